Source: an optimization exercise on an open RTL-to-GDS flow (aim: small area). Production flows keep margins and buffers that such runs may drop. Where RTL was checked, it was by simulation tests only, not by an equivalence proof against the original. The runs stand in the order in which they began. Some may have run side by side, so a run need not build on the results above it, and the first need not be the original design. Not every run is shown, and edits may drop behaviour that the tests do not exercise. The RTL of runs 4, 12 and 20 to 22 was laid out without a check of its function. The clock port is modelled as an ideal driver; clocking choices that lean on that would not hold on a real chip. Power figures rest on the tool's default switching activity, not on a simulated workload.

`design/flow/run.sh`:
```
#!/bin/bash
# synth_recipe.tcl (not shown) runs the flow's synth.tcl, then flattens the netlist and writes it again
# the make line also repeats each setting of config.mk as NAME=value (left out here)
make -C /OpenROAD-flow-scripts/flow DESIGN_CONFIG=/design/flow/config.mk WORK_HOME=/design/flow/orfs CLKGATE_MAP_FILE= SYNTH_SCRIPT=/design/flow/synth_recipe.tcl finish
```
`design/flow/config.mk`:
```
export PLATFORM = sky130hd
export DESIGN_NAME = top_mac_st
export DESIGN_NICKNAME = top_mac_st
export VERILOG_FILES = /design/flow/design.v
export SDC_FILE = /design/flow/constraint.sdc
export NUM_CORES = 4
export LEC_CHECK = 0
export CAP_MARGIN = 20
export CORE_MARGIN = 2
export CORE_UTILIZATION = 40
export SLEW_MARGIN = 20
```
`design/flow/constraint.sdc`:
```
create_clock -name core_clock -period 10.0 [get_ports {clk}]
set_input_delay 2.0000 -clock core_clock [delete_from_list [all_inputs] [get_ports {clk}]]
set_output_delay 2.0000 -clock core_clock [all_outputs]
set_load 0.01 [all_outputs]
```
`design/flow/design.v`:
```
module mac_st (clk, rst, accu_rst, a, w, config_aw, z);
	parameter HEADROOM = 4;
	input 		  clk, rst, accu_rst;
	input         [7:0] a ;            
	input         [7:0] w ;            
	input         [1:0] config_aw;
	output   reg  [15+HEADROOM:0] z;
	logic         [15+HEADROOM:0] z_tmp;
	logic         mode_8b, mode_4b, mode_2b;
	reg			  [15:0] mult;
	logic         [15:0] mult_tmp, p_88;
	logic         en8, en84;
    M88_top M88 (
    .a(a),
    .w(w),
    .mode_8b(mode_8b),.mode_4b(mode_4b), .mode_2b(mode_2b),
    .p(p_88)
    );
	always_comb begin
		case (config_aw)
			default: {mode_8b,mode_4b,mode_2b} = {1'b1, 1'b0, 1'b0};
			2'b01: {mode_8b,mode_4b,mode_2b} = {1'b0, 1'b1, 1'b0};
			2'b11: {mode_8b,mode_4b,mode_2b} = {1'b0, 1'b0, 1'b1};
		endcase
	end
	always_comb begin
		case (1'b1)
			default: mult_tmp = p_88;
			mode_4b: mult_tmp = {'0,p_88[12:4]};
			mode_2b: mult_tmp = {'0,p_88[11:6]};
		endcase
	end
	always_comb begin
		case (1'b1)
			default: z_tmp    = (accu_rst) ? '0 : $signed(z) + $signed({{HEADROOM{mult[15]}},mult});
			mode_4b: z_tmp    = (accu_rst) ? '0 : $signed(z[8+HEADROOM:0]) + $signed({{HEADROOM{mult[8]}},mult[8:0]});
			mode_2b: z_tmp    = (accu_rst) ? '0 : $signed(z[5+HEADROOM:0]) + $signed({{HEADROOM{mult[5]}},mult[5:0]});
		endcase
	end
	always_comb begin
		en8   = mode_8b;
		en84  = mode_8b|mode_4b;
	end
	always_ff @(posedge clk) begin
		if (rst) begin
			z    [5+HEADROOM:0]  <= 0;
			mult [5         :0]  <= 0;
		end
		else begin
			z    [5+HEADROOM:0]  <= z_tmp    [5+HEADROOM:0];
			mult [5         :0]  <= mult_tmp [5         :0];
		end
	end
	always_ff @(posedge clk) begin
		if (en8) begin
			if (rst) begin
				z    [15+HEADROOM: 9+HEADROOM]  <= 0;
				mult [15         : 9         ]  <= 0;
			end
			else begin
				z    [15+HEADROOM: 9+HEADROOM]  <= z_tmp    [15+HEADROOM: 9+HEADROOM];
				mult [15         : 9         ]  <= mult_tmp [15         : 9         ];
			end
		end
	end
	always_ff @(posedge clk) begin
		if (en84) begin
			if (rst) begin
				z    [8+HEADROOM:6+HEADROOM]  <= 0;
				mult [8         :6         ]  <= 0;
			end
			else begin
				z    [8+HEADROOM:6+HEADROOM]  <= z_tmp    [8+HEADROOM:6+HEADROOM];
				mult [8         :6         ]  <= mult_tmp [8         :6         ];
			end
		end
	end
endmodule  
module M_22_0 (xr1, xr2, yc1, yc2, sin11, sin12, sin21, cin11, cin12, sout21, sout22, sout12, cout21, cout22);
	input          xr1, xr2;                
	input          yc1, yc2;                
	input          sin11, sin12, sin21;     
	input          cin11, cin12;            
	output         sout21, sout22, sout12;  
	output         cout21, cout22;          
	logic          c11_21;                  
	logic          c12_22;                  
	logic          s11_22;                  
	M_adderUnit	M11 (
		.a         (xr1),
		.b         (yc1),
		.sin       (sin11),
		.cin       (cin11),
		.enable    (1'b1),
		.not_sel   (1'b1),
		.sout      (s11_22),
		.cout      (c11_21)
	);
	M_adderUnit	M12 (
		.a         (xr1),
		.b         (yc2),
		.sin       (sin12),
		.cin       (cin12),
		.enable    (1'b1),
		.not_sel   (1'b0),
		.sout      (sout12),
		.cout      (c12_22)
	);
	M_adderUnit	M21 (
		.a         (xr2),
		.b         (yc1),
		.sin       (sin21),
		.cin       (c11_21),
		.enable    (1'b1),
		.not_sel   (1'b1),
		.sout      (sout21),
		.cout      (cout21)
	);
	M_adderUnit	M22 (
		.a         (xr2),
		.b         (yc2),
		.sin       (s11_22),
		.cin       (c12_22),
		.enable    (1'b1),
		.not_sel   (1'b0),
		.sout      (sout22),
		.cout      (cout22)
	);
endmodule  
module M_22_16 (xr1, xr2, yc1, yc2, sin11, sin12, sin21, cin11, cin12, sout21, sout22, sout12, cout21, cout22, mode_2b);
	input          xr1, xr2;                
	input          yc1, yc2;                
	input          sin11, sin12, sin21;     
	input          cin11, cin12;            
	input          mode_2b;
	output         sout21, sout22, sout12;  
	output         cout21, cout22;          
	logic          c11_21;                  
	logic          c12_22;                  
	logic          s11_22;                  
	M_adderUnit	M11 (
		.a         (xr1),
		.b         (yc1),
		.sin       (sin11),
		.cin       (cin11),
		.enable    (~mode_2b),
		.not_sel   (1'b0),
		.sout      (s11_22),
		.cout      (c11_21)
	);
	M_adderUnit	M12 (
		.a         (xr1),
		.b         (yc2),
		.sin       (sin12),
		.cin       (cin12),
		.enable    (~mode_2b),
		.not_sel   (1'b0),
		.sout      (sout12),
		.cout      (c12_22)
	);
	M_adderUnit	M21 (
		.a         (xr2),
		.b         (yc1),
		.sin       (sin21),
		.cin       (c11_21),
		.enable    (~mode_2b),
		.not_sel   (1'b0),
		.sout      (sout21),
		.cout      (cout21)
	);
	M_adderUnit	M22 (
		.a         (xr2),
		.b         (yc2),
		.sin       (s11_22),
		.cin       (c12_22),
		.enable    (~mode_2b),
		.not_sel   (1'b0),
		.sout      (sout22),
		.cout      (cout22)
	);
endmodule  
module M_22_18 (xr1, xr2, yc1, yc2, sin11, sin12, sin21, cin11, cin12, sout21, sout22, sout12, cout21, cout22, mode_2b);
	input          xr1, xr2;                
	input          yc1, yc2;                
	input          sin11, sin12, sin21;     
	input          cin11, cin12;            
	input          mode_2b;
	output         sout21, sout22, sout12;  
	output         cout21, cout22;          
	logic          c11_21;                  
	logic          c12_22;                  
	logic          s11_22;                  
	M_adderUnit	M11 (
		.a         (xr1),
		.b         (yc1),
		.sin       (sin11),
		.cin       (cin11),
		.enable    (1'b1),
		.not_sel   (mode_2b),
		.sout      (s11_22),
		.cout      (c11_21)
	);
	M_adderUnit	M12 (
		.a         (xr1),
		.b         (yc2),
		.sin       (sin12),
		.cin       (cin12),
		.enable    (1'b1),
		.not_sel   (1'b0),
		.sout      (sout12),
		.cout      (c12_22)
	);
	M_adderUnit	M21 (
		.a         (xr2),
		.b         (yc1),
		.sin       (sin21),
		.cin       (c11_21),
		.enable    (1'b1),
		.not_sel   (mode_2b),
		.sout      (sout21),
		.cout      (cout21)
	);
	M_adderUnit	M22 (
		.a         (xr2),
		.b         (yc2),
		.sin       (s11_22),
		.cin       (c12_22),
		.enable    (1'b1),
		.not_sel   (1'b0),
		.sout      (sout22),
		.cout      (cout22)
	);
endmodule  
module M_22_2 (xr1, xr2, yc1, yc2, sin11, sin12, sin21, cin11, cin12, sout21, sout22, sout12, cout21, cout22, mode_2b);
	input          xr1, xr2;                
	input          yc1, yc2;                
	input          sin11, sin12, sin21;     
	input          cin11, cin12;            
	input          mode_2b;
	output         sout21, sout22, sout12;  
	output         cout21, cout22;          
	logic          c11_21;                  
	logic          c12_22;                  
	logic          s11_22;                  
	M_adderUnit	M11 (
		.a         (xr1),
		.b         (yc1),
		.sin       (sin11),
		.cin       (cin11),
		.enable    (~mode_2b),
		.not_sel   (1'b1),
		.sout      (s11_22),
		.cout      (c11_21)
	);
	M_adderUnit	M12 (
		.a         (xr1),
		.b         (yc2),
		.sin       (sin12),
		.cin       (cin12),
		.enable    (~mode_2b),
		.not_sel   (1'b0),
		.sout      (sout12),
		.cout      (c12_22)
	);
	M_adderUnit	M21 (
		.a         (xr2),
		.b         (yc1),
		.sin       (sin21),
		.cin       (c11_21),
		.enable    (~mode_2b),
		.not_sel   (1'b1),
		.sout      (sout21),
		.cout      (cout21)
	);
	M_adderUnit	M22 (
		.a         (xr2),
		.b         (yc2),
		.sin       (s11_22),
		.cin       (c12_22),
		.enable    (~mode_2b),
		.not_sel   (1'b0),
		.sout      (sout22),
		.cout      (cout22)
	);
endmodule  
module M_22_32 (xr1, xr2, yc1, yc2, sin11, sin12, sin21, cin11, cin12, sout21, sout22, sout12, cout21, cout22, mode_8b);
	input          xr1, xr2;                
	input          yc1, yc2;                
	input          sin11, sin12, sin21;     
	input          cin11, cin12;            
	input          mode_8b;
	output         sout21, sout22, sout12;  
	output         cout21, cout22;          
	logic          c11_21;                  
	logic          c12_22;                  
	logic          s11_22;                  
	M_adderUnit	M11 (
		.a         (xr1),
		.b         (yc1),
		.sin       (sin11),
		.cin       (cin11),
		.enable    (mode_8b),
		.not_sel   (1'b0),
		.sout      (s11_22),
		.cout      (c11_21)
	);
	M_adderUnit	M12 (
		.a         (xr1),
		.b         (yc2),
		.sin       (sin12),
		.cin       (cin12),
		.enable    (mode_8b),
		.not_sel   (1'b0),
		.sout      (sout12),
		.cout      (c12_22)
	);
	M_adderUnit	M21 (
		.a         (xr2),
		.b         (yc1),
		.sin       (sin21),
		.cin       (c11_21),
		.enable    (mode_8b),
		.not_sel   (1'b0),
		.sout      (sout21),
		.cout      (cout21)
	);
	M_adderUnit	M22 (
		.a         (xr2),
		.b         (yc2),
		.sin       (s11_22),
		.cin       (c12_22),
		.enable    (mode_8b),
		.not_sel   (1'b0),
		.sout      (sout22),
		.cout      (cout22)
	);
endmodule  
module M_22_36 (xr1, xr2, yc1, yc2, sin11, sin12, sin21, cin11, cin12, sout21, sout22, sout12, cout21, cout22, mode_8b);
	input          xr1, xr2;                
	input          yc1, yc2;                
	input          sin11, sin12, sin21;     
	input          cin11, cin12;            
	input          mode_8b;
	output         sout21, sout22, sout12;  
	output         cout21, cout22;          
	logic          c11_21;                  
	logic          c12_22;                  
	logic          s11_22;                  
	M_adderUnit	M11 (
		.a         (xr1),
		.b         (yc1),
		.sin       (sin11),
		.cin       (cin11),
		.enable    (1'b1),
		.not_sel   (~mode_8b),
		.sout      (s11_22),
		.cout      (c11_21)
	);
	M_adderUnit	M12 (
		.a         (xr1),
		.b         (yc2),
		.sin       (sin12),
		.cin       (cin12),
		.enable    (1'b1),
		.not_sel   (1'b0),
		.sout      (sout12),
		.cout      (c12_22)
	);
	M_adderUnit	M21 (
		.a         (xr2),
		.b         (yc1),
		.sin       (sin21),
		.cin       (c11_21),
		.enable    (1'b1),
		.not_sel   (~mode_8b),
		.sout      (sout21),
		.cout      (cout21)
	);
	M_adderUnit	M22 (
		.a         (xr2),
		.b         (yc2),
		.sin       (s11_22),
		.cin       (c12_22),
		.enable    (1'b1),
		.not_sel   (1'b0),
		.sout      (sout22),
		.cout      (cout22)
	);
endmodule  
module M_22_38 (xr1, xr2, yc1, yc2, sin11, sin12, sin21, cin11, cin12, sout21, sout22, sout12, cout21, cout22, mode_2b, mode_4b);
	input          xr1, xr2;                
	input          yc1, yc2;                
	input          sin11, sin12, sin21;     
	input          cin11, cin12;            
	input          mode_2b;
	input          mode_4b;
	output         sout21, sout22, sout12;  
	output         cout21, cout22;          
	logic          c11_21;                  
	logic          c12_22;                  
	logic          s11_22;                  
	M_adderUnit	M11 (
		.a         (xr1),
		.b         (yc1),
		.sin       (sin11),
		.cin       (cin11),
		.enable    (~mode_2b),
		.not_sel   (mode_4b),
		.sout      (s11_22),
		.cout      (c11_21)
	);
	M_adderUnit	M12 (
		.a         (xr1),
		.b         (yc2),
		.sin       (sin12),
		.cin       (cin12),
		.enable    (~mode_2b),
		.not_sel   (1'b0),
		.sout      (sout12),
		.cout      (c12_22)
	);
	M_adderUnit	M21 (
		.a         (xr2),
		.b         (yc1),
		.sin       (sin21),
		.cin       (c11_21),
		.enable    (~mode_2b),
		.not_sel   (mode_4b),
		.sout      (sout21),
		.cout      (cout21)
	);
	M_adderUnit	M22 (
		.a         (xr2),
		.b         (yc2),
		.sin       (s11_22),
		.cin       (c12_22),
		.enable    (~mode_2b),
		.not_sel   (1'b0),
		.sout      (sout22),
		.cout      (cout22)
	);
endmodule  
module M_22_4 (xr1, xr2, yc1, yc2, sin11, sin12, sin21, cin11, cin12, sout21, sout22, sout12, cout21, cout22, mode_8b);
	input          xr1, xr2;                
	input          yc1, yc2;                
	input          sin11, sin12, sin21;     
	input          cin11, cin12;            
	input          mode_8b;
	output         sout21, sout22, sout12;  
	output         cout21, cout22;          
	logic          c11_21;                  
	logic          c12_22;                  
	logic          s11_22;                  
	M_adderUnit	M11 (
		.a         (xr1),
		.b         (yc1),
		.sin       (sin11),
		.cin       (cin11),
		.enable    (mode_8b),
		.not_sel   (1'b1),
		.sout      (s11_22),
		.cout      (c11_21)
	);
	M_adderUnit	M12 (
		.a         (xr1),
		.b         (yc2),
		.sin       (sin12),
		.cin       (cin12),
		.enable    (mode_8b),
		.not_sel   (1'b0),
		.sout      (sout12),
		.cout      (c12_22)
	);
	M_adderUnit	M21 (
		.a         (xr2),
		.b         (yc1),
		.sin       (sin21),
		.cin       (c11_21),
		.enable    (mode_8b),
		.not_sel   (1'b1),
		.sout      (sout21),
		.cout      (cout21)
	);
	M_adderUnit	M22 (
		.a         (xr2),
		.b         (yc2),
		.sin       (s11_22),
		.cin       (c12_22),
		.enable    (mode_8b),
		.not_sel   (1'b0),
		.sout      (sout22),
		.cout      (cout22)
	);
endmodule  
module M_44_0 (xr1, xr2, xr3, xr4, 
               yc1, yc2, yc3, yc4,
               sin11, sin12, sin13, sin14, 
               sin21, sin31, sin41,
               cin11, cin12, cin13, cin14, 
               sout14, sout24, sout34, sout44,
               sout41, sout42, sout43, 
               cout41, cout42, cout43, cout44, 
               mode_2b);
	input          xr1, xr2, xr3, xr4;                
	input          yc1, yc2, yc3, yc4;                
	input          sin11, sin12, sin13, sin14;        
	input          sin21, sin31, sin41;               
	input          cin11, cin12, cin13, cin14;        
	input          mode_2b;
	output         sout14, sout24, sout34, sout44;    
	output         sout41, sout42, sout43;            
	output         cout41, cout42, cout43, cout44;    
	logic          c21_31, c22_32, c23_33, c24_34;            
	logic          s21_32, s22_33, s23_34, s12_23, s32_43;    
	M_22_0	M_22_0 (
		.xr1 (xr1),.xr2 (xr2),.yc1 (yc1),.yc2 (yc2),
		.sin11 (sin11),.sin12 (sin12),.sin21 (sin21),
		.cin11 (cin11),.cin12 (cin12),
		.sout21 (s21_32),.sout22 (s22_33),.sout12 (s12_23),
		.cout21 (c21_31),.cout22 (c22_32)
	);
	M_22_2	M_22_2 (
		.xr1 (xr3),.xr2 (xr4),.yc1 (yc1),.yc2 (yc2),
		.sin11 (sin31),.sin12 (s21_32),.sin21 (sin41),
		.cin11 (c21_31),.cin12 (c22_32),
		.mode_2b (mode_2b),
		.sout21 (sout41),.sout22 (sout42),.sout12 (s32_43),
		.cout21 (cout41),.cout22 (cout42)
	);
	M_22_16	M_22_16 (
		.xr1 (xr1),.xr2 (xr2),.yc1 (yc3),.yc2 (yc4),
		.sin11 (sin13),.sin12 (sin14),.sin21 (s12_23),
		.cin11 (cin13),.cin12 (cin14),
		.mode_2b (mode_2b),
		.sout21 (s23_34),.sout22 (sout24),.sout12 (sout14),
		.cout21 (c23_33),.cout22 (c24_34)
	);
	M_22_18	M_22_18 (
		.xr1 (xr3),.xr2 (xr4),.yc1 (yc3),.yc2 (yc4),
		.sin11 (s22_33),.sin12 (s23_34),.sin21 (s32_43),
		.cin11 (c23_33),.cin12 (c24_34),
		.mode_2b (mode_2b),
		.sout21 (sout43),.sout22 (sout44),.sout12 (sout34),
		.cout21 (cout43),.cout22 (cout44)
	);
endmodule  
module M_44_32 (xr1, xr2, xr3, xr4, 
                yc1, yc2, yc3, yc4,
                sin11, sin12, sin13, sin14, 
                sin21, sin31, sin41,
                cin11, cin12, cin13, cin14, 
                sout14, sout24, sout34, sout44,
                sout41, sout42, sout43, 
                cout41, cout42, cout43, cout44, 
                mode_8b);
	input          xr1, xr2, xr3, xr4;                
	input          yc1, yc2, yc3, yc4;                
	input          sin11, sin12, sin13, sin14;        
	input          sin21, sin31, sin41;               
	input          cin11, cin12, cin13, cin14;        
	input          mode_8b;
	output         sout14, sout24, sout34, sout44;    
	output         sout41, sout42, sout43;            
	output         cout41, cout42, cout43, cout44;    
	logic          c21_31, c22_32, c23_33, c24_34;            
	logic          s21_32, s22_33, s23_34, s12_23, s32_43;    
	M_22_32	M_22_32 (
		.xr1 (xr1),.xr2 (xr2),.yc1 (yc1),.yc2 (yc2),
		.sin11 (sin11),.sin12 (sin12),.sin21 (sin21),
		.cin11 (cin11),.cin12 (cin12),
		.mode_8b (mode_8b),
		.sout21 (s21_32),.sout22 (s22_33),.sout12 (s12_23),
		.cout21 (c21_31),.cout22 (c22_32)
	);
	M_22_32	M_22_34 (
		.xr1 (xr3),.xr2 (xr4),.yc1 (yc1),.yc2 (yc2),
		.sin11 (sin31),.sin12 (s21_32),.sin21 (sin41),
		.cin11 (c21_31),.cin12 (c22_32),
		.mode_8b (mode_8b),
		.sout21 (sout41),.sout22 (sout42),.sout12 (s32_43),
		.cout21 (cout41),.cout22 (cout42)
	);
	M_22_32	M_22_48 (
		.xr1 (xr1),.xr2 (xr2),.yc1 (yc3),.yc2 (yc4),
		.sin11 (sin13),.sin12 (sin14),.sin21 (s12_23),
		.cin11 (cin13),.cin12 (cin14),
		.mode_8b (mode_8b),
		.sout21 (s23_34),.sout22 (sout24),.sout12 (sout14),
		.cout21 (c23_33),.cout22 (c24_34)
	);
	M_22_32	M_22_50 (
		.xr1 (xr3),.xr2 (xr4),.yc1 (yc3),.yc2 (yc4),
		.sin11 (s22_33),.sin12 (s23_34),.sin21 (s32_43),
		.cin11 (c23_33),.cin12 (c24_34),
		.mode_8b (mode_8b),
		.sout21 (sout43),.sout22 (sout44),.sout12 (sout34),
		.cout21 (cout43),.cout22 (cout44)
	);
endmodule  
module M_44_36 (xr1, xr2, xr3, xr4, 
               yc1, yc2, yc3, yc4,
               sin11, sin12, sin13, sin14, 
               sin21, sin31, sin41,
               cin11, cin12, cin13, cin14, 
               sout14, sout24, sout34, sout44,
               sout41, sout42, sout43, 
               cout41, cout42, cout43, cout44, 
               mode_2b, mode_4b, mode_8b);
	input          xr1, xr2, xr3, xr4;                
	input          yc1, yc2, yc3, yc4;                
	input          sin11, sin12, sin13, sin14;        
	input          sin21, sin31, sin41;               
	input          cin11, cin12, cin13, cin14;        
	input          mode_2b;
	input          mode_4b;
	input          mode_8b;
	output         sout14, sout24, sout34, sout44;    
	output         sout41, sout42, sout43;            
	output         cout41, cout42, cout43, cout44;    
	logic          c21_31, c22_32, c23_33, c24_34;            
	logic          s21_32, s22_33, s23_34, s12_23, s32_43;    
	M_22_36	M_22_36 (
		.xr1 (xr1),.xr2 (xr2),.yc1 (yc1),.yc2 (yc2),
		.sin11 (sin11),.sin12 (sin12),.sin21 (sin21),
		.cin11 (cin11),.cin12 (cin12),
		.mode_8b(mode_8b),
		.sout21 (s21_32),.sout22 (s22_33),.sout12 (s12_23),
		.cout21 (c21_31),.cout22 (c22_32)
	);
	M_22_38	M_22_38 (
		.xr1 (xr3),.xr2 (xr4),.yc1 (yc1),.yc2 (yc2),
		.sin11 (sin31),.sin12 (s21_32),.sin21 (sin41),
		.cin11 (c21_31),.cin12 (c22_32),
		.mode_2b (mode_2b),
		.mode_4b (mode_4b),
		.sout21 (sout41),.sout22 (sout42),.sout12 (s32_43),
		.cout21 (cout41),.cout22 (cout42)
	);
	M_22_16	M_22_52 (
		.xr1 (xr1),.xr2 (xr2),.yc1 (yc3),.yc2 (yc4),
		.sin11 (sin13),.sin12 (sin14),.sin21 (s12_23),
		.cin11 (cin13),.cin12 (cin14),
		.mode_2b (mode_2b),
		.sout21 (s23_34),.sout22 (sout24),.sout12 (sout14),
		.cout21 (c23_33),.cout22 (c24_34)
	);
	M_22_18	M_22_54 (
		.xr1 (xr3),.xr2 (xr4),.yc1 (yc3),.yc2 (yc4),
		.sin11 (s22_33),.sin12 (s23_34),.sin21 (s32_43),
		.cin11 (c23_33),.cin12 (c24_34),
		.mode_2b (mode_2b),
		.sout21 (sout43),.sout22 (sout44),.sout12 (sout34),
		.cout21 (cout43),.cout22 (cout44)
	);
endmodule  
module M_44_4 (xr1, xr2, xr3, xr4, 
               yc1, yc2, yc3, yc4,
               sin11, sin12, sin13, sin14, 
               sin21, sin31, sin41,
               cin11, cin12, cin13, cin14, 
               sout14, sout24, sout34, sout44,
               sout41, sout42, sout43, 
               cout41, cout42, cout43, cout44, 
               mode_8b);
	input          xr1, xr2, xr3, xr4;                
	input          yc1, yc2, yc3, yc4;                
	input          sin11, sin12, sin13, sin14;        
	input          sin21, sin31, sin41;               
	input          cin11, cin12, cin13, cin14;        
	input          mode_8b;
	output         sout14, sout24, sout34, sout44;    
	output         sout41, sout42, sout43;            
	output         cout41, cout42, cout43, cout44;    
	logic          c21_31, c22_32, c23_33, c24_34;            
	logic          s21_32, s22_33, s23_34, s12_23, s32_43;    
	M_22_4	M_22_4 (
		.xr1 (xr1),.xr2 (xr2),.yc1 (yc1),.yc2 (yc2),
		.sin11 (sin11),.sin12 (sin12),.sin21 (sin21),
		.cin11 (cin11),.cin12 (cin12),
		.mode_8b (mode_8b),
		.sout21 (s21_32),.sout22 (s22_33),.sout12 (s12_23),
		.cout21 (c21_31),.cout22 (c22_32)
	);
	M_22_4	M_22_6 (
		.xr1 (xr3),.xr2 (xr4),.yc1 (yc1),.yc2 (yc2),
		.sin11 (sin31),.sin12 (s21_32),.sin21 (sin41),
		.cin11 (c21_31),.cin12 (c22_32),
		.mode_8b (mode_8b),
		.sout21 (sout41),.sout22 (sout42),.sout12 (s32_43),
		.cout21 (cout41),.cout22 (cout42)
	);
	M_22_32	M_22_20 (
		.xr1 (xr1),.xr2 (xr2),.yc1 (yc3),.yc2 (yc4),
		.sin11 (sin13),.sin12 (sin14),.sin21 (s12_23),
		.cin11 (cin13),.cin12 (cin14),
		.mode_8b (mode_8b),
		.sout21 (s23_34),.sout22 (sout24),.sout12 (sout14),
		.cout21 (c23_33),.cout22 (c24_34)
	);
	M_22_32	M_22_22 (
		.xr1 (xr3),.xr2 (xr4),.yc1 (yc3),.yc2 (yc4),
		.sin11 (s22_33),.sin12 (s23_34),.sin21 (s32_43),
		.cin11 (c23_33),.cin12 (c24_34),
		.mode_8b (mode_8b),
		.sout21 (sout43),.sout22 (sout44),.sout12 (sout34),
		.cout21 (cout43),.cout22 (cout44)
	);
endmodule  
module M_88_0 (xr1, xr2, xr3, xr4, xr5, xr6, xr7, xr8, 
               yc1, yc2, yc3, yc4, yc5, yc6, yc7, yc8,
               sin11, sin12, sin13, sin14, sin15, sin16, sin17, sin18, 
               sin21, sin31, sin41, sin51, sin61, sin71, sin81,
               cin11, cin12, cin13, cin14, cin15, cin16, cin17, cin18, 
               sout18, sout28, sout38, sout48, sout58, sout68, sout78, sout88,
               sout81, sout82, sout83, sout84, sout85, sout86, sout87, 
               cout81, cout82, cout83, cout84, cout85, cout86, cout87, cout88, 
               mode_2b, mode_4b, mode_8b);
	input          xr1, xr2, xr3, xr4, xr5, xr6, xr7, xr8;                        
	input          yc1, yc2, yc3, yc4, yc5, yc6, yc7, yc8;                        
	input          sin11, sin12, sin13, sin14, sin15, sin16, sin17, sin18;        
	input          sin21, sin31, sin41, sin51, sin61, sin71, sin81;               
	input          cin11, cin12, cin13, cin14, cin15, cin16, cin17, cin18;        
	input          mode_2b, mode_4b, mode_8b;
	output         sout18, sout28, sout38, sout48, sout58, sout68, sout78, sout88;    
	output         sout81, sout82, sout83, sout84, sout85, sout86, sout87;            
	output         cout81, cout82, cout83, cout84, cout85, cout86, cout87, cout88;    
	logic          c41_51, c42_52, c43_53, c44_54, c45_55, c46_56, c47_57, c48_58;                                          
	logic          s41_52, s42_53, s43_54, s44_55, s45_56, s46_57,s47_58, s14_25, s24_35,s34_45, s54_65, s64_75, s74_85;    
	M_44_0	M_44_0 (
		.xr1(xr1),.xr2(xr2), .xr3(xr3), .xr4(xr4),
		.yc1(yc1),.yc2(yc2), .yc3(yc3),.yc4(yc4),
		.sin11(sin11), .sin12(sin12), .sin13(sin13), .sin14(sin14),
		.sin21(sin21), .sin31(sin31), .sin41(sin41),
		.cin11(cin11), .cin12(cin12), .cin13(cin13), .cin14(cin14),
		.mode_2b(mode_2b),
		.sout14(s14_25), .sout24(s24_35), .sout34(s34_45), .sout44(s44_55),
		.sout41(s41_52), .sout42(s42_53), .sout43(s43_54),
		.cout41(c41_51), .cout42(c42_52), .cout43(c43_53), .cout44(c44_54)
	);
	M_44_4	M_44_4 (
		.xr1(xr5),.xr2(xr6), .xr3(xr7), .xr4(xr8),
		.yc1(yc1),.yc2(yc2), .yc3(yc3),.yc4(yc4),
		.sin11(sin51), .sin12(s41_52), .sin13(s42_53), .sin14(s43_54),
		.sin21(sin61), .sin31(sin71), .sin41(sin81),
		.cin11(c41_51), .cin12(c42_52), .cin13(c43_53), .cin14(c44_54),
		.mode_8b(mode_8b),
		.sout14(s54_65), .sout24(s64_75), .sout34(s74_85), .sout44(sout84),
		.sout41(sout81), .sout42(sout82), .sout43(sout83),
		.cout41(cout81), .cout42(cout82), .cout43(cout83), .cout44(cout84)
	);
	M_44_32	M_44_32 (
		.xr1(xr1),.xr2(xr2), .xr3(xr3), .xr4(xr4),
		.yc1(yc5),.yc2(yc6), .yc3(yc7),.yc4(yc8),
		.sin11(sin15), .sin12(sin16), .sin13(sin17), .sin14(sin18),
		.sin21(s14_25), .sin31(s24_35), .sin41(s34_45),
		.cin11(cin15), .cin12(cin16), .cin13(cin17), .cin14(cin18),
		.mode_8b(mode_8b),
		.sout14(sout18), .sout24(sout28), .sout34(sout38), .sout44(sout48),
		.sout41(s45_56), .sout42(s46_57), .sout43(s47_58),
		.cout41(c45_55), .cout42(c46_56), .cout43(c47_57), .cout44(c48_58)
	);
	M_44_36	M_44_36 (
		.xr1(xr5),.xr2(xr6), .xr3(xr7), .xr4(xr8),
		.yc1(yc5),.yc2(yc6), .yc3(yc7),.yc4(yc8),
		.sin11(s44_55), .sin12(s45_56), .sin13(s46_57), .sin14(s47_58),
		.sin21(s54_65), .sin31(s64_75), .sin41(s74_85),
		.cin11(c45_55), .cin12(c46_56), .cin13(c47_57), .cin14(c48_58),
		.mode_2b(mode_2b), .mode_4b(mode_4b), .mode_8b(mode_8b),
		.sout14(sout58), .sout24(sout68), .sout34(sout78), .sout44(sout88),
		.sout41(sout85), .sout42(sout86), .sout43(sout87),
		.cout41(cout85), .cout42(cout86), .cout43(cout87), .cout44(cout88)
	);
endmodule  
module M88_downAdder (s,c,mode_8b,p_high);
	input    [6:0] s;
	input    [7:0] c;
	input          mode_8b;
	output   [7:0] p_high;
	assign p_high = (mode_8b) ? {1'b1,s}+c : {1'b0,s}+c;
endmodule  
module M88_top (a, w, p, mode_8b, mode_4b, mode_2b);
	input    [7:0] a;       
	input    [7:0] w;       
	input          mode_8b;
	input          mode_4b;
	input          mode_2b;
	output  [15:0] p;      
	logic          sout81, sout82, sout83, sout84, sout85, sout86, sout87;            
	logic          cout81, cout82, cout83, cout84, cout85, cout86, cout87, cout88;    
	logic          sin11, sin21, sin31, sin51, sin61;                                 
	always_comb begin
		sin11 = mode_8b;
		sin21 = mode_4b;
		sin31 = mode_2b;
		sin51 = mode_2b;
		sin61 = mode_4b;
	end	
	M_88_0	M_88_0 (
		.xr1(a[0]), .xr2(a[1]), .xr3(a[2]), .xr4(a[3]), .xr5(a[4]), .xr6(a[5]), .xr7(a[6]), .xr8(a[7]), 
		.yc1(w[7]), .yc2(w[6]), .yc3(w[5]), .yc4(w[4]), .yc5(w[3]), .yc6(w[2]), .yc7(w[1]), .yc8(w[0]),
		.sin11(sin11), .sin12(1'b0), .sin13(1'b0), .sin14(1'b0), .sin15(1'b0), .sin16(1'b0), .sin17(1'b0), .sin18(1'b0),
		.sin21(sin21), .sin31(sin31), .sin41(1'b0), .sin51(sin51), .sin61(sin61), .sin71(1'b0), .sin81(1'b0),
        .cin11(1'b0), .cin12(1'b0), .cin13(1'b0), .cin14(1'b0), .cin15(1'b0), .cin16(1'b0), .cin17(1'b0), .cin18(1'b0),
		.mode_2b(mode_2b), .mode_4b(mode_4b), .mode_8b(mode_8b),
		.sout18(p[0]), .sout28(p[1]), .sout38(p[2]), .sout48(p[3]), .sout58(p[4]), .sout68(p[5]), .sout78(p[6]), .sout88(p[7]),
		.sout81(sout81), .sout82(sout82), .sout83(sout83), .sout84(sout84), .sout85(sout85), .sout86(sout86), .sout87(sout87), 
		.cout81(cout81), .cout82(cout82), .cout83(cout83), .cout84(cout84), .cout85(cout85), .cout86(cout86), .cout87(cout87), .cout88(cout88)
	);
	M88_downAdder	M88_downAdder (
		.s({sout81,sout82,sout83,sout84,sout85,sout86,sout87}),
		.c({cout81,cout82,cout83,cout84,cout85,cout86,cout87,cout88}),
		.mode_8b(mode_8b),
		.p_high(p[15:8])
	);
endmodule  
module M_adderUnit (a, b, sin, cin, enable, not_sel, sout, cout);
	input          a;
	input          b;
	input          sin;
	input          cin;
	input          enable;
	input          not_sel;
	output         sout;
	output         cout;
	logic ab;
	always_comb begin
		if (enable)
			ab = (not_sel) ? ~(a&b) : (a&b);
		else
			ab = 1'b0;
	end	
	assign {cout,sout} = sin + cin + ab;
endmodule  
module top_mac_st (clk, rst, accu_rst, a, w, config_aw, z);
	parameter HEADROOM = 4;
	input 		             clk;
	input 		             rst;
	input 		             accu_rst;
	input    [7:0]           a ;            
	input    [7:0]           w ;            
	input    [1:0]           config_aw;
	output   [15+HEADROOM:0] z;
	reg		 [7:0]           a_reg;
	reg		 [7:0]           w_reg;
	reg                      rst_reg;
	reg                      accu_rst_reg;
	mac_st #(
		.HEADROOM   (HEADROOM)
	)
	mac (
		.clk        (clk),
		.rst        (rst_reg),
		.accu_rst   (accu_rst_reg),
		.a          (a_reg),
		.w          (w_reg),
		.config_aw  (config_aw),
		.z          (z)
	);
	always_ff @(posedge clk) begin
		rst_reg       <= rst;
		accu_rst_reg  <= accu_rst;
	end
	always_ff @(posedge clk) begin
		if (rst == 1) begin
			w_reg <= 0;
			a_reg <= 0;
		end
		else begin
			w_reg <= w;
			a_reg <= a;
		end
	end
endmodule  
```
==> report_table.html, run 1 <==
<table>
<tr><th>Metric</th><th>Value</th></tr>
<tr><th colspan="2">Status</th></tr>
<tr><td>Outcome</td><td>finished clean</td></tr>
<tr><th colspan="2">Clocking</th></tr>
<tr><td>TritonCTS sink count</td><td>54</td></tr>
<tr><td>Htree depth</td><td>2</td></tr>
<tr><td>Buffer depth of the longest clock path</td><td>2</td></tr>
<tr><td>Clock insertion delay at the later pin of the skew report</td><td>300 ps</td></tr>
<tr><td>Cts bufs inserted</td><td>5</td></tr>
<tr><td>TritonCTS clock tree</td><td>built</td></tr>
<tr><td>Hold buffers post-CTS</td><td>0</td></tr>
<tr><td>Clock tree root buffer cell</td><td>sky130_fd_sc_hd__clkbuf_16</td></tr>
<tr><td>Clk pin slew, worst setup/hold paths</td><td>60 ps</td></tr>
<tr><td>Post-CTS Setup Inserts</td><td>0</td></tr>
<tr><td>Post-cts sizing count</td><td>0</td></tr>
<tr><th colspan="2">Logic synthesis</th></tr>
<tr><td>#FFs+latches synth</td><td>54</td></tr>
<tr><td>Synthesized cell area</td><td>0.00505 mm2</td></tr>
<tr><td>Average footprint of a synthesized cell</td><td>9.35 um2</td></tr>
<tr><td>Portion of the post-synthesis area used by sequential elements</td><td>25.4%</td></tr>
<tr><td>Cell variety after synth</td><td>50</td></tr>
<tr><td>Synth Warn #</td><td>4</td></tr>
<tr><td>Leading register cell type out of synthesis</td><td>sky130_fd_sc_hd__dfxtp_1</td></tr>
<tr><td>Cells after synthesis</td><td>540</td></tr>
<tr><td>Number of enable-type register cells in the synthesized netlist</td><td>20</td></tr>
<tr><td>Share of synthesized flip-flops with an asynchronous set or reset</td><td>0%</td></tr>
<tr><th colspan="2">Critical path</th></tr>
<tr><td>CP endpoint kind</td><td>flop</td></tr>
<tr><td>Startpoint Class</td><td>input port</td></tr>
<tr><td>Data arrival time of the critical path</td><td>8590 ps</td></tr>
<tr><td>Critical Path Fanout Max</td><td>14</td></tr>
<tr><td>Crit path kind</td><td>input port to flop</td></tr>
<tr><td>Required time of the critical path</td><td>10,050 ps</td></tr>
<tr><th colspan="2">Place</th></tr>
<tr><td>Final HPWL DP</td><td>8390 um</td></tr>
<tr><td>Count of buffers inserted at the top-level ports</td><td>40</td></tr>
<tr><td>Placed Instance Area</td><td>0.00561 mm2</td></tr>
<tr><td>Final weighted congestion in routability-driven placement</td><td>0.822</td></tr>
<tr><th colspan="2">GRT</th></tr>
<tr><td>Global-route wire length before repair</td><td>17,500 um</td></tr>
<tr><td>Number of global-route vias before repair</td><td>3,795</td></tr>
<tr><td>Total global routing overflow</td><td>0</td></tr>
<tr><td>Total track usage</td><td>16.4%</td></tr>
<tr><td>Number of antenna violations at the first check in global routing</td><td>0</td></tr>
<tr><td>Pin count of the biggest net entering global routing</td><td>22</td></tr>
<tr><th colspan="2">Route</th></tr>
<tr><td>Total length of routed wires</td><td>10,200 um</td></tr>
<tr><td>Number of DRC violations after detailed-routing iteration 0</td><td>203</td></tr>
<tr><td>Total vias in the final route</td><td>3,694</td></tr>
<tr><td>Post-detailed-route count of antenna-violating nets</td><td>0</td></tr>
<tr><td>DRC Markers</td><td>0</td></tr>
<tr><td>Top layer reached by signal wires</td><td>met4</td></tr>
<tr><td>Number of vias per cell after detailed routing</td><td>4.97</td></tr>
<tr><td>Detail Route met3 WL</td><td>276 um</td></tr>
<tr><td>Total iterations of the first detailed-routing run</td><td>4</td></tr>
<tr><td>Total met2 wirelength after detailed routing</td><td>5060 um</td></tr>
<tr><td>Post-Route M1 WL</td><td>4590 um</td></tr>
<tr><td>Wirelength per Cell</td><td>13.6 um</td></tr>
<tr><th colspan="2">Finish</th></tr>
<tr><td>Register with the most flip-flops</td><td>mac.z</td></tr>
<tr><td>Max FFs per register</td><td>20</td></tr>
<tr><td>Area overhead of the layout relative to synthesis</td><td>14.3%</td></tr>
<tr><td>Final instance area</td><td>0.00577 mm2</td></tr>
<tr><td>Final-stage net count</td><td>684</td></tr>
<tr><td>Fraction of final layout cells sized beyond drive strength 1</td><td>3.85%</td></tr>
<tr><td>Largest registers</td><td>mac.z: 20 flops, mac.mult: 16 flops</td></tr>
<tr><td>Diode insertion count for antenna repair</td><td>0</td></tr>
<tr><th colspan="2">Power</th></tr>
<tr><td>Maximum VDD drop</td><td>0.0605 mV</td></tr>
<tr><td>Power per cell area</td><td>146 mW/mm2</td></tr>
<tr><td>Leakage power</td><td>2.64 nW</td></tr>
<tr><th colspan="2">Timing</th></tr>
<tr><td>Transition time at the pin with the least slew margin</td><td>797 ps</td></tr>
<tr><td>Number of hold-slack violations in the final timing report</td><td>0</td></tr>
<tr><td>Maximum achievable frequency</td><td>117 MHz</td></tr>
<tr><td>Count of endpoints failing setup in the final report</td><td>0</td></tr>
<tr><td>Remaining max-slew budget at the tightest pin</td><td>46.5%</td></tr>
<tr><td>Post-route fraction of the period consumed by the critical path</td><td>85.4%</td></tr>
<tr><td>Max-slew violation count</td><td>0</td></tr>
<tr><td>Final worst path period need</td><td>8540 ps</td></tr>
<tr><td>Unrepaired setup endpoints after global routing</td><td>no</td></tr>
<tr><td>Final sum of negative setup slack</td><td>0 ps</td></tr>
<tr><td>Skew final</td><td>9.09 ps</td></tr>
<tr><th colspan="2">Die</th></tr>
<tr><td>Core area</td><td>0.0125 mm2</td></tr>
<tr><td>Die area</td><td>0.0135 mm2</td></tr>
<tr><td>Row cnt</td><td>41</td></tr>
<tr><td>Effective utilization at floorplan</td><td>40.5%</td></tr>
<tr><td>Height of the chip</td><td>116 um</td></tr>
<tr><td>Width of the die</td><td>116 um</td></tr>
<tr><td>Count of pins on the block boundary</td><td>41</td></tr>
<tr><th colspan="2">Run</th></tr>
<tr><td>Number of max-capacitance violations reported</td><td>0</td></tr>
<tr><th colspan="2">Hold path</th></tr>
<tr><td>Hold Path Class</td><td>flop to flop</td></tr>
</table>
path summary, 6_finish.rpt:
| kind | from | to | slack [ps] | cells past startpoint |
|---|---|---|---|---|
| worst min register to register | mac.mult[0] | mac.z[0] | 550 | 2 |
| worst min-delay path | mac.mult[0] | mac.z[0] | 550 | 2 |
| worst max-delay path | config_aw[0] | mac.mult[15] | 1460 | 22 |
| worst max register to register | w_reg[7] | mac.mult[15] | 3900 | 20 |
critical path, stage by stage:
cell and delay (ps):
sky130_fd_sc_hd__clkdlybuf4s50_1 790, sky130_fd_sc_hd__nand2b_1 260, sky130_fd_sc_hd__inv_1 270, sky130_fd_sc_hd__fa_1 470, sky130_fd_sc_hd__fa_1 530, sky130_fd_sc_hd__fa_1 550
sky130_fd_sc_hd__inv_1 60, sky130_fd_sc_hd__fa_1 530, sky130_fd_sc_hd__inv_1 60, sky130_fd_sc_hd__fa_1 520, sky130_fd_sc_hd__inv_1 50, sky130_fd_sc_hd__fa_1 440
sky130_fd_sc_hd__fa_1 540, sky130_fd_sc_hd__inv_1 50, sky130_fd_sc_hd__ha_1 270, sky130_fd_sc_hd__a21o_1 180, sky130_fd_sc_hd__a21oi_1 230, sky130_fd_sc_hd__nor2b_1 80
sky130_fd_sc_hd__o21a_1 180, sky130_fd_sc_hd__o41a_1 320, sky130_fd_sc_hd__xor2_1 140, sky130_fd_sc_hd__nor2_1 60
synth_stat cells (6+ instances only):
cell | n | area (um2)
sky130_fd_sc_hd__nand3_1 | 8 | 40.0
sky130_fd_sc_hd__xnor2_1 | 25 | 219
sky130_fd_sc_hd__a21o_1 | 17 | 128
sky130_fd_sc_hd__and3_1 | 12 | 75.1
sky130_fd_sc_hd__dfxtp_1 | 34 | 681
sky130_fd_sc_hd__clkbuf_1 | 12 | 45.0
sky130_fd_sc_hd__a211oi_1 | 6 | 45.0
sky130_fd_sc_hd__o21ai_0 | 11 | 55.1
sky130_fd_sc_hd__a21oi_1 | 31 | 155
sky130_fd_sc_hd__mux2i_1 | 7 | 70.1
sky130_fd_sc_hd__inv_1 | 60 | 225
sky130_fd_sc_hd__and2_1 | 25 | 156
sky130_fd_sc_hd__fa_1 | 45 | 901
sky130_fd_sc_hd__ha_1 | 47 | 588
sky130_fd_sc_hd__edfxtp_1 | 20 | 601
sky130_fd_sc_hd__nor2_1 | 41 | 154
sky130_fd_sc_hd__nand2_1 | 30 | 113
sky130_fd_sc_hd__nor2b_1 | 32 | 200
sky130_fd_sc_hd__xor2_1 | 11 | 96.3
cell usage in the layout (no fill, tap or decap), types with 2 or more instances in the layout:
| cell | n |
|---|---|
| sky130_fd_sc_hd__nor2_1 | 41 |
| sky130_fd_sc_hd__a22oi_1 | 2 |
| sky130_fd_sc_hd__o31ai_1 | 3 |
| sky130_fd_sc_hd__nand3_1 | 8 |
| sky130_fd_sc_hd__ha_1 | 47 |
| sky130_fd_sc_hd__a21o_1 | 17 |
| sky130_fd_sc_hd__dfxtp_1 | 34 |
| sky130_fd_sc_hd__buf_4 | 3 |
| sky130_fd_sc_hd__or3_1 | 2 |
| sky130_fd_sc_hd__nor2b_1 | 32 |
| sky130_fd_sc_hd__nand2b_1 | 2 |
| sky130_fd_sc_hd__and2_1 | 25 |
| sky130_fd_sc_hd__fa_1 | 45 |
| sky130_fd_sc_hd__o21bai_1 | 5 |
| sky130_fd_sc_hd__nor3_1 | 5 |
| sky130_fd_sc_hd__o22ai_1 | 5 |
| sky130_fd_sc_hd__a21oi_1 | 31 |
| sky130_fd_sc_hd__and3_1 | 12 |
| sky130_fd_sc_hd__inv_1 | 60 |
| sky130_fd_sc_hd__mux2i_1 | 7 |
| sky130_fd_sc_hd__o21ai_0 | 11 |
| sky130_fd_sc_hd__nand4_1 | 2 |
| sky130_fd_sc_hd__edfxtp_1 | 20 |
| sky130_fd_sc_hd__nand2_1 | 30 |
| sky130_fd_sc_hd__clkdlybuf4s50_1 | 40 |
| sky130_fd_sc_hd__xnor2_1 | 25 |
| sky130_fd_sc_hd__xor2_1 | 11 |
| sky130_fd_sc_hd__o21a_1 | 5 |
| sky130_fd_sc_hd__clkbuf_16 | 6 |
| sky130_fd_sc_hd__a41oi_1 | 2 |
| sky130_fd_sc_hd__a31oi_1 | 4 |
| sky130_fd_sc_hd__a211oi_1 | 6 |
| sky130_fd_sc_hd__or2_2 | 5 |
layout make-up:
type	count	area, um2
timing repair buffer	43	423
sequential	54	1280
inverter	61	229
tap	172	215
clock buffer	7	154
multi-input combinational	406	3460
fill	1233	6700
clock inverter	1	6.26
stage by stage:
| stage | hold slack (ps) | total power (W) | cells | util [%] | setup WS, ps |
|---|---|---|---|---|---|
| finish | 551 | 0.000840 | 744 | 46.3 | 1460 |
| floorplan | 516 | 0.000565 | 540 | - | 1820 |
| global route | 578 | 0.000917 | 744 | 46.3 | 1180 |
| global placement | 528 | 0.000653 | 736 | 45.0 | 1350 |
| detailed placement | 543 | 0.000662 | 736 | 45.0 | 1130 |
| CTS | 565 | 0.000853 | 744 | 46.3 | 1440 |
routing by layer:
layer / up-vias / global-route usage, %
li1: 1870 / -
met3: 14 / 3.22
met4: 0 / 5.56
met5: - / 0
met2: 54 / 29.4
met1: 1756 / 19.8
logic make-up (layout without fill, tap and decap cells):
| group | count (synthesis) | count (layout) | share of synthesized area, % |
|---|---|---|---|
| simple gates | 168 | 168 | 17.3 |
| compound gates | 103 | 103 | 14.2 |
| fa+ha+maj | 92 | 92 | 29.5 |
| buf+inv | 80 | 112 | 6.02 |
| flops | 54 | 54 | 25.4 |
| xor+xnor | 36 | 36 | 6.25 |
| mux | 7 | 7 | 1.39 |
power breakdown:
part           leakage (nW)  switching, W  internal, W
clock                0.0796     0.0000787     0.000108
combinational          2.07      0.000206     0.000173
sequential            0.493     0.0000209     0.000253
==> run 2: changes to the inputs <==
==> design/flow/design.v (replaced) <==
module mac_st (a, w, c0, c1, acc, sum);
  input  [7:0]  a;
  input  [7:0]  w;
  input         c0, c1;     
  input  [19:0] acc;
  output [19:0] sum;
  wire m2 = c0 & c1;       
  wire m8 = ~c0;           
  wire m4 = c0 & ~c1;      
  wire nm2 = ~m2;
  wire [7:0] anm2 = a & {8{nm2}};   
  wire [7:0] am8  = a & {8{m8}};    
  wire pp_0_0;
  wire pp_0_1;
  wire pp_0_2;
  wire pp_0_3;
  wire pp_0_4;
  wire pp_0_5;
  wire pp_0_6;
  wire pp_0_7;
  wire pp_1_0;
  wire pp_1_1;
  wire pp_1_2;
  wire pp_1_3;
  wire pp_1_4;
  wire pp_1_5;
  wire pp_1_6;
  wire pp_1_7;
  wire pp_2_0;
  wire pp_2_1;
  wire pp_2_2;
  wire pp_2_3;
  wire pp_2_4;
  wire pp_2_5;
  wire pp_2_6;
  wire pp_2_7;
  wire pp_3_0;
  wire pp_3_1;
  wire pp_3_2;
  wire pp_3_3;
  wire pp_3_4;
  wire pp_3_5;
  wire pp_3_6;
  wire pp_3_7;
  wire pp_4_0;
  wire pp_4_1;
  wire pp_4_2;
  wire pp_4_3;
  wire pp_4_4;
  wire pp_4_5;
  wire pp_4_6;
  wire pp_4_7;
  wire pp_5_0;
  wire pp_5_1;
  wire pp_5_2;
  wire pp_5_3;
  wire pp_5_4;
  wire pp_5_5;
  wire pp_5_6;
  wire pp_5_7;
  wire pp_6_0;
  wire pp_6_1;
  wire pp_6_2;
  wire pp_6_3;
  wire pp_6_4;
  wire pp_6_5;
  wire pp_6_6;
  wire pp_6_7;
  wire pp_7_0;
  wire pp_7_1;
  wire pp_7_2;
  wire pp_7_3;
  wire pp_7_4;
  wire pp_7_5;
  wire pp_7_6;
  wire pp_7_7;
  wire t_s1;
  wire t_c1;
  wire t_s2;
  wire t_c2;
  wire t_s3;
  wire t_c3;
  wire t_s4;
  wire t_c4;
  wire t_s5;
  wire t_c5;
  wire t_s6;
  wire t_c6;
  wire t_s7;
  wire t_c7;
  wire t_s8;
  wire t_c8;
  wire t_s9;
  wire t_c9;
  wire t_s10;
  wire t_c10;
  wire t_s11;
  wire t_c11;
  wire t_s12;
  wire t_c12;
  wire t_s13;
  wire t_c13;
  wire t_s14;
  wire t_c14;
  wire t_s15;
  wire t_c15;
  wire t_s16;
  wire t_c16;
  wire t_s17;
  wire t_c17;
  wire t_s18;
  wire t_c18;
  wire t_s19;
  wire t_c19;
  wire t_s20;
  wire t_c20;
  wire t_s21;
  wire t_c21;
  wire t_s22;
  wire t_c22;
  wire t_s23;
  wire t_c23;
  wire t_s24;
  wire t_c24;
  wire t_s25;
  wire t_c25;
  wire t_s26;
  wire t_c26;
  wire t_s27;
  wire t_c27;
  wire t_s28;
  wire t_c28;
  wire t_s29;
  wire t_c29;
  wire t_s30;
  wire t_c30;
  wire t_s31;
  wire t_c31;
  wire t_s32;
  wire t_c32;
  wire t_s33;
  wire t_c33;
  wire t_s34;
  wire t_c34;
  wire t_s35;
  wire t_c35;
  wire t_s36;
  wire t_c36;
  wire t_s37;
  wire t_c37;
  wire t_s38;
  wire t_c38;
  wire t_s39;
  wire t_c39;
  wire t_s40;
  wire t_c40;
  wire t_s41;
  wire t_c41;
  wire t_s42;
  wire t_c42;
  wire t_s43;
  wire t_c43;
  wire t_s44;
  wire t_c44;
  wire t_s45;
  wire t_c45;
  wire t_s46;
  wire t_c46;
  wire t_s47;
  wire t_c47;
  wire t_s48;
  wire t_c48;
  wire t_s49;
  wire t_c49;
  wire t_s50;
  wire t_c50;
  wire t_s51;
  wire t_c51;
  wire t_s52;
  wire t_c52;
  wire t_s53;
  wire t_c53;
  wire t_s54;
  wire t_c54;
  wire t_s55;
  wire t_c55;
  wire t_s56;
  wire t_c56;
  wire t_s57;
  wire t_c57;
  wire t_s58;
  wire t_c58;
  wire t_s59;
  wire t_c59;
  wire t_s60;
  wire t_c60;
  wire t_s61;
  wire t_c61;
  wire t_s62;
  wire t_c62;
  wire t_s63;
  wire t_c63;
  wire t_s64;
  wire t_c64;
  wire t_s65;
  wire t_c65;
  wire t_s66;
  wire t_c66;
  wire t_s67;
  wire t_c67;
  wire t_s68;
  wire t_c68;
  wire t_s69;
  wire t_c69;
  wire t_s70;
  wire t_c70;
  wire t_s71;
  wire t_c71;
  wire t_s72;
  wire t_c72;
  wire t_s73;
  wire t_c73;
  wire t_s74;
  wire t_c74;
  wire t_s75;
  wire t_c75;
  wire t_s76;
  wire t_c76;
  wire t_s77;
  wire t_c77;
  wire t_s78;
  wire t_c78;
  wire t_s79;
  wire t_c79;
  wire t_s80;
  wire t_c80;
  wire t_s81;
  wire t_c81;
  wire t_s82;
  wire t_c82;
  wire t_s83;
  wire t_c83;
  wire t_s84;
  wire t_c84;
  wire t_s85;
  wire t_c85;
  wire t_s86;
  wire t_c86;
  wire t_s87;
  wire t_c87;
  wire t_s88;
  wire t_c88;
  wire t_s89;
  wire t_c89;
  assign pp_0_0 = am8[0] & w[0];
  assign pp_0_1 = am8[0] & w[1];
  assign pp_0_2 = am8[0] & w[2];
  assign pp_0_3 = am8[0] & w[3];
  assign pp_0_4 = anm2[0] & w[4];
  assign pp_0_5 = anm2[0] & w[5];
  assign pp_0_6 = a[0] & w[6];
  assign pp_0_7 = ~(a[0] & w[7]);
  assign pp_1_0 = am8[1] & w[0];
  assign pp_1_1 = am8[1] & w[1];
  assign pp_1_2 = am8[1] & w[2];
  assign pp_1_3 = am8[1] & w[3];
  assign pp_1_4 = anm2[1] & w[4];
  assign pp_1_5 = anm2[1] & w[5];
  assign pp_1_6 = a[1] & w[6];
  assign pp_1_7 = ~(a[1] & w[7]);
  assign pp_2_0 = am8[2] & w[0];
  assign pp_2_1 = am8[2] & w[1];
  assign pp_2_2 = am8[2] & w[2];
  assign pp_2_3 = am8[2] & w[3];
  assign pp_2_4 = a[2] & w[4];
  assign pp_2_5 = (a[2] & w[5]) ^ m2;
  assign pp_2_6 = anm2[2] & w[6];
  assign pp_2_7 = ~(anm2[2] & w[7]);
  assign pp_3_0 = am8[3] & w[0];
  assign pp_3_1 = am8[3] & w[1];
  assign pp_3_2 = am8[3] & w[2];
  assign pp_3_3 = am8[3] & w[3];
  assign pp_3_4 = a[3] & w[4];
  assign pp_3_5 = (a[3] & w[5]) ^ m2;
  assign pp_3_6 = anm2[3] & w[6];
  assign pp_3_7 = ~(anm2[3] & w[7]);
  assign pp_4_0 = anm2[4] & w[0];
  assign pp_4_1 = anm2[4] & w[1];
  assign pp_4_2 = a[4] & w[2];
  assign pp_4_3 = (a[4] & w[3]) ^ c0;
  assign pp_4_4 = am8[4] & w[4];
  assign pp_4_5 = am8[4] & w[5];
  assign pp_4_6 = am8[4] & w[6];
  assign pp_4_7 = ~(am8[4] & w[7]);
  assign pp_5_0 = anm2[5] & w[0];
  assign pp_5_1 = anm2[5] & w[1];
  assign pp_5_2 = a[5] & w[2];
  assign pp_5_3 = (a[5] & w[3]) ^ c0;
  assign pp_5_4 = am8[5] & w[4];
  assign pp_5_5 = am8[5] & w[5];
  assign pp_5_6 = am8[5] & w[6];
  assign pp_5_7 = ~(am8[5] & w[7]);
  assign pp_6_0 = a[6] & w[0];
  assign pp_6_1 = (a[6] & w[1]) ^ m2;
  assign pp_6_2 = anm2[6] & w[2];
  assign pp_6_3 = (anm2[6] & w[3]) ^ c0;
  assign pp_6_4 = am8[6] & w[4];
  assign pp_6_5 = am8[6] & w[5];
  assign pp_6_6 = am8[6] & w[6];
  assign pp_6_7 = ~(am8[6] & w[7]);
  assign pp_7_0 = a[7] & w[0];
  assign pp_7_1 = (a[7] & w[1]) ^ m2;
  assign pp_7_2 = anm2[7] & w[2];
  assign pp_7_3 = (anm2[7] & w[3]) ^ c0;
  assign pp_7_4 = am8[7] & w[4];
  assign pp_7_5 = am8[7] & w[5];
  assign pp_7_6 = am8[7] & w[6];
  assign pp_7_7 = ~(am8[7] & w[7]);
  assign t_s1 = pp_0_7 ^ pp_1_6;
  assign t_c1 = pp_0_7 & pp_1_6;
  assign t_s2 = pp_1_7 ^ pp_2_6;
  assign t_c2 = pp_1_7 & pp_2_6;
  assign t_s3 = pp_0_5 ^ pp_1_4;
  assign t_c3 = pp_0_5 & pp_1_4;
  assign t_s4 = pp_0_6 ^ pp_1_5 ^ pp_2_4;
  assign t_c4 = (pp_0_6 & pp_1_5) | (pp_0_6 & pp_2_4) | (pp_1_5 & pp_2_4);
  assign t_s5 = pp_3_3 ^ pp_4_2;
  assign t_c5 = pp_3_3 & pp_4_2;
  assign t_s6 = t_s1 ^ pp_2_5 ^ pp_3_4;
  assign t_c6 = (t_s1 & pp_2_5) | (t_s1 & pp_3_4) | (pp_2_5 & pp_3_4);
  assign t_s7 = pp_4_3 ^ pp_5_2 ^ pp_6_1;
  assign t_c7 = (pp_4_3 & pp_5_2) | (pp_4_3 & pp_6_1) | (pp_5_2 & pp_6_1);
  assign t_s8 = pp_7_0 ^ acc[7];
  assign t_c8 = pp_7_0 & acc[7];
  assign t_s9 = t_c1 ^ t_s2 ^ pp_3_5;
  assign t_c9 = (t_c1 & t_s2) | (t_c1 & pp_3_5) | (t_s2 & pp_3_5);
  assign t_s10 = pp_4_4 ^ pp_5_3 ^ pp_6_2;
  assign t_c10 = (pp_4_4 & pp_5_3) | (pp_4_4 & pp_6_2) | (pp_5_3 & pp_6_2);
  assign t_s11 = pp_7_1 ^ acc[8] ^ m4;
  assign t_c11 = (pp_7_1 & acc[8]) | (pp_7_1 & m4) | (acc[8] & m4);
  assign t_s12 = t_c2 ^ pp_2_7 ^ pp_3_6;
  assign t_c12 = (t_c2 & pp_2_7) | (t_c2 & pp_3_6) | (pp_2_7 & pp_3_6);
  assign t_s13 = pp_4_5 ^ pp_5_4 ^ pp_6_3;
  assign t_c13 = (pp_4_5 & pp_5_4) | (pp_4_5 & pp_6_3) | (pp_5_4 & pp_6_3);
  assign t_s14 = pp_7_2 ^ acc[9] ^ m2;
  assign t_c14 = (pp_7_2 & acc[9]) | (pp_7_2 & m2) | (acc[9] & m2);
  assign t_s15 = pp_3_7 ^ pp_4_6 ^ pp_5_5;
  assign t_c15 = (pp_3_7 & pp_4_6) | (pp_3_7 & pp_5_5) | (pp_4_6 & pp_5_5);
  assign t_s16 = pp_6_4 ^ pp_7_3 ^ acc[10];
  assign t_c16 = (pp_6_4 & pp_7_3) | (pp_6_4 & acc[10]) | (pp_7_3 & acc[10]);
  assign t_s17 = pp_4_7 ^ pp_5_6 ^ pp_6_5;
  assign t_c17 = (pp_4_7 & pp_5_6) | (pp_4_7 & pp_6_5) | (pp_5_6 & pp_6_5);
  assign t_s18 = pp_0_3 ^ pp_1_2;
  assign t_c18 = pp_0_3 & pp_1_2;
  assign t_s19 = pp_0_4 ^ pp_1_3 ^ pp_2_2;
  assign t_c19 = (pp_0_4 & pp_1_3) | (pp_0_4 & pp_2_2) | (pp_1_3 & pp_2_2);
  assign t_s20 = pp_3_1 ^ pp_4_0;
  assign t_c20 = pp_3_1 & pp_4_0;
  assign t_s21 = t_s3 ^ pp_2_3 ^ pp_3_2;
  assign t_c21 = (t_s3 & pp_2_3) | (t_s3 & pp_3_2) | (pp_2_3 & pp_3_2);
  assign t_s22 = pp_4_1 ^ pp_5_0 ^ acc[5];
  assign t_c22 = (pp_4_1 & pp_5_0) | (pp_4_1 & acc[5]) | (pp_5_0 & acc[5]);
  assign t_s23 = t_c3 ^ t_s4 ^ t_s5;
  assign t_c23 = (t_c3 & t_s4) | (t_c3 & t_s5) | (t_s4 & t_s5);
  assign t_s24 = pp_5_1 ^ pp_6_0 ^ acc[6];
  assign t_c24 = (pp_5_1 & pp_6_0) | (pp_5_1 & acc[6]) | (pp_6_0 & acc[6]);
  assign t_s25 = t_c4 ^ t_c5 ^ t_s6;
  assign t_c25 = (t_c4 & t_c5) | (t_c4 & t_s6) | (t_c5 & t_s6);
  assign t_s26 = t_s7 ^ t_s8 ^ m8;
  assign t_c26 = (t_s7 & t_s8) | (t_s7 & m8) | (t_s8 & m8);
  assign t_s27 = t_c6 ^ t_c7 ^ t_c8;
  assign t_c27 = (t_c6 & t_c7) | (t_c6 & t_c8) | (t_c7 & t_c8);
  assign t_s28 = t_s9 ^ t_s10 ^ t_s11;
  assign t_c28 = (t_s9 & t_s10) | (t_s9 & t_s11) | (t_s10 & t_s11);
  assign t_s29 = t_c9 ^ t_c10 ^ t_c11;
  assign t_c29 = (t_c9 & t_c10) | (t_c9 & t_c11) | (t_c10 & t_c11);
  assign t_s30 = t_s12 ^ t_s13 ^ t_s14;
  assign t_c30 = (t_s12 & t_s13) | (t_s12 & t_s14) | (t_s13 & t_s14);
  assign t_s31 = t_c12 ^ t_c13 ^ t_c14;
  assign t_c31 = (t_c12 & t_c13) | (t_c12 & t_c14) | (t_c13 & t_c14);
  assign t_s32 = t_s15 ^ t_s16 ^ m2;
  assign t_c32 = (t_s15 & t_s16) | (t_s15 & m2) | (t_s16 & m2);
  assign t_s33 = t_c15 ^ t_c16 ^ t_s17;
  assign t_c33 = (t_c15 & t_c16) | (t_c15 & t_s17) | (t_c16 & t_s17);
  assign t_s34 = pp_7_4 ^ acc[11] ^ m4;
  assign t_c34 = (pp_7_4 & acc[11]) | (pp_7_4 & m4) | (acc[11] & m4);
  assign t_s35 = t_c17 ^ pp_5_7 ^ pp_6_6;
  assign t_c35 = (t_c17 & pp_5_7) | (t_c17 & pp_6_6) | (pp_5_7 & pp_6_6);
  assign t_s36 = pp_7_5 ^ acc[12] ^ c0;
  assign t_c36 = (pp_7_5 & acc[12]) | (pp_7_5 & c0) | (acc[12] & c0);
  assign t_s37 = pp_6_7 ^ pp_7_6 ^ acc[13];
  assign t_c37 = (pp_6_7 & pp_7_6) | (pp_6_7 & acc[13]) | (pp_7_6 & acc[13]);
  assign t_s38 = pp_0_2 ^ pp_1_1;
  assign t_c38 = pp_0_2 & pp_1_1;
  assign t_s39 = t_s18 ^ pp_2_1 ^ pp_3_0;
  assign t_c39 = (t_s18 & pp_2_1) | (t_s18 & pp_3_0) | (pp_2_1 & pp_3_0);
  assign t_s40 = t_c18 ^ t_s19 ^ t_s20;
  assign t_c40 = (t_c18 & t_s19) | (t_c18 & t_s20) | (t_s19 & t_s20);
  assign t_s41 = t_c19 ^ t_c20 ^ t_s21;
  assign t_c41 = (t_c19 & t_c20) | (t_c19 & t_s21) | (t_c20 & t_s21);
  assign t_s42 = t_c21 ^ t_c22 ^ t_s23;
  assign t_c42 = (t_c21 & t_c22) | (t_c21 & t_s23) | (t_c22 & t_s23);
  assign t_s43 = t_c23 ^ t_c24 ^ t_s25;
  assign t_c43 = (t_c23 & t_c24) | (t_c23 & t_s25) | (t_c24 & t_s25);
  assign t_s44 = t_c25 ^ t_c26 ^ t_s27;
  assign t_c44 = (t_c25 & t_c26) | (t_c25 & t_s27) | (t_c26 & t_s27);
  assign t_s45 = t_c27 ^ t_c28 ^ t_s29;
  assign t_c45 = (t_c27 & t_c28) | (t_c27 & t_s29) | (t_c28 & t_s29);
  assign t_s46 = t_c29 ^ t_c30 ^ t_s31;
  assign t_c46 = (t_c29 & t_c30) | (t_c29 & t_s31) | (t_c30 & t_s31);
  assign t_s47 = t_c31 ^ t_c32 ^ t_s33;
  assign t_c47 = (t_c31 & t_c32) | (t_c31 & t_s33) | (t_c32 & t_s33);
  assign t_s48 = t_c33 ^ t_c34 ^ t_s35;
  assign t_c48 = (t_c33 & t_c34) | (t_c33 & t_s35) | (t_c34 & t_s35);
  assign t_s49 = t_c35 ^ t_c36 ^ t_s37;
  assign t_c49 = (t_c35 & t_c36) | (t_c35 & t_s37) | (t_c36 & t_s37);
  assign t_s50 = t_c37 ^ pp_7_7 ^ acc[14];
  assign t_c50 = (t_c37 & pp_7_7) | (t_c37 & acc[14]) | (pp_7_7 & acc[14]);
  assign t_s51 = pp_0_1 ^ pp_1_0;
  assign t_c51 = pp_0_1 & pp_1_0;
  assign t_s52 = t_s38 ^ pp_2_0 ^ acc[2];
  assign t_c52 = (t_s38 & pp_2_0) | (t_s38 & acc[2]) | (pp_2_0 & acc[2]);
  assign t_s53 = t_c38 ^ t_s39 ^ acc[3];
  assign t_c53 = (t_c38 & t_s39) | (t_c38 & acc[3]) | (t_s39 & acc[3]);
  assign t_s54 = t_c39 ^ t_s40 ^ acc[4];
  assign t_c54 = (t_c39 & t_s40) | (t_c39 & acc[4]) | (t_s40 & acc[4]);
  assign t_s55 = t_c40 ^ t_s41 ^ t_s22;
  assign t_c55 = (t_c40 & t_s41) | (t_c40 & t_s22) | (t_s41 & t_s22);
  assign t_s56 = t_c41 ^ t_s42 ^ t_s24;
  assign t_c56 = (t_c41 & t_s42) | (t_c41 & t_s24) | (t_s42 & t_s24);
  assign t_s57 = t_c42 ^ t_s43 ^ t_s26;
  assign t_c57 = (t_c42 & t_s43) | (t_c42 & t_s26) | (t_s43 & t_s26);
  assign t_s58 = t_c43 ^ t_s44 ^ t_s28;
  assign t_c58 = (t_c43 & t_s44) | (t_c43 & t_s28) | (t_s44 & t_s28);
  assign t_s59 = t_c44 ^ t_s45 ^ t_s30;
  assign t_c59 = (t_c44 & t_s45) | (t_c44 & t_s30) | (t_s45 & t_s30);
  assign t_s60 = t_c45 ^ t_s46 ^ t_s32;
  assign t_c60 = (t_c45 & t_s46) | (t_c45 & t_s32) | (t_s46 & t_s32);
  assign t_s61 = t_c46 ^ t_s47 ^ t_s34;
  assign t_c61 = (t_c46 & t_s47) | (t_c46 & t_s34) | (t_s47 & t_s34);
  assign t_s62 = t_c47 ^ t_s48 ^ t_s36;
  assign t_c62 = (t_c47 & t_s48) | (t_c47 & t_s36) | (t_s48 & t_s36);
  assign t_s63 = t_c48 ^ t_s49 ^ c0;
  assign t_c63 = (t_c48 & t_s49) | (t_c48 & c0) | (t_s49 & c0);
  assign t_s64 = t_c49 ^ t_s50 ^ c0;
  assign t_c64 = (t_c49 & t_s50) | (t_c49 & c0) | (t_s50 & c0);
  assign t_s65 = t_c50 ^ acc[15] ^ m8;
  assign t_c65 = (t_c50 & acc[15]) | (t_c50 & m8) | (acc[15] & m8);
  assign t_s66 = acc[16] ^ 1'b1;
  assign t_c66 = acc[16] & 1'b1;
  assign t_s67 = acc[17] ^ 1'b1;
  assign t_c67 = acc[17] & 1'b1;
  assign t_s68 = acc[18] ^ 1'b1;
  assign t_c68 = acc[18] & 1'b1;
  assign t_s69 = acc[19] ^ 1'b1;
  assign t_c69 = acc[19] & 1'b1;
  assign t_s70 = pp_0_0 ^ acc[0];
  assign t_c70 = pp_0_0 & acc[0];
  assign t_s71 = t_s51 ^ acc[1] ^ t_c70;
  assign t_c71 = (t_s51 & acc[1]) | (t_s51 & t_c70) | (acc[1] & t_c70);
  assign t_s72 = t_c51 ^ t_s52 ^ t_c71;
  assign t_c72 = (t_c51 & t_s52) | (t_c51 & t_c71) | (t_s52 & t_c71);
  assign t_s73 = t_c52 ^ t_s53 ^ t_c72;
  assign t_c73 = (t_c52 & t_s53) | (t_c52 & t_c72) | (t_s53 & t_c72);
  assign t_s74 = t_c53 ^ t_s54 ^ t_c73;
  assign t_c74 = (t_c53 & t_s54) | (t_c53 & t_c73) | (t_s54 & t_c73);
  assign t_s75 = t_c54 ^ t_s55 ^ t_c74;
  assign t_c75 = (t_c54 & t_s55) | (t_c54 & t_c74) | (t_s55 & t_c74);
  assign t_s76 = t_c55 ^ t_s56 ^ t_c75;
  assign t_c76 = (t_c55 & t_s56) | (t_c55 & t_c75) | (t_s56 & t_c75);
  assign t_s77 = t_c56 ^ t_s57 ^ t_c76;
  assign t_c77 = (t_c56 & t_s57) | (t_c56 & t_c76) | (t_s57 & t_c76);
  assign t_s78 = t_c57 ^ t_s58 ^ t_c77;
  assign t_c78 = (t_c57 & t_s58) | (t_c57 & t_c77) | (t_s58 & t_c77);
  assign t_s79 = t_c58 ^ t_s59 ^ t_c78;
  assign t_c79 = (t_c58 & t_s59) | (t_c58 & t_c78) | (t_s59 & t_c78);
  assign t_s80 = t_c59 ^ t_s60 ^ t_c79;
  assign t_c80 = (t_c59 & t_s60) | (t_c59 & t_c79) | (t_s60 & t_c79);
  assign t_s81 = t_c60 ^ t_s61 ^ t_c80;
  assign t_c81 = (t_c60 & t_s61) | (t_c60 & t_c80) | (t_s61 & t_c80);
  assign t_s82 = t_c61 ^ t_s62 ^ t_c81;
  assign t_c82 = (t_c61 & t_s62) | (t_c61 & t_c81) | (t_s62 & t_c81);
  assign t_s83 = t_c62 ^ t_s63 ^ t_c82;
  assign t_c83 = (t_c62 & t_s63) | (t_c62 & t_c82) | (t_s63 & t_c82);
  assign t_s84 = t_c63 ^ t_s64 ^ t_c83;
  assign t_c84 = (t_c63 & t_s64) | (t_c63 & t_c83) | (t_s64 & t_c83);
  assign t_s85 = t_c64 ^ t_s65 ^ t_c84;
  assign t_c85 = (t_c64 & t_s65) | (t_c64 & t_c84) | (t_s65 & t_c84);
  assign t_s86 = t_c65 ^ t_s66 ^ t_c85;
  assign t_c86 = (t_c65 & t_s66) | (t_c65 & t_c85) | (t_s66 & t_c85);
  assign t_s87 = t_c66 ^ t_s67 ^ t_c86;
  assign t_c87 = (t_c66 & t_s67) | (t_c66 & t_c86) | (t_s67 & t_c86);
  assign t_s88 = t_c67 ^ t_s68 ^ t_c87;
  assign t_c88 = (t_c67 & t_s68) | (t_c67 & t_c87) | (t_s68 & t_c87);
  assign t_s89 = t_c68 ^ t_s69 ^ t_c88;
  assign t_c89 = (t_c68 & t_s69) | (t_c68 & t_c88) | (t_s69 & t_c88);
  assign sum = {t_s89, t_s88, t_s87, t_s86, t_s85, t_s84, t_s83, t_s82, t_s81, t_s80, t_s79, t_s78, t_s77, t_s76, t_s75, t_s74, t_s73, t_s72, t_s71, t_s70};
endmodule
module top_mac_st (clk, rst, accu_rst, a, w, config_aw, z);
	parameter HEADROOM = 4;
	input                    clk;
	input                    rst;
	input                    accu_rst;
	input    [7:0]           a;         
	input    [7:0]           w;         
	input    [1:0]           config_aw;
	output   [15+HEADROOM:0] z;
	reg      [7:0]           a1, w1, a2, w2;
	reg                      clr1;
	reg      [15+HEADROOM:0] acc;
	wire     [15+HEADROOM:0] sum;
	mac_st mac (
		.a   (a2),
		.w   (w2),
		.c0  (config_aw[0]),
		.c1  (config_aw[1]),
		.acc (acc),
		.sum (sum)
	);
	always_ff @(posedge clk) begin
		a1   <= rst ? 8'd0 : a;       
		w1   <= w;
		clr1 <= rst | accu_rst;
		a2   <= a1;
		w2   <= w1;
		acc  <= clr1 ? '0 : sum;
	end
	genvar k;
	generate
		for (k = 0; k < 20; k = k + 1) begin : g_z
			if (k < 10)
				assign z[k] = config_aw[0] ? (config_aw[1] ? acc[k+6] : acc[k+4]) : acc[k];
			else if (k < 13)
				assign z[k] = config_aw[0] ? acc[k+4] : acc[k];
			else
				assign z[k] = acc[k];
		end
	endgenerate
endmodule  
==> report_table.html, run 2 <==
<table>
<tr><th>Metric</th><th>Value</th></tr>
<tr><th colspan="2">Status</th></tr>
<tr><td>Outcome</td><td>finished clean</td></tr>
<tr><th colspan="2">Clocking</th></tr>
<tr><td>TritonCTS sink count</td><td>53 (-1.9%)</td></tr>
<tr><td>Clk pin slew, worst setup/hold paths</td><td>110 ps (+50 ps)</td></tr>
<tr><td>Htree depth</td><td>2 (unchanged)</td></tr>
<tr><td>Clock tree root buffer cell</td><td>sky130_fd_sc_hd__clkbuf_8</td></tr>
<tr><td>Post-CTS Setup Inserts</td><td>0 (unchanged)</td></tr>
<tr><td>TritonCTS clock tree</td><td>built</td></tr>
<tr><td>Cts bufs inserted</td><td>5 (unchanged)</td></tr>
<tr><td>Clock insertion delay at the later pin of the skew report</td><td>320 ps (+20 ps)</td></tr>
<tr><td>Buffer depth of the longest clock path</td><td>2 (unchanged)</td></tr>
<tr><th colspan="2">Power</th></tr>
<tr><td>Total Power Consumption</td><td>0.000833 W (-0.93%)</td></tr>
<tr><td>Leakage power</td><td>2.07 nW (-22%)</td></tr>
<tr><td>Power per cell area</td><td>182 mW/mm2 (+25%)</td></tr>
<tr><td>Maximum VDD drop</td><td>0.0924 mV (+53%)</td></tr>
<tr><th colspan="2">Route</th></tr>
<tr><td>Post-detailed-route count of antenna-violating nets</td><td>0 (unchanged)</td></tr>
<tr><td>Total iterations of the first detailed-routing run</td><td>4 (unchanged)</td></tr>
<tr><td>Total vias in the final route</td><td>2,407 (-35%)</td></tr>
<tr><td>Wirelength per Cell</td><td>13.4 um (-1.8%)</td></tr>
<tr><td>DRC Markers</td><td>0 (unchanged)</td></tr>
<tr><td>Total length of routed wires</td><td>7310 um (-28%)</td></tr>
<tr><td>Number of DRC violations after detailed-routing iteration 0</td><td>56 (-72%)</td></tr>
<tr><td>Number of vias per cell after detailed routing</td><td>4.41 (-11%)</td></tr>
<tr><th colspan="2">Timing</th></tr>
<tr><td>Number of hold-slack violations in the final timing report</td><td>0 (unchanged)</td></tr>
<tr><td>Post-route fraction of the period consumed by the critical path</td><td>97.0% (+12 points)</td></tr>
<tr><td>Maximum achievable frequency</td><td>103 MHz (-12%)</td></tr>
<tr><td>Final sum of negative setup slack</td><td>0 ps (unchanged)</td></tr>
<tr><td>Remaining max-slew budget at the tightest pin</td><td>48.3% (+1.8 points)</td></tr>
<tr><td>Minimum setup slack in the final design</td><td>302 ps (-1160 ps)</td></tr>
<tr><td>Count of endpoints failing setup in the final report</td><td>0 (unchanged)</td></tr>
<tr><td>Unrepaired setup endpoints after global routing</td><td>no</td></tr>
<tr><td>Max-slew violation count</td><td>0 (unchanged)</td></tr>
<tr><td>Skew final</td><td>15.0 ps (+5.87 ps)</td></tr>
<tr><td>Final worst path period need</td><td>9700 ps (+1160 ps)</td></tr>
<tr><td>Transition time at the pin with the least slew margin</td><td>774 ps (-22.7 ps)</td></tr>
<tr><th colspan="2">Run</th></tr>
<tr><td>Number of max-capacitance violations reported</td><td>0 (unchanged)</td></tr>
<tr><th colspan="2">Critical path</th></tr>
<tr><td>Startpoint Class</td><td>input port</td></tr>
<tr><td>Worst r2r dst</td><td>acc[18]</td></tr>
<tr><td>Critical R2R Launch</td><td>w2[3]</td></tr>
<tr><td>Required time of the critical path</td><td>10,260 ps (+210 ps)</td></tr>
<tr><td>Cells on worst reg2reg path</td><td>25 (+25%)</td></tr>
<tr><td>Slack of the worst reg-to-reg path</td><td>2060 ps (-1840 ps)</td></tr>
<tr><td>CP endpoint kind</td><td>flop</td></tr>
<tr><td>Critical Path Fanout Max</td><td>5 (-9)</td></tr>
<tr><td>Data arrival time of the critical path</td><td>9960 ps (+1370 ps)</td></tr>
<tr><td>Crit path kind</td><td>input port to flop</td></tr>
<tr><td>Start point of the critical path</td><td>config_aw[1]</td></tr>
<tr><th colspan="2">Finish</th></tr>
<tr><td>Final instance area</td><td>0.00457 mm2 (-21%)</td></tr>
<tr><td>Area overhead of the layout relative to synthesis</td><td>16.1%</td></tr>
<tr><td>Fraction of final layout cells sized beyond drive strength 1</td><td>6.30% (+2.4 points)</td></tr>
<tr><td>Number of standard cells in the layout, taps in and fillers out</td><td>546 (-27%)</td></tr>
<tr><td>Diode insertion count for antenna repair</td><td>0 (unchanged)</td></tr>
<tr><td>Max FFs per register</td><td>20 (unchanged)</td></tr>
<tr><td>Register with the most flip-flops</td><td>acc</td></tr>
<tr><td>Final-stage net count</td><td>517 (-24%)</td></tr>
<tr><td>Commonest non-fill, non-tap cell in the layout</td><td>sky130_fd_sc_hd__inv_1</td></tr>
<tr><td>Most used cells in the layout excluding fill and tap cells</td><td>sky130_fd_sc_hd__inv_1, sky130_fd_sc_hd__fa_1, sky130_fd_sc_hd__dfxtp_1, sky130_fd_sc_hd__clkdlybuf4s50_1, sky130_fd_sc_hd__nor2b_1</td></tr>
<tr><th colspan="2">Hold path</th></tr>
<tr><td>End of the worst hold path</td><td>w2[4]</td></tr>
<tr><td>Cell depth of the worst min-delay path</td><td>0 (-2)</td></tr>
<tr><td>Source of the worst hold timing path</td><td>w1[4]</td></tr>
<tr><td>Hold Path Class</td><td>flop to flop</td></tr>
<tr><th colspan="2">Place</th></tr>
<tr><td>Final HPWL DP</td><td>6070 um (-28%)</td></tr>
<tr><td>Placed Cells incl. Taps</td><td>538 (-27%)</td></tr>
<tr><td>Pre-CTS setup slack</td><td>-382 ps (-1520 ps)</td></tr>
<tr><td>Final weighted congestion in routability-driven placement</td><td>0.839 (+2.1%)</td></tr>
<tr><td>Count of buffers inserted at the top-level ports</td><td>40 (unchanged)</td></tr>
<tr><td>Placed Instance Area</td><td>0.00444 mm2 (-21%)</td></tr>
<tr><th colspan="2">Logic synthesis</th></tr>
<tr><td>Share of Yosys cell area claimed by the top area cell type</td><td>37.7% (+20 points)</td></tr>
<tr><td>Cell variety after synth</td><td>24 (-52%)</td></tr>
<tr><td>Top cells by instance count after synthesis</td><td>sky130_fd_sc_hd__inv_1, sky130_fd_sc_hd__fa_1, sky130_fd_sc_hd__dfxtp_1</td></tr>
<tr><td>#FFs+latches synth</td><td>53 (-1.9%)</td></tr>
<tr><td>Library cell with the highest instance count after synthesis</td><td>sky130_fd_sc_hd__inv_1</td></tr>
<tr><td>Number of enable-type register cells in the synthesized netlist</td><td>0 (-100%)</td></tr>
<tr><td>Most area-hungry cell type in the Yosys netlist</td><td>sky130_fd_sc_hd__fa_1</td></tr>
<tr><td>Ranking of synthesized cells by area</td><td>sky130_fd_sc_hd__fa_1, sky130_fd_sc_hd__dfxtp_1, sky130_fd_sc_hd__inv_1</td></tr>
<tr><td>Average footprint of a synthesized cell</td><td>10.5 um2 (+12%)</td></tr>
<tr><td>Synth Warn #</td><td>1 (-3)</td></tr>
<tr><td>Leading register cell type out of synthesis</td><td>sky130_fd_sc_hd__dfxtp_1</td></tr>
<tr><td>Cells after synthesis</td><td>374 (-31%)</td></tr>
<tr><td>Portion of the post-synthesis area used by sequential elements</td><td>27.0% (+1.6 points)</td></tr>
<tr><td>Share of synthesized flip-flops with an asynchronous set or reset</td><td>0% (unchanged)</td></tr>
<tr><td>Synthesized cell area</td><td>0.00393 mm2 (-22%)</td></tr>
<tr><th colspan="2">GRT</th></tr>
<tr><td>Number of global-route vias before repair</td><td>2,689 (-29%)</td></tr>
<tr><td>Number of antenna violations at the first check in global routing</td><td>0 (unchanged)</td></tr>
<tr><td>Total track usage</td><td>16.2% (-0.20 points)</td></tr>
<tr><td>Total global routing overflow</td><td>0 (unchanged)</td></tr>
<tr><td>Pin count of the biggest net entering global routing</td><td>26 (+18%)</td></tr>
<tr><td>Global-route wire length before repair</td><td>13,000 um (-25%)</td></tr>
<tr><th colspan="2">Die</th></tr>
<tr><td>Row cnt</td><td>36 (-12%)</td></tr>
<tr><td>Effective utilization at floorplan</td><td>40.8% (+0.31 points)</td></tr>
<tr><td>Die area</td><td>0.0106 mm2 (-21%)</td></tr>
<tr><td>Width of the die</td><td>103 um (-11%)</td></tr>
<tr><td>Height of the chip</td><td>103 um (-11%)</td></tr>
<tr><td>Core area</td><td>0.00964 mm2 (-23%)</td></tr>
<tr><td>Count of pins on the block boundary</td><td>41 (unchanged)</td></tr>
</table>
## run 2: how the worst max path moves through the flow
stage               to  slack, ps
4_1_cts        acc[18]         40
6_report       acc[18]        300
3_3_place_gp   acc[18]       -320
5_1_grt        acc[18]         40
3_5_place_dp   acc[18]       -380
2_1_floorplan  acc[18]        430
## run 2: logic make-up (layout without fill, tap and decap cells)
group	Yosys count	count (layout)	share of synthesized area, %
flops	53	53	27.0
simple gates	114	114	15.3
mux	14	14	3.63
xor+xnor	7	7	1.91
buf+inv	91	130	9.89
compound gates	11	11	1.40
fa+ha+maj	84	84	40.9
## run 2: per-layer routing
metal	vias up	global-route usage, %	part of all wire (%)
li1	1160	-	-
met1	1194	22.3	48
met2	43	26.0	47
met3	10	3.25	3.2
met4	0	5.26	1.7
met5	-	0	0
## run 2: layout make-up
type                       instances  area [um2]
fill                             924        5070
timing repair buffer              46         452
tap                              133         166
sequential                        53        1060
inverter                          76         285
clock buffer                       5        68.8
multi-input combinational        230        2500
clock inverter                     3        28.8
## run 2: power by group
| part | internal, W | total (W) | switching, W | leakage, nW |
|---|---|---|---|---|
| clock | 0.0000525 | 0.000130 | 0.0000779 | 0.0506 |
| sequential | 0.000237 | 0.000267 | 0.0000303 | 0.441 |
| combinational | 0.000233 | 0.000435 | 0.000202 | 1.58 |
## run 2: repair_timing
item | CTS | global route
resized for setup | 4 | 7
hold buffers | 0 | 0
setup endpoints to repair | 2 | 3
pin swaps | 0 | 1
## run 2: worst max-delay path: stages
cell and delay, ps:
sky130_fd_sc_hd__clkdlybuf4s50_1 500, sky130_fd_sc_hd__nand2_2 100, sky130_fd_sc_hd__and3_1 210, sky130_fd_sc_hd__ha_1 310, sky130_fd_sc_hd__fa_1 550, sky130_fd_sc_hd__fa_1 420
sky130_fd_sc_hd__fa_1 470, sky130_fd_sc_hd__fa_2 370, sky130_fd_sc_hd__fa_1 390, sky130_fd_sc_hd__fa_1 390, sky130_fd_sc_hd__fa_2 350, sky130_fd_sc_hd__fa_2 340
sky130_fd_sc_hd__fa_2 350, sky130_fd_sc_hd__fa_1 440, sky130_fd_sc_hd__fa_1 390, sky130_fd_sc_hd__fa_1 390, sky130_fd_sc_hd__fa_1 400, sky130_fd_sc_hd__fa_2 380
sky130_fd_sc_hd__fa_1 400, sky130_fd_sc_hd__inv_1 90, sky130_fd_sc_hd__fa_2 220, sky130_fd_sc_hd__fa_1 390, sky130_fd_sc_hd__nor2_1 100
## run 2: through the flow
stage          utilization (%)  hold WS (ps)
2_1_floorplan                -           310
6_report                  47.4           321
3_5_place_dp              46.1           312
5_1_grt                   47.4           332
4_1_cts                   47.2           327
3_3_place_gp              46.1           310
==> run 3: changes to the inputs <==
==> design/flow/design.v (replaced) <==
module mac_fa (x, y, z, s, c);
	input  x, y, z;
	output s, c;
	assign s = x ^ y ^ z;
	assign c = (x & y) | (x & z) | (y & z);
endmodule
module mac_ha (x, y, s, c);
	input  x, y;
	output s, c;
	assign s = x ^ y;
	assign c = x & y;
endmodule
module top_mac_st (clk, rst, accu_rst, a, w, config_aw, z);
	parameter HEADROOM = 4;
	input                    clk;
	input                    rst;
	input                    accu_rst;
	input    [7:0]           a;         
	input    [7:0]           w;         
	input    [1:0]           config_aw;
	output   [15+HEADROOM:0] z;
	reg      [7:0]           a1, w1, a2, w2;
	reg                      clr1;
	reg      [19:0]          acc;
	wire     [19:0]          sum;
	wire c0 = config_aw[0];
	wire c1 = config_aw[1];
	wire m2 = c0 & c1;          
	wire m8 = ~c0;              
	wire nm2 = ~m2;
	wire [7:0] anm2 = a2 & {8{nm2}};    
	wire [7:0] am8  = a2 & {8{m8}};     
	wire pp_0_0_1;
	wire pp_0_1_2;
	wire pp_0_2_3;
	wire pp_0_3_4;
	wire pp_0_4_5;
	wire pp_0_5_6;
	wire pp_0_6_7;
	wire pp_0_7_8;
	wire pp_1_0_9;
	wire pp_1_1_10;
	wire pp_1_2_11;
	wire pp_1_3_12;
	wire pp_1_4_13;
	wire pp_1_5_14;
	wire pp_1_6_15;
	wire pp_1_7_16;
	wire pp_2_0_17;
	wire pp_2_1_18;
	wire pp_2_2_19;
	wire pp_2_3_20;
	wire pp_2_4_21;
	wire pp_2_5_22;
	wire pp_2_6_23;
	wire pp_2_7_24;
	wire pp_3_0_25;
	wire pp_3_1_26;
	wire pp_3_2_27;
	wire pp_3_3_28;
	wire pp_3_4_29;
	wire pp_3_5_30;
	wire pp_3_6_31;
	wire pp_3_7_32;
	wire pp_4_0_33;
	wire pp_4_1_34;
	wire pp_4_2_35;
	wire pp_4_3_36;
	wire pp_4_4_37;
	wire pp_4_5_38;
	wire pp_4_6_39;
	wire pp_4_7_40;
	wire pp_5_0_41;
	wire pp_5_1_42;
	wire pp_5_2_43;
	wire pp_5_3_44;
	wire pp_5_4_45;
	wire pp_5_5_46;
	wire pp_5_6_47;
	wire pp_5_7_48;
	wire pp_6_0_49;
	wire pp_6_1_50;
	wire pp_6_2_51;
	wire pp_6_3_52;
	wire pp_6_4_53;
	wire pp_6_5_54;
	wire pp_6_6_55;
	wire pp_6_7_56;
	wire pp_7_0_57;
	wire pp_7_1_58;
	wire pp_7_2_59;
	wire pp_7_3_60;
	wire pp_7_4_61;
	wire pp_7_5_62;
	wire pp_7_6_63;
	wire pp_7_7_64;
	wire hs65;
	wire hc66;
	wire fs67;
	wire fc68;
	wire hs69;
	wire hc70;
	wire fs71;
	wire fc72;
	wire fs73;
	wire fc74;
	wire hs75;
	wire hc76;
	wire fs77;
	wire fc78;
	wire fs79;
	wire fc80;
	wire fs81;
	wire fc82;
	wire hs83;
	wire hc84;
	wire fs85;
	wire fc86;
	wire fs87;
	wire fc88;
	wire fs89;
	wire fc90;
	wire fs91;
	wire fc92;
	wire hs93;
	wire hc94;
	wire fs95;
	wire fc96;
	wire fs97;
	wire fc98;
	wire fs99;
	wire fc100;
	wire fs101;
	wire fc102;
	wire fs103;
	wire fc104;
	wire hs105;
	wire hc106;
	wire fs107;
	wire fc108;
	wire fs109;
	wire fc110;
	wire fs111;
	wire fc112;
	wire fs113;
	wire fc114;
	wire fs115;
	wire fc116;
	wire fs117;
	wire fc118;
	wire hs119;
	wire hc120;
	wire fs121;
	wire fc122;
	wire fs123;
	wire fc124;
	wire fs125;
	wire fc126;
	wire fs127;
	wire fc128;
	wire fs129;
	wire fc130;
	wire fs131;
	wire fc132;
	wire fs133;
	wire fc134;
	wire fs135;
	wire fc136;
	wire fs137;
	wire fc138;
	wire fs139;
	wire fc140;
	wire fs141;
	wire fc142;
	wire fs143;
	wire fc144;
	wire fs145;
	wire fc146;
	wire fs147;
	wire fc148;
	wire fs149;
	wire fc150;
	wire hs151;
	wire hc152;
	wire fs153;
	wire fc154;
	wire fs155;
	wire fc156;
	wire fs157;
	wire fc158;
	wire fs159;
	wire fc160;
	wire fs161;
	wire fc162;
	wire fs163;
	wire fc164;
	wire fs165;
	wire fc166;
	wire fs167;
	wire fc168;
	wire fs169;
	wire fc170;
	wire fs171;
	wire fc172;
	wire fs173;
	wire fc174;
	wire fs175;
	wire fc176;
	wire fs177;
	wire fc178;
	wire fs179;
	wire fc180;
	wire fs181;
	wire fc182;
	wire fs183;
	wire fc184;
	wire fs185;
	wire fc186;
	wire fs187;
	wire fc188;
	wire fs189;
	wire fc190;
	wire fs191;
	wire fc192;
	wire fs193;
	wire fc194;
	wire fs195;
	wire fc196;
	wire fs197;
	wire fc198;
	wire fs199;
	wire fc200;
	wire fs201;
	wire fc202;
	wire fs203;
	wire fc204;
	wire fs205;
	wire fc206;
	wire fs207;
	wire fc208;
	wire is209;
	wire fs210;
	wire fc211;
	wire is212;
	wire fs213;
	wire fc214;
	wire is215;
	wire fs216;
	wire fc217;
	wire is218;
	wire xs219;
	assign pp_0_0_1 = (am8[0] & w2[0]);
	assign pp_0_1_2 = (am8[0] & w2[1]);
	assign pp_0_2_3 = (am8[0] & w2[2]);
	assign pp_0_3_4 = (am8[0] & w2[3]);
	assign pp_0_4_5 = (anm2[0] & w2[4]);
	assign pp_0_5_6 = (anm2[0] & w2[5]);
	assign pp_0_6_7 = (a2[0] & w2[6]);
	assign pp_0_7_8 = ~(a2[0] & w2[7]);
	assign pp_1_0_9 = (am8[1] & w2[0]);
	assign pp_1_1_10 = (am8[1] & w2[1]);
	assign pp_1_2_11 = (am8[1] & w2[2]);
	assign pp_1_3_12 = (am8[1] & w2[3]);
	assign pp_1_4_13 = (anm2[1] & w2[4]);
	assign pp_1_5_14 = (anm2[1] & w2[5]);
	assign pp_1_6_15 = (a2[1] & w2[6]);
	assign pp_1_7_16 = ~(a2[1] & w2[7]);
	assign pp_2_0_17 = (am8[2] & w2[0]);
	assign pp_2_1_18 = (am8[2] & w2[1]);
	assign pp_2_2_19 = (am8[2] & w2[2]);
	assign pp_2_3_20 = (am8[2] & w2[3]);
	assign pp_2_4_21 = (a2[2] & w2[4]);
	assign pp_2_5_22 = ((a2[2] & w2[5]) ^ m2);
	assign pp_2_6_23 = ((anm2[2] & w2[6]) | m2);
	assign pp_2_7_24 = ~(anm2[2] & w2[7]);
	assign pp_3_0_25 = (am8[3] & w2[0]);
	assign pp_3_1_26 = (am8[3] & w2[1]);
	assign pp_3_2_27 = (am8[3] & w2[2]);
	assign pp_3_3_28 = (am8[3] & w2[3]);
	assign pp_3_4_29 = (a2[3] & w2[4]);
	assign pp_3_5_30 = ((a2[3] & w2[5]) ^ m2);
	assign pp_3_6_31 = (anm2[3] & w2[6]);
	assign pp_3_7_32 = ~(anm2[3] & w2[7]);
	assign pp_4_0_33 = (anm2[4] & w2[0]);
	assign pp_4_1_34 = (anm2[4] & w2[1]);
	assign pp_4_2_35 = (a2[4] & w2[2]);
	assign pp_4_3_36 = ((a2[4] & w2[3]) ^ c0);
	assign pp_4_4_37 = ((am8[4] & w2[4]) | c0);
	assign pp_4_5_38 = (am8[4] & w2[5]);
	assign pp_4_6_39 = ((am8[4] & w2[6]) | m2);
	assign pp_4_7_40 = ~((am8[4] & w2[7]) | c0);
	assign pp_5_0_41 = (anm2[5] & w2[0]);
	assign pp_5_1_42 = (anm2[5] & w2[1]);
	assign pp_5_2_43 = (a2[5] & w2[2]);
	assign pp_5_3_44 = ((a2[5] & w2[3]) ^ c0);
	assign pp_5_4_45 = (am8[5] & w2[4]);
	assign pp_5_5_46 = (am8[5] & w2[5]);
	assign pp_5_6_47 = (am8[5] & w2[6]);
	assign pp_5_7_48 = ~((am8[5] & w2[7]) | m2);
	assign pp_6_0_49 = (a2[6] & w2[0]);
	assign pp_6_1_50 = ((a2[6] & w2[1]) ^ m2);
	assign pp_6_2_51 = (anm2[6] & w2[2]);
	assign pp_6_3_52 = ((anm2[6] & w2[3]) ^ c0);
	assign pp_6_4_53 = (am8[6] & w2[4]);
	assign pp_6_5_54 = (am8[6] & w2[5]);
	assign pp_6_6_55 = (am8[6] & w2[6]);
	assign pp_6_7_56 = ~(am8[6] & w2[7]);
	assign pp_7_0_57 = (a2[7] & w2[0]);
	assign pp_7_1_58 = ((a2[7] & w2[1]) ^ m2);
	assign pp_7_2_59 = (anm2[7] & w2[2]);
	assign pp_7_3_60 = ((anm2[7] & w2[3]) ^ c0);
	assign pp_7_4_61 = ((am8[7] & w2[4]) | m2);
	assign pp_7_5_62 = (am8[7] & w2[5]);
	assign pp_7_6_63 = (am8[7] & w2[6]);
	assign pp_7_7_64 = ~(am8[7] & w2[7]);
	mac_ha u_hs65 (.x(acc[0]), .y(pp_0_0_1), .s(hs65), .c(hc66));
	mac_fa u_fs67 (.x(acc[1]), .y(pp_0_1_2), .z(pp_1_0_9), .s(fs67), .c(fc68));
	mac_ha u_hs69 (.x(hc66), .y(fs67), .s(hs69), .c(hc70));
	mac_fa u_fs71 (.x(acc[2]), .y(pp_0_2_3), .z(pp_1_1_10), .s(fs71), .c(fc72));
	mac_fa u_fs73 (.x(pp_2_0_17), .y(fc68), .z(fs71), .s(fs73), .c(fc74));
	mac_ha u_hs75 (.x(hc70), .y(fs73), .s(hs75), .c(hc76));
	mac_fa u_fs77 (.x(acc[3]), .y(pp_0_3_4), .z(pp_1_2_11), .s(fs77), .c(fc78));
	mac_fa u_fs79 (.x(pp_2_1_18), .y(pp_3_0_25), .z(fc72), .s(fs79), .c(fc80));
	mac_fa u_fs81 (.x(fs77), .y(fc74), .z(fs79), .s(fs81), .c(fc82));
	mac_ha u_hs83 (.x(hc76), .y(fs81), .s(hs83), .c(hc84));
	mac_fa u_fs85 (.x(acc[4]), .y(pp_0_4_5), .z(pp_1_3_12), .s(fs85), .c(fc86));
	mac_fa u_fs87 (.x(pp_2_2_19), .y(pp_3_1_26), .z(pp_4_0_33), .s(fs87), .c(fc88));
	mac_fa u_fs89 (.x(fc78), .y(fs85), .z(fs87), .s(fs89), .c(fc90));
	mac_fa u_fs91 (.x(fc80), .y(fs89), .z(fc82), .s(fs91), .c(fc92));
	mac_ha u_hs93 (.x(hc84), .y(fs91), .s(hs93), .c(hc94));
	mac_fa u_fs95 (.x(acc[5]), .y(pp_0_5_6), .z(pp_1_4_13), .s(fs95), .c(fc96));
	mac_fa u_fs97 (.x(pp_2_3_20), .y(pp_3_2_27), .z(pp_4_1_34), .s(fs97), .c(fc98));
	mac_fa u_fs99 (.x(pp_5_0_41), .y(fc86), .z(fc88), .s(fs99), .c(fc100));
	mac_fa u_fs101 (.x(fs95), .y(fs97), .z(fc90), .s(fs101), .c(fc102));
	mac_fa u_fs103 (.x(fs99), .y(fs101), .z(fc92), .s(fs103), .c(fc104));
	mac_ha u_hs105 (.x(hc94), .y(fs103), .s(hs105), .c(hc106));
	mac_fa u_fs107 (.x(acc[6]), .y(pp_0_6_7), .z(pp_1_5_14), .s(fs107), .c(fc108));
	mac_fa u_fs109 (.x(pp_2_4_21), .y(pp_3_3_28), .z(pp_4_2_35), .s(fs109), .c(fc110));
	mac_fa u_fs111 (.x(pp_5_1_42), .y(pp_6_0_49), .z(fc96), .s(fs111), .c(fc112));
	mac_fa u_fs113 (.x(fc98), .y(fs107), .z(fs109), .s(fs113), .c(fc114));
	mac_fa u_fs115 (.x(fc100), .y(fs111), .z(fs113), .s(fs115), .c(fc116));
	mac_fa u_fs117 (.x(fc102), .y(fs115), .z(fc104), .s(fs117), .c(fc118));
	mac_ha u_hs119 (.x(hc106), .y(fs117), .s(hs119), .c(hc120));
	mac_fa u_fs121 (.x(m8), .y(acc[7]), .z(pp_0_7_8), .s(fs121), .c(fc122));
	mac_fa u_fs123 (.x(pp_1_6_15), .y(pp_2_5_22), .z(pp_3_4_29), .s(fs123), .c(fc124));
	mac_fa u_fs125 (.x(pp_4_3_36), .y(pp_5_2_43), .z(pp_6_1_50), .s(fs125), .c(fc126));
	mac_fa u_fs127 (.x(pp_7_0_57), .y(fc108), .z(fc110), .s(fs127), .c(fc128));
	mac_fa u_fs129 (.x(fs121), .y(fs123), .z(fs125), .s(fs129), .c(fc130));
	mac_fa u_fs131 (.x(fc112), .y(fc114), .z(fs127), .s(fs131), .c(fc132));
	mac_fa u_fs133 (.x(fs129), .y(fc116), .z(fs131), .s(fs133), .c(fc134));
	mac_fa u_fs135 (.x(fs133), .y(fc118), .z(hc120), .s(fs135), .c(fc136));
	mac_fa u_fs137 (.x(acc[8]), .y(pp_1_7_16), .z(pp_2_6_23), .s(fs137), .c(fc138));
	mac_fa u_fs139 (.x(pp_3_5_30), .y(pp_4_4_37), .z(pp_5_3_44), .s(fs139), .c(fc140));
	mac_fa u_fs141 (.x(pp_6_2_51), .y(pp_7_1_58), .z(fc122), .s(fs141), .c(fc142));
	mac_fa u_fs143 (.x(fc124), .y(fc126), .z(fs137), .s(fs143), .c(fc144));
	mac_fa u_fs145 (.x(fs139), .y(fc128), .z(fc130), .s(fs145), .c(fc146));
	mac_fa u_fs147 (.x(fs141), .y(fs143), .z(fc132), .s(fs147), .c(fc148));
	mac_fa u_fs149 (.x(fs145), .y(fc134), .z(fs147), .s(fs149), .c(fc150));
	mac_ha u_hs151 (.x(fs149), .y(fc136), .s(hs151), .c(hc152));
	mac_fa u_fs153 (.x(acc[9]), .y(pp_2_7_24), .z(pp_3_6_31), .s(fs153), .c(fc154));
	mac_fa u_fs155 (.x(pp_4_5_38), .y(pp_5_4_45), .z(pp_6_3_52), .s(fs155), .c(fc156));
	mac_fa u_fs157 (.x(pp_7_2_59), .y(fc138), .z(fc140), .s(fs157), .c(fc158));
	mac_fa u_fs159 (.x(fs153), .y(fs155), .z(fc142), .s(fs159), .c(fc160));
	mac_fa u_fs161 (.x(fc144), .y(fs157), .z(fc146), .s(fs161), .c(fc162));
	mac_fa u_fs163 (.x(fs159), .y(fc148), .z(fs161), .s(fs163), .c(fc164));
	mac_fa u_fs165 (.x(fc150), .y(fs163), .z(hc152), .s(fs165), .c(fc166));
	mac_fa u_fs167 (.x(acc[10]), .y(pp_3_7_32), .z(pp_4_6_39), .s(fs167), .c(fc168));
	mac_fa u_fs169 (.x(pp_5_5_46), .y(pp_6_4_53), .z(pp_7_3_60), .s(fs169), .c(fc170));
	mac_fa u_fs171 (.x(fc154), .y(fc156), .z(fs167), .s(fs171), .c(fc172));
	mac_fa u_fs173 (.x(fs169), .y(fc158), .z(fs171), .s(fs173), .c(fc174));
	mac_fa u_fs175 (.x(fc160), .y(fs173), .z(fc162), .s(fs175), .c(fc176));
	mac_fa u_fs177 (.x(fc164), .y(fs175), .z(fc166), .s(fs177), .c(fc178));
	mac_fa u_fs179 (.x(acc[11]), .y(pp_4_7_40), .z(pp_5_6_47), .s(fs179), .c(fc180));
	mac_fa u_fs181 (.x(pp_6_5_54), .y(pp_7_4_61), .z(fc168), .s(fs181), .c(fc182));
	mac_fa u_fs183 (.x(fc170), .y(fs179), .z(fc172), .s(fs183), .c(fc184));
	mac_fa u_fs185 (.x(fs181), .y(fc174), .z(fs183), .s(fs185), .c(fc186));
	mac_fa u_fs187 (.x(fs185), .y(fc176), .z(fc178), .s(fs187), .c(fc188));
	mac_fa u_fs189 (.x(acc[12]), .y(pp_5_7_48), .z(pp_6_6_55), .s(fs189), .c(fc190));
	mac_fa u_fs191 (.x(pp_7_5_62), .y(fc180), .z(fs189), .s(fs191), .c(fc192));
	mac_fa u_fs193 (.x(fc182), .y(fs191), .z(fc184), .s(fs193), .c(fc194));
	mac_fa u_fs195 (.x(fc186), .y(fs193), .z(fc188), .s(fs195), .c(fc196));
	mac_fa u_fs197 (.x(acc[13]), .y(pp_6_7_56), .z(pp_7_6_63), .s(fs197), .c(fc198));
	mac_fa u_fs199 (.x(fc190), .y(fs197), .z(fc192), .s(fs199), .c(fc200));
	mac_fa u_fs201 (.x(fs199), .y(fc194), .z(fc196), .s(fs201), .c(fc202));
	mac_fa u_fs203 (.x(acc[14]), .y(pp_7_7_64), .z(fc198), .s(fs203), .c(fc204));
	mac_fa u_fs205 (.x(fs203), .y(fc200), .z(fc202), .s(fs205), .c(fc206));
	mac_fa u_fs207 (.x(acc[15]), .y(fc204), .z(fc206), .s(fs207), .c(fc208));
	assign is209 = ~fs207;
	mac_fa u_fs210 (.x(acc[16]), .y(fc208), .z(fs207), .s(fs210), .c(fc211));
	assign is212 = ~fs210;
	mac_fa u_fs213 (.x(acc[17]), .y(fc211), .z(fs210), .s(fs213), .c(fc214));
	assign is215 = ~fs213;
	mac_fa u_fs216 (.x(acc[18]), .y(fc214), .z(fs213), .s(fs216), .c(fc217));
	assign is218 = ~fs216;
	assign xs219 = ~(acc[19] ^ fc217 ^ fs216);
	assign sum = {xs219, is218, is215, is212, is209, fs205, fs201, fs195, fs187, fs177, fs165, hs151, fs135, hs119, hs105, hs93, hs83, hs75, hs69, hs65};
	always_ff @(posedge clk) begin
		a1   <= rst ? 8'd0 : a;       
		w1   <= w;
		clr1 <= rst | accu_rst;
		a2   <= a1;
		w2   <= w1;
		acc  <= clr1 ? '0 : sum;
	end
	genvar k;
	generate
		for (k = 0; k < 20; k = k + 1) begin : g_z
			if (k < 10)
				assign z[k] = (c0 ? (c1 ? acc[k+6] : acc[k+4]) : acc[k]);
			else if (k < 13)
				assign z[k] = (c0 ? acc[k+4] : acc[k]);
			else
				assign z[k] = acc[k];
		end
	endgenerate
endmodule  
--- a/design/flow/config.mk
+++ b/design/flow/config.mk
@@ -10,2 +10,3 @@
 export CORE_UTILIZATION = 40
 export SLEW_MARGIN = 20
+export SYNTH_HIERARCHICAL = 1
==> report_table.html, run 3 <==
<table>
<tr><th>Metric</th><th>Value</th></tr>
<tr><th colspan="2">Clocking</th></tr>
<tr><td>Buffer depth of the longest clock path</td><td>2 (unchanged)</td></tr>
<tr><td>Htree depth</td><td>2 (unchanged)</td></tr>
<tr><td>TritonCTS sink count</td><td>53 (unchanged)</td></tr>
<tr><td>Clk pin slew, worst setup/hold paths</td><td>100 ps (about the same)</td></tr>
<tr><td>Cts bufs inserted</td><td>5 (unchanged)</td></tr>
<tr><td>Clock insertion delay at the later pin of the skew report</td><td>310 ps (about the same)</td></tr>
<tr><td>TritonCTS clock tree</td><td>built</td></tr>
<tr><td>Clock tree root buffer cell</td><td>sky130_fd_sc_hd__clkbuf_8</td></tr>
<tr><th colspan="2">Power</th></tr>
<tr><td>Maximum VDD drop</td><td>0.242 mV (+160%)</td></tr>
<tr><td>Power per cell area</td><td>216 mW/mm2 (+18%)</td></tr>
<tr><td>Leakage power</td><td>1.85 nW (-11%)</td></tr>
<tr><th colspan="2">Timing</th></tr>
<tr><td>Maximum achievable frequency</td><td>102 MHz (-1.4%)</td></tr>
<tr><td>Max-slew violation count</td><td>0 (unchanged)</td></tr>
<tr><td>Remaining max-slew budget at the tightest pin</td><td>55.0% (+6.7 points)</td></tr>
<tr><td>Worst hold slack</td><td>336 ps (+15.0 ps)</td></tr>
<tr><td>Post-route fraction of the period consumed by the critical path</td><td>98.4% (+1.4 points)</td></tr>
<tr><td>Number of hold-slack violations in the final timing report</td><td>0 (unchanged)</td></tr>
<tr><td>Final worst path period need</td><td>9840 ps (+139 ps)</td></tr>
<tr><td>Skew final</td><td>2.22 ps (-12.7 ps)</td></tr>
<tr><td>Unrepaired setup endpoints after global routing</td><td>yes</td></tr>
<tr><td>Count of endpoints failing setup in the final report</td><td>0 (unchanged)</td></tr>
<tr><td>Transition time at the pin with the least slew margin</td><td>673 ps (-101 ps)</td></tr>
<tr><th colspan="2">Logic synthesis</th></tr>
<tr><td>Average footprint of a synthesized cell</td><td>12.1 um2 (+15%)</td></tr>
<tr><td>Cell variety after synth</td><td>25 (+4.2%)</td></tr>
<tr><td>Most area-hungry cell type in the Yosys netlist</td><td>sky130_fd_sc_hd__fa_1</td></tr>
<tr><td>#FFs+latches synth</td><td>53 (unchanged)</td></tr>
<tr><td>Cells after synthesis</td><td>293 (-22%)</td></tr>
<tr><td>Library cell with the highest instance count after synthesis</td><td>sky130_fd_sc_hd__fa_1</td></tr>
<tr><td>Portion of the post-synthesis area used by sequential elements</td><td>29.9% (+2.9 points)</td></tr>
<tr><td>Top cells by instance count after synthesis</td><td>sky130_fd_sc_hd__fa_1, sky130_fd_sc_hd__dfxtp_1, sky130_fd_sc_hd__and2_1</td></tr>
<tr><td>Synthesized cell area</td><td>0.00355 mm2 (-9.6%)</td></tr>
<tr><td>Number of enable-type register cells in the synthesized netlist</td><td>0 (unchanged)</td></tr>
<tr><td>Ranking of synthesized cells by area</td><td>sky130_fd_sc_hd__fa_1, sky130_fd_sc_hd__dfxtp_1, sky130_fd_sc_hd__and2_1</td></tr>
<tr><td>Share of synthesized flip-flops with an asynchronous set or reset</td><td>0% (unchanged)</td></tr>
<tr><td>Synth Warn #</td><td>7 (+6)</td></tr>
<tr><td>Leading register cell type out of synthesis</td><td>sky130_fd_sc_hd__dfxtp_1</td></tr>
<tr><td>Share of Yosys cell area claimed by the top area cell type</td><td>37.7% (+0.075 points)</td></tr>
<tr><th colspan="2">Route</th></tr>
<tr><td>Total length of routed wires</td><td>6840 um (-6.4%)</td></tr>
<tr><td>Total iterations of the first detailed-routing run</td><td>4 (unchanged)</td></tr>
<tr><td>DRC Markers</td><td>0 (unchanged)</td></tr>
<tr><td>Number of vias per cell after detailed routing</td><td>4.87 (+10%)</td></tr>
<tr><td>Number of DRC violations after detailed-routing iteration 0</td><td>90 (+61%)</td></tr>
<tr><td>Total vias in the final route</td><td>2,148 (-11%)</td></tr>
<tr><td>Wirelength per Cell</td><td>15.5 um (+16%)</td></tr>
<tr><td>Post-detailed-route count of antenna-violating nets</td><td>0 (unchanged)</td></tr>
<tr><th colspan="2">Place</th></tr>
<tr><td>Placed Instance Area</td><td>0.00408 mm2 (-8.0%)</td></tr>
<tr><td>Final weighted congestion in routability-driven placement</td><td>0.840 (about the same)</td></tr>
<tr><td>Placed Cells incl. Taps</td><td>432 (-20%)</td></tr>
<tr><td>Count of buffers inserted at the top-level ports</td><td>40 (unchanged)</td></tr>
<tr><td>Final HPWL DP</td><td>5540 um (-8.8%)</td></tr>
<tr><th colspan="2">Die</th></tr>
<tr><td>Die area</td><td>0.00965 mm2 (-9.3%)</td></tr>
<tr><td>Effective utilization at floorplan</td><td>40.9% (+0.15 points)</td></tr>
<tr><td>Height of the chip</td><td>98.3 um (-4.8%)</td></tr>
<tr><td>Count of pins on the block boundary</td><td>41 (unchanged)</td></tr>
<tr><td>Width of the die</td><td>98.3 um (-4.8%)</td></tr>
<tr><td>Row cnt</td><td>34 (-5.6%)</td></tr>
<tr><td>Core area</td><td>0.00868 mm2 (-10%)</td></tr>
<tr><th colspan="2">Finish</th></tr>
<tr><td>Commonest non-fill, non-tap cell in the layout</td><td>sky130_fd_sc_hd__dfxtp_1</td></tr>
<tr><td>Register with the most flip-flops</td><td>acc</td></tr>
<tr><td>Most used cells in the layout excluding fill and tap cells</td><td>sky130_fd_sc_hd__dfxtp_1, sky130_fd_sc_hd__fa_1, sky130_fd_sc_hd__clkdlybuf4s50_1, sky130_fd_sc_hd__and2_1, sky130_fd_sc_hd__nor2b_1</td></tr>
<tr><td>Fraction of final layout cells sized beyond drive strength 1</td><td>13.5% (+7.2 points)</td></tr>
<tr><td>Diode insertion count for antenna repair</td><td>0 (unchanged)</td></tr>
<tr><td>Area overhead of the layout relative to synthesis</td><td>18.6%</td></tr>
<tr><td>Final-stage net count</td><td>428 (-17%)</td></tr>
<tr><td>Filler Cell Count</td><td>809 (-12%)</td></tr>
<tr><td>Max FFs per register</td><td>20 (unchanged)</td></tr>
<tr><td>Number of standard cells in the layout, taps in and fillers out</td><td>441 (-19%)</td></tr>
<tr><td>Final instance area</td><td>0.00421 mm2 (-7.7%)</td></tr>
<tr><th colspan="2">GRT</th></tr>
<tr><td>Total track usage</td><td>15.5% (-0.72 points)</td></tr>
<tr><td>Number of antenna violations at the first check in global routing</td><td>0 (unchanged)</td></tr>
<tr><td>Total global routing overflow</td><td>0 (unchanged)</td></tr>
<tr><td>Pin count of the biggest net entering global routing</td><td>24 (-7.7%)</td></tr>
<tr><td>Global-route wire length before repair</td><td>11,800 um (-9.5%)</td></tr>
<tr><td>Number of global-route vias before repair</td><td>2,404 (-11%)</td></tr>
<tr><th colspan="2">Critical path</th></tr>
<tr><td>Worst path slowest cell</td><td>sky130_fd_sc_hd__fa_2</td></tr>
<tr><td>Cell mode on critical path</td><td>sky130_fd_sc_hd__fa_2</td></tr>
<tr><td>Startpoint Class</td><td>input port</td></tr>
<tr><td>Critical Path Fanout Max</td><td>5 (unchanged)</td></tr>
<tr><td>Crit path kind</td><td>input port to flop</td></tr>
<tr><td>Cell-by-cell trace of the critical path</td><td>buf_4 -&gt; nor2b_4 -&gt; and2_4 -&gt; fa_1 -&gt; fa_2 -&gt; fa_2 -&gt; fa_2 -&gt; fa_2 -&gt; fa_1 -&gt; ha_2 -&gt; fa_2 -&gt; ha_2 -&gt; fa_2 -&gt; fa_2 -&gt; fa_2 -&gt; fa_2 -&gt; fa_2 -&gt; fa_2 -&gt; fa_2 -&gt; fa_1 -&gt; fa_1 -&gt; fa_2 -&gt; nor2b_1 -&gt; mux2_4</td></tr>
<tr><td>Required time of the critical path</td><td>10,210 ps (-50 ps)</td></tr>
<tr><td>CP endpoint kind</td><td>flop</td></tr>
<tr><td>Data arrival time of the critical path</td><td>10,050 ps (+90 ps)</td></tr>
<tr><td>Peak per-stage delay on the critical path</td><td>560 ps (about the same)</td></tr>
<tr><th colspan="2">Hold path</th></tr>
<tr><td>Hold Path Class</td><td>flop to flop</td></tr>
<tr><th colspan="2">Run</th></tr>
<tr><td>Number of max-capacitance violations reported</td><td>0 (unchanged)</td></tr>
<tr><th colspan="2">Status</th></tr>
<tr><td>Outcome</td><td>finished clean</td></tr>
</table>
==> run 3: cell count changes after synthesis, moves of 3 or more <==
cell / previous run / this run
sky130_fd_sc_hd__nand2_1: 26 / 14
sky130_fd_sc_hd__nor2b_1: 30 / 22
sky130_fd_sc_hd__and2_1: 26 / 33
sky130_fd_sc_hd__inv_1: 76 / 1
sky130_fd_sc_hd__buf_4: 9 / 12
sky130_fd_sc_hd__fa_1: 74 / 67
sky130_fd_sc_hd__a22o_1: 0 / 4
sky130_fd_sc_hd__and2b_1: 0 / 10
==> run 3: path summary, 6_finish.rpt <==
path | startpoint | end | slack, ps | depth (start not counted)
max | config_aw[0] | acc[19] | 160 | 24
min | a1[4] | a2[4] | 340 | 0
max reg2reg | w2[1] | acc[19] | 1490 | 23
min reg2reg | a1[4] | a2[4] | 340 | 0
==> run 3: area by class of cell <==
type / count / area, um2 / area share (%)
multi-input combinational: 222 / 2450 / 58.1
sequential: 53 / 1060 / 25.2
timing repair buffer: 49 / 464 / 11.0
tap: 108 / 135 / 3.21
clock buffer: 5 / 68.8 / 1.63
clock inverter: 3 / 33.8 / 0.802
inverter: 1 / 3.75 / 0.0891
==> run 3: logic make-up (layout without fill, tap and decap cells) <==
family / after synthesis / in the layout / share of synthesized area (%)
xor+xnor: 7 / 7 / 1.73
fa+ha+maj: 75 / 75 / 40.6
buf+inv: 18 / 58 / 3.27
simple gates: 110 / 110 / 17.7
flops: 53 / 53 / 29.9
compound gates: 16 / 16 / 2.75
mux: 14 / 14 / 4.08
==> run 3: metal layers <==
layer / share of wire [%] / track usage (%) / vias to the layer above
met1: 46 / 20.3 / 1102
met3: 3.3 / 2.72 / 8
met4: 1.3 / 4.32 / 0
met5: 0 / 0 / -
met2: 50 / 26.8 / 37
li1: - / - / 1001
==> run 3: stage by stage <==
stage | util [%] | total power, W | worst slack, ps | TNS [ps]
2_1_floorplan | - | 0.000651 | 0.163 | 0
3_3_place_gp | 47.1 | 0.000755 | -724 | -1160
3_5_place_dp | 47.1 | 0.000764 | -806 | -1370
4_1_cts | 48.4 | 0.000901 | 6.82 | 0
5_1_grt | 48.6 | 0.00102 | -57.5 | -57.5
6_report | 48.6 | 0.000910 | 163 | 0
==> run 3: critical path: cells and delay by family <==
family | cells | cell delay, ps
simple gates | 3 | 420
fa+ha+maj | 19 | 7180
buf+inv | 1 | 150
mux | 1 | 280
==> run 3: where the power goes <==
group	leakage, nW	switching [W]	internal, W	total, W
combinational	1.36	0.000221	0.000289	0.000510
clock	0.0511	0.0000776	0.0000523	0.000130
sequential	0.441	0.0000311	0.000238	0.000270
==> run 3: repair_timing <==
action | 4_1_cts | 5_1_grt
pin swaps | 3 | 2
hold buffers | 0 | 0
hold endpoints to repair | 0 | 0
setup buffers | 0 | 1
setup endpoints to repair | 2 | 1
resized for setup | 11 | 3
==> run 3: per-module statistics from Yosys, one instance, submodules excluded <==
module	flops+latches	cell area, um2	cells inside
mac_fa	0	20.0	1
mac_ha	0	12.5	1
top_mac_st	53	2110	218
==> run 4: changes to the inputs <==
--- a/design/flow/design.v
+++ b/design/flow/design.v
@@ -22,8 +22,9 @@
 	reg      [7:0]           a1, w1, a2, w2;
 	reg                      clr1;
+	reg      [1:0]           cfg;       
 	reg      [19:0]          acc;
 	wire     [19:0]          sum;
-	wire c0 = config_aw[0];
-	wire c1 = config_aw[1];
+	wire c0 = cfg[0];
+	wire c1 = cfg[1];
 	wire m2 = c0 & c1;          
 	wire m8 = ~c0;              
@@ -399,4 +400,5 @@
 		w1   <= w;
 		clr1 <= rst | accu_rst;
+		cfg  <= config_aw;
 		a2   <= a1;
 		w2   <= w1;
==> design/flow/flow/run.sh (new file) <==
#!/bin/bash
# Own layout flow: the standard ORFS flow (standard.sh, unchanged synthesis) with
# layout-only changes:
#  - buffers that synthesis inserted are removed at floorplan (REMOVE_ABC_BUFFERS);
#  - port buffers are the smallest buffer (buf_1) instead of clkdlybuf4s50_1;
#  - the clock tree uses clkbuf_8 and no dummy loads.
set -euo pipefail
export REMOVE_ABC_BUFFERS=1
export BUFFER_PORTS_ARGS="-buffer_cell sky130_fd_sc_hd__buf_1"
export CTS_ARGS="-sink_clustering_enable -repair_clock_nets -buf_list sky130_fd_sc_hd__clkbuf_8 -root_buf sky130_fd_sc_hd__clkbuf_8 -dont_use_dummy_load"
bash standard.sh > standard.log 2>&1
==> design/flow/standard.sh (new file) <==
#!/bin/bash
# synth_recipe.tcl (not shown) runs the flow's synth.tcl, then flattens the netlist and writes it again
# the make line also repeats each setting of config.mk as NAME=value (left out here)
make -C /OpenROAD-flow-scripts/flow DESIGN_CONFIG=/design/flow/config.mk WORK_HOME=/design/flow/orfs CLKGATE_MAP_FILE= SYNTH_SCRIPT=/design/flow/synth_recipe.tcl "${@:-finish}"
removed: design/flow/run.sh
==> report_table.html, run 4 <==
<table>
<tr><th>Metric</th><th>Value</th></tr>
<tr><th colspan="2">Finish</th></tr>
<tr><td>Number of standard cells in the layout, taps in and fillers out</td><td>435 (-1.4%)</td></tr>
<tr><td>Fraction of final layout cells sized beyond drive strength 1</td><td>4.59% (-8.9 points)</td></tr>
<tr><td>Area overhead of the layout relative to synthesis</td><td>7.56%</td></tr>
<tr><td>Filler Cell Count</td><td>846 (+4.6%)</td></tr>
<tr><td>Diode insertion count for antenna repair</td><td>0 (unchanged)</td></tr>
<tr><td>Final-stage net count</td><td>425 (-0.70%)</td></tr>
<tr><td>Most used cells in the layout excluding fill and tap cells</td><td>sky130_fd_sc_hd__fa_1, sky130_fd_sc_hd__dfxtp_1, sky130_fd_sc_hd__buf_1, sky130_fd_sc_hd__and2_1, sky130_fd_sc_hd__nor2b_1</td></tr>
<tr><td>Max FFs per register</td><td>20 (unchanged)</td></tr>
<tr><td>Core utilization of the finished layout</td><td>44.3% (-4.2 points)</td></tr>
<tr><td>Register with the most flip-flops</td><td>acc</td></tr>
<tr><td>Commonest non-fill, non-tap cell in the layout</td><td>sky130_fd_sc_hd__fa_1</td></tr>
<tr><th colspan="2">GRT</th></tr>
<tr><td>Most used routing layer</td><td>met2</td></tr>
<tr><td>Total track usage</td><td>16.0% (+0.45 points)</td></tr>
<tr><td>Global-route wire length before repair</td><td>11,800 um (+0.24%)</td></tr>
<tr><td>Global Route met1 Usage</td><td>19.6% (-0.70 points)</td></tr>
<tr><td>Number of global-route vias before repair</td><td>2,432 (+1.2%)</td></tr>
<tr><td>Global-route met2 utilization</td><td>28.7% (+1.9 points)</td></tr>
<tr><td>Met3 Usage GRT</td><td>3.48% (+0.76 points)</td></tr>
<tr><td>Total global routing overflow</td><td>0 (unchanged)</td></tr>
<tr><td>Number of antenna violations at the first check in global routing</td><td>0 (unchanged)</td></tr>
<tr><td>Pin count of the biggest net entering global routing</td><td>24 (unchanged)</td></tr>
<tr><th colspan="2">Die</th></tr>
<tr><td>Height of the chip</td><td>98.8 um (+0.54%)</td></tr>
<tr><td>Width of the die</td><td>98.8 um (+0.54%)</td></tr>
<tr><td>Die area</td><td>0.00976 mm2 (+1.1%)</td></tr>
<tr><td>Count of pins on the block boundary</td><td>41 (unchanged)</td></tr>
<tr><td>Row cnt</td><td>34 (unchanged)</td></tr>
<tr><td>Core area</td><td>0.00872 mm2 (+0.49%)</td></tr>
<tr><td>Effective utilization at floorplan</td><td>41.2% (+0.26 points)</td></tr>
<tr><th colspan="2">Route</th></tr>
<tr><td>DRC Markers</td><td>0 (unchanged)</td></tr>
<tr><td>Wirelength per Cell</td><td>15.4 um (-0.59%)</td></tr>
<tr><td>Total iterations of the first detailed-routing run</td><td>6 (+2)</td></tr>
<tr><td>Number of DRC violations after detailed-routing iteration 0</td><td>50 (-44%)</td></tr>
<tr><td>Number of vias per cell after detailed routing</td><td>4.88 (+0.20%)</td></tr>
<tr><td>Total vias in the final route</td><td>2,123 (-1.2%)</td></tr>
<tr><td>Post-detailed-route count of antenna-violating nets</td><td>0 (unchanged)</td></tr>
<tr><td>Total length of routed wires</td><td>6710 um (-1.9%)</td></tr>
<tr><th colspan="2">Timing</th></tr>
<tr><td>Maximum achievable frequency</td><td>106 MHz (+4.3%)</td></tr>
<tr><td>Skew final</td><td>34.1 ps (+31.9 ps)</td></tr>
<tr><td>Count of endpoints failing setup in the final report</td><td>0 (unchanged)</td></tr>
<tr><td>Final sum of negative setup slack</td><td>0 ps (unchanged)</td></tr>
<tr><td>Number of hold-slack violations in the final timing report</td><td>0 (unchanged)</td></tr>
<tr><td>Remaining max-slew budget at the tightest pin</td><td>54.8% (-0.27 points)</td></tr>
<tr><td>Unrepaired setup endpoints after global routing</td><td>no</td></tr>
<tr><td>Transition time at the pin with the least slew margin</td><td>677 ps (+4.08 ps)</td></tr>
<tr><td>Final worst path period need</td><td>9430 ps (-403 ps)</td></tr>
<tr><td>Post-route fraction of the period consumed by the critical path</td><td>94.3% (-4.0 points)</td></tr>
<tr><td>Max-slew violation count</td><td>0 (unchanged)</td></tr>
<tr><th colspan="2">Critical path</th></tr>
<tr><td>CP endpoint kind</td><td>flop</td></tr>
<tr><td>Data arrival time of the critical path</td><td>9640 ps (-410 ps)</td></tr>
<tr><td>Cells on worst reg2reg path</td><td>23 (unchanged)</td></tr>
<tr><td>Startpoint Class</td><td>flop</td></tr>
<tr><td>Slack of the worst reg-to-reg path</td><td>570 ps (-920 ps)</td></tr>
<tr><td>Worst r2r dst</td><td>acc[19]</td></tr>
<tr><td>Crit path kind</td><td>flop to flop</td></tr>
<tr><td>Required time of the critical path</td><td>10,210 ps (about the same)</td></tr>
<tr><td>Critical Path Fanout Max</td><td>5 (unchanged)</td></tr>
<tr><td>Critical R2R Launch</td><td>w2[2]</td></tr>
<tr><th colspan="2">Power</th></tr>
<tr><td>Maximum VDD drop</td><td>0.179 mV (-26%)</td></tr>
<tr><td>Leakage power</td><td>1.73 nW (-6.4%)</td></tr>
<tr><td>Power per cell area</td><td>209 mW/mm2 (-3.1%)</td></tr>
<tr><th colspan="2">Clocking</th></tr>
<tr><td>Cts bufs inserted</td><td>5 (unchanged)</td></tr>
<tr><td>Hold buffers post-CTS</td><td>0 (unchanged)</td></tr>
<tr><td>Clock tree root buffer cell</td><td>sky130_fd_sc_hd__clkbuf_8</td></tr>
<tr><td>Buffer depth of the longest clock path</td><td>2 (unchanged)</td></tr>
<tr><td>TritonCTS clock tree</td><td>built</td></tr>
<tr><td>Post-cts sizing count</td><td>0 (-11)</td></tr>
<tr><td>Htree depth</td><td>2 (unchanged)</td></tr>
<tr><td>TritonCTS sink count</td><td>55 (+3.8%)</td></tr>
<tr><td>Clk pin slew, worst setup/hold paths</td><td>90 ps (about the same)</td></tr>
<tr><td>Post-CTS Setup Inserts</td><td>0 (unchanged)</td></tr>
<tr><td>Clock insertion delay at the later pin of the skew report</td><td>320 ps (about the same)</td></tr>
<tr><th colspan="2">Place</th></tr>
<tr><td>Placed Cells incl. Taps</td><td>430 (-0.46%)</td></tr>
<tr><td>Final HPWL DP</td><td>5440 um (-1.8%)</td></tr>
<tr><td>Count of buffers inserted at the top-level ports</td><td>40 (unchanged)</td></tr>
<tr><td>Final weighted congestion in routability-driven placement</td><td>0.823 (-2.1%)</td></tr>
<tr><th colspan="2">Logic synthesis</th></tr>
<tr><td>Library cell with the highest instance count after synthesis</td><td>sky130_fd_sc_hd__fa_1</td></tr>
<tr><td>Synthesized cell area</td><td>0.00359 mm2 (+1.1%)</td></tr>
<tr><td>Share of synthesized flip-flops with an asynchronous set or reset</td><td>0% (unchanged)</td></tr>
<tr><td>Leading register cell type out of synthesis</td><td>sky130_fd_sc_hd__dfxtp_1</td></tr>
<tr><td>Portion of the post-synthesis area used by sequential elements</td><td>30.6% (+0.78 points)</td></tr>
<tr><td>#FFs+latches synth</td><td>55 (+3.8%)</td></tr>
<tr><td>Synth Warn #</td><td>7 (unchanged)</td></tr>
<tr><td>Share of Yosys cell area claimed by the top area cell type</td><td>37.3% (-0.42 points)</td></tr>
<tr><td>Average footprint of a synthesized cell</td><td>12.2 um2 (+0.44%)</td></tr>
<tr><td>Cell variety after synth</td><td>25 (unchanged)</td></tr>
<tr><td>Top cells by instance count after synthesis</td><td>sky130_fd_sc_hd__fa_1, sky130_fd_sc_hd__dfxtp_1, sky130_fd_sc_hd__and2_1</td></tr>
<tr><td>Number of enable-type register cells in the synthesized netlist</td><td>0 (unchanged)</td></tr>
<tr><td>Most area-hungry cell type in the Yosys netlist</td><td>sky130_fd_sc_hd__fa_1</td></tr>
<tr><td>Cells after synthesis</td><td>295 (+0.68%)</td></tr>
<tr><td>Ranking of synthesized cells by area</td><td>sky130_fd_sc_hd__fa_1, sky130_fd_sc_hd__dfxtp_1, sky130_fd_sc_hd__and2_1</td></tr>
<tr><th colspan="2">Hold path</th></tr>
<tr><td>Source of the worst hold timing path</td><td>w1[2]</td></tr>
<tr><td>End of the worst hold path</td><td>w2[2]</td></tr>
<tr><td>Hold Path Class</td><td>flop to flop</td></tr>
<tr><td>Cell depth of the worst min-delay path</td><td>0 (unchanged)</td></tr>
<tr><th colspan="2">Run</th></tr>
<tr><td>Number of max-capacitance violations reported</td><td>0 (unchanged)</td></tr>
<tr><th colspan="2">Status</th></tr>
<tr><td>Outcome</td><td>finished clean</td></tr>
</table>
run 4: cell types whose count changed in the layout (fill, tap and decap cells not counted), moves of 2 or more:
cell,previous run,this run
sky130_fd_sc_hd__and2_1,31,33
sky130_fd_sc_hd__buf_4,10,4
sky130_fd_sc_hd__nor2b_4,2,0
sky130_fd_sc_hd__nor2b_1,20,22
sky130_fd_sc_hd__and2_4,2,0
sky130_fd_sc_hd__fa_2,15,0
sky130_fd_sc_hd__ha_2,2,0
sky130_fd_sc_hd__clkinv_4,2,0
sky130_fd_sc_hd__clkdlybuf4s50_1,38,0
sky130_fd_sc_hd__buf_1,0,40
sky130_fd_sc_hd__dfxtp_1,53,55
sky130_fd_sc_hd__ha_1,6,8
sky130_fd_sc_hd__fa_1,52,67
run 4: per-stage QoR:
stage / area (um2) / worst slack (ps) / power (W) / hold WS (ps)
6_report: 3860 / 566 / 0.000808 / 332
5_1_grt: 3860 / 47.8 / 0.000916 / 342
4_1_cts: 3860 / 478 / 0.000829 / 333
3_5_place_dp: 3800 / 481 / 0.000716 / 312
3_3_place_gp: 3800 / 578 / 0.000705 / 310
2_1_floorplan: 3480 / 129 / 0.000621 / 310
run 4: worst max-delay path by stage:
stage / from / endpoint / slack, ps
final: w2[2] / acc[19] / 570
after global routing: cfg[0] / acc[19] / 50
after CTS: w2[1] / acc[19] / 480
after detailed placement: w2[1] / acc[19] / 480
after global placement: w2[1] / acc[19] / 580
after floorplan: cfg[0] / acc[19] / 130
run 4: critical path, stage by stage (launching register included):
cell                      delay, ps
sky130_fd_sc_hd__dfxtp_1        380
sky130_fd_sc_hd__nor2b_1        250
sky130_fd_sc_hd__and2_1         190
sky130_fd_sc_hd__fa_1           410
sky130_fd_sc_hd__fa_1           430
sky130_fd_sc_hd__fa_1           450
sky130_fd_sc_hd__fa_1           440
sky130_fd_sc_hd__fa_1           420
sky130_fd_sc_hd__fa_1           460
sky130_fd_sc_hd__ha_1           220
sky130_fd_sc_hd__fa_1           400
sky130_fd_sc_hd__ha_1           230
sky130_fd_sc_hd__fa_1           420
sky130_fd_sc_hd__fa_1           420
sky130_fd_sc_hd__fa_1           430
sky130_fd_sc_hd__fa_1           430
sky130_fd_sc_hd__fa_1           420
sky130_fd_sc_hd__fa_1           420
sky130_fd_sc_hd__fa_1           510
sky130_fd_sc_hd__fa_1           580
sky130_fd_sc_hd__fa_1           470
sky130_fd_sc_hd__fa_1           420
sky130_fd_sc_hd__xor2_1         170
sky130_fd_sc_hd__mux2_2         340
run 4: area by class of cell:
type	count	area, um2	share of cell area, %
multi-input combinational	222	2380	61.5
timing repair buffer	44	180	4.66
inverter	1	3.75	0.0971
sequential	55	1100	28.5
tap	108	135	3.50
clock buffer	5	68.8	1.78
run 4: power breakdown:
group	internal, W	switching, W
registers	0.000246	0.0000304
logic	0.000216	0.000205
clock network	0.0000454	0.0000658
total	0.000507	0.000301
run 4: routing by layer:
| metal | share of wire (%) | up-vias | routed length [um] |
|---|---|---|---|
| li1 | - | 999 | - |
| met1 | 43 | 1074 | 2890 |
| met2 | 53 | 43 | 3530 |
| met3 | 3.2 | 7 | 216 |
| met4 | 1.2 | 0 | 78 |
| met5 | 0 | - | 0 |
run 4: Yosys stat by module, one instance, submodules excluded:
| module | cell area [um2] | copies in the design | cells | flops+latches |
|---|---|---|---|---|
| mac_fa | 20.0 | 67 | 1 | 0 |
| mac_ha | 12.5 | 8 | 1 | 0 |
| top_mac_st | 2150 | 1 | 220 | 55 |
run 4: cell families after synthesis:
| logic type | after synthesis | synth area share [%] |
|---|---|---|
| AO/OA/AOI/OAI | 16 | 2.72 |
| XOR/XNOR | 7 | 1.71 |
| adder cells (fa/ha/maj) | 75 | 40.1 |
| buffers and inverters | 18 | 3.24 |
| flip-flops | 55 | 30.6 |
| multiplexers | 14 | 4.04 |
| AND/OR/NAND/NOR | 110 | 17.5 |
==> run 5: changes to the inputs <==
--- a/design/flow/design.v
+++ b/design/flow/design.v
@@ -21,5 +21,6 @@
 	output   [15+HEADROOM:0] z;
 	reg      [7:0]           a1, w1, a2, w2;
-	reg                      clr1;
+	reg                      clr1;      
+	reg                      rst1;      
 	reg      [1:0]           cfg;       
 	reg      [19:0]          acc;
@@ -397,7 +398,8 @@
 	assign sum = {xs219, is218, is215, is212, is209, fs205, fs201, fs195, fs187, fs177, fs165, hs151, fs135, hs119, hs105, hs93, hs83, hs75, hs69, hs65};
 	always_ff @(posedge clk) begin
-		a1   <= rst ? 8'd0 : a;       
+		a1   <= a;
 		w1   <= w;
-		clr1 <= rst | accu_rst;
+		rst1 <= rst;
+		clr1 <= rst | accu_rst | rst1;
 		cfg  <= config_aw;
 		a2   <= a1;
==> design/flow/flow/run.sh (replaced) <==
#!/bin/bash
# Own layout flow: the standard ORFS flow (standard.sh, unchanged synthesis) with
# layout-only changes:
#  - buffers that synthesis inserted are removed at floorplan (REMOVE_ABC_BUFFERS);
#  - port buffers are the smallest buffer (buf_1) instead of clkdlybuf4s50_1;
#  - the clock tree uses clkbuf_8, clusters of up to 30 sinks and no dummy loads.
set -euo pipefail
export REMOVE_ABC_BUFFERS=1
export BUFFER_PORTS_ARGS="-buffer_cell sky130_fd_sc_hd__buf_1"
export CTS_ARGS="-sink_clustering_enable -repair_clock_nets -buf_list sky130_fd_sc_hd__clkbuf_8 -root_buf sky130_fd_sc_hd__clkbuf_8 -dont_use_dummy_load -sink_clustering_size 30"
bash standard.sh > standard.log 2>&1
==> report_table.html, run 5 <==
<table>
<tr><th>Metric</th><th>Value</th></tr>
<tr><th colspan="2">GRT</th></tr>
<tr><td>Total track usage</td><td>16.3% (+0.29 points)</td></tr>
<tr><td>Pin count of the biggest net entering global routing</td><td>21 (-13%)</td></tr>
<tr><td>Met3 Usage GRT</td><td>3.22% (-0.25 points)</td></tr>
<tr><td>Number of global-route vias before repair</td><td>2,465 (+1.4%)</td></tr>
<tr><td>Global-route met2 utilization</td><td>28.5% (-0.28 points)</td></tr>
<tr><td>Number of antenna violations at the first check in global routing</td><td>0 (unchanged)</td></tr>
<tr><td>Global-route wire length before repair</td><td>12,200 um (+3.1%)</td></tr>
<tr><td>Total global routing overflow</td><td>0 (unchanged)</td></tr>
<tr><td>Most used routing layer</td><td>met2</td></tr>
<tr><td>Global Route met1 Usage</td><td>20.9% (+1.3 points)</td></tr>
<tr><th colspan="2">Timing</th></tr>
<tr><td>Final sum of negative setup slack</td><td>0 ps (unchanged)</td></tr>
<tr><td>Unrepaired setup endpoints after global routing</td><td>no</td></tr>
<tr><td>Final worst path period need</td><td>9420 ps (-12.8 ps)</td></tr>
<tr><td>Post-route fraction of the period consumed by the critical path</td><td>94.2% (-0.13 points)</td></tr>
<tr><td>Number of hold-slack violations in the final timing report</td><td>0 (unchanged)</td></tr>
<tr><td>Count of endpoints failing setup in the final report</td><td>0 (unchanged)</td></tr>
<tr><td>Max-slew violation count</td><td>0 (unchanged)</td></tr>
<tr><td>Transition time at the pin with the least slew margin</td><td>577 ps (-100 ps)</td></tr>
<tr><td>Maximum achievable frequency</td><td>106 MHz (+0.14%)</td></tr>
<tr><td>Skew final</td><td>25.6 ps (-8.47 ps)</td></tr>
<tr><td>Remaining max-slew budget at the tightest pin</td><td>61.5% (+6.7 points)</td></tr>
<tr><th colspan="2">Route</th></tr>
<tr><td>DRC Markers</td><td>0 (unchanged)</td></tr>
<tr><td>Number of vias per cell after detailed routing</td><td>4.94 (+1.2%)</td></tr>
<tr><td>Post-detailed-route count of antenna-violating nets</td><td>0 (unchanged)</td></tr>
<tr><td>Number of DRC violations after detailed-routing iteration 0</td><td>78 (+56%)</td></tr>
<tr><td>Wirelength per Cell</td><td>16.0 um (+3.5%)</td></tr>
<tr><td>Total iterations of the first detailed-routing run</td><td>5 (-1)</td></tr>
<tr><td>Total length of routed wires</td><td>6870 um (+2.3%)</td></tr>
<tr><td>Total vias in the final route</td><td>2,123 (unchanged)</td></tr>
<tr><th colspan="2">Logic synthesis</th></tr>
<tr><td>Synthesized cell area</td><td>0.00356 mm2 (-0.84%)</td></tr>
<tr><td>Cells after synthesis</td><td>289 (-2.0%)</td></tr>
<tr><td>Share of synthesized flip-flops with an asynchronous set or reset</td><td>0% (unchanged)</td></tr>
<tr><td>Portion of the post-synthesis area used by sequential elements</td><td>31.5% (+0.82 points)</td></tr>
<tr><td>Ranking of synthesized cells by area</td><td>sky130_fd_sc_hd__fa_1, sky130_fd_sc_hd__dfxtp_1, sky130_fd_sc_hd__and2_1</td></tr>
<tr><td>XOR/XNOR Fraction of Synth Area</td><td>1.72% (+0.014 points)</td></tr>
<tr><td>Top cells by instance count after synthesis</td><td>sky130_fd_sc_hd__fa_1, sky130_fd_sc_hd__dfxtp_1, sky130_fd_sc_hd__and2_1</td></tr>
<tr><td>Most area-hungry cell type in the Yosys netlist</td><td>sky130_fd_sc_hd__fa_1</td></tr>
<tr><td>#FFs+latches synth</td><td>56 (+1.8%)</td></tr>
<tr><td>Simple-Gate Fraction of Synth Area</td><td>16.1% (-1.4 points)</td></tr>
<tr><td>Average footprint of a synthesized cell</td><td>12.3 um2 (+1.2%)</td></tr>
<tr><td>Largest family of logic cells by synthesized area</td><td>adder cells</td></tr>
<tr><td>Post-synthesis mux area share</td><td>4.07% (+0.034 points)</td></tr>
<tr><td>Complex-gate fraction of the synthesized area</td><td>2.88% (+0.16 points)</td></tr>
<tr><td>Cell variety after synth</td><td>26 (+4.0%)</td></tr>
<tr><td>Library cell with the highest instance count after synthesis</td><td>sky130_fd_sc_hd__fa_1</td></tr>
<tr><td>Share of Yosys cell area claimed by the top area cell type</td><td>37.6% (+0.31 points)</td></tr>
<tr><td>Number of enable-type register cells in the synthesized netlist</td><td>0 (unchanged)</td></tr>
<tr><td>Leading register cell type out of synthesis</td><td>sky130_fd_sc_hd__dfxtp_1</td></tr>
<tr><td>Synth Warn #</td><td>7 (unchanged)</td></tr>
<tr><td>Post-synthesis share of cell area spent on full adders, half adders and majority gates</td><td>40.4% (+0.34 points)</td></tr>
<tr><th colspan="2">Finish</th></tr>
<tr><td>Most used cells in the layout excluding fill and tap cells</td><td>sky130_fd_sc_hd__fa_1, sky130_fd_sc_hd__dfxtp_1, sky130_fd_sc_hd__buf_1, sky130_fd_sc_hd__and2_1</td></tr>
<tr><td>Register with the most flip-flops</td><td>acc</td></tr>
<tr><td>Area overhead of the layout relative to synthesis</td><td>7.87%</td></tr>
<tr><td>Diode insertion count for antenna repair</td><td>0 (unchanged)</td></tr>
<tr><td>Final-stage net count</td><td>420 (-1.2%)</td></tr>
<tr><td>Final instance area</td><td>0.00384 mm2 (-0.55%)</td></tr>
<tr><td>Filler Cell Count</td><td>851 (+0.59%)</td></tr>
<tr><td>Fraction of final layout cells sized beyond drive strength 1</td><td>4.97% (+0.38 points)</td></tr>
<tr><td>Max FFs per register</td><td>20 (unchanged)</td></tr>
<tr><td>Commonest non-fill, non-tap cell in the layout</td><td>sky130_fd_sc_hd__fa_1</td></tr>
<tr><th colspan="2">Place</th></tr>
<tr><td>Final weighted congestion in routability-driven placement</td><td>0.865 (+5.2%)</td></tr>
<tr><td>Placed Instance Area</td><td>0.00377 mm2 (-0.63%)</td></tr>
<tr><td>Final HPWL DP</td><td>5560 um (+2.2%)</td></tr>
<tr><td>Count of buffers inserted at the top-level ports</td><td>40 (unchanged)</td></tr>
<tr><th colspan="2">Power</th></tr>
<tr><td>Power per cell area</td><td>235 mW/mm2 (+13%)</td></tr>
<tr><td>Sequential Power Share</td><td>31.1% (-3.1 points)</td></tr>
<tr><td>Switching share of power</td><td>39.3% (+2.1 points)</td></tr>
<tr><td>Switching power total</td><td>0.000356 W (+18%)</td></tr>
<tr><td>Maximum VDD drop</td><td>0.190 mV (+6.0%)</td></tr>
<tr><td>Clock network fraction of design power</td><td>12.4% (-1.3 points)</td></tr>
<tr><td>Cell-internal power</td><td>0.000549 W (+8.2%)</td></tr>
<tr><td>Leakage power</td><td>1.71 nW (-0.97%)</td></tr>
<tr><td>Relative contribution of combinational cells to total power</td><td>56.5% (+4.4 points)</td></tr>
<tr><th colspan="2">Critical path</th></tr>
<tr><td>Startpoint Class</td><td>flop</td></tr>
<tr><td>Crit path kind</td><td>flop to flop</td></tr>
<tr><td>Critical R2R Launch</td><td>cfg[0]</td></tr>
<tr><td>Data arrival time of the critical path</td><td>9620 ps (-20 ps)</td></tr>
<tr><td>Critical Path Fanout Max</td><td>16 (+11)</td></tr>
<tr><td>Cells on worst reg2reg path</td><td>23 (unchanged)</td></tr>
<tr><td>Start point of the critical path</td><td>cfg[0]</td></tr>
<tr><td>CP endpoint kind</td><td>flop</td></tr>
<tr><td>Required time of the critical path</td><td>10,190 ps (-20 ps)</td></tr>
<tr><th colspan="2">Hold path</th></tr>
<tr><td>Hold Path Class</td><td>flop to flop</td></tr>
<tr><td>Cell depth of the worst min-delay path</td><td>0 (unchanged)</td></tr>
<tr><td>Source of the worst hold timing path</td><td>w1[7]</td></tr>
<tr><th colspan="2">Clocking</th></tr>
<tr><td>Clock insertion delay at the later pin of the skew report</td><td>320 ps (about the same)</td></tr>
<tr><td>TritonCTS sink count</td><td>56 (+1.8%)</td></tr>
<tr><td>Post-cts sizing count</td><td>0 (unchanged)</td></tr>
<tr><td>Post-CTS Setup Inserts</td><td>0 (unchanged)</td></tr>
<tr><td>Clk pin slew, worst setup/hold paths</td><td>110 ps (+20 ps)</td></tr>
<tr><td>Clock tree root buffer cell</td><td>sky130_fd_sc_hd__clkbuf_8</td></tr>
<tr><td>Hold buffers post-CTS</td><td>0 (unchanged)</td></tr>
<tr><td>Cts bufs inserted</td><td>5 (unchanged)</td></tr>
<tr><td>Buffer depth of the longest clock path</td><td>2 (unchanged)</td></tr>
<tr><td>Htree depth</td><td>2 (unchanged)</td></tr>
<tr><td>TritonCTS clock tree</td><td>built</td></tr>
<tr><th colspan="2">Run</th></tr>
<tr><td>Number of max-capacitance violations reported</td><td>0 (unchanged)</td></tr>
<tr><th colspan="2">Die</th></tr>
<tr><td>Row cnt</td><td>34 (unchanged)</td></tr>
<tr><td>Width of the die</td><td>98.4 um (-0.40%)</td></tr>
<tr><td>Effective utilization at floorplan</td><td>41.1% (-0.14 points)</td></tr>
<tr><td>Core area</td><td>0.00868 mm2 (-0.49%)</td></tr>
<tr><td>Height of the chip</td><td>98.4 um (-0.40%)</td></tr>
<tr><td>Die area</td><td>0.00968 mm2 (-0.80%)</td></tr>
<tr><td>Count of pins on the block boundary</td><td>41 (unchanged)</td></tr>
<tr><th colspan="2">Status</th></tr>
<tr><td>Outcome</td><td>finished clean</td></tr>
</table>
[run 5: cell types whose count changed after synthesis, sizes merged]
cell and delta:
nor2b -9, dfxtp +1, a22o -2, or3 +1, a21oi +2, a31oi +2, nand3b -2, and2b +2
or2 -1
[run 5: area by class of cell]
type | count | area, um2 | area share [%]
Clock buffer | 5 | 68.8 | 1.79
Inverter | 1 | 3.75 | 0.0977
Multi-Input combinational cell | 215 | 2330 | 60.5
Sequential cell | 56 | 1120 | 29.2
Tap cell | 108 | 135 | 3.52
Timing Repair Buffer | 45 | 188 | 4.88
[run 5: final timing paths]
kind,endpoint,slack [ps]
max reg2reg,acc[19],580
min reg2reg,w2[7],310
max,acc[19],580
min,w2[7],310
[run 5: kinds of logic (layout without fill, tap and decap cells)]
| family | count (synthesis) | after routing |
|---|---|---|
| buffers and inverters | 18 | 51 |
| adder cells (fa/ha/maj) | 75 | 75 |
| AO/OA/AOI/OAI | 18 | 18 |
| AND/OR/NAND/NOR | 101 | 101 |
| multiplexers | 14 | 14 |
| XOR/XNOR | 7 | 7 |
| flip-flops | 56 | 56 |
[run 5: modules after synthesis, one instance, submodules excluded]
module | cells inside | times used | cell area [um2] | flip-flops and latches
mac_ha | 1 | 8 | 12.5 | 0
mac_fa | 1 | 67 | 20.0 | 0
top_mac_st | 214 | 1 | 2120 | 56
[run 5: metal layers]
layer	vias up	wire, um
li1	983	-
met1	1081	2910
met2	51	3590
met3	8	280
met4	0	86
met5	-	0
[run 5: per-stage QoR]
step                      setup WS [ps]  hold slack (ps)  cells  utilization, %  power (W)
after CTS                           480              312    430            44.3   0.000933
after floorplan                     116              310    272               -   0.000687
after detailed placement            469              314    425            43.5   0.000820
final                               579              314    430            44.3   0.000905
after global routing               49.4              309    430            44.3    0.00105
after global placement              626              310    425            43.5   0.000792
[run 5: worst max-delay path, cell delays in order, from the launching register on]
cell,delay [ps]
sky130_fd_sc_hd__dfxtp_1,450
sky130_fd_sc_hd__buf_4,260
sky130_fd_sc_hd__nand2_2,110
sky130_fd_sc_hd__and3_1,210
sky130_fd_sc_hd__fa_1,520
sky130_fd_sc_hd__fa_1,470
sky130_fd_sc_hd__fa_1,500
sky130_fd_sc_hd__fa_1,460
sky130_fd_sc_hd__fa_1,470
sky130_fd_sc_hd__ha_1,230
sky130_fd_sc_hd__fa_1,390
sky130_fd_sc_hd__ha_1,220
sky130_fd_sc_hd__fa_1,410
sky130_fd_sc_hd__fa_1,420
sky130_fd_sc_hd__fa_1,420
sky130_fd_sc_hd__fa_1,420
sky130_fd_sc_hd__fa_1,430
sky130_fd_sc_hd__fa_1,430
sky130_fd_sc_hd__fa_1,510
sky130_fd_sc_hd__fa_1,580
sky130_fd_sc_hd__fa_1,480
sky130_fd_sc_hd__fa_1,420
sky130_fd_sc_hd__xor2_1,170
sky130_fd_sc_hd__mux2_2,340
[run 5: power groups by stage]
stage	registers, W	clock network [W]	logic, W
3_5_place_dp	0.000288	0	0.000532
2_1_floorplan	0.000279	0	0.000408
5_1_grt	0.000287	0.000126	0.000633
3_3_place_gp	0.000287	0	0.000505
6_report	0.000282	0.000112	0.000512
4_1_cts	0.000283	0.000119	0.000532
==> run 6: changes to the inputs <==
==> design/flow/flow/run.sh (replaced) <==
#!/bin/bash
# Own layout flow: the standard ORFS flow (standard.sh, unchanged synthesis) with
# layout-only changes:
#  - buffers that synthesis inserted are removed at floorplan (REMOVE_ABC_BUFFERS);
#  - port buffers are the smallest buffer (buf_1) instead of clkdlybuf4s50_1;
#  - the clock tree uses clkbuf_4 leaves, a clkbuf_8 root and no dummy loads.
set -euo pipefail
export REMOVE_ABC_BUFFERS=1
export BUFFER_PORTS_ARGS="-buffer_cell sky130_fd_sc_hd__buf_1"
export CTS_ARGS="-sink_clustering_enable -repair_clock_nets -buf_list sky130_fd_sc_hd__clkbuf_4 -root_buf sky130_fd_sc_hd__clkbuf_8 -dont_use_dummy_load"
bash standard.sh > standard.log 2>&1
==> report_table.html, run 6 <==
<table>
<tr><th>Metric</th><th>Value</th></tr>
<tr><th colspan="2">Die</th></tr>
<tr><td>Height of the chip</td><td>98.4 um (unchanged)</td></tr>
<tr><td>Width of the die</td><td>98.4 um (unchanged)</td></tr>
<tr><td>Die area</td><td>0.00968 mm2 (unchanged)</td></tr>
<tr><td>Count of pins on the block boundary</td><td>41 (unchanged)</td></tr>
<tr><td>Row cnt</td><td>34 (unchanged)</td></tr>
<tr><td>Effective utilization at floorplan</td><td>41.1% (unchanged)</td></tr>
<tr><td>Core area</td><td>0.00868 mm2 (unchanged)</td></tr>
<tr><th colspan="2">Route</th></tr>
<tr><td>Wirelength per Cell</td><td>16.0 um (unchanged)</td></tr>
<tr><td>Total length of routed wires</td><td>6870 um (unchanged)</td></tr>
<tr><td>DRC Markers</td><td>0 (unchanged)</td></tr>
<tr><td>Number of DRC violations after detailed-routing iteration 0</td><td>78 (unchanged)</td></tr>
<tr><td>Total vias in the final route</td><td>2,123 (unchanged)</td></tr>
<tr><td>Number of vias per cell after detailed routing</td><td>4.94 (unchanged)</td></tr>
<tr><td>Post-detailed-route count of antenna-violating nets</td><td>0 (unchanged)</td></tr>
<tr><td>Total iterations of the first detailed-routing run</td><td>5 (unchanged)</td></tr>
<tr><th colspan="2">Timing</th></tr>
<tr><td>Transition time at the pin with the least slew margin</td><td>577 ps (unchanged)</td></tr>
<tr><td>Number of hold-slack violations in the final timing report</td><td>0 (unchanged)</td></tr>
<tr><td>Final sum of negative setup slack</td><td>0 ps (unchanged)</td></tr>
<tr><td>Max-slew violation count</td><td>0 (unchanged)</td></tr>
<tr><td>Skew final</td><td>25.6 ps (unchanged)</td></tr>
<tr><td>Worst hold slack</td><td>314 ps (unchanged)</td></tr>
<tr><td>Final worst path period need</td><td>9420 ps (unchanged)</td></tr>
<tr><td>Maximum achievable frequency</td><td>106 MHz (unchanged)</td></tr>
<tr><td>Unrepaired setup endpoints after global routing</td><td>no</td></tr>
<tr><td>Remaining max-slew budget at the tightest pin</td><td>61.5% (unchanged)</td></tr>
<tr><td>Post-route fraction of the period consumed by the critical path</td><td>94.2% (unchanged)</td></tr>
<tr><td>Count of endpoints failing setup in the final report</td><td>0 (unchanged)</td></tr>
<tr><th colspan="2">Critical path</th></tr>
<tr><td>Critical Path Fanout Max</td><td>16 (unchanged)</td></tr>
<tr><td>Worst path slowest cell</td><td>sky130_fd_sc_hd__fa_1</td></tr>
<tr><td>Cell-by-cell trace of the critical path</td><td>buf_4 -&gt; nand2_2 -&gt; and3_1 -&gt; fa_1 -&gt; fa_1 -&gt; fa_1 -&gt; fa_1 -&gt; fa_1 -&gt; ha_1 -&gt; fa_1 -&gt; ha_1 -&gt; fa_1 -&gt; fa_1 -&gt; fa_1 -&gt; fa_1 -&gt; fa_1 -&gt; fa_1 -&gt; fa_1 -&gt; fa_1 -&gt; fa_1 -&gt; fa_1 -&gt; xor2_1 -&gt; mux2_2</td></tr>
<tr><td>Cell mode on critical path</td><td>sky130_fd_sc_hd__fa_1</td></tr>
<tr><td>Crit path kind</td><td>flop to flop</td></tr>
<tr><td>Required time of the critical path</td><td>10,190 ps (about the same)</td></tr>
<tr><td>CP endpoint kind</td><td>flop</td></tr>
<tr><td>Peak per-stage delay on the critical path</td><td>580 ps (about the same)</td></tr>
<tr><td>Data arrival time of the critical path</td><td>9620 ps (about the same)</td></tr>
<tr><td>Startpoint Class</td><td>flop</td></tr>
<tr><th colspan="2">Logic synthesis</th></tr>
<tr><td>Average footprint of a synthesized cell</td><td>12.3 um2 (unchanged)</td></tr>
<tr><td>Cells after synthesis</td><td>289 (unchanged)</td></tr>
<tr><td>Leading register cell type out of synthesis</td><td>sky130_fd_sc_hd__dfxtp_1</td></tr>
<tr><td>Ranking of synthesized cells by area</td><td>sky130_fd_sc_hd__fa_1, sky130_fd_sc_hd__dfxtp_1, sky130_fd_sc_hd__and2_1</td></tr>
<tr><td>Synth Warn #</td><td>7 (unchanged)</td></tr>
<tr><td>Library cell with the highest instance count after synthesis</td><td>sky130_fd_sc_hd__fa_1</td></tr>
<tr><td>Share of synthesized flip-flops with an asynchronous set or reset</td><td>0% (unchanged)</td></tr>
<tr><td>#FFs+latches synth</td><td>56 (unchanged)</td></tr>
<tr><td>Most area-hungry cell type in the Yosys netlist</td><td>sky130_fd_sc_hd__fa_1</td></tr>
<tr><td>Cell variety after synth</td><td>26 (unchanged)</td></tr>
<tr><td>Top cells by instance count after synthesis</td><td>sky130_fd_sc_hd__fa_1, sky130_fd_sc_hd__dfxtp_1, sky130_fd_sc_hd__and2_1</td></tr>
<tr><td>Portion of the post-synthesis area used by sequential elements</td><td>31.5% (unchanged)</td></tr>
<tr><td>Number of enable-type register cells in the synthesized netlist</td><td>0 (unchanged)</td></tr>
<tr><td>Share of Yosys cell area claimed by the top area cell type</td><td>37.6% (unchanged)</td></tr>
<tr><td>Synthesized cell area</td><td>0.00356 mm2 (unchanged)</td></tr>
<tr><th colspan="2">Power</th></tr>
<tr><td>Switching share of power</td><td>39.3% (unchanged)</td></tr>
<tr><td>Relative contribution of combinational cells to total power</td><td>56.5% (about the same)</td></tr>
<tr><td>Cell-internal power</td><td>0.000549 W (unchanged)</td></tr>
<tr><td>Maximum VDD drop</td><td>0.190 mV (unchanged)</td></tr>
<tr><td>Switching power total</td><td>0.000356 W (unchanged)</td></tr>
<tr><td>Total Power Consumption</td><td>0.000905 W (unchanged)</td></tr>
<tr><td>Leakage power</td><td>1.71 nW (unchanged)</td></tr>
<tr><td>Clock network fraction of design power</td><td>12.4% (about the same)</td></tr>
<tr><td>Sequential Power Share</td><td>31.1% (about the same)</td></tr>
<tr><td>Power per cell area</td><td>235 mW/mm2 (unchanged)</td></tr>
<tr><th colspan="2">Clocking</th></tr>
<tr><td>Clock tree root buffer cell</td><td>sky130_fd_sc_hd__clkbuf_8</td></tr>
<tr><td>Cts bufs inserted</td><td>5 (unchanged)</td></tr>
<tr><td>Hold buffers post-CTS</td><td>0 (unchanged)</td></tr>
<tr><td>Htree depth</td><td>2 (unchanged)</td></tr>
<tr><td>Buffer depth of the longest clock path</td><td>2 (unchanged)</td></tr>
<tr><td>TritonCTS sink count</td><td>56 (unchanged)</td></tr>
<tr><td>Clock insertion delay at the later pin of the skew report</td><td>320 ps (about the same)</td></tr>
<tr><td>Post-CTS Setup Inserts</td><td>0 (unchanged)</td></tr>
<tr><td>TritonCTS clock tree</td><td>built</td></tr>
<tr><td>Post-cts sizing count</td><td>0 (unchanged)</td></tr>
<tr><td>Clk pin slew, worst setup/hold paths</td><td>110 ps (about the same)</td></tr>
<tr><th colspan="2">GRT</th></tr>
<tr><td>Number of global-route vias before repair</td><td>2,465 (unchanged)</td></tr>
<tr><td>Total track usage</td><td>16.3% (unchanged)</td></tr>
<tr><td>Number of antenna violations at the first check in global routing</td><td>0 (unchanged)</td></tr>
<tr><td>Global-route wire length before repair</td><td>12,200 um (unchanged)</td></tr>
<tr><td>Total global routing overflow</td><td>0 (unchanged)</td></tr>
<tr><td>Pin count of the biggest net entering global routing</td><td>21 (unchanged)</td></tr>
<tr><th colspan="2">Finish</th></tr>
<tr><td>Area overhead of the layout relative to synthesis</td><td>7.87% (unchanged)</td></tr>
<tr><td>Most used cells in the layout excluding fill and tap cells</td><td>sky130_fd_sc_hd__fa_1, sky130_fd_sc_hd__dfxtp_1, sky130_fd_sc_hd__buf_1, sky130_fd_sc_hd__and2_1</td></tr>
<tr><td>Register with the most flip-flops</td><td>acc</td></tr>
<tr><td>Core utilization of the finished layout</td><td>44.3% (unchanged)</td></tr>
<tr><td>Final-stage net count</td><td>420 (unchanged)</td></tr>
<tr><td>Commonest non-fill, non-tap cell in the layout</td><td>sky130_fd_sc_hd__fa_1</td></tr>
<tr><td>Diode insertion count for antenna repair</td><td>0 (unchanged)</td></tr>
<tr><td>Fraction of final layout cells sized beyond drive strength 1</td><td>4.97% (unchanged)</td></tr>
<tr><td>Max FFs per register</td><td>20 (unchanged)</td></tr>
<tr><th colspan="2">Hold path</th></tr>
<tr><td>Hold Path Class</td><td>flop to flop</td></tr>
<tr><th colspan="2">Place</th></tr>
<tr><td>Final weighted congestion in routability-driven placement</td><td>0.865 (unchanged)</td></tr>
<tr><td>Count of buffers inserted at the top-level ports</td><td>40 (unchanged)</td></tr>
<tr><td>Final HPWL DP</td><td>5560 um (unchanged)</td></tr>
<tr><th colspan="2">Status</th></tr>
<tr><td>Outcome</td><td>finished clean</td></tr>
<tr><th colspan="2">Run</th></tr>
<tr><td>Number of max-capacitance violations reported</td><td>0 (unchanged)</td></tr>
</table>
==> run 6: logic make-up (layout without fill, tap and decap cells) <==
logic type / Yosys count / in the layout / share of synthesized area, %
simple gates: 101 / 101 / 16.1
fa+ha+maj: 75 / 75 / 40.4
flops: 56 / 56 / 31.5
compound gates: 18 / 18 / 2.88
buf+inv: 18 / 51 / 3.30
mux: 14 / 14 / 4.07
xor+xnor: 7 / 7 / 1.72
==> run 6: final timing paths <==
kind	slack, ps	start	cells after the start	endpoint
min	310	w1[7]	0	w2[7]
max reg2reg	580	cfg[0]	23	acc[19]
min reg2reg	310	w1[7]	0	w2[7]
max	580	cfg[0]	23	acc[19]
==> run 6: modules after synthesis (local to each module, per instance) <==
module,area [um2],flip-flops and latches,cells,copies in the design
mac_ha,12.5,0,1,8
top_mac_st,2120,56,214,1
mac_fa,20.0,0,1,67
==> run 6: power groups by stage <==
stage | sequential [W] | clock, W | combinational [W]
after floorplan | 0.000279 | 0 | 0.000408
after global placement | 0.000287 | 0 | 0.000505
after detailed placement | 0.000288 | 0 | 0.000532
after CTS | 0.000283 | 0.000119 | 0.000532
after global routing | 0.000287 | 0.000126 | 0.000633
final | 0.000282 | 0.000112 | 0.000512
==> run 6: layer usage <==
layer,track usage (%),share of wire (%),vias up
li1,-,-,983
met3,3.22,4.1,8
met2,28.5,52,51
met1,20.9,42,1081
met5,0,0,-
met4,3.79,1.3,0
==> run 6: per-stage QoR <==
stage               worst slack (ps)  std cells  area (um2)
floorplan                        116        272        3450
finish                           579        430        3840
global route                    49.4        430        3840
global placement                 626        425        3770
CTS                              480        430        3840
detailed placement               469        425        3770
==> run 6: area by class of cell <==
class                   instances  area, um2
clock buffers                   5       68.8
multi-input cells             215       2330
fillers                       851       4830
well taps                     108        135
repair buffers                 45        188
flip-flops and latches         56       1120
inverters                       1       3.75
==> run 6: critical path: cells and delay by family (launching register included) <==
kind,cells,cell delay (ps)
xor gates and xnor gates,1,170
DFF,1,450
and+or+nand+nor,2,320
buffers and inverters,1,260
muxes,1,340
adders and majority gates,18,7780
==> run 7: changes to the inputs <==
==> design/flow/design.v (replaced) <==
module mac_fa (x, y, z, s, c);
	input  x, y, z;
	output s, c;
	assign s = x ^ y ^ z;
	assign c = (x & y) | (x & z) | (y & z);
endmodule
module mac_ha (x, y, s, c);
	input  x, y;
	output s, c;
	assign s = x ^ y;
	assign c = x & y;
endmodule
module mac_and2b (a, b, y);
	input  a, b;
	output y;
	assign y = a & ~b;
endmodule
module mac_a21o (a, b, c, y);
	input  a, b, c;
	output y;
	assign y = (a & b) | c;
endmodule
module mac_a21oi (a, b, c, y);
	input  a, b, c;
	output y;
	assign y = ~((a & b) | c);
endmodule
module mac_a222oi (a, b, c, d, e, f, y);
	input  a, b, c, d, e, f;
	output y;
	assign y = ~((a & b) | (c & d) | (e & f));
endmodule
module mac_a22oi (a, b, c, d, y);
	input  a, b, c, d;
	output y;
	assign y = ~((a & b) | (c & d));
endmodule
module mac_a31o (a, b, c, d, y);
	input  a, b, c, d;
	output y;
	assign y = (a & b & c) | d;
endmodule
module mac_a31oi (a, b, c, d, y);
	input  a, b, c, d;
	output y;
	assign y = ~((a & b & c) | d);
endmodule
module mac_and2 (a, b, y);
	input  a, b;
	output y;
	assign y = a & b;
endmodule
module mac_and3 (a, b, c, y);
	input  a, b, c;
	output y;
	assign y = a & b & c;
endmodule
module mac_inv (a, y);
	input  a;
	output y;
	assign y = ~a;
endmodule
module mac_nand2 (a, b, y);
	input  a, b;
	output y;
	assign y = ~(a & b);
endmodule
module mac_nand3 (a, b, c, y);
	input  a, b, c;
	output y;
	assign y = ~(a & b & c);
endmodule
module mac_or2 (a, b, y);
	input  a, b;
	output y;
	assign y = a | b;
endmodule
module mac_xor2 (a, b, y);
	input  a, b;
	output y;
	assign y = a ^ b;
endmodule
module top_mac_st (clk, rst, accu_rst, a, w, config_aw, z);
	parameter HEADROOM = 4;
	input                    clk;
	input                    rst;
	input                    accu_rst;
	input    [7:0]           a;         
	input    [7:0]           w;         
	input    [1:0]           config_aw;
	output   [15+HEADROOM:0] z;
	reg      [7:0]           a1, w1, a2, w2;
	reg                      rst1;      
	reg                      clr1;      
	reg      [1:0]           cfg;       
	reg      [19:0]          accn;      
	wire     [19:0]          accd;      
	wire c0 = cfg[0];
	wire c1 = cfg[1];
	wire m8, s8, s4, m2, nm2, clr1n;
	mac_inv  u_m8 (.a(c0), .y(m8));                
	assign s8 = m8;
	mac_and2b u_s4 (.a(c0), .b(c1), .y(s4));        
	mac_and2 u_m2 (.a(c0), .b(c1), .y(m2));        
	assign s2 = m2;
	mac_inv  u_nm2 (.a(m2), .y(nm2));
	mac_inv  u_clr1n (.a(clr1), .y(clr1n));
	wire s2;
	wire pp_0_0_1;
	wire pp_0_1_2;
	wire pp_0_2_3;
	wire pp_0_3_4;
	wire pp_0_4_5;
	wire pp_0_5_6;
	wire pp_0_6_7;
	wire pp_0_7_8;
	wire pp_1_0_9;
	wire pp_1_1_10;
	wire pp_1_2_11;
	wire pp_1_3_12;
	wire pp_1_4_13;
	wire pp_1_5_14;
	wire pp_1_6_15;
	wire pp_1_7_16;
	wire pp_2_0_17;
	wire pp_2_1_18;
	wire pp_2_2_19;
	wire pp_2_3_20;
	wire pp_2_4_21;
	wire pp_2_5_22;
	wire px23;
	wire pp_2_6_24;
	wire pp_2_7_25;
	wire pp_3_0_26;
	wire pp_3_1_27;
	wire pp_3_2_28;
	wire pp_3_3_29;
	wire pp_3_4_30;
	wire pp_3_5_31;
	wire px32;
	wire pp_3_6_33;
	wire pp_3_7_34;
	wire pp_4_0_35;
	wire pp_4_1_36;
	wire pp_4_2_37;
	wire pp_4_3_38;
	wire px39;
	wire pp_4_4_40;
	wire pp_4_5_41;
	wire pp_4_6_42;
	wire pp_4_7_43;
	wire pp_5_0_44;
	wire pp_5_1_45;
	wire pp_5_2_46;
	wire pp_5_3_47;
	wire px48;
	wire pp_5_4_49;
	wire pp_5_5_50;
	wire pp_5_6_51;
	wire pp_5_7_52;
	wire pp_6_0_53;
	wire pp_6_1_54;
	wire px55;
	wire pp_6_2_56;
	wire pp_6_3_57;
	wire px58;
	wire pp_6_4_59;
	wire pp_6_5_60;
	wire pp_6_6_61;
	wire pp_6_7_62;
	wire pp_7_0_63;
	wire pp_7_1_64;
	wire px65;
	wire pp_7_2_66;
	wire pp_7_3_67;
	wire px68;
	wire pp_7_4_69;
	wire pp_7_5_70;
	wire pp_7_6_71;
	wire pp_7_7_72;
	wire hc73;
	wire hs74;
	wire fs75;
	wire fc76;
	wire hc77;
	wire hs78;
	wire fs79;
	wire fc80;
	wire fs81;
	wire fc82;
	wire hc83;
	wire hs84;
	wire fs85;
	wire fc86;
	wire fs87;
	wire fc88;
	wire fs89;
	wire fc90;
	wire hc91;
	wire hs92;
	wire fs93;
	wire fc94;
	wire fs95;
	wire fc96;
	wire fs97;
	wire fc98;
	wire fs99;
	wire fc100;
	wire hc101;
	wire hs102;
	wire fs103;
	wire fc104;
	wire fs105;
	wire fc106;
	wire fs107;
	wire fc108;
	wire fs109;
	wire fc110;
	wire fs111;
	wire fc112;
	wire hc113;
	wire hs114;
	wire fs115;
	wire fc116;
	wire fs117;
	wire fc118;
	wire fs119;
	wire fc120;
	wire fs121;
	wire fc122;
	wire fs123;
	wire fc124;
	wire fs125;
	wire fc126;
	wire hc127;
	wire hs128;
	wire fs129;
	wire fc130;
	wire fs131;
	wire fc132;
	wire fs133;
	wire fc134;
	wire fs135;
	wire fc136;
	wire fs137;
	wire fc138;
	wire fs139;
	wire fc140;
	wire fs141;
	wire fc142;
	wire fs143;
	wire fc144;
	wire fs145;
	wire fc146;
	wire fs147;
	wire fc148;
	wire fs149;
	wire fc150;
	wire fs151;
	wire fc152;
	wire fs153;
	wire fc154;
	wire fs155;
	wire fc156;
	wire fs157;
	wire fc158;
	wire hc159;
	wire hs160;
	wire fs161;
	wire fc162;
	wire fs163;
	wire fc164;
	wire fs165;
	wire fc166;
	wire fs167;
	wire fc168;
	wire fs169;
	wire fc170;
	wire fs171;
	wire fc172;
	wire fs173;
	wire fc174;
	wire fs175;
	wire fc176;
	wire fs177;
	wire fc178;
	wire fs179;
	wire fc180;
	wire fs181;
	wire fc182;
	wire fs183;
	wire fc184;
	wire fs185;
	wire fc186;
	wire fs187;
	wire fc188;
	wire fs189;
	wire fc190;
	wire fs191;
	wire fc192;
	wire fs193;
	wire fc194;
	wire fs195;
	wire fc196;
	wire fs197;
	wire fc198;
	wire fs199;
	wire fc200;
	wire fs201;
	wire fc202;
	wire fs203;
	wire fc204;
	wire fs205;
	wire fc206;
	wire fs207;
	wire fc208;
	wire fs209;
	wire fc210;
	wire fs211;
	wire fc212;
	wire fs213;
	wire fc214;
	wire fs215;
	wire fc216;
	wire fs217;
	wire fc218;
	wire fs219;
	wire fc220;
	wire fs221;
	wire fc222;
	wire xs223;
	wire xs224;
	mac_nand3 u_pp_0_0_1 (.a(a2[0]), .b(w2[0]), .c(m8), .y(pp_0_0_1));
	mac_nand3 u_pp_0_1_2 (.a(a2[0]), .b(w2[1]), .c(m8), .y(pp_0_1_2));
	mac_nand3 u_pp_0_2_3 (.a(a2[0]), .b(w2[2]), .c(m8), .y(pp_0_2_3));
	mac_nand3 u_pp_0_3_4 (.a(a2[0]), .b(w2[3]), .c(m8), .y(pp_0_3_4));
	mac_nand3 u_pp_0_4_5 (.a(a2[0]), .b(w2[4]), .c(nm2), .y(pp_0_4_5));
	mac_nand3 u_pp_0_5_6 (.a(a2[0]), .b(w2[5]), .c(nm2), .y(pp_0_5_6));
	mac_nand2 u_pp_0_6_7 (.a(a2[0]), .b(w2[6]), .y(pp_0_6_7));
	mac_and2 u_pp_0_7_8 (.a(a2[0]), .b(w2[7]), .y(pp_0_7_8));
	mac_nand3 u_pp_1_0_9 (.a(a2[1]), .b(w2[0]), .c(m8), .y(pp_1_0_9));
	mac_nand3 u_pp_1_1_10 (.a(a2[1]), .b(w2[1]), .c(m8), .y(pp_1_1_10));
	mac_nand3 u_pp_1_2_11 (.a(a2[1]), .b(w2[2]), .c(m8), .y(pp_1_2_11));
	mac_nand3 u_pp_1_3_12 (.a(a2[1]), .b(w2[3]), .c(m8), .y(pp_1_3_12));
	mac_nand3 u_pp_1_4_13 (.a(a2[1]), .b(w2[4]), .c(nm2), .y(pp_1_4_13));
	mac_nand3 u_pp_1_5_14 (.a(a2[1]), .b(w2[5]), .c(nm2), .y(pp_1_5_14));
	mac_nand2 u_pp_1_6_15 (.a(a2[1]), .b(w2[6]), .y(pp_1_6_15));
	mac_and2 u_pp_1_7_16 (.a(a2[1]), .b(w2[7]), .y(pp_1_7_16));
	mac_nand3 u_pp_2_0_17 (.a(a2[2]), .b(w2[0]), .c(m8), .y(pp_2_0_17));
	mac_nand3 u_pp_2_1_18 (.a(a2[2]), .b(w2[1]), .c(m8), .y(pp_2_1_18));
	mac_nand3 u_pp_2_2_19 (.a(a2[2]), .b(w2[2]), .c(m8), .y(pp_2_2_19));
	mac_nand3 u_pp_2_3_20 (.a(a2[2]), .b(w2[3]), .c(m8), .y(pp_2_3_20));
	mac_nand2 u_pp_2_4_21 (.a(a2[2]), .b(w2[4]), .y(pp_2_4_21));
	mac_nand2 u_px23 (.a(a2[2]), .b(w2[5]), .y(px23));
	mac_xor2 u_pp_2_5_22 (.a(px23), .b(m2), .y(pp_2_5_22));
	mac_a21oi u_pp_2_6_24 (.a(a2[2]), .b(w2[6]), .c(m2), .y(pp_2_6_24));
	mac_and3 u_pp_2_7_25 (.a(a2[2]), .b(w2[7]), .c(nm2), .y(pp_2_7_25));
	mac_nand3 u_pp_3_0_26 (.a(a2[3]), .b(w2[0]), .c(m8), .y(pp_3_0_26));
	mac_nand3 u_pp_3_1_27 (.a(a2[3]), .b(w2[1]), .c(m8), .y(pp_3_1_27));
	mac_nand3 u_pp_3_2_28 (.a(a2[3]), .b(w2[2]), .c(m8), .y(pp_3_2_28));
	mac_nand3 u_pp_3_3_29 (.a(a2[3]), .b(w2[3]), .c(m8), .y(pp_3_3_29));
	mac_nand2 u_pp_3_4_30 (.a(a2[3]), .b(w2[4]), .y(pp_3_4_30));
	mac_nand2 u_px32 (.a(a2[3]), .b(w2[5]), .y(px32));
	mac_xor2 u_pp_3_5_31 (.a(px32), .b(m2), .y(pp_3_5_31));
	mac_nand3 u_pp_3_6_33 (.a(a2[3]), .b(w2[6]), .c(nm2), .y(pp_3_6_33));
	mac_and3 u_pp_3_7_34 (.a(a2[3]), .b(w2[7]), .c(nm2), .y(pp_3_7_34));
	mac_nand3 u_pp_4_0_35 (.a(a2[4]), .b(w2[0]), .c(nm2), .y(pp_4_0_35));
	mac_nand3 u_pp_4_1_36 (.a(a2[4]), .b(w2[1]), .c(nm2), .y(pp_4_1_36));
	mac_nand2 u_pp_4_2_37 (.a(a2[4]), .b(w2[2]), .y(pp_4_2_37));
	mac_nand2 u_px39 (.a(a2[4]), .b(w2[3]), .y(px39));
	mac_xor2 u_pp_4_3_38 (.a(px39), .b(c0), .y(pp_4_3_38));
	mac_a21oi u_pp_4_4_40 (.a(a2[4]), .b(w2[4]), .c(c0), .y(pp_4_4_40));
	mac_nand3 u_pp_4_5_41 (.a(a2[4]), .b(w2[5]), .c(m8), .y(pp_4_5_41));
	mac_a31oi u_pp_4_6_42 (.a(a2[4]), .b(w2[6]), .c(m8), .d(m2), .y(pp_4_6_42));
	mac_a21o u_pp_4_7_43 (.a(a2[4]), .b(w2[7]), .c(c0), .y(pp_4_7_43));
	mac_nand3 u_pp_5_0_44 (.a(a2[5]), .b(w2[0]), .c(nm2), .y(pp_5_0_44));
	mac_nand3 u_pp_5_1_45 (.a(a2[5]), .b(w2[1]), .c(nm2), .y(pp_5_1_45));
	mac_nand2 u_pp_5_2_46 (.a(a2[5]), .b(w2[2]), .y(pp_5_2_46));
	mac_nand2 u_px48 (.a(a2[5]), .b(w2[3]), .y(px48));
	mac_xor2 u_pp_5_3_47 (.a(px48), .b(c0), .y(pp_5_3_47));
	mac_nand3 u_pp_5_4_49 (.a(a2[5]), .b(w2[4]), .c(m8), .y(pp_5_4_49));
	mac_nand3 u_pp_5_5_50 (.a(a2[5]), .b(w2[5]), .c(m8), .y(pp_5_5_50));
	mac_nand3 u_pp_5_6_51 (.a(a2[5]), .b(w2[6]), .c(m8), .y(pp_5_6_51));
	mac_a31o u_pp_5_7_52 (.a(a2[5]), .b(w2[7]), .c(m8), .d(m2), .y(pp_5_7_52));
	mac_nand2 u_pp_6_0_53 (.a(a2[6]), .b(w2[0]), .y(pp_6_0_53));
	mac_nand2 u_px55 (.a(a2[6]), .b(w2[1]), .y(px55));
	mac_xor2 u_pp_6_1_54 (.a(px55), .b(m2), .y(pp_6_1_54));
	mac_nand3 u_pp_6_2_56 (.a(a2[6]), .b(w2[2]), .c(nm2), .y(pp_6_2_56));
	mac_nand3 u_px58 (.a(a2[6]), .b(w2[3]), .c(nm2), .y(px58));
	mac_xor2 u_pp_6_3_57 (.a(px58), .b(c0), .y(pp_6_3_57));
	mac_nand3 u_pp_6_4_59 (.a(a2[6]), .b(w2[4]), .c(m8), .y(pp_6_4_59));
	mac_nand3 u_pp_6_5_60 (.a(a2[6]), .b(w2[5]), .c(m8), .y(pp_6_5_60));
	mac_nand3 u_pp_6_6_61 (.a(a2[6]), .b(w2[6]), .c(m8), .y(pp_6_6_61));
	mac_and3 u_pp_6_7_62 (.a(a2[6]), .b(w2[7]), .c(m8), .y(pp_6_7_62));
	mac_nand2 u_pp_7_0_63 (.a(a2[7]), .b(w2[0]), .y(pp_7_0_63));
	mac_nand2 u_px65 (.a(a2[7]), .b(w2[1]), .y(px65));
	mac_xor2 u_pp_7_1_64 (.a(px65), .b(m2), .y(pp_7_1_64));
	mac_nand3 u_pp_7_2_66 (.a(a2[7]), .b(w2[2]), .c(nm2), .y(pp_7_2_66));
	mac_nand3 u_px68 (.a(a2[7]), .b(w2[3]), .c(nm2), .y(px68));
	mac_xor2 u_pp_7_3_67 (.a(px68), .b(c0), .y(pp_7_3_67));
	mac_a31oi u_pp_7_4_69 (.a(a2[7]), .b(w2[4]), .c(m8), .d(m2), .y(pp_7_4_69));
	mac_nand3 u_pp_7_5_70 (.a(a2[7]), .b(w2[5]), .c(m8), .y(pp_7_5_70));
	mac_nand3 u_pp_7_6_71 (.a(a2[7]), .b(w2[6]), .c(m8), .y(pp_7_6_71));
	mac_and3 u_pp_7_7_72 (.a(a2[7]), .b(w2[7]), .c(m8), .y(pp_7_7_72));
	mac_or2 u_hc73 (.a(accn[0]), .b(pp_0_0_1), .y(hc73));
	mac_xor2 u_hs74 (.a(accn[0]), .b(pp_0_0_1), .y(hs74));
	mac_fa u_fs75 (.x(accn[1]), .y(pp_0_1_2), .z(pp_1_0_9), .s(fs75), .c(fc76));
	mac_or2 u_hc77 (.a(hc73), .b(fs75), .y(hc77));
	mac_xor2 u_hs78 (.a(hc73), .b(fs75), .y(hs78));
	mac_fa u_fs79 (.x(accn[2]), .y(pp_0_2_3), .z(pp_1_1_10), .s(fs79), .c(fc80));
	mac_fa u_fs81 (.x(pp_2_0_17), .y(fc76), .z(fs79), .s(fs81), .c(fc82));
	mac_or2 u_hc83 (.a(hc77), .b(fs81), .y(hc83));
	mac_xor2 u_hs84 (.a(hc77), .b(fs81), .y(hs84));
	mac_fa u_fs85 (.x(accn[3]), .y(pp_0_3_4), .z(pp_1_2_11), .s(fs85), .c(fc86));
	mac_fa u_fs87 (.x(pp_2_1_18), .y(pp_3_0_26), .z(fc80), .s(fs87), .c(fc88));
	mac_fa u_fs89 (.x(fs85), .y(fc82), .z(fs87), .s(fs89), .c(fc90));
	mac_or2 u_hc91 (.a(hc83), .b(fs89), .y(hc91));
	mac_xor2 u_hs92 (.a(hc83), .b(fs89), .y(hs92));
	mac_fa u_fs93 (.x(accn[4]), .y(pp_0_4_5), .z(pp_1_3_12), .s(fs93), .c(fc94));
	mac_fa u_fs95 (.x(pp_2_2_19), .y(pp_3_1_27), .z(pp_4_0_35), .s(fs95), .c(fc96));
	mac_fa u_fs97 (.x(fc86), .y(fs93), .z(fs95), .s(fs97), .c(fc98));
	mac_fa u_fs99 (.x(fc88), .y(fs97), .z(fc90), .s(fs99), .c(fc100));
	mac_or2 u_hc101 (.a(hc91), .b(fs99), .y(hc101));
	mac_xor2 u_hs102 (.a(hc91), .b(fs99), .y(hs102));
	mac_fa u_fs103 (.x(accn[5]), .y(pp_0_5_6), .z(pp_1_4_13), .s(fs103), .c(fc104));
	mac_fa u_fs105 (.x(pp_2_3_20), .y(pp_3_2_28), .z(pp_4_1_36), .s(fs105), .c(fc106));
	mac_fa u_fs107 (.x(pp_5_0_44), .y(fc94), .z(fc96), .s(fs107), .c(fc108));
	mac_fa u_fs109 (.x(fs103), .y(fs105), .z(fc98), .s(fs109), .c(fc110));
	mac_fa u_fs111 (.x(fs107), .y(fs109), .z(fc100), .s(fs111), .c(fc112));
	mac_or2 u_hc113 (.a(hc101), .b(fs111), .y(hc113));
	mac_xor2 u_hs114 (.a(hc101), .b(fs111), .y(hs114));
	mac_fa u_fs115 (.x(accn[6]), .y(pp_0_6_7), .z(pp_1_5_14), .s(fs115), .c(fc116));
	mac_fa u_fs117 (.x(pp_2_4_21), .y(pp_3_3_29), .z(pp_4_2_37), .s(fs117), .c(fc118));
	mac_fa u_fs119 (.x(pp_5_1_45), .y(pp_6_0_53), .z(fc104), .s(fs119), .c(fc120));
	mac_fa u_fs121 (.x(fc106), .y(fs115), .z(fs117), .s(fs121), .c(fc122));
	mac_fa u_fs123 (.x(fc108), .y(fs119), .z(fs121), .s(fs123), .c(fc124));
	mac_fa u_fs125 (.x(fc110), .y(fs123), .z(fc112), .s(fs125), .c(fc126));
	mac_or2 u_hc127 (.a(hc113), .b(fs125), .y(hc127));
	mac_xor2 u_hs128 (.a(hc113), .b(fs125), .y(hs128));
	mac_fa u_fs129 (.x(c0), .y(accn[7]), .z(pp_0_7_8), .s(fs129), .c(fc130));
	mac_fa u_fs131 (.x(pp_1_6_15), .y(pp_2_5_22), .z(pp_3_4_30), .s(fs131), .c(fc132));
	mac_fa u_fs133 (.x(pp_4_3_38), .y(pp_5_2_46), .z(pp_6_1_54), .s(fs133), .c(fc134));
	mac_fa u_fs135 (.x(pp_7_0_63), .y(fc116), .z(fc118), .s(fs135), .c(fc136));
	mac_fa u_fs137 (.x(fs129), .y(fs131), .z(fs133), .s(fs137), .c(fc138));
	mac_fa u_fs139 (.x(fc120), .y(fc122), .z(fs135), .s(fs139), .c(fc140));
	mac_fa u_fs141 (.x(fs137), .y(fc124), .z(fs139), .s(fs141), .c(fc142));
	mac_fa u_fs143 (.x(fs141), .y(fc126), .z(hc127), .s(fs143), .c(fc144));
	mac_fa u_fs145 (.x(accn[8]), .y(pp_1_7_16), .z(pp_2_6_24), .s(fs145), .c(fc146));
	mac_fa u_fs147 (.x(pp_3_5_31), .y(pp_4_4_40), .z(pp_5_3_47), .s(fs147), .c(fc148));
	mac_fa u_fs149 (.x(pp_6_2_56), .y(pp_7_1_64), .z(fc130), .s(fs149), .c(fc150));
	mac_fa u_fs151 (.x(fc132), .y(fc134), .z(fs145), .s(fs151), .c(fc152));
	mac_fa u_fs153 (.x(fs147), .y(fc136), .z(fc138), .s(fs153), .c(fc154));
	mac_fa u_fs155 (.x(fs149), .y(fs151), .z(fc140), .s(fs155), .c(fc156));
	mac_fa u_fs157 (.x(fs153), .y(fc142), .z(fs155), .s(fs157), .c(fc158));
	mac_or2 u_hc159 (.a(fs157), .b(fc144), .y(hc159));
	mac_xor2 u_hs160 (.a(fs157), .b(fc144), .y(hs160));
	mac_fa u_fs161 (.x(accn[9]), .y(pp_2_7_25), .z(pp_3_6_33), .s(fs161), .c(fc162));
	mac_fa u_fs163 (.x(pp_4_5_41), .y(pp_5_4_49), .z(pp_6_3_57), .s(fs163), .c(fc164));
	mac_fa u_fs165 (.x(pp_7_2_66), .y(fc146), .z(fc148), .s(fs165), .c(fc166));
	mac_fa u_fs167 (.x(fs161), .y(fs163), .z(fc150), .s(fs167), .c(fc168));
	mac_fa u_fs169 (.x(fc152), .y(fs165), .z(fc154), .s(fs169), .c(fc170));
	mac_fa u_fs171 (.x(fs167), .y(fc156), .z(fs169), .s(fs171), .c(fc172));
	mac_fa u_fs173 (.x(fc158), .y(fs171), .z(hc159), .s(fs173), .c(fc174));
	mac_fa u_fs175 (.x(accn[10]), .y(pp_3_7_34), .z(pp_4_6_42), .s(fs175), .c(fc176));
	mac_fa u_fs177 (.x(pp_5_5_50), .y(pp_6_4_59), .z(pp_7_3_67), .s(fs177), .c(fc178));
	mac_fa u_fs179 (.x(fc162), .y(fc164), .z(fs175), .s(fs179), .c(fc180));
	mac_fa u_fs181 (.x(fs177), .y(fc166), .z(fs179), .s(fs181), .c(fc182));
	mac_fa u_fs183 (.x(fc168), .y(fs181), .z(fc170), .s(fs183), .c(fc184));
	mac_fa u_fs185 (.x(fc172), .y(fs183), .z(fc174), .s(fs185), .c(fc186));
	mac_fa u_fs187 (.x(accn[11]), .y(pp_4_7_43), .z(pp_5_6_51), .s(fs187), .c(fc188));
	mac_fa u_fs189 (.x(pp_6_5_60), .y(pp_7_4_69), .z(fc176), .s(fs189), .c(fc190));
	mac_fa u_fs191 (.x(fc178), .y(fs187), .z(fc180), .s(fs191), .c(fc192));
	mac_fa u_fs193 (.x(fs189), .y(fc182), .z(fs191), .s(fs193), .c(fc194));
	mac_fa u_fs195 (.x(fs193), .y(fc184), .z(fc186), .s(fs195), .c(fc196));
	mac_fa u_fs197 (.x(accn[12]), .y(pp_5_7_52), .z(pp_6_6_61), .s(fs197), .c(fc198));
	mac_fa u_fs199 (.x(pp_7_5_70), .y(fc188), .z(fs197), .s(fs199), .c(fc200));
	mac_fa u_fs201 (.x(fc190), .y(fs199), .z(fc192), .s(fs201), .c(fc202));
	mac_fa u_fs203 (.x(fc194), .y(fs201), .z(fc196), .s(fs203), .c(fc204));
	mac_fa u_fs205 (.x(accn[13]), .y(pp_6_7_62), .z(pp_7_6_71), .s(fs205), .c(fc206));
	mac_fa u_fs207 (.x(fc198), .y(fs205), .z(fc200), .s(fs207), .c(fc208));
	mac_fa u_fs209 (.x(fs207), .y(fc202), .z(fc204), .s(fs209), .c(fc210));
	mac_fa u_fs211 (.x(accn[14]), .y(pp_7_7_72), .z(fc206), .s(fs211), .c(fc212));
	mac_fa u_fs213 (.x(fs211), .y(fc208), .z(fc210), .s(fs213), .c(fc214));
	mac_fa u_fs215 (.x(accn[15]), .y(fc212), .z(fc214), .s(fs215), .c(fc216));
	mac_fa u_fs217 (.x(accn[16]), .y(fc216), .z(fs215), .s(fs217), .c(fc218));
	mac_fa u_fs219 (.x(accn[17]), .y(fc218), .z(fs217), .s(fs219), .c(fc220));
	mac_fa u_fs221 (.x(accn[18]), .y(fc220), .z(fs219), .s(fs221), .c(fc222));
	mac_xor2 u_xs223 (.a(accn[19]), .b(fc222), .y(xs223));
	mac_xor2 u_xs224 (.a(xs223), .b(fs221), .y(xs224));
	mac_nand2 u_accd_0 (.a(hs74), .b(clr1n), .y(accd[0]));
	mac_nand2 u_accd_1 (.a(hs78), .b(clr1n), .y(accd[1]));
	mac_nand2 u_accd_2 (.a(hs84), .b(clr1n), .y(accd[2]));
	mac_nand2 u_accd_3 (.a(hs92), .b(clr1n), .y(accd[3]));
	mac_nand2 u_accd_4 (.a(hs102), .b(clr1n), .y(accd[4]));
	mac_nand2 u_accd_5 (.a(hs114), .b(clr1n), .y(accd[5]));
	mac_nand2 u_accd_6 (.a(hs128), .b(clr1n), .y(accd[6]));
	mac_or2 u_accd_7 (.a(fs143), .b(clr1), .y(accd[7]));
	mac_nand2 u_accd_8 (.a(hs160), .b(clr1n), .y(accd[8]));
	mac_or2 u_accd_9 (.a(fs173), .b(clr1), .y(accd[9]));
	mac_or2 u_accd_10 (.a(fs185), .b(clr1), .y(accd[10]));
	mac_or2 u_accd_11 (.a(fs195), .b(clr1), .y(accd[11]));
	mac_or2 u_accd_12 (.a(fs203), .b(clr1), .y(accd[12]));
	mac_or2 u_accd_13 (.a(fs209), .b(clr1), .y(accd[13]));
	mac_or2 u_accd_14 (.a(fs213), .b(clr1), .y(accd[14]));
	mac_nand2 u_accd_15 (.a(fs215), .b(clr1n), .y(accd[15]));
	mac_nand2 u_accd_16 (.a(fs217), .b(clr1n), .y(accd[16]));
	mac_nand2 u_accd_17 (.a(fs219), .b(clr1n), .y(accd[17]));
	mac_nand2 u_accd_18 (.a(fs221), .b(clr1n), .y(accd[18]));
	mac_nand2 u_accd_19 (.a(xs224), .b(clr1n), .y(accd[19]));
	mac_a222oi u_z_0 (.a(accn[0]), .b(s8), .c(accn[4]), .d(s4), .e(accn[6]), .f(s2), .y(z[0]));
	mac_a222oi u_z_1 (.a(accn[1]), .b(s8), .c(accn[5]), .d(s4), .e(accn[7]), .f(s2), .y(z[1]));
	mac_a222oi u_z_2 (.a(accn[2]), .b(s8), .c(accn[6]), .d(s4), .e(accn[8]), .f(s2), .y(z[2]));
	mac_a222oi u_z_3 (.a(accn[3]), .b(s8), .c(accn[7]), .d(s4), .e(accn[9]), .f(s2), .y(z[3]));
	mac_a222oi u_z_4 (.a(accn[4]), .b(s8), .c(accn[8]), .d(s4), .e(accn[10]), .f(s2), .y(z[4]));
	mac_a222oi u_z_5 (.a(accn[5]), .b(s8), .c(accn[9]), .d(s4), .e(accn[11]), .f(s2), .y(z[5]));
	mac_a222oi u_z_6 (.a(accn[6]), .b(s8), .c(accn[10]), .d(s4), .e(accn[12]), .f(s2), .y(z[6]));
	mac_a222oi u_z_7 (.a(accn[7]), .b(s8), .c(accn[11]), .d(s4), .e(accn[13]), .f(s2), .y(z[7]));
	mac_a222oi u_z_8 (.a(accn[8]), .b(s8), .c(accn[12]), .d(s4), .e(accn[14]), .f(s2), .y(z[8]));
	mac_a222oi u_z_9 (.a(accn[9]), .b(s8), .c(accn[13]), .d(s4), .e(accn[15]), .f(s2), .y(z[9]));
	mac_a22oi u_z_10 (.a(accn[10]), .b(s8), .c(accn[14]), .d(c0), .y(z[10]));
	mac_a22oi u_z_11 (.a(accn[11]), .b(s8), .c(accn[15]), .d(c0), .y(z[11]));
	mac_a22oi u_z_12 (.a(accn[12]), .b(s8), .c(accn[16]), .d(c0), .y(z[12]));
	mac_inv u_z_13 (.a(accn[13]), .y(z[13]));
	mac_inv u_z_14 (.a(accn[14]), .y(z[14]));
	mac_inv u_z_15 (.a(accn[15]), .y(z[15]));
	mac_inv u_z_16 (.a(accn[16]), .y(z[16]));
	mac_inv u_z_17 (.a(accn[17]), .y(z[17]));
	mac_inv u_z_18 (.a(accn[18]), .y(z[18]));
	mac_inv u_z_19 (.a(accn[19]), .y(z[19]));
	always_ff @(posedge clk) begin
		a1   <= a;
		w1   <= w;
		rst1 <= rst;
		clr1 <= rst | accu_rst | rst1;
		cfg  <= config_aw;
		a2   <= a1;
		w2   <= w1;
		accn <= accd;
	end
endmodule  
==> design/flow/flow/run.sh (replaced) <==
#!/bin/bash
# Own layout flow: the standard ORFS flow (standard.sh, unchanged synthesis) with
# layout-only changes:
#  - buffers that synthesis inserted are removed at floorplan (REMOVE_ABC_BUFFERS);
#  - port buffers are the smallest buffer (buf_1) instead of clkdlybuf4s50_1;
#  - the clock tree uses clkbuf_8 and no dummy loads;
set -euo pipefail
export REMOVE_ABC_BUFFERS=1
export BUFFER_PORTS_ARGS="-buffer_cell sky130_fd_sc_hd__buf_1"
export CTS_ARGS="-sink_clustering_enable -repair_clock_nets -buf_list sky130_fd_sc_hd__clkbuf_8 -root_buf sky130_fd_sc_hd__clkbuf_8 -dont_use_dummy_load"
bash standard.sh > standard.log 2>&1
==> report_table.html, run 7 <==
<table>
<tr><th>Metric</th><th>Value</th></tr>
<tr><th colspan="2">Route</th></tr>
<tr><td>DRC Markers</td><td>0 (unchanged)</td></tr>
<tr><td>Total iterations of the first detailed-routing run</td><td>7 (+2)</td></tr>
<tr><td>Wirelength per Cell</td><td>17.1 um (+6.9%)</td></tr>
<tr><td>Total vias in the final route</td><td>2,153 (+1.4%)</td></tr>
<tr><td>Number of vias per cell after detailed routing</td><td>5.19 (+5.1%)</td></tr>
<tr><td>Number of DRC violations after detailed-routing iteration 0</td><td>126 (+62%)</td></tr>
<tr><td>Post-detailed-route count of antenna-violating nets</td><td>0 (unchanged)</td></tr>
<tr><td>Total length of routed wires</td><td>7080 um (+3.2%)</td></tr>
<tr><th colspan="2">Critical path</th></tr>
<tr><td>Cells on worst reg2reg path</td><td>25 (+8.7%)</td></tr>
<tr><td>Data arrival time of the critical path</td><td>9650 ps (+30 ps)</td></tr>
<tr><td>Crit path kind</td><td>flop to flop</td></tr>
<tr><td>Critical Path Fanout Max</td><td>12 (-4)</td></tr>
<tr><td>Startpoint Class</td><td>flop</td></tr>
<tr><td>Required time of the critical path</td><td>10,190 ps (about the same)</td></tr>
<tr><td>CP endpoint kind</td><td>flop</td></tr>
<tr><th colspan="2">Timing</th></tr>
<tr><td>Number of hold-slack violations in the final timing report</td><td>0 (unchanged)</td></tr>
<tr><td>Remaining max-slew budget at the tightest pin</td><td>72.0% (+11 points)</td></tr>
<tr><td>Unrepaired setup endpoints after global routing</td><td>no</td></tr>
<tr><td>Final worst path period need</td><td>9470 ps (+44.7 ps)</td></tr>
<tr><td>Final sum of negative setup slack</td><td>0 ps (unchanged)</td></tr>
<tr><td>Transition time at the pin with the least slew margin</td><td>420 ps (-157 ps)</td></tr>
<tr><td>Max-slew violation count</td><td>0 (unchanged)</td></tr>
<tr><td>Count of endpoints failing setup in the final report</td><td>0 (unchanged)</td></tr>
<tr><td>Maximum achievable frequency</td><td>106 MHz (-0.47%)</td></tr>
<tr><td>Post-route fraction of the period consumed by the critical path</td><td>94.7% (+0.45 points)</td></tr>
<tr><td>Skew final</td><td>20.3 ps (-5.30 ps)</td></tr>
<tr><th colspan="2">Finish</th></tr>
<tr><td>Max FFs per register</td><td>20 (unchanged)</td></tr>
<tr><td>Diode insertion count for antenna repair</td><td>0 (unchanged)</td></tr>
<tr><td>Final-stage net count</td><td>400 (-4.8%)</td></tr>
<tr><td>Commonest non-fill, non-tap cell in the layout</td><td>sky130_fd_sc_hd__fa_1</td></tr>
<tr><td>Core utilization of the finished layout</td><td>45.6% (+1.3 points)</td></tr>
<tr><td>Most used cells in the layout excluding fill and tap cells</td><td>sky130_fd_sc_hd__fa_1, sky130_fd_sc_hd__dfxtp_1, sky130_fd_sc_hd__buf_1, sky130_fd_sc_hd__nand3_1, sky130_fd_sc_hd__nand2_1</td></tr>
<tr><td>Register with the most flip-flops</td><td>accn</td></tr>
<tr><td>Area overhead of the layout relative to synthesis</td><td>12.1%</td></tr>
<tr><td>Fraction of final layout cells sized beyond drive strength 1</td><td>5.48% (+0.51 points)</td></tr>
<tr><th colspan="2">Status</th></tr>
<tr><td>Outcome</td><td>finished clean</td></tr>
<tr><th colspan="2">Hold path</th></tr>
<tr><td>Cell depth of the worst min-delay path</td><td>0 (unchanged)</td></tr>
<tr><td>Hold Path Class</td><td>flop to flop</td></tr>
<tr><th colspan="2">Logic synthesis</th></tr>
<tr><td>Library cell with the highest instance count after synthesis</td><td>sky130_fd_sc_hd__fa_1</td></tr>
<tr><td>Synthesized cell area</td><td>0.00329 mm2 (-7.7%)</td></tr>
<tr><td>Share of Yosys cell area claimed by the top area cell type</td><td>40.8% (+3.1 points)</td></tr>
<tr><td>Cells after synthesis</td><td>259 (-10%)</td></tr>
<tr><td>Synth Warn #</td><td>7 (unchanged)</td></tr>
<tr><td>Leading register cell type out of synthesis</td><td>sky130_fd_sc_hd__dfxtp_1</td></tr>
<tr><td>Cell variety after synth</td><td>17 (-35%)</td></tr>
<tr><td>#FFs+latches synth</td><td>56 (unchanged)</td></tr>
<tr><td>Share of synthesized flip-flops with an asynchronous set or reset</td><td>0% (unchanged)</td></tr>
<tr><td>Portion of the post-synthesis area used by sequential elements</td><td>34.1% (+2.6 points)</td></tr>
<tr><td>Top cells by instance count after synthesis</td><td>sky130_fd_sc_hd__fa_1, sky130_fd_sc_hd__dfxtp_1, sky130_fd_sc_hd__nand3_1</td></tr>
<tr><td>Number of enable-type register cells in the synthesized netlist</td><td>0 (unchanged)</td></tr>
<tr><td>Most area-hungry cell type in the Yosys netlist</td><td>sky130_fd_sc_hd__fa_1</td></tr>
<tr><td>Average footprint of a synthesized cell</td><td>12.7 um2 (+3.0%)</td></tr>
<tr><td>Ranking of synthesized cells by area</td><td>sky130_fd_sc_hd__fa_1, sky130_fd_sc_hd__dfxtp_1, sky130_fd_sc_hd__nand3_1</td></tr>
<tr><th colspan="2">GRT</th></tr>
<tr><td>Total global routing overflow</td><td>0 (unchanged)</td></tr>
<tr><td>Number of antenna violations at the first check in global routing</td><td>0 (unchanged)</td></tr>
<tr><td>Total track usage</td><td>17.9% (+1.6 points)</td></tr>
<tr><td>Global-route wire length before repair</td><td>12,100 um (-0.74%)</td></tr>
<tr><td>Number of global-route vias before repair</td><td>2,459 (-0.24%)</td></tr>
<tr><td>Pin count of the biggest net entering global routing</td><td>39 (+86%)</td></tr>
<tr><th colspan="2">Clocking</th></tr>
<tr><td>Clock insertion delay at the later pin of the skew report</td><td>310 ps (about the same)</td></tr>
<tr><td>Clk pin slew, worst setup/hold paths</td><td>90 ps (-20 ps)</td></tr>
<tr><td>TritonCTS clock tree</td><td>built</td></tr>
<tr><td>Cts bufs inserted</td><td>5 (unchanged)</td></tr>
<tr><td>Buffer depth of the longest clock path</td><td>2 (unchanged)</td></tr>
<tr><td>Hold buffers post-CTS</td><td>0 (unchanged)</td></tr>
<tr><td>Htree depth</td><td>2 (unchanged)</td></tr>
<tr><td>Clock tree root buffer cell</td><td>sky130_fd_sc_hd__clkbuf_8</td></tr>
<tr><td>TritonCTS sink count</td><td>56 (unchanged)</td></tr>
<tr><th colspan="2">Power</th></tr>
<tr><td>Leakage power</td><td>1.27 nW (-26%)</td></tr>
<tr><td>Power per cell area</td><td>239 mW/mm2 (+1.6%)</td></tr>
<tr><td>Maximum VDD drop</td><td>0.153 mV (-19%)</td></tr>
<tr><th colspan="2">Place</th></tr>
<tr><td>Count of buffers inserted at the top-level ports</td><td>40 (unchanged)</td></tr>
<tr><td>Final HPWL DP</td><td>5490 um (-1.3%)</td></tr>
<tr><td>Final weighted congestion in routability-driven placement</td><td>0.830 (-4.1%)</td></tr>
<tr><th colspan="2">Die</th></tr>
<tr><td>Row cnt</td><td>33 (-2.9%)</td></tr>
<tr><td>Width of the die</td><td>94.7 um (-3.7%)</td></tr>
<tr><td>Effective utilization at floorplan</td><td>40.7% (-0.40 points)</td></tr>
<tr><td>Core area</td><td>0.00809 mm2 (-6.7%)</td></tr>
<tr><td>Count of pins on the block boundary</td><td>41 (unchanged)</td></tr>
<tr><td>Height of the chip</td><td>94.7 um (-3.7%)</td></tr>
<tr><td>Die area</td><td>0.00897 mm2 (-7.4%)</td></tr>
<tr><th colspan="2">Run</th></tr>
<tr><td>Number of max-capacitance violations reported</td><td>0 (unchanged)</td></tr>
</table>
run 7: cell types whose count changed after synthesis, moves of 12 or more:
cell                      before  now
sky130_fd_sc_hd__nand3_1       2   38
sky130_fd_sc_hd__a21oi_1      13    0
sky130_fd_sc_hd__and2b_1      12    0
sky130_fd_sc_hd__nor2_1       14    0
sky130_fd_sc_hd__nor2b_1      13    0
sky130_fd_sc_hd__nand2_1      14   27
sky130_fd_sc_hd__and2_1       33    3
sky130_fd_sc_hd__or2_1         0   15
sky130_fd_sc_hd__xor2_1        5   18
run 7: kinds of logic (layout without fill, tap and decap cells):
| logic type | count (synthesis) | after routing | synth area share, % |
|---|---|---|---|
| buffers and inverters | 10 | 61 | 1.14 |
| and+or+nand+nor | 89 | 89 | 13.7 |
| xor gates and xnor gates | 18 | 18 | 4.79 |
| DFF | 56 | 56 | 34.1 |
| adders and majority gates | 67 | 67 | 40.8 |
| AOI/OAI and AO/OA | 19 | 19 | 5.59 |
run 7: worst max-delay path, cell delays in order, from the launching register on:
cell	delay, ps
sky130_fd_sc_hd__dfxtp_1	320
sky130_fd_sc_hd__buf_4	200
sky130_fd_sc_hd__and2_1	200
sky130_fd_sc_hd__inv_1	140
sky130_fd_sc_hd__nand3_1	140
sky130_fd_sc_hd__fa_1	530
sky130_fd_sc_hd__fa_1	450
sky130_fd_sc_hd__fa_1	500
sky130_fd_sc_hd__fa_1	460
sky130_fd_sc_hd__fa_1	500
sky130_fd_sc_hd__or2_1	260
sky130_fd_sc_hd__fa_1	420
sky130_fd_sc_hd__or2_1	260
sky130_fd_sc_hd__fa_1	420
sky130_fd_sc_hd__fa_1	420
sky130_fd_sc_hd__fa_1	430
sky130_fd_sc_hd__fa_1	420
sky130_fd_sc_hd__fa_1	430
sky130_fd_sc_hd__fa_1	430
sky130_fd_sc_hd__fa_1	510
sky130_fd_sc_hd__fa_1	570
sky130_fd_sc_hd__fa_1	470
sky130_fd_sc_hd__fa_1	420
sky130_fd_sc_hd__xor2_1	200
sky130_fd_sc_hd__xor2_1	170
sky130_fd_sc_hd__nand2_1	60
run 7: power by group:
part	internal [W]	leakage (nW)	switching [W]
logic	0.000235	0.766	0.000258
registers	0.000247	0.467	0.0000314
clock network	0.0000454	0.0359	0.0000658
total	0.000528	1.27	0.000355
run 7: per-layer routing:
| metal | up-vias | global-route usage, % | wire length [um] |
|---|---|---|---|
| met3 | 10 | 3.19 | 272 |
| met4 | 0 | 5.19 | 128 |
| met2 | 62 | 30.4 | 3660 |
| li1 | 971 | - | - |
| met5 | - | 0 | 0 |
| met1 | 1110 | 23.6 | 3020 |
run 7: worst paths after layout:
check	start	endpoint	slack [ps]
max	cfg[0]	accn[19]	530
min	w1[2]	w2[2]	330
max reg2reg	cfg[0]	accn[19]	530
min reg2reg	w1[2]	w2[2]	330
run 7: final cells by class:
cell class                      count  area [um2]
Inverter                           10        37.5
Tap cell                          105         131
Timing Repair Buffer               46         199
Fill cell                         774        4400
Clock buffer                        5        68.8
Multi-Input combinational cell    193        2130
Sequential cell                    56        1120
run 7: per-stage QoR:
step / hold slack [ps] / total power, W / cells / setup WS (ps) / cell area [um2]
2_1_floorplan: 310 / 0.000664 / 259 / 54.6 / 3290
3_3_place_gp: 310 / 0.000769 / 410 / 566 / 3620
3_5_place_dp: 312 / 0.000784 / 410 / 410 / 3620
4_1_cts: 331 / 0.000895 / 415 / 417 / 3690
5_1_grt: 337 / 0.000982 / 415 / 37.7 / 3690
6_report: 330 / 0.000883 / 415 / 534 / 3690
run 7: repair_timing:
item,in CTS,in global routing
endpoints found under the setup margin,0,1
hold endpoints to repair,0,0
setup buffers,0,0
gates resized for setup,0,1
run 7: per-module statistics from Yosys (local to each module, per instance), excerpt:
module / cells / flops+latches / cell area (um2)
mac_a21o: 1 / 0 / 7.51
mac_a222oi: 1 / 0 / 10.0
mac_a22oi: 1 / 0 / 12.5
mac_a31oi: 1 / 0 / 6.26
mac_and2: 1 / 0 / 6.26
mac_and2b: 1 / 0 / 13.8
mac_and3: 1 / 0 / 6.26
mac_fa: 1 / 0 / 20.0
mac_inv: 1 / 0 / 3.75
mac_nand2: 1 / 0 / 3.75
mac_nand3: 1 / 0 / 5.00
mac_or2: 1 / 0 / 6.26
mac_xor2: 1 / 0 / 8.76
top_mac_st: 57 / 56 / 1130
==> run 8: changes to the inputs <==
--- a/design/flow/flow/run.sh
+++ b/design/flow/flow/run.sh
@@ -5,7 +5,9 @@
 #  - port buffers are the smallest buffer (buf_1) instead of clkdlybuf4s50_1;
 #  - the clock tree uses clkbuf_8 and no dummy loads;
+#  - after global routing, cells off the critical paths are downsized (RECOVER_POWER).
 set -euo pipefail
 export REMOVE_ABC_BUFFERS=1
 export BUFFER_PORTS_ARGS="-buffer_cell sky130_fd_sc_hd__buf_1"
 export CTS_ARGS="-sink_clustering_enable -repair_clock_nets -buf_list sky130_fd_sc_hd__clkbuf_8 -root_buf sky130_fd_sc_hd__clkbuf_8 -dont_use_dummy_load"
+export RECOVER_POWER=100
 bash standard.sh > standard.log 2>&1
==> report_table.html, run 8 <==
<table>
<tr><th>Metric</th><th>Value</th></tr>
<tr><th colspan="2">Clocking</th></tr>
<tr><td>Buffer depth of the longest clock path</td><td>2 (unchanged)</td></tr>
<tr><td>Clock insertion delay at the later pin of the skew report</td><td>310 ps (about the same)</td></tr>
<tr><td>Cts bufs inserted</td><td>5 (unchanged)</td></tr>
<tr><td>Hold buffers post-CTS</td><td>0 (unchanged)</td></tr>
<tr><td>TritonCTS sink count</td><td>56 (unchanged)</td></tr>
<tr><td>Clock tree root buffer cell</td><td>sky130_fd_sc_hd__clkbuf_8</td></tr>
<tr><td>Htree depth</td><td>2 (unchanged)</td></tr>
<tr><td>TritonCTS clock tree</td><td>built</td></tr>
<tr><td>Clk pin slew, worst setup/hold paths</td><td>90 ps (about the same)</td></tr>
<tr><th colspan="2">Critical path</th></tr>
<tr><td>Data arrival time of the critical path</td><td>9670 ps (+20 ps)</td></tr>
<tr><td>Worst path slowest cell</td><td>sky130_fd_sc_hd__fa_1</td></tr>
<tr><td>Peak per-stage delay on the critical path</td><td>560 ps (about the same)</td></tr>
<tr><td>Startpoint Class</td><td>flop</td></tr>
<tr><td>CP endpoint kind</td><td>flop</td></tr>
<tr><td>Cell mode on critical path</td><td>sky130_fd_sc_hd__fa_1</td></tr>
<tr><td>Critical Path Fanout Max</td><td>12 (unchanged)</td></tr>
<tr><td>Required time of the critical path</td><td>10,190 ps (about the same)</td></tr>
<tr><td>Crit path kind</td><td>flop to flop</td></tr>
<tr><th colspan="2">Logic synthesis</th></tr>
<tr><td>Post-synthesis mux area share</td><td>0% (unchanged)</td></tr>
<tr><td>Cells after synthesis</td><td>259 (unchanged)</td></tr>
<tr><td>Leading register cell type out of synthesis</td><td>sky130_fd_sc_hd__dfxtp_1</td></tr>
<tr><td>XOR/XNOR Fraction of Synth Area</td><td>4.79% (unchanged)</td></tr>
<tr><td>Library cell with the highest instance count after synthesis</td><td>sky130_fd_sc_hd__fa_1</td></tr>
<tr><td>Synthesized cell area</td><td>0.00329 mm2 (unchanged)</td></tr>
<tr><td>Synth Warn #</td><td>7 (unchanged)</td></tr>
<tr><td>Largest family of logic cells by synthesized area</td><td>adder cells</td></tr>
<tr><td>Cell variety after synth</td><td>17 (unchanged)</td></tr>
<tr><td>Share of Yosys cell area claimed by the top area cell type</td><td>40.8% (unchanged)</td></tr>
<tr><td>Top cells by instance count after synthesis</td><td>sky130_fd_sc_hd__fa_1, sky130_fd_sc_hd__dfxtp_1, sky130_fd_sc_hd__nand3_1</td></tr>
<tr><td>Portion of the post-synthesis area used by sequential elements</td><td>34.1% (unchanged)</td></tr>
<tr><td>#FFs+latches synth</td><td>56 (unchanged)</td></tr>
<tr><td>Average footprint of a synthesized cell</td><td>12.7 um2 (unchanged)</td></tr>
<tr><td>Complex-gate fraction of the synthesized area</td><td>5.59% (unchanged)</td></tr>
<tr><td>Number of enable-type register cells in the synthesized netlist</td><td>0 (unchanged)</td></tr>
<tr><td>Simple-Gate Fraction of Synth Area</td><td>13.7% (unchanged)</td></tr>
<tr><td>Ranking of synthesized cells by area</td><td>sky130_fd_sc_hd__fa_1, sky130_fd_sc_hd__dfxtp_1, sky130_fd_sc_hd__nand3_1</td></tr>
<tr><td>Share of synthesized flip-flops with an asynchronous set or reset</td><td>0% (unchanged)</td></tr>
<tr><td>Post-synthesis share of cell area spent on full adders, half adders and majority gates</td><td>40.8% (unchanged)</td></tr>
<tr><td>Most area-hungry cell type in the Yosys netlist</td><td>sky130_fd_sc_hd__fa_1</td></tr>
<tr><th colspan="2">Die</th></tr>
<tr><td>Count of pins on the block boundary</td><td>41 (unchanged)</td></tr>
<tr><td>Width of the die</td><td>94.7 um (unchanged)</td></tr>
<tr><td>Height of the chip</td><td>94.7 um (unchanged)</td></tr>
<tr><td>Die area</td><td>0.00897 mm2 (unchanged)</td></tr>
<tr><td>Row cnt</td><td>33 (unchanged)</td></tr>
<tr><td>Core area</td><td>0.00809 mm2 (unchanged)</td></tr>
<tr><td>Effective utilization at floorplan</td><td>40.7% (unchanged)</td></tr>
<tr><th colspan="2">Timing</th></tr>
<tr><td>Transition time at the pin with the least slew margin</td><td>1030 ps (+609 ps)</td></tr>
<tr><td>Number of hold-slack violations in the final timing report</td><td>0 (unchanged)</td></tr>
<tr><td>Count of endpoints failing setup in the final report</td><td>0 (unchanged)</td></tr>
<tr><td>Final sum of negative setup slack</td><td>0 ps (unchanged)</td></tr>
<tr><td>Max-slew violation count</td><td>0 (unchanged)</td></tr>
<tr><td>Remaining max-slew budget at the tightest pin</td><td>31.4% (-41 points)</td></tr>
<tr><td>Maximum achievable frequency</td><td>105 MHz (-0.14%)</td></tr>
<tr><td>Final worst path period need</td><td>9480 ps (+13.5 ps)</td></tr>
<tr><td>Post-route fraction of the period consumed by the critical path</td><td>94.8% (+0.13 points)</td></tr>
<tr><td>Skew final</td><td>20.6 ps (+0.294 ps)</td></tr>
<tr><td>Unrepaired setup endpoints after global routing</td><td>no</td></tr>
<tr><td>Minimum setup slack in the final design</td><td>520 ps (-13.5 ps)</td></tr>
<tr><th colspan="2">Status</th></tr>
<tr><td>Outcome</td><td>finished clean</td></tr>
<tr><th colspan="2">Route</th></tr>
<tr><td>Total length of routed wires</td><td>7070 um (-0.21%)</td></tr>
<tr><td>Total iterations of the first detailed-routing run</td><td>7 (unchanged)</td></tr>
<tr><td>Total vias in the final route</td><td>2,138 (-0.70%)</td></tr>
<tr><td>Number of vias per cell after detailed routing</td><td>5.15 (-0.70%)</td></tr>
<tr><td>DRC Markers</td><td>0 (unchanged)</td></tr>
<tr><td>Post-Route M1 WL</td><td>2950 um (-2.2%)</td></tr>
<tr><td>Number of DRC violations after detailed-routing iteration 0</td><td>130 (+3.2%)</td></tr>
<tr><td>Wirelength per Cell</td><td>17.0 um (-0.21%)</td></tr>
<tr><td>Total met2 wirelength after detailed routing</td><td>3640 um (-0.49%)</td></tr>
<tr><td>Detail Route met3 WL</td><td>368 um (+35%)</td></tr>
<tr><td>Top layer reached by signal wires</td><td>met4</td></tr>
<tr><td>Post-detailed-route count of antenna-violating nets</td><td>0 (unchanged)</td></tr>
<tr><th colspan="2">Place</th></tr>
<tr><td>Pre-CTS setup slack</td><td>410 ps (unchanged)</td></tr>
<tr><td>Count of buffers inserted at the top-level ports</td><td>40 (unchanged)</td></tr>
<tr><td>Final HPWL DP</td><td>5490 um (unchanged)</td></tr>
<tr><td>Final weighted congestion in routability-driven placement</td><td>0.830 (unchanged)</td></tr>
<tr><th colspan="2">Finish</th></tr>
<tr><td>Filler Cell Count</td><td>778 (+0.52%)</td></tr>
<tr><td>Final-stage net count</td><td>400 (unchanged)</td></tr>
<tr><td>Diode insertion count for antenna repair</td><td>0 (unchanged)</td></tr>
<tr><td>Area overhead of the layout relative to synthesis</td><td>11.6%</td></tr>
<tr><td>Fraction of final layout cells sized beyond drive strength 1</td><td>4.19% (-1.3 points)</td></tr>
<tr><td>Most used cells in the layout excluding fill and tap cells</td><td>sky130_fd_sc_hd__fa_1, sky130_fd_sc_hd__dfxtp_1, sky130_fd_sc_hd__buf_1, sky130_fd_sc_hd__nand3_1, sky130_fd_sc_hd__nand2_1</td></tr>
<tr><td>Register with the most flip-flops</td><td>accn</td></tr>
<tr><td>Commonest non-fill, non-tap cell in the layout</td><td>sky130_fd_sc_hd__fa_1</td></tr>
<tr><td>Max FFs per register</td><td>20 (unchanged)</td></tr>
<tr><th colspan="2">GRT</th></tr>
<tr><td>Total global routing overflow</td><td>0 (unchanged)</td></tr>
<tr><td>Pin count of the biggest net entering global routing</td><td>39 (unchanged)</td></tr>
<tr><td>Number of antenna violations at the first check in global routing</td><td>0 (unchanged)</td></tr>
<tr><td>Number of global-route vias before repair</td><td>2,459 (unchanged)</td></tr>
<tr><td>Global-route wire length before repair</td><td>12,100 um (unchanged)</td></tr>
<tr><td>Total track usage</td><td>17.9% (unchanged)</td></tr>
<tr><th colspan="2">Power</th></tr>
<tr><td>Total Power Consumption</td><td>0.000882 W (-0.15%)</td></tr>
<tr><td>Maximum VDD drop</td><td>0.155 mV (+1.0%)</td></tr>
<tr><td>Leakage power</td><td>1.26 nW (-0.41%)</td></tr>
<tr><td>Power per cell area</td><td>240 mW/mm2 (+0.36%)</td></tr>
<tr><th colspan="2">Run</th></tr>
<tr><td>Number of max-capacitance violations reported</td><td>0 (unchanged)</td></tr>
<tr><th colspan="2">Hold path</th></tr>
<tr><td>Hold Path Class</td><td>flop to flop</td></tr>
</table>
[run 8: per-stage QoR]
step	utilization [%]	instance area (um2)	cells	hold WS, ps
3_3_place_gp	44.7	3620	410	310
5_1_grt	45.4	3670	415	337
3_5_place_dp	44.7	3620	410	312
2_1_floorplan	-	3290	259	310
6_report	45.4	3670	415	330
4_1_cts	45.5	3690	415	331
[run 8: path summary, 6_finish.rpt]
| path | startpoint | cells past startpoint | slack [ps] | end |
|---|---|---|---|---|
| setup reg to reg | cfg[0] | 25 | 520 | accn[19] |
| setup / recovery | cfg[0] | 25 | 520 | accn[19] |
| hold / removal | w1[2] | 0 | 330 | w2[2] |
| hold reg to reg | w1[2] | 0 | 330 | w2[2] |
[run 8: modules after synthesis (local to each module, per instance), a selection]
module	times used	flip-flops and latches	area (um2)
top_mac_st	1	56	1130
mac_a22oi	3	0	12.5
mac_a222oi	10	0	10.0
mac_xor2	18	0	8.76
mac_a21oi	2	0	8.76
mac_a31o	1	0	8.76
mac_and2	3	0	6.26
mac_nand3	38	0	5.00
mac_inv	10	0	3.75
[run 8: layout make-up]
class	count	area [um2]	area share, %
Multi-Input combinational cell	193	2120	57.7
Sequential cell	56	1120	30.5
Timing Repair Buffer	46	195	5.32
Tap cell	105	131	3.58
Clock buffer	5	68.8	1.87
Inverter	10	37.5	1.02
[run 8: logic make-up after synthesis]
logic type                 count (synthesis)
and+or+nand+nor                           89
adders and majority gates                 67
DFF                                       56
AOI/OAI and AO/OA                         19
xor gates and xnor gates                  18
buffers and inverters                     10
[run 8: worst max-delay path: cells and delay by family (launching register included)]
family | cells | cell delay, ps
adder cells (fa/ha/maj) | 16 | 7380
buffers and inverters | 2 | 340
XOR/XNOR | 2 | 370
flip-flops | 1 | 320
AND/OR/NAND/NOR | 5 | 910
[run 8: routing by layer]
layer	global-route usage, %	up-vias
met4	5.19	0
met5	0	-
met1	23.6	1094
met3	3.19	8
met2	30.4	65
li1	-	971
[run 8: repair_timing]
item                       4_1_cts  5_1_grt
setup buffers                    0        0
setup endpoints to repair        0        1
gates resized for setup          0        1
[run 8: power by group]
group	switching (W)	internal (W)
Clock	0.0000657	0.0000454
Sequential	0.0000298	0.000247
Combinational	0.000259	0.000235
Total	0.000355	0.000527
==> run 9: changes to the inputs <==
--- a/design/flow/design.v
+++ b/design/flow/design.v
@@ -11,8 +11,8 @@
 	assign c = x & y;
 endmodule
-module mac_and2b (a, b, y);
+module mac_nor2 (a, b, y);
 	input  a, b;
 	output y;
-	assign y = a & ~b;
+	assign y = ~(a | b);
 endmodule
 module mac_a21o (a, b, c, y);
@@ -31,9 +31,4 @@
 	assign y = ~((a & b) | (c & d) | (e & f));
 endmodule
-module mac_a22oi (a, b, c, d, y);
-	input  a, b, c, d;
-	output y;
-	assign y = ~((a & b) | (c & d));
-endmodule
 module mac_a31o (a, b, c, d, y);
 	input  a, b, c, d;
@@ -101,5 +96,5 @@
 	mac_inv  u_m8 (.a(c0), .y(m8));                
 	assign s8 = m8;
-	mac_and2b u_s4 (.a(c0), .b(c1), .y(s4));        
+	mac_nor2 u_s4 (.a(m8), .b(c1), .y(s4));        
 	mac_and2 u_m2 (.a(c0), .b(c1), .y(m2));        
 	assign s2 = m2;
@@ -518,7 +513,7 @@
 	mac_a222oi u_z_8 (.a(accn[8]), .b(s8), .c(accn[12]), .d(s4), .e(accn[14]), .f(s2), .y(z[8]));
 	mac_a222oi u_z_9 (.a(accn[9]), .b(s8), .c(accn[13]), .d(s4), .e(accn[15]), .f(s2), .y(z[9]));
-	mac_a22oi u_z_10 (.a(accn[10]), .b(s8), .c(accn[14]), .d(c0), .y(z[10]));
-	mac_a22oi u_z_11 (.a(accn[11]), .b(s8), .c(accn[15]), .d(c0), .y(z[11]));
-	mac_a22oi u_z_12 (.a(accn[12]), .b(s8), .c(accn[16]), .d(c0), .y(z[12]));
+	mac_a222oi u_z_10 (.a(accn[10]), .b(s8), .c(accn[14]), .d(s4), .e(accn[16]), .f(s2), .y(z[10]));
+	mac_a222oi u_z_11 (.a(accn[11]), .b(s8), .c(accn[15]), .d(s4), .e(accn[17]), .f(s2), .y(z[11]));
+	mac_a222oi u_z_12 (.a(accn[12]), .b(s8), .c(accn[16]), .d(s4), .e(accn[18]), .f(s2), .y(z[12]));
 	mac_inv u_z_13 (.a(accn[13]), .y(z[13]));
 	mac_inv u_z_14 (.a(accn[14]), .y(z[14]));
==> report_table.html, run 9 <==
<table>
<tr><th>Metric</th><th>Value</th></tr>
<tr><th colspan="2">Power</th></tr>
<tr><td>Maximum VDD drop</td><td>0.187 mV (+21%)</td></tr>
<tr><td>Leakage power</td><td>1.25 nW (-0.77%)</td></tr>
<tr><td>Power per cell area</td><td>240 mW/mm2 (about the same)</td></tr>
<tr><td>Total Power Consumption</td><td>0.000878 W (-0.37%)</td></tr>
<tr><th colspan="2">Route</th></tr>
<tr><td>Number of vias per cell after detailed routing</td><td>5.29 (+2.7%)</td></tr>
<tr><td>DRC Markers</td><td>0 (unchanged)</td></tr>
<tr><td>Number of DRC violations after detailed-routing iteration 0</td><td>232 (+78%)</td></tr>
<tr><td>Post-detailed-route count of antenna-violating nets</td><td>0 (unchanged)</td></tr>
<tr><td>Total vias in the final route</td><td>2,174 (+1.7%)</td></tr>
<tr><td>Wirelength per Cell</td><td>17.1 um (+0.64%)</td></tr>
<tr><td>Total iterations of the first detailed-routing run</td><td>7 (unchanged)</td></tr>
<tr><td>Total length of routed wires</td><td>7050 um (-0.33%)</td></tr>
<tr><th colspan="2">Clocking</th></tr>
<tr><td>Hold buffers post-CTS</td><td>0 (unchanged)</td></tr>
<tr><td>Post-CTS Setup Inserts</td><td>0 (unchanged)</td></tr>
<tr><td>Clock insertion delay at the later pin of the skew report</td><td>310 ps (about the same)</td></tr>
<tr><td>TritonCTS sink count</td><td>56 (unchanged)</td></tr>
<tr><td>Post-cts sizing count</td><td>0 (unchanged)</td></tr>
<tr><td>Htree depth</td><td>2 (unchanged)</td></tr>
<tr><td>Clock tree root buffer cell</td><td>sky130_fd_sc_hd__clkbuf_8</td></tr>
<tr><td>Cts bufs inserted</td><td>5 (unchanged)</td></tr>
<tr><td>Clk pin slew, worst setup/hold paths</td><td>90 ps (about the same)</td></tr>
<tr><td>TritonCTS clock tree</td><td>built</td></tr>
<tr><td>Buffer depth of the longest clock path</td><td>2 (unchanged)</td></tr>
<tr><th colspan="2">Place</th></tr>
<tr><td>Count of buffers inserted at the top-level ports</td><td>40 (unchanged)</td></tr>
<tr><td>Placed Cells incl. Taps</td><td>406 (-0.98%)</td></tr>
<tr><td>Final HPWL DP</td><td>5420 um (-1.3%)</td></tr>
<tr><td>Final weighted congestion in routability-driven placement</td><td>0.851 (+2.5%)</td></tr>
<tr><th colspan="2">Finish</th></tr>
<tr><td>Final-stage net count</td><td>399 (-0.25%)</td></tr>
<tr><td>Number of standard cells in the layout, taps in and fillers out</td><td>411 (-0.96%)</td></tr>
<tr><td>Diode insertion count for antenna repair</td><td>0 (unchanged)</td></tr>
<tr><td>Filler Cell Count</td><td>774 (-0.51%)</td></tr>
<tr><td>Register with the most flip-flops</td><td>accn</td></tr>
<tr><td>Area overhead of the layout relative to synthesis</td><td>11.7%</td></tr>
<tr><td>Commonest non-fill, non-tap cell in the layout</td><td>sky130_fd_sc_hd__fa_1</td></tr>
<tr><td>Most used cells in the layout excluding fill and tap cells</td><td>sky130_fd_sc_hd__fa_1, sky130_fd_sc_hd__dfxtp_1, sky130_fd_sc_hd__buf_1, sky130_fd_sc_hd__nand3_1, sky130_fd_sc_hd__nand2_1</td></tr>
<tr><td>Max FFs per register</td><td>20 (unchanged)</td></tr>
<tr><td>Fraction of final layout cells sized beyond drive strength 1</td><td>3.88% (-0.31 points)</td></tr>
<tr><th colspan="2">Critical path</th></tr>
<tr><td>CP delay by family, top</td><td>adder cells</td></tr>
<tr><td>Cell mode on critical path</td><td>sky130_fd_sc_hd__fa_1</td></tr>
<tr><td>Cells on worst reg2reg path</td><td>24 (-4.0%)</td></tr>
<tr><td>Crit path kind</td><td>flop to flop</td></tr>
<tr><td>Worst r2r dst</td><td>accn[19]</td></tr>
<tr><td>Cell-by-cell trace of the critical path</td><td>inv_1 -&gt; buf_4 -&gt; nand3_1 -&gt; fa_1 -&gt; fa_1 -&gt; fa_1 -&gt; fa_1 -&gt; fa_1 -&gt; or2_0 -&gt; fa_1 -&gt; or2_1 -&gt; fa_1 -&gt; fa_1 -&gt; fa_1 -&gt; fa_1 -&gt; fa_1 -&gt; fa_1 -&gt; fa_1 -&gt; fa_1 -&gt; fa_1 -&gt; fa_1 -&gt; xor2_1 -&gt; xor2_1 -&gt; nand2_1</td></tr>
<tr><td>Critical R2R Launch</td><td>cfg[0]</td></tr>
<tr><td>Buf/Inv on CP</td><td>2 (unchanged)</td></tr>
<tr><td>Peak per-stage delay on the critical path</td><td>560 ps (about the same)</td></tr>
<tr><td>Slack of the worst reg-to-reg path</td><td>520 ps (about the same)</td></tr>
<tr><td>Data arrival time of the critical path</td><td>9660 ps (about the same)</td></tr>
<tr><td>Startpoint Class</td><td>flop</td></tr>
<tr><td>Required time of the critical path</td><td>10,180 ps (about the same)</td></tr>
<tr><td>CP endpoint kind</td><td>flop</td></tr>
<tr><td>Critical Path Fanout Max</td><td>37 (+25)</td></tr>
<tr><td>Worst path slowest cell</td><td>sky130_fd_sc_hd__fa_1</td></tr>
<tr><th colspan="2">Timing</th></tr>
<tr><td>Count of endpoints failing setup in the final report</td><td>0 (unchanged)</td></tr>
<tr><td>Max-slew violation count</td><td>0 (unchanged)</td></tr>
<tr><td>Number of hold-slack violations in the final timing report</td><td>0 (unchanged)</td></tr>
<tr><td>Transition time at the pin with the least slew margin</td><td>822 ps (-207 ps)</td></tr>
<tr><td>Worst hold slack</td><td>332 ps (+1.78 ps)</td></tr>
<tr><td>Skew final</td><td>30.4 ps (+9.77 ps)</td></tr>
<tr><td>Post-route fraction of the period consumed by the critical path</td><td>94.8% (about the same)</td></tr>
<tr><td>Remaining max-slew budget at the tightest pin</td><td>45.0% (+14 points)</td></tr>
<tr><td>Maximum achievable frequency</td><td>105 MHz (about the same)</td></tr>
<tr><td>Final worst path period need</td><td>9480 ps (-0.0190 ps)</td></tr>
<tr><td>Final sum of negative setup slack</td><td>0 ps (unchanged)</td></tr>
<tr><td>Unrepaired setup endpoints after global routing</td><td>no</td></tr>
<tr><th colspan="2">Logic synthesis</th></tr>
<tr><td>Top cells by instance count after synthesis</td><td>sky130_fd_sc_hd__fa_1, sky130_fd_sc_hd__dfxtp_1, sky130_fd_sc_hd__nand3_1</td></tr>
<tr><td>Leading register cell type out of synthesis</td><td>sky130_fd_sc_hd__dfxtp_1</td></tr>
<tr><td>Synth Warn #</td><td>7 (unchanged)</td></tr>
<tr><td>Number of enable-type register cells in the synthesized netlist</td><td>0 (unchanged)</td></tr>
<tr><td>Most area-hungry cell type in the Yosys netlist</td><td>sky130_fd_sc_hd__fa_1</td></tr>
<tr><td>Average footprint of a synthesized cell</td><td>12.6 um2 (-0.53%)</td></tr>
<tr><td>Share of synthesized flip-flops with an asynchronous set or reset</td><td>0% (unchanged)</td></tr>
<tr><td>Ranking of synthesized cells by area</td><td>sky130_fd_sc_hd__fa_1, sky130_fd_sc_hd__dfxtp_1, sky130_fd_sc_hd__nand3_1</td></tr>
<tr><td>Cell variety after synth</td><td>16 (-1)</td></tr>
<tr><td>#FFs+latches synth</td><td>56 (unchanged)</td></tr>
<tr><td>Cells after synthesis</td><td>259 (unchanged)</td></tr>
<tr><td>Share of Yosys cell area claimed by the top area cell type</td><td>41.0% (+0.22 points)</td></tr>
<tr><td>Synthesized cell area</td><td>0.00327 mm2 (-0.53%)</td></tr>
<tr><td>Library cell with the highest instance count after synthesis</td><td>sky130_fd_sc_hd__fa_1</td></tr>
<tr><td>Portion of the post-synthesis area used by sequential elements</td><td>34.3% (+0.18 points)</td></tr>
<tr><th colspan="2">Die</th></tr>
<tr><td>Count of pins on the block boundary</td><td>41 (unchanged)</td></tr>
<tr><td>Row cnt</td><td>32 (-3.0%)</td></tr>
<tr><td>Width of the die</td><td>94.5 um (-0.25%)</td></tr>
<tr><td>Effective utilization at floorplan</td><td>41.7% (+1.0 points)</td></tr>
<tr><td>Height of the chip</td><td>94.5 um (-0.25%)</td></tr>
<tr><td>Die area</td><td>0.00892 mm2 (-0.51%)</td></tr>
<tr><td>Core area</td><td>0.00785 mm2 (-3.0%)</td></tr>
<tr><th colspan="2">GRT</th></tr>
<tr><td>Total track usage</td><td>17.8% (-0.15 points)</td></tr>
<tr><td>Global-route wire length before repair</td><td>11,900 um (-1.8%)</td></tr>
<tr><td>Pin count of the biggest net entering global routing</td><td>38 (-2.6%)</td></tr>
<tr><td>Number of antenna violations at the first check in global routing</td><td>0 (unchanged)</td></tr>
<tr><td>Number of global-route vias before repair</td><td>2,355 (-4.2%)</td></tr>
<tr><td>Total global routing overflow</td><td>0 (unchanged)</td></tr>
<tr><th colspan="2">Hold path</th></tr>
<tr><td>End of the worst hold path</td><td>a2[2]</td></tr>
<tr><td>Source of the worst hold timing path</td><td>a1[2]</td></tr>
<tr><td>Hold Path Class</td><td>flop to flop</td></tr>
<tr><td>Cell depth of the worst min-delay path</td><td>0 (unchanged)</td></tr>
<tr><th colspan="2">Status</th></tr>
<tr><td>Outcome</td><td>finished clean</td></tr>
<tr><th colspan="2">Run</th></tr>
<tr><td>Number of max-capacitance violations reported</td><td>0 (unchanged)</td></tr>
</table>
run 9: cell types whose count changed after synthesis:
cell	change
sky130_fd_sc_hd__a22oi_2	-3
sky130_fd_sc_hd__nor2_1	+1
sky130_fd_sc_hd__a222oi_1	+3
sky130_fd_sc_hd__nor2b_4	-1
run 9: through the flow:
stage          setup WS, ps  utilization, %  cell area [um2]
2_1_floorplan           154               -             3270
3_3_place_gp            600            45.7             3590
3_5_place_dp            473            45.7             3590
4_1_cts                 492            46.6             3660
5_1_grt                14.5            46.6             3660
6_report                520            46.6             3660
run 9: cell type report:
| cell class | instances | area (um2) | share of cell area [%] |
|---|---|---|---|
| multi-input cells | 193 | 2110 | 57.8 |
| clock buffers | 5 | 68.8 | 1.88 |
| flip-flops and latches | 56 | 1120 | 30.7 |
| inverters | 10 | 37.5 | 1.03 |
| well taps | 102 | 128 | 3.49 |
| repair buffers | 45 | 188 | 5.13 |
run 9: how the worst max path moves through the flow:
| stage | start | to | slack [ps] | cells after the start |
|---|---|---|---|---|
| after floorplan | cfg[0] | accn[19] | 150 | 24 |
| after global placement | a2[1] | accn[19] | 600 | 23 |
| after detailed placement | cfg[0] | accn[19] | 470 | 24 |
| after CTS | cfg[0] | accn[19] | 490 | 24 |
| after global routing | cfg[0] | accn[19] | 10 | 24 |
| final | cfg[0] | accn[19] | 520 | 24 |
run 9: modules after synthesis (local to each module, per instance), a selection:
module	flops+latches	area (um2)
mac_xor2	0	8.76
mac_a21oi	0	8.76
mac_a31oi	0	6.26
mac_a31o	0	8.76
mac_and3	0	6.26
mac_inv	0	3.75
mac_fa	0	20.0
mac_and2	0	6.26
mac_or2	0	6.26
run 9: power breakdown:
| part | leakage [nW] | switching (W) | total [W] | internal [W] |
|---|---|---|---|---|
| Combinational | 0.751 | 0.000255 | 0.000489 | 0.000234 |
| Sequential | 0.467 | 0.0000317 | 0.000279 | 0.000247 |
| Clock | 0.0359 | 0.0000656 | 0.000111 | 0.0000454 |
run 9: routing by layer:
layer / GRT usage, % / share of wire, % / vias to the layer above
li1: - / - / 976
met1: 24.2 / 42 / 1111
met2: 29.9 / 50 / 77
met3: 3.75 / 6.1 / 10
met4: 3.14 / 1.0 / 0
met5: 0 / 0 / -
run 9: logic make-up after synthesis:
kind of cell	after synthesis	synth area share, %
simple gates	89	13.4
buf+inv	10	1.15
compound gates	19	5.39
fa+ha+maj	67	41.0
flops	56	34.3
xor+xnor	18	4.82
run 9: worst register-to-register path, delay by kind of cell, from the launching register on:
family | cells | cell delay (ps)
AND/OR/NAND/NOR | 4 | 750
flip-flops | 1 | 320
buffers and inverters | 2 | 550
adder cells (fa/ha/maj) | 16 | 7360
XOR/XNOR | 2 | 340
==> run 10: changes to the inputs <==
--- a/design/flow/flow/run.sh
+++ b/design/flow/flow/run.sh
@@ -4,9 +4,10 @@
 #  - buffers that synthesis inserted are removed at floorplan (REMOVE_ABC_BUFFERS);
 #  - port buffers are the smallest buffer (buf_1) instead of clkdlybuf4s50_1;
-#  - the clock tree uses clkbuf_8 and no dummy loads;
+#  - the clock tree is one clkbuf_16 at the centre of the flip-flops (flow/pre_cts.tcl);
 #  - after global routing, cells off the critical paths are downsized (RECOVER_POWER).
 set -euo pipefail
 export REMOVE_ABC_BUFFERS=1
 export BUFFER_PORTS_ARGS="-buffer_cell sky130_fd_sc_hd__buf_1"
+export PRE_CTS_TCL="$PWD/flow/pre_cts.tcl"
 export CTS_ARGS="-sink_clustering_enable -repair_clock_nets -buf_list sky130_fd_sc_hd__clkbuf_8 -root_buf sky130_fd_sc_hd__clkbuf_8 -dont_use_dummy_load"
 export RECOVER_POWER=100
==> design/flow/flow/pre_cts.tcl (new file) <==
# Clock tree of one buffer: the clock port drives one clkbuf_16 placed at the centre of the
# flip-flops, and that buffer drives every flip-flop (all registers see the same clock path).
set block [ord::get_db_block]
set sx 0
set sy 0
set n 0
foreach inst [$block getInsts] {
  if { [string match "sky130_fd_sc_hd__df*" [[$inst getMaster] getName]] } {
    set box [$inst getBBox]
    set sx [expr { $sx + ([$box xMin] + [$box xMax]) / 2.0 }]
    set sy [expr { $sy + ([$box yMin] + [$box yMax]) / 2.0 }]
    incr n
  }
}
set dbu [$block getDefUnits]
set x [expr { $sx / $n / $dbu }]
set y [expr { $sy / $n / $dbu }]
puts "clock buffer at $x $y for $n flip-flops"
insert_buffer -buffer_cell sky130_fd_sc_hd__clkbuf_16 -net clk -buffer_name clkbuf_root -net_name clknet_root -location [list $x $y]
==> report_table.html, run 10 <==
<table>
<tr><th>Metric</th><th>Value</th></tr>
<tr><th colspan="2">Clocking</th></tr>
<tr><td>TritonCTS clock tree</td><td>built</td></tr>
<tr><td>Hold buffers post-CTS</td><td>0 (unchanged)</td></tr>
<tr><td>TritonCTS sink count</td><td>56 (unchanged)</td></tr>
<tr><td>Cts bufs inserted</td><td>5 (unchanged)</td></tr>
<tr><td>Clock insertion delay at the later pin of the skew report</td><td>420 ps (+110 ps)</td></tr>
<tr><td>Post-cts sizing count</td><td>0 (unchanged)</td></tr>
<tr><td>Clk pin slew, worst setup/hold paths</td><td>90 ps (about the same)</td></tr>
<tr><td>Post-CTS Setup Inserts</td><td>0 (unchanged)</td></tr>
<tr><th colspan="2">Critical path</th></tr>
<tr><td>Start point of the critical path</td><td>cfg[0]</td></tr>
<tr><td>Crit path kind</td><td>flop to flop</td></tr>
<tr><td>Critical Path Fanout Max</td><td>37 (unchanged)</td></tr>
<tr><td>Data arrival time of the critical path</td><td>9750 ps (+90 ps)</td></tr>
<tr><td>Cell-by-cell trace of the critical path</td><td>inv_1 -&gt; buf_4 -&gt; nand3_1 -&gt; fa_1 -&gt; fa_1 -&gt; fa_1 -&gt; fa_1 -&gt; fa_1 -&gt; or2_0 -&gt; fa_1 -&gt; or2_1 -&gt; fa_1 -&gt; fa_1 -&gt; fa_1 -&gt; fa_1 -&gt; fa_1 -&gt; fa_1 -&gt; fa_1 -&gt; fa_1 -&gt; fa_1 -&gt; fa_1 -&gt; xor2_1 -&gt; xor2_1 -&gt; nand2_1</td></tr>
<tr><td>Slack of the worst reg-to-reg path</td><td>540 ps (+20 ps)</td></tr>
<tr><td>Buf/Inv on CP</td><td>2 (unchanged)</td></tr>
<tr><td>Peak per-stage delay on the critical path</td><td>560 ps (about the same)</td></tr>
<tr><td>Startpoint Class</td><td>flop</td></tr>
<tr><td>Worst path slowest cell</td><td>sky130_fd_sc_hd__fa_1</td></tr>
<tr><td>Cells on worst reg2reg path</td><td>24 (unchanged)</td></tr>
<tr><td>Cell mode on critical path</td><td>sky130_fd_sc_hd__fa_1</td></tr>
<tr><td>CP delay by family, top</td><td>adder cells</td></tr>
<tr><td>Required time of the critical path</td><td>10,280 ps (+100 ps)</td></tr>
<tr><td>Worst r2r dst</td><td>accn[19]</td></tr>
<tr><td>CP endpoint kind</td><td>flop</td></tr>
<tr><td>Critical R2R Launch</td><td>cfg[0]</td></tr>
<tr><th colspan="2">Logic synthesis</th></tr>
<tr><td>Top cells by instance count after synthesis</td><td>sky130_fd_sc_hd__fa_1, sky130_fd_sc_hd__dfxtp_1, sky130_fd_sc_hd__nand3_1</td></tr>
<tr><td>Portion of the post-synthesis area used by sequential elements</td><td>34.3% (unchanged)</td></tr>
<tr><td>Synth Warn #</td><td>7 (unchanged)</td></tr>
<tr><td>Cell variety after synth</td><td>16 (unchanged)</td></tr>
<tr><td>Number of enable-type register cells in the synthesized netlist</td><td>0 (unchanged)</td></tr>
<tr><td>#FFs+latches synth</td><td>56 (unchanged)</td></tr>
<tr><td>Share of synthesized flip-flops with an asynchronous set or reset</td><td>0% (unchanged)</td></tr>
<tr><td>Cells after synthesis</td><td>259 (unchanged)</td></tr>
<tr><td>Library cell with the highest instance count after synthesis</td><td>sky130_fd_sc_hd__fa_1</td></tr>
<tr><td>Synthesized cell area</td><td>0.00327 mm2 (unchanged)</td></tr>
<tr><td>Share of Yosys cell area claimed by the top area cell type</td><td>41.0% (unchanged)</td></tr>
<tr><td>Ranking of synthesized cells by area</td><td>sky130_fd_sc_hd__fa_1, sky130_fd_sc_hd__dfxtp_1, sky130_fd_sc_hd__nand3_1</td></tr>
<tr><td>Most area-hungry cell type in the Yosys netlist</td><td>sky130_fd_sc_hd__fa_1</td></tr>
<tr><td>Leading register cell type out of synthesis</td><td>sky130_fd_sc_hd__dfxtp_1</td></tr>
<tr><td>Average footprint of a synthesized cell</td><td>12.6 um2 (unchanged)</td></tr>
<tr><th colspan="2">GRT</th></tr>
<tr><td>Number of antenna violations at the first check in global routing</td><td>0 (unchanged)</td></tr>
<tr><td>Global-route wire length before repair</td><td>11,900 um (+0.35%)</td></tr>
<tr><td>Number of global-route vias before repair</td><td>2,368 (+0.55%)</td></tr>
<tr><td>Pin count of the biggest net entering global routing</td><td>38 (unchanged)</td></tr>
<tr><td>Total global routing overflow</td><td>0 (unchanged)</td></tr>
<tr><td>Total track usage</td><td>17.6% (-0.19 points)</td></tr>
<tr><th colspan="2">Timing</th></tr>
<tr><td>Minimum setup slack in the final design</td><td>536 ps (+16.0 ps)</td></tr>
<tr><td>Skew final</td><td>31.2 ps (+0.830 ps)</td></tr>
<tr><td>Number of hold-slack violations in the final timing report</td><td>0 (unchanged)</td></tr>
<tr><td>Max-slew violation count</td><td>0 (unchanged)</td></tr>
<tr><td>Unrepaired setup endpoints after global routing</td><td>no</td></tr>
<tr><td>Post-route fraction of the period consumed by the critical path</td><td>94.6% (-0.16 points)</td></tr>
<tr><td>Maximum achievable frequency</td><td>106 MHz (+0.17%)</td></tr>
<tr><td>Count of endpoints failing setup in the final report</td><td>0 (unchanged)</td></tr>
<tr><td>Final worst path period need</td><td>9460 ps (-16.0 ps)</td></tr>
<tr><td>Remaining max-slew budget at the tightest pin</td><td>46.7% (+1.7 points)</td></tr>
<tr><td>Final sum of negative setup slack</td><td>0 ps (unchanged)</td></tr>
<tr><td>Transition time at the pin with the least slew margin</td><td>796 ps (-25.8 ps)</td></tr>
<tr><th colspan="2">Finish</th></tr>
<tr><td>Register with the most flip-flops</td><td>accn</td></tr>
<tr><td>Diode insertion count for antenna repair</td><td>0 (unchanged)</td></tr>
<tr><td>Most used cells in the layout excluding fill and tap cells</td><td>sky130_fd_sc_hd__fa_1, sky130_fd_sc_hd__dfxtp_1, sky130_fd_sc_hd__buf_1, sky130_fd_sc_hd__nand3_1, sky130_fd_sc_hd__nand2_1</td></tr>
<tr><td>Max FFs per register</td><td>20 (unchanged)</td></tr>
<tr><td>Core utilization of the finished layout</td><td>46.9% (+0.32 points)</td></tr>
<tr><td>Area overhead of the layout relative to synthesis</td><td>12.5%</td></tr>
<tr><td>Final instance area</td><td>0.00368 mm2 (+0.68%)</td></tr>
<tr><td>Final-stage net count</td><td>400 (+0.25%)</td></tr>
<tr><td>Fraction of final layout cells sized beyond drive strength 1</td><td>4.19% (+0.31 points)</td></tr>
<tr><td>Commonest non-fill, non-tap cell in the layout</td><td>sky130_fd_sc_hd__fa_1</td></tr>
<tr><th colspan="2">Hold path</th></tr>
<tr><td>Source of the worst hold timing path</td><td>a1[2]</td></tr>
<tr><td>Cell depth of the worst min-delay path</td><td>0 (unchanged)</td></tr>
<tr><td>End of the worst hold path</td><td>a2[2]</td></tr>
<tr><td>Hold Path Class</td><td>flop to flop</td></tr>
<tr><th colspan="2">Power</th></tr>
<tr><td>Maximum VDD drop</td><td>0.187 mV (-0.14%)</td></tr>
<tr><td>Power per cell area</td><td>244 mW/mm2 (+1.4%)</td></tr>
<tr><td>Leakage power</td><td>1.27 nW (+0.98%)</td></tr>
<tr><td>Total Power Consumption</td><td>0.000897 W (+2.1%)</td></tr>
<tr><th colspan="2">Die</th></tr>
<tr><td>Row cnt</td><td>32 (unchanged)</td></tr>
<tr><td>Width of the die</td><td>94.5 um (unchanged)</td></tr>
<tr><td>Height of the chip</td><td>94.5 um (unchanged)</td></tr>
<tr><td>Effective utilization at floorplan</td><td>41.7% (unchanged)</td></tr>
<tr><td>Count of pins on the block boundary</td><td>41 (unchanged)</td></tr>
<tr><td>Die area</td><td>0.00892 mm2 (unchanged)</td></tr>
<tr><td>Core area</td><td>0.00785 mm2 (unchanged)</td></tr>
<tr><th colspan="2">Route</th></tr>
<tr><td>Number of vias per cell after detailed routing</td><td>5.27 (-0.29%)</td></tr>
<tr><td>Post-detailed-route count of antenna-violating nets</td><td>0 (unchanged)</td></tr>
<tr><td>Total iterations of the first detailed-routing run</td><td>9 (+2)</td></tr>
<tr><td>DRC Markers</td><td>0 (unchanged)</td></tr>
<tr><td>Wirelength per Cell</td><td>17.1 um (-0.38%)</td></tr>
<tr><td>Total vias in the final route</td><td>2,173 (-0.046%)</td></tr>
<tr><td>Total length of routed wires</td><td>7040 um (-0.14%)</td></tr>
<tr><td>Number of DRC violations after detailed-routing iteration 0</td><td>195 (-16%)</td></tr>
<tr><th colspan="2">Status</th></tr>
<tr><td>Outcome</td><td>finished clean</td></tr>
<tr><th colspan="2">Place</th></tr>
<tr><td>Final weighted congestion in routability-driven placement</td><td>0.851 (unchanged)</td></tr>
<tr><td>Count of buffers inserted at the top-level ports</td><td>40 (unchanged)</td></tr>
<tr><td>Placed Instance Area</td><td>0.00359 mm2 (unchanged)</td></tr>
<tr><td>Final HPWL DP</td><td>5420 um (unchanged)</td></tr>
<tr><td>Pre-CTS setup slack</td><td>473 ps (unchanged)</td></tr>
<tr><th colspan="2">Run</th></tr>
<tr><td>Number of max-capacitance violations reported</td><td>0 (unchanged)</td></tr>
</table>
==> run 10: cell count changes in the layout (fill, tap and decap cells not counted), sizes merged <==
| cell | previous run | this run |
|---|---|---|
| clkbuf | 5 | 6 |
==> run 10: area by class of cell, clock buffers not listed <==
type,instances,area [um2]
fill,769,4170
inverter,10,37.5
multi-input combinational,193,2110
sequential,56,1120
tap,102,128
timing repair buffer,45,188
==> run 10: kinds of logic after synthesis <==
group | Yosys count | share of synthesized area, %
flip-flops | 56 | 34.3
AND/OR/NAND/NOR | 89 | 13.4
XOR/XNOR | 18 | 4.82
adder cells (fa/ha/maj) | 67 | 41.0
AO/OA/AOI/OAI | 19 | 5.39
buffers and inverters | 10 | 1.15
==> run 10: power breakdown <==
group          leakage (nW)  internal (W)  switching [W]
Sequential            0.467      0.000247      0.0000319
Combinational         0.751      0.000234       0.000255
Clock                0.0483     0.0000623      0.0000670
Total                  1.27      0.000543       0.000354
==> run 10: metrics by stage <==
stage / cells / hold WS [ps]
6_report: 412 / 332
5_1_grt: 412 / 345
4_1_cts: 412 / 335
3_5_place_dp: 406 / 312
3_3_place_gp: 406 / 311
2_1_floorplan: 259 / 310
==> run 10: worst max-delay path by stage <==
stage               endpoint  cells after the start
finish              accn[19]                     24
detailed placement  accn[19]                     24
global route        accn[19]                     24
global placement    accn[19]                     23
floorplan           accn[19]                     24
CTS                 accn[19]                     24
==> run 10: routing by layer <==
metal | share of wire [%] | track usage (%) | up-vias | routed length, um
met2 | 52 | 29.9 | 70 | 3640
met3 | 4.8 | 3.03 | 4 | 340
met5 | 0 | 0 | - | 0
li1 | - | - | 975 | -
met1 | 43 | 24.3 | 1124 | 3010
met4 | 0.63 | 2.78 | 0 | 44
==> run 10: Yosys stat by module, one instance, submodules excluded, a selection <==
module | cells | copies in the design | area, um2
top_mac_st | 57 | 1 | 1130
mac_fa | 1 | 67 | 20.0
mac_a222oi | 1 | 13 | 10.0
mac_a21oi | 1 | 2 | 8.76
mac_and3 | 1 | 4 | 6.26
mac_nand2 | 1 | 27 | 3.75
mac_inv | 1 | 10 | 3.75
==> run 10: worst register-to-register path, cell delays in order, from the launching register on <==
cell,delay [ps]
sky130_fd_sc_hd__dfxtp_1,320
sky130_fd_sc_hd__inv_1,180
sky130_fd_sc_hd__buf_4,370
sky130_fd_sc_hd__nand3_1,160
sky130_fd_sc_hd__fa_1,520
sky130_fd_sc_hd__fa_1,460
sky130_fd_sc_hd__fa_1,490
sky130_fd_sc_hd__fa_1,450
sky130_fd_sc_hd__fa_1,490
sky130_fd_sc_hd__or2_0,260
sky130_fd_sc_hd__fa_1,440
sky130_fd_sc_hd__or2_1,260
sky130_fd_sc_hd__fa_1,430
sky130_fd_sc_hd__fa_1,420
sky130_fd_sc_hd__fa_1,430
sky130_fd_sc_hd__fa_1,420
sky130_fd_sc_hd__fa_1,430
sky130_fd_sc_hd__fa_1,420
sky130_fd_sc_hd__fa_1,560
sky130_fd_sc_hd__fa_1,460
sky130_fd_sc_hd__fa_1,520
sky130_fd_sc_hd__fa_1,420
sky130_fd_sc_hd__xor2_1,180
sky130_fd_sc_hd__xor2_1,160
sky130_fd_sc_hd__nand2_1,70
==> run 11: changes to the inputs <==
==> design/flow/flow/run.sh (replaced) <==
#!/bin/bash
# Own layout flow: the standard ORFS flow (standard.sh, unchanged synthesis) with
# layout-only changes:
#  - buffers that synthesis inserted are removed at floorplan (REMOVE_ABC_BUFFERS);
#  - port buffers are the smallest buffer (buf_1) instead of clkdlybuf4s50_1;
#  - the clock tree uses clkbuf_8 and no dummy loads;
#  - after global routing, cells off the critical paths are downsized (RECOVER_POWER).
set -euo pipefail
export REMOVE_ABC_BUFFERS=1
export BUFFER_PORTS_ARGS="-buffer_cell sky130_fd_sc_hd__buf_1"
export CTS_ARGS="-sink_clustering_enable -repair_clock_nets -buf_list sky130_fd_sc_hd__clkbuf_8 -root_buf sky130_fd_sc_hd__clkbuf_8 -dont_use_dummy_load"
export RECOVER_POWER=100
bash standard.sh > standard.log 2>&1
--- a/design/flow/config.mk
+++ b/design/flow/config.mk
@@ -9,4 +9,5 @@
 export CORE_MARGIN = 2
 export CORE_UTILIZATION = 40
+export GPL_TIMING_DRIVEN = 0
 export SLEW_MARGIN = 20
 export SYNTH_HIERARCHICAL = 1
removed: design/flow/flow/pre_cts.tcl
==> report_table.html, run 11 <==
<table>
<tr><th>Metric</th><th>Value</th></tr>
<tr><th colspan="2">Die</th></tr>
<tr><td>Height of the chip</td><td>94.5 um (unchanged)</td></tr>
<tr><td>Count of pins on the block boundary</td><td>41 (unchanged)</td></tr>
<tr><td>Effective utilization at floorplan</td><td>41.7% (unchanged)</td></tr>
<tr><td>Core area</td><td>0.00785 mm2 (unchanged)</td></tr>
<tr><td>Row cnt</td><td>32 (unchanged)</td></tr>
<tr><td>Width of the die</td><td>94.5 um (unchanged)</td></tr>
<tr><td>Die area</td><td>0.00892 mm2 (unchanged)</td></tr>
<tr><th colspan="2">Logic synthesis</th></tr>
<tr><td>Top cells by instance count after synthesis</td><td>sky130_fd_sc_hd__fa_1, sky130_fd_sc_hd__dfxtp_1, sky130_fd_sc_hd__nand3_1</td></tr>
<tr><td>Most area-hungry cell type in the Yosys netlist</td><td>sky130_fd_sc_hd__fa_1</td></tr>
<tr><td>Number of enable-type register cells in the synthesized netlist</td><td>0 (unchanged)</td></tr>
<tr><td>Share of Yosys cell area claimed by the top area cell type</td><td>41.0% (unchanged)</td></tr>
<tr><td>Portion of the post-synthesis area used by sequential elements</td><td>34.3% (unchanged)</td></tr>
<tr><td>#FFs+latches synth</td><td>56 (unchanged)</td></tr>
<tr><td>Leading register cell type out of synthesis</td><td>sky130_fd_sc_hd__dfxtp_1</td></tr>
<tr><td>Average footprint of a synthesized cell</td><td>12.6 um2 (unchanged)</td></tr>
<tr><td>Synth Warn #</td><td>7 (unchanged)</td></tr>
<tr><td>Cells after synthesis</td><td>259 (unchanged)</td></tr>
<tr><td>Cell variety after synth</td><td>16 (unchanged)</td></tr>
<tr><td>Share of synthesized flip-flops with an asynchronous set or reset</td><td>0% (unchanged)</td></tr>
<tr><td>Library cell with the highest instance count after synthesis</td><td>sky130_fd_sc_hd__fa_1</td></tr>
<tr><td>Synthesized cell area</td><td>0.00327 mm2 (unchanged)</td></tr>
<tr><td>Ranking of synthesized cells by area</td><td>sky130_fd_sc_hd__fa_1, sky130_fd_sc_hd__dfxtp_1, sky130_fd_sc_hd__nand3_1</td></tr>
<tr><th colspan="2">Route</th></tr>
<tr><td>Post-detailed-route count of antenna-violating nets</td><td>0 (unchanged)</td></tr>
<tr><td>Number of vias per cell after detailed routing</td><td>5.26 (-0.19%)</td></tr>
<tr><td>Wirelength per Cell</td><td>17.2 um (+0.70%)</td></tr>
<tr><td>Total vias in the final route</td><td>2,211 (+1.7%)</td></tr>
<tr><td>Number of DRC violations after detailed-routing iteration 0</td><td>147 (-25%)</td></tr>
<tr><td>DRC Markers</td><td>0 (unchanged)</td></tr>
<tr><td>Total iterations of the first detailed-routing run</td><td>5 (-4)</td></tr>
<tr><td>Total length of routed wires</td><td>7220 um (+2.7%)</td></tr>
<tr><th colspan="2">Finish</th></tr>
<tr><td>Commonest non-fill, non-tap cell in the layout</td><td>sky130_fd_sc_hd__fa_1</td></tr>
<tr><td>Sequential cell area</td><td>0.00112 mm2 (+0.33%)</td></tr>
<tr><td>Max FFs per register</td><td>20 (unchanged)</td></tr>
<tr><td>Area occupied by multi-input gates</td><td>0.00212 mm2 (+0.47%)</td></tr>
<tr><td>Register with the most flip-flops</td><td>accn</td></tr>
<tr><td>Final-stage net count</td><td>408 (+2.0%)</td></tr>
<tr><td>Area overhead of the layout relative to synthesis</td><td>14.0%</td></tr>
<tr><td>Number of standard cells in the layout, taps in and fillers out</td><td>420 (+1.9%)</td></tr>
<tr><td>Fraction of final layout cells sized beyond drive strength 1</td><td>7.55% (+3.4 points)</td></tr>
<tr><td>Most used cells in the layout excluding fill and tap cells</td><td>sky130_fd_sc_hd__fa_1, sky130_fd_sc_hd__dfxtp_1, sky130_fd_sc_hd__buf_1, sky130_fd_sc_hd__nand3_1, sky130_fd_sc_hd__nand2_1</td></tr>
<tr><td>Filler Cell Count</td><td>780 (+1.4%)</td></tr>
<tr><td>Diode insertion count for antenna repair</td><td>0 (unchanged)</td></tr>
<tr><th colspan="2">GRT</th></tr>
<tr><td>Number of global-route vias before repair</td><td>2,360 (-0.34%)</td></tr>
<tr><td>Global-route wire length before repair</td><td>11,800 um (-1.2%)</td></tr>
<tr><td>Total global routing overflow</td><td>0 (unchanged)</td></tr>
<tr><td>Total track usage</td><td>17.7% (+0.11 points)</td></tr>
<tr><td>Number of antenna violations at the first check in global routing</td><td>0 (unchanged)</td></tr>
<tr><td>Pin count of the biggest net entering global routing</td><td>23 (-39%)</td></tr>
<tr><th colspan="2">Timing</th></tr>
<tr><td>Skew final</td><td>31.1 ps (-0.131 ps)</td></tr>
<tr><td>Final sum of negative setup slack</td><td>0 ps (unchanged)</td></tr>
<tr><td>Unrepaired setup endpoints after global routing</td><td>no</td></tr>
<tr><td>Minimum setup slack in the final design</td><td>443 ps (-93.6 ps)</td></tr>
<tr><td>Maximum achievable frequency</td><td>105 MHz (-0.98%)</td></tr>
<tr><td>Post-route fraction of the period consumed by the critical path</td><td>95.6% (+0.94 points)</td></tr>
<tr><td>Count of endpoints failing setup in the final report</td><td>0 (unchanged)</td></tr>
<tr><td>Max-slew violation count</td><td>0 (unchanged)</td></tr>
<tr><td>Remaining max-slew budget at the tightest pin</td><td>45.6% (-1.2 points)</td></tr>
<tr><td>Transition time at the pin with the least slew margin</td><td>814 ps (+17.6 ps)</td></tr>
<tr><td>Number of hold-slack violations in the final timing report</td><td>0 (unchanged)</td></tr>
<tr><td>Final worst path period need</td><td>9560 ps (+93.6 ps)</td></tr>
<tr><th colspan="2">Status</th></tr>
<tr><td>Outcome</td><td>finished clean</td></tr>
<tr><th colspan="2">Critical path</th></tr>
<tr><td>Critical Path Fanout Max</td><td>11 (-70%)</td></tr>
<tr><td>Cell mode on critical path</td><td>sky130_fd_sc_hd__fa_1</td></tr>
<tr><td>Data arrival time of the critical path</td><td>9740 ps (about the same)</td></tr>
<tr><td>Critical R2R Launch</td><td>cfg[0]</td></tr>
<tr><td>Worst path slowest cell</td><td>sky130_fd_sc_hd__fa_1</td></tr>
<tr><td>Cell-by-cell trace of the critical path</td><td>and2_4 -&gt; clkinvlp_4 -&gt; nand3_1 -&gt; fa_1 -&gt; fa_1 -&gt; fa_1 -&gt; fa_1 -&gt; fa_1 -&gt; or2_0 -&gt; fa_1 -&gt; or2_0 -&gt; fa_1 -&gt; fa_1 -&gt; fa_1 -&gt; fa_1 -&gt; fa_1 -&gt; fa_1 -&gt; fa_1 -&gt; fa_1 -&gt; fa_1 -&gt; fa_1 -&gt; xor2_1 -&gt; xor2_1 -&gt; nand2_1</td></tr>
<tr><td>Slack of the worst reg-to-reg path</td><td>440 ps (-90 ps)</td></tr>
<tr><td>Worst r2r dst</td><td>accn[19]</td></tr>
<tr><td>Peak per-stage delay on the critical path</td><td>570 ps (about the same)</td></tr>
<tr><td>Startpoint Class</td><td>flop</td></tr>
<tr><td>Cells on worst reg2reg path</td><td>24 (unchanged)</td></tr>
<tr><td>Crit path kind</td><td>flop to flop</td></tr>
<tr><td>CP endpoint kind</td><td>flop</td></tr>
<tr><td>Required time of the critical path</td><td>10,180 ps (-100 ps)</td></tr>
<tr><th colspan="2">Power</th></tr>
<tr><td>Total Power Consumption</td><td>0.000877 W (-2.2%)</td></tr>
<tr><td>Power per cell area</td><td>235 mW/mm2 (-3.5%)</td></tr>
<tr><td>Leakage power</td><td>1.28 nW (+0.78%)</td></tr>
<tr><td>Maximum VDD drop</td><td>0.181 mV (-3.0%)</td></tr>
<tr><th colspan="2">Clocking</th></tr>
<tr><td>Clock tree root buffer cell</td><td>sky130_fd_sc_hd__clkbuf_8</td></tr>
<tr><td>Clock insertion delay at the later pin of the skew report</td><td>320 ps (-100 ps)</td></tr>
<tr><td>TritonCTS sink count</td><td>56 (unchanged)</td></tr>
<tr><td>Htree depth</td><td>2</td></tr>
<tr><td>Buffer depth of the longest clock path</td><td>2</td></tr>
<tr><td>Hold buffers post-CTS</td><td>0 (unchanged)</td></tr>
<tr><td>Clk pin slew, worst setup/hold paths</td><td>110 ps (+20 ps)</td></tr>
<tr><td>TritonCTS clock tree</td><td>built</td></tr>
<tr><td>Cts bufs inserted</td><td>5 (unchanged)</td></tr>
<tr><th colspan="2">Place</th></tr>
<tr><td>Final weighted congestion in routability-driven placement</td><td>0.792 (-7.0%)</td></tr>
<tr><td>Final HPWL DP</td><td>5220 um (-3.7%)</td></tr>
<tr><td>Pre-CTS setup slack</td><td>-506 ps (-979 ps)</td></tr>
<tr><td>Placed Cells incl. Taps</td><td>401 (-1.2%)</td></tr>
<tr><td>Count of buffers inserted at the top-level ports</td><td>40 (unchanged)</td></tr>
<tr><th colspan="2">Hold path</th></tr>
<tr><td>End of the worst hold path</td><td>a2[7]</td></tr>
<tr><td>Cell depth of the worst min-delay path</td><td>0 (unchanged)</td></tr>
<tr><td>Source of the worst hold timing path</td><td>a1[7]</td></tr>
<tr><td>Hold Path Class</td><td>flop to flop</td></tr>
<tr><th colspan="2">Run</th></tr>
<tr><td>Number of max-capacitance violations reported</td><td>0 (unchanged)</td></tr>
</table>
==> run 11: how the worst max path moves through the flow <==
stage / startpoint / to / slack [ps] / cells past startpoint
3_5_place_dp: cfg[0] / accn[19] / -510 / 24
5_1_grt: cfg[0] / accn[19] / 40 / 24
6_report: cfg[0] / accn[19] / 440 / 24
3_3_place_gp: cfg[0] / accn[19] / -410 / 24
4_1_cts: cfg[0] / accn[19] / 130 / 24
2_1_floorplan: cfg[0] / accn[19] / 150 / 24
==> run 11: metrics by stage <==
| step | util (%) | hold WS, ps | cell area, um2 |
|---|---|---|---|
| after floorplan | - | 310 | 3270 |
| after global placement | 45.2 | 311 | 3550 |
| after detailed placement | 45.2 | 312 | 3550 |
| after CTS | 46.3 | 327 | 3640 |
| after global routing | 47.6 | 326 | 3730 |
| final | 47.6 | 327 | 3730 |
==> run 11: what timing repair did <==
item                       CTS  global route
setup endpoints to repair    2             1
pin swaps                    0             1
gates resized for setup      4             3
gates cloned                 2             1
buffers inserted             0            11
==> run 11: power by group <==
group          switching, W  total, W  internal (W)
logic              0.000250  0.000486      0.000236
registers         0.0000333  0.000280      0.000247
clock network     0.0000659  0.000111     0.0000454
==> run 11: metal layers <==
metal	wire [um]	track usage [%]	up-vias
li1	-	-	997
met1	3100	23.0	1129
met2	3540	29.9	72
met3	422	3.35	13
met4	167	5.80	0
met5	0	0	-
==> run 11: Yosys stat by module, one instance, submodules excluded, excerpt <==
module	area, um2	flip-flops and latches	copies in the design	cells inside
mac_inv	3.75	0	10	1
mac_and2	6.26	0	3	1
mac_a21oi	8.76	0	2	1
mac_nand2	3.75	0	27	1
mac_xor2	8.76	0	18	1
mac_a31oi	6.26	0	2	1
top_mac_st	1130	56	1	57
==> run 11: logic make-up (layout without fill, tap and decap cells) <==
kind of cell    Yosys count  in the layout  synth area share (%)
buf+inv                  10             68                  1.15
xor+xnor                 18             18                  4.82
flops                    56             56                  34.3
simple gates             89             90                  13.4
fa+ha+maj                67             67                  41.0
compound gates           19             19                  5.39
==> run 11: worst max-delay path, delay by kind of cell, from the launching register on <==
family / cells / cell delay (ps)
fa+ha+maj: 16 / 7270
simple gates: 5 / 1050
flops: 1 / 450
xor+xnor: 2 / 360
buf+inv: 1 / 250
==> run 11: layout make-up <==
class	count	share of cell area, %
Clock buffer	5	1.84
Inverter	10	1.21
Multi-Input combinational cell	194	56.9
Sequential cell	56	30.1
Tap cell	102	3.42
Timing Repair Buffer	51	6.13
Timing Repair inverter	2	0.335
==> run 12: changes to the inputs <==
--- a/design/flow/design.v
+++ b/design/flow/design.v
@@ -11,4 +11,29 @@
 	assign c = x & y;
 endmodule
+module mac_inv_d1 (a, y);
+	input  a;
+	output y;
+	assign y = ~a;
+endmodule
+module mac_inv_d2 (a, y);
+	input  a;
+	output y;
+	assign y = ~a;
+endmodule
+module mac_inv_d3 (a, y);
+	input  a;
+	output y;
+	assign y = ~a;
+endmodule
+module mac_inv_d4 (a, y);
+	input  a;
+	output y;
+	assign y = ~a;
+endmodule
+module mac_and2_d1 (a, b, y);
+	input  a, b;
+	output y;
+	assign y = a & b;
+endmodule
 module mac_nor2 (a, b, y);
 	input  a, b;
@@ -100,4 +125,10 @@
 	assign s2 = m2;
 	mac_inv  u_nm2 (.a(m2), .y(nm2));
+	wire m8a, m8b, nm2a, nm2b, m2a;
+	mac_inv_d1  u_m8a (.a(c0), .y(m8a));
+	mac_inv_d2  u_m8b (.a(c0), .y(m8b));
+	mac_and2_d1 u_m2a (.a(c0), .b(c1), .y(m2a));
+	mac_inv_d3  u_nm2a (.a(m2a), .y(nm2a));
+	mac_inv_d4  u_nm2b (.a(m2a), .y(nm2b));
 	mac_inv  u_clr1n (.a(clr1), .y(clr1n));
 	wire s2;
@@ -326,76 +357,76 @@
 	wire xs223;
 	wire xs224;
-	mac_nand3 u_pp_0_0_1 (.a(a2[0]), .b(w2[0]), .c(m8), .y(pp_0_0_1));
-	mac_nand3 u_pp_0_1_2 (.a(a2[0]), .b(w2[1]), .c(m8), .y(pp_0_1_2));
-	mac_nand3 u_pp_0_2_3 (.a(a2[0]), .b(w2[2]), .c(m8), .y(pp_0_2_3));
-	mac_nand3 u_pp_0_3_4 (.a(a2[0]), .b(w2[3]), .c(m8), .y(pp_0_3_4));
-	mac_nand3 u_pp_0_4_5 (.a(a2[0]), .b(w2[4]), .c(nm2), .y(pp_0_4_5));
-	mac_nand3 u_pp_0_5_6 (.a(a2[0]), .b(w2[5]), .c(nm2), .y(pp_0_5_6));
+	mac_nand3 u_pp_0_0_1 (.a(a2[0]), .b(w2[0]), .c(m8a), .y(pp_0_0_1));
+	mac_nand3 u_pp_0_1_2 (.a(a2[0]), .b(w2[1]), .c(m8a), .y(pp_0_1_2));
+	mac_nand3 u_pp_0_2_3 (.a(a2[0]), .b(w2[2]), .c(m8a), .y(pp_0_2_3));
+	mac_nand3 u_pp_0_3_4 (.a(a2[0]), .b(w2[3]), .c(m8a), .y(pp_0_3_4));
+	mac_nand3 u_pp_0_4_5 (.a(a2[0]), .b(w2[4]), .c(nm2a), .y(pp_0_4_5));
+	mac_nand3 u_pp_0_5_6 (.a(a2[0]), .b(w2[5]), .c(nm2a), .y(pp_0_5_6));
 	mac_nand2 u_pp_0_6_7 (.a(a2[0]), .b(w2[6]), .y(pp_0_6_7));
 	mac_and2 u_pp_0_7_8 (.a(a2[0]), .b(w2[7]), .y(pp_0_7_8));
-	mac_nand3 u_pp_1_0_9 (.a(a2[1]), .b(w2[0]), .c(m8), .y(pp_1_0_9));
-	mac_nand3 u_pp_1_1_10 (.a(a2[1]), .b(w2[1]), .c(m8), .y(pp_1_1_10));
-	mac_nand3 u_pp_1_2_11 (.a(a2[1]), .b(w2[2]), .c(m8), .y(pp_1_2_11));
-	mac_nand3 u_pp_1_3_12 (.a(a2[1]), .b(w2[3]), .c(m8), .y(pp_1_3_12));
-	mac_nand3 u_pp_1_4_13 (.a(a2[1]), .b(w2[4]), .c(nm2), .y(pp_1_4_13));
-	mac_nand3 u_pp_1_5_14 (.a(a2[1]), .b(w2[5]), .c(nm2), .y(pp_1_5_14));
+	mac_nand3 u_pp_1_0_9 (.a(a2[1]), .b(w2[0]), .c(m8a), .y(pp_1_0_9));
+	mac_nand3 u_pp_1_1_10 (.a(a2[1]), .b(w2[1]), .c(m8a), .y(pp_1_1_10));
+	mac_nand3 u_pp_1_2_11 (.a(a2[1]), .b(w2[2]), .c(m8a), .y(pp_1_2_11));
+	mac_nand3 u_pp_1_3_12 (.a(a2[1]), .b(w2[3]), .c(m8a), .y(pp_1_3_12));
+	mac_nand3 u_pp_1_4_13 (.a(a2[1]), .b(w2[4]), .c(nm2a), .y(pp_1_4_13));
+	mac_nand3 u_pp_1_5_14 (.a(a2[1]), .b(w2[5]), .c(nm2a), .y(pp_1_5_14));
 	mac_nand2 u_pp_1_6_15 (.a(a2[1]), .b(w2[6]), .y(pp_1_6_15));
 	mac_and2 u_pp_1_7_16 (.a(a2[1]), .b(w2[7]), .y(pp_1_7_16));
-	mac_nand3 u_pp_2_0_17 (.a(a2[2]), .b(w2[0]), .c(m8), .y(pp_2_0_17));
-	mac_nand3 u_pp_2_1_18 (.a(a2[2]), .b(w2[1]), .c(m8), .y(pp_2_1_18));
-	mac_nand3 u_pp_2_2_19 (.a(a2[2]), .b(w2[2]), .c(m8), .y(pp_2_2_19));
-	mac_nand3 u_pp_2_3_20 (.a(a2[2]), .b(w2[3]), .c(m8), .y(pp_2_3_20));
+	mac_nand3 u_pp_2_0_17 (.a(a2[2]), .b(w2[0]), .c(m8a), .y(pp_2_0_17));
+	mac_nand3 u_pp_2_1_18 (.a(a2[2]), .b(w2[1]), .c(m8a), .y(pp_2_1_18));
+	mac_nand3 u_pp_2_2_19 (.a(a2[2]), .b(w2[2]), .c(m8a), .y(pp_2_2_19));
+	mac_nand3 u_pp_2_3_20 (.a(a2[2]), .b(w2[3]), .c(m8a), .y(pp_2_3_20));
 	mac_nand2 u_pp_2_4_21 (.a(a2[2]), .b(w2[4]), .y(pp_2_4_21));
 	mac_nand2 u_px23 (.a(a2[2]), .b(w2[5]), .y(px23));
-	mac_xor2 u_pp_2_5_22 (.a(px23), .b(m2), .y(pp_2_5_22));
-	mac_a21oi u_pp_2_6_24 (.a(a2[2]), .b(w2[6]), .c(m2), .y(pp_2_6_24));
-	mac_and3 u_pp_2_7_25 (.a(a2[2]), .b(w2[7]), .c(nm2), .y(pp_2_7_25));
-	mac_nand3 u_pp_3_0_26 (.a(a2[3]), .b(w2[0]), .c(m8), .y(pp_3_0_26));
-	mac_nand3 u_pp_3_1_27 (.a(a2[3]), .b(w2[1]), .c(m8), .y(pp_3_1_27));
-	mac_nand3 u_pp_3_2_28 (.a(a2[3]), .b(w2[2]), .c(m8), .y(pp_3_2_28));
-	mac_nand3 u_pp_3_3_29 (.a(a2[3]), .b(w2[3]), .c(m8), .y(pp_3_3_29));
+	mac_xor2 u_pp_2_5_22 (.a(px23), .b(m2a), .y(pp_2_5_22));
+	mac_a21oi u_pp_2_6_24 (.a(a2[2]), .b(w2[6]), .c(m2a), .y(pp_2_6_24));
+	mac_and3 u_pp_2_7_25 (.a(a2[2]), .b(w2[7]), .c(nm2a), .y(pp_2_7_25));
+	mac_nand3 u_pp_3_0_26 (.a(a2[3]), .b(w2[0]), .c(m8a), .y(pp_3_0_26));
+	mac_nand3 u_pp_3_1_27 (.a(a2[3]), .b(w2[1]), .c(m8a), .y(pp_3_1_27));
+	mac_nand3 u_pp_3_2_28 (.a(a2[3]), .b(w2[2]), .c(m8a), .y(pp_3_2_28));
+	mac_nand3 u_pp_3_3_29 (.a(a2[3]), .b(w2[3]), .c(m8a), .y(pp_3_3_29));
 	mac_nand2 u_pp_3_4_30 (.a(a2[3]), .b(w2[4]), .y(pp_3_4_30));
 	mac_nand2 u_px32 (.a(a2[3]), .b(w2[5]), .y(px32));
-	mac_xor2 u_pp_3_5_31 (.a(px32), .b(m2), .y(pp_3_5_31));
-	mac_nand3 u_pp_3_6_33 (.a(a2[3]), .b(w2[6]), .c(nm2), .y(pp_3_6_33));
-	mac_and3 u_pp_3_7_34 (.a(a2[3]), .b(w2[7]), .c(nm2), .y(pp_3_7_34));
-	mac_nand3 u_pp_4_0_35 (.a(a2[4]), .b(w2[0]), .c(nm2), .y(pp_4_0_35));
-	mac_nand3 u_pp_4_1_36 (.a(a2[4]), .b(w2[1]), .c(nm2), .y(pp_4_1_36));
+	mac_xor2 u_pp_3_5_31 (.a(px32), .b(m2a), .y(pp_3_5_31));
+	mac_nand3 u_pp_3_6_33 (.a(a2[3]), .b(w2[6]), .c(nm2a), .y(pp_3_6_33));
+	mac_and3 u_pp_3_7_34 (.a(a2[3]), .b(w2[7]), .c(nm2a), .y(pp_3_7_34));
+	mac_nand3 u_pp_4_0_35 (.a(a2[4]), .b(w2[0]), .c(nm2b), .y(pp_4_0_35));
+	mac_nand3 u_pp_4_1_36 (.a(a2[4]), .b(w2[1]), .c(nm2b), .y(pp_4_1_36));
 	mac_nand2 u_pp_4_2_37 (.a(a2[4]), .b(w2[2]), .y(pp_4_2_37));
 	mac_nand2 u_px39 (.a(a2[4]), .b(w2[3]), .y(px39));
 	mac_xor2 u_pp_4_3_38 (.a(px39), .b(c0), .y(pp_4_3_38));
 	mac_a21oi u_pp_4_4_40 (.a(a2[4]), .b(w2[4]), .c(c0), .y(pp_4_4_40));
-	mac_nand3 u_pp_4_5_41 (.a(a2[4]), .b(w2[5]), .c(m8), .y(pp_4_5_41));
-	mac_a31oi u_pp_4_6_42 (.a(a2[4]), .b(w2[6]), .c(m8), .d(m2), .y(pp_4_6_42));
+	mac_nand3 u_pp_4_5_41 (.a(a2[4]), .b(w2[5]), .c(m8b), .y(pp_4_5_41));
+	mac_a31oi u_pp_4_6_42 (.a(a2[4]), .b(w2[6]), .c(m8b), .d(m2a), .y(pp_4_6_42));
 	mac_a21o u_pp_4_7_43 (.a(a2[4]), .b(w2[7]), .c(c0), .y(pp_4_7_43));
-	mac_nand3 u_pp_5_0_44 (.a(a2[5]), .b(w2[0]), .c(nm2), .y(pp_5_0_44));
-	mac_nand3 u_pp_5_1_45 (.a(a2[5]), .b(w2[1]), .c(nm2), .y(pp_5_1_45));
+	mac_nand3 u_pp_5_0_44 (.a(a2[5]), .b(w2[0]), .c(nm2b), .y(pp_5_0_44));
+	mac_nand3 u_pp_5_1_45 (.a(a2[5]), .b(w2[1]), .c(nm2b), .y(pp_5_1_45));
 	mac_nand2 u_pp_5_2_46 (.a(a2[5]), .b(w2[2]), .y(pp_5_2_46));
 	mac_nand2 u_px48 (.a(a2[5]), .b(w2[3]), .y(px48));
 	mac_xor2 u_pp_5_3_47 (.a(px48), .b(c0), .y(pp_5_3_47));
-	mac_nand3 u_pp_5_4_49 (.a(a2[5]), .b(w2[4]), .c(m8), .y(pp_5_4_49));
-	mac_nand3 u_pp_5_5_50 (.a(a2[5]), .b(w2[5]), .c(m8), .y(pp_5_5_50));
-	mac_nand3 u_pp_5_6_51 (.a(a2[5]), .b(w2[6]), .c(m8), .y(pp_5_6_51));
-	mac_a31o u_pp_5_7_52 (.a(a2[5]), .b(w2[7]), .c(m8), .d(m2), .y(pp_5_7_52));
+	mac_nand3 u_pp_5_4_49 (.a(a2[5]), .b(w2[4]), .c(m8b), .y(pp_5_4_49));
+	mac_nand3 u_pp_5_5_50 (.a(a2[5]), .b(w2[5]), .c(m8b), .y(pp_5_5_50));
+	mac_nand3 u_pp_5_6_51 (.a(a2[5]), .b(w2[6]), .c(m8b), .y(pp_5_6_51));
+	mac_a31o u_pp_5_7_52 (.a(a2[5]), .b(w2[7]), .c(m8b), .d(m2a), .y(pp_5_7_52));
 	mac_nand2 u_pp_6_0_53 (.a(a2[6]), .b(w2[0]), .y(pp_6_0_53));
 	mac_nand2 u_px55 (.a(a2[6]), .b(w2[1]), .y(px55));
-	mac_xor2 u_pp_6_1_54 (.a(px55), .b(m2), .y(pp_6_1_54));
-	mac_nand3 u_pp_6_2_56 (.a(a2[6]), .b(w2[2]), .c(nm2), .y(pp_6_2_56));
-	mac_nand3 u_px58 (.a(a2[6]), .b(w2[3]), .c(nm2), .y(px58));
+	mac_xor2 u_pp_6_1_54 (.a(px55), .b(m2a), .y(pp_6_1_54));
+	mac_nand3 u_pp_6_2_56 (.a(a2[6]), .b(w2[2]), .c(nm2b), .y(pp_6_2_56));
+	mac_nand3 u_px58 (.a(a2[6]), .b(w2[3]), .c(nm2b), .y(px58));
 	mac_xor2 u_pp_6_3_57 (.a(px58), .b(c0), .y(pp_6_3_57));
-	mac_nand3 u_pp_6_4_59 (.a(a2[6]), .b(w2[4]), .c(m8), .y(pp_6_4_59));
-	mac_nand3 u_pp_6_5_60 (.a(a2[6]), .b(w2[5]), .c(m8), .y(pp_6_5_60));
-	mac_nand3 u_pp_6_6_61 (.a(a2[6]), .b(w2[6]), .c(m8), .y(pp_6_6_61));
-	mac_and3 u_pp_6_7_62 (.a(a2[6]), .b(w2[7]), .c(m8), .y(pp_6_7_62));
+	mac_nand3 u_pp_6_4_59 (.a(a2[6]), .b(w2[4]), .c(m8b), .y(pp_6_4_59));
+	mac_nand3 u_pp_6_5_60 (.a(a2[6]), .b(w2[5]), .c(m8b), .y(pp_6_5_60));
+	mac_nand3 u_pp_6_6_61 (.a(a2[6]), .b(w2[6]), .c(m8b), .y(pp_6_6_61));
+	mac_and3 u_pp_6_7_62 (.a(a2[6]), .b(w2[7]), .c(m8b), .y(pp_6_7_62));
 	mac_nand2 u_pp_7_0_63 (.a(a2[7]), .b(w2[0]), .y(pp_7_0_63));
 	mac_nand2 u_px65 (.a(a2[7]), .b(w2[1]), .y(px65));
-	mac_xor2 u_pp_7_1_64 (.a(px65), .b(m2), .y(pp_7_1_64));
-	mac_nand3 u_pp_7_2_66 (.a(a2[7]), .b(w2[2]), .c(nm2), .y(pp_7_2_66));
-	mac_nand3 u_px68 (.a(a2[7]), .b(w2[3]), .c(nm2), .y(px68));
+	mac_xor2 u_pp_7_1_64 (.a(px65), .b(m2a), .y(pp_7_1_64));
+	mac_nand3 u_pp_7_2_66 (.a(a2[7]), .b(w2[2]), .c(nm2b), .y(pp_7_2_66));
+	mac_nand3 u_px68 (.a(a2[7]), .b(w2[3]), .c(nm2b), .y(px68));
 	mac_xor2 u_pp_7_3_67 (.a(px68), .b(c0), .y(pp_7_3_67));
-	mac_a31oi u_pp_7_4_69 (.a(a2[7]), .b(w2[4]), .c(m8), .d(m2), .y(pp_7_4_69));
-	mac_nand3 u_pp_7_5_70 (.a(a2[7]), .b(w2[5]), .c(m8), .y(pp_7_5_70));
-	mac_nand3 u_pp_7_6_71 (.a(a2[7]), .b(w2[6]), .c(m8), .y(pp_7_6_71));
-	mac_and3 u_pp_7_7_72 (.a(a2[7]), .b(w2[7]), .c(m8), .y(pp_7_7_72));
+	mac_a31oi u_pp_7_4_69 (.a(a2[7]), .b(w2[4]), .c(m8b), .d(m2a), .y(pp_7_4_69));
+	mac_nand3 u_pp_7_5_70 (.a(a2[7]), .b(w2[5]), .c(m8b), .y(pp_7_5_70));
+	mac_nand3 u_pp_7_6_71 (.a(a2[7]), .b(w2[6]), .c(m8b), .y(pp_7_6_71));
+	mac_and3 u_pp_7_7_72 (.a(a2[7]), .b(w2[7]), .c(m8b), .y(pp_7_7_72));
 	mac_or2 u_hc73 (.a(accn[0]), .b(pp_0_0_1), .y(hc73));
 	mac_xor2 u_hs74 (.a(accn[0]), .b(pp_0_0_1), .y(hs74));
--- a/design/flow/config.mk
+++ b/design/flow/config.mk
@@ -9,5 +9,4 @@
 export CORE_MARGIN = 2
 export CORE_UTILIZATION = 40
-export GPL_TIMING_DRIVEN = 0
 export SLEW_MARGIN = 20
 export SYNTH_HIERARCHICAL = 1
==> report_table.html, run 12 <==
<table>
<tr><th>Metric</th><th>Value</th></tr>
<tr><th colspan="2">Logic synthesis</th></tr>
<tr><td>Cell variety after synth</td><td>16 (unchanged)</td></tr>
<tr><td>Cells after synthesis</td><td>263 (+1.5%)</td></tr>
<tr><td>Synthesized cell area</td><td>0.00329 mm2 (+0.54%)</td></tr>
<tr><td>Synth Warn #</td><td>7 (unchanged)</td></tr>
<tr><td>Leading register cell type out of synthesis</td><td>sky130_fd_sc_hd__dfxtp_1</td></tr>
<tr><td>Average footprint of a synthesized cell</td><td>12.5 um2 (-0.99%)</td></tr>
<tr><td>Share of Yosys cell area claimed by the top area cell type</td><td>40.8% (-0.22 points)</td></tr>
<tr><td>Most area-hungry cell type in the Yosys netlist</td><td>sky130_fd_sc_hd__fa_1</td></tr>
<tr><td>Portion of the post-synthesis area used by sequential elements</td><td>34.1% (-0.18 points)</td></tr>
<tr><td>Share of synthesized flip-flops with an asynchronous set or reset</td><td>0% (unchanged)</td></tr>
<tr><td>Number of enable-type register cells in the synthesized netlist</td><td>0 (unchanged)</td></tr>
<tr><td>Top cells by instance count after synthesis</td><td>sky130_fd_sc_hd__fa_1, sky130_fd_sc_hd__dfxtp_1, sky130_fd_sc_hd__nand3_1</td></tr>
<tr><td>Ranking of synthesized cells by area</td><td>sky130_fd_sc_hd__fa_1, sky130_fd_sc_hd__dfxtp_1, sky130_fd_sc_hd__nand3_1</td></tr>
<tr><td>#FFs+latches synth</td><td>56 (unchanged)</td></tr>
<tr><td>Library cell with the highest instance count after synthesis</td><td>sky130_fd_sc_hd__fa_1</td></tr>
<tr><th colspan="2">Finish</th></tr>
<tr><td>Most used cells in the layout excluding fill and tap cells</td><td>sky130_fd_sc_hd__fa_1, sky130_fd_sc_hd__dfxtp_1, sky130_fd_sc_hd__buf_1, sky130_fd_sc_hd__nand3_1, sky130_fd_sc_hd__nand2_1</td></tr>
<tr><td>Filler Cell Count</td><td>792 (+1.5%)</td></tr>
<tr><td>Final-stage net count</td><td>403 (-1.2%)</td></tr>
<tr><td>Final instance area</td><td>0.00368 mm2 (-1.4%)</td></tr>
<tr><td>Fraction of final layout cells sized beyond drive strength 1</td><td>3.83% (-3.7 points)</td></tr>
<tr><td>Area overhead of the layout relative to synthesis</td><td>11.8%</td></tr>
<tr><td>Max FFs per register</td><td>20 (unchanged)</td></tr>
<tr><td>Commonest non-fill, non-tap cell in the layout</td><td>sky130_fd_sc_hd__fa_1</td></tr>
<tr><td>Diode insertion count for antenna repair</td><td>0 (unchanged)</td></tr>
<tr><td>Register with the most flip-flops</td><td>accn</td></tr>
<tr><td>Sequential cell area</td><td>0.00112 mm2 (-0.33%)</td></tr>
<tr><td>Area occupied by multi-input gates</td><td>0.00212 mm2 (-0.18%)</td></tr>
<tr><th colspan="2">Timing</th></tr>
<tr><td>Skew final</td><td>25.0 ps (-6.02 ps)</td></tr>
<tr><td>Maximum achievable frequency</td><td>106 MHz (+1.3%)</td></tr>
<tr><td>Count of endpoints failing setup in the final report</td><td>0 (unchanged)</td></tr>
<tr><td>Number of hold-slack violations in the final timing report</td><td>0 (unchanged)</td></tr>
<tr><td>Minimum setup slack in the final design</td><td>565 ps (+122 ps)</td></tr>
<tr><td>Transition time at the pin with the least slew margin</td><td>724 ps (-90.1 ps)</td></tr>
<tr><td>Unrepaired setup endpoints after global routing</td><td>no</td></tr>
<tr><td>Worst hold slack</td><td>332 ps (+4.40 ps)</td></tr>
<tr><td>Post-route fraction of the period consumed by the critical path</td><td>94.4% (-1.2 points)</td></tr>
<tr><td>Remaining max-slew budget at the tightest pin</td><td>51.6% (+6.0 points)</td></tr>
<tr><td>Final sum of negative setup slack</td><td>0 ps (unchanged)</td></tr>
<tr><td>Max-slew violation count</td><td>0 (unchanged)</td></tr>
<tr><td>Final worst path period need</td><td>9440 ps (-122 ps)</td></tr>
<tr><th colspan="2">Place</th></tr>
<tr><td>Final weighted congestion in routability-driven placement</td><td>0.917 (+16%)</td></tr>
<tr><td>Placed Instance Area</td><td>0.00361 mm2 (+1.7%)</td></tr>
<tr><td>Pre-CTS setup slack</td><td>524 ps (+1030 ps)</td></tr>
<tr><td>Final HPWL DP</td><td>5590 um (+7.1%)</td></tr>
<tr><td>Count of buffers inserted at the top-level ports</td><td>40 (unchanged)</td></tr>
<tr><th colspan="2">Clocking</th></tr>
<tr><td>Clk pin slew, worst setup/hold paths</td><td>80 ps (-30 ps)</td></tr>
<tr><td>TritonCTS sink count</td><td>56 (unchanged)</td></tr>
<tr><td>Hold buffers post-CTS</td><td>0 (unchanged)</td></tr>
<tr><td>Cts bufs inserted</td><td>5 (unchanged)</td></tr>
<tr><td>TritonCTS clock tree</td><td>built</td></tr>
<tr><td>Buffer depth of the longest clock path</td><td>2 (unchanged)</td></tr>
<tr><td>Post-cts sizing count</td><td>0 (-4)</td></tr>
<tr><td>Post-CTS Setup Inserts</td><td>0 (unchanged)</td></tr>
<tr><td>Clock insertion delay at the later pin of the skew report</td><td>330 ps (about the same)</td></tr>
<tr><td>Htree depth</td><td>2 (unchanged)</td></tr>
<tr><td>Clock tree root buffer cell</td><td>sky130_fd_sc_hd__clkbuf_8</td></tr>
<tr><th colspan="2">Route</th></tr>
<tr><td>Post-detailed-route count of antenna-violating nets</td><td>0 (unchanged)</td></tr>
<tr><td>Number of vias per cell after detailed routing</td><td>5.27 (about the same)</td></tr>
<tr><td>DRC Markers</td><td>0 (unchanged)</td></tr>
<tr><td>Total length of routed wires</td><td>6990 um (-3.2%)</td></tr>
<tr><td>Total iterations of the first detailed-routing run</td><td>7 (+2)</td></tr>
<tr><td>Wirelength per Cell</td><td>16.7 um (-2.8%)</td></tr>
<tr><td>Total vias in the final route</td><td>2,201 (-0.45%)</td></tr>
<tr><td>Number of DRC violations after detailed-routing iteration 0</td><td>186 (+27%)</td></tr>
<tr><th colspan="2">Run</th></tr>
<tr><td>Number of max-capacitance violations reported</td><td>0 (unchanged)</td></tr>
<tr><th colspan="2">GRT</th></tr>
<tr><td>Global-route met2 utilization</td><td>28.8% (-1.1 points)</td></tr>
<tr><td>Total global routing overflow</td><td>0 (unchanged)</td></tr>
<tr><td>Global Route met1 Usage</td><td>23.0% (-0.080 points)</td></tr>
<tr><td>Most used routing layer</td><td>met2</td></tr>
<tr><td>Number of antenna violations at the first check in global routing</td><td>0 (unchanged)</td></tr>
<tr><td>Number of global-route vias before repair</td><td>2,269 (-3.9%)</td></tr>
<tr><td>Total track usage</td><td>17.4% (-0.25 points)</td></tr>
<tr><td>Pin count of the biggest net entering global routing</td><td>21 (-8.7%)</td></tr>
<tr><td>Met3 Usage GRT</td><td>2.95% (-0.40 points)</td></tr>
<tr><td>Global-route wire length before repair</td><td>11,500 um (-2.9%)</td></tr>
<tr><th colspan="2">Die</th></tr>
<tr><td>Effective utilization at floorplan</td><td>40.7% (-1.0 points)</td></tr>
<tr><td>Row cnt</td><td>33 (+3.1%)</td></tr>
<tr><td>Height of the chip</td><td>94.7 um (+0.25%)</td></tr>
<tr><td>Width of the die</td><td>94.7 um (+0.25%)</td></tr>
<tr><td>Die area</td><td>0.00897 mm2 (+0.51%)</td></tr>
<tr><td>Core area</td><td>0.00809 mm2 (+3.1%)</td></tr>
<tr><td>Count of pins on the block boundary</td><td>41 (unchanged)</td></tr>
<tr><th colspan="2">Power</th></tr>
<tr><td>Total Power Consumption</td><td>0.000880 W (+0.24%)</td></tr>
<tr><td>Maximum VDD drop</td><td>0.153 mV (-16%)</td></tr>
<tr><td>Leakage power</td><td>1.27 nW (-0.44%)</td></tr>
<tr><td>Power per cell area</td><td>239 mW/mm2 (+1.7%)</td></tr>
<tr><th colspan="2">Critical path</th></tr>
<tr><td>Critical Path Fanout Max</td><td>9 (-2)</td></tr>
<tr><td>Data arrival time of the critical path</td><td>9620 ps (-120 ps)</td></tr>
<tr><td>Crit path kind</td><td>flop to flop</td></tr>
<tr><td>Required time of the critical path</td><td>10,190 ps (about the same)</td></tr>
<tr><td>Startpoint Class</td><td>flop</td></tr>
<tr><td>CP endpoint kind</td><td>flop</td></tr>
<tr><th colspan="2">Hold path</th></tr>
<tr><td>Hold Path Class</td><td>flop to flop</td></tr>
<tr><th colspan="2">Status</th></tr>
<tr><td>Outcome</td><td>finished clean</td></tr>
</table>
[run 12: cell count changes after synthesis, sizes merged]
| cell | previous run | this run |
|---|---|---|
| and2 | 3 | 4 |
| inv | 10 | 13 |
[run 12: worst paths after layout]
check,start,to,slack (ps),cells past startpoint
setup reg to reg,cfg[0],accn[19],560,25
hold reg to reg,w1[1],w2[1],330,0
setup / recovery,cfg[0],accn[19],560,25
hold / removal,w1[1],w2[1],330,0
[run 12: report_power, final]
part / internal [W] / switching [W] / leakage (nW) / total, W
Sequential: 0.000247 / 0.0000323 / 0.467 / 0.000279
Clock: 0.0000454 / 0.0000671 / 0.0359 / 0.000112
Combinational: 0.000235 / 0.000253 / 0.768 / 0.000488
Total: 0.000527 / 0.000353 / 1.27 / 0.000880
[run 12: layer usage]
metal,up-vias,part of all wire [%]
met2,71,51
li1,985,-
met1,1129,42
met4,0,2.5
met3,16,4.2
met5,-,0
[run 12: cell type report]
type	count	share of cell area (%)
well taps	105	3.57
inverters	13	1.33
flip-flops and latches	56	30.5
clock buffers	5	1.87
multi-input cells	194	57.7
repair buffers	45	5.10
[run 12: worst max-delay path: stages, from the launching register on]
cell                      delay, ps
sky130_fd_sc_hd__dfxtp_1        340
sky130_fd_sc_hd__buf_4          180
sky130_fd_sc_hd__and2_1         180
sky130_fd_sc_hd__inv_1          180
sky130_fd_sc_hd__nand3_1        140
sky130_fd_sc_hd__fa_1           530
sky130_fd_sc_hd__fa_1           460
sky130_fd_sc_hd__fa_1           490
sky130_fd_sc_hd__fa_1           450
sky130_fd_sc_hd__fa_1           490
sky130_fd_sc_hd__or2_0          260
sky130_fd_sc_hd__fa_1           420
sky130_fd_sc_hd__or2_1          260
sky130_fd_sc_hd__fa_1           410
sky130_fd_sc_hd__fa_1           420
sky130_fd_sc_hd__fa_1           420
sky130_fd_sc_hd__fa_1           420
sky130_fd_sc_hd__fa_1           420
sky130_fd_sc_hd__fa_1           430
sky130_fd_sc_hd__fa_1           570
sky130_fd_sc_hd__fa_1           460
sky130_fd_sc_hd__fa_1           520
sky130_fd_sc_hd__fa_1           420
sky130_fd_sc_hd__xor2_1         190
sky130_fd_sc_hd__xor2_1         160
sky130_fd_sc_hd__nand2_1         60
[run 12: per-module statistics from Yosys, one instance, submodules excluded, excerpt]
module      flip-flops and latches  times used
mac_a222oi                       0          13
mac_a21oi                        0           2
mac_xor2                         0          18
mac_a31o                         0           1
mac_and3                         0           4
mac_and2                         0           3
mac_inv_d1                       0           1
[run 12: cell families (layout without fill, tap and decap cells)]
group / after synthesis / count (layout) / share of synthesized area, %
xor+xnor: 18 / 18 / 4.79
flops: 56 / 56 / 34.1
fa+ha+maj: 67 / 67 / 40.8
simple gates: 90 / 90 / 13.5
buf+inv: 13 / 63 / 1.48
compound gates: 19 / 19 / 5.36
[run 12: stage by stage]
stage	instances	util [%]
2_1_floorplan	263	-
3_3_place_gp	413	44.6
3_5_place_dp	413	44.6
4_1_cts	418	45.5
5_1_grt	418	45.5
6_report	418	45.5
==> run 13: changes to the inputs <==
==> design/flow/design.v: back to that of run 9 <==
--- a/design/flow/config.mk
+++ b/design/flow/config.mk
@@ -6,7 +6,7 @@
 export NUM_CORES = 4
 export LEC_CHECK = 0
-export CAP_MARGIN = 20
+export CAP_MARGIN = 0
 export CORE_MARGIN = 2
 export CORE_UTILIZATION = 40
-export SLEW_MARGIN = 20
+export SLEW_MARGIN = 0
 export SYNTH_HIERARCHICAL = 1
==> report_table.html, run 13 <==
<table>
<tr><th>Metric</th><th>Value</th></tr>
<tr><th colspan="2">Timing</th></tr>
<tr><td>Maximum achievable frequency</td><td>105 MHz (-0.47%)</td></tr>
<tr><td>Minimum setup slack in the final design</td><td>520 ps (-44.4 ps)</td></tr>
<tr><td>Skew final</td><td>30.4 ps (+5.33 ps)</td></tr>
<tr><td>Remaining max-slew budget at the tightest pin</td><td>45.0% (-6.6 points)</td></tr>
<tr><td>Final sum of negative setup slack</td><td>0 ps (unchanged)</td></tr>
<tr><td>Count of endpoints failing setup in the final report</td><td>0 (unchanged)</td></tr>
<tr><td>Unrepaired setup endpoints after global routing</td><td>no</td></tr>
<tr><td>Post-route fraction of the period consumed by the critical path</td><td>94.8% (+0.44 points)</td></tr>
<tr><td>Max-slew violation count</td><td>0 (unchanged)</td></tr>
<tr><td>Transition time at the pin with the least slew margin</td><td>822 ps (+98.2 ps)</td></tr>
<tr><td>Final worst path period need</td><td>9480 ps (+44.4 ps)</td></tr>
<tr><td>Number of hold-slack violations in the final timing report</td><td>0 (unchanged)</td></tr>
<tr><th colspan="2">Logic synthesis</th></tr>
<tr><td>#FFs+latches synth</td><td>56 (unchanged)</td></tr>
<tr><td>Average footprint of a synthesized cell</td><td>12.6 um2 (+1.0%)</td></tr>
<tr><td>Leading register cell type out of synthesis</td><td>sky130_fd_sc_hd__dfxtp_1</td></tr>
<tr><td>Most area-hungry cell type in the Yosys netlist</td><td>sky130_fd_sc_hd__fa_1</td></tr>
<tr><td>Ranking of synthesized cells by area</td><td>sky130_fd_sc_hd__fa_1, sky130_fd_sc_hd__dfxtp_1, sky130_fd_sc_hd__nand3_1</td></tr>
<tr><td>Cells after synthesis</td><td>259 (-1.5%)</td></tr>
<tr><td>Number of enable-type register cells in the synthesized netlist</td><td>0 (unchanged)</td></tr>
<tr><td>Synthesized cell area</td><td>0.00327 mm2 (-0.53%)</td></tr>
<tr><td>Share of synthesized flip-flops with an asynchronous set or reset</td><td>0% (unchanged)</td></tr>
<tr><td>Synth Warn #</td><td>7 (unchanged)</td></tr>
<tr><td>Share of Yosys cell area claimed by the top area cell type</td><td>41.0% (+0.22 points)</td></tr>
<tr><td>Portion of the post-synthesis area used by sequential elements</td><td>34.3% (+0.18 points)</td></tr>
<tr><td>Library cell with the highest instance count after synthesis</td><td>sky130_fd_sc_hd__fa_1</td></tr>
<tr><td>Cell variety after synth</td><td>16 (unchanged)</td></tr>
<tr><td>Top cells by instance count after synthesis</td><td>sky130_fd_sc_hd__fa_1, sky130_fd_sc_hd__dfxtp_1, sky130_fd_sc_hd__nand3_1</td></tr>
<tr><th colspan="2">Power</th></tr>
<tr><td>Sequential Power Share</td><td>31.7% (about the same)</td></tr>
<tr><td>Maximum VDD drop</td><td>0.187 mV (+22%)</td></tr>
<tr><td>Relative contribution of combinational cells to total power</td><td>55.6% (about the same)</td></tr>
<tr><td>Switching share of power</td><td>40.1% (about the same)</td></tr>
<tr><td>Switching power total</td><td>0.000352 W (-0.15%)</td></tr>
<tr><td>Cell-internal power</td><td>0.000526 W (-0.12%)</td></tr>
<tr><td>Clock network fraction of design power</td><td>12.6% (-0.2 points)</td></tr>
<tr><td>Total Power Consumption</td><td>0.000878 W (-0.13%)</td></tr>
<tr><td>Power per cell area</td><td>240 mW/mm2 (+0.45%)</td></tr>
<tr><td>Leakage power</td><td>1.25 nW (-1.3%)</td></tr>
<tr><th colspan="2">Route</th></tr>
<tr><td>Wirelength per Cell</td><td>17.1 um (+2.5%)</td></tr>
<tr><td>Total vias in the final route</td><td>2,174 (-1.2%)</td></tr>
<tr><td>Number of DRC violations after detailed-routing iteration 0</td><td>232 (+25%)</td></tr>
<tr><td>Post-detailed-route count of antenna-violating nets</td><td>0 (unchanged)</td></tr>
<tr><td>Total length of routed wires</td><td>7050 um (+0.80%)</td></tr>
<tr><td>Number of vias per cell after detailed routing</td><td>5.29 (+0.46%)</td></tr>
<tr><td>Total iterations of the first detailed-routing run</td><td>7 (unchanged)</td></tr>
<tr><td>DRC Markers</td><td>0 (unchanged)</td></tr>
<tr><th colspan="2">Clocking</th></tr>
<tr><td>TritonCTS sink count</td><td>56 (unchanged)</td></tr>
<tr><td>Clock insertion delay at the later pin of the skew report</td><td>310 ps (-20 ps)</td></tr>
<tr><td>Buffer depth of the longest clock path</td><td>2 (unchanged)</td></tr>
<tr><td>Clk pin slew, worst setup/hold paths</td><td>90 ps (about the same)</td></tr>
<tr><td>TritonCTS clock tree</td><td>built</td></tr>
<tr><td>Cts bufs inserted</td><td>5 (unchanged)</td></tr>
<tr><td>Hold buffers post-CTS</td><td>0 (unchanged)</td></tr>
<tr><td>Post-cts sizing count</td><td>0 (unchanged)</td></tr>
<tr><td>Htree depth</td><td>2 (unchanged)</td></tr>
<tr><td>Post-CTS Setup Inserts</td><td>0 (unchanged)</td></tr>
<tr><td>Clock tree root buffer cell</td><td>sky130_fd_sc_hd__clkbuf_8</td></tr>
<tr><th colspan="2">GRT</th></tr>
<tr><td>Pin count of the biggest net entering global routing</td><td>38 (+81%)</td></tr>
<tr><td>Most used routing layer</td><td>met2</td></tr>
<tr><td>Number of global-route vias before repair</td><td>2,355 (+3.8%)</td></tr>
<tr><td>Number of antenna violations at the first check in global routing</td><td>0 (unchanged)</td></tr>
<tr><td>Total track usage</td><td>17.8% (+0.33 points)</td></tr>
<tr><td>Global Route met1 Usage</td><td>24.2% (+1.2 points)</td></tr>
<tr><td>Global-route wire length before repair</td><td>11,900 um (+3.8%)</td></tr>
<tr><td>Global-route met2 utilization</td><td>29.9% (+1.1 points)</td></tr>
<tr><td>Total global routing overflow</td><td>0 (unchanged)</td></tr>
<tr><td>Met3 Usage GRT</td><td>3.75% (+0.80 points)</td></tr>
<tr><th colspan="2">Critical path</th></tr>
<tr><td>Crit path kind</td><td>flop to flop</td></tr>
<tr><td>Data arrival time of the critical path</td><td>9660 ps (+40 ps)</td></tr>
<tr><td>CP endpoint kind</td><td>flop</td></tr>
<tr><td>Critical Path Fanout Max</td><td>37 (+28)</td></tr>
<tr><td>Required time of the critical path</td><td>10,180 ps (about the same)</td></tr>
<tr><td>Startpoint Class</td><td>flop</td></tr>
<tr><th colspan="2">Finish</th></tr>
<tr><td>Area occupied by multi-input gates</td><td>0.00211 mm2 (-0.29%)</td></tr>
<tr><td>Most used cells in the layout excluding fill and tap cells</td><td>sky130_fd_sc_hd__fa_1, sky130_fd_sc_hd__dfxtp_1, sky130_fd_sc_hd__buf_1, sky130_fd_sc_hd__nand3_1, sky130_fd_sc_hd__nand2_1</td></tr>
<tr><td>Sequential cell area</td><td>0.00112 mm2 (unchanged)</td></tr>
<tr><td>Max FFs per register</td><td>20 (unchanged)</td></tr>
<tr><td>Register with the most flip-flops</td><td>accn</td></tr>
<tr><td>Core utilization of the finished layout</td><td>46.6% (+1.1 points)</td></tr>
<tr><td>Diode insertion count for antenna repair</td><td>0 (unchanged)</td></tr>
<tr><td>Area overhead of the layout relative to synthesis</td><td>11.7% (about the same)</td></tr>
<tr><td>Commonest non-fill, non-tap cell in the layout</td><td>sky130_fd_sc_hd__fa_1</td></tr>
<tr><td>Final-stage net count</td><td>399 (-0.99%)</td></tr>
<tr><td>Fraction of final layout cells sized beyond drive strength 1</td><td>3.88% (+0.050 points)</td></tr>
<tr><td>Number of standard cells in the layout, taps in and fillers out</td><td>411 (-1.7%)</td></tr>
<tr><td>Filler Cell Count</td><td>774 (-2.3%)</td></tr>
<tr><th colspan="2">Die</th></tr>
<tr><td>Die area</td><td>0.00892 mm2 (-0.51%)</td></tr>
<tr><td>Core area</td><td>0.00785 mm2 (-3.0%)</td></tr>
<tr><td>Count of pins on the block boundary</td><td>41 (unchanged)</td></tr>
<tr><td>Width of the die</td><td>94.5 um (-0.25%)</td></tr>
<tr><td>Row cnt</td><td>32 (-3.0%)</td></tr>
<tr><td>Effective utilization at floorplan</td><td>41.7% (+1.0 points)</td></tr>
<tr><td>Height of the chip</td><td>94.5 um (-0.25%)</td></tr>
<tr><th colspan="2">Place</th></tr>
<tr><td>Count of buffers inserted at the top-level ports</td><td>40 (unchanged)</td></tr>
<tr><td>Final weighted congestion in routability-driven placement</td><td>0.851 (-7.2%)</td></tr>
<tr><td>Pre-CTS setup slack</td><td>473 ps (-50.4 ps)</td></tr>
<tr><td>Final HPWL DP</td><td>5420 um (-3.0%)</td></tr>
<tr><td>Placed Cells incl. Taps</td><td>406 (-1.7%)</td></tr>
<tr><th colspan="2">Status</th></tr>
<tr><td>Outcome</td><td>finished clean</td></tr>
<tr><th colspan="2">Run</th></tr>
<tr><td>Number of max-capacitance violations reported</td><td>0 (unchanged)</td></tr>
<tr><th colspan="2">Hold path</th></tr>
<tr><td>Hold Path Class</td><td>flop to flop</td></tr>
</table>
==> run 13: cell types whose count changed after synthesis <==
cell	previous run	this run
sky130_fd_sc_hd__and2_1	4	3
sky130_fd_sc_hd__inv_1	13	10
==> run 13: worst paths after layout <==
path	slack, ps	end	cells past startpoint	start
min	330	a2[2]	0	a1[2]
max reg2reg	520	accn[19]	24	cfg[0]
max	520	accn[19]	24	cfg[0]
min reg2reg	330	a2[2]	0	a1[2]
==> run 13: area by class of cell <==
cell class	count	share of cell area (%)
clock buffers	5	1.88
multi-input cells	193	57.8
inverters	10	1.03
repair buffers	45	5.13
well taps	102	3.49
flip-flops and latches	56	30.7
==> run 13: kinds of logic after synthesis <==
| family | after synthesis | share of synthesized area (%) |
|---|---|---|
| xor+xnor | 18 | 4.82 |
| flops | 56 | 34.3 |
| fa+ha+maj | 67 | 41.0 |
| simple gates | 89 | 13.4 |
| compound gates | 19 | 5.39 |
| buf+inv | 10 | 1.15 |
==> run 13: worst max-delay path, stage by stage (launching register included) <==
cell and delay [ps]:
sky130_fd_sc_hd__dfxtp_1 320, sky130_fd_sc_hd__inv_1 180, sky130_fd_sc_hd__buf_4 370, sky130_fd_sc_hd__nand3_1 160, sky130_fd_sc_hd__fa_1 520, sky130_fd_sc_hd__fa_1 460
sky130_fd_sc_hd__fa_1 490, sky130_fd_sc_hd__fa_1 450, sky130_fd_sc_hd__fa_1 490, sky130_fd_sc_hd__or2_0 260, sky130_fd_sc_hd__fa_1 440, sky130_fd_sc_hd__or2_1 260
sky130_fd_sc_hd__fa_1 430, sky130_fd_sc_hd__fa_1 420, sky130_fd_sc_hd__fa_1 430, sky130_fd_sc_hd__fa_1 420, sky130_fd_sc_hd__fa_1 430, sky130_fd_sc_hd__fa_1 420
sky130_fd_sc_hd__fa_1 560, sky130_fd_sc_hd__fa_1 460, sky130_fd_sc_hd__fa_1 520, sky130_fd_sc_hd__fa_1 420, sky130_fd_sc_hd__xor2_1 180, sky130_fd_sc_hd__xor2_1 160
sky130_fd_sc_hd__nand2_1 70
==> run 13: metrics by stage <==
step | hold slack, ps | cell area [um2]
6_report | 332 | 3660
5_1_grt | 345 | 3660
4_1_cts | 335 | 3660
3_5_place_dp | 312 | 3590
3_3_place_gp | 311 | 3590
2_1_floorplan | 310 | 3270
==> run 13: per-module statistics from Yosys, one instance, submodules excluded, excerpt <==
module	cells	area [um2]	copies in the design
mac_inv	1	3.75	10
mac_a21oi	1	8.76	2
mac_and2	1	6.26	3
mac_a21o	1	7.51	1
mac_nand2	1	3.75	27
mac_and3	1	6.26	4
mac_fa	1	20.0	67
mac_or2	1	6.26	15
mac_a31o	1	8.76	1
mac_xor2	1	8.76	18
top_mac_st	57	1130	1
==> run 13: metal layers <==
| metal | vias to the layer above | share of wire [%] |
|---|---|---|
| met5 | - | 0 |
| met4 | 0 | 1.0 |
| met3 | 10 | 6.1 |
| met2 | 77 | 50 |
| met1 | 1111 | 42 |
| li1 | 976 | - |
==> run 13: power by group through the flow <==
stage          registers, W  clock network, W  logic, W
6_report           0.000279          0.000111  0.000489
4_1_cts            0.000279          0.000117  0.000502
3_5_place_dp       0.000284                 0  0.000500
2_1_floorplan      0.000271                 0  0.000391
3_3_place_gp       0.000284                 0  0.000484
5_1_grt            0.000282          0.000127  0.000589
==> run 14: changes to the inputs <==
==> design/flow/flow/run.sh (replaced) <==
#!/bin/bash
# Own layout flow: the standard ORFS flow (standard.sh, unchanged synthesis) with
# layout-only changes:
#  - buffers that synthesis inserted are removed at floorplan (REMOVE_ABC_BUFFERS);
#  - port buffers are the smallest buffer (buf_1) instead of clkdlybuf4s50_1;
#  - the clock tree is built by flow/pre_cts.tcl: a root buffer and three clkbuf_8 leaves;
#  - after global routing, cells off the critical paths are downsized (RECOVER_POWER).
set -euo pipefail
export REMOVE_ABC_BUFFERS=1
export BUFFER_PORTS_ARGS="-buffer_cell sky130_fd_sc_hd__buf_1"
export PRE_CTS_TCL="$PWD/flow/pre_cts.tcl"
export CTS_ARGS="-clk_nets clk -buf_list sky130_fd_sc_hd__clkbuf_8 -root_buf sky130_fd_sc_hd__clkbuf_8 -dont_use_dummy_load"
export RECOVER_POWER=100
bash standard.sh > standard.log 2>&1
==> design/flow/flow/pre_cts.tcl (new file) <==
set NLEAF 3
set block [ord::get_db_block]
set clknet [$block findNet clk]
set sinks {}
foreach it [$clknet getITerms] {
  set inst [$it getInst]
  set box [$inst getBBox]
  lappend sinks [list [expr { ([$box xMin] + [$box xMax]) / 2 }] [expr { ([$box yMin] + [$box yMax]) / 2 }] $it]
}
set n [llength $sinks]
puts "clock sinks: $n"
# split into groups: k-means on the sink positions, started from an x-sorted split
set sinks [lsort -integer -index 0 $sinks]
set cent {}
for {set g 0} {$g < $NLEAF} {incr g} {
  set lo [expr { $g * $n / $NLEAF }]
  set hi [expr { ($g + 1) * $n / $NLEAF - 1 }]
  set sx 0; set sy 0
  foreach s [lrange $sinks $lo $hi] { set sx [expr { $sx + [lindex $s 0] }]; set sy [expr { $sy + [lindex $s 1] }] }
  set m [expr { $hi - $lo + 1 }]
  lappend cent [list [expr { $sx / $m }] [expr { $sy / $m }]]
}
for {set iter 0} {$iter < 20} {incr iter} {
  set groups {}
  for {set g 0} {$g < $NLEAF} {incr g} { lappend groups {} }
  foreach s $sinks {
    set best 0; set bd -1
    for {set g 0} {$g < $NLEAF} {incr g} {
      set c [lindex $cent $g]
      set d [expr { abs([lindex $s 0] - [lindex $c 0]) + abs([lindex $s 1] - [lindex $c 1]) }]
      if { $bd < 0 || $d < $bd } { set bd $d; set best $g }
    }
    lset groups $best [concat [lindex $groups $best] [list $s]]
  }
  set cent {}
  foreach grp $groups {
    set sx 0; set sy 0
    foreach s $grp { set sx [expr { $sx + [lindex $s 0] }]; set sy [expr { $sy + [lindex $s 1] }] }
    set m [llength $grp]
    if { $m == 0 } { set m 1 }
    lappend cent [list [expr { $sx / $m }] [expr { $sy / $m }]]
  }
}
set leafm [$block getDataBase]
set db [ord::get_db]
set mleaf [$db findMaster sky130_fd_sc_hd__clkbuf_8]
set mroot [$db findMaster sky130_fd_sc_hd__clkbuf_2]
# root buffer at the centre of the leaf buffers
set rx 0; set ry 0
foreach c $cent { set rx [expr { $rx + [lindex $c 0] }]; set ry [expr { $ry + [lindex $c 1] }] }
set rx [expr { $rx / $NLEAF }]; set ry [expr { $ry / $NLEAF }]
set rootnet [odb::dbNet_create $block clknet_root]
$rootnet setSigType CLOCK
set root [odb::dbInst_create $block $mroot clkbuf_root]
$root setLocation [expr { int($rx) }] [expr { int($ry) }]
$root setPlacementStatus PLACED
[$root findITerm A] connect $clknet
[$root findITerm X] connect $rootnet
for {set g 0} {$g < $NLEAF} {incr g} {
  set c [lindex $cent $g]
  set net [odb::dbNet_create $block clknet_leaf_$g]
  $net setSigType CLOCK
  set buf [odb::dbInst_create $block $mleaf clkbuf_leaf_$g]
  $buf setLocation [expr { int([lindex $c 0]) }] [expr { int([lindex $c 1]) }]
  $buf setPlacementStatus PLACED
  [$buf findITerm A] connect $rootnet
  [$buf findITerm X] connect $net
  foreach s [lindex $groups $g] {
    set it [lindex $s 2]
    $it disconnect
    $it connect $net
  }
  puts "leaf $g: [llength [lindex $groups $g]] sinks at $c"
}
--- a/design/flow/config.mk
+++ b/design/flow/config.mk
@@ -6,7 +6,7 @@
 export NUM_CORES = 4
 export LEC_CHECK = 0
-export CAP_MARGIN = 0
+export CAP_MARGIN = 20
 export CORE_MARGIN = 2
 export CORE_UTILIZATION = 40
-export SLEW_MARGIN = 0
+export SLEW_MARGIN = 20
 export SYNTH_HIERARCHICAL = 1
==> report_table.html, run 14 <==
<table>
<tr><th>Metric</th><th>Value</th></tr>
<tr><th colspan="2">GRT</th></tr>
<tr><td>Total global routing overflow</td><td>0 (unchanged)</td></tr>
<tr><td>Global-route wire length before repair</td><td>11,800 um (-0.58%)</td></tr>
<tr><td>Pin count of the biggest net entering global routing</td><td>38 (unchanged)</td></tr>
<tr><td>Number of global-route vias before repair</td><td>2,349 (-0.25%)</td></tr>
<tr><td>Number of antenna violations at the first check in global routing</td><td>0 (unchanged)</td></tr>
<tr><td>Total track usage</td><td>17.0% (-0.79 points)</td></tr>
<tr><th colspan="2">Route</th></tr>
<tr><td>Top layer reached by signal wires</td><td>met4</td></tr>
<tr><td>Number of DRC violations after detailed-routing iteration 0</td><td>198 (-15%)</td></tr>
<tr><td>Post-Route M1 WL</td><td>2950 um (-1.1%)</td></tr>
<tr><td>Total iterations of the first detailed-routing run</td><td>9 (+2)</td></tr>
<tr><td>Detail Route met3 WL</td><td>389 um (-8.9%)</td></tr>
<tr><td>Post-detailed-route count of antenna-violating nets</td><td>0 (unchanged)</td></tr>
<tr><td>Total length of routed wires</td><td>6990 um (-0.85%)</td></tr>
<tr><td>Wirelength per Cell</td><td>17.0 um (-0.61%)</td></tr>
<tr><td>Number of vias per cell after detailed routing</td><td>5.26 (-0.63%)</td></tr>
<tr><td>Total vias in the final route</td><td>2,155 (-0.87%)</td></tr>
<tr><td>Total met2 wirelength after detailed routing</td><td>3550 um (-0.28%)</td></tr>
<tr><td>DRC Markers</td><td>0 (unchanged)</td></tr>
<tr><th colspan="2">Power</th></tr>
<tr><td>Switching share of power</td><td>40.7% (+0.63 points)</td></tr>
<tr><td>Switching power total</td><td>0.000351 W (-0.44%)</td></tr>
<tr><td>Total Power Consumption</td><td>0.000861 W (-2.0%)</td></tr>
<tr><td>Power per cell area</td><td>237 mW/mm2 (-1.4%)</td></tr>
<tr><td>Maximum VDD drop</td><td>0.203 mV (+8.7%)</td></tr>
<tr><td>Clock network fraction of design power</td><td>10.9% (-1.7 points)</td></tr>
<tr><td>Cell-internal power</td><td>0.000510 W (-3.0%)</td></tr>
<tr><td>Sequential Power Share</td><td>32.4% (+0.7 points)</td></tr>
<tr><td>Leakage power</td><td>1.24 nW (-0.82%)</td></tr>
<tr><td>Relative contribution of combinational cells to total power</td><td>56.7% (+1.1 points)</td></tr>
<tr><th colspan="2">Logic synthesis</th></tr>
<tr><td>Library cell with the highest instance count after synthesis</td><td>sky130_fd_sc_hd__fa_1</td></tr>
<tr><td>#FFs+latches synth</td><td>56 (unchanged)</td></tr>
<tr><td>Portion of the post-synthesis area used by sequential elements</td><td>34.3% (unchanged)</td></tr>
<tr><td>Top cells by instance count after synthesis</td><td>sky130_fd_sc_hd__fa_1, sky130_fd_sc_hd__dfxtp_1, sky130_fd_sc_hd__nand3_1</td></tr>
<tr><td>Leading register cell type out of synthesis</td><td>sky130_fd_sc_hd__dfxtp_1</td></tr>
<tr><td>Synthesized cell area</td><td>0.00327 mm2 (unchanged)</td></tr>
<tr><td>Number of enable-type register cells in the synthesized netlist</td><td>0 (unchanged)</td></tr>
<tr><td>Synth Warn #</td><td>7 (unchanged)</td></tr>
<tr><td>Ranking of synthesized cells by area</td><td>sky130_fd_sc_hd__fa_1, sky130_fd_sc_hd__dfxtp_1, sky130_fd_sc_hd__nand3_1</td></tr>
<tr><td>Cell variety after synth</td><td>16 (unchanged)</td></tr>
<tr><td>Share of synthesized flip-flops with an asynchronous set or reset</td><td>0% (unchanged)</td></tr>
<tr><td>Most area-hungry cell type in the Yosys netlist</td><td>sky130_fd_sc_hd__fa_1</td></tr>
<tr><td>Share of Yosys cell area claimed by the top area cell type</td><td>41.0% (unchanged)</td></tr>
<tr><td>Average footprint of a synthesized cell</td><td>12.6 um2 (unchanged)</td></tr>
<tr><td>Cells after synthesis</td><td>259 (unchanged)</td></tr>
<tr><th colspan="2">Timing</th></tr>
<tr><td>Maximum achievable frequency</td><td>106 MHz (about the same)</td></tr>
<tr><td>Skew final</td><td>9.67 ps (-20.7 ps)</td></tr>
<tr><td>Count of endpoints failing setup in the final report</td><td>0 (unchanged)</td></tr>
<tr><td>Unrepaired setup endpoints after global routing</td><td>no</td></tr>
<tr><td>Max-slew violation count</td><td>0 (unchanged)</td></tr>
<tr><td>Remaining max-slew budget at the tightest pin</td><td>44.7% (-0.27 points)</td></tr>
<tr><td>Transition time at the pin with the least slew margin</td><td>826 ps (+3.99 ps)</td></tr>
<tr><td>Post-route fraction of the period consumed by the critical path</td><td>94.8% (about the same)</td></tr>
<tr><td>Final worst path period need</td><td>9480 ps (-4.14 ps)</td></tr>
<tr><td>Final sum of negative setup slack</td><td>0 ps (unchanged)</td></tr>
<tr><td>Number of hold-slack violations in the final timing report</td><td>0 (unchanged)</td></tr>
<tr><td>Worst hold slack</td><td>338 ps (+5.87 ps)</td></tr>
<tr><th colspan="2">Clocking</th></tr>
<tr><td>Hold buffers post-CTS</td><td>0 (unchanged)</td></tr>
<tr><td>Post-cts sizing count</td><td>0 (unchanged)</td></tr>
<tr><td>Post-CTS Setup Inserts</td><td>0 (unchanged)</td></tr>
<tr><td>Clock insertion delay at the later pin of the skew report</td><td>410 ps (+100 ps)</td></tr>
<tr><td>Clk pin slew, worst setup/hold paths</td><td>110 ps (+20 ps)</td></tr>
<tr><th colspan="2">Critical path</th></tr>
<tr><td>Data arrival time of the critical path</td><td>9760 ps (+100 ps)</td></tr>
<tr><td>Required time of the critical path</td><td>10,280 ps (+100 ps)</td></tr>
<tr><td>Slack of the worst reg-to-reg path</td><td>520 ps (about the same)</td></tr>
<tr><td>Startpoint Class</td><td>flop</td></tr>
<tr><td>CP endpoint kind</td><td>flop</td></tr>
<tr><td>Crit path kind</td><td>flop to flop</td></tr>
<tr><td>Critical Path Fanout Max</td><td>37 (unchanged)</td></tr>
<tr><th colspan="2">Finish</th></tr>
<tr><td>Fraction of final layout cells sized beyond drive strength 1</td><td>3.57% (-0.31 points)</td></tr>
<tr><td>Final-stage net count</td><td>398 (-0.25%)</td></tr>
<tr><td>Core utilization of the finished layout</td><td>46.3% (-0.29 points)</td></tr>
<tr><td>Diode insertion count for antenna repair</td><td>0 (unchanged)</td></tr>
<tr><td>Commonest non-fill, non-tap cell in the layout</td><td>sky130_fd_sc_hd__fa_1</td></tr>
<tr><td>Area overhead of the layout relative to synthesis</td><td>11.0%</td></tr>
<tr><td>Register with the most flip-flops</td><td>accn</td></tr>
<tr><td>Max FFs per register</td><td>20 (unchanged)</td></tr>
<tr><td>Most used cells in the layout excluding fill and tap cells</td><td>sky130_fd_sc_hd__fa_1, sky130_fd_sc_hd__dfxtp_1, sky130_fd_sc_hd__buf_1, sky130_fd_sc_hd__nand3_1, sky130_fd_sc_hd__nand2_1</td></tr>
<tr><th colspan="2">Run</th></tr>
<tr><td>Number of max-capacitance violations reported</td><td>0 (unchanged)</td></tr>
<tr><th colspan="2">Hold path</th></tr>
<tr><td>Hold Path Class</td><td>flop to flop</td></tr>
<tr><th colspan="2">Die</th></tr>
<tr><td>Row cnt</td><td>32 (unchanged)</td></tr>
<tr><td>Core area</td><td>0.00785 mm2 (unchanged)</td></tr>
<tr><td>Effective utilization at floorplan</td><td>41.7% (unchanged)</td></tr>
<tr><td>Count of pins on the block boundary</td><td>41 (unchanged)</td></tr>
<tr><td>Height of the chip</td><td>94.5 um (unchanged)</td></tr>
<tr><td>Die area</td><td>0.00892 mm2 (unchanged)</td></tr>
<tr><td>Width of the die</td><td>94.5 um (unchanged)</td></tr>
<tr><th colspan="2">Place</th></tr>
<tr><td>Final HPWL DP</td><td>5420 um (unchanged)</td></tr>
<tr><td>Count of buffers inserted at the top-level ports</td><td>40 (unchanged)</td></tr>
<tr><td>Final weighted congestion in routability-driven placement</td><td>0.851 (unchanged)</td></tr>
<tr><th colspan="2">Status</th></tr>
<tr><td>Outcome</td><td>finished clean</td></tr>
</table>
==> run 14: cell counts after synthesis <==
No cell type changed its count.
==> run 14: layout make-up <==
cell class              count  area, um2
repair buffers             45        188
well taps                 102        128
multi-input cells         193       2110
plain buffers               4       46.3
inverters                  10       37.5
fillers                   776       4210
flip-flops and latches     56       1120
==> run 14: per-stage QoR <==
| step | setup slack (ps) | cell area (um2) | cells |
|---|---|---|---|
| 2_1_floorplan | 154 | 3270 | 259 |
| 3_3_place_gp | 600 | 3590 | 406 |
| 3_5_place_dp | 473 | 3590 | 406 |
| 4_1_cts | 492 | 3630 | 410 |
| 5_1_grt | 6.23 | 3630 | 410 |
| 6_report | 524 | 3630 | 410 |
==> run 14: Yosys stat by module, one instance, submodules excluded, a selection <==
module / cells inside / cell area, um2 / times used
mac_or2: 1 / 6.26 / 15
mac_inv: 1 / 3.75 / 10
mac_a31oi: 1 / 6.26 / 2
mac_a222oi: 1 / 10.0 / 13
mac_a21o: 1 / 7.51 / 1
mac_and2: 1 / 6.26 / 3
mac_a31o: 1 / 8.76 / 1
mac_nand2: 1 / 3.75 / 27
mac_fa: 1 / 20.0 / 67
==> run 14: power by group through the flow <==
stage | Combinational (W) | Sequential (W) | Clock, W
after floorplan | 0.000391 | 0.000271 | 0
after global placement | 0.000484 | 0.000284 | 0
after detailed placement | 0.000500 | 0.000284 | 0
after CTS | 0.000502 | 0.000284 | 0.0000683
after global routing | 0.000589 | 0.000282 | 0.000105
final | 0.000489 | 0.000279 | 0.0000938
==> run 14: cells by family (layout without fill, tap and decap cells) <==
family / Yosys count / in the layout / synth area share (%)
buffers and inverters: 10 / 59 / 1.15
flip-flops: 56 / 56 / 34.3
XOR/XNOR: 18 / 18 / 4.82
AND/OR/NAND/NOR: 89 / 89 / 13.4
AO/OA/AOI/OAI: 19 / 19 / 5.39
adder cells (fa/ha/maj): 67 / 67 / 41.0
==> run 14: path summary, 6_finish.rpt <==
path           from        to  cells after the start
max          cfg[0]  accn[19]                     24
min           w1[3]     w2[3]                      0
max reg2reg  cfg[0]  accn[19]                     24
min reg2reg   w1[3]     w2[3]                      0
==> run 14: metal layers <==
metal / global-route usage, % / vias to the layer above
li1: - / 975
met1: 23.7 / 1105
met2: 29.8 / 68
met3: 1.52 / 7
met4: 2.29 / 0
met5: 0 / -
==> run 14: critical path, stage by stage, from the launching register on <==
cell,delay (ps)
sky130_fd_sc_hd__dfxtp_1,320
sky130_fd_sc_hd__inv_1,180
sky130_fd_sc_hd__buf_4,380
sky130_fd_sc_hd__nand3_1,160
sky130_fd_sc_hd__fa_1,520
sky130_fd_sc_hd__fa_1,460
sky130_fd_sc_hd__fa_1,490
sky130_fd_sc_hd__fa_1,450
sky130_fd_sc_hd__fa_1,490
sky130_fd_sc_hd__or2_1,260
sky130_fd_sc_hd__fa_1,430
sky130_fd_sc_hd__or2_1,260
sky130_fd_sc_hd__fa_1,430
sky130_fd_sc_hd__fa_1,420
sky130_fd_sc_hd__fa_1,430
sky130_fd_sc_hd__fa_1,420
sky130_fd_sc_hd__fa_1,420
sky130_fd_sc_hd__fa_1,420
sky130_fd_sc_hd__fa_1,560
sky130_fd_sc_hd__fa_1,460
sky130_fd_sc_hd__fa_1,520
sky130_fd_sc_hd__fa_1,420
sky130_fd_sc_hd__xor2_1,180
sky130_fd_sc_hd__xor2_1,160
sky130_fd_sc_hd__nand2_1,70
==> run 15: changes to the inputs <==
--- a/design/flow/flow/run.sh
+++ b/design/flow/flow/run.sh
@@ -4,5 +4,5 @@
 #  - buffers that synthesis inserted are removed at floorplan (REMOVE_ABC_BUFFERS);
 #  - port buffers are the smallest buffer (buf_1) instead of clkdlybuf4s50_1;
-#  - the clock tree is built by flow/pre_cts.tcl: a root buffer and three clkbuf_8 leaves;
+#  - the clock tree is built by flow/pre_cts.tcl: three clkbuf_8 buffers driven by the clock port;
 #  - after global routing, cells off the critical paths are downsized (RECOVER_POWER).
 set -euo pipefail
--- a/design/flow/flow/pre_cts.tcl
+++ b/design/flow/flow/pre_cts.tcl
@@ -1,2 +1,6 @@
+# Clock tree built here instead of by TritonCTS: the clock port drives NLEAF clkbuf_8 leaf
+# buffers; the flip-flops are split into NLEAF groups by position and each leaf buffer, placed
+# at the centre of its group, drives one group. Every register's clock goes through one
+# clkbuf_8.
 set NLEAF 3
 set block [ord::get_db_block]
@@ -45,16 +49,4 @@
 set db [ord::get_db]
 set mleaf [$db findMaster sky130_fd_sc_hd__clkbuf_8]
-set mroot [$db findMaster sky130_fd_sc_hd__clkbuf_2]
-# root buffer at the centre of the leaf buffers
-set rx 0; set ry 0
-foreach c $cent { set rx [expr { $rx + [lindex $c 0] }]; set ry [expr { $ry + [lindex $c 1] }] }
-set rx [expr { $rx / $NLEAF }]; set ry [expr { $ry / $NLEAF }]
-set rootnet [odb::dbNet_create $block clknet_root]
-$rootnet setSigType CLOCK
-set root [odb::dbInst_create $block $mroot clkbuf_root]
-$root setLocation [expr { int($rx) }] [expr { int($ry) }]
-$root setPlacementStatus PLACED
-[$root findITerm A] connect $clknet
-[$root findITerm X] connect $rootnet
 for {set g 0} {$g < $NLEAF} {incr g} {
   set c [lindex $cent $g]
@@ -64,5 +56,5 @@
   $buf setLocation [expr { int([lindex $c 0]) }] [expr { int([lindex $c 1]) }]
   $buf setPlacementStatus PLACED
-  [$buf findITerm A] connect $rootnet
+  [$buf findITerm A] connect $clknet
   [$buf findITerm X] connect $net
   foreach s [lindex $groups $g] {
==> report_table.html, run 15 <==
<table>
<tr><th>Metric</th><th>Value</th></tr>
<tr><th colspan="2">Status</th></tr>
<tr><td>Outcome</td><td>finished clean</td></tr>
<tr><th colspan="2">Timing</th></tr>
<tr><td>Skew final</td><td>28.8 ps (+19.2 ps)</td></tr>
<tr><td>Final worst path period need</td><td>9440 ps (-35.3 ps)</td></tr>
<tr><td>Unrepaired setup endpoints after global routing</td><td>no</td></tr>
<tr><td>Number of hold-slack violations in the final timing report</td><td>0 (unchanged)</td></tr>
<tr><td>Max-slew violation count</td><td>0 (unchanged)</td></tr>
<tr><td>Post-route fraction of the period consumed by the critical path</td><td>94.4% (-0.35 points)</td></tr>
<tr><td>Transition time at the pin with the least slew margin</td><td>798 ps (-28.1 ps)</td></tr>
<tr><td>Final sum of negative setup slack</td><td>0 ps (unchanged)</td></tr>
<tr><td>Count of endpoints failing setup in the final report</td><td>0 (unchanged)</td></tr>
<tr><td>Remaining max-slew budget at the tightest pin</td><td>46.6% (+1.9 points)</td></tr>
<tr><td>Maximum achievable frequency</td><td>106 MHz (+0.37%)</td></tr>
<tr><td>Worst hold slack</td><td>338 ps (-0.0550 ps)</td></tr>
<tr><th colspan="2">Logic synthesis</th></tr>
<tr><td>Share of synthesized flip-flops with an asynchronous set or reset</td><td>0% (unchanged)</td></tr>
<tr><td>Top cells by instance count after synthesis</td><td>sky130_fd_sc_hd__fa_1, sky130_fd_sc_hd__dfxtp_1, sky130_fd_sc_hd__nand3_1</td></tr>
<tr><td>Simple-Gate Fraction of Synth Area</td><td>13.4% (unchanged)</td></tr>
<tr><td>Leading register cell type out of synthesis</td><td>sky130_fd_sc_hd__dfxtp_1</td></tr>
<tr><td>Ranking of synthesized cells by area</td><td>sky130_fd_sc_hd__fa_1, sky130_fd_sc_hd__dfxtp_1, sky130_fd_sc_hd__nand3_1</td></tr>
<tr><td>#FFs+latches synth</td><td>56 (unchanged)</td></tr>
<tr><td>Portion of the post-synthesis area used by sequential elements</td><td>34.3% (unchanged)</td></tr>
<tr><td>Share of Yosys cell area claimed by the top area cell type</td><td>41.0% (unchanged)</td></tr>
<tr><td>Synthesized cell area</td><td>0.00327 mm2 (unchanged)</td></tr>
<tr><td>Post-synthesis mux area share</td><td>0% (unchanged)</td></tr>
<tr><td>Post-synthesis share of cell area spent on full adders, half adders and majority gates</td><td>41.0% (unchanged)</td></tr>
<tr><td>Library cell with the highest instance count after synthesis</td><td>sky130_fd_sc_hd__fa_1</td></tr>
<tr><td>Largest family of logic cells by synthesized area</td><td>adder cells</td></tr>
<tr><td>XOR/XNOR Fraction of Synth Area</td><td>4.82% (unchanged)</td></tr>
<tr><td>Synth Warn #</td><td>7 (unchanged)</td></tr>
<tr><td>Cell variety after synth</td><td>16 (unchanged)</td></tr>
<tr><td>Number of enable-type register cells in the synthesized netlist</td><td>0 (unchanged)</td></tr>
<tr><td>Average footprint of a synthesized cell</td><td>12.6 um2 (unchanged)</td></tr>
<tr><td>Cells after synthesis</td><td>259 (unchanged)</td></tr>
<tr><td>Complex-gate fraction of the synthesized area</td><td>5.39% (unchanged)</td></tr>
<tr><td>Most area-hungry cell type in the Yosys netlist</td><td>sky130_fd_sc_hd__fa_1</td></tr>
<tr><th colspan="2">Route</th></tr>
<tr><td>Total iterations of the first detailed-routing run</td><td>8 (-1)</td></tr>
<tr><td>Post-detailed-route count of antenna-violating nets</td><td>0 (unchanged)</td></tr>
<tr><td>Number of vias per cell after detailed routing</td><td>5.27 (+0.21%)</td></tr>
<tr><td>Total vias in the final route</td><td>2,170 (+0.70%)</td></tr>
<tr><td>Number of DRC violations after detailed-routing iteration 0</td><td>211 (+6.6%)</td></tr>
<tr><td>Wirelength per Cell</td><td>17.1 um (+0.28%)</td></tr>
<tr><td>DRC Markers</td><td>0 (unchanged)</td></tr>
<tr><td>Total length of routed wires</td><td>7040 um (+0.77%)</td></tr>
<tr><th colspan="2">Critical path</th></tr>
<tr><td>Cell-by-cell trace of the critical path</td><td>inv_1 -&gt; buf_4 -&gt; nand3_1 -&gt; fa_1 -&gt; fa_1 -&gt; fa_1 -&gt; fa_1 -&gt; fa_1 -&gt; or2_0 -&gt; fa_1 -&gt; or2_1 -&gt; fa_1 -&gt; fa_1 -&gt; fa_1 -&gt; fa_1 -&gt; fa_1 -&gt; fa_1 -&gt; fa_1 -&gt; fa_1 -&gt; fa_1 -&gt; fa_1 -&gt; xor2_1 -&gt; xor2_1 -&gt; nand2_1</td></tr>
<tr><td>Peak per-stage delay on the critical path</td><td>560 ps (about the same)</td></tr>
<tr><td>Critical R2R Launch</td><td>cfg[0]</td></tr>
<tr><td>Required time of the critical path</td><td>10,300 ps (+20 ps)</td></tr>
<tr><td>Startpoint Class</td><td>flop</td></tr>
<tr><td>Data arrival time of the critical path</td><td>9740 ps (-20 ps)</td></tr>
<tr><td>Cell mode on critical path</td><td>sky130_fd_sc_hd__fa_1</td></tr>
<tr><td>Critical Path Fanout Max</td><td>37 (unchanged)</td></tr>
<tr><td>Cells on worst reg2reg path</td><td>24 (unchanged)</td></tr>
<tr><td>Slack of the worst reg-to-reg path</td><td>560 ps (+40 ps)</td></tr>
<tr><td>Worst r2r dst</td><td>accn[19]</td></tr>
<tr><td>Crit path kind</td><td>flop to flop</td></tr>
<tr><td>CP endpoint kind</td><td>flop</td></tr>
<tr><td>Worst path slowest cell</td><td>sky130_fd_sc_hd__fa_1</td></tr>
<tr><th colspan="2">Hold path</th></tr>
<tr><td>End of the worst hold path</td><td>a2[2]</td></tr>
<tr><td>Hold Path Class</td><td>flop to flop</td></tr>
<tr><td>Cell depth of the worst min-delay path</td><td>0 (unchanged)</td></tr>
<tr><td>Source of the worst hold timing path</td><td>a1[2]</td></tr>
<tr><th colspan="2">Power</th></tr>
<tr><td>Power per cell area</td><td>242 mW/mm2 (+2.3%)</td></tr>
<tr><td>Total Power Consumption</td><td>0.000890 W (+3.4%)</td></tr>
<tr><td>Maximum VDD drop</td><td>0.204 mV (+0.21%)</td></tr>
<tr><td>Leakage power</td><td>1.26 nW (+1.4%)</td></tr>
<tr><th colspan="2">Die</th></tr>
<tr><td>Width of the die</td><td>94.5 um (unchanged)</td></tr>
<tr><td>Height of the chip</td><td>94.5 um (unchanged)</td></tr>
<tr><td>Row cnt</td><td>32 (unchanged)</td></tr>
<tr><td>Die area</td><td>0.00892 mm2 (unchanged)</td></tr>
<tr><td>Core area</td><td>0.00785 mm2 (unchanged)</td></tr>
<tr><td>Count of pins on the block boundary</td><td>41 (unchanged)</td></tr>
<tr><td>Effective utilization at floorplan</td><td>41.7% (unchanged)</td></tr>
<tr><th colspan="2">Place</th></tr>
<tr><td>Final weighted congestion in routability-driven placement</td><td>0.851 (unchanged)</td></tr>
<tr><td>Final HPWL DP</td><td>5420 um (unchanged)</td></tr>
<tr><td>Count of buffers inserted at the top-level ports</td><td>40 (unchanged)</td></tr>
<tr><th colspan="2">Clocking</th></tr>
<tr><td>TritonCTS clock tree</td><td>built</td></tr>
<tr><td>Post-CTS Setup Inserts</td><td>0 (unchanged)</td></tr>
<tr><td>Post-cts sizing count</td><td>0 (unchanged)</td></tr>
<tr><td>Clock insertion delay at the later pin of the skew report</td><td>420 ps (about the same)</td></tr>
<tr><td>Cts bufs inserted</td><td>3</td></tr>
<tr><td>Clk pin slew, worst setup/hold paths</td><td>110 ps (about the same)</td></tr>
<tr><td>Hold buffers post-CTS</td><td>0 (unchanged)</td></tr>
<tr><th colspan="2">GRT</th></tr>
<tr><td>Number of antenna violations at the first check in global routing</td><td>0 (unchanged)</td></tr>
<tr><td>Global-route wire length before repair</td><td>11,900 um (+0.36%)</td></tr>
<tr><td>Total global routing overflow</td><td>0 (unchanged)</td></tr>
<tr><td>Number of global-route vias before repair</td><td>2,370 (+0.89%)</td></tr>
<tr><td>Pin count of the biggest net entering global routing</td><td>38 (unchanged)</td></tr>
<tr><td>Total track usage</td><td>17.6% (+0.58 points)</td></tr>
<tr><th colspan="2">Finish</th></tr>
<tr><td>Fraction of final layout cells sized beyond drive strength 1</td><td>4.19% (+0.62 points)</td></tr>
<tr><td>Diode insertion count for antenna repair</td><td>0 (unchanged)</td></tr>
<tr><td>Area overhead of the layout relative to synthesis</td><td>12.2%</td></tr>
<tr><td>Sequential cell area</td><td>0.00112 mm2 (unchanged)</td></tr>
<tr><td>Commonest non-fill, non-tap cell in the layout</td><td>sky130_fd_sc_hd__fa_1</td></tr>
<tr><td>Area occupied by multi-input gates</td><td>0.00211 mm2 (unchanged)</td></tr>
<tr><td>Final-stage net count</td><td>400 (+0.50%)</td></tr>
<tr><td>Filler Cell Count</td><td>771 (-0.64%)</td></tr>
<tr><td>Most used cells in the layout excluding fill and tap cells</td><td>sky130_fd_sc_hd__fa_1, sky130_fd_sc_hd__dfxtp_1, sky130_fd_sc_hd__buf_1, sky130_fd_sc_hd__nand3_1, sky130_fd_sc_hd__nand2_1</td></tr>
<tr><td>Register with the most flip-flops</td><td>accn</td></tr>
<tr><td>Max FFs per register</td><td>20 (unchanged)</td></tr>
<tr><th colspan="2">Run</th></tr>
<tr><td>Number of max-capacitance violations reported</td><td>0 (unchanged)</td></tr>
</table>
run 15: cell types whose count changed in the layout (fill, tap and decap cells not counted):
cell                       before  now
sky130_fd_sc_hd__clkbuf_8       3    6
sky130_fd_sc_hd__or2_1         14   13
sky130_fd_sc_hd__or2_0          1    2
sky130_fd_sc_hd__clkbuf_2       1    0
run 15: how the worst max path moves through the flow:
| stage | start | endpoint | slack (ps) | depth (start not counted) |
|---|---|---|---|---|
| 3_3_place_gp | a2[1] | accn[19] | 600 | 23 |
| 5_1_grt | cfg[0] | accn[19] | 20 | 24 |
| 2_1_floorplan | cfg[0] | accn[19] | 150 | 24 |
| 6_report | cfg[0] | accn[19] | 560 | 24 |
| 4_1_cts | cfg[0] | accn[19] | 500 | 24 |
| 3_5_place_dp | cfg[0] | accn[19] | 470 | 24 |
run 15: cell families after synthesis:
kind of cell,after synthesis
and+or+nand+nor,89
adders and majority gates,67
DFF,56
AOI/OAI and AO/OA,19
xor gates and xnor gates,18
buffers and inverters,10
run 15: metal layers:
metal | vias to the layer above | routed length (um) | share of wire (%) | GRT usage [%]
met3 | 8 | 390 | 5.5 | 3.19
met4 | 0 | 72 | 1.0 | 3.50
met2 | 82 | 3580 | 51 | 30.0
li1 | 978 | - | - | -
met5 | - | 0 | 0 | 0
met1 | 1102 | 2990 | 43 | 23.7
run 15: layout make-up, clock buffers not listed:
cell class | count | share of cell area [%]
buffer | 3 | 1.12
inverter | 10 | 1.02
multi-input combinational | 193 | 57.6
sequential | 56 | 30.5
tap | 102 | 3.48
timing repair buffer | 45 | 5.11
run 15: critical path, delay by kind of cell (launching register included):
kind,cells,cell delay (ps)
flops,1,320
xor+xnor,2,340
simple gates,4,750
buf+inv,2,540
fa+ha+maj,16,7340
run 15: stage by stage:
step           std cells  setup slack [ps]  area (um2)  utilization (%)
6_report             412               560        3670             46.8
3_3_place_gp         406               600        3590             45.7
5_1_grt              412              19.8        3670             46.8
3_5_place_dp         406               473        3590             45.7
2_1_floorplan        259               154        3270                -
4_1_cts              412               501        3670             46.8
run 15: Yosys stat by module (local to each module, per instance), a selection:
| module | cells inside | times used | area, um2 | flops+latches |
|---|---|---|---|---|
| mac_a21o | 1 | 1 | 7.51 | 0 |
| mac_a222oi | 1 | 13 | 10.0 | 0 |
| mac_a31oi | 1 | 2 | 6.26 | 0 |
| mac_fa | 1 | 67 | 20.0 | 0 |
| mac_nand3 | 1 | 38 | 5.00 | 0 |
| mac_xor2 | 1 | 18 | 8.76 | 0 |
run 15: power breakdown:
group / internal, W / switching (W) / leakage [nW]
Clock: 0.0000538 / 0.0000676 / 0.0431
Sequential: 0.000247 / 0.0000318 / 0.467
Combinational: 0.000234 / 0.000255 / 0.751
==> run 16: changes to the inputs <==
--- a/design/flow/flow/run.sh
+++ b/design/flow/flow/run.sh
@@ -4,5 +4,6 @@
 #  - buffers that synthesis inserted are removed at floorplan (REMOVE_ABC_BUFFERS);
 #  - port buffers are the smallest buffer (buf_1) instead of clkdlybuf4s50_1;
-#  - the clock tree is built by flow/pre_cts.tcl: three clkbuf_8 buffers driven by the clock port;
+#  - the clock tree is built by flow/pre_cts.tcl: a root buffer and three clkbuf_8 leaves;
+#  - global placement does not keep the buffers its timing-driven passes insert;
 #  - after global routing, cells off the critical paths are downsized (RECOVER_POWER).
 set -euo pipefail
@@ -12,3 +13,4 @@
 export CTS_ARGS="-clk_nets clk -buf_list sky130_fd_sc_hd__clkbuf_8 -root_buf sky130_fd_sc_hd__clkbuf_8 -dont_use_dummy_load"
 export RECOVER_POWER=100
+export GPL_KEEP_OVERFLOW=0
 bash standard.sh > standard.log 2>&1
--- a/design/flow/flow/pre_cts.tcl
+++ b/design/flow/flow/pre_cts.tcl
@@ -1,6 +1,2 @@
-# Clock tree built here instead of by TritonCTS: the clock port drives NLEAF clkbuf_8 leaf
-# buffers; the flip-flops are split into NLEAF groups by position and each leaf buffer, placed
-# at the centre of its group, drives one group. Every register's clock goes through one
-# clkbuf_8.
 set NLEAF 3
 set block [ord::get_db_block]
@@ -49,4 +45,16 @@
 set db [ord::get_db]
 set mleaf [$db findMaster sky130_fd_sc_hd__clkbuf_8]
+set mroot [$db findMaster sky130_fd_sc_hd__clkbuf_2]
+# root buffer at the centre of the leaf buffers
+set rx 0; set ry 0
+foreach c $cent { set rx [expr { $rx + [lindex $c 0] }]; set ry [expr { $ry + [lindex $c 1] }] }
+set rx [expr { $rx / $NLEAF }]; set ry [expr { $ry / $NLEAF }]
+set rootnet [odb::dbNet_create $block clknet_root]
+$rootnet setSigType CLOCK
+set root [odb::dbInst_create $block $mroot clkbuf_root]
+$root setLocation [expr { int($rx) }] [expr { int($ry) }]
+$root setPlacementStatus PLACED
+[$root findITerm A] connect $clknet
+[$root findITerm X] connect $rootnet
 for {set g 0} {$g < $NLEAF} {incr g} {
   set c [lindex $cent $g]
@@ -56,5 +64,5 @@
   $buf setLocation [expr { int([lindex $c 0]) }] [expr { int([lindex $c 1]) }]
   $buf setPlacementStatus PLACED
-  [$buf findITerm A] connect $clknet
+  [$buf findITerm A] connect $rootnet
   [$buf findITerm X] connect $net
   foreach s [lindex $groups $g] {
==> report_table.html, run 16 <==
<table>
<tr><th>Metric</th><th>Value</th></tr>
<tr><th colspan="2">Status</th></tr>
<tr><td>Outcome</td><td>finished clean</td></tr>
<tr><th colspan="2">Power</th></tr>
<tr><td>Switching power total</td><td>0.000346 W (-2.4%)</td></tr>
<tr><td>Clock network fraction of design power</td><td>10.8% (-2.8 points)</td></tr>
<tr><td>Sequential Power Share</td><td>32.6% (+1.3 points)</td></tr>
<tr><td>Power per cell area</td><td>230 mW/mm2 (-5.0%)</td></tr>
<tr><td>Leakage power</td><td>1.28 nW (+1.1%)</td></tr>
<tr><td>Relative contribution of combinational cells to total power</td><td>56.6% (+1.6 points)</td></tr>
<tr><td>Cell-internal power</td><td>0.000511 W (-4.5%)</td></tr>
<tr><td>Maximum VDD drop</td><td>0.192 mV (-5.7%)</td></tr>
<tr><td>Total Power Consumption</td><td>0.000857 W (-3.6%)</td></tr>
<tr><td>Switching share of power</td><td>40.4% (+0.53 points)</td></tr>
<tr><th colspan="2">Logic synthesis</th></tr>
<tr><td>Library cell with the highest instance count after synthesis</td><td>sky130_fd_sc_hd__fa_1</td></tr>
<tr><td>Share of Yosys cell area claimed by the top area cell type</td><td>41.0% (unchanged)</td></tr>
<tr><td>Leading register cell type out of synthesis</td><td>sky130_fd_sc_hd__dfxtp_1</td></tr>
<tr><td>#FFs+latches synth</td><td>56 (unchanged)</td></tr>
<tr><td>Synth Warn #</td><td>7 (unchanged)</td></tr>
<tr><td>Number of enable-type register cells in the synthesized netlist</td><td>0 (unchanged)</td></tr>
<tr><td>Share of synthesized flip-flops with an asynchronous set or reset</td><td>0% (unchanged)</td></tr>
<tr><td>Top cells by instance count after synthesis</td><td>sky130_fd_sc_hd__fa_1, sky130_fd_sc_hd__dfxtp_1, sky130_fd_sc_hd__nand3_1</td></tr>
<tr><td>Portion of the post-synthesis area used by sequential elements</td><td>34.3% (unchanged)</td></tr>
<tr><td>Cells after synthesis</td><td>259 (unchanged)</td></tr>
<tr><td>Ranking of synthesized cells by area</td><td>sky130_fd_sc_hd__fa_1, sky130_fd_sc_hd__dfxtp_1, sky130_fd_sc_hd__nand3_1</td></tr>
<tr><td>Most area-hungry cell type in the Yosys netlist</td><td>sky130_fd_sc_hd__fa_1</td></tr>
<tr><td>Cell variety after synth</td><td>16 (unchanged)</td></tr>
<tr><td>Synthesized cell area</td><td>0.00327 mm2 (unchanged)</td></tr>
<tr><td>Average footprint of a synthesized cell</td><td>12.6 um2 (unchanged)</td></tr>
<tr><th colspan="2">Route</th></tr>
<tr><td>Number of DRC violations after detailed-routing iteration 0</td><td>198 (-6.2%)</td></tr>
<tr><td>DRC Markers</td><td>0 (unchanged)</td></tr>
<tr><td>Number of vias per cell after detailed routing</td><td>5.44 (+3.2%)</td></tr>
<tr><td>Wirelength per Cell</td><td>17.3 um (+1.3%)</td></tr>
<tr><td>Post-detailed-route count of antenna-violating nets</td><td>0 (unchanged)</td></tr>
<tr><td>Total vias in the final route</td><td>2,289 (+5.5%)</td></tr>
<tr><td>Total iterations of the first detailed-routing run</td><td>8 (unchanged)</td></tr>
<tr><td>Total length of routed wires</td><td>7290 um (+3.5%)</td></tr>
<tr><th colspan="2">Critical path</th></tr>
<tr><td>Worst r2r dst</td><td>accn[19]</td></tr>
<tr><td>Critical path endpoint</td><td>accn[19]</td></tr>
<tr><td>Peak per-stage delay on the critical path</td><td>560 ps (about the same)</td></tr>
<tr><td>Critical R2R Launch</td><td>cfg[0]</td></tr>
<tr><td>Data arrival time of the critical path</td><td>9790 ps (+50 ps)</td></tr>
<tr><td>Critical Path Fanout Max</td><td>9 (-76%)</td></tr>
<tr><td>Crit path kind</td><td>flop to flop</td></tr>
<tr><td>Start point of the critical path</td><td>cfg[0]</td></tr>
<tr><td>Required time of the critical path</td><td>10,300 ps (about the same)</td></tr>
<tr><td>Cell-by-cell trace of the critical path</td><td>clkinvlp_4 -&gt; nand3_1 -&gt; fa_1 -&gt; fa_1 -&gt; fa_1 -&gt; fa_1 -&gt; fa_1 -&gt; fa_1 -&gt; or2_0 -&gt; fa_1 -&gt; or2_1 -&gt; fa_1 -&gt; fa_1 -&gt; fa_1 -&gt; fa_1 -&gt; fa_1 -&gt; fa_1 -&gt; fa_1 -&gt; fa_1 -&gt; fa_1 -&gt; fa_1 -&gt; xor2_1 -&gt; xor2_1 -&gt; nand2_1</td></tr>
<tr><td>Cells on worst reg2reg path</td><td>24 (unchanged)</td></tr>
<tr><td>Slack of the worst reg-to-reg path</td><td>510 ps (-50 ps)</td></tr>
<tr><td>Cell mode on critical path</td><td>sky130_fd_sc_hd__fa_1</td></tr>
<tr><td>Worst path slowest cell</td><td>sky130_fd_sc_hd__fa_1</td></tr>
<tr><td>Startpoint Class</td><td>flop</td></tr>
<tr><td>CP endpoint kind</td><td>flop</td></tr>
<tr><th colspan="2">Timing</th></tr>
<tr><td>Maximum achievable frequency</td><td>105 MHz (-0.48%)</td></tr>
<tr><td>Max-slew violation count</td><td>0 (unchanged)</td></tr>
<tr><td>Remaining max-slew budget at the tightest pin</td><td>46.1% (-0.52 points)</td></tr>
<tr><td>Final worst path period need</td><td>9490 ps (+45.6 ps)</td></tr>
<tr><td>Transition time at the pin with the least slew margin</td><td>806 ps (+7.83 ps)</td></tr>
<tr><td>Number of hold-slack violations in the final timing report</td><td>0 (unchanged)</td></tr>
<tr><td>Post-route fraction of the period consumed by the critical path</td><td>94.9% (+0.46 points)</td></tr>
<tr><td>Count of endpoints failing setup in the final report</td><td>0 (unchanged)</td></tr>
<tr><td>Skew final</td><td>31.6 ps (+2.75 ps)</td></tr>
<tr><td>Unrepaired setup endpoints after global routing</td><td>no</td></tr>
<tr><th colspan="2">Finish</th></tr>
<tr><td>Most used cells in the layout excluding fill and tap cells</td><td>sky130_fd_sc_hd__fa_1, sky130_fd_sc_hd__dfxtp_1, sky130_fd_sc_hd__buf_1, sky130_fd_sc_hd__nand3_1, sky130_fd_sc_hd__nand2_1</td></tr>
<tr><td>Diode insertion count for antenna repair</td><td>0 (unchanged)</td></tr>
<tr><td>Final-stage net count</td><td>409 (+2.3%)</td></tr>
<tr><td>Max FFs per register</td><td>20 (unchanged)</td></tr>
<tr><td>Register with the most flip-flops</td><td>accn</td></tr>
<tr><td>Final instance area</td><td>0.00372 mm2 (+1.5%)</td></tr>
<tr><td>Area overhead of the layout relative to synthesis</td><td>13.8%</td></tr>
<tr><td>Commonest non-fill, non-tap cell in the layout</td><td>sky130_fd_sc_hd__fa_1</td></tr>
<tr><td>Fraction of final layout cells sized beyond drive strength 1</td><td>7.84% (+3.6 points)</td></tr>
<tr><td>Sequential cell area</td><td>0.00112 mm2 (+0.33%)</td></tr>
<tr><td>Filler Cell Count</td><td>773 (+0.26%)</td></tr>
<tr><td>Area occupied by multi-input gates</td><td>0.00212 mm2 (+0.47%)</td></tr>
<tr><th colspan="2">Die</th></tr>
<tr><td>Height of the chip</td><td>94.5 um (unchanged)</td></tr>
<tr><td>Core area</td><td>0.00785 mm2 (unchanged)</td></tr>
<tr><td>Row cnt</td><td>32 (unchanged)</td></tr>
<tr><td>Count of pins on the block boundary</td><td>41 (unchanged)</td></tr>
<tr><td>Effective utilization at floorplan</td><td>41.7% (unchanged)</td></tr>
<tr><td>Width of the die</td><td>94.5 um (unchanged)</td></tr>
<tr><td>Die area</td><td>0.00892 mm2 (unchanged)</td></tr>
<tr><th colspan="2">Hold path</th></tr>
<tr><td>Cell depth of the worst min-delay path</td><td>0 (unchanged)</td></tr>
<tr><td>Hold Path Class</td><td>flop to flop</td></tr>
<tr><th colspan="2">GRT</th></tr>
<tr><td>Global-route wire length before repair</td><td>12,100 um (+2.1%)</td></tr>
<tr><td>Total track usage</td><td>17.2% (-0.34 points)</td></tr>
<tr><td>Number of global-route vias before repair</td><td>2,490 (+5.1%)</td></tr>
<tr><td>Total global routing overflow</td><td>0 (unchanged)</td></tr>
<tr><td>Pin count of the biggest net entering global routing</td><td>23 (-39%)</td></tr>
<tr><td>Number of antenna violations at the first check in global routing</td><td>0 (unchanged)</td></tr>
<tr><th colspan="2">Place</th></tr>
<tr><td>Placed Instance Area</td><td>0.00355 mm2 (-1.0%)</td></tr>
<tr><td>Count of buffers inserted at the top-level ports</td><td>40 (unchanged)</td></tr>
<tr><td>Final HPWL DP</td><td>5230 um (-3.6%)</td></tr>
<tr><td>Final weighted congestion in routability-driven placement</td><td>0.852 (+0.13%)</td></tr>
<tr><th colspan="2">Clocking</th></tr>
<tr><td>Clk pin slew, worst setup/hold paths</td><td>120 ps (about the same)</td></tr>
<tr><td>Hold buffers post-CTS</td><td>0 (unchanged)</td></tr>
<tr><td>Clock insertion delay at the later pin of the skew report</td><td>410 ps (about the same)</td></tr>
<tr><th colspan="2">Run</th></tr>
<tr><td>Number of max-capacitance violations reported</td><td>0 (unchanged)</td></tr>
</table>
==> run 16: cell counts after synthesis <==
Identical to the previous run, type by type.
==> run 16: cell type report <==
class | count | area share (%)
Timing Repair Buffer | 53 | 6.55
Buffer | 4 | 1.24
Timing Repair inverter | 2 | 0.336
Tap cell | 102 | 3.43
Inverter | 10 | 1.21
Sequential cell | 56 | 30.2
Multi-Input combinational cell | 194 | 57.0
==> run 16: logic make-up (layout without fill, tap and decap cells) <==
group / Yosys count / after routing / synth area share, %
fa+ha+maj: 67 / 67 / 41.0
simple gates: 89 / 90 / 13.4
buf+inv: 10 / 69 / 1.15
compound gates: 19 / 19 / 5.39
flops: 56 / 56 / 34.3
xor+xnor: 18 / 18 / 4.82
==> run 16: per-stage QoR <==
stage	setup slack (ps)	setup TNS (ps)	hold slack [ps]	util [%]	instances
global route	41.2	0	339	47.5	421
CTS	199	0	312	46.1	407
floorplan	154	0	310	-	259
finish	514	0	332	47.5	421
detailed placement	-488	-732	312	45.2	401
global placement	-319	-435	310	45.2	401
==> run 16: worst min path at each step <==
stage	startpoint	end	slack (ps)
finish	w1[0]	w2[0]	330
global route	a1[3]	a2[3]	340
CTS	a1[5]	a2[5]	310
detailed placement	a1[5]	a2[5]	310
global placement	a1[7]	a2[7]	310
floorplan	a1[0]	a2[0]	310
==> run 16: layer usage <==
metal | track usage [%] | wire length (um) | up-vias
met4 | 4.11 | 231 | 0
li1 | - | - | 1000
met2 | 30.1 | 3600 | 113
met5 | 0 | 0 | -
met3 | 1.60 | 482 | 20
met1 | 23.4 | 2970 | 1156
==> run 16: critical path, delay by kind of cell (launching register included) <==
family / cells / cell delay [ps]
and+or+nand+nor: 4 / 730
xor gates and xnor gates: 2 / 370
DFF: 1 / 450
adders and majority gates: 17 / 7630
buffers and inverters: 1 / 200
==> run 16: timing repair <==
action | in CTS | in global routing
endpoints found under the setup margin | 2 | 1
gates cloned | 2 | 1
pin swaps | 0 | 1
setup buffers | 0 | 13
resized for setup | 4 | 3
==> run 16: modules after synthesis, one instance, submodules excluded, excerpt <==
module | cells inside | area [um2] | flip-flops and latches
mac_a21o | 1 | 7.51 | 0
mac_a21oi | 1 | 8.76 | 0
mac_and2 | 1 | 6.26 | 0
mac_and3 | 1 | 6.26 | 0
mac_inv | 1 | 3.75 | 0
mac_nand2 | 1 | 3.75 | 0
mac_xor2 | 1 | 8.76 | 0
==> run 16: power groups by stage <==
stage	combinational [W]	sequential (W)	clock [W]
after floorplan	0.000391	0.000271	0
after global placement	0.000481	0.000285	0
after detailed placement	0.000489	0.000285	0
after CTS	0.000494	0.000286	0.0000683
after global routing	0.000581	0.000283	0.000105
final	0.000485	0.000280	0.0000926
==> run 17: changes to the inputs <==
--- a/design/flow/flow/run.sh
+++ b/design/flow/flow/run.sh
@@ -5,5 +5,4 @@
 #  - port buffers are the smallest buffer (buf_1) instead of clkdlybuf4s50_1;
 #  - the clock tree is built by flow/pre_cts.tcl: a root buffer and three clkbuf_8 leaves;
-#  - global placement does not keep the buffers its timing-driven passes insert;
 #  - after global routing, cells off the critical paths are downsized (RECOVER_POWER).
 set -euo pipefail
@@ -13,4 +12,3 @@
 export CTS_ARGS="-clk_nets clk -buf_list sky130_fd_sc_hd__clkbuf_8 -root_buf sky130_fd_sc_hd__clkbuf_8 -dont_use_dummy_load"
 export RECOVER_POWER=100
-export GPL_KEEP_OVERFLOW=0
 bash standard.sh > standard.log 2>&1
--- a/design/flow/config.mk
+++ b/design/flow/config.mk
@@ -8,5 +8,5 @@
 export CAP_MARGIN = 20
 export CORE_MARGIN = 2
-export CORE_UTILIZATION = 40
+export CORE_UTILIZATION = 60
 export SLEW_MARGIN = 20
 export SYNTH_HIERARCHICAL = 1
==> report_table.html, run 17 <==
<table>
<tr><th>Metric</th><th>Value</th></tr>
<tr><th colspan="2">Clocking</th></tr>
<tr><td>Post-cts sizing count</td><td>0 (-4)</td></tr>
<tr><td>Hold buffers post-CTS</td><td>0 (unchanged)</td></tr>
<tr><td>Clk pin slew, worst setup/hold paths</td><td>110 ps (about the same)</td></tr>
<tr><td>Clock insertion delay at the later pin of the skew report</td><td>400 ps (about the same)</td></tr>
<tr><td>Post-CTS Setup Inserts</td><td>0 (unchanged)</td></tr>
<tr><th colspan="2">Route</th></tr>
<tr><td>Number of DRC violations after detailed-routing iteration 0</td><td>156 (-21%)</td></tr>
<tr><td>Number of vias per cell after detailed routing</td><td>5.69 (+4.7%)</td></tr>
<tr><td>Wirelength per Cell</td><td>17.5 um (+1.2%)</td></tr>
<tr><td>Total iterations of the first detailed-routing run</td><td>7 (-1)</td></tr>
<tr><td>Total length of routed wires</td><td>6620 um (-9.1%)</td></tr>
<tr><td>Post-detailed-route count of antenna-violating nets</td><td>0 (unchanged)</td></tr>
<tr><td>DRC Markers</td><td>0 (unchanged)</td></tr>
<tr><td>Total vias in the final route</td><td>2,152 (-6.0%)</td></tr>
<tr><th colspan="2">Logic synthesis</th></tr>
<tr><td>Share of synthesized flip-flops with an asynchronous set or reset</td><td>0% (unchanged)</td></tr>
<tr><td>Top cells by instance count after synthesis</td><td>sky130_fd_sc_hd__fa_1, sky130_fd_sc_hd__dfxtp_1, sky130_fd_sc_hd__nand3_1</td></tr>
<tr><td>#FFs+latches synth</td><td>56 (unchanged)</td></tr>
<tr><td>Synthesized cell area</td><td>0.00327 mm2 (unchanged)</td></tr>
<tr><td>Share of Yosys cell area claimed by the top area cell type</td><td>41.0% (unchanged)</td></tr>
<tr><td>Ranking of synthesized cells by area</td><td>sky130_fd_sc_hd__fa_1, sky130_fd_sc_hd__dfxtp_1, sky130_fd_sc_hd__nand3_1</td></tr>
<tr><td>Leading register cell type out of synthesis</td><td>sky130_fd_sc_hd__dfxtp_1</td></tr>
<tr><td>Cells after synthesis</td><td>259 (unchanged)</td></tr>
<tr><td>Portion of the post-synthesis area used by sequential elements</td><td>34.3% (unchanged)</td></tr>
<tr><td>Most area-hungry cell type in the Yosys netlist</td><td>sky130_fd_sc_hd__fa_1</td></tr>
<tr><td>Synth Warn #</td><td>7 (unchanged)</td></tr>
<tr><td>Number of enable-type register cells in the synthesized netlist</td><td>0 (unchanged)</td></tr>
<tr><td>Average footprint of a synthesized cell</td><td>12.6 um2 (unchanged)</td></tr>
<tr><td>Library cell with the highest instance count after synthesis</td><td>sky130_fd_sc_hd__fa_1</td></tr>
<tr><td>Cell variety after synth</td><td>16 (unchanged)</td></tr>
<tr><th colspan="2">Critical path</th></tr>
<tr><td>Cell-by-cell trace of the critical path</td><td>inv_1 -&gt; nand3_1 -&gt; fa_1 -&gt; fa_1 -&gt; fa_1 -&gt; fa_1 -&gt; fa_1 -&gt; fa_1 -&gt; or2_1 -&gt; fa_1 -&gt; or2_1 -&gt; fa_1 -&gt; fa_1 -&gt; fa_1 -&gt; fa_1 -&gt; fa_1 -&gt; fa_1 -&gt; fa_1 -&gt; fa_1 -&gt; fa_1 -&gt; fa_1 -&gt; xor2_1 -&gt; xor2_1 -&gt; nand2_1</td></tr>
<tr><td>Data arrival time of the critical path</td><td>9890 ps (+100 ps)</td></tr>
<tr><td>Worst path slowest cell</td><td>sky130_fd_sc_hd__fa_1</td></tr>
<tr><td>CP delay by family, top</td><td>adder cells</td></tr>
<tr><td>Critical Path Fanout Max</td><td>17 (+8)</td></tr>
<tr><td>Required time of the critical path</td><td>10,290 ps (about the same)</td></tr>
<tr><td>Cell mode on critical path</td><td>sky130_fd_sc_hd__fa_1</td></tr>
<tr><td>CP endpoint kind</td><td>flop</td></tr>
<tr><td>Peak per-stage delay on the critical path</td><td>570 ps (about the same)</td></tr>
<tr><td>Crit path kind</td><td>flop to flop</td></tr>
<tr><td>Buf/Inv on CP</td><td>1 (unchanged)</td></tr>
<tr><td>Startpoint Class</td><td>flop</td></tr>
<tr><th colspan="2">Run</th></tr>
<tr><td>Number of max-capacitance violations reported</td><td>0 (unchanged)</td></tr>
<tr><th colspan="2">Timing</th></tr>
<tr><td>Number of hold-slack violations in the final timing report</td><td>0 (unchanged)</td></tr>
<tr><td>Final worst path period need</td><td>9600 ps (+117 ps)</td></tr>
<tr><td>Max-slew violation count</td><td>0 (unchanged)</td></tr>
<tr><td>Post-route fraction of the period consumed by the critical path</td><td>96.0% (+1.2 points)</td></tr>
<tr><td>Final sum of negative setup slack</td><td>0 ps (unchanged)</td></tr>
<tr><td>Remaining max-slew budget at the tightest pin</td><td>23.4% (-23 points)</td></tr>
<tr><td>Skew final</td><td>15.9 ps (-15.7 ps)</td></tr>
<tr><td>Maximum achievable frequency</td><td>104 MHz (-1.2%)</td></tr>
<tr><td>Unrepaired setup endpoints after global routing</td><td>no</td></tr>
<tr><td>Count of endpoints failing setup in the final report</td><td>0 (unchanged)</td></tr>
<tr><td>Transition time at the pin with the least slew margin</td><td>1150 ps (+343 ps)</td></tr>
<tr><th colspan="2">Finish</th></tr>
<tr><td>Area overhead of the layout relative to synthesis</td><td>9.71%</td></tr>
<tr><td>Commonest non-fill, non-tap cell in the layout</td><td>sky130_fd_sc_hd__fa_1</td></tr>
<tr><td>Max FFs per register</td><td>20 (unchanged)</td></tr>
<tr><td>Register with the most flip-flops</td><td>accn</td></tr>
<tr><td>Diode insertion count for antenna repair</td><td>0 (unchanged)</td></tr>
<tr><td>Final instance area</td><td>0.00359 mm2 (-3.6%)</td></tr>
<tr><td>Most used cells in the layout excluding fill and tap cells</td><td>sky130_fd_sc_hd__fa_1, sky130_fd_sc_hd__dfxtp_1, sky130_fd_sc_hd__buf_1, sky130_fd_sc_hd__nand3_1, sky130_fd_sc_hd__nand2_1</td></tr>
<tr><td>Fraction of final layout cells sized beyond drive strength 1</td><td>3.25% (-4.6 points)</td></tr>
<tr><td>Final-stage net count</td><td>398 (-2.7%)</td></tr>
<tr><th colspan="2">Power</th></tr>
<tr><td>Switching power total</td><td>0.000340 W (-1.9%)</td></tr>
<tr><td>Cell-internal power</td><td>0.000508 W (-0.57%)</td></tr>
<tr><td>Leakage power</td><td>1.24 nW (-2.8%)</td></tr>
<tr><td>Maximum VDD drop</td><td>0.175 mV (-9.0%)</td></tr>
<tr><td>Sequential Power Share</td><td>32.7% (about the same)</td></tr>
<tr><td>Power per cell area</td><td>236 mW/mm2 (+2.6%)</td></tr>
<tr><td>Relative contribution of combinational cells to total power</td><td>56.4% (-0.2 points)</td></tr>
<tr><td>Switching share of power</td><td>40.1% (-0.31 points)</td></tr>
<tr><td>Clock network fraction of design power</td><td>11.0% (+0.2 points)</td></tr>
<tr><th colspan="2">Die</th></tr>
<tr><td>Row cnt</td><td>26 (-19%)</td></tr>
<tr><td>Count of pins on the block boundary</td><td>41 (unchanged)</td></tr>
<tr><td>Width of the die</td><td>77.9 um (-18%)</td></tr>
<tr><td>Core area</td><td>0.00517 mm2 (-34%)</td></tr>
<tr><td>Die area</td><td>0.00606 mm2 (-32%)</td></tr>
<tr><td>Height of the chip</td><td>77.9 um (-18%)</td></tr>
<tr><td>Effective utilization at floorplan</td><td>63.3% (+22 points)</td></tr>
<tr><th colspan="2">GRT</th></tr>
<tr><td>Number of global-route vias before repair</td><td>2,291 (-8.0%)</td></tr>
<tr><td>Pin count of the biggest net entering global routing</td><td>29 (+26%)</td></tr>
<tr><td>Global-route wire length before repair</td><td>11,300 um (-7.2%)</td></tr>
<tr><td>Total global routing overflow</td><td>0 (unchanged)</td></tr>
<tr><td>Total track usage</td><td>23.9% (+6.7 points)</td></tr>
<tr><td>Number of antenna violations at the first check in global routing</td><td>0 (unchanged)</td></tr>
<tr><th colspan="2">Hold path</th></tr>
<tr><td>Hold Path Class</td><td>flop to flop</td></tr>
<tr><th colspan="2">Status</th></tr>
<tr><td>Outcome</td><td>finished clean</td></tr>
<tr><th colspan="2">Place</th></tr>
<tr><td>Placed Instance Area</td><td>0.00355 mm2 (about the same)</td></tr>
<tr><td>Final HPWL DP</td><td>5100 um (-2.4%)</td></tr>
<tr><td>Final weighted congestion in routability-driven placement</td><td>0.880 (+3.3%)</td></tr>
<tr><td>Count of buffers inserted at the top-level ports</td><td>40 (unchanged)</td></tr>
</table>
-- run 17: modules after synthesis, one instance, submodules excluded, excerpt --
module,area [um2],times used,flops+latches
mac_a21oi,8.76,2,0
mac_nand2,3.75,27,0
mac_and3,6.26,4,0
mac_or2,6.26,15,0
mac_nor2,3.75,1,0
mac_fa,20.0,67,0
mac_a31o,8.76,1,0
mac_and2,6.26,3,0
mac_nand3,5.00,38,0
mac_a222oi,10.0,13,0
mac_xor2,8.76,18,0
mac_a31oi,6.26,2,0
-- run 17: kinds of logic after synthesis --
logic type | count (synthesis) | synth area share [%]
buffers and inverters | 10 | 1.15
AO/OA/AOI/OAI | 19 | 5.39
XOR/XNOR | 18 | 4.82
AND/OR/NAND/NOR | 89 | 13.4
adder cells (fa/ha/maj) | 67 | 41.0
flip-flops | 56 | 34.3
-- run 17: worst paths after layout --
| path | start | endpoint | slack [ps] | depth (start not counted) |
|---|---|---|---|---|
| worst max register to register | cfg[0] | accn[19] | 400 | 24 |
| worst min-delay path | w1[2] | w2[2] | 340 | 0 |
| worst min register to register | w1[2] | w2[2] | 340 | 0 |
| worst max-delay path | cfg[0] | accn[19] | 400 | 24 |
-- run 17: per-layer routing --
layer,up-vias,global-route usage [%],share of wire (%)
met4,0,4.46,2.0
met5,-,0,0
met2,78,41.0,50
li1,975,-,-
met3,16,4.07,6.2
met1,1083,32.6,41
-- run 17: power groups by stage --
| stage | combinational [W] | sequential, W | clock, W |
|---|---|---|---|
| detailed placement | 0.000486 | 0.000282 | 0 |
| global placement | 0.000473 | 0.000282 | 0 |
| finish | 0.000478 | 0.000277 | 0.0000929 |
| CTS | 0.000490 | 0.000283 | 0.0000683 |
| global route | 0.000562 | 0.000281 | 0.000106 |
| floorplan | 0.000391 | 0.000271 | 0 |
-- run 17: metrics by stage --
step | hold WS (ps) | total power (W) | setup slack, ps | utilization, % | cells
after global placement | 310 | 0.000755 | 486 | 68.6 | 374
after detailed placement | 312 | 0.000768 | 360 | 68.6 | 374
after global routing | 341 | 0.000949 | 4.26 | 69.4 | 378
after CTS | 312 | 0.000841 | 350 | 69.5 | 378
final | 338 | 0.000848 | 397 | 69.4 | 378
after floorplan | 310 | 0.000662 | 154 | - | 259
-- run 17: worst register-to-register path, cell delays in order, from the launching register on --
cell and delay [ps]:
sky130_fd_sc_hd__dfxtp_1 320, sky130_fd_sc_hd__inv_1 340, sky130_fd_sc_hd__nand3_1 190, sky130_fd_sc_hd__fa_1 530, sky130_fd_sc_hd__fa_1 430, sky130_fd_sc_hd__fa_1 450
sky130_fd_sc_hd__fa_1 430, sky130_fd_sc_hd__fa_1 430, sky130_fd_sc_hd__fa_1 500, sky130_fd_sc_hd__or2_1 260, sky130_fd_sc_hd__fa_1 420, sky130_fd_sc_hd__or2_1 260
sky130_fd_sc_hd__fa_1 420, sky130_fd_sc_hd__fa_1 420, sky130_fd_sc_hd__fa_1 420, sky130_fd_sc_hd__fa_1 430, sky130_fd_sc_hd__fa_1 430, sky130_fd_sc_hd__fa_1 450
sky130_fd_sc_hd__fa_1 510, sky130_fd_sc_hd__fa_1 570, sky130_fd_sc_hd__fa_1 470, sky130_fd_sc_hd__fa_1 420, sky130_fd_sc_hd__xor2_1 190, sky130_fd_sc_hd__xor2_1 160
sky130_fd_sc_hd__nand2_1 60
-- run 17: layout make-up --
type,instances,area (um2)
multi-input combinational,193,2110
inverter,10,37.5
sequential,56,1120
fill,410,1580
timing repair buffer,45,184
tap,70,87.6
buffer,4,46.3
==> run 18: changes to the inputs <==
--- a/design/flow/design.v
+++ b/design/flow/design.v
@@ -21,9 +21,4 @@
 	assign y = (a & b) | c;
 endmodule
-module mac_a21oi (a, b, c, y);
-	input  a, b, c;
-	output y;
-	assign y = ~((a & b) | c);
-endmodule
 module mac_a222oi (a, b, c, d, e, f, y);
 	input  a, b, c, d, e, f;
@@ -349,5 +344,5 @@
 	mac_nand2 u_px23 (.a(a2[2]), .b(w2[5]), .y(px23));
 	mac_xor2 u_pp_2_5_22 (.a(px23), .b(m2), .y(pp_2_5_22));
-	mac_a21oi u_pp_2_6_24 (.a(a2[2]), .b(w2[6]), .c(m2), .y(pp_2_6_24));
+	mac_a31oi u_pp_2_6_24 (.a(a2[2]), .b(w2[6]), .c(nm2), .d(m2), .y(pp_2_6_24));
 	mac_and3 u_pp_2_7_25 (.a(a2[2]), .b(w2[7]), .c(nm2), .y(pp_2_7_25));
 	mac_nand3 u_pp_3_0_26 (.a(a2[3]), .b(w2[0]), .c(m8), .y(pp_3_0_26));
@@ -365,5 +360,5 @@
 	mac_nand2 u_px39 (.a(a2[4]), .b(w2[3]), .y(px39));
 	mac_xor2 u_pp_4_3_38 (.a(px39), .b(c0), .y(pp_4_3_38));
-	mac_a21oi u_pp_4_4_40 (.a(a2[4]), .b(w2[4]), .c(c0), .y(pp_4_4_40));
+	mac_a31oi u_pp_4_4_40 (.a(a2[4]), .b(w2[4]), .c(m8), .d(c0), .y(pp_4_4_40));
 	mac_nand3 u_pp_4_5_41 (.a(a2[4]), .b(w2[5]), .c(m8), .y(pp_4_5_41));
 	mac_a31oi u_pp_4_6_42 (.a(a2[4]), .b(w2[6]), .c(m8), .d(m2), .y(pp_4_6_42));
==> report_table.html, run 18 <==
<table>
<tr><th>Metric</th><th>Value</th></tr>
<tr><th colspan="2">Timing</th></tr>
<tr><td>Unrepaired setup endpoints after global routing</td><td>no</td></tr>
<tr><td>Maximum achievable frequency</td><td>105 MHz (+0.88%)</td></tr>
<tr><td>Post-route fraction of the period consumed by the critical path</td><td>95.2% (-0.84 points)</td></tr>
<tr><td>Worst hold slack</td><td>335 ps (-2.70 ps)</td></tr>
<tr><td>Final sum of negative setup slack</td><td>0 ps (unchanged)</td></tr>
<tr><td>Max-slew violation count</td><td>0 (unchanged)</td></tr>
<tr><td>Count of endpoints failing setup in the final report</td><td>0 (unchanged)</td></tr>
<tr><td>Skew final</td><td>23.4 ps (+7.53 ps)</td></tr>
<tr><td>Transition time at the pin with the least slew margin</td><td>816 ps (-333 ps)</td></tr>
<tr><td>Remaining max-slew budget at the tightest pin</td><td>45.4% (+22 points)</td></tr>
<tr><td>Final worst path period need</td><td>9520 ps (-83.8 ps)</td></tr>
<tr><td>Number of hold-slack violations in the final timing report</td><td>0 (unchanged)</td></tr>
<tr><th colspan="2">Route</th></tr>
<tr><td>Post-detailed-route count of antenna-violating nets</td><td>0 (unchanged)</td></tr>
<tr><td>Total vias in the final route</td><td>2,199 (+2.2%)</td></tr>
<tr><td>Number of vias per cell after detailed routing</td><td>5.82 (+2.2%)</td></tr>
<tr><td>Detail Route met3 WL</td><td>403 um (-1.9%)</td></tr>
<tr><td>Post-Route M1 WL</td><td>2780 um (+1.2%)</td></tr>
<tr><td>Total iterations of the first detailed-routing run</td><td>9 (+2)</td></tr>
<tr><td>Wirelength per Cell</td><td>18.0 um (+2.5%)</td></tr>
<tr><td>Total length of routed wires</td><td>6790 um (+2.5%)</td></tr>
<tr><td>Top layer reached by signal wires</td><td>met4</td></tr>
<tr><td>DRC Markers</td><td>0 (unchanged)</td></tr>
<tr><td>Total met2 wirelength after detailed routing</td><td>3500 um (+5.0%)</td></tr>
<tr><td>Number of DRC violations after detailed-routing iteration 0</td><td>205 (+31%)</td></tr>
<tr><th colspan="2">Logic synthesis</th></tr>
<tr><td>Share of Yosys cell area claimed by the top area cell type</td><td>41.0% (+0.063 points)</td></tr>
<tr><td>Synth Warn #</td><td>7 (unchanged)</td></tr>
<tr><td>Ranking of synthesized cells by area</td><td>sky130_fd_sc_hd__fa_1, sky130_fd_sc_hd__dfxtp_1, sky130_fd_sc_hd__nand3_1</td></tr>
<tr><td>Cell variety after synth</td><td>15 (-1)</td></tr>
<tr><td>#FFs+latches synth</td><td>56 (unchanged)</td></tr>
<tr><td>Portion of the post-synthesis area used by sequential elements</td><td>34.3% (+0.052 points)</td></tr>
<tr><td>Number of enable-type register cells in the synthesized netlist</td><td>0 (unchanged)</td></tr>
<tr><td>Average footprint of a synthesized cell</td><td>12.6 um2 (-0.15%)</td></tr>
<tr><td>Most area-hungry cell type in the Yosys netlist</td><td>sky130_fd_sc_hd__fa_1</td></tr>
<tr><td>Top cells by instance count after synthesis</td><td>sky130_fd_sc_hd__fa_1, sky130_fd_sc_hd__dfxtp_1, sky130_fd_sc_hd__nand3_1</td></tr>
<tr><td>Synthesized cell area</td><td>0.00327 mm2 (-0.15%)</td></tr>
<tr><td>Cells after synthesis</td><td>259 (unchanged)</td></tr>
<tr><td>Leading register cell type out of synthesis</td><td>sky130_fd_sc_hd__dfxtp_1</td></tr>
<tr><td>Share of synthesized flip-flops with an asynchronous set or reset</td><td>0% (unchanged)</td></tr>
<tr><td>Library cell with the highest instance count after synthesis</td><td>sky130_fd_sc_hd__fa_1</td></tr>
<tr><th colspan="2">GRT</th></tr>
<tr><td>Total global routing overflow</td><td>0 (unchanged)</td></tr>
<tr><td>Number of global-route vias before repair</td><td>2,374 (+3.6%)</td></tr>
<tr><td>Total track usage</td><td>24.7% (+0.78 points)</td></tr>
<tr><td>Global-route wire length before repair</td><td>11,800 um (+4.5%)</td></tr>
<tr><td>Number of antenna violations at the first check in global routing</td><td>0 (unchanged)</td></tr>
<tr><td>Pin count of the biggest net entering global routing</td><td>40 (+38%)</td></tr>
<tr><th colspan="2">Die</th></tr>
<tr><td>Height of the chip</td><td>77.8 um (about the same)</td></tr>
<tr><td>Width of the die</td><td>77.8 um (about the same)</td></tr>
<tr><td>Die area</td><td>0.00605 mm2 (-0.14%)</td></tr>
<tr><td>Effective utilization at floorplan</td><td>63.2% (-0.097 points)</td></tr>
<tr><td>Row cnt</td><td>26 (unchanged)</td></tr>
<tr><td>Core area</td><td>0.00517 mm2 (unchanged)</td></tr>
<tr><td>Count of pins on the block boundary</td><td>41 (unchanged)</td></tr>
<tr><th colspan="2">Critical path</th></tr>
<tr><td>Data arrival time of the critical path</td><td>9800 ps (-90 ps)</td></tr>
<tr><td>Critical R2R Launch</td><td>a2[0]</td></tr>
<tr><td>Cell mode on critical path</td><td>sky130_fd_sc_hd__fa_1</td></tr>
<tr><td>Crit path kind</td><td>flop to flop</td></tr>
<tr><td>Cell-by-cell trace of the critical path</td><td>nand3_1 -&gt; fa_1 -&gt; fa_1 -&gt; fa_1 -&gt; fa_1 -&gt; fa_1 -&gt; fa_1 -&gt; or2_0 -&gt; fa_1 -&gt; or2_0 -&gt; fa_1 -&gt; fa_1 -&gt; fa_1 -&gt; fa_1 -&gt; fa_1 -&gt; fa_1 -&gt; fa_1 -&gt; fa_1 -&gt; fa_1 -&gt; fa_1 -&gt; xor2_1 -&gt; xor2_1 -&gt; nand2_1</td></tr>
<tr><td>Cells on worst reg2reg path</td><td>23 (-4.2%)</td></tr>
<tr><td>Required time of the critical path</td><td>10,280 ps (about the same)</td></tr>
<tr><td>Peak per-stage delay on the critical path</td><td>570 ps (about the same)</td></tr>
<tr><td>Critical Path Fanout Max</td><td>8 (-9)</td></tr>
<tr><td>CP endpoint kind</td><td>flop</td></tr>
<tr><td>Startpoint Class</td><td>flop</td></tr>
<tr><td>Slack of the worst reg-to-reg path</td><td>480 ps (+80 ps)</td></tr>
<tr><td>Worst path slowest cell</td><td>sky130_fd_sc_hd__fa_1</td></tr>
<tr><td>Worst r2r dst</td><td>accn[19]</td></tr>
<tr><td>Start point of the critical path</td><td>a2[0]</td></tr>
<tr><th colspan="2">Finish</th></tr>
<tr><td>Filler Cell Count</td><td>401 (-2.2%)</td></tr>
<tr><td>Fraction of final layout cells sized beyond drive strength 1</td><td>2.92% (-0.32 points)</td></tr>
<tr><td>Core utilization of the finished layout</td><td>69.4% (about the same)</td></tr>
<tr><td>Max FFs per register</td><td>20 (unchanged)</td></tr>
<tr><td>Register with the most flip-flops</td><td>accn</td></tr>
<tr><td>Diode insertion count for antenna repair</td><td>0 (unchanged)</td></tr>
<tr><td>Commonest non-fill, non-tap cell in the layout</td><td>sky130_fd_sc_hd__fa_1</td></tr>
<tr><td>Area overhead of the layout relative to synthesis</td><td>9.84%</td></tr>
<tr><td>Number of standard cells in the layout, taps in and fillers out</td><td>378 (unchanged)</td></tr>
<tr><td>Final-stage net count</td><td>398 (unchanged)</td></tr>
<tr><td>Most used cells in the layout excluding fill and tap cells</td><td>sky130_fd_sc_hd__fa_1, sky130_fd_sc_hd__dfxtp_1, sky130_fd_sc_hd__buf_1, sky130_fd_sc_hd__nand3_1, sky130_fd_sc_hd__nand2_1</td></tr>
<tr><th colspan="2">Hold path</th></tr>
<tr><td>Cell depth of the worst min-delay path</td><td>0 (unchanged)</td></tr>
<tr><td>Source of the worst hold timing path</td><td>w1[4]</td></tr>
<tr><td>Hold Path Class</td><td>flop to flop</td></tr>
<tr><td>End of the worst hold path</td><td>w2[4]</td></tr>
<tr><th colspan="2">Power</th></tr>
<tr><td>Leakage power</td><td>1.24 nW (+0.19%)</td></tr>
<tr><td>Switching share of power</td><td>40.3% (+0.21 points)</td></tr>
<tr><td>Total Power Consumption</td><td>0.000855 W (+0.86%)</td></tr>
<tr><td>Switching power total</td><td>0.000345 W (+1.4%)</td></tr>
<tr><td>Cell-internal power</td><td>0.000511 W (+0.51%)</td></tr>
<tr><td>Relative contribution of combinational cells to total power</td><td>56.9% (+0.5 points)</td></tr>
<tr><td>Clock network fraction of design power</td><td>10.7% (-0.3 points)</td></tr>
<tr><td>Maximum VDD drop</td><td>0.150 mV (-14%)</td></tr>
<tr><td>Sequential Power Share</td><td>32.4% (-0.3 points)</td></tr>
<tr><td>Power per cell area</td><td>238 mW/mm2 (+0.90%)</td></tr>
<tr><th colspan="2">Place</th></tr>
<tr><td>Placed Cells incl. Taps</td><td>374 (unchanged)</td></tr>
<tr><td>Final HPWL DP</td><td>5240 um (+2.8%)</td></tr>
<tr><td>Count of buffers inserted at the top-level ports</td><td>40 (unchanged)</td></tr>
<tr><td>Final weighted congestion in routability-driven placement</td><td>0.864 (-1.8%)</td></tr>
<tr><th colspan="2">Clocking</th></tr>
<tr><td>Post-cts sizing count</td><td>0 (unchanged)</td></tr>
<tr><td>Hold buffers post-CTS</td><td>0 (unchanged)</td></tr>
<tr><td>Clk pin slew, worst setup/hold paths</td><td>120 ps (about the same)</td></tr>
<tr><td>Clock insertion delay at the later pin of the skew report</td><td>390 ps (about the same)</td></tr>
<tr><td>Post-CTS Setup Inserts</td><td>0 (unchanged)</td></tr>
<tr><th colspan="2">Status</th></tr>
<tr><td>Outcome</td><td>finished clean</td></tr>
<tr><th colspan="2">Run</th></tr>
<tr><td>Number of max-capacitance violations reported</td><td>0 (unchanged)</td></tr>
</table>
## run 18: area by class of cell
class | count | area [um2] | area share, %
Buffer | 4 | 46.3 | 1.29
Inverter | 10 | 37.5 | 1.05
Sequential cell | 56 | 1120 | 31.2
Tap cell | 70 | 87.6 | 2.44
Timing Repair Buffer | 45 | 188 | 5.23
Multi-Input combinational cell | 193 | 2110 | 58.8
## run 18: stage by stage
step	worst slack, ps	cell area (um2)
floorplan	150	3270
global placement	597	3540
detailed placement	446	3540
CTS	450	3590
global route	79.8	3590
finish	481	3590
## run 18: per-module statistics from Yosys, one instance, submodules excluded
| module | cells inside | flip-flops and latches | cell area [um2] |
|---|---|---|---|
| mac_a21o | 1 | 0 | 7.51 |
| mac_or2 | 1 | 0 | 6.26 |
| mac_a31oi | 1 | 0 | 6.26 |
| mac_inv | 1 | 0 | 3.75 |
| top_mac_st | 57 | 56 | 1130 |
| mac_and2 | 1 | 0 | 6.26 |
| mac_xor2 | 1 | 0 | 8.76 |
| mac_a222oi | 1 | 0 | 10.0 |
| mac_and3 | 1 | 0 | 6.26 |
| mac_nand3 | 1 | 0 | 5.00 |
| mac_nand2 | 1 | 0 | 3.75 |
| mac_fa | 1 | 0 | 20.0 |
| mac_a31o | 1 | 0 | 8.76 |
| mac_nor2 | 1 | 0 | 3.75 |
## run 18: layer usage
layer	up-vias	GRT usage, %
li1	974	-
met1	1133	33.4
met2	81	43.9
met3	11	2.56
met4	0	4.46
met5	-	0
## run 18: power by group through the flow
stage	combinational [W]	clock (W)	sequential (W)
2_1_floorplan	0.000391	0	0.000271
3_3_place_gp	0.000476	0	0.000282
3_5_place_dp	0.000498	0	0.000282
4_1_cts	0.000499	0.0000683	0.000283
5_1_grt	0.000572	0.000102	0.000281
6_report	0.000487	0.0000912	0.000277
## run 18: logic make-up after synthesis
family          after synthesis  synth area share [%]
fa+ha+maj                    67                  41.0
flops                        56                  34.3
xor+xnor                     18                  4.82
simple gates                 89                  13.4
buf+inv                      10                  1.15
compound gates               19                  5.24
## run 18: worst max-delay path by stage
stage                     endpoint  slack, ps
after CTS                 accn[19]        450
after detailed placement  accn[19]        450
after global placement    accn[19]        600
final                     accn[19]        480
after global routing      accn[19]         80
after floorplan           accn[19]        150
## run 18: critical path, delay by kind of cell, from the launching register on
family / cells / cell delay, ps
XOR/XNOR: 2 / 340
adder cells (fa/ha/maj): 17 / 7780
flip-flops: 1 / 520
AND/OR/NAND/NOR: 4 / 760
==> run 19: changes to the inputs <==
--- a/design/flow/config.mk
+++ b/design/flow/config.mk
@@ -8,5 +8,5 @@
 export CAP_MARGIN = 20
 export CORE_MARGIN = 2
-export CORE_UTILIZATION = 60
+export CORE_UTILIZATION = 40
 export SLEW_MARGIN = 20
 export SYNTH_HIERARCHICAL = 1
==> report_table.html, run 19 <==
<table>
<tr><th>Metric</th><th>Value</th></tr>
<tr><th colspan="2">Status</th></tr>
<tr><td>Outcome</td><td>finished clean</td></tr>
<tr><th colspan="2">Route</th></tr>
<tr><td>DRC Markers</td><td>0 (unchanged)</td></tr>
<tr><td>Total iterations of the first detailed-routing run</td><td>8 (-1)</td></tr>
<tr><td>Post-detailed-route count of antenna-violating nets</td><td>0 (unchanged)</td></tr>
<tr><td>Total length of routed wires</td><td>7260 um (+7.0%)</td></tr>
<tr><td>Wirelength per Cell</td><td>17.8 um (-1.1%)</td></tr>
<tr><td>Total vias in the final route</td><td>2,131 (-3.1%)</td></tr>
<tr><td>Number of vias per cell after detailed routing</td><td>5.21 (-10%)</td></tr>
<tr><td>Number of DRC violations after detailed-routing iteration 0</td><td>135 (-34%)</td></tr>
<tr><th colspan="2">Clocking</th></tr>
<tr><td>Clk pin slew, worst setup/hold paths</td><td>100 ps (-20 ps)</td></tr>
<tr><td>Clock insertion delay at the later pin of the skew report</td><td>410 ps (+20 ps)</td></tr>
<tr><td>Hold buffers post-CTS</td><td>0 (unchanged)</td></tr>
<tr><th colspan="2">Critical path</th></tr>
<tr><td>Required time of the critical path</td><td>10,290 ps (about the same)</td></tr>
<tr><td>Critical R2R Launch</td><td>w2[1]</td></tr>
<tr><td>Start point of the critical path</td><td>w2[1]</td></tr>
<tr><td>Crit path kind</td><td>flop to flop</td></tr>
<tr><td>CP endpoint kind</td><td>flop</td></tr>
<tr><td>Critical Path Fanout Max</td><td>8 (unchanged)</td></tr>
<tr><td>Data arrival time of the critical path</td><td>9780 ps (-20 ps)</td></tr>
<tr><td>Critical path endpoint</td><td>accn[19]</td></tr>
<tr><td>Cells on worst reg2reg path</td><td>23 (unchanged)</td></tr>
<tr><td>Startpoint Class</td><td>flop</td></tr>
<tr><td>Slack of the worst reg-to-reg path</td><td>510 ps (+30 ps)</td></tr>
<tr><td>Worst r2r dst</td><td>accn[19]</td></tr>
<tr><th colspan="2">Logic synthesis</th></tr>
<tr><td>Synthesized cell area</td><td>0.00327 mm2 (unchanged)</td></tr>
<tr><td>Simple-Gate Fraction of Synth Area</td><td>13.4% (unchanged)</td></tr>
<tr><td>Share of Yosys cell area claimed by the top area cell type</td><td>41.0% (unchanged)</td></tr>
<tr><td>XOR/XNOR Fraction of Synth Area</td><td>4.82% (unchanged)</td></tr>
<tr><td>Synth Warn #</td><td>7 (unchanged)</td></tr>
<tr><td>Ranking of synthesized cells by area</td><td>sky130_fd_sc_hd__fa_1, sky130_fd_sc_hd__dfxtp_1, sky130_fd_sc_hd__nand3_1</td></tr>
<tr><td>Cell variety after synth</td><td>15 (unchanged)</td></tr>
<tr><td>Number of enable-type register cells in the synthesized netlist</td><td>0 (unchanged)</td></tr>
<tr><td>Largest family of logic cells by synthesized area</td><td>adder cells</td></tr>
<tr><td>Post-synthesis share of cell area spent on full adders, half adders and majority gates</td><td>41.0% (unchanged)</td></tr>
<tr><td>#FFs+latches synth</td><td>56 (unchanged)</td></tr>
<tr><td>Complex-gate fraction of the synthesized area</td><td>5.25% (unchanged)</td></tr>
<tr><td>Post-synthesis mux area share</td><td>0% (unchanged)</td></tr>
<tr><td>Cells after synthesis</td><td>259 (unchanged)</td></tr>
<tr><td>Leading register cell type out of synthesis</td><td>sky130_fd_sc_hd__dfxtp_1</td></tr>
<tr><td>Most area-hungry cell type in the Yosys netlist</td><td>sky130_fd_sc_hd__fa_1</td></tr>
<tr><td>Average footprint of a synthesized cell</td><td>12.6 um2 (unchanged)</td></tr>
<tr><td>Library cell with the highest instance count after synthesis</td><td>sky130_fd_sc_hd__fa_1</td></tr>
<tr><td>Portion of the post-synthesis area used by sequential elements</td><td>34.3% (unchanged)</td></tr>
<tr><td>Top cells by instance count after synthesis</td><td>sky130_fd_sc_hd__fa_1, sky130_fd_sc_hd__dfxtp_1, sky130_fd_sc_hd__nand3_1</td></tr>
<tr><td>Share of synthesized flip-flops with an asynchronous set or reset</td><td>0% (unchanged)</td></tr>
<tr><th colspan="2">Die</th></tr>
<tr><td>Effective utilization at floorplan</td><td>41.9% (-21 points)</td></tr>
<tr><td>Row cnt</td><td>32 (+23%)</td></tr>
<tr><td>Height of the chip</td><td>94.4 um (+21%)</td></tr>
<tr><td>Core area</td><td>0.00781 mm2 (+51%)</td></tr>
<tr><td>Die area</td><td>0.00891 mm2 (+47%)</td></tr>
<tr><td>Width of the die</td><td>94.4 um (+21%)</td></tr>
<tr><td>Count of pins on the block boundary</td><td>41 (unchanged)</td></tr>
<tr><th colspan="2">Place</th></tr>
<tr><td>Placed Instance Area</td><td>0.00358 mm2 (+0.92%)</td></tr>
<tr><td>Final HPWL DP</td><td>5650 um (+7.9%)</td></tr>
<tr><td>Final weighted congestion in routability-driven placement</td><td>0.885 (+2.4%)</td></tr>
<tr><td>Placed Cells incl. Taps</td><td>405 (+8.3%)</td></tr>
<tr><td>Count of buffers inserted at the top-level ports</td><td>40 (unchanged)</td></tr>
<tr><th colspan="2">GRT</th></tr>
<tr><td>Total track usage</td><td>18.2% (-6.5 points)</td></tr>
<tr><td>Number of global-route vias before repair</td><td>2,503 (+5.4%)</td></tr>
<tr><td>Total global routing overflow</td><td>0 (unchanged)</td></tr>
<tr><td>Pin count of the biggest net entering global routing</td><td>37 (-7.5%)</td></tr>
<tr><td>Number of antenna violations at the first check in global routing</td><td>0 (unchanged)</td></tr>
<tr><td>Global-route wire length before repair</td><td>12,700 um (+7.6%)</td></tr>
<tr><th colspan="2">Finish</th></tr>
<tr><td>Final instance area</td><td>0.00363 mm2 (+1.0%)</td></tr>
<tr><td>Diode insertion count for antenna repair</td><td>0 (unchanged)</td></tr>
<tr><td>Commonest non-fill, non-tap cell in the layout</td><td>sky130_fd_sc_hd__fa_1</td></tr>
<tr><td>Fraction of final layout cells sized beyond drive strength 1</td><td>2.93% (+0.0095 points)</td></tr>
<tr><td>Max FFs per register</td><td>20 (unchanged)</td></tr>
<tr><td>Area occupied by multi-input gates</td><td>0.00211 mm2 (unchanged)</td></tr>
<tr><td>Register with the most flip-flops</td><td>accn</td></tr>
<tr><td>Final-stage net count</td><td>397 (-0.25%)</td></tr>
<tr><td>Most used cells in the layout excluding fill and tap cells</td><td>sky130_fd_sc_hd__fa_1, sky130_fd_sc_hd__dfxtp_1, sky130_fd_sc_hd__buf_1, sky130_fd_sc_hd__nand3_1, sky130_fd_sc_hd__nand2_1</td></tr>
<tr><td>Sequential cell area</td><td>0.00112 mm2 (unchanged)</td></tr>
<tr><td>Number of standard cells in the layout, taps in and fillers out</td><td>409 (+8.2%)</td></tr>
<tr><td>Area overhead of the layout relative to synthesis</td><td>10.9%</td></tr>
<tr><td>Filler Cell Count</td><td>769 (+92%)</td></tr>
<tr><th colspan="2">Timing</th></tr>
<tr><td>Number of hold-slack violations in the final timing report</td><td>0 (unchanged)</td></tr>
<tr><td>Maximum achievable frequency</td><td>105 MHz (+0.29%)</td></tr>
<tr><td>Remaining max-slew budget at the tightest pin</td><td>43.4% (-2.0 points)</td></tr>
<tr><td>Skew final</td><td>13.5 ps (-9.93 ps)</td></tr>
<tr><td>Count of endpoints failing setup in the final report</td><td>0 (unchanged)</td></tr>
<tr><td>Max-slew violation count</td><td>0 (unchanged)</td></tr>
<tr><td>Post-route fraction of the period consumed by the critical path</td><td>94.9% (-0.27 points)</td></tr>
<tr><td>Transition time at the pin with the least slew margin</td><td>846 ps (+29.2 ps)</td></tr>
<tr><td>Final sum of negative setup slack</td><td>0 ps (unchanged)</td></tr>
<tr><td>Final worst path period need</td><td>9490 ps (-27.4 ps)</td></tr>
<tr><td>Unrepaired setup endpoints after global routing</td><td>no</td></tr>
<tr><th colspan="2">Run</th></tr>
<tr><td>Number of max-capacitance violations reported</td><td>0 (unchanged)</td></tr>
<tr><th colspan="2">Power</th></tr>
<tr><td>Maximum VDD drop</td><td>0.231 mV (+54%)</td></tr>
<tr><td>Total Power Consumption</td><td>0.000858 W (+0.25%)</td></tr>
<tr><td>Leakage power</td><td>1.24 nW (-0.37%)</td></tr>
<tr><td>Power per cell area</td><td>237 mW/mm2 (-0.75%)</td></tr>
<tr><th colspan="2">Hold path</th></tr>
<tr><td>Hold Path Class</td><td>flop to flop</td></tr>
<tr><td>Source of the worst hold timing path</td><td>w1[2]</td></tr>
</table>
-- run 19: cells by family after synthesis --
kind of cell | count (synthesis)
AO/OA/AOI/OAI | 19
buffers and inverters | 10
adder cells (fa/ha/maj) | 67
flip-flops | 56
XOR/XNOR | 18
AND/OR/NAND/NOR | 89
-- run 19: power by group --
part / leakage [nW] / switching (W) / internal (W)
sequential: 0.467 / 0.0000329 / 0.000247
clock: 0.0257 / 0.0000632 / 0.0000298
combinational: 0.745 / 0.000253 / 0.000232
total: 1.24 / 0.000349 / 0.000508
-- run 19: critical path, stage by stage, from the launching register on --
cell and delay [ps]:
sky130_fd_sc_hd__dfxtp_1 560, sky130_fd_sc_hd__nand3_1 160, sky130_fd_sc_hd__fa_1 530, sky130_fd_sc_hd__fa_1 430, sky130_fd_sc_hd__fa_1 450, sky130_fd_sc_hd__fa_1 420, sky130_fd_sc_hd__fa_1 420, sky130_fd_sc_hd__fa_1 490
sky130_fd_sc_hd__or2_0 260, sky130_fd_sc_hd__fa_1 420, sky130_fd_sc_hd__or2_1 260, sky130_fd_sc_hd__fa_1 410, sky130_fd_sc_hd__fa_1 420, sky130_fd_sc_hd__fa_1 430, sky130_fd_sc_hd__fa_1 430, sky130_fd_sc_hd__fa_1 430
sky130_fd_sc_hd__fa_1 440, sky130_fd_sc_hd__fa_1 570, sky130_fd_sc_hd__fa_1 470, sky130_fd_sc_hd__fa_1 540, sky130_fd_sc_hd__fa_1 430, sky130_fd_sc_hd__xor2_1 190, sky130_fd_sc_hd__xor2_1 160, sky130_fd_sc_hd__nand2_1 60
-- run 19: through the flow --
step           hold slack, ps  worst slack (ps)  utilization, %
6_report                  335               508            46.4
5_1_grt                   346              11.1            46.4
4_1_cts                   312               412            46.4
3_5_place_dp              312               443            45.8
3_3_place_gp              311               573            45.8
2_1_floorplan             310               150               -
-- run 19: modules after synthesis (local to each module, per instance), excerpt --
module / cells / flip-flops and latches / cell area, um2 / copies in the design
mac_nand2: 1 / 0 / 3.75 / 27
mac_a31o: 1 / 0 / 8.76 / 1
mac_or2: 1 / 0 / 6.26 / 15
mac_a222oi: 1 / 0 / 10.0 / 13
mac_and3: 1 / 0 / 6.26 / 4
mac_and2: 1 / 0 / 6.26 / 3
mac_nor2: 1 / 0 / 3.75 / 1
mac_fa: 1 / 0 / 20.0 / 67
mac_a21o: 1 / 0 / 7.51 / 1
-- run 19: per-layer routing --
metal | wire [um] | vias up | GRT usage (%) | share of wire, %
met2 | 3720 | 61 | 31.7 | 51
met1 | 2980 | 1087 | 24.8 | 41
met4 | 161 | 0 | 4.23 | 2.2
met5 | 0 | - | 0 | 0
li1 | - | 971 | - | -
met3 | 397 | 12 | 1.52 | 5.5
-- run 19: worst min-delay path by stage --
| stage | depth (start not counted) | end | slack, ps |
|---|---|---|---|
| after global placement | 0 | a2[7] | 310 |
| after floorplan | 0 | a2[0] | 310 |
| final | 0 | w2[2] | 340 |
| after CTS | 0 | a2[5] | 310 |
| after global routing | 0 | a2[1] | 350 |
| after detailed placement | 0 | a2[0] | 310 |
-- run 19: area by class of cell --
class | instances | share of cell area, %
Timing Repair Buffer | 44 | 5.07
Inverter | 10 | 1.04
Buffer | 4 | 1.28
Tap cell | 102 | 3.52
Sequential cell | 56 | 30.9
Multi-Input combinational cell | 193 | 58.2
-- run 19: repair_timing --
| item | CTS | global route |
|---|---|---|
| endpoints found under the setup margin | 0 | 1 |
| endpoints found under the hold margin | 0 | 0 |
| setup buffers | 0 | 0 |
| resized for setup | 0 | 2 |
==> run 20: changes to the inputs <==
--- a/design/flow/design.v
+++ b/design/flow/design.v
@@ -83,9 +83,9 @@
 	reg                      rst1;      
 	reg                      clr1;      
-	reg      [1:0]           cfg;       
+	reg      [0:0]           cfg;       
 	reg      [19:0]          accn;      
 	wire     [19:0]          accd;      
 	wire c0 = cfg[0];
-	wire c1 = cfg[1];
+	wire c1 = config_aw[1];    
 	wire m8, s8, s4, m2, nm2, clr1n;
 	mac_inv  u_m8 (.a(c0), .y(m8));                
@@ -523,5 +523,5 @@
 		rst1 <= rst;
 		clr1 <= rst | accu_rst | rst1;
-		cfg  <= config_aw;
+		cfg  <= config_aw[0];
 		a2   <= a1;
 		w2   <= w1;
==> report_table.html, run 20 <==
<table>
<tr><th>Metric</th><th>Value</th></tr>
<tr><th colspan="2">GRT</th></tr>
<tr><td>Global-route wire length before repair</td><td>12,200 um (-3.7%)</td></tr>
<tr><td>Total track usage</td><td>17.6% (-0.57 points)</td></tr>
<tr><td>Pin count of the biggest net entering global routing</td><td>40 (+8.1%)</td></tr>
<tr><td>Number of antenna violations at the first check in global routing</td><td>0 (unchanged)</td></tr>
<tr><td>Number of global-route vias before repair</td><td>2,407 (-3.8%)</td></tr>
<tr><td>Total global routing overflow</td><td>0 (unchanged)</td></tr>
<tr><th colspan="2">Logic synthesis</th></tr>
<tr><td>Cell variety after synth</td><td>15 (unchanged)</td></tr>
<tr><td>Synth Warn #</td><td>7 (unchanged)</td></tr>
<tr><td>Leading register cell type out of synthesis</td><td>sky130_fd_sc_hd__dfxtp_1</td></tr>
<tr><td>Most area-hungry cell type in the Yosys netlist</td><td>sky130_fd_sc_hd__fa_1</td></tr>
<tr><td>Largest family of logic cells by synthesized area</td><td>adder cells</td></tr>
<tr><td>Average footprint of a synthesized cell</td><td>12.6 um2 (-0.23%)</td></tr>
<tr><td>Number of enable-type register cells in the synthesized netlist</td><td>0 (unchanged)</td></tr>
<tr><td>Ranking of synthesized cells by area</td><td>sky130_fd_sc_hd__fa_1, sky130_fd_sc_hd__dfxtp_1, sky130_fd_sc_hd__nand3_1</td></tr>
<tr><td>XOR/XNOR Fraction of Synth Area</td><td>4.85% (+0.030 points)</td></tr>
<tr><td>Complex-gate fraction of the synthesized area</td><td>5.28% (+0.032 points)</td></tr>
<tr><td>Share of synthesized flip-flops with an asynchronous set or reset</td><td>0% (unchanged)</td></tr>
<tr><td>Top cells by instance count after synthesis</td><td>sky130_fd_sc_hd__fa_1, sky130_fd_sc_hd__dfxtp_1, sky130_fd_sc_hd__nand3_1</td></tr>
<tr><td>Simple-Gate Fraction of Synth Area</td><td>13.5% (+0.083 points)</td></tr>
<tr><td>Synthesized cell area</td><td>0.00325 mm2 (-0.61%)</td></tr>
<tr><td>Library cell with the highest instance count after synthesis</td><td>sky130_fd_sc_hd__fa_1</td></tr>
<tr><td>Portion of the post-synthesis area used by sequential elements</td><td>33.9% (-0.40 points)</td></tr>
<tr><td>Post-synthesis share of cell area spent on full adders, half adders and majority gates</td><td>41.3% (+0.25 points)</td></tr>
<tr><td>Share of Yosys cell area claimed by the top area cell type</td><td>41.3% (+0.25 points)</td></tr>
<tr><td>Cells after synthesis</td><td>258 (-0.39%)</td></tr>
<tr><td>#FFs+latches synth</td><td>55 (-1.8%)</td></tr>
<tr><td>Post-synthesis mux area share</td><td>0% (unchanged)</td></tr>
<tr><th colspan="2">Die</th></tr>
<tr><td>Width of the die</td><td>94.1 um (-0.30%)</td></tr>
<tr><td>Effective utilization at floorplan</td><td>41.6% (-0.26 points)</td></tr>
<tr><td>Count of pins on the block boundary</td><td>41 (unchanged)</td></tr>
<tr><td>Die area</td><td>0.00886 mm2 (-0.59%)</td></tr>
<tr><td>Height of the chip</td><td>94.1 um (-0.30%)</td></tr>
<tr><td>Row cnt</td><td>32 (unchanged)</td></tr>
<tr><td>Core area</td><td>0.00781 mm2 (unchanged)</td></tr>
<tr><th colspan="2">Route</th></tr>
<tr><td>Post-detailed-route count of antenna-violating nets</td><td>0 (unchanged)</td></tr>
<tr><td>Total length of routed wires</td><td>7160 um (-1.4%)</td></tr>
<tr><td>Number of vias per cell after detailed routing</td><td>5.28 (+1.3%)</td></tr>
<tr><td>Total iterations of the first detailed-routing run</td><td>7 (-1)</td></tr>
<tr><td>Number of DRC violations after detailed-routing iteration 0</td><td>126 (-6.7%)</td></tr>
<tr><td>DRC Markers</td><td>0 (unchanged)</td></tr>
<tr><td>Total vias in the final route</td><td>2,212 (+3.8%)</td></tr>
<tr><td>Wirelength per Cell</td><td>17.1 um (-3.8%)</td></tr>
<tr><th colspan="2">Timing</th></tr>
<tr><td>Number of hold-slack violations in the final timing report</td><td>0 (unchanged)</td></tr>
<tr><td>Final worst path period need</td><td>9680 ps (+187 ps)</td></tr>
<tr><td>Unrepaired setup endpoints after global routing</td><td>no</td></tr>
<tr><td>Post-route fraction of the period consumed by the critical path</td><td>96.8% (+1.9 points)</td></tr>
<tr><td>Transition time at the pin with the least slew margin</td><td>852 ps (+6.56 ps)</td></tr>
<tr><td>Skew final</td><td>12.3 ps (-1.15 ps)</td></tr>
<tr><td>Max-slew violation count</td><td>0 (unchanged)</td></tr>
<tr><td>Minimum setup slack in the final design</td><td>322 ps (-187 ps)</td></tr>
<tr><td>Remaining max-slew budget at the tightest pin</td><td>43.0% (-0.44 points)</td></tr>
<tr><td>Maximum achievable frequency</td><td>103 MHz (-1.9%)</td></tr>
<tr><td>Count of endpoints failing setup in the final report</td><td>0 (unchanged)</td></tr>
<tr><th colspan="2">Place</th></tr>
<tr><td>Pre-CTS setup slack</td><td>-958 ps (-1400 ps)</td></tr>
<tr><td>Final HPWL DP</td><td>5580 um (-1.3%)</td></tr>
<tr><td>Count of buffers inserted at the top-level ports</td><td>40 (unchanged)</td></tr>
<tr><td>Final weighted congestion in routability-driven placement</td><td>0.859 (-2.9%)</td></tr>
<tr><td>Placed Instance Area</td><td>0.00362 mm2 (+1.3%)</td></tr>
<tr><td>Placed Cells incl. Taps</td><td>413 (+2.0%)</td></tr>
<tr><th colspan="2">Finish</th></tr>
<tr><td>Area overhead of the layout relative to synthesis</td><td>14.8%</td></tr>
<tr><td>Diode insertion count for antenna repair</td><td>0 (unchanged)</td></tr>
<tr><td>Final instance area</td><td>0.00373 mm2 (+2.8%)</td></tr>
<tr><td>Max FFs per register</td><td>20 (unchanged)</td></tr>
<tr><td>Register with the most flip-flops</td><td>accn</td></tr>
<tr><td>Filler Cell Count</td><td>744 (-3.3%)</td></tr>
<tr><td>Number of standard cells in the layout, taps in and fillers out</td><td>419 (+2.4%)</td></tr>
<tr><td>Most used cells in the layout excluding fill and tap cells</td><td>sky130_fd_sc_hd__fa_1, sky130_fd_sc_hd__dfxtp_1, sky130_fd_sc_hd__buf_1, sky130_fd_sc_hd__nand3_1, sky130_fd_sc_hd__nand2_1</td></tr>
<tr><td>Fraction of final layout cells sized beyond drive strength 1</td><td>10.7% (+7.8 points)</td></tr>
<tr><td>Final-stage net count</td><td>407 (+2.5%)</td></tr>
<tr><th colspan="2">Power</th></tr>
<tr><td>Sequential Power Share</td><td>29.3% (-3.3 points)</td></tr>
<tr><td>Relative contribution of combinational cells to total power</td><td>61.3% (+4.8 points)</td></tr>
<tr><td>Leakage power</td><td>1.28 nW (+3.6%)</td></tr>
<tr><td>Cell-internal power</td><td>0.000571 W (+12%)</td></tr>
<tr><td>Switching share of power</td><td>40.7% (-0.044 points)</td></tr>
<tr><td>Switching power total</td><td>0.000391 W (+12%)</td></tr>
<tr><td>Power per cell area</td><td>258 mW/mm2 (+9.1%)</td></tr>
<tr><td>Maximum VDD drop</td><td>0.263 mV (+14%)</td></tr>
<tr><td>Total Power Consumption</td><td>0.000962 W (+12%)</td></tr>
<tr><td>Clock network fraction of design power</td><td>9.4% (-1.4 points)</td></tr>
<tr><th colspan="2">Critical path</th></tr>
<tr><td>Startpoint Class</td><td>input port</td></tr>
<tr><td>Data arrival time of the critical path</td><td>9970 ps (+190 ps)</td></tr>
<tr><td>Critical Path Fanout Max</td><td>3 (-5)</td></tr>
<tr><td>Cell mode on critical path</td><td>sky130_fd_sc_hd__fa_2</td></tr>
<tr><td>Cell-by-cell trace of the critical path</td><td>clkbuf_1 -&gt; and2_4 -&gt; inv_4 -&gt; nand3_1 -&gt; fa_1 -&gt; fa_2 -&gt; fa_2 -&gt; fa_2 -&gt; fa_1 -&gt; or2_1 -&gt; fa_2 -&gt; or2_1 -&gt; fa_2 -&gt; fa_2 -&gt; fa_2 -&gt; fa_2 -&gt; fa_2 -&gt; fa_2 -&gt; fa_1 -&gt; fa_1 -&gt; fa_1 -&gt; fa_2 -&gt; xor2_1 -&gt; nand2_1</td></tr>
<tr><td>CP endpoint kind</td><td>flop</td></tr>
<tr><td>Required time of the critical path</td><td>10,290 ps (about the same)</td></tr>
<tr><td>Crit path kind</td><td>input port to flop</td></tr>
<tr><td>Peak per-stage delay on the critical path</td><td>610 ps (+40 ps)</td></tr>
<tr><td>Worst path slowest cell</td><td>sky130_fd_sc_hd__fa_2</td></tr>
<tr><th colspan="2">Clocking</th></tr>
<tr><td>Hold buffers post-CTS</td><td>0 (unchanged)</td></tr>
<tr><td>Clk pin slew, worst setup/hold paths</td><td>100 ps (about the same)</td></tr>
<tr><td>Clock insertion delay at the later pin of the skew report</td><td>410 ps (about the same)</td></tr>
<tr><th colspan="2">Run</th></tr>
<tr><td>Number of max-capacitance violations reported</td><td>0 (unchanged)</td></tr>
<tr><th colspan="2">Hold path</th></tr>
<tr><td>Hold Path Class</td><td>flop to flop</td></tr>
<tr><th colspan="2">Status</th></tr>
<tr><td>Outcome</td><td>finished clean</td></tr>
</table>
-- run 20: cell types whose count changed after synthesis, sizes merged --
cell   delta
dfxtp     -1
-- run 20: final cells by class --
| type | count | area (um2) | share of cell area (%) |
|---|---|---|---|
| Buffer | 4 | 46.3 | 1.24 |
| Inverter | 10 | 40.0 | 1.07 |
| Multi-Input combinational cell | 193 | 2150 | 57.6 |
| Sequential cell | 55 | 1100 | 29.5 |
| Tap cell | 102 | 128 | 3.42 |
| Timing Repair Buffer | 55 | 267 | 7.15 |
-- run 20: final timing paths --
kind,from,endpoint,slack (ps),depth (start not counted)
setup / recovery,config_aw[1],accn[19],320,24
setup reg to reg,cfg,accn[19],1200,23
hold / removal,a1[2],a2[2],330,0
hold reg to reg,a1[2],a2[2],330,0
-- run 20: power by group through the flow --
stage / Sequential [W] / Combinational, W / Clock [W]
after floorplan: 0.000270 / 0.000430 / 0
after global placement: 0.000286 / 0.000552 / 0
after detailed placement: 0.000286 / 0.000571 / 0
after CTS: 0.000287 / 0.000596 / 0.0000677
after global routing: 0.000286 / 0.000684 / 0.000104
final: 0.000282 / 0.000590 / 0.0000903
-- run 20: what timing repair did --
item / in CTS / in global routing
buffers inserted: 2 / 0
hold endpoints to repair: 0 / 0
endpoints found under the setup margin: 3 / 0
gates resized for setup: 20 / 0
-- run 20: modules after synthesis (local to each module, per instance) --
| module | cell area, um2 | copies in the design | flip-flops and latches |
|---|---|---|---|
| mac_a21o | 7.51 | 1 | 0 |
| mac_a222oi | 10.0 | 13 | 0 |
| mac_a31o | 8.76 | 1 | 0 |
| mac_a31oi | 6.26 | 4 | 0 |
| mac_and2 | 6.26 | 3 | 0 |
| mac_and3 | 6.26 | 4 | 0 |
| mac_fa | 20.0 | 67 | 0 |
| mac_inv | 3.75 | 10 | 0 |
| mac_nand2 | 3.75 | 27 | 0 |
| mac_nand3 | 5.00 | 38 | 0 |
| mac_nor2 | 3.75 | 1 | 0 |
| mac_or2 | 6.26 | 15 | 0 |
| mac_xor2 | 8.76 | 18 | 0 |
| top_mac_st | 1110 | 1 | 55 |
-- run 20: logic make-up after synthesis --
kind of cell / after synthesis
buf+inv: 10
compound gates: 19
simple gates: 89
flops: 55
fa+ha+maj: 67
xor+xnor: 18
-- run 20: routing by layer --
layer / up-vias / GRT usage (%) / part of all wire [%]
met5: - / 0 / 0
met4: 0 / 3.62 / 1.6
met3: 9 / 1.93 / 6.8
met2: 80 / 30.3 / 51
met1: 1131 / 24.2 / 40
li1: 992 / - / -
-- run 20: critical path: cells and delay by family --
kind | cells | cell delay, ps
adder cells (fa/ha/maj) | 16 | 6860
AND/OR/NAND/NOR | 5 | 780
XOR/XNOR | 1 | 150
buffers and inverters | 2 | 160
-- run 20: metrics by stage --
stage	utilization, %	TNS, ps	hold WS, ps
2_1_floorplan	-	-2590	310
3_3_place_gp	46.4	-1540	311
3_5_place_dp	46.4	-1950	314
4_1_cts	47.9	-61.5	314
5_1_grt	47.8	0	347
6_report	47.8	0	335
==> run 21: changes to the inputs <==
--- a/design/flow/design.v
+++ b/design/flow/design.v
@@ -83,9 +83,9 @@
 	reg                      rst1;      
 	reg                      clr1;      
-	reg      [0:0]           cfg;       
+	reg      [1:0]           cfg;       
 	reg      [19:0]          accn;      
 	wire     [19:0]          accd;      
 	wire c0 = cfg[0];
-	wire c1 = config_aw[1];    
+	wire c1 = cfg[1];
 	wire m8, s8, s4, m2, nm2, clr1n;
 	mac_inv  u_m8 (.a(c0), .y(m8));                
@@ -311,14 +311,21 @@
 	wire fs213;
 	wire fc214;
-	wire fs215;
-	wire fc216;
-	wire fs217;
-	wire fc218;
-	wire fs219;
-	wire fc220;
-	wire fs221;
-	wire fc222;
-	wire xs223;
-	wire xs224;
+	wire hs215;
+	wire hc216;
+	wire hc217;
+	wire hs218;
+	wire hs219;
+	wire hc220;
+	wire hc221;
+	wire hs222;
+	wire hs223;
+	wire hc224;
+	wire hc225;
+	wire hs226;
+	wire ei227;
+	wire fs228;
+	wire fc229;
+	wire xs230;
+	wire xs231;
 	mac_nand3 u_pp_0_0_1 (.a(a2[0]), .b(w2[0]), .c(m8), .y(pp_0_0_1));
 	mac_nand3 u_pp_0_1_2 (.a(a2[0]), .b(w2[1]), .c(m8), .y(pp_0_1_2));
@@ -472,10 +479,17 @@
 	mac_fa u_fs211 (.x(accn[14]), .y(pp_7_7_72), .z(fc206), .s(fs211), .c(fc212));
 	mac_fa u_fs213 (.x(fs211), .y(fc208), .z(fc210), .s(fs213), .c(fc214));
-	mac_fa u_fs215 (.x(accn[15]), .y(fc212), .z(fc214), .s(fs215), .c(fc216));
-	mac_fa u_fs217 (.x(accn[16]), .y(fc216), .z(fs215), .s(fs217), .c(fc218));
-	mac_fa u_fs219 (.x(accn[17]), .y(fc218), .z(fs217), .s(fs219), .c(fc220));
-	mac_fa u_fs221 (.x(accn[18]), .y(fc220), .z(fs219), .s(fs221), .c(fc222));
-	mac_xor2 u_xs223 (.a(accn[19]), .b(fc222), .y(xs223));
-	mac_xor2 u_xs224 (.a(xs223), .b(fs221), .y(xs224));
+	mac_ha u_hs215 (.x(accn[15]), .y(fc212), .s(hs215), .c(hc216));
+	mac_or2 u_hc217 (.a(hs215), .b(fc214), .y(hc217));
+	mac_xor2 u_hs218 (.a(hs215), .b(fc214), .y(hs218));
+	mac_ha u_hs219 (.x(accn[16]), .y(hc216), .s(hs219), .c(hc220));
+	mac_or2 u_hc221 (.a(hs219), .b(hc217), .y(hc221));
+	mac_xor2 u_hs222 (.a(hs219), .b(hc217), .y(hs222));
+	mac_ha u_hs223 (.x(accn[17]), .y(hc220), .s(hs223), .c(hc224));
+	mac_or2 u_hc225 (.a(hs223), .b(hc221), .y(hc225));
+	mac_xor2 u_hs226 (.a(hs223), .b(hc221), .y(hs226));
+	mac_inv u_ei227 (.a(accn[18]), .y(ei227));
+	mac_fa u_fs228 (.x(ei227), .y(hc224), .z(hc225), .s(fs228), .c(fc229));
+	mac_xor2 u_xs230 (.a(accn[19]), .b(accn[18]), .y(xs230));
+	mac_xor2 u_xs231 (.a(xs230), .b(fc229), .y(xs231));
 	mac_nand2 u_accd_0 (.a(hs74), .b(clr1n), .y(accd[0]));
 	mac_nand2 u_accd_1 (.a(hs78), .b(clr1n), .y(accd[1]));
@@ -493,9 +507,9 @@
 	mac_or2 u_accd_13 (.a(fs209), .b(clr1), .y(accd[13]));
 	mac_or2 u_accd_14 (.a(fs213), .b(clr1), .y(accd[14]));
-	mac_nand2 u_accd_15 (.a(fs215), .b(clr1n), .y(accd[15]));
-	mac_nand2 u_accd_16 (.a(fs217), .b(clr1n), .y(accd[16]));
-	mac_nand2 u_accd_17 (.a(fs219), .b(clr1n), .y(accd[17]));
-	mac_nand2 u_accd_18 (.a(fs221), .b(clr1n), .y(accd[18]));
-	mac_nand2 u_accd_19 (.a(xs224), .b(clr1n), .y(accd[19]));
+	mac_nand2 u_accd_15 (.a(hs218), .b(clr1n), .y(accd[15]));
+	mac_nand2 u_accd_16 (.a(hs222), .b(clr1n), .y(accd[16]));
+	mac_nand2 u_accd_17 (.a(hs226), .b(clr1n), .y(accd[17]));
+	mac_or2 u_accd_18 (.a(fs228), .b(clr1), .y(accd[18]));
+	mac_nand2 u_accd_19 (.a(xs231), .b(clr1n), .y(accd[19]));
 	mac_a222oi u_z_0 (.a(accn[0]), .b(s8), .c(accn[4]), .d(s4), .e(accn[6]), .f(s2), .y(z[0]));
 	mac_a222oi u_z_1 (.a(accn[1]), .b(s8), .c(accn[5]), .d(s4), .e(accn[7]), .f(s2), .y(z[1]));
@@ -523,5 +537,5 @@
 		rst1 <= rst;
 		clr1 <= rst | accu_rst | rst1;
-		cfg  <= config_aw[0];
+		cfg  <= config_aw;
 		a2   <= a1;
 		w2   <= w1;
==> report_table.html, run 21 <==
<table>
<tr><th>Metric</th><th>Value</th></tr>
<tr><th colspan="2">Logic synthesis</th></tr>
<tr><td>Portion of the post-synthesis area used by sequential elements</td><td>34.0% (+0.11 points)</td></tr>
<tr><td>Share of Yosys cell area claimed by the top area cell type</td><td>38.9% (-2.4 points)</td></tr>
<tr><td>Number of enable-type register cells in the synthesized netlist</td><td>0 (unchanged)</td></tr>
<tr><td>Share of synthesized flip-flops with an asynchronous set or reset</td><td>0% (unchanged)</td></tr>
<tr><td>Synth Warn #</td><td>7 (unchanged)</td></tr>
<tr><td>#FFs+latches synth</td><td>56 (+1.8%)</td></tr>
<tr><td>Top cells by instance count after synthesis</td><td>sky130_fd_sc_hd__fa_1, sky130_fd_sc_hd__dfxtp_1, sky130_fd_sc_hd__nand3_1</td></tr>
<tr><td>Library cell with the highest instance count after synthesis</td><td>sky130_fd_sc_hd__fa_1</td></tr>
<tr><td>Average footprint of a synthesized cell</td><td>12.4 um2 (-1.6%)</td></tr>
<tr><td>Most area-hungry cell type in the Yosys netlist</td><td>sky130_fd_sc_hd__fa_1</td></tr>
<tr><td>Ranking of synthesized cells by area</td><td>sky130_fd_sc_hd__fa_1, sky130_fd_sc_hd__dfxtp_1, sky130_fd_sc_hd__nand3_1</td></tr>
<tr><td>Leading register cell type out of synthesis</td><td>sky130_fd_sc_hd__dfxtp_1</td></tr>
<tr><td>Cells after synthesis</td><td>266 (+3.1%)</td></tr>
<tr><td>Cell variety after synth</td><td>16 (+1)</td></tr>
<tr><td>Synthesized cell area</td><td>0.00330 mm2 (+1.5%)</td></tr>
<tr><th colspan="2">Timing</th></tr>
<tr><td>Minimum setup slack in the final design</td><td>1320 ps (+1000 ps)</td></tr>
<tr><td>Post-route fraction of the period consumed by the critical path</td><td>86.8% (-10 points)</td></tr>
<tr><td>Count of endpoints failing setup in the final report</td><td>0 (unchanged)</td></tr>
<tr><td>Skew final</td><td>14.7 ps (+2.44 ps)</td></tr>
<tr><td>Max-slew violation count</td><td>0 (unchanged)</td></tr>
<tr><td>Remaining max-slew budget at the tightest pin</td><td>40.3% (-2.7 points)</td></tr>
<tr><td>Maximum achievable frequency</td><td>115 MHz (+12%)</td></tr>
<tr><td>Transition time at the pin with the least slew margin</td><td>893 ps (+40.8 ps)</td></tr>
<tr><td>Final sum of negative setup slack</td><td>0 ps (unchanged)</td></tr>
<tr><td>Number of hold-slack violations in the final timing report</td><td>0 (unchanged)</td></tr>
<tr><td>Unrepaired setup endpoints after global routing</td><td>no</td></tr>
<tr><td>Final worst path period need</td><td>8680 ps (-1000 ps)</td></tr>
<tr><th colspan="2">Critical path</th></tr>
<tr><td>Startpoint Class</td><td>flop</td></tr>
<tr><td>Critical path endpoint</td><td>accn[18]</td></tr>
<tr><td>CP endpoint kind</td><td>flop</td></tr>
<tr><td>Crit path kind</td><td>flop to flop</td></tr>
<tr><td>Data arrival time of the critical path</td><td>8990 ps (-980 ps)</td></tr>
<tr><td>Critical R2R Launch</td><td>cfg[0]</td></tr>
<tr><td>Worst r2r dst</td><td>accn[18]</td></tr>
<tr><td>Cells on worst reg2reg path</td><td>22 (-4.3%)</td></tr>
<tr><td>Slack of the worst reg-to-reg path</td><td>1320 ps (+120 ps)</td></tr>
<tr><td>Critical Path Fanout Max</td><td>16 (+13)</td></tr>
<tr><td>Required time of the critical path</td><td>10,320 ps (+30 ps)</td></tr>
<tr><td>Start point of the critical path</td><td>cfg[0]</td></tr>
<tr><th colspan="2">Place</th></tr>
<tr><td>Final weighted congestion in routability-driven placement</td><td>0.863 (+0.43%)</td></tr>
<tr><td>Placed Cells incl. Taps</td><td>413 (unchanged)</td></tr>
<tr><td>Placed Instance Area</td><td>0.00359 mm2 (-0.83%)</td></tr>
<tr><td>Final HPWL DP</td><td>5400 um (-3.2%)</td></tr>
<tr><td>Pre-CTS setup slack</td><td>1340 ps (+2300 ps)</td></tr>
<tr><td>Count of buffers inserted at the top-level ports</td><td>40 (unchanged)</td></tr>
<tr><th colspan="2">GRT</th></tr>
<tr><td>Number of antenna violations at the first check in global routing</td><td>0 (unchanged)</td></tr>
<tr><td>Number of global-route vias before repair</td><td>2,400 (-0.29%)</td></tr>
<tr><td>Pin count of the biggest net entering global routing</td><td>42 (+5.0%)</td></tr>
<tr><td>Total track usage</td><td>17.3% (-0.34 points)</td></tr>
<tr><td>Total global routing overflow</td><td>0 (unchanged)</td></tr>
<tr><td>Global-route wire length before repair</td><td>12,000 um (-1.6%)</td></tr>
<tr><th colspan="2">Finish</th></tr>
<tr><td>Most used cells in the layout excluding fill and tap cells</td><td>sky130_fd_sc_hd__fa_1, sky130_fd_sc_hd__dfxtp_1, sky130_fd_sc_hd__buf_1, sky130_fd_sc_hd__nand3_1, sky130_fd_sc_hd__nand2_1</td></tr>
<tr><td>Max FFs per register</td><td>20 (unchanged)</td></tr>
<tr><td>Area overhead of the layout relative to synthesis</td><td>10.4%</td></tr>
<tr><td>Number of standard cells in the layout, taps in and fillers out</td><td>417 (-0.48%)</td></tr>
<tr><td>Area occupied by multi-input gates</td><td>0.00213 mm2 (-0.58%)</td></tr>
<tr><td>Fraction of final layout cells sized beyond drive strength 1</td><td>1.92% (-8.8 points)</td></tr>
<tr><td>Commonest non-fill, non-tap cell in the layout</td><td>sky130_fd_sc_hd__fa_1</td></tr>
<tr><td>Filler Cell Count</td><td>806 (+8.3%)</td></tr>
<tr><td>Register with the most flip-flops</td><td>accn</td></tr>
<tr><td>Final instance area</td><td>0.00364 mm2 (-2.4%)</td></tr>
<tr><td>Diode insertion count for antenna repair</td><td>0 (unchanged)</td></tr>
<tr><td>Final-stage net count</td><td>402 (-1.2%)</td></tr>
<tr><td>Sequential cell area</td><td>0.00112 mm2 (+1.8%)</td></tr>
<tr><th colspan="2">Route</th></tr>
<tr><td>Number of vias per cell after detailed routing</td><td>5.27 (-0.16%)</td></tr>
<tr><td>DRC Markers</td><td>0 (unchanged)</td></tr>
<tr><td>Post-detailed-route count of antenna-violating nets</td><td>0 (unchanged)</td></tr>
<tr><td>Number of DRC violations after detailed-routing iteration 0</td><td>205 (+63%)</td></tr>
<tr><td>Total length of routed wires</td><td>7060 um (-1.4%)</td></tr>
<tr><td>Total iterations of the first detailed-routing run</td><td>8 (+1)</td></tr>
<tr><td>Total vias in the final route</td><td>2,198 (-0.63%)</td></tr>
<tr><td>Wirelength per Cell</td><td>16.9 um (-0.95%)</td></tr>
<tr><th colspan="2">Power</th></tr>
<tr><td>Sequential Power Share</td><td>35.0% (+5.7 points)</td></tr>
<tr><td>Power per cell area</td><td>223 mW/mm2 (-14%)</td></tr>
<tr><td>Switching power total</td><td>0.000323 W (-17%)</td></tr>
<tr><td>Cell-internal power</td><td>0.000488 W (-14%)</td></tr>
<tr><td>Clock network fraction of design power</td><td>11.7% (+2.3 points)</td></tr>
<tr><td>Switching share of power</td><td>39.8% (-0.85 points)</td></tr>
<tr><td>Maximum VDD drop</td><td>0.159 mV (-40%)</td></tr>
<tr><td>Relative contribution of combinational cells to total power</td><td>53.3% (-8.0 points)</td></tr>
<tr><td>Leakage power</td><td>1.26 nW (-1.8%)</td></tr>
<tr><th colspan="2">Die</th></tr>
<tr><td>Row cnt</td><td>33 (+3.1%)</td></tr>
<tr><td>Die area</td><td>0.00898 mm2 (+1.4%)</td></tr>
<tr><td>Height of the chip</td><td>94.8 um (+0.72%)</td></tr>
<tr><td>Core area</td><td>0.00809 mm2 (+3.7%)</td></tr>
<tr><td>Effective utilization at floorplan</td><td>40.7% (-0.86 points)</td></tr>
<tr><td>Width of the die</td><td>94.8 um (+0.72%)</td></tr>
<tr><td>Count of pins on the block boundary</td><td>41 (unchanged)</td></tr>
<tr><th colspan="2">Clocking</th></tr>
<tr><td>Clock insertion delay at the later pin of the skew report</td><td>420 ps (about the same)</td></tr>
<tr><td>Hold buffers post-CTS</td><td>0 (unchanged)</td></tr>
<tr><td>Clk pin slew, worst setup/hold paths</td><td>120 ps (+20 ps)</td></tr>
<tr><td>Post-cts sizing count</td><td>0 (-100%)</td></tr>
<tr><td>Post-CTS Setup Inserts</td><td>0 (-2)</td></tr>
<tr><th colspan="2">Hold path</th></tr>
<tr><td>Hold Path Class</td><td>flop to flop</td></tr>
<tr><th colspan="2">Run</th></tr>
<tr><td>Number of max-capacitance violations reported</td><td>0 (unchanged)</td></tr>
<tr><th colspan="2">Status</th></tr>
<tr><td>Outcome</td><td>finished clean</td></tr>
</table>
run 21: final cells by class:
| cell class | count | share of cell area, % |
|---|---|---|
| timing repair buffer | 42 | 4.54 |
| tap | 105 | 3.61 |
| buffer | 4 | 1.27 |
| sequential | 56 | 30.8 |
| multi-input combinational | 199 | 58.6 |
| inverter | 11 | 1.13 |
run 21: how the worst min path moves through the flow:
stage,start,end,depth (start not counted)
5_1_grt,w1[2],w2[2],0
2_1_floorplan,a1[0],a2[0],0
4_1_cts,a1[6],a2[6],0
3_5_place_dp,a1[6],a2[6],0
3_3_place_gp,a1[7],a2[7],0
6_report,w1[2],w2[2],0
run 21: kinds of logic (layout without fill, tap and decap cells):
group	count (synthesis)	count (layout)	share of synthesized area, %
simple gates	92	92	14.0
flops	56	56	34.0
compound gates	19	19	5.20
xor+xnor	21	21	5.58
fa+ha+maj	67	67	40.0
buf+inv	11	57	1.25
run 21: power by group through the flow:
stage,Clock (W),Sequential [W],Combinational [W]
floorplan,0,0.000273,0.000353
global placement,0,0.000288,0.000441
detailed placement,0,0.000289,0.000447
CTS,0.0000683,0.000289,0.000449
global route,0.000105,0.000288,0.000529
finish,0.0000950,0.000284,0.000433
run 21: modules after synthesis, one instance, submodules excluded:
module	cells	flops+latches	copies in the design	cell area (um2)
mac_fa	1	0	64	20.0
mac_ha	1	0	3	12.5
mac_xor2	1	0	21	8.76
mac_nand2	1	0	26	3.75
mac_inv	1	0	11	3.75
mac_a31o	1	0	1	8.76
mac_a222oi	1	0	13	10.0
mac_a31oi	1	0	4	6.26
mac_nand3	1	0	38	5.00
mac_and3	1	0	4	6.26
mac_a21o	1	0	1	7.51
mac_or2	1	0	19	6.26
mac_and2	1	0	3	6.26
mac_nor2	1	0	1	3.75
top_mac_st	57	56	1	1130
run 21: stage by stage:
| stage | hold WS (ps) | power [W] | util, % |
|---|---|---|---|
| after floorplan | 310 | 0.000626 | - |
| after global placement | 310 | 0.000730 | 44.4 |
| final | 339 | 0.000811 | 45.0 |
| after detailed placement | 312 | 0.000735 | 44.4 |
| after global routing | 344 | 0.000921 | 45.0 |
| after CTS | 312 | 0.000806 | 45.0 |
run 21: layer usage:
layer  share of wire [%]  wire, um  global-route usage, %
met1                  41      2870                   23.0
met4                 2.4       166                   3.38
met3                 6.7       472                   2.55
met2                  50      3540                   30.2
met5                   0         0                      0
run 21: worst max-delay path: stages, from the launching register on:
cell                      delay, ps
sky130_fd_sc_hd__dfxtp_1        460
sky130_fd_sc_hd__and2_0         230
sky130_fd_sc_hd__inv_1          350
sky130_fd_sc_hd__nand3_1        180
sky130_fd_sc_hd__fa_1           540
sky130_fd_sc_hd__fa_1           460
sky130_fd_sc_hd__fa_1           500
sky130_fd_sc_hd__fa_1           450
sky130_fd_sc_hd__fa_1           490
sky130_fd_sc_hd__or2_0          260
sky130_fd_sc_hd__fa_1           420
sky130_fd_sc_hd__or2_0          260
sky130_fd_sc_hd__fa_1           420
sky130_fd_sc_hd__fa_1           420
sky130_fd_sc_hd__fa_1           420
sky130_fd_sc_hd__fa_1           420
sky130_fd_sc_hd__fa_1           420
sky130_fd_sc_hd__fa_1           430
sky130_fd_sc_hd__or2_0          270
sky130_fd_sc_hd__or2_0          260
sky130_fd_sc_hd__or2_0          260
sky130_fd_sc_hd__fa_1           440
sky130_fd_sc_hd__or2_1          210
==> run 22: changes to the inputs <==
--- a/design/flow/design.v
+++ b/design/flow/design.v
@@ -83,9 +83,9 @@
 	reg                      rst1;      
 	reg                      clr1;      
-	reg      [1:0]           cfg;       
+	reg      [0:0]           cfg;       
 	reg      [19:0]          accn;      
 	wire     [19:0]          accd;      
 	wire c0 = cfg[0];
-	wire c1 = cfg[1];
+	wire c1 = config_aw[1];    
 	wire m8, s8, s4, m2, nm2, clr1n;
 	mac_inv  u_m8 (.a(c0), .y(m8));                
@@ -537,5 +537,5 @@
 		rst1 <= rst;
 		clr1 <= rst | accu_rst | rst1;
-		cfg  <= config_aw;
+		cfg  <= config_aw[0];
 		a2   <= a1;
 		w2   <= w1;
==> report_table.html, run 22 <==
<table>
<tr><th>Metric</th><th>Value</th></tr>
<tr><th colspan="2">Die</th></tr>
<tr><td>Core area</td><td>0.00809 mm2 (unchanged)</td></tr>
<tr><td>Height of the chip</td><td>94.5 um (-0.29%)</td></tr>
<tr><td>Die area</td><td>0.00893 mm2 (-0.58%)</td></tr>
<tr><td>Row cnt</td><td>33 (unchanged)</td></tr>
<tr><td>Width of the die</td><td>94.5 um (-0.29%)</td></tr>
<tr><td>Effective utilization at floorplan</td><td>40.5% (-0.25 points)</td></tr>
<tr><td>Count of pins on the block boundary</td><td>41 (unchanged)</td></tr>
<tr><th colspan="2">Timing</th></tr>
<tr><td>Number of hold-slack violations in the final timing report</td><td>0 (unchanged)</td></tr>
<tr><td>Count of endpoints failing setup in the final report</td><td>0 (unchanged)</td></tr>
<tr><td>Final worst path period need</td><td>9540 ps (+863 ps)</td></tr>
<tr><td>Skew final</td><td>23.0 ps (+8.27 ps)</td></tr>
<tr><td>Remaining max-slew budget at the tightest pin</td><td>40.9% (+0.68 points)</td></tr>
<tr><td>Max-slew violation count</td><td>0 (unchanged)</td></tr>
<tr><td>Minimum setup slack in the final design</td><td>460 ps (-863 ps)</td></tr>
<tr><td>Final sum of negative setup slack</td><td>0 ps (unchanged)</td></tr>
<tr><td>Post-route fraction of the period consumed by the critical path</td><td>95.4% (+8.6 points)</td></tr>
<tr><td>Unrepaired setup endpoints after global routing</td><td>no</td></tr>
<tr><td>Transition time at the pin with the least slew margin</td><td>883 ps (-10.2 ps)</td></tr>
<tr><td>Maximum achievable frequency</td><td>105 MHz (-9.0%)</td></tr>
<tr><th colspan="2">Critical path</th></tr>
<tr><td>Crit path kind</td><td>input port to flop</td></tr>
<tr><td>Data arrival time of the critical path</td><td>9850 ps (+860 ps)</td></tr>
<tr><td>Startpoint Class</td><td>input port</td></tr>
<tr><td>CP endpoint kind</td><td>flop</td></tr>
<tr><td>Critical Path Fanout Max</td><td>3 (-13)</td></tr>
<tr><td>Required time of the critical path</td><td>10,310 ps (about the same)</td></tr>
<tr><th colspan="2">Finish</th></tr>
<tr><td>Diode insertion count for antenna repair</td><td>0 (unchanged)</td></tr>
<tr><td>Commonest non-fill, non-tap cell in the layout</td><td>sky130_fd_sc_hd__fa_1</td></tr>
<tr><td>Max FFs per register</td><td>20 (unchanged)</td></tr>
<tr><td>Final-stage net count</td><td>402 (unchanged)</td></tr>
<tr><td>Fraction of final layout cells sized beyond drive strength 1</td><td>2.24% (+0.32 points)</td></tr>
<tr><td>Register with the most flip-flops</td><td>accn</td></tr>
<tr><td>Most used cells in the layout excluding fill and tap cells</td><td>sky130_fd_sc_hd__fa_1, sky130_fd_sc_hd__dfxtp_1, sky130_fd_sc_hd__buf_1, sky130_fd_sc_hd__nand3_1, sky130_fd_sc_hd__nand2_1</td></tr>
<tr><td>Area overhead of the layout relative to synthesis</td><td>10.7%</td></tr>
<tr><th colspan="2">Place</th></tr>
<tr><td>Count of buffers inserted at the top-level ports</td><td>40 (unchanged)</td></tr>
<tr><td>Pre-CTS setup slack</td><td>20.6 ps (-1320 ps)</td></tr>
<tr><td>Final HPWL DP</td><td>5460 um (+1.1%)</td></tr>
<tr><td>Final weighted congestion in routability-driven placement</td><td>0.825 (-4.4%)</td></tr>
<tr><th colspan="2">Route</th></tr>
<tr><td>Post-detailed-route count of antenna-violating nets</td><td>0 (unchanged)</td></tr>
<tr><td>Number of vias per cell after detailed routing</td><td>5.25 (-0.36%)</td></tr>
<tr><td>Total length of routed wires</td><td>7020 um (-0.51%)</td></tr>
<tr><td>Number of DRC violations after detailed-routing iteration 0</td><td>175 (-15%)</td></tr>
<tr><td>Total vias in the final route</td><td>2,190 (-0.36%)</td></tr>
<tr><td>DRC Markers</td><td>0 (unchanged)</td></tr>
<tr><td>Wirelength per Cell</td><td>16.8 um (-0.51%)</td></tr>
<tr><td>Total iterations of the first detailed-routing run</td><td>8 (unchanged)</td></tr>
<tr><th colspan="2">Clocking</th></tr>
<tr><td>Hold buffers post-CTS</td><td>0 (unchanged)</td></tr>
<tr><td>Post-CTS Setup Inserts</td><td>0 (unchanged)</td></tr>
<tr><td>Clk pin slew, worst setup/hold paths</td><td>100 ps (-20 ps)</td></tr>
<tr><td>Post-cts sizing count</td><td>0 (unchanged)</td></tr>
<tr><td>Clock insertion delay at the later pin of the skew report</td><td>420 ps (about the same)</td></tr>
<tr><th colspan="2">GRT</th></tr>
<tr><td>Number of antenna violations at the first check in global routing</td><td>0 (unchanged)</td></tr>
<tr><td>Number of global-route vias before repair</td><td>2,416 (+0.67%)</td></tr>
<tr><td>Total global routing overflow</td><td>0 (unchanged)</td></tr>
<tr><td>Pin count of the biggest net entering global routing</td><td>38 (-9.5%)</td></tr>
<tr><td>Total track usage</td><td>17.2% (-0.099 points)</td></tr>
<tr><td>Global-route wire length before repair</td><td>12,000 um (-0.18%)</td></tr>
<tr><th colspan="2">Logic synthesis</th></tr>
<tr><td>Average footprint of a synthesized cell</td><td>12.4 um2 (-0.23%)</td></tr>
<tr><td>Share of Yosys cell area claimed by the top area cell type</td><td>39.1% (+0.24 points)</td></tr>
<tr><td>Synth Warn #</td><td>7 (unchanged)</td></tr>
<tr><td>Cell variety after synth</td><td>16 (unchanged)</td></tr>
<tr><td>Leading register cell type out of synthesis</td><td>sky130_fd_sc_hd__dfxtp_1</td></tr>
<tr><td>Synthesized cell area</td><td>0.00328 mm2 (-0.61%)</td></tr>
<tr><td>Ranking of synthesized cells by area</td><td>sky130_fd_sc_hd__fa_1, sky130_fd_sc_hd__dfxtp_1, sky130_fd_sc_hd__nand3_1</td></tr>
<tr><td>Share of synthesized flip-flops with an asynchronous set or reset</td><td>0% (unchanged)</td></tr>
<tr><td>Top cells by instance count after synthesis</td><td>sky130_fd_sc_hd__fa_1, sky130_fd_sc_hd__dfxtp_1, sky130_fd_sc_hd__nand3_1</td></tr>
<tr><td>Number of enable-type register cells in the synthesized netlist</td><td>0 (unchanged)</td></tr>
<tr><td>Cells after synthesis</td><td>265 (-0.38%)</td></tr>
<tr><td>Library cell with the highest instance count after synthesis</td><td>sky130_fd_sc_hd__fa_1</td></tr>
<tr><td>Portion of the post-synthesis area used by sequential elements</td><td>33.6% (-0.40 points)</td></tr>
<tr><td>#FFs+latches synth</td><td>55 (-1.8%)</td></tr>
<tr><td>Most area-hungry cell type in the Yosys netlist</td><td>sky130_fd_sc_hd__fa_1</td></tr>
<tr><th colspan="2">Power</th></tr>
<tr><td>Leakage power</td><td>1.26 nW (-0.32%)</td></tr>
<tr><td>Maximum VDD drop</td><td>0.140 mV (-12%)</td></tr>
<tr><td>Power per cell area</td><td>236 mW/mm2 (+5.7%)</td></tr>
<tr><th colspan="2">Run</th></tr>
<tr><td>Number of max-capacitance violations reported</td><td>0 (unchanged)</td></tr>
<tr><th colspan="2">Status</th></tr>
<tr><td>Outcome</td><td>finished clean</td></tr>
<tr><th colspan="2">Hold path</th></tr>
<tr><td>Hold Path Class</td><td>flop to flop</td></tr>
</table>
==> run 22: layer usage <==
layer | GRT usage, % | vias to the layer above | wire length [um]
met5 | 0 | - | 0
met4 | 3.02 | 0 | 94
met3 | 1.76 | 8 | 253
met2 | 31.2 | 45 | 3720
met1 | 22.5 | 1148 | 2950
li1 | - | 989 | -
==> run 22: power breakdown <==
part	internal (W)	switching, W
Clock	0.0000297	0.0000622
Sequential	0.000246	0.0000392
Combinational	0.000233	0.000245
==> run 22: modules after synthesis (local to each module, per instance), a selection <==
module | times used | area [um2] | flip-flops and latches
mac_ha | 3 | 12.5 | 0
mac_fa | 64 | 20.0 | 0
mac_a31o | 1 | 8.76 | 0
mac_nand2 | 26 | 3.75 | 0
mac_inv | 11 | 3.75 | 0
mac_a222oi | 13 | 10.0 | 0
mac_nand3 | 38 | 5.00 | 0
top_mac_st | 1 | 1110 | 55
mac_and2 | 3 | 6.26 | 0
mac_xor2 | 21 | 8.76 | 0
mac_or2 | 19 | 6.26 | 0
mac_a31oi | 4 | 6.26 | 0
mac_nor2 | 1 | 3.75 | 0
==> run 22: final timing paths <==
kind           startpoint        to  slack (ps)  depth (start not counted)
min reg2reg         w1[2]     w2[2]         330                          0
max          config_aw[1]  accn[18]         460                         23
max reg2reg           cfg  accn[18]        1200                         22
min                 w1[2]     w2[2]         330                          0
==> run 22: stage by stage <==
stage	power, W	instances	instance area [um2]	util, %	hold slack (ps)
2_1_floorplan	0.000660	265	3280	-	310
3_3_place_gp	0.000770	413	3580	44.2	310
3_5_place_dp	0.000782	413	3580	44.2	313
4_1_cts	0.000851	417	3630	44.8	313
5_1_grt	0.000961	417	3630	44.8	343
6_report	0.000855	417	3630	44.8	333
==> run 22: critical path: stages <==
cell	delay [ps]
sky130_fd_sc_hd__buf_1	110
sky130_fd_sc_hd__and2_0	160
sky130_fd_sc_hd__inv_1	100
sky130_fd_sc_hd__nand3_1	110
sky130_fd_sc_hd__fa_1	530
sky130_fd_sc_hd__fa_1	450
sky130_fd_sc_hd__fa_1	500
sky130_fd_sc_hd__fa_1	450
sky130_fd_sc_hd__fa_1	500
sky130_fd_sc_hd__or2_0	260
sky130_fd_sc_hd__fa_1	430
sky130_fd_sc_hd__or2_0	260
sky130_fd_sc_hd__fa_1	420
sky130_fd_sc_hd__fa_1	420
sky130_fd_sc_hd__fa_1	420
sky130_fd_sc_hd__fa_1	430
sky130_fd_sc_hd__fa_1	430
sky130_fd_sc_hd__fa_1	430
sky130_fd_sc_hd__or2_0	270
sky130_fd_sc_hd__or2_0	260
sky130_fd_sc_hd__or2_0	260
sky130_fd_sc_hd__fa_1	450
sky130_fd_sc_hd__or2_1	210
==> run 22: logic make-up (layout without fill, tap and decap cells) <==
family | count (synthesis) | after routing | synth area share, %
fa+ha+maj | 67 | 67 | 40.2
buf+inv | 11 | 58 | 1.26
flops | 55 | 55 | 33.6
simple gates | 92 | 92 | 14.1
compound gates | 19 | 19 | 5.23
xor+xnor | 21 | 21 | 5.61
==> run 22: layout make-up <==
class                      count  area [um2]
buffer                         4        46.3
fill                         808        4470
inverter                      11        41.3
multi-input combinational    199        2130
sequential                    55        1100
tap                          105         131
timing repair buffer          43         173
==> run 23: changes to the inputs <==
--- a/design/flow/design.v
+++ b/design/flow/design.v
@@ -83,9 +83,9 @@
 	reg                      rst1;      
 	reg                      clr1;      
-	reg      [0:0]           cfg;       
+	reg      [1:0]           cfg;       
 	reg      [19:0]          accn;      
 	wire     [19:0]          accd;      
 	wire c0 = cfg[0];
-	wire c1 = config_aw[1];    
+	wire c1 = cfg[1];
 	wire m8, s8, s4, m2, nm2, clr1n;
 	mac_inv  u_m8 (.a(c0), .y(m8));                
@@ -311,21 +311,16 @@
 	wire fs213;
 	wire fc214;
-	wire hs215;
-	wire hc216;
-	wire hc217;
-	wire hs218;
-	wire hs219;
-	wire hc220;
-	wire hc221;
-	wire hs222;
-	wire hs223;
-	wire hc224;
-	wire hc225;
-	wire hs226;
-	wire ei227;
-	wire fs228;
-	wire fc229;
-	wire xs230;
-	wire xs231;
+	wire fs215;
+	wire fc216;
+	wire ei217;
+	wire fs218;
+	wire fc219;
+	wire fs220;
+	wire fc221;
+	wire ei222;
+	wire fs223;
+	wire fc224;
+	wire xs225;
+	wire xs226;
 	mac_nand3 u_pp_0_0_1 (.a(a2[0]), .b(w2[0]), .c(m8), .y(pp_0_0_1));
 	mac_nand3 u_pp_0_1_2 (.a(a2[0]), .b(w2[1]), .c(m8), .y(pp_0_1_2));
@@ -479,17 +474,12 @@
 	mac_fa u_fs211 (.x(accn[14]), .y(pp_7_7_72), .z(fc206), .s(fs211), .c(fc212));
 	mac_fa u_fs213 (.x(fs211), .y(fc208), .z(fc210), .s(fs213), .c(fc214));
-	mac_ha u_hs215 (.x(accn[15]), .y(fc212), .s(hs215), .c(hc216));
-	mac_or2 u_hc217 (.a(hs215), .b(fc214), .y(hc217));
-	mac_xor2 u_hs218 (.a(hs215), .b(fc214), .y(hs218));
-	mac_ha u_hs219 (.x(accn[16]), .y(hc216), .s(hs219), .c(hc220));
-	mac_or2 u_hc221 (.a(hs219), .b(hc217), .y(hc221));
-	mac_xor2 u_hs222 (.a(hs219), .b(hc217), .y(hs222));
-	mac_ha u_hs223 (.x(accn[17]), .y(hc220), .s(hs223), .c(hc224));
-	mac_or2 u_hc225 (.a(hs223), .b(hc221), .y(hc225));
-	mac_xor2 u_hs226 (.a(hs223), .b(hc221), .y(hs226));
-	mac_inv u_ei227 (.a(accn[18]), .y(ei227));
-	mac_fa u_fs228 (.x(ei227), .y(hc224), .z(hc225), .s(fs228), .c(fc229));
-	mac_xor2 u_xs230 (.a(accn[19]), .b(accn[18]), .y(xs230));
-	mac_xor2 u_xs231 (.a(xs230), .b(fc229), .y(xs231));
+	mac_fa u_fs215 (.x(accn[15]), .y(fc212), .z(fc214), .s(fs215), .c(fc216));
+	mac_inv u_ei217 (.a(accn[16]), .y(ei217));
+	mac_fa u_fs218 (.x(ei217), .y(fc216), .z(fs215), .s(fs218), .c(fc219));
+	mac_fa u_fs220 (.x(accn[17]), .y(accn[16]), .z(fc219), .s(fs220), .c(fc221));
+	mac_inv u_ei222 (.a(accn[18]), .y(ei222));
+	mac_fa u_fs223 (.x(ei222), .y(fc221), .z(fs220), .s(fs223), .c(fc224));
+	mac_xor2 u_xs225 (.a(accn[19]), .b(accn[18]), .y(xs225));
+	mac_xor2 u_xs226 (.a(xs225), .b(fc224), .y(xs226));
 	mac_nand2 u_accd_0 (.a(hs74), .b(clr1n), .y(accd[0]));
 	mac_nand2 u_accd_1 (.a(hs78), .b(clr1n), .y(accd[1]));
@@ -507,9 +497,9 @@
 	mac_or2 u_accd_13 (.a(fs209), .b(clr1), .y(accd[13]));
 	mac_or2 u_accd_14 (.a(fs213), .b(clr1), .y(accd[14]));
-	mac_nand2 u_accd_15 (.a(hs218), .b(clr1n), .y(accd[15]));
-	mac_nand2 u_accd_16 (.a(hs222), .b(clr1n), .y(accd[16]));
-	mac_nand2 u_accd_17 (.a(hs226), .b(clr1n), .y(accd[17]));
-	mac_or2 u_accd_18 (.a(fs228), .b(clr1), .y(accd[18]));
-	mac_nand2 u_accd_19 (.a(xs231), .b(clr1n), .y(accd[19]));
+	mac_nand2 u_accd_15 (.a(fs215), .b(clr1n), .y(accd[15]));
+	mac_or2 u_accd_16 (.a(fs218), .b(clr1), .y(accd[16]));
+	mac_nand2 u_accd_17 (.a(fs220), .b(clr1n), .y(accd[17]));
+	mac_or2 u_accd_18 (.a(fs223), .b(clr1), .y(accd[18]));
+	mac_nand2 u_accd_19 (.a(xs226), .b(clr1n), .y(accd[19]));
 	mac_a222oi u_z_0 (.a(accn[0]), .b(s8), .c(accn[4]), .d(s4), .e(accn[6]), .f(s2), .y(z[0]));
 	mac_a222oi u_z_1 (.a(accn[1]), .b(s8), .c(accn[5]), .d(s4), .e(accn[7]), .f(s2), .y(z[1]));
@@ -537,5 +527,5 @@
 		rst1 <= rst;
 		clr1 <= rst | accu_rst | rst1;
-		cfg  <= config_aw[0];
+		cfg  <= config_aw;
 		a2   <= a1;
 		w2   <= w1;
==> report_table.html, run 23 <==
<table>
<tr><th>Metric</th><th>Value</th></tr>
<tr><th colspan="2">Die</th></tr>
<tr><td>Height of the chip</td><td>94.6 um (about the same)</td></tr>
<tr><td>Die area</td><td>0.00894 mm2 (+0.11%)</td></tr>
<tr><td>Count of pins on the block boundary</td><td>41 (unchanged)</td></tr>
<tr><td>Core area</td><td>0.00809 mm2 (unchanged)</td></tr>
<tr><td>Width of the die</td><td>94.6 um (about the same)</td></tr>
<tr><td>Effective utilization at floorplan</td><td>40.5% (+0.046 points)</td></tr>
<tr><td>Row cnt</td><td>33 (unchanged)</td></tr>
<tr><th colspan="2">Logic synthesis</th></tr>
<tr><td>Average footprint of a synthesized cell</td><td>12.6 um2 (+1.6%)</td></tr>
<tr><td>Cell variety after synth</td><td>15 (-1)</td></tr>
<tr><td>Share of Yosys cell area claimed by the top area cell type</td><td>40.9% (+1.8 points)</td></tr>
<tr><td>Share of synthesized flip-flops with an asynchronous set or reset</td><td>0% (unchanged)</td></tr>
<tr><td>Synthesized cell area</td><td>0.00328 mm2 (+0.11%)</td></tr>
<tr><td>Ranking of synthesized cells by area</td><td>sky130_fd_sc_hd__fa_1, sky130_fd_sc_hd__dfxtp_1, sky130_fd_sc_hd__nand3_1</td></tr>
<tr><td>Number of enable-type register cells in the synthesized netlist</td><td>0 (unchanged)</td></tr>
<tr><td>Top cells by instance count after synthesis</td><td>sky130_fd_sc_hd__fa_1, sky130_fd_sc_hd__dfxtp_1, sky130_fd_sc_hd__nand3_1</td></tr>
<tr><td>Library cell with the highest instance count after synthesis</td><td>sky130_fd_sc_hd__fa_1</td></tr>
<tr><td>Cells after synthesis</td><td>261 (-1.5%)</td></tr>
<tr><td>Most area-hungry cell type in the Yosys netlist</td><td>sky130_fd_sc_hd__fa_1</td></tr>
<tr><td>Simple-Gate Fraction of Synth Area</td><td>13.5% (-0.51 points)</td></tr>
<tr><td>Portion of the post-synthesis area used by sequential elements</td><td>34.2% (+0.57 points)</td></tr>
<tr><td>Synth Warn #</td><td>7 (unchanged)</td></tr>
<tr><td>Leading register cell type out of synthesis</td><td>sky130_fd_sc_hd__dfxtp_1</td></tr>
<tr><td>Post-synthesis mux area share</td><td>0% (unchanged)</td></tr>
<tr><td>Largest family of logic cells by synthesized area</td><td>adder cells</td></tr>
<tr><td>#FFs+latches synth</td><td>56 (+1.8%)</td></tr>
<tr><td>Post-synthesis share of cell area spent on full adders, half adders and majority gates</td><td>40.9% (+0.64 points)</td></tr>
<tr><td>Complex-gate fraction of the synthesized area</td><td>5.23% (-0.0060 points)</td></tr>
<tr><td>XOR/XNOR Fraction of Synth Area</td><td>4.81% (-0.81 points)</td></tr>
<tr><th colspan="2">Timing</th></tr>
<tr><td>Final worst path period need</td><td>9440 ps (-104 ps)</td></tr>
<tr><td>Transition time at the pin with the least slew margin</td><td>960 ps (+77.7 ps)</td></tr>
<tr><td>Number of hold-slack violations in the final timing report</td><td>0 (unchanged)</td></tr>
<tr><td>Count of endpoints failing setup in the final report</td><td>0 (unchanged)</td></tr>
<tr><td>Remaining max-slew budget at the tightest pin</td><td>35.7% (-5.2 points)</td></tr>
<tr><td>Skew final</td><td>21.7 ps (-1.31 ps)</td></tr>
<tr><td>Unrepaired setup endpoints after global routing</td><td>no</td></tr>
<tr><td>Maximum achievable frequency</td><td>106 MHz (+1.1%)</td></tr>
<tr><td>Final sum of negative setup slack</td><td>0 ps (unchanged)</td></tr>
<tr><td>Post-route fraction of the period consumed by the critical path</td><td>94.4% (-1.0 points)</td></tr>
<tr><td>Max-slew violation count</td><td>0 (unchanged)</td></tr>
<tr><th colspan="2">Finish</th></tr>
<tr><td>Most used cells in the layout excluding fill and tap cells</td><td>sky130_fd_sc_hd__fa_1, sky130_fd_sc_hd__dfxtp_1, sky130_fd_sc_hd__buf_1, sky130_fd_sc_hd__nand3_1, sky130_fd_sc_hd__nand2_1</td></tr>
<tr><td>Sequential cell area</td><td>0.00112 mm2 (+1.8%)</td></tr>
<tr><td>Area occupied by multi-input gates</td><td>0.00211 mm2 (-0.94%)</td></tr>
<tr><td>Final-stage net count</td><td>397 (-1.2%)</td></tr>
<tr><td>Diode insertion count for antenna repair</td><td>0 (unchanged)</td></tr>
<tr><td>Filler Cell Count</td><td>817 (+1.1%)</td></tr>
<tr><td>Commonest non-fill, non-tap cell in the layout</td><td>sky130_fd_sc_hd__fa_1</td></tr>
<tr><td>Max FFs per register</td><td>20 (unchanged)</td></tr>
<tr><td>Area overhead of the layout relative to synthesis</td><td>10.5%</td></tr>
<tr><td>Register with the most flip-flops</td><td>accn</td></tr>
<tr><td>Fraction of final layout cells sized beyond drive strength 1</td><td>1.95% (-0.29 points)</td></tr>
<tr><th colspan="2">Power</th></tr>
<tr><td>Maximum VDD drop</td><td>0.182 mV (+30%)</td></tr>
<tr><td>Total Power Consumption</td><td>0.000836 W (-2.2%)</td></tr>
<tr><td>Clock network fraction of design power</td><td>11.2% (+0.4 points)</td></tr>
<tr><td>Cell-internal power</td><td>0.000501 W (-1.5%)</td></tr>
<tr><td>Relative contribution of combinational cells to total power</td><td>54.7% (-1.2 points)</td></tr>
<tr><td>Switching power total</td><td>0.000335 W (-3.3%)</td></tr>
<tr><td>Power per cell area</td><td>231 mW/mm2 (-2.1%)</td></tr>
<tr><td>Leakage power</td><td>1.25 nW (-0.14%)</td></tr>
<tr><td>Switching share of power</td><td>40.0% (-0.45 points)</td></tr>
<tr><td>Sequential Power Share</td><td>34.2% (+0.8 points)</td></tr>
<tr><th colspan="2">Route</th></tr>
<tr><td>Wirelength per Cell</td><td>16.6 um (-1.6%)</td></tr>
<tr><td>Total met2 wirelength after detailed routing</td><td>3600 um (-3.4%)</td></tr>
<tr><td>Detail Route met3 WL</td><td>505 um (+100%)</td></tr>
<tr><td>DRC Markers</td><td>0 (unchanged)</td></tr>
<tr><td>Total vias in the final route</td><td>2,176 (-0.64%)</td></tr>
<tr><td>Total iterations of the first detailed-routing run</td><td>7 (-1)</td></tr>
<tr><td>Top layer reached by signal wires</td><td>met4</td></tr>
<tr><td>Total length of routed wires</td><td>6830 um (-2.7%)</td></tr>
<tr><td>Post-Route M1 WL</td><td>2590 um (-12%)</td></tr>
<tr><td>Number of vias per cell after detailed routing</td><td>5.28 (+0.57%)</td></tr>
<tr><td>Post-detailed-route count of antenna-violating nets</td><td>0 (unchanged)</td></tr>
<tr><td>Number of DRC violations after detailed-routing iteration 0</td><td>201 (+15%)</td></tr>
<tr><th colspan="2">GRT</th></tr>
<tr><td>Global-route wire length before repair</td><td>12,100 um (+1.3%)</td></tr>
<tr><td>Number of antenna violations at the first check in global routing</td><td>0 (unchanged)</td></tr>
<tr><td>Total global routing overflow</td><td>0 (unchanged)</td></tr>
<tr><td>Pin count of the biggest net entering global routing</td><td>39 (+2.6%)</td></tr>
<tr><td>Number of global-route vias before repair</td><td>2,506 (+3.7%)</td></tr>
<tr><td>Total track usage</td><td>17.3% (+0.18 points)</td></tr>
<tr><th colspan="2">Clocking</th></tr>
<tr><td>Clk pin slew, worst setup/hold paths</td><td>120 ps (+20 ps)</td></tr>
<tr><td>Hold buffers post-CTS</td><td>0 (unchanged)</td></tr>
<tr><td>Post-CTS Setup Inserts</td><td>0 (unchanged)</td></tr>
<tr><td>Post-cts sizing count</td><td>0 (unchanged)</td></tr>
<tr><td>Clock insertion delay at the later pin of the skew report</td><td>430 ps (about the same)</td></tr>
<tr><th colspan="2">Critical path</th></tr>
<tr><td>Cell-by-cell trace of the critical path</td><td>inv_1 -&gt; nand3_1 -&gt; fa_1 -&gt; fa_1 -&gt; fa_1 -&gt; fa_1 -&gt; fa_1 -&gt; fa_1 -&gt; or2_1 -&gt; fa_1 -&gt; or2_1 -&gt; fa_1 -&gt; fa_1 -&gt; fa_1 -&gt; fa_1 -&gt; fa_1 -&gt; fa_1 -&gt; fa_1 -&gt; fa_1 -&gt; fa_1 -&gt; fa_1 -&gt; or2_1</td></tr>
<tr><td>Data arrival time of the critical path</td><td>9760 ps (-90 ps)</td></tr>
<tr><td>Startpoint Class</td><td>flop</td></tr>
<tr><td>CP endpoint kind</td><td>flop</td></tr>
<tr><td>Critical Path Fanout Max</td><td>9 (+6)</td></tr>
<tr><td>Worst path slowest cell</td><td>sky130_fd_sc_hd__dfxtp_1</td></tr>
<tr><td>Required time of the critical path</td><td>10,320 ps (about the same)</td></tr>
<tr><td>Peak per-stage delay on the critical path</td><td>600 ps (+70 ps)</td></tr>
<tr><td>Cell mode on critical path</td><td>sky130_fd_sc_hd__fa_1</td></tr>
<tr><td>Crit path kind</td><td>flop to flop</td></tr>
<tr><th colspan="2">Status</th></tr>
<tr><td>Outcome</td><td>finished clean</td></tr>
<tr><th colspan="2">Run</th></tr>
<tr><td>Number of max-capacitance violations reported</td><td>0 (unchanged)</td></tr>
<tr><th colspan="2">Place</th></tr>
<tr><td>Final HPWL DP</td><td>5220 um (-4.3%)</td></tr>
<tr><td>Count of buffers inserted at the top-level ports</td><td>40 (unchanged)</td></tr>
<tr><td>Final weighted congestion in routability-driven placement</td><td>0.910 (+10%)</td></tr>
<tr><th colspan="2">Hold path</th></tr>
<tr><td>Hold Path Class</td><td>flop to flop</td></tr>
</table>
==> run 23: worst max-delay path, delay by kind of cell, from the launching register on <==
family / cells / cell delay, ps
adder cells (fa/ha/maj): 17 / 7590
buffers and inverters: 1 / 240
flip-flops: 1 / 600
AND/OR/NAND/NOR: 4 / 890
==> run 23: Yosys stat by module (local to each module, per instance), a selection <==
module	cell area [um2]	times used	flops+latches	cells
mac_nand3	5.00	38	0	1
mac_a21o	7.51	1	0	1
mac_fa	20.0	67	0	1
mac_and3	6.26	4	0	1
mac_a31o	8.76	1	0	1
mac_or2	6.26	17	0	1
==> run 23: path summary, 6_finish.rpt <==
check             startpoint       end  slack, ps  cells past startpoint
setup reg to reg      cfg[0]  accn[18]        560                     22
setup / recovery      cfg[0]  accn[18]        560                     22
hold reg to reg        a1[1]     a2[1]        330                      0
hold / removal         a1[1]     a2[1]        330                      0
==> run 23: layout make-up <==
class,instances,area share (%)
repair buffers,42,4.56
well taps,105,3.63
multi-input cells,193,58.4
flip-flops and latches,56,30.9
inverters,12,1.24
plain buffers,4,1.28
==> run 23: power by group through the flow <==
stage               Clock [W]  Sequential (W)  Combinational [W]
finish              0.0000934        0.000286           0.000457
global route         0.000109        0.000290           0.000551
CTS                 0.0000683        0.000291           0.000471
detailed placement          0        0.000291           0.000469
global placement            0        0.000291           0.000453
floorplan                   0        0.000276           0.000366
==> run 23: stage by stage <==
stage / hold slack [ps] / worst slack [ps] / utilization [%] / instance area [um2] / cells
final: 334 / 565 / 44.8 / 3620 / 412
after global routing: 349 / 13.2 / 44.8 / 3620 / 412
after CTS: 312 / 500 / 44.8 / 3620 / 412
after detailed placement: 312 / 527 / 44.2 / 3580 / 408
after global placement: 310 / 700 / 44.2 / 3580 / 408
after floorplan: 310 / 385 / - / 3280 / 261
==> run 23: cell families after synthesis <==
logic type               count (synthesis)
AO/OA/AOI/OAI                           19
XOR/XNOR                                18
adder cells (fa/ha/maj)                 67
buffers and inverters                   12
flip-flops                              56
AND/OR/NAND/NOR                         89
==> run 23: metal layers <==
metal / vias up / track usage [%]
met2: 79 / 31.6
met3: 14 / 2.23
met4: 0 / 2.90
met5: - / 0
li1: 970 / -
met1: 1113 / 22.5

==> static timing again, ports no longer ideal <==
How much do the figures lean on ideal ports? The routed layouts below were timed once more, with nothing changed but the port constraints. Step 1 (the two cells are an assumption about what drives the block):
set clk [get_ports {clk}]
set_driving_cell -lib_cell sky130_fd_sc_hd__clkbuf_16 $clk
set_driving_cell -lib_cell sky130_fd_sc_hd__buf_2 [delete_from_list [all_inputs] $clk]
Step 2, shift: input delay + t, output delay - t, t = (earliest + latest rising clock arrival at the registers) / 2. This alone moves slack from input paths to output paths. Slacks: no drivers / after step 1 / after step 2; pairs: no drivers / after step 1.
| run | t (ns) | slack for setup (ns) | worst setup path after step 2 | worst slew at a driven data input, ns |
|---|---|---|---|---|
| run 1 | 0.336 | 1.461 / 1.478 / 1.143 | input to register | 0.03 |
| run 2 | 0.345 | 0.302 / 0.309 / -0.036 | input to register | 0.03 |
| run 3 | 0.338 | 0.163 / 0.169 / -0.169 | input to register | 0.03 |
| run 4 | 0.337 | 0.566 / 0.566 / 0.566 | register to register | 0.03 |
| run 5 | 0.333 | 0.578 / 0.578 / 0.578 | register to register | 0.03 |
| run 6 | 0.333 | 0.578 / 0.578 / 0.578 | register to register | 0.03 |
| run 7 | 0.326 | 0.534 / 0.534 / 0.534 | register to register | 0.04 |
| run 8 | 0.327 | 0.520 / 0.520 / 0.520 | register to register | 0.04 |
| run 9 | 0.329 | 0.520 / 0.520 / 0.520 | register to register | 0.03 |
| run 10 | 0.434 | 0.536 / 0.536 / 0.536 | register to register | 0.03 |
| run 11 | 0.335 | 0.443 / 0.443 / 0.443 | register to register | 0.03 |
| run 12 | 0.342 | 0.565 / 0.565 / 0.565 | register to register | 0.03 |
| run 13 | 0.329 | 0.520 / 0.520 / 0.520 | register to register | 0.03 |
| run 14 | 0.432 | 0.524 / 0.524 / 0.524 | register to register | 0.03 |
| run 15 | 0.438 | 0.560 / 0.560 / 0.560 | register to register | 0.03 |
| run 16 | 0.425 | 0.514 / 0.514 / 0.514 | register to register | 0.03 |
| run 17 | 0.417 | 0.397 / 0.397 / 0.397 | register to register | 0.03 |
| run 18 | 0.406 | 0.481 / 0.481 / 0.481 | register to register | 0.03 |
| run 19 | 0.430 | 0.508 / 0.508 / 0.508 | register to register | 0.03 |
| run 20 | 0.432 | 0.322 / 0.325 / -0.107 | input to register | 0.03 |
| run 21 | 0.447 | 1.323 / 1.323 / 1.323 | register to register | 0.04 |
| run 22 | 0.430 | 0.460 / 0.465 / 0.035 | input to register | 0.03 |
| run 23 | 0.450 | 0.565 / 0.565 / 0.565 | register to register | 0.03 |
With both steps, setup timing fails in run 2, run 3 and run 20, where it was met with ideal ports. The setup slack of run 20, which loses most, moves by +0.003 ns with the drivers and by -0.429 ns with both steps.
